Source: an optimization exercise on an open RTL-to-GDS flow (aim: small area, a short achievable clock period and few clock cycles). Production flows keep margins and buffers that such runs may drop. In this exercise RTL edits were held to simulation tests only and were not proved equivalent to the original. The runs stand in the order in which they began. Some may have run side by side, so a run need not build on the results above it, and the first need not be the original design. Not every run is shown, and edits may drop behaviour that the tests do not exercise.

[design/flow/design.v]
module pe #(
    parameter int DATA_WIDTH = 8
)(
    input  logic clk,
    input  logic rst,
    input  logic signed [DATA_WIDTH-1:0] w,    
    input  logic signed [DATA_WIDTH-1:0] x,    
    output logic signed [2*DATA_WIDTH-1:0] y     
);
    logic signed [2*DATA_WIDTH-1:0] mult_result;
    always_ff @(posedge clk or posedge rst) begin
        if (rst) begin
            mult_result <= '0;
        end else begin
            mult_result <= w * x;
        end
    end
    assign y = mult_result;   
endmodule
module scale_calculator (
    input clk,
    input reset_n,
    input [31:0] max_abs,
    input start,
    output reg [31:0] reciprocal_scale,
    output reg ready
);
localparam DIVIDEND = 32'd2130706432;   
localparam MAX_CYCLES = 32;
reg [5:0] cycle_count;
reg [63:0] rem_quot;    
reg [31:0] divisor;
reg active;
always @(posedge clk or negedge reset_n) begin
    if (!reset_n) begin
        ready <= 0;
        reciprocal_scale <= 0;
        cycle_count <= 0;
        active <= 0;
        rem_quot <= 0;
        divisor <= 0;
    end else begin
        if (start && !active) begin
            if (max_abs == 0) begin
                reciprocal_scale <= 0;
                ready <= 1;
            end else begin
                divisor <= max_abs;
                rem_quot <= {32'b0, DIVIDEND};
                cycle_count <= 0;
                active <= 1;
                ready <= 0;
            end
        end else if (active) begin
            logic [63:0] next_rem_quot;
            next_rem_quot = rem_quot << 1;
            if (next_rem_quot[63:32] >= divisor) begin
                next_rem_quot[63:32] = next_rem_quot[63:32] - divisor;
                next_rem_quot[0] = 1'b1;   
            end
            rem_quot <= next_rem_quot;
            if (cycle_count == MAX_CYCLES-1) begin
                reciprocal_scale <= next_rem_quot[31:0];
                ready <= 1;
                active <= 0;
            end else begin
                cycle_count <= cycle_count + 1;
            end
        end else begin
            ready <= 0;
        end
    end
end
endmodule
module quantizer_pipeline (
    input clk,
    input reset_n,
    input signed [31:0] int32_value,
    input [31:0] reciprocal_scale,  
    input valid_in,
    output reg signed [7:0] int8_value,
    output reg valid_out
);
    reg signed [31:0] stage1_value;
    reg [31:0] stage1_scale;
    reg stage1_valid;
    always_ff @(posedge clk or negedge reset_n) begin
        if (!reset_n) begin
            stage1_valid <= 0;
        end else begin
            stage1_value <= int32_value;
            stage1_scale <= reciprocal_scale;
            stage1_valid <= valid_in;
        end
    end
    logic signed [63:0] stage2_product;
    logic stage2_valid;
    reg signed [63:0] mult_pipe [0:3];
    reg [3:0] valid_pipe;
    always_ff @(posedge clk or negedge reset_n) begin
        if(!reset_n) begin
             valid_pipe <= 0;
             mult_pipe[0] <= 0;
             mult_pipe[1] <= 0; 
             mult_pipe[2] <= 0; 
             mult_pipe[3] <= 0;
        end else begin
             valid_pipe <= {valid_pipe[2:0], stage1_valid};
             mult_pipe[0] <= $signed(stage1_value) * $signed({1'b0, stage1_scale});
             mult_pipe[1] <= mult_pipe[0];
             mult_pipe[2] <= mult_pipe[1];
             mult_pipe[3] <= mult_pipe[2];
        end
    end
    assign stage2_product = mult_pipe[3];
    assign stage2_valid = valid_pipe[3];
    reg signed [63:0] stage3_rounded;
    reg stage3_valid;
    always_ff @(posedge clk or negedge reset_n) begin
        if (!reset_n) begin
            stage3_valid <= 0;
        end else begin
            stage3_rounded <= (stage2_product + (1 << 23)) >>> 24;
            stage3_valid <= stage2_valid;
        end
    end
    always_ff @(posedge clk or negedge reset_n) begin
        if (!reset_n) begin
            int8_value <= 0;
            valid_out <= 0;
        end else begin
            valid_out <= stage3_valid;
            if (stage3_valid) begin
                if (stage3_rounded > 127)
                    int8_value <= 127;
                else if (stage3_rounded <= -128)
                    int8_value <= -128;
                else
                    int8_value <= $signed(stage3_rounded[7:0]);
            end
        end
    end
endmodule
module gemv_ram #(
    parameter int DEPTH = 64
) (
    output logic [31:0] dout,
    input  logic        clk,
    input  logic        wre,
    input  logic [9:0]  wad,
    input  logic [31:0] di,
    input  logic [9:0]  rad
);
    localparam int AW = $clog2(DEPTH);
    logic [31:0] mem [0:DEPTH-1];
    always_ff @(posedge clk) begin
        dout <= mem[rad[AW-1:0]];
    end
    always_ff @(posedge clk) begin
        if (wre)
            mem[wad[AW-1:0]] <= di;
    end
endmodule
module gemv_unit_core #(
    parameter DATA_WIDTH = 8,
    parameter MAX_ROWS = 784,
    parameter MAX_COLUMNS = 784,
    parameter TILE_SIZE = 32
) (
    input logic clk,
    input logic rst,
    input logic start,
    output logic w_ready,
    input logic w_valid,
    input logic [TILE_SIZE-1:0][DATA_WIDTH-1:0] w_tile_row_in,
    input logic x_tile_valid,
    input logic [TILE_SIZE-1:0][DATA_WIDTH-1:0] x_tile_in,
    output logic x_tile_ready,
    input logic [9:0] x_tile_idx,
    input logic bias_tile_valid,
    input logic [TILE_SIZE-1:0][DATA_WIDTH-1:0] bias_tile_in,
    output logic bias_tile_ready,
    input logic [9:0] bias_tile_idx,
    output logic y_tile_valid,
    output logic [TILE_SIZE-1:0][DATA_WIDTH-1:0] y_tile_out,
    input logic y_tile_ready,
    output logic [9:0] y_tile_idx,
    input logic [9:0] rows,
    input logic [9:0] cols,
    output logic tile_done,
    output logic done
);
    enum int unsigned {
        IDLE            = 0,
        LOAD_X          = 1,
        STORE_X         = 2,
        LOAD_BIAS       = 3,
        STORE_BIAS      = 4,      
        LOAD_X_TILE     = 6,      
        WAIT_TILE       = 7,
        WAIT_PE         = 8,
        READ_ACCUM      = 17,     
        ACCUMULATE      = 9,
        READ_ACCUM_2    = 18,     
        ACCUMULATE_2    = 10,
        WAIT_NEXT       = 11,
        READ_MAX        = 19,     
        FIND_MAX        = 12,
        COMPUTE_SCALE   = 13,
        READ_QUANTIZE   = 20,     
        QUANTIZE        = 14,
        READ_OUTPUT_Y   = 21,     
        SUM_PARTIAL     = 22,     
        PREP_ACCUM      = 23,     
        PREP_MAX        = 24,     
        READ_X_TILE     = 25,     
        OUTPUT_Y        = 15,
        DONE_STATE      = 16
    } state, next_state;
    localparam ROW_IDX_WIDTH  = $clog2(MAX_ROWS);
    localparam COL_IDX_WIDTH  = $clog2(MAX_COLUMNS);
    localparam TILE_IDX_WIDTH = $clog2(MAX_COLUMNS/TILE_SIZE + 1);
    logic [ROW_IDX_WIDTH-1:0] row_idx;
    logic [TILE_IDX_WIDTH-1:0] tile_idx;
    logic signed [DATA_WIDTH-1:0] w_latched [0:TILE_SIZE-1];
    logic signed [DATA_WIDTH-1:0] x_in [0:TILE_SIZE-1];
    logic signed [2*DATA_WIDTH-1:0] pe_out [0:TILE_SIZE-1];
    logic last_in_row;
    logic row_overflow;
    logic [COL_IDX_WIDTH-1:0] col_start;
    logic [COL_IDX_WIDTH-1:0] num_current_row;
    logic signed [4*DATA_WIDTH-1:0] sum_current_row;
    logic signed [4*DATA_WIDTH-1:0] sum_next_row;
    logic [COL_IDX_WIDTH-1:0] num_current_row_reg;
    logic last_in_row_reg;
    logic row_overflow_reg;
    logic signed [4*DATA_WIDTH-1:0] sum_current_row_reg;
    logic signed [4*DATA_WIDTH-1:0] sum_next_row_reg;
    logic signed [4*DATA_WIDTH-1:0] partial_sum_reg [0:TILE_SIZE/2-1];
    logic signed [4*DATA_WIDTH-1:0] accum_result_reg;
    logic signed [4*DATA_WIDTH-1:0] current_abs_reg;
    logic signed [4*DATA_WIDTH-1:0] reciprocal_scale;
    logic scale_ready;
    logic signed [4*DATA_WIDTH-1:0] max_abs_reg;
    logic signed [4*DATA_WIDTH-1:0] current_abs;
    logic [ROW_IDX_WIDTH-1:0] max_idx;
    logic signed [4*DATA_WIDTH-1:0] int32_value;
    logic signed [DATA_WIDTH-1:0] int8_value;
    logic [ROW_IDX_WIDTH-1:0] quant_in_idx, quant_out_idx;
    logic quant_valid_in, quant_valid_out;
    logic [ROW_IDX_WIDTH-1:0] output_y_idx;
    logic [31:0] res_dout, res_din;
    logic [ROW_IDX_WIDTH-1:0] res_rad, res_wad;
    logic res_wre;
    logic signed [DATA_WIDTH-1:0] x_current_tile [0:TILE_SIZE-1];
    logic [31:0] x_mem_dout, x_mem_din;
    logic [9:0] x_mem_wad, x_mem_rad;
    logic x_mem_wre;
    logic signed [DATA_WIDTH-1:0] x_latched [0:TILE_SIZE-1];
    logic [9:0] x_store_idx;       
    logic [0:0] x_store_elem;      
    logic [0:0] x_load_elem;       
    logic signed [DATA_WIDTH-1:0] bias_latched [0:TILE_SIZE-1];
    logic [ROW_IDX_WIDTH-1:0] bias_store_idx;    
    logic [2:0] bias_store_elem;                  
    logic [9:0] x_load_tile_count;
    logic [9:0] bias_load_tile_count;
    logic [9:0] total_x_tiles;
    logic [9:0] total_bias_tiles;
    logic [9:0] y_output_tile_count;
    logic [9:0] total_y_tiles;
    logic [2:0] y_elem_idx;
    localparam COL_START_WIDTH = TILE_IDX_WIDTH + $clog2(TILE_SIZE);
    logic [COL_START_WIDTH-1:0] col_start_full;
    assign col_start_full = tile_idx * TILE_SIZE;
    assign col_start = col_start_full[COL_IDX_WIDTH-1:0];
    assign num_current_row = (col_start < cols[COL_IDX_WIDTH-1:0]) ? 
                           ((int'(col_start) + TILE_SIZE <= cols[COL_IDX_WIDTH-1:0]) ? TILE_SIZE[9:0] : cols[COL_IDX_WIDTH-1:0] - col_start) : 
                           0; 
    always_comb begin
        for (int i = 0; i < TILE_SIZE; i++) begin
            x_in[i] = x_current_tile[i];
        end
    end
    always_comb begin
        sum_current_row = '0;
        sum_next_row = '0;   
        for (int j = 0; j < TILE_SIZE; j++) begin
            logic signed [4*DATA_WIDTH-1:0] extended_out;
            extended_out = {{(2*DATA_WIDTH){pe_out[j][2*DATA_WIDTH-1]}}, pe_out[j]};
            sum_current_row += extended_out;
        end
    end
    assign last_in_row = (int'(col_start) + TILE_SIZE >= cols[COL_IDX_WIDTH-1:0]);
    assign row_overflow = (col_start < cols[COL_IDX_WIDTH-1:0]) && (int'(col_start) + TILE_SIZE > cols[COL_IDX_WIDTH-1:0]);
    assign current_abs = ($signed(res_dout) >= 0) ? $signed(res_dout) : -$signed(res_dout);
    gemv_ram #(.DEPTH(32)) x_mem (
        .dout(x_mem_dout),
        .clk(clk),
        .wre(x_mem_wre),
        .wad(x_mem_wad),
        .di(x_mem_din),
        .rad(x_mem_rad)
    );
    gemv_ram #(.DEPTH(64)) res_mem (
        .dout(res_dout),
        .clk(clk),
        .wre(res_wre),
        .wad(res_wad),
        .di(res_din),
        .rad(res_rad)
    );
    always_comb begin
        x_mem_wre = 0;
        x_mem_wad = 0;
        x_mem_din = 0;
        x_mem_rad = 0;
        case(state)
            STORE_X: begin
                x_mem_wad = x_store_idx;
                x_mem_wre = 1;
                if (x_store_elem == 0)
                    x_mem_din = {x_latched[3], x_latched[2], x_latched[1], x_latched[0]};
                else
                    x_mem_din = {x_latched[7], x_latched[6], x_latched[5], x_latched[4]};
            end
            READ_X_TILE: begin
                x_mem_rad = {2'b0, tile_idx, 1'b0} + {9'b0, x_load_elem};
            end
            LOAD_X_TILE: begin
                x_mem_rad = {2'b0, tile_idx, 1'b0} + {9'b0, x_load_elem} + 10'd1;
            end
            PREP_ACCUM: begin
                if (last_in_row_reg)
                    x_mem_rad = 10'd0;   
                else
                    x_mem_rad = {2'b0, tile_idx + 1'b1, 1'b0};   
            end
            ACCUMULATE: begin
                if (last_in_row_reg)
                    x_mem_rad = 10'd1;   
                else
                    x_mem_rad = {2'b0, tile_idx + 1'b1, 1'b0} + 10'd1;   
            end
            default: ;
        endcase
    end
    always_comb begin
        res_wre = 0;
        res_wad = 0;
        res_din = 0;
        res_rad = 0;
        case(state)
            STORE_BIAS: begin
                res_wad = bias_store_idx;
                res_wre = 1;
                res_din = {{(3*DATA_WIDTH){bias_latched[bias_store_elem][DATA_WIDTH-1]}}, bias_latched[bias_store_elem]};
            end
            READ_ACCUM: begin
                res_rad = row_idx;           
            end
            ACCUMULATE: begin
                res_wad = row_idx;
                res_wre = 1;
                res_din = accum_result_reg;
            end
            READ_ACCUM_2: begin
                res_rad = row_idx + 1;       
            end
            ACCUMULATE_2: begin
                res_wad = row_idx + 1;
                res_wre = 1;
                res_din = $signed(res_dout) + sum_next_row_reg;
            end
            READ_MAX: begin
                res_rad = max_idx;           
            end
            READ_QUANTIZE: begin
                res_rad = quant_in_idx;      
            end
            QUANTIZE: begin
                res_rad = quant_in_idx + 1;
                if (quant_valid_out) begin
                    res_wre = 1;
                    res_wad = quant_out_idx;
                    res_din = {{(3*DATA_WIDTH){int8_value[DATA_WIDTH-1]}}, int8_value};
                end
            end
            READ_OUTPUT_Y: begin
                res_rad = output_y_idx;      
            end
            OUTPUT_Y: begin
                if (y_tile_ready || !y_tile_valid)
                    res_rad = output_y_idx + 1;  
                else
                    res_rad = output_y_idx;      
            end
            default: ;
        endcase
    end
    always_comb begin : next_state_logic
        next_state = IDLE;
        case (state)
            IDLE: next_state = start ? LOAD_X : IDLE;
            LOAD_X: next_state = x_tile_valid ? STORE_X : LOAD_X;
            STORE_X: begin
                if (x_store_elem == 1) begin   
                    if (x_load_tile_count + 1 >= total_x_tiles)
                        next_state = LOAD_BIAS;
                    else
                        next_state = LOAD_X;
                end else
                    next_state = STORE_X;
            end
            LOAD_BIAS: next_state = bias_tile_valid ? STORE_BIAS : LOAD_BIAS;
            STORE_BIAS: begin
                if (bias_store_elem == TILE_SIZE - 1) begin
                    if (bias_load_tile_count + 1 >= total_bias_tiles)
                        next_state = READ_X_TILE;    
                    else
                        next_state = LOAD_BIAS;
                end else
                    next_state = STORE_BIAS;
            end
            LOAD_X_TILE: begin
                next_state = (x_load_elem == 1) ? WAIT_TILE : LOAD_X_TILE;   
            end
            WAIT_TILE:    next_state = w_valid ? WAIT_PE : WAIT_TILE;
            WAIT_PE:      next_state = SUM_PARTIAL;     
            SUM_PARTIAL:  next_state = READ_ACCUM;      
            READ_ACCUM:   next_state = PREP_ACCUM;      
            PREP_ACCUM:   next_state = ACCUMULATE;
            ACCUMULATE:   next_state = row_overflow_reg ? READ_ACCUM_2 : WAIT_NEXT;
            READ_ACCUM_2: next_state = ACCUMULATE_2;
            ACCUMULATE_2: next_state = WAIT_NEXT;
            WAIT_NEXT: begin
                if (last_in_row_reg) begin
                    if (row_idx < rows[ROW_IDX_WIDTH-1:0] - 1)
                        next_state = WAIT_TILE;         
                    else
                        next_state = READ_MAX;          
                end else
                    next_state = WAIT_TILE;             
            end
            READ_X_TILE: next_state = LOAD_X_TILE;
            READ_MAX:   next_state = PREP_MAX;
            PREP_MAX:   next_state = FIND_MAX;
            FIND_MAX:   next_state = int'(max_idx) < int'(rows) - 1 ? READ_MAX : COMPUTE_SCALE;
            COMPUTE_SCALE: next_state = scale_ready ? READ_QUANTIZE : COMPUTE_SCALE;
            READ_QUANTIZE: next_state = QUANTIZE;
            QUANTIZE: next_state = quant_valid_out ? (quant_out_idx < rows[ROW_IDX_WIDTH-1:0] - 1 ? QUANTIZE : READ_OUTPUT_Y) : QUANTIZE;
            READ_OUTPUT_Y: next_state = OUTPUT_Y;
            OUTPUT_Y: next_state = (y_output_tile_count >= total_y_tiles && y_tile_ready) ? DONE_STATE : OUTPUT_Y;
            DONE_STATE: next_state = IDLE;
            default: next_state = IDLE;
        endcase
    end
    always_ff@(posedge clk or posedge rst) begin
        if(rst) state <= IDLE;
        else begin
            state <= next_state;
        end
    end
    always_ff @(posedge clk or posedge rst) begin
        if (rst) begin
            w_ready <= 0;
            tile_done <= 0;
            done <= 0;
            row_idx <= 0;
            tile_idx <= 0;
            max_idx <= 0;
            max_abs_reg <= 0;
            quant_in_idx <= 0;
            quant_out_idx <= 0;
            output_y_idx <= 0;
            x_tile_ready <= 0;
            bias_tile_ready <= 0;
            y_tile_valid <= 0;
            y_tile_idx <= 0;
            x_load_tile_count <= 0;
            bias_load_tile_count <= 0;
            y_output_tile_count <= 0;
            total_x_tiles <= 0;
            total_bias_tiles <= 0;
            total_y_tiles <= 0;
            y_elem_idx <= 0;
            quant_valid_in <= 0;
            int32_value <= 0;
            x_store_idx <= 0;
            x_store_elem <= 0;
            x_load_elem <= 0;
            bias_store_idx <= 0;
            bias_store_elem <= 0;
            for (int i = 0; i < TILE_SIZE; i++) begin
                x_current_tile[i] <= 0;
                w_latched[i] <= 0;
                y_tile_out[i] <= 0;
                x_latched[i] <= 0;
                bias_latched[i] <= 0;
            end
            num_current_row_reg <= 0;
            last_in_row_reg <= 0;
            row_overflow_reg <= 0;
            sum_current_row_reg <= 0;
            sum_next_row_reg <= 0;
            for (int p = 0; p < TILE_SIZE/2; p++)
                partial_sum_reg[p] <= '0;
            accum_result_reg <= '0;
            current_abs_reg  <= '0;
        end else begin
            case (state)
                IDLE: begin
                    w_ready <= 0;
                    tile_done <= 0;
                    done <= 0;
                    row_idx <= 0;
                    if (start) begin
                        total_x_tiles <= (cols + TILE_SIZE - 1) / TILE_SIZE;
                        total_bias_tiles <= (rows + TILE_SIZE - 1) / TILE_SIZE;
                        total_y_tiles <= (rows + TILE_SIZE - 1) / TILE_SIZE;
                        x_load_tile_count <= 0;
                        bias_load_tile_count <= 0;
                        y_output_tile_count <= 0;
                        x_store_idx <= 0;
                        x_store_elem <= 0;
                        bias_store_idx <= 0;
                        bias_store_elem <= 0;
                        x_tile_ready <= 1;
                        output_y_idx <= 0;
                        y_elem_idx <= 0;
                        quant_in_idx <= 0;
                        quant_out_idx <= 0;
                    end
                end
                LOAD_X: begin
                    x_tile_ready <= 1;
                    if (x_tile_valid) begin
                        for (int i = 0; i < TILE_SIZE; i++)
                            x_latched[i] <= x_tile_in[i];
                        x_store_elem <= 0;
                        x_tile_ready <= 0;  
                    end
                end
                STORE_X: begin
                    x_store_idx <= x_store_idx + 1;
                    x_store_elem <= x_store_elem + 1;
                    if (x_store_elem == 1) begin   
                        x_load_tile_count <= x_load_tile_count + 1;
                        if (x_load_tile_count + 1 >= total_x_tiles) begin
                            x_tile_ready <= 0;
                            bias_tile_ready <= 1;
                        end else begin
                            x_tile_ready <= 1;  
                        end
                    end
                end
                LOAD_BIAS: begin
                    bias_tile_ready <= 1;
                    if (bias_tile_valid) begin
                        for (int i = 0; i < TILE_SIZE; i++)
                            bias_latched[i] <= bias_tile_in[i];
                        bias_store_elem <= 0;
                        bias_tile_ready <= 0;  
                    end
                end
                STORE_BIAS: begin
                    bias_store_idx <= bias_store_idx + 1;
                    bias_store_elem <= bias_store_elem + 1;
                    if (bias_store_elem == TILE_SIZE - 1) begin
                        bias_load_tile_count <= bias_load_tile_count + 1;
                        if (bias_load_tile_count + 1 >= total_bias_tiles) begin
                            bias_tile_ready <= 0;
                            row_idx <= 0;
                            tile_idx <= '0;
                            max_idx <= '0;
                            max_abs_reg <= '0;
                        end else begin
                            bias_tile_ready <= 1;  
                        end
                    end
                end
                LOAD_X_TILE: begin
                    if (x_load_elem == 0) begin
                        x_current_tile[0] <= (10'd0 < num_current_row) ? x_mem_dout[0*8 +: 8] : '0;
                        x_current_tile[1] <= (10'd1 < num_current_row) ? x_mem_dout[1*8 +: 8] : '0;
                        x_current_tile[2] <= (10'd2 < num_current_row) ? x_mem_dout[2*8 +: 8] : '0;
                        x_current_tile[3] <= (10'd3 < num_current_row) ? x_mem_dout[3*8 +: 8] : '0;
                    end else begin
                        x_current_tile[4] <= (10'd4 < num_current_row) ? x_mem_dout[0*8 +: 8] : '0;
                        x_current_tile[5] <= (10'd5 < num_current_row) ? x_mem_dout[1*8 +: 8] : '0;
                        x_current_tile[6] <= (10'd6 < num_current_row) ? x_mem_dout[2*8 +: 8] : '0;
                        x_current_tile[7] <= (10'd7 < num_current_row) ? x_mem_dout[3*8 +: 8] : '0;
                    end
                    x_load_elem <= x_load_elem + 1;
                    if (x_load_elem == 1) begin   
                        x_load_elem <= 0;
                    end
                end
                WAIT_TILE: begin
                    w_ready <= 1;
                    tile_done <= 0;
                    num_current_row_reg <= num_current_row;
                    last_in_row_reg     <= last_in_row;
                    row_overflow_reg    <= row_overflow;
                    if (w_valid) begin
                        for (int i = 0; i < TILE_SIZE; i++) w_latched[i] <= w_tile_row_in[i];
                        w_ready <= 0;
                    end
                end
                WAIT_PE: begin
                    tile_done <= 0;
                end
                SUM_PARTIAL: begin
                    for (int p = 0; p < TILE_SIZE/2; p++) begin
                        partial_sum_reg[p] <=
                            {{(2*DATA_WIDTH){pe_out[2*p][2*DATA_WIDTH-1]}}, pe_out[2*p]}
                          + {{(2*DATA_WIDTH){pe_out[2*p+1][2*DATA_WIDTH-1]}}, pe_out[2*p+1]};
                    end
                end
                READ_ACCUM: begin
                    sum_current_row_reg <= partial_sum_reg[0] + partial_sum_reg[1]
                                        + partial_sum_reg[2] + partial_sum_reg[3];
                    sum_next_row_reg    <= '0;   
                end
                PREP_ACCUM: begin
                    accum_result_reg <= $signed(res_dout) + sum_current_row_reg;
                end
                ACCUMULATE: begin
                    tile_done <= !row_overflow_reg;
                    x_current_tile[0] <= x_mem_dout[0*8 +: 8];
                    x_current_tile[1] <= x_mem_dout[1*8 +: 8];
                    x_current_tile[2] <= x_mem_dout[2*8 +: 8];
                    x_current_tile[3] <= x_mem_dout[3*8 +: 8];
                end
                READ_ACCUM_2: begin
                    x_current_tile[4] <= x_mem_dout[0*8 +: 8];
                    x_current_tile[5] <= x_mem_dout[1*8 +: 8];
                    x_current_tile[6] <= x_mem_dout[2*8 +: 8];
                    x_current_tile[7] <= x_mem_dout[3*8 +: 8];
                end
                ACCUMULATE_2: begin
                    tile_done <= 1;
                end
                WAIT_NEXT: begin
                    tile_done <= 0;
                    if (last_in_row_reg) begin
                        tile_idx <= '0;
                        if (row_idx < rows[ROW_IDX_WIDTH-1:0] - 1) row_idx <= row_idx + 1;
                    end else begin
                        tile_idx <= tile_idx + 1;
                    end
                    if (!row_overflow_reg) begin
                        x_current_tile[4] <= x_mem_dout[0*8 +: 8];
                        x_current_tile[5] <= x_mem_dout[1*8 +: 8];
                        x_current_tile[6] <= x_mem_dout[2*8 +: 8];
                        x_current_tile[7] <= x_mem_dout[3*8 +: 8];
                    end
                end
                PREP_MAX: begin
                    current_abs_reg <= current_abs;
                end
                FIND_MAX: begin
                    if (current_abs_reg > max_abs_reg) max_abs_reg <= current_abs_reg;
                    if (int'(max_idx) < int'(rows) - 1) max_idx <= max_idx + 1;
                    else if (max_abs_reg == 0 && current_abs_reg == 0) max_abs_reg <= 1;
                end
                COMPUTE_SCALE: begin
                    if (scale_ready) begin
                        quant_in_idx <= 0;
                        quant_out_idx <= 0;
                    end
                end
                QUANTIZE: begin
                    quant_valid_in <= 0;
                    if (int'(quant_in_idx) < MAX_ROWS) begin
                        int32_value <= res_dout;
                        quant_in_idx <= quant_in_idx + 1;
                        quant_valid_in <= (quant_in_idx < rows[ROW_IDX_WIDTH-1:0]);
                    end
                    if (quant_valid_out) begin
                        if (int'(quant_out_idx) < MAX_ROWS) quant_out_idx <= quant_out_idx + 1;
                    end
                end
                OUTPUT_Y: begin
                    if (y_tile_ready || !y_tile_valid) begin
                        y_tile_out[y_elem_idx] <= res_dout[DATA_WIDTH-1:0];
                        output_y_idx <= output_y_idx + 1;
                        y_elem_idx <= y_elem_idx + 1;
                        if (y_elem_idx == TILE_SIZE - 1) begin
                            y_tile_valid <= 1;
                            y_tile_idx <= y_output_tile_count;
                            y_output_tile_count <= y_output_tile_count + 1;
                            y_elem_idx <= 0;
                        end
                    end
                    if (y_tile_ready && y_tile_valid) begin
                        y_tile_valid <= 0;
                    end
                end
                DONE_STATE: begin
                    done <= 1;
                    y_tile_valid <= 0;
                end
                default: ;
            endcase
        end
    end
    generate
        for (genvar i = 0; i < TILE_SIZE; i++) begin : pe_array
            pe #(.DATA_WIDTH(DATA_WIDTH)) pe_inst (.clk(clk), .rst(rst), .w(w_latched[i]), .x(x_in[i]), .y(pe_out[i]));
        end
    endgenerate
    scale_calculator scale_inst (.clk(clk), .reset_n(~rst), .max_abs(max_abs_reg), .start(state == COMPUTE_SCALE), .reciprocal_scale(reciprocal_scale), .ready(scale_ready));
    quantizer_pipeline quantize_inst (.clk(clk), .reset_n(~rst), .int32_value(int32_value), .reciprocal_scale(reciprocal_scale), .valid_in(quant_valid_in), .int8_value(int8_value), .valid_out(quant_valid_out));
endmodule
module gemv_top (
    input  logic        clk,
    input  logic        rst,
    input  logic        start,
    input  logic [9:0]  rows,
    input  logic [9:0]  cols,
    input  logic        x_tile_valid,
    input  logic [63:0] x_tile_in,
    output logic        x_tile_ready,
    input  logic        bias_tile_valid,
    input  logic [63:0] bias_tile_in,
    output logic        bias_tile_ready,
    input  logic        w_valid,
    input  logic [63:0] w_tile_row_in,
    output logic        w_ready,
    output logic        y_tile_valid,
    output logic [63:0] y_tile_out,
    output logic [9:0]  y_tile_idx,
    input  logic        y_tile_ready,
    output logic        tile_done,
    output logic        done
);
    gemv_unit_core #(
        .DATA_WIDTH(8),
        .MAX_ROWS(784),
        .MAX_COLUMNS(784),
        .TILE_SIZE(8)
    ) core (
        .clk(clk),
        .rst(rst),
        .start(start),
        .w_ready(w_ready),
        .w_valid(w_valid),
        .w_tile_row_in(w_tile_row_in),
        .x_tile_valid(x_tile_valid),
        .x_tile_in(x_tile_in),
        .x_tile_ready(x_tile_ready),
        .x_tile_idx(10'd0),
        .bias_tile_valid(bias_tile_valid),
        .bias_tile_in(bias_tile_in),
        .bias_tile_ready(bias_tile_ready),
        .bias_tile_idx(10'd0),
        .y_tile_valid(y_tile_valid),
        .y_tile_out(y_tile_out),
        .y_tile_ready(y_tile_ready),
        .y_tile_idx(y_tile_idx),
        .rows(rows),
        .cols(cols),
        .tile_done(tile_done),
        .done(done)
    );
endmodule
[design/flow/run.sh]
#!/bin/bash
# synth_recipe.tcl (not shown) runs the flow's synth.tcl, then flattens the netlist and writes it again
# the make line also repeats each setting of config.mk as NAME=value (left out here)
make -C /OpenROAD-flow-scripts/flow DESIGN_CONFIG=/design/flow/config.mk WORK_HOME=/design/flow/orfs CLKGATE_MAP_FILE= SYNTH_SCRIPT=/design/flow/synth_recipe.tcl finish
[design/flow/config.mk]
export PLATFORM = sky130hd
export DESIGN_NAME = gemv_top
export DESIGN_NICKNAME = gemv_top
export VERILOG_FILES = /design/flow/design.v
export SDC_FILE = /design/flow/constraint.sdc
export NUM_CORES = 4
export LEC_CHECK = 0
export CAP_MARGIN = 20
export CORE_MARGIN = 2
export CORE_UTILIZATION = 40
export SLEW_MARGIN = 20
[design/flow/constraint.sdc]
create_clock -name core_clock -period 10.0 [get_ports {clk}]
set_input_delay 2.0000 -clock core_clock [delete_from_list [all_inputs] [get_ports {clk}]]
set_output_delay 2.0000 -clock core_clock [all_outputs]
set_load 0.01 [all_outputs]
==> results_tabular.tex, run 1 <==
\begin{tabular}{lr}
\hline
Metric & Value \\
\hline
\multicolumn{2}{l}{\textbf{Global routing}} \\
\quad Maximum number of pins on one net before global-route repair & 175 \\
\quad Global route overflow & 0 \\
\quad All-Layer GR Usage & 23.1\% \\
\quad Global-route wire length before repair & 1020 mm \\
\quad Number of antenna violations at the first check in global routing & 79 \\
\quad Vias in the first global route & 151,000 \\
\multicolumn{2}{l}{\textbf{Clock tree}} \\
\quad Number of buffers on the longest clock path & 4 \\
\quad Clock Sink Count & 4,376 \\
\quad Number of levels in the clock H-tree & 5 \\
\quad \# Post-CTS Setup Buffers & 0 \\
\quad Post-CTS Hold Buffers & 0 \\
\quad CTS root buf & sky130\_fd\_sc\_hd\_\_clkbuf\_16 \\
\quad Clock latency of the later-clocked register in the worst-skew pair & 1.09 ns \\
\quad Inserted Clock Buffers & 460 \\
\quad Clock tree from TritonCTS & yes \\
\quad Clock transition time at the flip-flop clock pins of the worst setup and hold paths & 0.07 ns \\
\quad Post-cts repair resize count & 0 \\
\multicolumn{2}{l}{\textbf{Timing}} \\
\quad Achievable frequency & 113 MHz \\
\quad Setup-violating endpoint count in the final report & 0 \\
\quad Normalized max-slew margin & 17.8\% \\
\quad RSZ-0062 raised after global routing & false \\
\quad Share of the clock period used by the worst path after layout & 88.4\% \\
\quad Minimum period implied by the final worst setup slack & 8.84 ns \\
\quad Final hold viol count & 0 \\
\quad Final critical-path setup slack & 1.16 ns \\
\quad Number of max-slew violations in the final report & 0 \\
\quad Slew at the pin with the worst max-slew slack & 1.22 ns \\
\quad Total negative slack for setup checks & 0 ns \\
\quad Post-Route Skew & 0.120 ns \\
\multicolumn{2}{l}{\textbf{Hold path}} \\
\quad Hold Path Sink & core.quantize\_inst.mult\_pipe[3][45] \\
\quad Worst Hold Depth & 0 \\
\quad Hold/Removal Path Class & register to register \\
\quad Hold path startpoint & core.quantize\_inst.mult\_pipe[2][45] \\
\multicolumn{2}{l}{\textbf{Job}} \\
\quad Max-cap check violation count & 0 \\
\multicolumn{2}{l}{\textbf{Synth}} \\
\quad Syn Area/Cell & 11.9 µm² \\
\quad Library cells used by synthesis & 95 \\
\quad Leading post-synthesis cells by cell area & sky130\_fd\_sc\_hd\_\_edfxtp\_1 41\%, sky130\_fd\_sc\_hd\_\_dfrtp\_1 12\%, sky130\_fd\_sc\_hd\_\_fa\_1 12\% \\
\quad Top flip-flop cell by instance count after synthesis & sky130\_fd\_sc\_hd\_\_edfxtp\_1 \\
\quad Share of the yosys chip area belonging to registers & 53.7\% \\
\quad Share of flip-flops with an asynchronous set or reset after synthesis & 26.0\% \\
\quad Flip-flop and latch count after synthesis & 4,376 \\
\quad Area share of the largest cell type after synthesis & 41.0\% \\
\quad Post-synthesis instance area & 233,000 µm² \\
\quad Synth warnings & 20 \\
\quad Number of enable-type register cells in the synthesized netlist & 3,176 \\
\quad Dominant cell type by area after synthesis & sky130\_fd\_sc\_hd\_\_edfxtp\_1 \\
\quad Count of mapped cells out of synthesis & 19,500 \\
\multicolumn{2}{l}{\textbf{Placement}} \\
\quad RePlAce Congestion & 0.902 \\
\quad Pre-CTS setup slack & 0.937 ns \\
\quad DP HPWL & 457 mm \\
\quad Quantity of I/O buffers inserted on ports & 298 \\
\multicolumn{2}{l}{\textbf{Layout}} \\
\quad Fill cells & 52,900 \\
\quad Fraction of final layout cells with drive strength greater than 1 & 8.10\% \\
\quad Final layout net count & 22,100 \\
\quad Core utilization of the finished layout & 45.1\% \\
\quad Max FFs per register & 2,048 \\
\quad Commonest non-fill, non-tap cells in the layout & 3,181 x sky130\_fd\_sc\_hd\_\_nand2\_1, 3,176 x sky130\_fd\_sc\_hd\_\_edfxtp\_1, 1,629 x sky130\_fd\_sc\_hd\_\_inv\_1, 1,378 x sky130\_fd\_sc\_hd\_\_fa\_1, 1,227 x sky130\_fd\_sc\_hd\_\_and2\_1 \\
\quad Synth-to-Final Area Change & 12.4\% \\
\quad Commonest non-fill, non-tap cell in the layout & sky130\_fd\_sc\_hd\_\_nand2\_1 \\
\multicolumn{2}{l}{\textbf{Critical path}} \\
\quad Total buffers and inverters traversed by the critical path & 4 \\
\quad Length in cells of the worst reg-to-reg path & 24 \\
\quad FF-to-FF Start & core.quantize\_inst.stage1\_value[24] \\
\quad Most common cell type on the critical path & sky130\_fd\_sc\_hd\_\_fa\_1 \\
\quad Critical Path End Type & register \\
\quad Reg-to-reg setup timing slack & 1.16 ns \\
\quad Critical register-to-register path endpoint & core.quantize\_inst.mult\_pipe[0][62] \\
\quad Critical path peak fanout & 21 \\
\quad CP arrival & 9.72 ns \\
\quad Largest stage delay on the critical path & 0.83 ns \\
\quad Kind of start point of the critical path & register \\
\quad Critical path, cell by cell & buf\_4 -> nand2\_1 -> fa\_1 -> inv\_1 -> fa\_1 -> fa\_1 -> fa\_1 -> fa\_1 -> fa\_1 -> fa\_1 -> inv\_1 -> fa\_1 -> inv\_1 -> ha\_1 -> nand4\_1 -> nor2\_1 -> nand3\_1 -> nor2\_1 -> o21ai\_0 -> a31o\_2 -> o21bai\_1 -> a41oi\_1 -> o21bai\_1 -> xor2\_1 \\
\quad Critical path startpoint & core.quantize\_inst.stage1\_value[24] \\
\quad Critical setup path kind & register to register \\
\quad Critical-path cell with the highest stage delay & sky130\_fd\_sc\_hd\_\_edfxtp\_1 \\
\quad Required time at the worst-slack endpoint & 10.88 ns \\
\quad Cell family contributing the most delay on the critical path & adder cells \\
\multicolumn{2}{l}{\textbf{Floorplanning}} \\
\quad Area of the die & 588,000 µm² \\
\quad Die X-Extent & 767 µm \\
\quad Die height & 767 µm \\
\quad CORE AREA & 581,000 µm² \\
\quad I/O Pins & 299 \\
\quad Starting density of the core & 40.1\% \\
\quad Row count & 280 \\
\multicolumn{2}{l}{\textbf{Detailed routing}} \\
\quad Remaining routing DRC violations & 0 \\
\quad DR WL/cell & 24.9 µm \\
\quad Count of vias placed by the detailed router & 154,000 \\
\quad Count of nets left with antenna violations after detail routing & 0 \\
\quad Number of vias per cell & 5.52 \\
\quad Number of DRC markers in iteration 0 & 15,500 \\
\quad Wirelength, routed & 695 mm \\
\quad Number of search-and-repair iterations in the first detailed-routing pass & 9 \\
\multicolumn{2}{l}{\textbf{Run status}} \\
\quad Outcome & no timing/DRC/antenna violations \\
\hline
\end{tabular}
==> worst max-delay path by stage <==
stage | slack [ns] | depth (start not counted) | end
2_1_floorplan | -12.95 | 1 | core.quantize_inst.stage1_scale[0]
3_3_place_gp | 0.88 | 26 | core.quantize_inst.mult_pipe[0][62]
3_5_place_dp | 0.94 | 26 | core.quantize_inst.mult_pipe[0][62]
4_1_cts | 0.85 | 26 | core.quantize_inst.mult_pipe[0][62]
5_1_grt | 0.80 | 24 | core.quantize_inst.mult_pipe[0][62]
6_report | 1.16 | 24 | core.quantize_inst.mult_pipe[0][62]
==> kinds of logic after synthesis <==
group	count (synthesis)	share of synthesized area (%)
AND/OR/NAND/NOR	6632	13.4
flip-flops	4376	53.7
buffers and inverters	2675	4.44
AO/OA/AOI/OAI	2613	7.84
adder cells (fa/ha/maj)	2187	16.2
multiplexers	620	2.83
XOR/XNOR	425	1.60
==> synthesized netlist by cell type, drive strengths merged (292+ instances only) <==
master	n
fa	1378
nand2	3196
inv	1630
o21ai	562
dfrtp	1136
edfxtp	3176
mux2i	397
clkbuf	751
and2	1230
buf	292
a211oi	544
ha	809
nor2	495
nand3	920
==> per-stage QoR <==
stage / instances / cell area (µm²) / hold WS [ns]
global route: 27900 / 262000 / 0.309
finish: 27900 / 262000 / 0.286
detailed placement: 27000 / 246000 / 0.335
global placement: 27000 / 246000 / 0.333
CTS: 27800 / 262000 / 0.283
floorplan: 19500 / 233000 / 0.331
==> final cells by class <==
| class | instances | area (µm²) | share of cell area, % |
|---|---|---|---|
| Sequential cell | 4376 | 125000 | 47.8 |
| Multi-Input combinational cell | 12500 | 98900 | 37.8 |
| Clock buffer | 617 | 12600 | 4.80 |
| Tap cell | 7755 | 9700 | 3.71 |
| Timing Repair Buffer | 736 | 6780 | 2.59 |
| Inverter | 1632 | 6130 | 2.34 |
| Clock inverter | 245 | 2550 | 0.972 |
| Antenna cell | 49 | 123 | 0.0468 |
==> metal layers <==
metal  wire (µm)  track usage [%]  up-vias
met5         167                0        -
met4       24600             7.42       24
met3       57600             4.41     1140
met2      315000             36.0     5634
met1      298000             32.6    78800
li1            -                -    68200
Testbench counts, summed over its fixed seeds: cycles 86,326.
Power of run 1 is not shown: the default activity estimate is doubtful for this run.
==> inputs of run 2 (changes only) <==
==> design/flow/design.v (replaced) <==
module gemv_top (
    input  logic        clk,
    input  logic        rst,
    input  logic        start,
    input  logic [9:0]  rows,
    input  logic [9:0]  cols,
    input  logic        x_tile_valid,
    input  logic [63:0] x_tile_in,
    output logic        x_tile_ready,
    input  logic        bias_tile_valid,
    input  logic [63:0] bias_tile_in,
    output logic        bias_tile_ready,
    input  logic        w_valid,
    input  logic [63:0] w_tile_row_in,
    output logic        w_ready,
    output logic        y_tile_valid,
    output logic [63:0] y_tile_out,
    output logic [9:0]  y_tile_idx,
    input  logic        y_tile_ready,
    output logic        tile_done,
    output logic        done
);
    logic xrdy, wrdy, brdy, yvld;
    wire  xf = x_tile_valid & xrdy;
    wire  wf = w_valid & wrdy;
    wire  bf = bias_tile_valid & brdy;
    wire  yf = yvld & y_tile_ready;
    assign x_tile_ready    = xrdy;
    assign w_ready         = wrdy;
    assign bias_tile_ready = brdy;
    assign y_tile_valid    = yvld;
    logic       busy;
    logic [3:0] ntm1;        
    logic [3:0] lm1;         
    logic       u7, u4, u2, u1;    
    logic [5:0] rm1;         
    logic [3:0] nbt;         
    logic [2:0] xm;          
    wire [9:0] cm1_in = cols - 10'd1;
    wire [9:0] rm1_in = rows - 10'd1;
    wire [3:0] ntm1_in = cm1_in[6:3];
    wire [3:0] lm1_in = (ntm1_in == 4'd0) ? 4'd1 : ntm1_in;
    wire [3:0] d_in = lm1_in - 4'd1;               
    wire       u7_in = (d_in >= 4'd7);
    wire [3:0] r_in = u7_in ? d_in - 4'd7 : d_in;
    logic [63:0] xr [0:15];
    logic [3:0]  ph, phn;    
    logic [4:0]  kx;         
    logic        xall;       
    logic [7:0]  xmk;        
    wire [63:0] m7 = u7 ? xr[8]  : xr[1];
    wire [63:0] m4 = u4 ? xr[12] : m7;
    wire [63:0] m2 = u2 ? xr[14] : m4;
    wire [63:0] m1 = u1 ? xr[15] : m2;
    logic [63:0] xin_m;
    always_comb begin
        for (int e = 0; e < 8; e++)
            xin_m[8*e +: 8] = x_tile_in[8*e +: 8] & {8{xmk[e]}};
    end
    always_ff @(posedge clk) begin
        xr[0] <= xf ? xin_m : m1;
        xr[1] <= xr[0];
        for (int i = 2; i <= 8; i++)  xr[i] <= xr[i-1];
        xr[9] <= m7;
        for (int i = 10; i <= 12; i++) xr[i] <= xr[i-1];
        xr[13] <= m4;
        xr[14] <= xr[13];
        xr[15] <= m2;
    end
    function automatic [7:0] lastmask(input [2:0] m);
        for (int e = 0; e < 8; e++) lastmask[e] = (e <= m);
    endfunction
    logic [3:0]  tw;         
    logic [5:0]  rw;         
    logic        wact;       
    logic [3:0]  brd;        
    logic [63:0] breg;       
    wire        tw_last = (tw == ntm1);
    wire [3:0]  phn_n   = (phn == lm1) ? 4'd0 : phn + 4'd1;
    wire [4:0]  kx_n    = kx + {4'd0, xf};
    wire        xall_n  = xall | (xf & (kx[3:0] == ntm1));
    wire        xrdy_n  = xf ? (kx[3:0] != ntm1) : (~xall & (phn_n == kx[3:0]));
    wire [3:0]  tw_n    = wf ? (tw_last ? 4'd0 : tw + 4'd1) : tw;
    wire [5:0]  rw_n    = (wf & tw_last) ? rw + 6'd1 : rw;
    wire        wact_n  = wact & ~(wf & tw_last & (rw == rm1));
    wire [3:0]  brd_n   = brd + {3'd0, bf};
    wire [6:0]  nb_n    = (tw_n == 4'd0) ? {1'b0, rw_n} : {1'b0, rw_n} + 7'd1;
    wire        brdy_n  = (brd_n < nbt) & (nb_n[6:3] >= brd_n);
    wire        wrdy_n  = wact_n & (phn == tw_n) & (xall_n | ({1'b0, tw_n} < kx_n))
                        & ((tw_n != 4'd0) | ({1'b0, rw_n[5:3]} < brd_n));
    logic [63:0] wr;
    logic        v1, f1, l1;
    logic [7:0]  b1;
    logic signed [15:0] pr [0:7];
    logic        v2, f2, l2;
    logic [7:0]  b2;
    logic signed [22:0] acc;
    logic        rd3;
    assign tile_done = v1;
    always_ff @(posedge clk) begin
        wr <= w_tile_row_in;
        f1 <= (tw == 4'd0);
        l1 <= tw_last;
        b1 <= breg[8*rw[2:0] +: 8];
        for (int i = 0; i < 8; i++)
            pr[i] <= $signed(wr[8*i +: 8]) * $signed(xr[1][8*i +: 8]);
        f2 <= f1;
        l2 <= l1;
        b2 <= b1;
    end
    logic signed [18:0] psum;
    always_comb begin
        psum = '0;
        for (int i = 0; i < 8; i++) psum = psum + 19'(pr[i]);
    end
    always_ff @(posedge clk) begin
        if (v2) acc <= (f2 ? 23'($signed(b2)) : acc) + 23'(psum);
    end
    logic signed [22:0] st [0:63];
    logic sh;
    logic iss;
    assign sh = rd3 | iss;
    wire signed [22:0] s32 = rm1[5] ? st[32] : st[0];
    wire signed [22:0] s16 = rm1[4] ? st[48] : s32;
    wire signed [22:0] s8  = rm1[3] ? st[56] : s16;
    wire signed [22:0] s4  = rm1[2] ? st[60] : s8;
    wire signed [22:0] s2  = rm1[1] ? st[62] : s4;
    wire signed [22:0] head = rm1[0] ? st[63] : s2;
    always_ff @(posedge clk) begin
        if (sh) begin
            st[0] <= acc;
            st[1] <= st[0];
            for (int i = 2; i <= 32; i++) st[i] <= st[i-1];
            st[33] <= s32;
            for (int i = 34; i <= 48; i++) st[i] <= st[i-1];
            st[49] <= s16;
            for (int i = 50; i <= 56; i++) st[i] <= st[i-1];
            st[57] <= s8;
            for (int i = 58; i <= 60; i++) st[i] <= st[i-1];
            st[61] <= s4;
            st[62] <= st[61];
            st[63] <= s2;
        end
    end
    logic [22:0] maxkey;
    wire  [22:0] key = acc[22] ? {~acc[21:0], 1'b1} : {acc[21:0], 1'b0};
    wire         kup = rd3 & (key > maxkey);
    logic        mku;        
    logic        dinit;      
    logic [21:0] dM;
    logic [21:0] drem;
    logic [4:0]  dcnt;       
    logic [30:0] dq;
    wire [22:0] mk1 = maxkey + 23'd1;
    wire [21:0] Mv  = (mk1[22:1] == 22'd0) ? 22'd1 : mk1[22:1];
    logic [4:0] msb;
    always_comb begin
        msb = 5'd0;
        for (int i = 0; i < 22; i++) if (dM[i]) msb = 5'(i);
    end
    wire [4:0]  nit  = 5'd31 - msb;                          
    wire [31:0] kshr = 32'h7F000000 >> nit;                  
    wire        kb   = (dcnt >= 5'd25);                      
    wire [22:0] r2   = {drem, kb};
    wire [23:0] dif  = {1'b0, r2} - {2'b0, dM};
    wire        qb   = ~dif[23];
    logic        qph;        
    logic [2:0]  ecnt;       
    logic [6:0]  qi;         
    logic [3:0]  tx;         
    logic signed [22:0] qa;
    logic        qv1, ql1;
    logic [2:0]  qs1;
    logic [31:0] plo;
    logic [15:0] phi;
    logic        qv2, ql2;
    logic [2:0]  qs2;
    logic [63:0] asm_r;
    logic        acomp;
    logic [63:0] yout;
    logic [3:0]  yidx;
    wire divdone = ~mku & ~dinit & (dcnt == 5'd0);
    wire credit  = ({1'b0, qi[5:3]} <= tx + 4'd1);
    assign iss   = qph & divdone & (qi <= {1'b0, rm1}) & credit;
    wire [31:0] psumq = plo + {phi, 16'd0} + 32'h00800000;
    wire [7:0]  ybyte = psumq[31:24];
    wire        ymove = acomp & (~yvld | yf);
    assign y_tile_out = yout;
    assign y_tile_idx = {6'd0, yidx};
    always_ff @(posedge clk) begin
        if (iss) qa <= head;
        plo <= $signed(qa) * $signed({1'b0, dq[15:0]});
        phi <= 16'($signed(qa) * $signed({1'b0, dq[30:16]}));
        if (qv2) asm_r[8*qs2 +: 8] <= ybyte;
        if (ymove) yout <= asm_r;
        qs1 <= qi[2:0];
        ql1 <= (qi[5:0] == rm1);
        qs2 <= qs1;
        ql2 <= ql1;
    end
    always_ff @(posedge clk or posedge rst) begin
        if (rst) begin
            busy <= 1'b0;
            done <= 1'b0;
            xrdy <= 1'b0; wrdy <= 1'b0; brdy <= 1'b0; yvld <= 1'b0;
            ntm1 <= '0; lm1 <= 4'd1; u7 <= 1'b0; u4 <= 1'b0; u2 <= 1'b0; u1 <= 1'b0;
            rm1 <= '0; nbt <= '0; xm <= '0;
            ph <= '0; phn <= '0; kx <= '0; xall <= 1'b0; xmk <= '0;
            tw <= '0; rw <= '0; wact <= 1'b0; brd <= '0;
            v1 <= 1'b0; v2 <= 1'b0; rd3 <= 1'b0;
            maxkey <= '0; mku <= 1'b0; dinit <= 1'b0; dcnt <= '0;
            qph <= 1'b0; ecnt <= '0; qi <= '0; tx <= '0;
            qv1 <= 1'b0; qv2 <= 1'b0; acomp <= 1'b0; yidx <= '0;
        end else begin
            done <= 1'b0;
            ph  <= phn;
            phn <= phn_n;
            if (~busy) begin
                xrdy <= 1'b0; wrdy <= 1'b0; brdy <= 1'b0;
                if (start) begin
                    busy <= 1'b1;
                    ntm1 <= ntm1_in;
                    lm1  <= lm1_in;
                    u7 <= u7_in; u4 <= r_in[2]; u2 <= r_in[1]; u1 <= r_in[0];
                    rm1 <= rm1_in[5:0];
                    nbt <= {1'b0, rm1_in[5:3]} + 4'd1;
                    xm  <= cm1_in[2:0];
                    xmk <= (ntm1_in == 4'd0) ? lastmask(cm1_in[2:0]) : 8'hFF;
                    ph  <= lm1_in;
                    phn <= 4'd0;
                    kx <= '0; xall <= 1'b0; xrdy <= 1'b1;
                    tw <= '0; rw <= '0; wact <= 1'b1; brd <= '0; brdy <= 1'b1;
                    maxkey <= '0; mku <= 1'b1;
                    qph <= 1'b0; ecnt <= '0; qi <= '0; tx <= '0; yidx <= '0;
                    acomp <= 1'b0;
                end
            end else begin
                kx   <= kx_n;
                xall <= xall_n;
                xrdy <= xrdy_n;
                if (xf) xmk <= (kx[3:0] + 4'd1 == ntm1) ? lastmask(xm) : 8'hFF;
                tw   <= tw_n;
                rw   <= rw_n;
                wact <= wact_n;
                wrdy <= wrdy_n;
                brd  <= brd_n;
                brdy <= brdy_n;
                if (wf & tw_last & (rw == rm1)) ecnt <= 3'd1;
                else if (ecnt != 3'd0 && ecnt != 3'd4) ecnt <= ecnt + 3'd1;
                if (ecnt == 3'd3) qph <= 1'b1;
                if (iss) qi <= qi + 7'd1;
                if (yf) tx <= tx + 4'd1;
                if (ymove) begin
                    yvld <= 1'b1;
                    acomp <= 1'b0;
                end else if (yf) begin
                    yvld <= 1'b0;
                end
                if (qv2 & ((qs2 == 3'd7) | ql2)) acomp <= 1'b1;
                if (yf) yidx <= yidx + 4'd1;
                if (yf & (yidx == nbt - 4'd1)) begin
                    busy <= 1'b0;
                    done <= 1'b1;
                    xrdy <= 1'b0; wrdy <= 1'b0; brdy <= 1'b0;
                end
                if (kup) maxkey <= key;
                mku <= kup;
                dinit <= mku;
                if (dinit) begin
                    dcnt <= nit;
                end else if (dcnt != 5'd0) begin
                    dcnt <= dcnt - 5'd1;
                end
            end
            v1  <= wf;
            v2  <= v1;
            rd3 <= v2 & l2;
            qv1 <= iss;
            qv2 <= qv1;
        end
    end
    always_ff @(posedge clk) begin
        if (bf) breg <= bias_tile_in;
        if (mku) dM <= Mv;
        if (dinit) begin
            drem <= kshr[21:0];
            dq   <= '0;
        end else if (dcnt != 5'd0) begin
            drem <= qb ? dif[21:0] : r2[21:0];
            dq   <= {dq[29:0], qb};
        end
    end
endmodule
==> results_tabular.tex, run 2 <==
\begin{tabular}{lr}
\hline
Metric & Value \\
\hline
\multicolumn{2}{l}{\textbf{Detailed routing}} \\
\quad Remaining routing DRC violations & 0 (unchanged) \\
\quad Number of DRC markers in iteration 0 & 4,784 (was 15,500) \\
\quad Count of vias placed by the detailed router & 69,000 (was 154,000) \\
\quad Number of vias per cell & 4.68 (was 5.52) \\
\quad Wirelength, routed & 260 mm (was 695 mm) \\
\quad Count of nets left with antenna violations after detail routing & 0 (unchanged) \\
\quad Number of search-and-repair iterations in the first detailed-routing pass & 6 (was 9) \\
\quad DR WL/cell & 17.7 µm (was 24.9 µm) \\
\multicolumn{2}{l}{\textbf{Floorplanning}} \\
\quad Row count & 213 (was 280) \\
\quad Die X-Extent & 585 µm (was 767 µm) \\
\quad I/O Pins & 299 (unchanged) \\
\quad Area of the die & 342,000 µm² (was 588,000 µm²) \\
\quad Die height & 585 µm (was 767 µm) \\
\quad Starting density of the core & 40.2\% (was 40.1\%) \\
\quad CORE AREA & 336,000 µm² (was 581,000 µm²) \\
\multicolumn{2}{l}{\textbf{Global routing}} \\
\quad Vias in the first global route & 73,000 (was 151,000) \\
\quad Maximum number of pins on one net before global-route repair & 216 (was 175) \\
\quad Number of antenna violations at the first check in global routing & 17 (was 79) \\
\quad Global-route wire length before repair & 413 mm (was 1020 mm) \\
\quad All-Layer GR Usage & 15.3\% (was 23.1\%) \\
\quad Global route overflow & 0 (unchanged) \\
\multicolumn{2}{l}{\textbf{Clock tree}} \\
\quad Post-CTS Hold Buffers & 0 (unchanged) \\
\quad CTS root buf & sky130\_fd\_sc\_hd\_\_clkbuf\_16 (unchanged) \\
\quad \# Post-CTS Setup Buffers & 0 (unchanged) \\
\quad Clock transition time at the flip-flop clock pins of the worst setup and hold paths & 0.06 ns (was 0.07 ns) \\
\quad Clock Sink Count & 3,180 (was 4,376) \\
\quad Number of buffers on the longest clock path & 4 (unchanged) \\
\quad Number of levels in the clock H-tree & 5 (unchanged) \\
\quad Clock tree from TritonCTS & yes (unchanged) \\
\quad Inserted Clock Buffers & 320 (was 460) \\
\quad Post-cts repair resize count & 0 (unchanged) \\
\quad Clock latency of the later-clocked register in the worst-skew pair & 0.93 ns (was 1.09 ns) \\
\multicolumn{2}{l}{\textbf{Synth}} \\
\quad Synth Area in Compound Gates & 3.27\% (was 7.84\%) \\
\quad Post-synthesis share of cell area spent on and, or, nand and nor gates & 6.73\% (was 13.4\%) \\
\quad Post-synthesis instance area & 135,000 µm² (was 233,000 µm²) \\
\quad Number of enable-type register cells in the synthesized netlist & 1,754 (was 3,176) \\
\quad Flip-flop and latch count after synthesis & 3,180 (was 4,376) \\
\quad Top flip-flop cell by instance count after synthesis & sky130\_fd\_sc\_hd\_\_edfxtp\_1 (unchanged) \\
\quad Library cells used by synthesis & 87 (was 95) \\
\quad Largest family of logic cells by synthesized area & adder cells (unchanged) \\
\quad Arithmetic-cell share of the synthesized area counting full adders, half adders and majority gates & 18.8\% (was 16.2\%) \\
\quad Synth warnings & 4 (was 20) \\
\quad Share of the yosys chip area belonging to registers & 60.6\% (was 53.7\%) \\
\quad Post-synthesis xor/xnor area fraction & 2.19\% (was 1.60\%) \\
\quad Area share of the largest cell type after synthesis & 39.0\% (was 41.0\%) \\
\quad Most frequent cell after synthesis & sky130\_fd\_sc\_hd\_\_edfxtp\_1 (was sky130\_fd\_sc\_hd\_\_nand2\_1) \\
\quad Post-synth top cells & 1,754 x sky130\_fd\_sc\_hd\_\_edfxtp\_1, 1,311 x sky130\_fd\_sc\_hd\_\_inv\_1, 1,307 x sky130\_fd\_sc\_hd\_\_dfxtp\_1 (was 3,196 x sky130\_fd\_sc\_hd\_\_nand2\_1, 3,176 x sky130\_fd\_sc\_hd\_\_edfxtp\_1, 1,630 x sky130\_fd\_sc\_hd\_\_inv\_1) \\
\quad Syn Area/Cell & 14.2 µm² (was 11.9 µm²) \\
\quad Dominant cell type by area after synthesis & sky130\_fd\_sc\_hd\_\_edfxtp\_1 (unchanged) \\
\quad Multiplexer share of the synthesized area & 4.08\% (was 2.83\%) \\
\quad Share of flip-flops with an asynchronous set or reset after synthesis & 3.74\% (was 26.0\%) \\
\quad Count of mapped cells out of synthesis & 9,514 (was 19,500) \\
\quad Leading post-synthesis cells by cell area & sky130\_fd\_sc\_hd\_\_edfxtp\_1 39\%, sky130\_fd\_sc\_hd\_\_dfxtp\_1 19\%, sky130\_fd\_sc\_hd\_\_fa\_1 14\% (was sky130\_fd\_sc\_hd\_\_edfxtp\_1 41\%, sky130\_fd\_sc\_hd\_\_dfrtp\_1 12\%, sky130\_fd\_sc\_hd\_\_fa\_1 12\%) \\
\multicolumn{2}{l}{\textbf{Critical path}} \\
\quad Critical path peak fanout & 22 (was 21) \\
\quad Required time at the worst-slack endpoint & 10.75 ns (was 10.88 ns) \\
\quad Critical Path End Type & register (unchanged) \\
\quad CP arrival & 7.74 ns (was 9.72 ns) \\
\quad Critical setup path kind & register to register (unchanged) \\
\quad Kind of start point of the critical path & register (unchanged) \\
\multicolumn{2}{l}{\textbf{Layout}} \\
\quad Fill cells & 29,600 (was 52,900) \\
\quad Commonest non-fill, non-tap cells in the layout & 1,754 x sky130\_fd\_sc\_hd\_\_edfxtp\_1, 1,310 x sky130\_fd\_sc\_hd\_\_inv\_1, 1,306 x sky130\_fd\_sc\_hd\_\_dfxtp\_1, 948 x sky130\_fd\_sc\_hd\_\_fa\_1, 654 x sky130\_fd\_sc\_hd\_\_nand2\_1 (was 3,181 x sky130\_fd\_sc\_hd\_\_nand2\_1, 3,176 x sky130\_fd\_sc\_hd\_\_edfxtp\_1, 1,629 x sky130\_fd\_sc\_hd\_\_inv\_1, 1,378 x sky130\_fd\_sc\_hd\_\_fa\_1, 1,227 x sky130\_fd\_sc\_hd\_\_and2\_1) \\
\quad Synth-to-Final Area Change & 14.2\% (was 12.4\%) \\
\quad Max FFs per register & 1,472 (was 2,048) \\
\quad Core utilization of the finished layout & 45.9\% (was 45.1\%) \\
\quad Final layout net count & 11,600 (was 22,100) \\
\quad Commonest non-fill, non-tap cell in the layout & sky130\_fd\_sc\_hd\_\_edfxtp\_1 (was sky130\_fd\_sc\_hd\_\_nand2\_1) \\
\quad Fraction of final layout cells with drive strength greater than 1 & 9.54\% (was 8.10\%) \\
\multicolumn{2}{l}{\textbf{Job}} \\
\quad Max-cap check violation count & 0 (unchanged) \\
\multicolumn{2}{l}{\textbf{Timing}} \\
\quad Post-Route Skew & 0.0652 ns (was 0.120 ns) \\
\quad Number of max-slew violations in the final report & 0 (unchanged) \\
\quad Normalized max-slew margin & 25.5\% (was 17.8\%) \\
\quad Total negative slack for setup checks & 0 ns (unchanged) \\
\quad Final critical-path setup slack & 3.02 ns (was 1.16 ns) \\
\quad Setup-violating endpoint count in the final report & 0 (unchanged) \\
\quad Final hold viol count & 0 (unchanged) \\
\quad Share of the clock period used by the worst path after layout & 69.8\% (was 88.4\%) \\
\quad RSZ-0062 raised after global routing & false (unchanged) \\
\quad Slew at the pin with the worst max-slew slack & 1.12 ns (was 1.22 ns) \\
\quad Minimum period implied by the final worst setup slack & 6.98 ns (was 8.84 ns) \\
\quad Achievable frequency & 143 MHz (was 113 MHz) \\
\multicolumn{2}{l}{\textbf{Placement}} \\
\quad RePlAce Congestion & 0.831 (was 0.902) \\
\quad Pre-CTS setup slack & 2.98 ns (was 0.937 ns) \\
\quad DP HPWL & 181 mm (was 457 mm) \\
\quad Quantity of I/O buffers inserted on ports & 285 (was 298) \\
\multicolumn{2}{l}{\textbf{Run status}} \\
\quad Outcome & no timing/DRC/antenna violations (unchanged) \\
\multicolumn{2}{l}{\textbf{Hold path}} \\
\quad Hold/Removal Path Class & register to register (unchanged) \\
\hline
\end{tabular}
-- run 2: cell count changes after synthesis, sizes merged, moves of 311 or more --
cell and delta:
dfrtp -1018, nand3 -779, inv -311, dfxtp +1243
clkbuf -571, and2 -698, edfxtp -1422, fa -430
nand2 -2541, mux2i -327, a211oi -530, o21ai -324
-- run 2: logic make-up (layout without fill, tap and decap cells) --
logic type | count (synthesis) | in the layout
fa+ha+maj | 1460 | 1460
mux | 454 | 454
flops | 3180 | 3180
simple gates | 1828 | 1828
xor+xnor | 338 | 338
compound gates | 694 | 694
other cells | 1 | 12
buf+inv | 1559 | 2258
-- run 2: critical path, stage by stage, from the launching register on --
cell	delay, ns
sky130_fd_sc_hd__edfxtp_1	1.06
sky130_fd_sc_hd__and2_1	0.25
sky130_fd_sc_hd__fa_1	0.41
sky130_fd_sc_hd__inv_1	0.08
sky130_fd_sc_hd__fa_1	0.43
sky130_fd_sc_hd__fa_1	0.53
sky130_fd_sc_hd__inv_1	0.07
sky130_fd_sc_hd__fa_1	0.48
sky130_fd_sc_hd__fa_1	0.49
sky130_fd_sc_hd__inv_1	0.05
sky130_fd_sc_hd__fa_1	0.47
sky130_fd_sc_hd__inv_1	0.04
sky130_fd_sc_hd__ha_1	0.33
sky130_fd_sc_hd__a21oi_1	0.15
sky130_fd_sc_hd__a21oi_1	0.09
sky130_fd_sc_hd__o41ai_1	0.49
sky130_fd_sc_hd__nand2_1	0.11
sky130_fd_sc_hd__o221ai_1	0.40
sky130_fd_sc_hd__o21ai_1	0.20
sky130_fd_sc_hd__o41a_1	0.36
sky130_fd_sc_hd__a21oi_1	0.20
sky130_fd_sc_hd__xnor2_1	0.08
-- run 2: layout make-up --
class	count	area (µm²)	share of cell area, %
diodes	6	15.0	0.00973
clock buffers	414	8810	5.71
clock inverters	172	2040	1.32
inverters	1323	4970	3.22
multi-input cells	4780	47500	30.8
flip-flops and latches	3180	81800	53.0
well taps	4515	5650	3.66
repair buffers	349	3500	2.27
-- run 2: routing by layer --
metal | up-vias | wire length, µm | global-route usage (%)
met5 | - | 13 | 0
met3 | 434 | 9700 | 1.98
met2 | 1286 | 123000 | 25.0
met4 | 2 | 7860 | 4.86
met1 | 34900 | 120000 | 21.0
li1 | 32400 | - | -
-- run 2: per-stage QoR --
stage,instance area (µm²),cells,hold WS (ns)
global placement,143000,14100,0.310
detailed placement,143000,14100,0.312
CTS,154000,14700,0.296
global route,154000,14700,0.308
floorplan,135000,9519,0.310
finish,154000,14700,0.293
-- run 2: path summary, 6_finish.rpt --
| path | slack (ns) | depth (start not counted) | endpoint | from |
|---|---|---|---|---|
| max | 3.02 | 21 | plo[31] | qa[10] |
| min | 0.29 | 0 | xr[4][36] | xr[3][36] |
| max reg2reg | 3.02 | 21 | plo[31] | qa[10] |
| min reg2reg | 0.29 | 0 | xr[4][36] | xr[3][36] |
| max in group asynchronous | 7.03 | 3 | u2 | rst |
| min in group asynchronous | 1.80 | 2 | dcnt[1] | rst |
Testbench counts for the RTL of run 2, summed over its fixed seeds: cycles 10,808.
Power of run 2 is not shown: default switching activity piles up to over one toggle a cycle in this logic, so the estimate is an artifact.
==> inputs of run 3 (changes only) <==
==> design/flow/design.v (replaced) <==
module mac_pair (
    input  wire [7:0]  x0, x1,
    input  wire [11:0] e0, e1,    
    output wire [16:0] s, c
);
    wire t0;
    wire t1, t2, t3, t4, t5, t6, t7, t8, t9, t10, t11, t12, t13, t14, t15, t16, t17, t18, t19, t20, t21, t22, t23, t24, t25, t26, t27, t28, t29, t30, t31, t32, t33, t34, t35, t36, t37, t38, t39, t40, t41, t42, t43, t44, t45, t46, t47, t48, t49, t50, t51, t52, t53, t54, t55, t56, t57, t58, t59, t60, t61, t62, t63, t64, t65, t66, t67, t68, t69, t70, t71, t72, t73, t74, t75, t76, t77, t78, t79, t80, t81, t82, t83, t84, t85, t86, t87, t88, t89, t90, t91, t92, t93, t94, t95, t96, t97, t98, t99, t100, t101, t102, t103, t104, t105, t106, t107, t108, t109, t110, t111, t112, t113, t114, t115, t116, t117, t118, t119, t120, t121, t122, t123, t124, t125, t126, t127, t128, t129, t130, t131, t132, t133, t134, t135, t136, t137, t138, t139, t140, t141, t142, t143, t144, t145, t146, t147, t148, t149, t150, t151, t152, t153, t154, t155, t156, t157, t158, t159, t160, t161, t162, t163, t164, t165, t166, t167, t168, t169, t170, t171, t172, t173, t174, t175, t176, t177, t178, t179, t180, t181, t182, t183, t184, t185, t186, t187, t188, t189, t190, t191, t192;
    assign t1 = ((e0[0] & x0[0])) ^ e0[2];
    assign t2 = ((e0[0] & x0[1]) | (e0[1] & x0[0])) ^ e0[2];
    assign t3 = ((e0[0] & x0[2]) | (e0[1] & x0[1])) ^ e0[2];
    assign t4 = ((e0[0] & x0[3]) | (e0[1] & x0[2])) ^ e0[2];
    assign t5 = ((e0[0] & x0[4]) | (e0[1] & x0[3])) ^ e0[2];
    assign t6 = ((e0[0] & x0[5]) | (e0[1] & x0[4])) ^ e0[2];
    assign t7 = ((e0[0] & x0[6]) | (e0[1] & x0[5])) ^ e0[2];
    assign t8 = ((e0[0] & x0[7]) | (e0[1] & x0[6])) ^ e0[2];
    assign t9 = ~(((e0[0] & x0[7]) | (e0[1] & x0[7])) ^ e0[2]);
    assign t10 = ((e0[3] & x0[0])) ^ e0[5];
    assign t11 = ((e0[3] & x0[1]) | (e0[4] & x0[0])) ^ e0[5];
    assign t12 = ((e0[3] & x0[2]) | (e0[4] & x0[1])) ^ e0[5];
    assign t13 = ((e0[3] & x0[3]) | (e0[4] & x0[2])) ^ e0[5];
    assign t14 = ((e0[3] & x0[4]) | (e0[4] & x0[3])) ^ e0[5];
    assign t15 = ((e0[3] & x0[5]) | (e0[4] & x0[4])) ^ e0[5];
    assign t16 = ((e0[3] & x0[6]) | (e0[4] & x0[5])) ^ e0[5];
    assign t17 = ((e0[3] & x0[7]) | (e0[4] & x0[6])) ^ e0[5];
    assign t18 = ~(((e0[3] & x0[7]) | (e0[4] & x0[7])) ^ e0[5]);
    assign t19 = ((e0[6] & x0[0])) ^ e0[8];
    assign t20 = ((e0[6] & x0[1]) | (e0[7] & x0[0])) ^ e0[8];
    assign t21 = ((e0[6] & x0[2]) | (e0[7] & x0[1])) ^ e0[8];
    assign t22 = ((e0[6] & x0[3]) | (e0[7] & x0[2])) ^ e0[8];
    assign t23 = ((e0[6] & x0[4]) | (e0[7] & x0[3])) ^ e0[8];
    assign t24 = ((e0[6] & x0[5]) | (e0[7] & x0[4])) ^ e0[8];
    assign t25 = ((e0[6] & x0[6]) | (e0[7] & x0[5])) ^ e0[8];
    assign t26 = ((e0[6] & x0[7]) | (e0[7] & x0[6])) ^ e0[8];
    assign t27 = ~(((e0[6] & x0[7]) | (e0[7] & x0[7])) ^ e0[8]);
    assign t28 = ((e0[9] & x0[0])) ^ e0[11];
    assign t29 = ((e0[9] & x0[1]) | (e0[10] & x0[0])) ^ e0[11];
    assign t30 = ((e0[9] & x0[2]) | (e0[10] & x0[1])) ^ e0[11];
    assign t31 = ((e0[9] & x0[3]) | (e0[10] & x0[2])) ^ e0[11];
    assign t32 = ((e0[9] & x0[4]) | (e0[10] & x0[3])) ^ e0[11];
    assign t33 = ((e0[9] & x0[5]) | (e0[10] & x0[4])) ^ e0[11];
    assign t34 = ((e0[9] & x0[6]) | (e0[10] & x0[5])) ^ e0[11];
    assign t35 = ((e0[9] & x0[7]) | (e0[10] & x0[6])) ^ e0[11];
    assign t36 = ~(((e0[9] & x0[7]) | (e0[10] & x0[7])) ^ e0[11]);
    assign t37 = ((e1[0] & x1[0])) ^ e1[2];
    assign t38 = ((e1[0] & x1[1]) | (e1[1] & x1[0])) ^ e1[2];
    assign t39 = ((e1[0] & x1[2]) | (e1[1] & x1[1])) ^ e1[2];
    assign t40 = ((e1[0] & x1[3]) | (e1[1] & x1[2])) ^ e1[2];
    assign t41 = ((e1[0] & x1[4]) | (e1[1] & x1[3])) ^ e1[2];
    assign t42 = ((e1[0] & x1[5]) | (e1[1] & x1[4])) ^ e1[2];
    assign t43 = ((e1[0] & x1[6]) | (e1[1] & x1[5])) ^ e1[2];
    assign t44 = ((e1[0] & x1[7]) | (e1[1] & x1[6])) ^ e1[2];
    assign t45 = ~(((e1[0] & x1[7]) | (e1[1] & x1[7])) ^ e1[2]);
    assign t46 = ((e1[3] & x1[0])) ^ e1[5];
    assign t47 = ((e1[3] & x1[1]) | (e1[4] & x1[0])) ^ e1[5];
    assign t48 = ((e1[3] & x1[2]) | (e1[4] & x1[1])) ^ e1[5];
    assign t49 = ((e1[3] & x1[3]) | (e1[4] & x1[2])) ^ e1[5];
    assign t50 = ((e1[3] & x1[4]) | (e1[4] & x1[3])) ^ e1[5];
    assign t51 = ((e1[3] & x1[5]) | (e1[4] & x1[4])) ^ e1[5];
    assign t52 = ((e1[3] & x1[6]) | (e1[4] & x1[5])) ^ e1[5];
    assign t53 = ((e1[3] & x1[7]) | (e1[4] & x1[6])) ^ e1[5];
    assign t54 = ~(((e1[3] & x1[7]) | (e1[4] & x1[7])) ^ e1[5]);
    assign t55 = ((e1[6] & x1[0])) ^ e1[8];
    assign t56 = ((e1[6] & x1[1]) | (e1[7] & x1[0])) ^ e1[8];
    assign t57 = ((e1[6] & x1[2]) | (e1[7] & x1[1])) ^ e1[8];
    assign t58 = ((e1[6] & x1[3]) | (e1[7] & x1[2])) ^ e1[8];
    assign t59 = ((e1[6] & x1[4]) | (e1[7] & x1[3])) ^ e1[8];
    assign t60 = ((e1[6] & x1[5]) | (e1[7] & x1[4])) ^ e1[8];
    assign t61 = ((e1[6] & x1[6]) | (e1[7] & x1[5])) ^ e1[8];
    assign t62 = ((e1[6] & x1[7]) | (e1[7] & x1[6])) ^ e1[8];
    assign t63 = ~(((e1[6] & x1[7]) | (e1[7] & x1[7])) ^ e1[8]);
    assign t64 = ((e1[9] & x1[0])) ^ e1[11];
    assign t65 = ((e1[9] & x1[1]) | (e1[10] & x1[0])) ^ e1[11];
    assign t66 = ((e1[9] & x1[2]) | (e1[10] & x1[1])) ^ e1[11];
    assign t67 = ((e1[9] & x1[3]) | (e1[10] & x1[2])) ^ e1[11];
    assign t68 = ((e1[9] & x1[4]) | (e1[10] & x1[3])) ^ e1[11];
    assign t69 = ((e1[9] & x1[5]) | (e1[10] & x1[4])) ^ e1[11];
    assign t70 = ((e1[9] & x1[6]) | (e1[10] & x1[5])) ^ e1[11];
    assign t71 = ((e1[9] & x1[7]) | (e1[10] & x1[6])) ^ e1[11];
    assign t72 = ~(((e1[9] & x1[7]) | (e1[10] & x1[7])) ^ e1[11]);
    assign t73 = e0[2] ^ e1[2] ^ t1;
    assign t74 = (e0[2] & e1[2]) | (e0[2] & t1) | (e1[2] & t1);
    assign t75 = t2 ^ t38;
    assign t76 = t2 & t38;
    assign t77 = e0[5] ^ e1[5] ^ t3;
    assign t78 = (e0[5] & e1[5]) | (e0[5] & t3) | (e1[5] & t3);
    assign t79 = t10 ^ t39 ^ t46;
    assign t80 = (t10 & t39) | (t10 & t46) | (t39 & t46);
    assign t81 = t76 ^ t77;
    assign t82 = t76 & t77;
    assign t83 = t4 ^ t11 ^ t40;
    assign t84 = (t4 & t11) | (t4 & t40) | (t11 & t40);
    assign t85 = t47 ^ t78 ^ t80;
    assign t86 = (t47 & t78) | (t47 & t80) | (t78 & t80);
    assign t87 = t83 ^ t82;
    assign t88 = t83 & t82;
    assign t89 = e0[8] ^ e1[8] ^ t5;
    assign t90 = (e0[8] & e1[8]) | (e0[8] & t5) | (e1[8] & t5);
    assign t91 = t12 ^ t19 ^ t41;
    assign t92 = (t12 & t19) | (t12 & t41) | (t19 & t41);
    assign t93 = t48 ^ t55 ^ t84;
    assign t94 = (t48 & t55) | (t48 & t84) | (t55 & t84);
    assign t95 = t89 ^ t91 ^ t86;
    assign t96 = (t89 & t91) | (t89 & t86) | (t91 & t86);
    assign t97 = t93 ^ t88;
    assign t98 = t93 & t88;
    assign t99 = t6 ^ t13 ^ t20;
    assign t100 = (t6 & t13) | (t6 & t20) | (t13 & t20);
    assign t101 = t42 ^ t49 ^ t56;
    assign t102 = (t42 & t49) | (t42 & t56) | (t49 & t56);
    assign t103 = t90 ^ t92 ^ t99;
    assign t104 = (t90 & t92) | (t90 & t99) | (t92 & t99);
    assign t105 = t101 ^ t94 ^ t103;
    assign t106 = (t101 & t94) | (t101 & t103) | (t94 & t103);
    assign t107 = t96 ^ t98;
    assign t108 = t96 & t98;
    assign t109 = e0[11] ^ e1[11] ^ t7;
    assign t110 = (e0[11] & e1[11]) | (e0[11] & t7) | (e1[11] & t7);
    assign t111 = t14 ^ t21 ^ t28;
    assign t112 = (t14 & t21) | (t14 & t28) | (t21 & t28);
    assign t113 = t43 ^ t50 ^ t57;
    assign t114 = (t43 & t50) | (t43 & t57) | (t50 & t57);
    assign t115 = t64 ^ t100 ^ t102;
    assign t116 = (t64 & t100) | (t64 & t102) | (t100 & t102);
    assign t117 = t109 ^ t111 ^ t113;
    assign t118 = (t109 & t111) | (t109 & t113) | (t111 & t113);
    assign t119 = t115 ^ t104 ^ t117;
    assign t120 = (t115 & t104) | (t115 & t117) | (t104 & t117);
    assign t121 = t106 ^ t119;
    assign t122 = t106 & t119;
    assign t123 = t8 ^ t15 ^ t22;
    assign t124 = (t8 & t15) | (t8 & t22) | (t15 & t22);
    assign t125 = t29 ^ t44 ^ t51;
    assign t126 = (t29 & t44) | (t29 & t51) | (t44 & t51);
    assign t127 = t58 ^ t65 ^ t110;
    assign t128 = (t58 & t65) | (t58 & t110) | (t65 & t110);
    assign t129 = t112 ^ t114 ^ t123;
    assign t130 = (t112 & t114) | (t112 & t123) | (t114 & t123);
    assign t131 = t125 ^ t116 ^ t127;
    assign t132 = (t125 & t116) | (t125 & t127) | (t116 & t127);
    assign t133 = t118 ^ t129 ^ t120;
    assign t134 = (t118 & t129) | (t118 & t120) | (t129 & t120);
    assign t135 = t131 ^ t122;
    assign t136 = t131 & t122;
    assign t137 = t9 ^ t16 ^ t23;
    assign t138 = (t9 & t16) | (t9 & t23) | (t16 & t23);
    assign t139 = t30 ^ t45 ^ t52;
    assign t140 = (t30 & t45) | (t30 & t52) | (t45 & t52);
    assign t141 = t59 ^ t66 ^ t124;
    assign t142 = (t59 & t66) | (t59 & t124) | (t66 & t124);
    assign t143 = t126 ^ t137 ^ t139;
    assign t144 = (t126 & t137) | (t126 & t139) | (t137 & t139);
    assign t145 = t128 ^ t141 ^ t130;
    assign t146 = (t128 & t141) | (t128 & t130) | (t141 & t130);
    assign t147 = t143 ^ t132 ^ t145;
    assign t148 = (t143 & t132) | (t143 & t145) | (t132 & t145);
    assign t149 = t134 ^ t147;
    assign t150 = t134 & t147;
    assign t151 = t17 ^ t24 ^ t31;
    assign t152 = (t17 & t24) | (t17 & t31) | (t24 & t31);
    assign t153 = t53 ^ t60 ^ t67;
    assign t154 = (t53 & t60) | (t53 & t67) | (t60 & t67);
    assign t155 = t138 ^ t140 ^ t151;
    assign t156 = (t138 & t140) | (t138 & t151) | (t140 & t151);
    assign t157 = t153 ^ t142 ^ t144;
    assign t158 = (t153 & t142) | (t153 & t144) | (t142 & t144);
    assign t159 = t155 ^ t146 ^ t157;
    assign t160 = (t155 & t146) | (t155 & t157) | (t146 & t157);
    assign t161 = t148 ^ t159;
    assign t162 = t148 & t159;
    assign t163 = t18 ^ t25 ^ t32;
    assign t164 = (t18 & t25) | (t18 & t32) | (t25 & t32);
    assign t165 = t54 ^ t61 ^ t68;
    assign t166 = (t54 & t61) | (t54 & t68) | (t61 & t68);
    assign t167 = t152 ^ t154 ^ t163;
    assign t168 = (t152 & t154) | (t152 & t163) | (t154 & t163);
    assign t169 = t165 ^ t156 ^ t167;
    assign t170 = (t165 & t156) | (t165 & t167) | (t156 & t167);
    assign t171 = t158 ^ t169 ^ t160;
    assign t172 = (t158 & t169) | (t158 & t160) | (t169 & t160);
    assign t173 = t26 ^ t33 ^ t62;
    assign t174 = (t26 & t33) | (t26 & t62) | (t33 & t62);
    assign t175 = t69 ^ t164 ^ t166;
    assign t176 = (t69 & t164) | (t69 & t166) | (t164 & t166);
    assign t177 = t173 ^ t175 ^ t168;
    assign t178 = (t173 & t175) | (t173 & t168) | (t175 & t168);
    assign t179 = t170 ^ t177;
    assign t180 = t170 & t177;
    assign t181 = t27 ^ t34 ^ t63;
    assign t182 = (t27 & t34) | (t27 & t63) | (t34 & t63);
    assign t183 = t70 ^ t174 ^ t181;
    assign t184 = (t70 & t174) | (t70 & t181) | (t174 & t181);
    assign t185 = t176 ^ t183 ^ t178;
    assign t186 = (t176 & t183) | (t176 & t178) | (t183 & t178);
    assign t187 = t35 ^ t71 ^ t182;
    assign t188 = (t35 & t71) | (t35 & t182) | (t71 & t182);
    assign t189 = t187 ^ t184;
    assign t190 = t187 & t184;
    assign t191 = t36 ^ t72 ^ t188;
    assign t192 = (t36 & t72) | (t36 & t188) | (t72 & t188);
    assign s = {1'b0, t192, t190, t186, t180, t172, t162, t150, t136, t133, t108, t105, t95, t85, t79, t74, t37};
    assign c = {1'b0, 1'b0, t191, t189, t185, t179, t171, t161, t149, t135, t121, t107, t97, t87, t81, t75, t73};
endmodule
module mac_sum (
    input  wire [16:0] s0, c0, s1, c1, s2, c2, s3, c3,
    output wire [22:0] s, c
);
    wire t0;
    wire t1, t2, t3, t4, t5, t6, t7, t8, t9, t10, t11, t12, t13, t14, t15, t16, t17, t18, t19, t20, t21, t22, t23, t24, t25, t26, t27, t28, t29, t30, t31, t32, t33, t34, t35, t36, t37, t38, t39, t40, t41, t42, t43, t44, t45, t46, t47, t48, t49, t50, t51, t52, t53, t54, t55, t56, t57, t58, t59, t60, t61, t62, t63, t64, t65, t66, t67, t68, t69, t70, t71, t72, t73, t74, t75, t76, t77, t78, t79, t80, t81, t82, t83, t84, t85, t86, t87, t88, t89, t90, t91, t92, t93, t94, t95, t96, t97, t98, t99, t100, t101, t102, t103, t104, t105, t106, t107, t108, t109, t110, t111, t112, t113, t114, t115, t116, t117, t118, t119, t120, t121, t122, t123, t124, t125, t126, t127, t128, t129, t130, t131, t132, t133, t134, t135, t136, t137, t138, t139, t140, t141, t142, t143, t144, t145, t146, t147, t148, t149, t150, t151, t152, t153, t154, t155, t156, t157, t158, t159, t160, t161, t162, t163, t164, t165, t166, t167, t168, t169, t170, t171, t172, t173, t174, t175, t176, t177, t178, t179, t180, t181, t182, t183, t184, t185, t186, t187, t188, t189, t190, t191, t192, t193, t194, t195, t196, t197, t198, t199, t200, t201, t202, t203, t204, t205, t206, t207, t208, t209, t210, t211, t212, t213, t214, t215, t216;
    assign t1 = s0[0] ^ c0[0] ^ s1[0];
    assign t2 = (s0[0] & c0[0]) | (s0[0] & s1[0]) | (c0[0] & s1[0]);
    assign t3 = c1[0] ^ s2[0] ^ c2[0];
    assign t4 = (c1[0] & s2[0]) | (c1[0] & c2[0]) | (s2[0] & c2[0]);
    assign t5 = s3[0] ^ c3[0] ^ t1;
    assign t6 = (s3[0] & c3[0]) | (s3[0] & t1) | (c3[0] & t1);
    assign t7 = s0[1] ^ c0[1] ^ s1[1];
    assign t8 = (s0[1] & c0[1]) | (s0[1] & s1[1]) | (c0[1] & s1[1]);
    assign t9 = c1[1] ^ s2[1] ^ c2[1];
    assign t10 = (c1[1] & s2[1]) | (c1[1] & c2[1]) | (s2[1] & c2[1]);
    assign t11 = s3[1] ^ c3[1] ^ t2;
    assign t12 = (s3[1] & c3[1]) | (s3[1] & t2) | (c3[1] & t2);
    assign t13 = t4 ^ t7 ^ t9;
    assign t14 = (t4 & t7) | (t4 & t9) | (t7 & t9);
    assign t15 = t6 ^ t11;
    assign t16 = t6 & t11;
    assign t17 = s0[2] ^ c0[2] ^ s1[2];
    assign t18 = (s0[2] & c0[2]) | (s0[2] & s1[2]) | (c0[2] & s1[2]);
    assign t19 = c1[2] ^ s2[2] ^ c2[2];
    assign t20 = (c1[2] & s2[2]) | (c1[2] & c2[2]) | (s2[2] & c2[2]);
    assign t21 = s3[2] ^ c3[2] ^ t8;
    assign t22 = (s3[2] & c3[2]) | (s3[2] & t8) | (c3[2] & t8);
    assign t23 = t10 ^ t17 ^ t19;
    assign t24 = (t10 & t17) | (t10 & t19) | (t17 & t19);
    assign t25 = t12 ^ t14 ^ t21;
    assign t26 = (t12 & t14) | (t12 & t21) | (t14 & t21);
    assign t27 = t23 ^ t16;
    assign t28 = t23 & t16;
    assign t29 = s0[3] ^ c0[3] ^ s1[3];
    assign t30 = (s0[3] & c0[3]) | (s0[3] & s1[3]) | (c0[3] & s1[3]);
    assign t31 = c1[3] ^ s2[3] ^ c2[3];
    assign t32 = (c1[3] & s2[3]) | (c1[3] & c2[3]) | (s2[3] & c2[3]);
    assign t33 = s3[3] ^ c3[3] ^ t18;
    assign t34 = (s3[3] & c3[3]) | (s3[3] & t18) | (c3[3] & t18);
    assign t35 = t20 ^ t29 ^ t31;
    assign t36 = (t20 & t29) | (t20 & t31) | (t29 & t31);
    assign t37 = t22 ^ t24 ^ t33;
    assign t38 = (t22 & t24) | (t22 & t33) | (t24 & t33);
    assign t39 = t35 ^ t26 ^ t37;
    assign t40 = (t35 & t26) | (t35 & t37) | (t26 & t37);
    assign t41 = s0[4] ^ c0[4] ^ s1[4];
    assign t42 = (s0[4] & c0[4]) | (s0[4] & s1[4]) | (c0[4] & s1[4]);
    assign t43 = c1[4] ^ s2[4] ^ c2[4];
    assign t44 = (c1[4] & s2[4]) | (c1[4] & c2[4]) | (s2[4] & c2[4]);
    assign t45 = s3[4] ^ c3[4] ^ t30;
    assign t46 = (s3[4] & c3[4]) | (s3[4] & t30) | (c3[4] & t30);
    assign t47 = t32 ^ t41 ^ t43;
    assign t48 = (t32 & t41) | (t32 & t43) | (t41 & t43);
    assign t49 = t34 ^ t36 ^ t45;
    assign t50 = (t34 & t36) | (t34 & t45) | (t36 & t45);
    assign t51 = t47 ^ t38 ^ t49;
    assign t52 = (t47 & t38) | (t47 & t49) | (t38 & t49);
    assign t53 = s0[5] ^ c0[5] ^ s1[5];
    assign t54 = (s0[5] & c0[5]) | (s0[5] & s1[5]) | (c0[5] & s1[5]);
    assign t55 = c1[5] ^ s2[5] ^ c2[5];
    assign t56 = (c1[5] & s2[5]) | (c1[5] & c2[5]) | (s2[5] & c2[5]);
    assign t57 = s3[5] ^ c3[5] ^ t42;
    assign t58 = (s3[5] & c3[5]) | (s3[5] & t42) | (c3[5] & t42);
    assign t59 = t44 ^ t53 ^ t55;
    assign t60 = (t44 & t53) | (t44 & t55) | (t53 & t55);
    assign t61 = t46 ^ t48 ^ t57;
    assign t62 = (t46 & t48) | (t46 & t57) | (t48 & t57);
    assign t63 = t59 ^ t50 ^ t61;
    assign t64 = (t59 & t50) | (t59 & t61) | (t50 & t61);
    assign t65 = s0[6] ^ c0[6] ^ s1[6];
    assign t66 = (s0[6] & c0[6]) | (s0[6] & s1[6]) | (c0[6] & s1[6]);
    assign t67 = c1[6] ^ s2[6] ^ c2[6];
    assign t68 = (c1[6] & s2[6]) | (c1[6] & c2[6]) | (s2[6] & c2[6]);
    assign t69 = s3[6] ^ c3[6] ^ t54;
    assign t70 = (s3[6] & c3[6]) | (s3[6] & t54) | (c3[6] & t54);
    assign t71 = t56 ^ t65 ^ t67;
    assign t72 = (t56 & t65) | (t56 & t67) | (t65 & t67);
    assign t73 = t58 ^ t60 ^ t69;
    assign t74 = (t58 & t60) | (t58 & t69) | (t60 & t69);
    assign t75 = t71 ^ t62 ^ t73;
    assign t76 = (t71 & t62) | (t71 & t73) | (t62 & t73);
    assign t77 = s0[7] ^ c0[7] ^ s1[7];
    assign t78 = (s0[7] & c0[7]) | (s0[7] & s1[7]) | (c0[7] & s1[7]);
    assign t79 = c1[7] ^ s2[7] ^ c2[7];
    assign t80 = (c1[7] & s2[7]) | (c1[7] & c2[7]) | (s2[7] & c2[7]);
    assign t81 = s3[7] ^ c3[7] ^ t66;
    assign t82 = (s3[7] & c3[7]) | (s3[7] & t66) | (c3[7] & t66);
    assign t83 = t68 ^ t77 ^ t79;
    assign t84 = (t68 & t77) | (t68 & t79) | (t77 & t79);
    assign t85 = t70 ^ t72 ^ t81;
    assign t86 = (t70 & t72) | (t70 & t81) | (t72 & t81);
    assign t87 = t83 ^ t74 ^ t85;
    assign t88 = (t83 & t74) | (t83 & t85) | (t74 & t85);
    assign t89 = s0[8] ^ c0[8] ^ s1[8];
    assign t90 = (s0[8] & c0[8]) | (s0[8] & s1[8]) | (c0[8] & s1[8]);
    assign t91 = c1[8] ^ s2[8] ^ c2[8];
    assign t92 = (c1[8] & s2[8]) | (c1[8] & c2[8]) | (s2[8] & c2[8]);
    assign t93 = s3[8] ^ c3[8] ^ t78;
    assign t94 = (s3[8] & c3[8]) | (s3[8] & t78) | (c3[8] & t78);
    assign t95 = t80 ^ t89 ^ t91;
    assign t96 = (t80 & t89) | (t80 & t91) | (t89 & t91);
    assign t97 = t82 ^ t84 ^ t93;
    assign t98 = (t82 & t84) | (t82 & t93) | (t84 & t93);
    assign t99 = t95 ^ t86 ^ t97;
    assign t100 = (t95 & t86) | (t95 & t97) | (t86 & t97);
    assign t101 = s0[9] ^ c0[9] ^ s1[9];
    assign t102 = (s0[9] & c0[9]) | (s0[9] & s1[9]) | (c0[9] & s1[9]);
    assign t103 = c1[9] ^ s2[9] ^ c2[9];
    assign t104 = (c1[9] & s2[9]) | (c1[9] & c2[9]) | (s2[9] & c2[9]);
    assign t105 = s3[9] ^ c3[9] ^ t90;
    assign t106 = (s3[9] & c3[9]) | (s3[9] & t90) | (c3[9] & t90);
    assign t107 = t92 ^ t101 ^ t103;
    assign t108 = (t92 & t101) | (t92 & t103) | (t101 & t103);
    assign t109 = t94 ^ t96 ^ t105;
    assign t110 = (t94 & t96) | (t94 & t105) | (t96 & t105);
    assign t111 = t107 ^ t98 ^ t109;
    assign t112 = (t107 & t98) | (t107 & t109) | (t98 & t109);
    assign t113 = s0[10] ^ c0[10] ^ s1[10];
    assign t114 = (s0[10] & c0[10]) | (s0[10] & s1[10]) | (c0[10] & s1[10]);
    assign t115 = c1[10] ^ s2[10] ^ c2[10];
    assign t116 = (c1[10] & s2[10]) | (c1[10] & c2[10]) | (s2[10] & c2[10]);
    assign t117 = s3[10] ^ c3[10] ^ t102;
    assign t118 = (s3[10] & c3[10]) | (s3[10] & t102) | (c3[10] & t102);
    assign t119 = t104 ^ t113 ^ t115;
    assign t120 = (t104 & t113) | (t104 & t115) | (t113 & t115);
    assign t121 = t106 ^ t108 ^ t117;
    assign t122 = (t106 & t108) | (t106 & t117) | (t108 & t117);
    assign t123 = t119 ^ t110 ^ t121;
    assign t124 = (t119 & t110) | (t119 & t121) | (t110 & t121);
    assign t125 = s0[11] ^ c0[11] ^ s1[11];
    assign t126 = (s0[11] & c0[11]) | (s0[11] & s1[11]) | (c0[11] & s1[11]);
    assign t127 = c1[11] ^ s2[11] ^ c2[11];
    assign t128 = (c1[11] & s2[11]) | (c1[11] & c2[11]) | (s2[11] & c2[11]);
    assign t129 = s3[11] ^ c3[11] ^ 1'b1;
    assign t130 = (s3[11] & c3[11]) | (s3[11] & 1'b1) | (c3[11] & 1'b1);
    assign t131 = t114 ^ t116 ^ t125;
    assign t132 = (t114 & t116) | (t114 & t125) | (t116 & t125);
    assign t133 = t127 ^ t129 ^ t118;
    assign t134 = (t127 & t129) | (t127 & t118) | (t129 & t118);
    assign t135 = t120 ^ t131 ^ t122;
    assign t136 = (t120 & t131) | (t120 & t122) | (t131 & t122);
    assign t137 = t133 ^ t135;
    assign t138 = t133 & t135;
    assign t139 = s0[12] ^ c0[12] ^ s1[12];
    assign t140 = (s0[12] & c0[12]) | (s0[12] & s1[12]) | (c0[12] & s1[12]);
    assign t141 = c1[12] ^ s2[12] ^ c2[12];
    assign t142 = (c1[12] & s2[12]) | (c1[12] & c2[12]) | (s2[12] & c2[12]);
    assign t143 = s3[12] ^ c3[12] ^ 1'b1;
    assign t144 = (s3[12] & c3[12]) | (s3[12] & 1'b1) | (c3[12] & 1'b1);
    assign t145 = t126 ^ t128 ^ t130;
    assign t146 = (t126 & t128) | (t126 & t130) | (t128 & t130);
    assign t147 = t139 ^ t141 ^ t143;
    assign t148 = (t139 & t141) | (t139 & t143) | (t141 & t143);
    assign t149 = t132 ^ t145 ^ t147;
    assign t150 = (t132 & t145) | (t132 & t147) | (t145 & t147);
    assign t151 = t134 ^ t149 ^ t136;
    assign t152 = (t134 & t149) | (t134 & t136) | (t149 & t136);
    assign t153 = s0[13] ^ c0[13] ^ s1[13];
    assign t154 = (s0[13] & c0[13]) | (s0[13] & s1[13]) | (c0[13] & s1[13]);
    assign t155 = c1[13] ^ s2[13] ^ c2[13];
    assign t156 = (c1[13] & s2[13]) | (c1[13] & c2[13]) | (s2[13] & c2[13]);
    assign t157 = s3[13] ^ c3[13] ^ t140;
    assign t158 = (s3[13] & c3[13]) | (s3[13] & t140) | (c3[13] & t140);
    assign t159 = t142 ^ t144 ^ t153;
    assign t160 = (t142 & t144) | (t142 & t153) | (t144 & t153);
    assign t161 = t155 ^ t146 ^ t148;
    assign t162 = (t155 & t146) | (t155 & t148) | (t146 & t148);
    assign t163 = t157 ^ t159 ^ t150;
    assign t164 = (t157 & t159) | (t157 & t150) | (t159 & t150);
    assign t165 = t161 ^ t163;
    assign t166 = t161 & t163;
    assign t167 = s0[14] ^ c0[14] ^ s1[14];
    assign t168 = (s0[14] & c0[14]) | (s0[14] & s1[14]) | (c0[14] & s1[14]);
    assign t169 = c1[14] ^ s2[14] ^ c2[14];
    assign t170 = (c1[14] & s2[14]) | (c1[14] & c2[14]) | (s2[14] & c2[14]);
    assign t171 = s3[14] ^ c3[14] ^ 1'b1;
    assign t172 = (s3[14] & c3[14]) | (s3[14] & 1'b1) | (c3[14] & 1'b1);
    assign t173 = t154 ^ t156 ^ t167;
    assign t174 = (t154 & t156) | (t154 & t167) | (t156 & t167);
    assign t175 = t169 ^ t171 ^ t158;
    assign t176 = (t169 & t171) | (t169 & t158) | (t171 & t158);
    assign t177 = t160 ^ t173 ^ t162;
    assign t178 = (t160 & t173) | (t160 & t162) | (t173 & t162);
    assign t179 = t175 ^ t177 ^ t164;
    assign t180 = (t175 & t177) | (t175 & t164) | (t177 & t164);
    assign t181 = s0[15] ^ c0[15] ^ s1[15];
    assign t182 = (s0[15] & c0[15]) | (s0[15] & s1[15]) | (c0[15] & s1[15]);
    assign t183 = c1[15] ^ s2[15] ^ c2[15];
    assign t184 = (c1[15] & s2[15]) | (c1[15] & c2[15]) | (s2[15] & c2[15]);
    assign t185 = s3[15] ^ c3[15] ^ t168;
    assign t186 = (s3[15] & c3[15]) | (s3[15] & t168) | (c3[15] & t168);
    assign t187 = t170 ^ t172 ^ t181;
    assign t188 = (t170 & t172) | (t170 & t181) | (t172 & t181);
    assign t189 = t183 ^ t174 ^ t185;
    assign t190 = (t183 & t174) | (t183 & t185) | (t174 & t185);
    assign t191 = t187 ^ t176 ^ t189;
    assign t192 = (t187 & t176) | (t187 & t189) | (t176 & t189);
    assign t193 = t178 ^ t191;
    assign t194 = t178 & t191;
    assign t195 = s0[16] ^ c0[16] ^ s1[16];
    assign t196 = (s0[16] & c0[16]) | (s0[16] & s1[16]) | (c0[16] & s1[16]);
    assign t197 = c1[16] ^ s2[16] ^ c2[16];
    assign t198 = (c1[16] & s2[16]) | (c1[16] & c2[16]) | (s2[16] & c2[16]);
    assign t199 = s3[16] ^ c3[16] ^ 1'b1;
    assign t200 = (s3[16] & c3[16]) | (s3[16] & 1'b1) | (c3[16] & 1'b1);
    assign t201 = t182 ^ t184 ^ t195;
    assign t202 = (t182 & t184) | (t182 & t195) | (t184 & t195);
    assign t203 = t197 ^ t199 ^ t186;
    assign t204 = (t197 & t199) | (t197 & t186) | (t199 & t186);
    assign t205 = t188 ^ t201 ^ t190;
    assign t206 = (t188 & t201) | (t188 & t190) | (t201 & t190);
    assign t207 = t203 ^ t205 ^ t192;
    assign t208 = (t203 & t205) | (t203 & t192) | (t205 & t192);
    assign t209 = t196 ^ t198 ^ t200;
    assign t210 = (t196 & t198) | (t196 & t200) | (t198 & t200);
    assign t211 = t202 ^ t209 ^ t204;
    assign t212 = (t202 & t209) | (t202 & t204) | (t209 & t204);
    assign t213 = t206 ^ t211;
    assign t214 = t206 & t211;
    assign t215 = 1'b1 ^ t210 ^ t212;
    assign t216 = (1'b1 & t210) | (1'b1 & t212) | (t210 & t212);
    assign s = {1'b1, 1'b1, 1'b1, 1'b1, t214, t208, t194, t180, t166, t152, t138, t124, t112, t100, t88, t76, t64, t52, t40, t28, t25, t13, t3};
    assign c = {1'b0, 1'b0, 1'b0, t216, t215, t213, t207, t193, t179, t165, t151, t137, t123, t111, t99, t87, t75, t63, t51, t39, t27, t15, t5};
endmodule
module quant_tree (
    input  wire [39:0] e,         
    input  wire [31:0] q, q3,
    output wire [31:0] s, c
);
    wire t0;
    wire t1, t2, t3, t4, t5, t6, t7, t8, t9, t10, t11, t12, t13, t14, t15, t16, t17, t18, t19, t20, t21, t22, t23, t24, t25, t26, t27, t28, t29, t30, t31, t32, t33, t34, t35, t36, t37, t38, t39, t40, t41, t42, t43, t44, t45, t46, t47, t48, t49, t50, t51, t52, t53, t54, t55, t56, t57, t58, t59, t60, t61, t62, t63, t64, t65, t66, t67, t68, t69, t70, t71, t72, t73, t74, t75, t76, t77, t78, t79, t80, t81, t82, t83, t84, t85, t86, t87, t88, t89, t90, t91, t92, t93, t94, t95, t96, t97, t98, t99, t100, t101, t102, t103, t104, t105, t106, t107, t108, t109, t110, t111, t112, t113, t114, t115, t116, t117, t118, t119, t120, t121, t122, t123, t124, t125, t126, t127, t128, t129, t130, t131, t132, t133, t134, t135, t136, t137, t138, t139, t140, t141, t142, t143, t144, t145, t146, t147, t148, t149, t150, t151, t152, t153, t154, t155, t156, t157, t158, t159, t160, t161, t162, t163, t164, t165, t166, t167, t168, t169, t170, t171, t172, t173, t174, t175, t176, t177, t178, t179, t180, t181, t182, t183, t184, t185, t186, t187, t188, t189, t190, t191, t192, t193, t194, t195, t196, t197, t198, t199, t200, t201, t202, t203, t204, t205, t206, t207, t208, t209, t210, t211, t212, t213, t214, t215, t216, t217, t218, t219, t220, t221, t222, t223, t224, t225, t226, t227, t228, t229, t230, t231, t232, t233, t234, t235, t236, t237, t238, t239, t240, t241, t242, t243, t244, t245, t246, t247, t248, t249, t250, t251, t252, t253, t254, t255, t256, t257, t258, t259, t260, t261, t262, t263, t264, t265, t266, t267, t268, t269, t270, t271, t272, t273, t274, t275, t276, t277, t278, t279, t280, t281, t282, t283, t284, t285, t286, t287, t288, t289, t290, t291, t292, t293, t294, t295, t296, t297, t298, t299, t300, t301, t302, t303, t304, t305, t306, t307, t308, t309, t310, t311, t312, t313, t314, t315, t316, t317, t318, t319, t320, t321, t322, t323, t324, t325, t326, t327, t328, t329, t330, t331, t332, t333, t334, t335, t336, t337, t338, t339, t340, t341, t342, t343, t344, t345, t346, t347, t348, t349, t350, t351, t352, t353, t354, t355, t356, t357, t358, t359, t360, t361, t362, t363, t364, t365, t366, t367, t368, t369, t370, t371, t372, t373, t374, t375, t376, t377, t378, t379, t380, t381, t382, t383, t384, t385, t386, t387, t388, t389, t390, t391, t392, t393, t394, t395, t396, t397, t398, t399, t400, t401, t402, t403, t404, t405, t406, t407, t408, t409, t410, t411, t412, t413, t414, t415, t416, t417, t418, t419, t420, t421, t422, t423, t424, t425, t426, t427, t428, t429, t430, t431, t432, t433, t434, t435, t436, t437, t438, t439, t440, t441, t442, t443, t444, t445, t446, t447, t448, t449, t450, t451, t452, t453, t454, t455, t456, t457, t458, t459, t460;
    assign t1 = ((e[0] & q[0]) | (e[2] & q3[0])) ^ e[4];
    assign t2 = ((e[0] & q[1]) | (e[1] & q[0]) | (e[2] & q3[1])) ^ e[4];
    assign t3 = ((e[0] & q[2]) | (e[1] & q[1]) | (e[2] & q3[2]) | (e[3] & q[0])) ^ e[4];
    assign t4 = ((e[0] & q[3]) | (e[1] & q[2]) | (e[2] & q3[3]) | (e[3] & q[1])) ^ e[4];
    assign t5 = ((e[0] & q[4]) | (e[1] & q[3]) | (e[2] & q3[4]) | (e[3] & q[2])) ^ e[4];
    assign t6 = ((e[0] & q[5]) | (e[1] & q[4]) | (e[2] & q3[5]) | (e[3] & q[3])) ^ e[4];
    assign t7 = ((e[0] & q[6]) | (e[1] & q[5]) | (e[2] & q3[6]) | (e[3] & q[4])) ^ e[4];
    assign t8 = ((e[0] & q[7]) | (e[1] & q[6]) | (e[2] & q3[7]) | (e[3] & q[5])) ^ e[4];
    assign t9 = ((e[0] & q[8]) | (e[1] & q[7]) | (e[2] & q3[8]) | (e[3] & q[6])) ^ e[4];
    assign t10 = ((e[0] & q[9]) | (e[1] & q[8]) | (e[2] & q3[9]) | (e[3] & q[7])) ^ e[4];
    assign t11 = ((e[0] & q[10]) | (e[1] & q[9]) | (e[2] & q3[10]) | (e[3] & q[8])) ^ e[4];
    assign t12 = ((e[0] & q[11]) | (e[1] & q[10]) | (e[2] & q3[11]) | (e[3] & q[9])) ^ e[4];
    assign t13 = ((e[0] & q[12]) | (e[1] & q[11]) | (e[2] & q3[12]) | (e[3] & q[10])) ^ e[4];
    assign t14 = ((e[0] & q[13]) | (e[1] & q[12]) | (e[2] & q3[13]) | (e[3] & q[11])) ^ e[4];
    assign t15 = ((e[0] & q[14]) | (e[1] & q[13]) | (e[2] & q3[14]) | (e[3] & q[12])) ^ e[4];
    assign t16 = ((e[0] & q[15]) | (e[1] & q[14]) | (e[2] & q3[15]) | (e[3] & q[13])) ^ e[4];
    assign t17 = ((e[0] & q[16]) | (e[1] & q[15]) | (e[2] & q3[16]) | (e[3] & q[14])) ^ e[4];
    assign t18 = ((e[0] & q[17]) | (e[1] & q[16]) | (e[2] & q3[17]) | (e[3] & q[15])) ^ e[4];
    assign t19 = ((e[0] & q[18]) | (e[1] & q[17]) | (e[2] & q3[18]) | (e[3] & q[16])) ^ e[4];
    assign t20 = ((e[0] & q[19]) | (e[1] & q[18]) | (e[2] & q3[19]) | (e[3] & q[17])) ^ e[4];
    assign t21 = ((e[0] & q[20]) | (e[1] & q[19]) | (e[2] & q3[20]) | (e[3] & q[18])) ^ e[4];
    assign t22 = ((e[0] & q[21]) | (e[1] & q[20]) | (e[2] & q3[21]) | (e[3] & q[19])) ^ e[4];
    assign t23 = ((e[0] & q[22]) | (e[1] & q[21]) | (e[2] & q3[22]) | (e[3] & q[20])) ^ e[4];
    assign t24 = ((e[0] & q[23]) | (e[1] & q[22]) | (e[2] & q3[23]) | (e[3] & q[21])) ^ e[4];
    assign t25 = ((e[0] & q[24]) | (e[1] & q[23]) | (e[2] & q3[24]) | (e[3] & q[22])) ^ e[4];
    assign t26 = ((e[0] & q[25]) | (e[1] & q[24]) | (e[2] & q3[25]) | (e[3] & q[23])) ^ e[4];
    assign t27 = ((e[0] & q[26]) | (e[1] & q[25]) | (e[2] & q3[26]) | (e[3] & q[24])) ^ e[4];
    assign t28 = ((e[0] & q[27]) | (e[1] & q[26]) | (e[2] & q3[27]) | (e[3] & q[25])) ^ e[4];
    assign t29 = ((e[0] & q[28]) | (e[1] & q[27]) | (e[2] & q3[28]) | (e[3] & q[26])) ^ e[4];
    assign t30 = ((e[0] & q[29]) | (e[1] & q[28]) | (e[2] & q3[29]) | (e[3] & q[27])) ^ e[4];
    assign t31 = ((e[0] & q[30]) | (e[1] & q[29]) | (e[2] & q3[30]) | (e[3] & q[28])) ^ e[4];
    assign t32 = ((e[0] & q[31]) | (e[1] & q[30]) | (e[2] & q3[31]) | (e[3] & q[29])) ^ e[4];
    assign t33 = ((e[5] & q[0]) | (e[7] & q3[0])) ^ e[9];
    assign t34 = ((e[5] & q[1]) | (e[6] & q[0]) | (e[7] & q3[1])) ^ e[9];
    assign t35 = ((e[5] & q[2]) | (e[6] & q[1]) | (e[7] & q3[2]) | (e[8] & q[0])) ^ e[9];
    assign t36 = ((e[5] & q[3]) | (e[6] & q[2]) | (e[7] & q3[3]) | (e[8] & q[1])) ^ e[9];
    assign t37 = ((e[5] & q[4]) | (e[6] & q[3]) | (e[7] & q3[4]) | (e[8] & q[2])) ^ e[9];
    assign t38 = ((e[5] & q[5]) | (e[6] & q[4]) | (e[7] & q3[5]) | (e[8] & q[3])) ^ e[9];
    assign t39 = ((e[5] & q[6]) | (e[6] & q[5]) | (e[7] & q3[6]) | (e[8] & q[4])) ^ e[9];
    assign t40 = ((e[5] & q[7]) | (e[6] & q[6]) | (e[7] & q3[7]) | (e[8] & q[5])) ^ e[9];
    assign t41 = ((e[5] & q[8]) | (e[6] & q[7]) | (e[7] & q3[8]) | (e[8] & q[6])) ^ e[9];
    assign t42 = ((e[5] & q[9]) | (e[6] & q[8]) | (e[7] & q3[9]) | (e[8] & q[7])) ^ e[9];
    assign t43 = ((e[5] & q[10]) | (e[6] & q[9]) | (e[7] & q3[10]) | (e[8] & q[8])) ^ e[9];
    assign t44 = ((e[5] & q[11]) | (e[6] & q[10]) | (e[7] & q3[11]) | (e[8] & q[9])) ^ e[9];
    assign t45 = ((e[5] & q[12]) | (e[6] & q[11]) | (e[7] & q3[12]) | (e[8] & q[10])) ^ e[9];
    assign t46 = ((e[5] & q[13]) | (e[6] & q[12]) | (e[7] & q3[13]) | (e[8] & q[11])) ^ e[9];
    assign t47 = ((e[5] & q[14]) | (e[6] & q[13]) | (e[7] & q3[14]) | (e[8] & q[12])) ^ e[9];
    assign t48 = ((e[5] & q[15]) | (e[6] & q[14]) | (e[7] & q3[15]) | (e[8] & q[13])) ^ e[9];
    assign t49 = ((e[5] & q[16]) | (e[6] & q[15]) | (e[7] & q3[16]) | (e[8] & q[14])) ^ e[9];
    assign t50 = ((e[5] & q[17]) | (e[6] & q[16]) | (e[7] & q3[17]) | (e[8] & q[15])) ^ e[9];
    assign t51 = ((e[5] & q[18]) | (e[6] & q[17]) | (e[7] & q3[18]) | (e[8] & q[16])) ^ e[9];
    assign t52 = ((e[5] & q[19]) | (e[6] & q[18]) | (e[7] & q3[19]) | (e[8] & q[17])) ^ e[9];
    assign t53 = ((e[5] & q[20]) | (e[6] & q[19]) | (e[7] & q3[20]) | (e[8] & q[18])) ^ e[9];
    assign t54 = ((e[5] & q[21]) | (e[6] & q[20]) | (e[7] & q3[21]) | (e[8] & q[19])) ^ e[9];
    assign t55 = ((e[5] & q[22]) | (e[6] & q[21]) | (e[7] & q3[22]) | (e[8] & q[20])) ^ e[9];
    assign t56 = ((e[5] & q[23]) | (e[6] & q[22]) | (e[7] & q3[23]) | (e[8] & q[21])) ^ e[9];
    assign t57 = ((e[5] & q[24]) | (e[6] & q[23]) | (e[7] & q3[24]) | (e[8] & q[22])) ^ e[9];
    assign t58 = ((e[5] & q[25]) | (e[6] & q[24]) | (e[7] & q3[25]) | (e[8] & q[23])) ^ e[9];
    assign t59 = ((e[5] & q[26]) | (e[6] & q[25]) | (e[7] & q3[26]) | (e[8] & q[24])) ^ e[9];
    assign t60 = ((e[5] & q[27]) | (e[6] & q[26]) | (e[7] & q3[27]) | (e[8] & q[25])) ^ e[9];
    assign t61 = ((e[5] & q[28]) | (e[6] & q[27]) | (e[7] & q3[28]) | (e[8] & q[26])) ^ e[9];
    assign t62 = ((e[10] & q[0]) | (e[12] & q3[0])) ^ e[14];
    assign t63 = ((e[10] & q[1]) | (e[11] & q[0]) | (e[12] & q3[1])) ^ e[14];
    assign t64 = ((e[10] & q[2]) | (e[11] & q[1]) | (e[12] & q3[2]) | (e[13] & q[0])) ^ e[14];
    assign t65 = ((e[10] & q[3]) | (e[11] & q[2]) | (e[12] & q3[3]) | (e[13] & q[1])) ^ e[14];
    assign t66 = ((e[10] & q[4]) | (e[11] & q[3]) | (e[12] & q3[4]) | (e[13] & q[2])) ^ e[14];
    assign t67 = ((e[10] & q[5]) | (e[11] & q[4]) | (e[12] & q3[5]) | (e[13] & q[3])) ^ e[14];
    assign t68 = ((e[10] & q[6]) | (e[11] & q[5]) | (e[12] & q3[6]) | (e[13] & q[4])) ^ e[14];
    assign t69 = ((e[10] & q[7]) | (e[11] & q[6]) | (e[12] & q3[7]) | (e[13] & q[5])) ^ e[14];
    assign t70 = ((e[10] & q[8]) | (e[11] & q[7]) | (e[12] & q3[8]) | (e[13] & q[6])) ^ e[14];
    assign t71 = ((e[10] & q[9]) | (e[11] & q[8]) | (e[12] & q3[9]) | (e[13] & q[7])) ^ e[14];
    assign t72 = ((e[10] & q[10]) | (e[11] & q[9]) | (e[12] & q3[10]) | (e[13] & q[8])) ^ e[14];
    assign t73 = ((e[10] & q[11]) | (e[11] & q[10]) | (e[12] & q3[11]) | (e[13] & q[9])) ^ e[14];
    assign t74 = ((e[10] & q[12]) | (e[11] & q[11]) | (e[12] & q3[12]) | (e[13] & q[10])) ^ e[14];
    assign t75 = ((e[10] & q[13]) | (e[11] & q[12]) | (e[12] & q3[13]) | (e[13] & q[11])) ^ e[14];
    assign t76 = ((e[10] & q[14]) | (e[11] & q[13]) | (e[12] & q3[14]) | (e[13] & q[12])) ^ e[14];
    assign t77 = ((e[10] & q[15]) | (e[11] & q[14]) | (e[12] & q3[15]) | (e[13] & q[13])) ^ e[14];
    assign t78 = ((e[10] & q[16]) | (e[11] & q[15]) | (e[12] & q3[16]) | (e[13] & q[14])) ^ e[14];
    assign t79 = ((e[10] & q[17]) | (e[11] & q[16]) | (e[12] & q3[17]) | (e[13] & q[15])) ^ e[14];
    assign t80 = ((e[10] & q[18]) | (e[11] & q[17]) | (e[12] & q3[18]) | (e[13] & q[16])) ^ e[14];
    assign t81 = ((e[10] & q[19]) | (e[11] & q[18]) | (e[12] & q3[19]) | (e[13] & q[17])) ^ e[14];
    assign t82 = ((e[10] & q[20]) | (e[11] & q[19]) | (e[12] & q3[20]) | (e[13] & q[18])) ^ e[14];
    assign t83 = ((e[10] & q[21]) | (e[11] & q[20]) | (e[12] & q3[21]) | (e[13] & q[19])) ^ e[14];
    assign t84 = ((e[10] & q[22]) | (e[11] & q[21]) | (e[12] & q3[22]) | (e[13] & q[20])) ^ e[14];
    assign t85 = ((e[10] & q[23]) | (e[11] & q[22]) | (e[12] & q3[23]) | (e[13] & q[21])) ^ e[14];
    assign t86 = ((e[10] & q[24]) | (e[11] & q[23]) | (e[12] & q3[24]) | (e[13] & q[22])) ^ e[14];
    assign t87 = ((e[10] & q[25]) | (e[11] & q[24]) | (e[12] & q3[25]) | (e[13] & q[23])) ^ e[14];
    assign t88 = ((e[15] & q[0]) | (e[17] & q3[0])) ^ e[19];
    assign t89 = ((e[15] & q[1]) | (e[16] & q[0]) | (e[17] & q3[1])) ^ e[19];
    assign t90 = ((e[15] & q[2]) | (e[16] & q[1]) | (e[17] & q3[2]) | (e[18] & q[0])) ^ e[19];
    assign t91 = ((e[15] & q[3]) | (e[16] & q[2]) | (e[17] & q3[3]) | (e[18] & q[1])) ^ e[19];
    assign t92 = ((e[15] & q[4]) | (e[16] & q[3]) | (e[17] & q3[4]) | (e[18] & q[2])) ^ e[19];
    assign t93 = ((e[15] & q[5]) | (e[16] & q[4]) | (e[17] & q3[5]) | (e[18] & q[3])) ^ e[19];
    assign t94 = ((e[15] & q[6]) | (e[16] & q[5]) | (e[17] & q3[6]) | (e[18] & q[4])) ^ e[19];
    assign t95 = ((e[15] & q[7]) | (e[16] & q[6]) | (e[17] & q3[7]) | (e[18] & q[5])) ^ e[19];
    assign t96 = ((e[15] & q[8]) | (e[16] & q[7]) | (e[17] & q3[8]) | (e[18] & q[6])) ^ e[19];
    assign t97 = ((e[15] & q[9]) | (e[16] & q[8]) | (e[17] & q3[9]) | (e[18] & q[7])) ^ e[19];
    assign t98 = ((e[15] & q[10]) | (e[16] & q[9]) | (e[17] & q3[10]) | (e[18] & q[8])) ^ e[19];
    assign t99 = ((e[15] & q[11]) | (e[16] & q[10]) | (e[17] & q3[11]) | (e[18] & q[9])) ^ e[19];
    assign t100 = ((e[15] & q[12]) | (e[16] & q[11]) | (e[17] & q3[12]) | (e[18] & q[10])) ^ e[19];
    assign t101 = ((e[15] & q[13]) | (e[16] & q[12]) | (e[17] & q3[13]) | (e[18] & q[11])) ^ e[19];
    assign t102 = ((e[15] & q[14]) | (e[16] & q[13]) | (e[17] & q3[14]) | (e[18] & q[12])) ^ e[19];
    assign t103 = ((e[15] & q[15]) | (e[16] & q[14]) | (e[17] & q3[15]) | (e[18] & q[13])) ^ e[19];
    assign t104 = ((e[15] & q[16]) | (e[16] & q[15]) | (e[17] & q3[16]) | (e[18] & q[14])) ^ e[19];
    assign t105 = ((e[15] & q[17]) | (e[16] & q[16]) | (e[17] & q3[17]) | (e[18] & q[15])) ^ e[19];
    assign t106 = ((e[15] & q[18]) | (e[16] & q[17]) | (e[17] & q3[18]) | (e[18] & q[16])) ^ e[19];
    assign t107 = ((e[15] & q[19]) | (e[16] & q[18]) | (e[17] & q3[19]) | (e[18] & q[17])) ^ e[19];
    assign t108 = ((e[15] & q[20]) | (e[16] & q[19]) | (e[17] & q3[20]) | (e[18] & q[18])) ^ e[19];
    assign t109 = ((e[15] & q[21]) | (e[16] & q[20]) | (e[17] & q3[21]) | (e[18] & q[19])) ^ e[19];
    assign t110 = ((e[15] & q[22]) | (e[16] & q[21]) | (e[17] & q3[22]) | (e[18] & q[20])) ^ e[19];
    assign t111 = ((e[20] & q[0]) | (e[22] & q3[0])) ^ e[24];
    assign t112 = ((e[20] & q[1]) | (e[21] & q[0]) | (e[22] & q3[1])) ^ e[24];
    assign t113 = ((e[20] & q[2]) | (e[21] & q[1]) | (e[22] & q3[2]) | (e[23] & q[0])) ^ e[24];
    assign t114 = ((e[20] & q[3]) | (e[21] & q[2]) | (e[22] & q3[3]) | (e[23] & q[1])) ^ e[24];
    assign t115 = ((e[20] & q[4]) | (e[21] & q[3]) | (e[22] & q3[4]) | (e[23] & q[2])) ^ e[24];
    assign t116 = ((e[20] & q[5]) | (e[21] & q[4]) | (e[22] & q3[5]) | (e[23] & q[3])) ^ e[24];
    assign t117 = ((e[20] & q[6]) | (e[21] & q[5]) | (e[22] & q3[6]) | (e[23] & q[4])) ^ e[24];
    assign t118 = ((e[20] & q[7]) | (e[21] & q[6]) | (e[22] & q3[7]) | (e[23] & q[5])) ^ e[24];
    assign t119 = ((e[20] & q[8]) | (e[21] & q[7]) | (e[22] & q3[8]) | (e[23] & q[6])) ^ e[24];
    assign t120 = ((e[20] & q[9]) | (e[21] & q[8]) | (e[22] & q3[9]) | (e[23] & q[7])) ^ e[24];
    assign t121 = ((e[20] & q[10]) | (e[21] & q[9]) | (e[22] & q3[10]) | (e[23] & q[8])) ^ e[24];
    assign t122 = ((e[20] & q[11]) | (e[21] & q[10]) | (e[22] & q3[11]) | (e[23] & q[9])) ^ e[24];
    assign t123 = ((e[20] & q[12]) | (e[21] & q[11]) | (e[22] & q3[12]) | (e[23] & q[10])) ^ e[24];
    assign t124 = ((e[20] & q[13]) | (e[21] & q[12]) | (e[22] & q3[13]) | (e[23] & q[11])) ^ e[24];
    assign t125 = ((e[20] & q[14]) | (e[21] & q[13]) | (e[22] & q3[14]) | (e[23] & q[12])) ^ e[24];
    assign t126 = ((e[20] & q[15]) | (e[21] & q[14]) | (e[22] & q3[15]) | (e[23] & q[13])) ^ e[24];
    assign t127 = ((e[20] & q[16]) | (e[21] & q[15]) | (e[22] & q3[16]) | (e[23] & q[14])) ^ e[24];
    assign t128 = ((e[20] & q[17]) | (e[21] & q[16]) | (e[22] & q3[17]) | (e[23] & q[15])) ^ e[24];
    assign t129 = ((e[20] & q[18]) | (e[21] & q[17]) | (e[22] & q3[18]) | (e[23] & q[16])) ^ e[24];
    assign t130 = ((e[20] & q[19]) | (e[21] & q[18]) | (e[22] & q3[19]) | (e[23] & q[17])) ^ e[24];
    assign t131 = ((e[25] & q[0]) | (e[27] & q3[0])) ^ e[29];
    assign t132 = ((e[25] & q[1]) | (e[26] & q[0]) | (e[27] & q3[1])) ^ e[29];
    assign t133 = ((e[25] & q[2]) | (e[26] & q[1]) | (e[27] & q3[2]) | (e[28] & q[0])) ^ e[29];
    assign t134 = ((e[25] & q[3]) | (e[26] & q[2]) | (e[27] & q3[3]) | (e[28] & q[1])) ^ e[29];
    assign t135 = ((e[25] & q[4]) | (e[26] & q[3]) | (e[27] & q3[4]) | (e[28] & q[2])) ^ e[29];
    assign t136 = ((e[25] & q[5]) | (e[26] & q[4]) | (e[27] & q3[5]) | (e[28] & q[3])) ^ e[29];
    assign t137 = ((e[25] & q[6]) | (e[26] & q[5]) | (e[27] & q3[6]) | (e[28] & q[4])) ^ e[29];
    assign t138 = ((e[25] & q[7]) | (e[26] & q[6]) | (e[27] & q3[7]) | (e[28] & q[5])) ^ e[29];
    assign t139 = ((e[25] & q[8]) | (e[26] & q[7]) | (e[27] & q3[8]) | (e[28] & q[6])) ^ e[29];
    assign t140 = ((e[25] & q[9]) | (e[26] & q[8]) | (e[27] & q3[9]) | (e[28] & q[7])) ^ e[29];
    assign t141 = ((e[25] & q[10]) | (e[26] & q[9]) | (e[27] & q3[10]) | (e[28] & q[8])) ^ e[29];
    assign t142 = ((e[25] & q[11]) | (e[26] & q[10]) | (e[27] & q3[11]) | (e[28] & q[9])) ^ e[29];
    assign t143 = ((e[25] & q[12]) | (e[26] & q[11]) | (e[27] & q3[12]) | (e[28] & q[10])) ^ e[29];
    assign t144 = ((e[25] & q[13]) | (e[26] & q[12]) | (e[27] & q3[13]) | (e[28] & q[11])) ^ e[29];
    assign t145 = ((e[25] & q[14]) | (e[26] & q[13]) | (e[27] & q3[14]) | (e[28] & q[12])) ^ e[29];
    assign t146 = ((e[25] & q[15]) | (e[26] & q[14]) | (e[27] & q3[15]) | (e[28] & q[13])) ^ e[29];
    assign t147 = ((e[25] & q[16]) | (e[26] & q[15]) | (e[27] & q3[16]) | (e[28] & q[14])) ^ e[29];
    assign t148 = ((e[30] & q[0]) | (e[32] & q3[0])) ^ e[34];
    assign t149 = ((e[30] & q[1]) | (e[31] & q[0]) | (e[32] & q3[1])) ^ e[34];
    assign t150 = ((e[30] & q[2]) | (e[31] & q[1]) | (e[32] & q3[2]) | (e[33] & q[0])) ^ e[34];
    assign t151 = ((e[30] & q[3]) | (e[31] & q[2]) | (e[32] & q3[3]) | (e[33] & q[1])) ^ e[34];
    assign t152 = ((e[30] & q[4]) | (e[31] & q[3]) | (e[32] & q3[4]) | (e[33] & q[2])) ^ e[34];
    assign t153 = ((e[30] & q[5]) | (e[31] & q[4]) | (e[32] & q3[5]) | (e[33] & q[3])) ^ e[34];
    assign t154 = ((e[30] & q[6]) | (e[31] & q[5]) | (e[32] & q3[6]) | (e[33] & q[4])) ^ e[34];
    assign t155 = ((e[30] & q[7]) | (e[31] & q[6]) | (e[32] & q3[7]) | (e[33] & q[5])) ^ e[34];
    assign t156 = ((e[30] & q[8]) | (e[31] & q[7]) | (e[32] & q3[8]) | (e[33] & q[6])) ^ e[34];
    assign t157 = ((e[30] & q[9]) | (e[31] & q[8]) | (e[32] & q3[9]) | (e[33] & q[7])) ^ e[34];
    assign t158 = ((e[30] & q[10]) | (e[31] & q[9]) | (e[32] & q3[10]) | (e[33] & q[8])) ^ e[34];
    assign t159 = ((e[30] & q[11]) | (e[31] & q[10]) | (e[32] & q3[11]) | (e[33] & q[9])) ^ e[34];
    assign t160 = ((e[30] & q[12]) | (e[31] & q[11]) | (e[32] & q3[12]) | (e[33] & q[10])) ^ e[34];
    assign t161 = ((e[30] & q[13]) | (e[31] & q[12]) | (e[32] & q3[13]) | (e[33] & q[11])) ^ e[34];
    assign t162 = ((e[35] & q[0]) | (e[37] & q3[0])) ^ e[39];
    assign t163 = ((e[35] & q[1]) | (e[36] & q[0]) | (e[37] & q3[1])) ^ e[39];
    assign t164 = ((e[35] & q[2]) | (e[36] & q[1]) | (e[37] & q3[2]) | (e[38] & q[0])) ^ e[39];
    assign t165 = ((e[35] & q[3]) | (e[36] & q[2]) | (e[37] & q3[3]) | (e[38] & q[1])) ^ e[39];
    assign t166 = ((e[35] & q[4]) | (e[36] & q[3]) | (e[37] & q3[4]) | (e[38] & q[2])) ^ e[39];
    assign t167 = ((e[35] & q[5]) | (e[36] & q[4]) | (e[37] & q3[5]) | (e[38] & q[3])) ^ e[39];
    assign t168 = ((e[35] & q[6]) | (e[36] & q[5]) | (e[37] & q3[6]) | (e[38] & q[4])) ^ e[39];
    assign t169 = ((e[35] & q[7]) | (e[36] & q[6]) | (e[37] & q3[7]) | (e[38] & q[5])) ^ e[39];
    assign t170 = ((e[35] & q[8]) | (e[36] & q[7]) | (e[37] & q3[8]) | (e[38] & q[6])) ^ e[39];
    assign t171 = ((e[35] & q[9]) | (e[36] & q[8]) | (e[37] & q3[9]) | (e[38] & q[7])) ^ e[39];
    assign t172 = ((e[35] & q[10]) | (e[36] & q[9]) | (e[37] & q3[10]) | (e[38] & q[8])) ^ e[39];
    assign t173 = e[9] ^ t4;
    assign t174 = e[9] & t4;
    assign t175 = t5 ^ t34;
    assign t176 = t5 & t34;
    assign t177 = t6 ^ t35;
    assign t178 = t6 & t35;
    assign t179 = e[14] ^ t7 ^ t36;
    assign t180 = (e[14] & t7) | (e[14] & t36) | (t7 & t36);
    assign t181 = t62 ^ t178;
    assign t182 = t62 & t178;
    assign t183 = t8 ^ t37 ^ t63;
    assign t184 = (t8 & t37) | (t8 & t63) | (t37 & t63);
    assign t185 = t180 ^ t183;
    assign t186 = t180 & t183;
    assign t187 = t9 ^ t38 ^ t64;
    assign t188 = (t9 & t38) | (t9 & t64) | (t38 & t64);
    assign t189 = t184 ^ t187;
    assign t190 = t184 & t187;
    assign t191 = e[19] ^ t10 ^ t39;
    assign t192 = (e[19] & t10) | (e[19] & t39) | (t10 & t39);
    assign t193 = t65 ^ t88 ^ t188;
    assign t194 = (t65 & t88) | (t65 & t188) | (t88 & t188);
    assign t195 = t191 ^ t190;
    assign t196 = t191 & t190;
    assign t197 = t11 ^ t40 ^ t66;
    assign t198 = (t11 & t40) | (t11 & t66) | (t40 & t66);
    assign t199 = t89 ^ t192 ^ t197;
    assign t200 = (t89 & t192) | (t89 & t197) | (t192 & t197);
    assign t201 = t194 ^ t199;
    assign t202 = t194 & t199;
    assign t203 = t12 ^ t41 ^ t67;
    assign t204 = (t12 & t41) | (t12 & t67) | (t41 & t67);
    assign t205 = t90 ^ t198 ^ t203;
    assign t206 = (t90 & t198) | (t90 & t203) | (t198 & t203);
    assign t207 = t200 ^ t205;
    assign t208 = t200 & t205;
    assign t209 = e[24] ^ t13 ^ t42;
    assign t210 = (e[24] & t13) | (e[24] & t42) | (t13 & t42);
    assign t211 = t68 ^ t91 ^ t111;
    assign t212 = (t68 & t91) | (t68 & t111) | (t91 & t111);
    assign t213 = t204 ^ t209 ^ t211;
    assign t214 = (t204 & t209) | (t204 & t211) | (t209 & t211);
    assign t215 = t206 ^ t213;
    assign t216 = t206 & t213;
    assign t217 = t14 ^ t43 ^ t69;
    assign t218 = (t14 & t43) | (t14 & t69) | (t43 & t69);
    assign t219 = t92 ^ t112 ^ t210;
    assign t220 = (t92 & t112) | (t92 & t210) | (t112 & t210);
    assign t221 = t212 ^ t217 ^ t214;
    assign t222 = (t212 & t217) | (t212 & t214) | (t217 & t214);
    assign t223 = t219 ^ t216;
    assign t224 = t219 & t216;
    assign t225 = t15 ^ t44 ^ t70;
    assign t226 = (t15 & t44) | (t15 & t70) | (t44 & t70);
    assign t227 = t93 ^ t113 ^ t218;
    assign t228 = (t93 & t113) | (t93 & t218) | (t113 & t218);
    assign t229 = t225 ^ t220 ^ t227;
    assign t230 = (t225 & t220) | (t225 & t227) | (t220 & t227);
    assign t231 = t222 ^ t229;
    assign t232 = t222 & t229;
    assign t233 = e[29] ^ t16 ^ t45;
    assign t234 = (e[29] & t16) | (e[29] & t45) | (t16 & t45);
    assign t235 = t71 ^ t94 ^ t114;
    assign t236 = (t71 & t94) | (t71 & t114) | (t94 & t114);
    assign t237 = t131 ^ t226 ^ t233;
    assign t238 = (t131 & t226) | (t131 & t233) | (t226 & t233);
    assign t239 = t235 ^ t228 ^ t237;
    assign t240 = (t235 & t228) | (t235 & t237) | (t228 & t237);
    assign t241 = t230 ^ t239;
    assign t242 = t230 & t239;
    assign t243 = t17 ^ t46 ^ t72;
    assign t244 = (t17 & t46) | (t17 & t72) | (t46 & t72);
    assign t245 = t95 ^ t115 ^ t132;
    assign t246 = (t95 & t115) | (t95 & t132) | (t115 & t132);
    assign t247 = t234 ^ t236 ^ t243;
    assign t248 = (t234 & t236) | (t234 & t243) | (t236 & t243);
    assign t249 = t245 ^ t238 ^ t247;
    assign t250 = (t245 & t238) | (t245 & t247) | (t238 & t247);
    assign t251 = t240 ^ t249;
    assign t252 = t240 & t249;
    assign t253 = t18 ^ t47 ^ t73;
    assign t254 = (t18 & t47) | (t18 & t73) | (t47 & t73);
    assign t255 = t96 ^ t116 ^ t133;
    assign t256 = (t96 & t116) | (t96 & t133) | (t116 & t133);
    assign t257 = t244 ^ t246 ^ t253;
    assign t258 = (t244 & t246) | (t244 & t253) | (t246 & t253);
    assign t259 = t255 ^ t248 ^ t257;
    assign t260 = (t255 & t248) | (t255 & t257) | (t248 & t257);
    assign t261 = t250 ^ t259;
    assign t262 = t250 & t259;
    assign t263 = e[34] ^ t19 ^ t48;
    assign t264 = (e[34] & t19) | (e[34] & t48) | (t19 & t48);
    assign t265 = t74 ^ t97 ^ t117;
    assign t266 = (t74 & t97) | (t74 & t117) | (t97 & t117);
    assign t267 = t134 ^ t148 ^ t254;
    assign t268 = (t134 & t148) | (t134 & t254) | (t148 & t254);
    assign t269 = t256 ^ t263 ^ t265;
    assign t270 = (t256 & t263) | (t256 & t265) | (t263 & t265);
    assign t271 = t258 ^ t267 ^ t269;
    assign t272 = (t258 & t267) | (t258 & t269) | (t267 & t269);
    assign t273 = t260 ^ t271;
    assign t274 = t260 & t271;
    assign t275 = t20 ^ t49 ^ t75;
    assign t276 = (t20 & t49) | (t20 & t75) | (t49 & t75);
    assign t277 = t98 ^ t118 ^ t135;
    assign t278 = (t98 & t118) | (t98 & t135) | (t118 & t135);
    assign t279 = t149 ^ t264 ^ t266;
    assign t280 = (t149 & t264) | (t149 & t266) | (t264 & t266);
    assign t281 = t275 ^ t277 ^ t268;
    assign t282 = (t275 & t277) | (t275 & t268) | (t277 & t268);
    assign t283 = t270 ^ t279 ^ t281;
    assign t284 = (t270 & t279) | (t270 & t281) | (t279 & t281);
    assign t285 = t272 ^ t274;
    assign t286 = t272 & t274;
    assign t287 = t21 ^ t50 ^ t76;
    assign t288 = (t21 & t50) | (t21 & t76) | (t50 & t76);
    assign t289 = t99 ^ t119 ^ t136;
    assign t290 = (t99 & t119) | (t99 & t136) | (t119 & t136);
    assign t291 = t150 ^ t276 ^ t278;
    assign t292 = (t150 & t276) | (t150 & t278) | (t276 & t278);
    assign t293 = t287 ^ t289 ^ t280;
    assign t294 = (t287 & t289) | (t287 & t280) | (t289 & t280);
    assign t295 = t291 ^ t282 ^ t293;
    assign t296 = (t291 & t282) | (t291 & t293) | (t282 & t293);
    assign t297 = t284 ^ t295;
    assign t298 = t284 & t295;
    assign t299 = e[39] ^ t22 ^ t51;
    assign t300 = (e[39] & t22) | (e[39] & t51) | (t22 & t51);
    assign t301 = t77 ^ t100 ^ t120;
    assign t302 = (t77 & t100) | (t77 & t120) | (t100 & t120);
    assign t303 = t137 ^ t151 ^ t162;
    assign t304 = (t137 & t151) | (t137 & t162) | (t151 & t162);
    assign t305 = t288 ^ t290 ^ t299;
    assign t306 = (t288 & t290) | (t288 & t299) | (t290 & t299);
    assign t307 = t301 ^ t303 ^ t292;
    assign t308 = (t301 & t303) | (t301 & t292) | (t303 & t292);
    assign t309 = t305 ^ t294 ^ t307;
    assign t310 = (t305 & t294) | (t305 & t307) | (t294 & t307);
    assign t311 = t296 ^ t309;
    assign t312 = t296 & t309;
    assign t313 = t23 ^ t52 ^ t78;
    assign t314 = (t23 & t52) | (t23 & t78) | (t52 & t78);
    assign t315 = t101 ^ t121 ^ t138;
    assign t316 = (t101 & t121) | (t101 & t138) | (t121 & t138);
    assign t317 = t152 ^ t163 ^ t300;
    assign t318 = (t152 & t163) | (t152 & t300) | (t163 & t300);
    assign t319 = t302 ^ t304 ^ t313;
    assign t320 = (t302 & t304) | (t302 & t313) | (t304 & t313);
    assign t321 = t315 ^ t306 ^ t317;
    assign t322 = (t315 & t306) | (t315 & t317) | (t306 & t317);
    assign t323 = t319 ^ t308 ^ t321;
    assign t324 = (t319 & t308) | (t319 & t321) | (t308 & t321);
    assign t325 = t310 ^ t323;
    assign t326 = t310 & t323;
    assign t327 = 1'b1 ^ t24 ^ t53;
    assign t328 = (1'b1 & t24) | (1'b1 & t53) | (t24 & t53);
    assign t329 = t79 ^ t102 ^ t122;
    assign t330 = (t79 & t102) | (t79 & t122) | (t102 & t122);
    assign t331 = t139 ^ t153 ^ t164;
    assign t332 = (t139 & t153) | (t139 & t164) | (t153 & t164);
    assign t333 = t314 ^ t316 ^ t327;
    assign t334 = (t314 & t316) | (t314 & t327) | (t316 & t327);
    assign t335 = t329 ^ t331 ^ t318;
    assign t336 = (t329 & t331) | (t329 & t318) | (t331 & t318);
    assign t337 = t320 ^ t333 ^ t335;
    assign t338 = (t320 & t333) | (t320 & t335) | (t333 & t335);
    assign t339 = t322 ^ t324 ^ t337;
    assign t340 = (t322 & t324) | (t322 & t337) | (t324 & t337);
    assign t341 = t25 ^ t54 ^ t80;
    assign t342 = (t25 & t54) | (t25 & t80) | (t54 & t80);
    assign t343 = t103 ^ t123 ^ t140;
    assign t344 = (t103 & t123) | (t103 & t140) | (t123 & t140);
    assign t345 = t154 ^ t165 ^ t328;
    assign t346 = (t154 & t165) | (t154 & t328) | (t165 & t328);
    assign t347 = t330 ^ t332 ^ t341;
    assign t348 = (t330 & t332) | (t330 & t341) | (t332 & t341);
    assign t349 = t343 ^ t334 ^ t345;
    assign t350 = (t343 & t334) | (t343 & t345) | (t334 & t345);
    assign t351 = t347 ^ t336 ^ t349;
    assign t352 = (t347 & t336) | (t347 & t349) | (t336 & t349);
    assign t353 = t338 ^ t351;
    assign t354 = t338 & t351;
    assign t355 = t26 ^ t55 ^ t81;
    assign t356 = (t26 & t55) | (t26 & t81) | (t55 & t81);
    assign t357 = t104 ^ t124 ^ t141;
    assign t358 = (t104 & t124) | (t104 & t141) | (t124 & t141);
    assign t359 = t155 ^ t166 ^ t342;
    assign t360 = (t155 & t166) | (t155 & t342) | (t166 & t342);
    assign t361 = t344 ^ t355 ^ t357;
    assign t362 = (t344 & t355) | (t344 & t357) | (t355 & t357);
    assign t363 = t346 ^ t348 ^ t359;
    assign t364 = (t346 & t348) | (t346 & t359) | (t348 & t359);
    assign t365 = t361 ^ t350 ^ t363;
    assign t366 = (t361 & t350) | (t361 & t363) | (t350 & t363);
    assign t367 = t352 ^ t365;
    assign t368 = t352 & t365;
    assign t369 = t27 ^ t56 ^ t82;
    assign t370 = (t27 & t56) | (t27 & t82) | (t56 & t82);
    assign t371 = t105 ^ t125 ^ t142;
    assign t372 = (t105 & t125) | (t105 & t142) | (t125 & t142);
    assign t373 = t156 ^ t167 ^ t356;
    assign t374 = (t156 & t167) | (t156 & t356) | (t167 & t356);
    assign t375 = t358 ^ t369 ^ t371;
    assign t376 = (t358 & t369) | (t358 & t371) | (t369 & t371);
    assign t377 = t360 ^ t362 ^ t373;
    assign t378 = (t360 & t362) | (t360 & t373) | (t362 & t373);
    assign t379 = t375 ^ t364 ^ t377;
    assign t380 = (t375 & t364) | (t375 & t377) | (t364 & t377);
    assign t381 = t366 ^ t379;
    assign t382 = t366 & t379;
    assign t383 = t28 ^ t57 ^ t83;
    assign t384 = (t28 & t57) | (t28 & t83) | (t57 & t83);
    assign t385 = t106 ^ t126 ^ t143;
    assign t386 = (t106 & t126) | (t106 & t143) | (t126 & t143);
    assign t387 = t157 ^ t168 ^ t370;
    assign t388 = (t157 & t168) | (t157 & t370) | (t168 & t370);
    assign t389 = t372 ^ t383 ^ t385;
    assign t390 = (t372 & t383) | (t372 & t385) | (t383 & t385);
    assign t391 = t374 ^ t376 ^ t387;
    assign t392 = (t374 & t376) | (t374 & t387) | (t376 & t387);
    assign t393 = t389 ^ t378 ^ t391;
    assign t394 = (t389 & t378) | (t389 & t391) | (t378 & t391);
    assign t395 = t380 ^ t393;
    assign t396 = t380 & t393;
    assign t397 = t29 ^ t58 ^ t84;
    assign t398 = (t29 & t58) | (t29 & t84) | (t58 & t84);
    assign t399 = t107 ^ t127 ^ t144;
    assign t400 = (t107 & t127) | (t107 & t144) | (t127 & t144);
    assign t401 = t158 ^ t169 ^ t384;
    assign t402 = (t158 & t169) | (t158 & t384) | (t169 & t384);
    assign t403 = t386 ^ t397 ^ t399;
    assign t404 = (t386 & t397) | (t386 & t399) | (t397 & t399);
    assign t405 = t388 ^ t390 ^ t401;
    assign t406 = (t388 & t390) | (t388 & t401) | (t390 & t401);
    assign t407 = t403 ^ t392 ^ t405;
    assign t408 = (t403 & t392) | (t403 & t405) | (t392 & t405);
    assign t409 = t394 ^ t407;
    assign t410 = t394 & t407;
    assign t411 = t30 ^ t59 ^ t85;
    assign t412 = (t30 & t59) | (t30 & t85) | (t59 & t85);
    assign t413 = t108 ^ t128 ^ t145;
    assign t414 = (t108 & t128) | (t108 & t145) | (t128 & t145);
    assign t415 = t159 ^ t170 ^ t398;
    assign t416 = (t159 & t170) | (t159 & t398) | (t170 & t398);
    assign t417 = t400 ^ t411 ^ t413;
    assign t418 = (t400 & t411) | (t400 & t413) | (t411 & t413);
    assign t419 = t402 ^ t404 ^ t415;
    assign t420 = (t402 & t404) | (t402 & t415) | (t404 & t415);
    assign t421 = t417 ^ t406 ^ t419;
    assign t422 = (t417 & t406) | (t417 & t419) | (t406 & t419);
    assign t423 = t408 ^ t421;
    assign t424 = t408 & t421;
    assign t425 = t31 ^ t60 ^ t86;
    assign t426 = (t31 & t60) | (t31 & t86) | (t60 & t86);
    assign t427 = t109 ^ t129 ^ t146;
    assign t428 = (t109 & t129) | (t109 & t146) | (t129 & t146);
    assign t429 = t160 ^ t171 ^ t412;
    assign t430 = (t160 & t171) | (t160 & t412) | (t171 & t412);
    assign t431 = t414 ^ t425 ^ t427;
    assign t432 = (t414 & t425) | (t414 & t427) | (t425 & t427);
    assign t433 = t416 ^ t418 ^ t429;
    assign t434 = (t416 & t418) | (t416 & t429) | (t418 & t429);
    assign t435 = t431 ^ t420 ^ t433;
    assign t436 = (t431 & t420) | (t431 & t433) | (t420 & t433);
    assign t437 = t422 ^ t435;
    assign t438 = t422 & t435;
    assign t439 = t32 ^ t61 ^ t87;
    assign t440 = (t32 & t61) | (t32 & t87) | (t61 & t87);
    assign t441 = t110 ^ t130 ^ t147;
    assign t442 = (t110 & t130) | (t110 & t147) | (t130 & t147);
    assign t443 = t161 ^ t172 ^ t426;
    assign t444 = (t161 & t172) | (t161 & t426) | (t172 & t426);
    assign t445 = t428 ^ t439 ^ t441;
    assign t446 = (t428 & t439) | (t428 & t441) | (t439 & t441);
    assign t447 = t430 ^ t432 ^ t443;
    assign t448 = (t430 & t432) | (t430 & t443) | (t432 & t443);
    assign t449 = t445 ^ t434 ^ t447;
    assign t450 = (t445 & t434) | (t445 & t447) | (t434 & t447);
    assign t451 = t436 ^ t449;
    assign t452 = t436 & t449;
    assign t453 = t440 ^ t442 ^ t444;
    assign t454 = (t440 & t442) | (t440 & t444) | (t442 & t444);
    assign t455 = t446 ^ t453 ^ t448;
    assign t456 = (t446 & t453) | (t446 & t448) | (t453 & t448);
    assign t457 = t450 ^ t455;
    assign t458 = t450 & t455;
    assign t459 = t454 ^ t456;
    assign t460 = t454 & t456;
    assign s = {t438, t424, t410, t396, t382, t368, t354, t340, t326, t312, t298, t286, t283, t262, t252, t242, t232, t224, t221, t208, t202, t196, t193, t186, t182, t179, t176, t174, t33, t3, t2, t1};
    assign c = {t451, t437, t423, t409, t395, t381, t367, t353, t339, t325, t311, t297, t285, t273, t261, t251, t241, t231, t223, t215, t207, t201, t195, t189, t185, t181, t177, t175, t173, 1'b0, 1'b0, e[4]};
endmodule
module gemv_top (
    input  logic        clk,
    input  logic        rst,
    input  logic        start,
    input  logic [9:0]  rows,
    input  logic [9:0]  cols,
    input  logic        x_tile_valid,
    input  logic [63:0] x_tile_in,
    output logic        x_tile_ready,
    input  logic        bias_tile_valid,
    input  logic [63:0] bias_tile_in,
    output logic        bias_tile_ready,
    input  logic        w_valid,
    input  logic [63:0] w_tile_row_in,
    output logic        w_ready,
    output logic        y_tile_valid,
    output logic [63:0] y_tile_out,
    output logic [9:0]  y_tile_idx,
    input  logic        y_tile_ready,
    output logic        tile_done,
    output logic        done
);
    logic xrdy, wrdy, brdy, yvld;
    wire  xf = x_tile_valid & xrdy;
    wire  wf = w_valid & wrdy;
    wire  bf = bias_tile_valid & brdy;
    wire  yf = yvld & y_tile_ready;
    assign x_tile_ready    = xrdy;
    assign w_ready         = wrdy;
    assign bias_tile_ready = brdy;
    assign y_tile_valid    = yvld;
    logic       busy, cfg;
    logic [7:0] cq;          
    logic [6:0] rq;          
    logic [3:0] ntm1;        
    logic [3:0] lm1;         
    logic       u7, u4, u2, u1;    
    logic [5:0] rm1;         
    logic [3:0] nbt;         
    logic [7:0] lmask;       
    wire [7:0] cm1_c  = cq - 8'd1;
    wire [6:0] rm1_c  = rq - 7'd1;
    wire [3:0] ntm1_c = cm1_c[6:3];
    wire [3:0] lm1_c  = (ntm1_c == 4'd0) ? 4'd1 : ntm1_c;
    wire [3:0] d_c    = lm1_c - 4'd1;                
    wire       u7_c   = (d_c >= 4'd7);
    wire [3:0] r_c    = u7_c ? d_c - 4'd7 : d_c;
    logic [7:0] lmask_c;
    always_comb begin
        for (int e = 0; e < 8; e++) lmask_c[e] = (3'(e) <= cm1_c[2:0]);
    end
    logic [63:0] xr [0:15];
    logic [3:0]  ph, phn;    
    logic [4:0]  kx;         
    logic        xall;       
    logic [7:0]  xmk;        
    wire [63:0] m7 = u7 ? xr[8]  : xr[1];
    wire [63:0] m4 = u4 ? xr[12] : m7;
    wire [63:0] m2 = u2 ? xr[14] : m4;
    wire [63:0] m1 = u1 ? xr[15] : m2;
    logic [63:0] xin_m;
    always_comb begin
        for (int e = 0; e < 8; e++)
            xin_m[8*e +: 8] = x_tile_in[8*e +: 8] & {8{xmk[e]}};
    end
    always_ff @(posedge clk) begin
        xr[0] <= xrdy ? xin_m : m1;
        xr[1] <= xr[0];
        for (int i = 2; i <= 8; i++)  xr[i] <= xr[i-1];
        xr[9] <= m7;
        for (int i = 10; i <= 12; i++) xr[i] <= xr[i-1];
        xr[13] <= m4;
        xr[14] <= xr[13];
        xr[15] <= m2;
    end
    logic [3:0]  tw;         
    logic [5:0]  rw;         
    logic        wact;       
    logic [3:0]  brd;        
    logic [63:0] breg;       
    wire        tw_last = (tw == ntm1);
    wire        w_end   = tw_last & (rw == rm1);
    wire [3:0]  twi     = tw_last ? 4'd0 : tw + 4'd1;    
    wire [5:0]  rwi     = tw_last ? rw + 6'd1 : rw;
    wire [3:0]  phn_n   = (phn == lm1) ? 4'd0 : phn + 4'd1;
    wire        hv_pre  = xall | ({1'b0, phn} < kx);     
    wire        wa0     = wact & (phn == tw);
    wire        wa1     = wact & ~w_end & (phn == twi);
    wire        wb0     = (tw  != 4'd0) | ({1'b0, rw[5:3]}  < brd);
    wire        wb1     = (twi != 4'd0) | ({1'b0, rwi[5:3]} < brd);
    wire [6:0]  nb0     = (tw  == 4'd0) ? {1'b0, rw}  : {1'b0, rw}  + 7'd1;
    wire [6:0]  nb1     = (twi == 4'd0) ? {1'b0, rwi} : {1'b0, rwi} + 7'd1;
    wire        bg0     = (nb0[6:3] >= brd);
    wire        bg1     = (nb1[6:3] >= brd);
    wire        bmore   = (brd < nbt);
    wire        xrdy_n  = xf ? (kx[3:0] != ntm1) : (~xall & (phn_n == kx[3:0]));
    wire        wrdy_n  = (xf | hv_pre) & (wf ? wa1 : wa0) & (bf | (wf ? wb1 : wb0));
    wire        brdy_n  = ~bf & bmore & (wf ? bg1 : bg0);
    logic [95:0] we;
    logic        v1, f1, l1;
    logic [7:0]  b1;
    logic        v2, f2, l2;
    logic [7:0]  b2;
    logic        v3, f3, l3;
    logic [7:0]  b3;
    logic        rd4;
    logic signed [22:0] acc;
    assign tile_done = v1;
    function automatic [11:0] booth4(input [7:0] w);
        logic [8:0] wx;
        wx = {w, 1'b0};
        for (int j = 0; j < 4; j++) begin
            booth4[3*j]   = wx[2*j+1] ^ wx[2*j];                                    
            booth4[3*j+1] = (wx[2*j+2] & ~wx[2*j+1] & ~wx[2*j])
                          | (~wx[2*j+2] & wx[2*j+1] & wx[2*j]);                      
            booth4[3*j+2] = wx[2*j+2];                                               
        end
    endfunction
    always_ff @(posedge clk) begin
        for (int i = 0; i < 8; i++) we[12*i +: 12] <= booth4(w_tile_row_in[8*i +: 8]);
        f1 <= (tw == 4'd0);
        l1 <= tw_last;
        b1 <= breg[8*rw[2:0] +: 8];
        f2 <= f1; l2 <= l1; b2 <= b1;
        f3 <= f2; l3 <= l2; b3 <= b2;
    end
    localparam int PW = 17;
    logic [PW-1:0] ps [0:3];
    logic [PW-1:0] pc [0:3];
    logic [PW-1:0] ps_n [0:3];
    logic [PW-1:0] pc_n [0:3];
    logic [22:0]   ts, tc, ts_n, tc_n;
    for (genvar k = 0; k < 4; k++) begin : g_pair
        mac_pair u_pair (
            .x0(xr[1][16*k +: 8]), .x1(xr[1][16*k+8 +: 8]),
            .e0(we[24*k +: 12]),   .e1(we[24*k+12 +: 12]),
            .s(ps_n[k]), .c(pc_n[k])
        );
    end
    mac_sum u_sum (
        .s0(ps[0]), .c0(pc[0]), .s1(ps[1]), .c1(pc[1]),
        .s2(ps[2]), .c2(pc[2]), .s3(ps[3]), .c3(pc[3]),
        .s(ts_n), .c(tc_n)
    );
    always_ff @(posedge clk) begin
        for (int k = 0; k < 4; k++) begin
            ps[k] <= ps_n[k];
            pc[k] <= pc_n[k];
        end
        ts <= ts_n;
        tc <= tc_n;
        if (v3) acc <= (f3 ? 23'($signed(b3)) : acc) + ts + tc;
    end
    logic signed [22:0] st [0:63];
    logic iss, sh;           
    wire signed [22:0] s32  = rm1[5] ? st[32] : st[0];
    wire signed [22:0] s16  = rm1[4] ? st[48] : s32;
    wire signed [22:0] s8   = rm1[3] ? st[56] : s16;
    wire signed [22:0] s4   = rm1[2] ? st[60] : s8;
    wire signed [22:0] s2   = rm1[1] ? st[62] : s4;
    wire signed [22:0] head = rm1[0] ? st[63] : s2;
    always_ff @(posedge clk) begin
        if (sh) begin
            st[0] <= acc;
            for (int i = 1; i <= 32; i++) st[i] <= st[i-1];
            st[33] <= s32;
            for (int i = 34; i <= 48; i++) st[i] <= st[i-1];
            st[49] <= s16;
            for (int i = 50; i <= 56; i++) st[i] <= st[i-1];
            st[57] <= s8;
            for (int i = 58; i <= 60; i++) st[i] <= st[i-1];
            st[61] <= s4;
            st[62] <= st[61];
            st[63] <= s2;
        end
    end
    logic [22:0] maxkey;
    wire  [22:0] key = acc[22] ? {~acc[21:0], 1'b1} : {acc[21:0], 1'b0};
    wire         kup = rd4 & (key > maxkey);
    logic        mku;        
    logic        dinit;      
    logic [21:0] dM;
    logic [21:0] drem;
    logic [4:0]  dcnt;       
    logic [30:0] dq;
    logic [31:0] dq3;        
    wire [22:0] mk1 = maxkey + 23'd1;
    wire [21:0] Mv  = (mk1[22:1] == 22'd0) ? 22'd1 : mk1[22:1];
    logic [4:0] msb;
    always_comb begin
        msb = 5'd0;
        for (int i = 0; i < 22; i++) if (dM[i]) msb = 5'(i);
    end
    wire [4:0]  nit  = 5'd31 - msb;                          
    wire [31:0] kshr = 32'h7F000000 >> nit;                  
    wire        kb   = (dcnt >= 5'd25);                      
    wire [22:0] r2   = {drem, kb};
    wire [23:0] dif  = {1'b0, r2} - {2'b0, dM};
    wire        qb   = ~dif[23];
    always_ff @(posedge clk) begin
        if (brdy) breg <= bias_tile_in;    
        if (mku) dM <= Mv;
        if (dinit) begin
            drem <= kshr[21:0];
            dq   <= '0;
        end else if (dcnt != 5'd0) begin
            drem <= qb ? dif[21:0] : r2[21:0];
            dq   <= {dq[29:0], qb};
        end
        dq3 <= {1'b0, dq} + {dq, 1'b0};
    end
    logic        qph;        
    logic [2:0]  ecnt;       
    logic [6:0]  qi;         
    logic [3:0]  tx;         
    logic [39:0] qe;
    logic        qv1, ql1;
    logic [2:0]  qs1;
    logic [31:0] qs, qc, qs_n, qc_n;
    logic        qv2, ql2;
    logic [2:0]  qs2;
    logic [63:0] asm_r;
    logic        acomp;
    logic [63:0] yout;
    logic [3:0]  yidx;
    function automatic [39:0] booth8(input [22:0] a);
        logic [24:0] ax;
        logic [3:0]  g;
        logic signed [3:0] d;
        logic [2:0]  m;
        ax = {a[22], a, 1'b0};
        for (int j = 0; j < 8; j++) begin
            g = ax[3*j +: 4];
            d = -4 * $signed({3'b0, g[3]}) + 2 * $signed({3'b0, g[2]})
              + $signed({3'b0, g[1]}) + $signed({3'b0, g[0]});
            m = g[3] ? 3'(-d) : 3'(d);
            booth8[5*j]   = (m == 3'd1);
            booth8[5*j+1] = (m == 3'd2);
            booth8[5*j+2] = (m == 3'd3);
            booth8[5*j+3] = (m == 3'd4);
            booth8[5*j+4] = g[3];
        end
    endfunction
    wire [6:0] qi_n    = qi + {6'd0, iss};
    wire       iss_n   = (qph | (ecnt == 3'd4)) & ~kup & ~mku & ~dinit & (dcnt <= 5'd1)
                       & (qi_n <= {1'b0, rm1}) & ({1'b0, qi_n[5:3]} <= tx + 4'd1);
    quant_tree u_qt (.e(qe), .q({1'b0, dq}), .q3(dq3), .s(qs_n), .c(qc_n));
    wire [31:0] qsum  = qs + qc;
    wire [7:0]  ybyte = qsum[31:24];
    wire        ymove = acomp & ~yvld;
    assign y_tile_out = yout;
    assign y_tile_idx = {6'd0, yidx};
    always_ff @(posedge clk) begin
        if (iss) qe <= booth8(head);
        qs <= qs_n;
        qc <= qc_n;
        if (qv2) asm_r[8*qs2 +: 8] <= ybyte;
        if (ymove) yout <= asm_r;
        qs1 <= qi[2:0];
        ql1 <= (qi[5:0] == rm1);
        qs2 <= qs1;
        ql2 <= ql1;
    end
    always_ff @(posedge clk or posedge rst) begin
        if (rst) begin
            busy <= 1'b0; cfg <= 1'b0;
            done <= 1'b0;
            xrdy <= 1'b0; wrdy <= 1'b0; brdy <= 1'b0; yvld <= 1'b0;
            kx <= '0; xall <= 1'b0;
            tw <= '0; rw <= '0; wact <= 1'b0; brd <= '0;
            iss <= 1'b0; sh <= 1'b0;
            v1 <= 1'b0; v2 <= 1'b0; v3 <= 1'b0; rd4 <= 1'b0;
            mku <= 1'b0; dinit <= 1'b0; dcnt <= '0;
            qph <= 1'b0; ecnt <= '0; qi <= '0; tx <= '0;
            qv1 <= 1'b0; qv2 <= 1'b0; acomp <= 1'b0;
        end else begin
            done <= 1'b0;
            cfg  <= 1'b0;
            if (~busy) begin
                xrdy <= 1'b0; wrdy <= 1'b0; brdy <= 1'b0;
                if (start) begin
                    busy <= 1'b1;
                    cfg  <= 1'b1;
                end
            end else if (cfg) begin
                xrdy <= 1'b1;
                brdy <= 1'b1;
                kx <= '0; xall <= 1'b0;
                tw <= '0; rw <= '0; wact <= 1'b1; brd <= '0;
                mku <= 1'b1;
                qph <= 1'b0; ecnt <= '0; qi <= '0; tx <= '0;
                acomp <= 1'b0;
                iss <= 1'b0; sh <= 1'b0;
            end else begin
                kx   <= kx + {4'd0, xf};
                xall <= xall | (xf & (kx[3:0] == ntm1));
                xrdy <= xrdy_n;
                if (wf) begin
                    tw <= twi;
                    rw <= rwi;
                end
                wact <= wact & ~(wf & w_end);
                wrdy <= wrdy_n;
                brd  <= brd + {3'd0, bf};
                brdy <= brdy_n;
                if (wf & w_end) ecnt <= 3'd1;
                else if (ecnt != 3'd0 && ecnt != 3'd5) ecnt <= ecnt + 3'd1;
                if (ecnt == 3'd4) qph <= 1'b1;
                qi  <= qi_n;
                iss <= iss_n;
                sh  <= (v3 & l3) | iss_n;
                if (yf) tx <= tx + 4'd1;
                if (ymove) begin
                    yvld <= 1'b1;
                    acomp <= 1'b0;
                end else if (yf) begin
                    yvld <= 1'b0;
                end
                if (qv2 & ((qs2 == 3'd7) | ql2)) acomp <= 1'b1;
                if (yf & (yidx == nbt - 4'd1)) begin
                    busy <= 1'b0;
                    done <= 1'b1;
                    xrdy <= 1'b0; wrdy <= 1'b0; brdy <= 1'b0;
                end
                mku   <= kup;
                dinit <= mku;
                if (dinit) dcnt <= nit;
                else if (dcnt != 5'd0) dcnt <= dcnt - 5'd1;
            end
            v1  <= wf;
            v2  <= v1;
            v3  <= v2;
            rd4 <= v3 & l3;
            qv1 <= iss;
            qv2 <= qv1;
        end
    end
    always_ff @(posedge clk) begin
        if (~busy) begin
            cq <= cols[7:0];
            rq <= rows[6:0];
        end
        if (cfg) maxkey <= '0;
        else if (kup) maxkey <= key;
        if (cfg) begin
            ntm1 <= ntm1_c;
            lm1  <= lm1_c;
            u7 <= u7_c; u4 <= r_c[2]; u2 <= r_c[1]; u1 <= r_c[0];
            rm1 <= rm1_c[5:0];
            nbt <= {1'b0, rm1_c[5:3]} + 4'd1;
            lmask <= lmask_c;
            xmk <= (ntm1_c == 4'd0) ? lmask_c : 8'hFF;
            ph  <= lm1_c;
            phn <= 4'd0;
            yidx <= '0;
        end else begin
            ph  <= phn;
            phn <= phn_n;
            if (xf) xmk <= (kx[3:0] + 4'd1 == ntm1) ? lmask : 8'hFF;
            if (yf) yidx <= yidx + 4'd1;
        end
    end
endmodule
==> results_tabular.tex, run 3 <==
\begin{tabular}{lr}
\hline
Metric & Value \\
\hline
\multicolumn{2}{l}{\textbf{Run status}} \\
\quad Outcome & no timing/DRC/antenna violations (unchanged) \\
\multicolumn{2}{l}{\textbf{Timing}} \\
\quad Final critical-path setup slack & 5.50 ns (was 3.02 ns) \\
\quad Number of max-slew violations in the final report & 0 (unchanged) \\
\quad Slew at the pin with the worst max-slew slack & 1.16 ns (was 1.12 ns) \\
\quad Post-Route Skew & 0.0439 ns (was 0.0652 ns) \\
\quad Share of the clock period used by the worst path after layout & 45.0\% (was 69.8\%) \\
\quad Total negative slack for setup checks & 0 ns (unchanged) \\
\quad RSZ-0062 raised after global routing & false (unchanged) \\
\quad Normalized max-slew margin & 20.9\% (was 25.5\%) \\
\quad Setup-violating endpoint count in the final report & 0 (unchanged) \\
\quad Final hold viol count & 0 (unchanged) \\
\quad Achievable frequency & 222 MHz (was 143 MHz) \\
\quad Minimum period implied by the final worst setup slack & 4.50 ns (was 6.98 ns) \\
\multicolumn{2}{l}{\textbf{Synth}} \\
\quad Dominant cell type by area after synthesis & sky130\_fd\_sc\_hd\_\_edfxtp\_1 (unchanged) \\
\quad Leading post-synthesis cells by cell area & sky130\_fd\_sc\_hd\_\_edfxtp\_1 43\%, sky130\_fd\_sc\_hd\_\_dfxtp\_1 23\%, sky130\_fd\_sc\_hd\_\_fa\_1 6.5\% (was sky130\_fd\_sc\_hd\_\_edfxtp\_1 39\%, sky130\_fd\_sc\_hd\_\_dfxtp\_1 19\%, sky130\_fd\_sc\_hd\_\_fa\_1 14\%) \\
\quad Post-synth top cells & 1,822 x sky130\_fd\_sc\_hd\_\_edfxtp\_1, 1,475 x sky130\_fd\_sc\_hd\_\_dfxtp\_1, 577 x sky130\_fd\_sc\_hd\_\_inv\_1 (was 1,754 x sky130\_fd\_sc\_hd\_\_edfxtp\_1, 1,311 x sky130\_fd\_sc\_hd\_\_inv\_1, 1,307 x sky130\_fd\_sc\_hd\_\_dfxtp\_1) \\
\quad Share of the yosys chip area belonging to registers & 68.1\% (was 60.6\%) \\
\quad Synth warnings & 11 (was 4) \\
\quad Area share of the largest cell type after synthesis & 43.5\% (was 39.0\%) \\
\quad Share of flip-flops with an asynchronous set or reset after synthesis & 1.76\% (was 3.74\%) \\
\quad Syn Area/Cell & 15.2 µm² (was 14.2 µm²) \\
\quad Count of mapped cells out of synthesis & 8,300 (was 9,514) \\
\quad Most frequent cell after synthesis & sky130\_fd\_sc\_hd\_\_edfxtp\_1 (unchanged) \\
\quad Number of enable-type register cells in the synthesized netlist & 1,822 (was 1,754) \\
\quad Top flip-flop cell by instance count after synthesis & sky130\_fd\_sc\_hd\_\_edfxtp\_1 (unchanged) \\
\quad Post-synthesis instance area & 126,000 µm² (was 135,000 µm²) \\
\quad Flip-flop and latch count after synthesis & 3,356 (was 3,180) \\
\quad Library cells used by synthesis & 83 (was 87) \\
\multicolumn{2}{l}{\textbf{Critical path}} \\
\quad Critical path peak fanout & 24 (was 22) \\
\quad Critical Path End Type & register (unchanged) \\
\quad Critical setup path kind & register to register (unchanged) \\
\quad Largest stage delay on the critical path & 0.68 ns (was 1.06 ns) \\
\quad Cell family contributing the most delay on the critical path & multiplexers (was adder cells) \\
\quad Kind of start point of the critical path & register (unchanged) \\
\quad Critical-path cell with the highest stage delay & sky130\_fd\_sc\_hd\_\_inv\_2 (was sky130\_fd\_sc\_hd\_\_edfxtp\_1) \\
\quad Total buffers and inverters traversed by the critical path & 3 (was 4) \\
\quad Required time at the worst-slack endpoint & 10.74 ns (was 10.75 ns) \\
\quad Critical path, cell by cell & inv\_2 -> mux2\_2 -> mux2\_2 -> mux2\_2 -> mux2\_2 -> mux2i\_4 -> inv\_1 -> ha\_1 -> ha\_1 -> inv\_1 -> ha\_1 -> xnor2\_1 -> nor3b\_1 -> a21oi\_1 -> nor2\_1 (was and2\_1 -> fa\_1 -> inv\_1 -> fa\_1 -> fa\_1 -> inv\_1 -> fa\_1 -> fa\_1 -> inv\_1 -> fa\_1 -> inv\_1 -> ha\_1 -> a21oi\_1 -> a21oi\_1 -> o41ai\_1 -> nand2\_1 -> o221ai\_1 -> o21ai\_1 -> o41a\_1 -> a21oi\_1 -> xnor2\_1) \\
\quad Most common cell type on the critical path & sky130\_fd\_sc\_hd\_\_mux2\_2 (was sky130\_fd\_sc\_hd\_\_fa\_1) \\
\quad CP arrival & 5.24 ns (was 7.74 ns) \\
\multicolumn{2}{l}{\textbf{Placement}} \\
\quad RePlAce Congestion & 0.862 (was 0.831) \\
\quad Pre-CTS setup slack & 5.48 ns (was 2.98 ns) \\
\quad Post-placement cell count & 12,400 (was 14,100) \\
\quad DP HPWL & 174 mm (was 181 mm) \\
\quad Quantity of I/O buffers inserted on ports & 285 (unchanged) \\
\multicolumn{2}{l}{\textbf{Floorplanning}} \\
\quad Row count & 205 (was 213) \\
\quad Area of the die & 319,000 µm² (was 342,000 µm²) \\
\quad Die height & 565 µm (was 585 µm) \\
\quad I/O Pins & 299 (unchanged) \\
\quad Starting density of the core & 40.3\% (was 40.2\%) \\
\quad Die X-Extent & 565 µm (was 585 µm) \\
\quad CORE AREA & 312,000 µm² (was 336,000 µm²) \\
\multicolumn{2}{l}{\textbf{Layout}} \\
\quad Max FFs per register & 1,472 (unchanged) \\
\quad Commonest non-fill, non-tap cells in the layout & 1,822 x sky130\_fd\_sc\_hd\_\_edfxtp\_1, 1,474 x sky130\_fd\_sc\_hd\_\_dfxtp\_1, 576 x sky130\_fd\_sc\_hd\_\_inv\_1, 418 x sky130\_fd\_sc\_hd\_\_xnor2\_1, 407 x sky130\_fd\_sc\_hd\_\_fa\_1 (was 1,754 x sky130\_fd\_sc\_hd\_\_edfxtp\_1, 1,310 x sky130\_fd\_sc\_hd\_\_inv\_1, 1,306 x sky130\_fd\_sc\_hd\_\_dfxtp\_1, 948 x sky130\_fd\_sc\_hd\_\_fa\_1, 654 x sky130\_fd\_sc\_hd\_\_nand2\_1) \\
\quad Area taken by flip-flops and latches & 85,700 µm² (was 81,800 µm²) \\
\quad Final layout net count & 9,495 (was 11,600) \\
\quad Final instance count without filler cells & 13,000 (was 14,700) \\
\quad Commonest non-fill, non-tap cell in the layout & sky130\_fd\_sc\_hd\_\_edfxtp\_1 (unchanged) \\
\quad Fraction of final layout cells with drive strength greater than 1 & 11.5\% (was 9.54\%) \\
\quad Synth-to-Final Area Change & 14.6\% (was 14.2\%) \\
\quad Fill cells & 27,000 (was 29,600) \\
\quad Area of the multi-input gates & 36,200 µm² (was 47,500 µm²) \\
\multicolumn{2}{l}{\textbf{Clock tree}} \\
\quad Clock transition time at the flip-flop clock pins of the worst setup and hold paths & 0.06 ns (about the same) \\
\quad Clock tree from TritonCTS & yes (unchanged) \\
\quad Post-cts repair resize count & 0 (unchanged) \\
\quad Number of buffers on the longest clock path & 4 (unchanged) \\
\quad CTS root buf & sky130\_fd\_sc\_hd\_\_clkbuf\_16 (unchanged) \\
\quad Inserted Clock Buffers & 338 (was 320) \\
\quad Post-CTS Hold Buffers & 0 (unchanged) \\
\quad Clock Sink Count & 3,356 (was 3,180) \\
\quad Number of levels in the clock H-tree & 5 (unchanged) \\
\quad Clock latency of the later-clocked register in the worst-skew pair & 0.91 ns (was 0.93 ns) \\
\quad \# Post-CTS Setup Buffers & 0 (unchanged) \\
\multicolumn{2}{l}{\textbf{Hold path}} \\
\quad Hold/Removal Path Class & register to register (unchanged) \\
\multicolumn{2}{l}{\textbf{Global routing}} \\
\quad Met1 usage & 21.8\% (was 21.0\%) \\
\quad Peak-usage layer in the global routing report & met2 (unchanged) \\
\quad Number of antenna violations at the first check in global routing & 33 (was 17) \\
\quad All-Layer GR Usage & 16.0\% (was 15.3\%) \\
\quad Global-route wire length before repair & 399 mm (was 413 mm) \\
\quad Vias in the first global route & 66,100 (was 73,000) \\
\quad Maximum number of pins on one net before global-route repair & 210 (was 216) \\
\quad Met3 capacity usage during global routing & 2.76\% (was 1.98\%) \\
\quad Global route overflow & 0 (unchanged) \\
\quad Met2 Usage GRT & 26.2\% (was 25.0\%) \\
\multicolumn{2}{l}{\textbf{Detailed routing}} \\
\quad Number of search-and-repair iterations in the first detailed-routing pass & 8 (was 6) \\
\quad Count of vias placed by the detailed router & 64,800 (was 69,000) \\
\quad Count of nets left with antenna violations after detail routing & 0 (unchanged) \\
\quad Number of vias per cell & 4.98 (was 4.68) \\
\quad Remaining routing DRC violations & 0 (unchanged) \\
\quad Wirelength, routed & 259 mm (was 260 mm) \\
\quad DR WL/cell & 19.9 µm (was 17.7 µm) \\
\quad Number of DRC markers in iteration 0 & 4,775 (was 4,784) \\
\multicolumn{2}{l}{\textbf{Job}} \\
\quad Max-cap check violation count & 0 (unchanged) \\
\hline
\end{tabular}
[run 3: cell types whose count changed after synthesis, moves of 170 or more]
cell,before,now
sky130_fd_sc_hd__inv_1,1311,577
sky130_fd_sc_hd__fa_1,948,407
sky130_fd_sc_hd__and2_1,532,17
sky130_fd_sc_hd__nand2_1,655,231
sky130_fd_sc_hd__a22oi_1,0,235
sky130_fd_sc_hd__ha_1,512,290
sky130_fd_sc_hd__clkbuf_1,180,375
sky130_fd_sc_hd__xor2_1,90,271
sky130_fd_sc_hd__xnor2_1,248,418
[run 3: kinds of logic (layout without fill, tap and decap cells)]
| group | after synthesis | after routing | share of synthesized area, % |
|---|---|---|---|
| buf+inv | 1037 | 1586 | 3.14 |
| other cells | 1 | 14 | 0.00298 |
| xor+xnor | 689 | 689 | 4.80 |
| fa+ha+maj | 697 | 697 | 9.36 |
| mux | 475 | 475 | 4.40 |
| flops | 3356 | 3356 | 68.1 |
| simple gates | 810 | 810 | 3.09 |
| compound gates | 1235 | 1235 | 7.06 |
[run 3: path summary, 6_finish.rpt]
kind,end,depth (start not counted),slack (ns),start
min in group asynchronous,cfg,3,1.68,rst
hold / removal,xr[4][6],0,0.31,xr[3][6]
max in group asynchronous,sh,3,7.70,rst
hold reg to reg,xr[4][6],0,0.31,xr[3][6]
setup reg to reg,qe[20],15,5.50,rm1[4]
setup / recovery,qe[20],15,5.50,rm1[4]
[run 3: per-layer routing]
metal,part of all wire (%),routed length (µm)
met1,45,116000
met2,47,123000
met3,5.0,12800
met4,2.8,7350
met5,0.062,161
[run 3: final cells by class]
cell class,count,area share [%]
diodes,8,0.0139
clock buffers,429,6.37
clock inverters,186,1.43
inverters,597,1.55
multi-input cells,3912,25.1
flip-flops and latches,3356,59.5
well taps,4140,3.59
repair buffers,374,2.49
[run 3: worst reg2reg max path, cell delays in order (launching register included)]
cell and delay [ns]:
sky130_fd_sc_hd__edfxtp_1 0.50, sky130_fd_sc_hd__inv_2 0.69, sky130_fd_sc_hd__mux2_2 0.52, sky130_fd_sc_hd__mux2_2 0.30, sky130_fd_sc_hd__mux2_2 0.31, sky130_fd_sc_hd__mux2_2 0.32, sky130_fd_sc_hd__mux2i_4 0.22, sky130_fd_sc_hd__inv_1 0.11
sky130_fd_sc_hd__ha_1 0.20, sky130_fd_sc_hd__ha_1 0.29, sky130_fd_sc_hd__inv_1 0.08, sky130_fd_sc_hd__ha_1 0.20, sky130_fd_sc_hd__xnor2_1 0.23, sky130_fd_sc_hd__nor3b_1 0.21, sky130_fd_sc_hd__a21oi_1 0.06, sky130_fd_sc_hd__nor2_1 0.10
[run 3: metrics by stage]
| stage | utilization [%] | hold slack (ns) | instance area [µm²] |
|---|---|---|---|
| floorplan | - | 0.310 | 126000 |
| global placement | 42.5 | 0.310 | 133000 |
| detailed placement | 42.5 | 0.312 | 133000 |
| CTS | 46.1 | 0.311 | 144000 |
| global route | 46.1 | 0.318 | 144000 |
| finish | 46.2 | 0.313 | 144000 |
Testbench counts for the RTL of run 3, summed over its fixed seeds: cycles 10,859.
Power of run 3 is not shown: the default activity estimate is doubtful for this run.
## Run 4: large edit since run 3, in outline
design/flow/design.v: 1260 -> 1246 lines; modules unchanged: 1
  mac_sum: edited, 225 -> 256 lines
  quant_tree: edited, 470 -> 409 lines, shown in part
  gemv_top: edited, 363 -> 379 lines
==> module mac_sum as of run 4 <==
module mac_sum (
    input  wire [16:0] s0, c0, s1, c1, s2, c2, s3, c3,
    input  wire [7:0]  b,
    output wire [22:0] s, c
);
    wire t0;
    wire t1, t2, t3, t4, t5, t6, t7, t8, t9, t10, t11, t12, t13, t14, t15, t16, t17, t18, t19, t20, t21, t22, t23, t24, t25, t26, t27, t28, t29, t30, t31, t32, t33, t34, t35, t36, t37, t38, t39, t40, t41, t42, t43, t44, t45, t46, t47, t48, t49, t50, t51, t52, t53, t54, t55, t56, t57, t58, t59, t60, t61, t62, t63, t64, t65, t66, t67, t68, t69, t70, t71, t72, t73, t74, t75, t76, t77, t78, t79, t80, t81, t82, t83, t84, t85, t86, t87, t88, t89, t90, t91, t92, t93, t94, t95, t96, t97, t98, t99, t100, t101, t102, t103, t104, t105, t106, t107, t108, t109, t110, t111, t112, t113, t114, t115, t116, t117, t118, t119, t120, t121, t122, t123, t124, t125, t126, t127, t128, t129, t130, t131, t132, t133, t134, t135, t136, t137, t138, t139, t140, t141, t142, t143, t144, t145, t146, t147, t148, t149, t150, t151, t152, t153, t154, t155, t156, t157, t158, t159, t160, t161, t162, t163, t164, t165, t166, t167, t168, t169, t170, t171, t172, t173, t174, t175, t176, t177, t178, t179, t180, t181, t182, t183, t184, t185, t186, t187, t188, t189, t190, t191, t192, t193, t194, t195, t196, t197, t198, t199, t200, t201, t202, t203, t204, t205, t206, t207, t208, t209, t210, t211, t212, t213, t214, t215, t216, t217, t218, t219, t220, t221, t222, t223, t224, t225, t226, t227, t228, t229, t230, t231, t232, t233, t234, t235, t236, t237, t238, t239, t240, t241, t242, t243, t244, t245, t246;
    assign t1 = s0[0] ^ c0[0] ^ s1[0];
    assign t2 = (s0[0] & c0[0]) | (s0[0] & s1[0]) | (c0[0] & s1[0]);
    assign t3 = c1[0] ^ s2[0] ^ c2[0];
    assign t4 = (c1[0] & s2[0]) | (c1[0] & c2[0]) | (s2[0] & c2[0]);
    assign t5 = s3[0] ^ c3[0] ^ b[0];
    assign t6 = (s3[0] & c3[0]) | (s3[0] & b[0]) | (c3[0] & b[0]);
    assign t7 = t1 ^ t3;
    assign t8 = t1 & t3;
    assign t9 = s0[1] ^ c0[1] ^ s1[1];
    assign t10 = (s0[1] & c0[1]) | (s0[1] & s1[1]) | (c0[1] & s1[1]);
    assign t11 = c1[1] ^ s2[1] ^ c2[1];
    assign t12 = (c1[1] & s2[1]) | (c1[1] & c2[1]) | (s2[1] & c2[1]);
    assign t13 = s3[1] ^ c3[1] ^ b[1];
    assign t14 = (s3[1] & c3[1]) | (s3[1] & b[1]) | (c3[1] & b[1]);
    assign t15 = t2 ^ t4 ^ t6;
    assign t16 = (t2 & t4) | (t2 & t6) | (t4 & t6);
    assign t17 = t9 ^ t11 ^ t13;
    assign t18 = (t9 & t11) | (t9 & t13) | (t11 & t13);
    assign t19 = t8 ^ t15;
    assign t20 = t8 & t15;
    assign t21 = s0[2] ^ c0[2] ^ s1[2];
    assign t22 = (s0[2] & c0[2]) | (s0[2] & s1[2]) | (c0[2] & s1[2]);
    assign t23 = c1[2] ^ s2[2] ^ c2[2];
    assign t24 = (c1[2] & s2[2]) | (c1[2] & c2[2]) | (s2[2] & c2[2]);
    assign t25 = s3[2] ^ c3[2] ^ b[2];
    assign t26 = (s3[2] & c3[2]) | (s3[2] & b[2]) | (c3[2] & b[2]);
    assign t27 = t10 ^ t12 ^ t14;
    assign t28 = (t10 & t12) | (t10 & t14) | (t12 & t14);
    assign t29 = t21 ^ t23 ^ t25;
    assign t30 = (t21 & t23) | (t21 & t25) | (t23 & t25);
    assign t31 = t16 ^ t18 ^ t27;
    assign t32 = (t16 & t18) | (t16 & t27) | (t18 & t27);
    assign t33 = t29 ^ t20;
    assign t34 = t29 & t20;
    assign t35 = s0[3] ^ c0[3] ^ s1[3];
    assign t36 = (s0[3] & c0[3]) | (s0[3] & s1[3]) | (c0[3] & s1[3]);
    assign t37 = c1[3] ^ s2[3] ^ c2[3];
    assign t38 = (c1[3] & s2[3]) | (c1[3] & c2[3]) | (s2[3] & c2[3]);
    assign t39 = s3[3] ^ c3[3] ^ b[3];
    assign t40 = (s3[3] & c3[3]) | (s3[3] & b[3]) | (c3[3] & b[3]);
    assign t41 = t22 ^ t24 ^ t26;
    assign t42 = (t22 & t24) | (t22 & t26) | (t24 & t26);
    assign t43 = t35 ^ t37 ^ t39;
    assign t44 = (t35 & t37) | (t35 & t39) | (t37 & t39);
    assign t45 = t28 ^ t30 ^ t41;
    assign t46 = (t28 & t30) | (t28 & t41) | (t30 & t41);
    assign t47 = t43 ^ t32 ^ t45;
    assign t48 = (t43 & t32) | (t43 & t45) | (t32 & t45);
    assign t49 = s0[4] ^ c0[4] ^ s1[4];
    assign t50 = (s0[4] & c0[4]) | (s0[4] & s1[4]) | (c0[4] & s1[4]);
    assign t51 = c1[4] ^ s2[4] ^ c2[4];
    assign t52 = (c1[4] & s2[4]) | (c1[4] & c2[4]) | (s2[4] & c2[4]);
    assign t53 = s3[4] ^ c3[4] ^ b[4];
    assign t54 = (s3[4] & c3[4]) | (s3[4] & b[4]) | (c3[4] & b[4]);
    assign t55 = t36 ^ t38 ^ t40;
    assign t56 = (t36 & t38) | (t36 & t40) | (t38 & t40);
    assign t57 = t49 ^ t51 ^ t53;
    assign t58 = (t49 & t51) | (t49 & t53) | (t51 & t53);
    assign t59 = t42 ^ t44 ^ t55;
    assign t60 = (t42 & t44) | (t42 & t55) | (t44 & t55);
    assign t61 = t57 ^ t46 ^ t59;
    assign t62 = (t57 & t46) | (t57 & t59) | (t46 & t59);
    assign t63 = s0[5] ^ c0[5] ^ s1[5];
    assign t64 = (s0[5] & c0[5]) | (s0[5] & s1[5]) | (c0[5] & s1[5]);
    assign t65 = c1[5] ^ s2[5] ^ c2[5];
    assign t66 = (c1[5] & s2[5]) | (c1[5] & c2[5]) | (s2[5] & c2[5]);
    assign t67 = s3[5] ^ c3[5] ^ b[5];
    assign t68 = (s3[5] & c3[5]) | (s3[5] & b[5]) | (c3[5] & b[5]);
    assign t69 = t50 ^ t52 ^ t54;
    assign t70 = (t50 & t52) | (t50 & t54) | (t52 & t54);
    assign t71 = t63 ^ t65 ^ t67;
    assign t72 = (t63 & t65) | (t63 & t67) | (t65 & t67);
    assign t73 = t56 ^ t58 ^ t69;
    assign t74 = (t56 & t58) | (t56 & t69) | (t58 & t69);
    assign t75 = t71 ^ t60 ^ t73;
    assign t76 = (t71 & t60) | (t71 & t73) | (t60 & t73);
    assign t77 = s0[6] ^ c0[6] ^ s1[6];
    assign t78 = (s0[6] & c0[6]) | (s0[6] & s1[6]) | (c0[6] & s1[6]);
    assign t79 = c1[6] ^ s2[6] ^ c2[6];
    assign t80 = (c1[6] & s2[6]) | (c1[6] & c2[6]) | (s2[6] & c2[6]);
    assign t81 = s3[6] ^ c3[6] ^ b[6];
    assign t82 = (s3[6] & c3[6]) | (s3[6] & b[6]) | (c3[6] & b[6]);
    assign t83 = t64 ^ t66 ^ t68;
    assign t84 = (t64 & t66) | (t64 & t68) | (t66 & t68);
    assign t85 = t77 ^ t79 ^ t81;
    assign t86 = (t77 & t79) | (t77 & t81) | (t79 & t81);
    assign t87 = t70 ^ t72 ^ t83;
    assign t88 = (t70 & t72) | (t70 & t83) | (t72 & t83);
    assign t89 = t85 ^ t74 ^ t87;
    assign t90 = (t85 & t74) | (t85 & t87) | (t74 & t87);
    assign t91 = s0[7] ^ c0[7] ^ s1[7];
    assign t92 = (s0[7] & c0[7]) | (s0[7] & s1[7]) | (c0[7] & s1[7]);
    assign t93 = c1[7] ^ s2[7] ^ c2[7];
    assign t94 = (c1[7] & s2[7]) | (c1[7] & c2[7]) | (s2[7] & c2[7]);
    assign t95 = s3[7] ^ c3[7] ^ 1'b1;
    assign t96 = (s3[7] & c3[7]) | (s3[7] & 1'b1) | (c3[7] & 1'b1);
    assign t97 = ~b[7] ^ t78 ^ t80;
    assign t98 = (~b[7] & t78) | (~b[7] & t80) | (t78 & t80);
    assign t99 = t82 ^ t91 ^ t93;
    assign t100 = (t82 & t91) | (t82 & t93) | (t91 & t93);
    assign t101 = t95 ^ t84 ^ t86;
    assign t102 = (t95 & t84) | (t95 & t86) | (t84 & t86);
    assign t103 = t97 ^ t99 ^ t88;
    assign t104 = (t97 & t99) | (t97 & t88) | (t99 & t88);
    assign t105 = t101 ^ t103;
    assign t106 = t101 & t103;
    assign t107 = s0[8] ^ c0[8] ^ s1[8];
    assign t108 = (s0[8] & c0[8]) | (s0[8] & s1[8]) | (c0[8] & s1[8]);
    assign t109 = c1[8] ^ s2[8] ^ c2[8];
    assign t110 = (c1[8] & s2[8]) | (c1[8] & c2[8]) | (s2[8] & c2[8]);
    assign t111 = s3[8] ^ c3[8] ^ 1'b1;
    assign t112 = (s3[8] & c3[8]) | (s3[8] & 1'b1) | (c3[8] & 1'b1);
    assign t113 = t92 ^ t94 ^ t96;
    assign t114 = (t92 & t94) | (t92 & t96) | (t94 & t96);
    assign t115 = t107 ^ t109 ^ t111;
    assign t116 = (t107 & t109) | (t107 & t111) | (t109 & t111);
    assign t117 = t98 ^ t100 ^ t113;
    assign t118 = (t98 & t100) | (t98 & t113) | (t100 & t113);
    assign t119 = t115 ^ t102 ^ t117;
    assign t120 = (t115 & t102) | (t115 & t117) | (t102 & t117);
    assign t121 = t104 ^ t119;
    assign t122 = t104 & t119;
    assign t123 = s0[9] ^ c0[9] ^ s1[9];
    assign t124 = (s0[9] & c0[9]) | (s0[9] & s1[9]) | (c0[9] & s1[9]);
    assign t125 = c1[9] ^ s2[9] ^ c2[9];
    assign t126 = (c1[9] & s2[9]) | (c1[9] & c2[9]) | (s2[9] & c2[9]);
    assign t127 = s3[9] ^ c3[9] ^ 1'b1;
    assign t128 = (s3[9] & c3[9]) | (s3[9] & 1'b1) | (c3[9] & 1'b1);
    assign t129 = t108 ^ t110 ^ t112;
    assign t130 = (t108 & t110) | (t108 & t112) | (t110 & t112);
    assign t131 = t123 ^ t125 ^ t127;
    assign t132 = (t123 & t125) | (t123 & t127) | (t125 & t127);
    assign t133 = t114 ^ t116 ^ t129;
    assign t134 = (t114 & t116) | (t114 & t129) | (t116 & t129);
    assign t135 = t131 ^ t118 ^ t133;
    assign t136 = (t131 & t118) | (t131 & t133) | (t118 & t133);
    assign t137 = t120 ^ t135;
    assign t138 = t120 & t135;
    assign t139 = s0[10] ^ c0[10] ^ s1[10];
    assign t140 = (s0[10] & c0[10]) | (s0[10] & s1[10]) | (c0[10] & s1[10]);
    assign t141 = c1[10] ^ s2[10] ^ c2[10];
    assign t142 = (c1[10] & s2[10]) | (c1[10] & c2[10]) | (s2[10] & c2[10]);
    assign t143 = s3[10] ^ c3[10] ^ 1'b1;
    assign t144 = (s3[10] & c3[10]) | (s3[10] & 1'b1) | (c3[10] & 1'b1);
    assign t145 = t124 ^ t126 ^ t128;
    assign t146 = (t124 & t126) | (t124 & t128) | (t126 & t128);
    assign t147 = t139 ^ t141 ^ t143;
    assign t148 = (t139 & t141) | (t139 & t143) | (t141 & t143);
    assign t149 = t130 ^ t132 ^ t145;
    assign t150 = (t130 & t132) | (t130 & t145) | (t132 & t145);
    assign t151 = t147 ^ t134 ^ t149;
    assign t152 = (t147 & t134) | (t147 & t149) | (t134 & t149);
    assign t153 = t136 ^ t151;
    assign t154 = t136 & t151;
    assign t155 = s0[11] ^ c0[11] ^ s1[11];
    assign t156 = (s0[11] & c0[11]) | (s0[11] & s1[11]) | (c0[11] & s1[11]);
    assign t157 = c1[11] ^ s2[11] ^ c2[11];
    assign t158 = (c1[11] & s2[11]) | (c1[11] & c2[11]) | (s2[11] & c2[11]);
    assign t159 = s3[11] ^ c3[11] ^ t140;
    assign t160 = (s3[11] & c3[11]) | (s3[11] & t140) | (c3[11] & t140);
    assign t161 = t142 ^ t144 ^ t155;
    assign t162 = (t142 & t144) | (t142 & t155) | (t144 & t155);
    assign t163 = t157 ^ t146 ^ t148;
    assign t164 = (t157 & t146) | (t157 & t148) | (t146 & t148);
    assign t165 = t159 ^ t161 ^ t150;
    assign t166 = (t159 & t161) | (t159 & t150) | (t161 & t150);
    assign t167 = t163 ^ t165 ^ t152;
    assign t168 = (t163 & t165) | (t163 & t152) | (t165 & t152);
    assign t169 = s0[12] ^ c0[12] ^ s1[12];
    assign t170 = (s0[12] & c0[12]) | (s0[12] & s1[12]) | (c0[12] & s1[12]);
    assign t171 = c1[12] ^ s2[12] ^ c2[12];
    assign t172 = (c1[12] & s2[12]) | (c1[12] & c2[12]) | (s2[12] & c2[12]);
    assign t173 = s3[12] ^ c3[12] ^ 1'b1;
    assign t174 = (s3[12] & c3[12]) | (s3[12] & 1'b1) | (c3[12] & 1'b1);
    assign t175 = t156 ^ t158 ^ t169;
    assign t176 = (t156 & t158) | (t156 & t169) | (t158 & t169);
    assign t177 = t171 ^ t173 ^ t160;
    assign t178 = (t171 & t173) | (t171 & t160) | (t173 & t160);
    assign t179 = t162 ^ t175 ^ t164;
    assign t180 = (t162 & t175) | (t162 & t164) | (t175 & t164);
    assign t181 = t177 ^ t166 ^ t179;
    assign t182 = (t177 & t166) | (t177 & t179) | (t166 & t179);
    assign t183 = s0[13] ^ c0[13] ^ s1[13];
    assign t184 = (s0[13] & c0[13]) | (s0[13] & s1[13]) | (c0[13] & s1[13]);
    assign t185 = c1[13] ^ s2[13] ^ c2[13];
    assign t186 = (c1[13] & s2[13]) | (c1[13] & c2[13]) | (s2[13] & c2[13]);
    assign t187 = s3[13] ^ c3[13] ^ t170;
    assign t188 = (s3[13] & c3[13]) | (s3[13] & t170) | (c3[13] & t170);
    assign t189 = t172 ^ t174 ^ t183;
    assign t190 = (t172 & t174) | (t172 & t183) | (t174 & t183);
    assign t191 = t185 ^ t176 ^ t187;
    assign t192 = (t185 & t176) | (t185 & t187) | (t176 & t187);
    assign t193 = t189 ^ t178 ^ t191;
    assign t194 = (t189 & t178) | (t189 & t191) | (t178 & t191);
    assign t195 = t180 ^ t193;
    assign t196 = t180 & t193;
    assign t197 = s0[14] ^ c0[14] ^ s1[14];
    assign t198 = (s0[14] & c0[14]) | (s0[14] & s1[14]) | (c0[14] & s1[14]);
    assign t199 = c1[14] ^ s2[14] ^ c2[14];
    assign t200 = (c1[14] & s2[14]) | (c1[14] & c2[14]) | (s2[14] & c2[14]);
    assign t201 = s3[14] ^ c3[14] ^ 1'b1;
    assign t202 = (s3[14] & c3[14]) | (s3[14] & 1'b1) | (c3[14] & 1'b1);
    assign t203 = t184 ^ t186 ^ t197;
    assign t204 = (t184 & t186) | (t184 & t197) | (t186 & t197);
    assign t205 = t199 ^ t201 ^ t188;
    assign t206 = (t199 & t201) | (t199 & t188) | (t201 & t188);
    assign t207 = t190 ^ t203 ^ t192;
    assign t208 = (t190 & t203) | (t190 & t192) | (t203 & t192);
    assign t209 = t205 ^ t207 ^ t194;
    assign t210 = (t205 & t207) | (t205 & t194) | (t207 & t194);
    assign t211 = s0[15] ^ c0[15] ^ s1[15];
    assign t212 = (s0[15] & c0[15]) | (s0[15] & s1[15]) | (c0[15] & s1[15]);
    assign t213 = c1[15] ^ s2[15] ^ c2[15];
    assign t214 = (c1[15] & s2[15]) | (c1[15] & c2[15]) | (s2[15] & c2[15]);
    assign t215 = s3[15] ^ c3[15] ^ t198;
    assign t216 = (s3[15] & c3[15]) | (s3[15] & t198) | (c3[15] & t198);
    assign t217 = t200 ^ t202 ^ t211;
    assign t218 = (t200 & t202) | (t200 & t211) | (t202 & t211);
    assign t219 = t213 ^ t204 ^ t215;
    assign t220 = (t213 & t204) | (t213 & t215) | (t204 & t215);
    assign t221 = t217 ^ t206 ^ t219;
    assign t222 = (t217 & t206) | (t217 & t219) | (t206 & t219);
    assign t223 = t208 ^ t221;
    assign t224 = t208 & t221;
    assign t225 = s0[16] ^ c0[16] ^ s1[16];
    assign t226 = (s0[16] & c0[16]) | (s0[16] & s1[16]) | (c0[16] & s1[16]);
    assign t227 = c1[16] ^ s2[16] ^ c2[16];
    assign t228 = (c1[16] & s2[16]) | (c1[16] & c2[16]) | (s2[16] & c2[16]);
    assign t229 = s3[16] ^ c3[16] ^ 1'b1;
    assign t230 = (s3[16] & c3[16]) | (s3[16] & 1'b1) | (c3[16] & 1'b1);
    assign t231 = t212 ^ t214 ^ t225;
    assign t232 = (t212 & t214) | (t212 & t225) | (t214 & t225);
    assign t233 = t227 ^ t229 ^ t216;
    assign t234 = (t227 & t229) | (t227 & t216) | (t229 & t216);
    assign t235 = t218 ^ t231 ^ t220;
    assign t236 = (t218 & t231) | (t218 & t220) | (t231 & t220);
    assign t237 = t233 ^ t235 ^ t222;
    assign t238 = (t233 & t235) | (t233 & t222) | (t235 & t222);
    assign t239 = t226 ^ t228 ^ t230;
    assign t240 = (t226 & t228) | (t226 & t230) | (t228 & t230);
    assign t241 = t232 ^ t239 ^ t234;
    assign t242 = (t232 & t239) | (t232 & t234) | (t239 & t234);
    assign t243 = t236 ^ t241;
    assign t244 = t236 & t241;
    assign t245 = 1'b1 ^ t240 ^ t242;
    assign t246 = (1'b1 & t240) | (1'b1 & t242) | (t240 & t242);
    assign s = {1'b1, 1'b1, 1'b1, 1'b1, t244, t238, t224, t210, t196, t182, t168, t154, t138, t122, t106, t90, t76, t62, t48, t34, t31, t17, t5};
    assign c = {1'b0, 1'b0, 1'b0, t246, t245, t243, t237, t223, t209, t195, t181, t167, t153, t137, t121, t105, t89, t75, t61, t47, t33, t19, t7};
endmodule
==> module quant_tree as of run 4, first 6 of 409 lines <==
module quant_tree (
    input  wire [39:0] e,         
    input  wire [31:0] q, q3,
    output wire [31:0] s, c, d
);
    wire t0;
==> module gemv_top, changes in run 4 <==
@@ -63,8 +63,9 @@
         for (int e = 0; e < 8; e++)
             xin_m[8*e +: 8] = x_tile_in[8*e +: 8] & {8{xmk[e]}};
     end
+    logic xsel, bsel;
     always_ff @(posedge clk) begin
-        xr[0] <= xrdy ? xin_m : m1;
+        xr[0] <= xsel ? xin_m : m1;
         xr[1] <= xr[0];
         for (int i = 2; i <= 8; i++)  xr[i] <= xr[i-1];
         xr[9] <= m7;
@@ -102,9 +103,8 @@
     logic        v2, f2, l2;
     logic [7:0]  b2;
     logic        v3, f3, l3;
-    logic [7:0]  b3;
-    logic        rd4;
-    logic signed [22:0] acc;
+    logic        rd4, rd5;
+    logic [22:0] as_r, ac_r;     
     assign tile_done = v1;
     function automatic [11:0] booth4(input [7:0] w);
         logic [8:0] wx;
@@ -122,7 +122,7 @@
         l1 <= tw_last;
         b1 <= breg[8*rw[2:0] +: 8];
         f2 <= f1; l2 <= l1; b2 <= b1;
-        f3 <= f2; l3 <= l2; b3 <= b2;
+        f3 <= f2; l3 <= l2;
     end
     localparam int PW = 17;
     logic [PW-1:0] ps [0:3];
@@ -140,8 +140,17 @@
     mac_sum u_sum (
         .s0(ps[0]), .c0(pc[0]), .s1(ps[1]), .c1(pc[1]),
         .s2(ps[2]), .c2(pc[2]), .s3(ps[3]), .c3(pc[3]),
+        .b(f2 ? b2 : 8'd0),
         .s(ts_n), .c(tc_n)
     );
+    wire [22:0] ga  = f3 ? 23'd0 : as_r;
+    wire [22:0] gc  = f3 ? 23'd0 : ac_r;
+    wire [22:0] a3s = ga ^ gc ^ ts;
+    wire [22:0] a3c = (ga & gc) | (ga & ts) | (gc & ts);
+    wire [22:0] a3d = {a3c[21:0], 1'b0};
+    wire [22:0] a4s = a3s ^ a3d ^ tc;
+    wire [22:0] a4c = (a3s & a3d) | (a3s & tc) | (a3d & tc);
+    wire [22:0] acc = as_r + ac_r;    
     always_ff @(posedge clk) begin
         for (int k = 0; k < 4; k++) begin
             ps[k] <= ps_n[k];
@@ -149,7 +158,10 @@
         end
         ts <= ts_n;
         tc <= tc_n;
-        if (v3) acc <= (f3 ? 23'($signed(b3)) : acc) + ts + tc;
+        if (v3) begin            
+            as_r <= a4s;
+            ac_r <= {a4c[21:0], 1'b0};
+        end
     end
     logic signed [22:0] st [0:63];
     logic iss, sh;           
@@ -158,7 +170,8 @@
     wire signed [22:0] s8   = rm1[3] ? st[56] : s16;
     wire signed [22:0] s4   = rm1[2] ? st[60] : s8;
     wire signed [22:0] s2   = rm1[1] ? st[62] : s4;
-    wire signed [22:0] head = rm1[0] ? st[63] : s2;
+    wire signed [22:0] s1   = rm1[0] ? st[63] : s2;
+    logic signed [22:0] head;    
     always_ff @(posedge clk) begin
         if (sh) begin
             st[0] <= acc;
@@ -172,11 +185,12 @@
             st[61] <= s4;
             st[62] <= st[61];
             st[63] <= s2;
+            head   <= s1;
         end
     end
     logic [22:0] maxkey;
-    wire  [22:0] key = acc[22] ? {~acc[21:0], 1'b1} : {acc[21:0], 1'b0};
-    wire         kup = rd4 & (key > maxkey);
+    wire  [22:0] key = st[0][22] ? {~st[0][21:0], 1'b1} : {st[0][21:0], 1'b0};
+    wire         kup = rd5 & (key > maxkey);
     logic        mku;        
     logic        dinit;      
     logic [21:0] dM;
@@ -198,7 +212,9 @@
     wire [23:0] dif  = {1'b0, r2} - {2'b0, dM};
     wire        qb   = ~dif[23];
     always_ff @(posedge clk) begin
-        if (brdy) breg <= bias_tile_in;    
+        if (bsel) breg <= bias_tile_in;    
+        xsel <= busy & (cfg | xrdy_n);      
+        bsel <= busy & (cfg | brdy_n);      
         if (mku) dM <= Mv;
         if (dinit) begin
             drem <= kshr[21:0];
@@ -216,36 +232,34 @@
     logic [39:0] qe;
     logic        qv1, ql1;
     logic [2:0]  qs1;
-    logic [31:0] qs, qc, qs_n, qc_n;
+    logic [31:0] qs, qc, qd, qs_n, qc_n, qd_n;
     logic        qv2, ql2;
     logic [2:0]  qs2;
     logic [63:0] asm_r;
     logic        acomp;
     logic [63:0] yout;
     logic [3:0]  yidx;
+    logic        ylast;      
     function automatic [39:0] booth8(input [22:0] a);
         logic [24:0] ax;
-        logic [3:0]  g;
-        logic signed [3:0] d;
-        logic [2:0]  m;
+        logic b3, b2, b1, b0;
         ax = {a[22], a, 1'b0};
         for (int j = 0; j < 8; j++) begin
-            g = ax[3*j +: 4];
-            d = -4 * $signed({3'b0, g[3]}) + 2 * $signed({3'b0, g[2]})
-              + $signed({3'b0, g[1]}) + $signed({3'b0, g[0]});
-            m = g[3] ? 3'(-d) : 3'(d);
-            booth8[5*j]   = (m == 3'd1);
-            booth8[5*j+1] = (m == 3'd2);
-            booth8[5*j+2] = (m == 3'd3);
-            booth8[5*j+3] = (m == 3'd4);
-            booth8[5*j+4] = g[3];
+            {b3, b2, b1, b0} = ax[3*j +: 4];        
+            booth8[5*j]   = (b1 ^ b0) & ~(b3 ^ b2);                     
+            booth8[5*j+1] = b2 ? (~b1 & ~b0) : (b1 & b0);               
+            booth8[5*j+2] = (b3 ^ b2) & (b1 ^ b0);                      
+            booth8[5*j+3] = b3 ? (~b2 & ~b1 & ~b0) : (b2 & b1 & b0);    
+            booth8[5*j+4] = b3;                                         
         end
     endfunction
     wire [6:0] qi_n    = qi + {6'd0, iss};
-    wire       iss_n   = (qph | (ecnt == 3'd4)) & ~kup & ~mku & ~dinit & (dcnt <= 5'd1)
+    wire       iss_n   = (qph | (ecnt == 3'd6)) & ~mku & ~dinit & (dcnt <= 5'd1)
                        & (qi_n <= {1'b0, rm1}) & ({1'b0, qi_n[5:3]} <= tx + 4'd1);
-    quant_tree u_qt (.e(qe), .q({1'b0, dq}), .q3(dq3), .s(qs_n), .c(qc_n));
-    wire [31:0] qsum  = qs + qc;
+    quant_tree u_qt (.e(qe), .q({1'b0, dq}), .q3(dq3), .s(qs_n), .c(qc_n), .d(qd_n));
+    wire [31:0] q3s   = qs ^ qc ^ qd;
+    wire [31:0] q3c   = (qs & qc) | (qs & qd) | (qc & qd);
+    wire [31:0] qsum  = q3s + {q3c[30:0], 1'b0};
     wire [7:0]  ybyte = qsum[31:24];
     wire        ymove = acomp & ~yvld;
     assign y_tile_out = yout;
@@ -254,6 +268,7 @@
         if (iss) qe <= booth8(head);
         qs <= qs_n;
         qc <= qc_n;
+        qd <= qd_n;
         if (qv2) asm_r[8*qs2 +: 8] <= ybyte;
         if (ymove) yout <= asm_r;
         qs1 <= qi[2:0];
@@ -269,7 +284,7 @@
             kx <= '0; xall <= 1'b0;
             tw <= '0; rw <= '0; wact <= 1'b0; brd <= '0;
             iss <= 1'b0; sh <= 1'b0;
-            v1 <= 1'b0; v2 <= 1'b0; v3 <= 1'b0; rd4 <= 1'b0;
+            v1 <= 1'b0; v2 <= 1'b0; v3 <= 1'b0; rd4 <= 1'b0; rd5 <= 1'b0;
             mku <= 1'b0; dinit <= 1'b0; dcnt <= '0;
             qph <= 1'b0; ecnt <= '0; qi <= '0; tx <= '0;
             qv1 <= 1'b0; qv2 <= 1'b0; acomp <= 1'b0;
@@ -304,11 +319,11 @@
                 brd  <= brd + {3'd0, bf};
                 brdy <= brdy_n;
                 if (wf & w_end) ecnt <= 3'd1;
-                else if (ecnt != 3'd0 && ecnt != 3'd5) ecnt <= ecnt + 3'd1;
-                if (ecnt == 3'd4) qph <= 1'b1;
+                else if (ecnt != 3'd0 && ecnt != 3'd7) ecnt <= ecnt + 3'd1;
+                if (ecnt == 3'd6) qph <= 1'b1;
                 qi  <= qi_n;
                 iss <= iss_n;
-                sh  <= (v3 & l3) | iss_n;
+                sh  <= (v3 & l3) | (ecnt == 3'd4) | iss_n;    
                 if (yf) tx <= tx + 4'd1;
                 if (ymove) begin
                     yvld <= 1'b1;
@@ -317,10 +332,9 @@
                     yvld <= 1'b0;
                 end
                 if (qv2 & ((qs2 == 3'd7) | ql2)) acomp <= 1'b1;
-                if (yf & (yidx == nbt - 4'd1)) begin
+                if (yf & ylast) begin
                     busy <= 1'b0;
                     done <= 1'b1;
-                    xrdy <= 1'b0; wrdy <= 1'b0; brdy <= 1'b0;
                 end
                 mku   <= kup;
                 dinit <= mku;
@@ -331,6 +345,7 @@
             v2  <= v1;
             v3  <= v2;
             rd4 <= v3 & l3;
+            rd5 <= rd4;
             qv1 <= iss;
             qv2 <= qv1;
         end
@@ -358,6 +373,7 @@
             phn <= phn_n;
             if (xf) xmk <= (kx[3:0] + 4'd1 == ntm1) ? lmask : 8'hFF;
             if (yf) yidx <= yidx + 4'd1;
+            ylast <= ((yf ? yidx + 4'd1 : yidx) == nbt - 4'd1);
         end
     end
 endmodule
removed: design/flow/run.sh
==> design/flow/flow/run.sh (new file) <==
#!/bin/bash
set -euo pipefail
bash standard.sh SETUP_SLACK_MARGIN=6.4 MATCH_CELL_FOOTPRINT=0 \
    "BUFFER_PORTS_ARGS=-buffer_cell sky130_fd_sc_hd__buf_4" finish > flow_standard.log 2>&1
==> design/flow/standard.sh (new file) <==
#!/bin/bash
# synth_recipe.tcl (not shown) runs the flow's synth.tcl, then flattens the netlist and writes it again
# the make line also repeats each setting of config.mk as NAME=value (left out here)
make -C /OpenROAD-flow-scripts/flow DESIGN_CONFIG=/design/flow/config.mk WORK_HOME=/design/flow/orfs CLKGATE_MAP_FILE= SYNTH_SCRIPT=/design/flow/synth_recipe.tcl "${@:-finish}"
--- a/design/flow/config.mk
+++ b/design/flow/config.mk
@@ -8,4 +8,7 @@
 export CAP_MARGIN = 20
 export CORE_MARGIN = 2
 export CORE_UTILIZATION = 40
+export CTS_BUF_LIST = sky130_fd_sc_hd__clkbuf_8 sky130_fd_sc_hd__clkbuf_16
+export CTS_CLUSTER_DIAMETER = 60
+export CTS_CLUSTER_SIZE = 35
 export SLEW_MARGIN = 20
==> results_tabular.tex, run 4 <==
\begin{tabular}{lr}
\hline
Metric & Value \\
\hline
\multicolumn{2}{l}{\textbf{Run status}} \\
\quad Outcome & no timing/DRC/antenna violations (unchanged) \\
\multicolumn{2}{l}{\textbf{Clock tree}} \\
\quad Clock transition time at the flip-flop clock pins of the worst setup and hold paths & 0.11 ns (was 0.06 ns) \\
\quad Inserted Clock Buffers & 189 (was 338) \\
\quad CTS root buf & sky130\_fd\_sc\_hd\_\_clkbuf\_16 (unchanged) \\
\quad Number of buffers on the longest clock path & 4 (unchanged) \\
\quad Clock latency of the later-clocked register in the worst-skew pair & 0.91 ns (about the same) \\
\quad Clock tree from TritonCTS & yes (unchanged) \\
\quad Clock Sink Count & 3,423 (was 3,356) \\
\quad Post-CTS Hold Buffers & 0 (unchanged) \\
\quad Number of levels in the clock H-tree & 4 (was 5) \\
\multicolumn{2}{l}{\textbf{Synth}} \\
\quad Leading post-synthesis cells by cell area & sky130\_fd\_sc\_hd\_\_edfxtp\_1 44\%, sky130\_fd\_sc\_hd\_\_dfxtp\_1 23\%, sky130\_fd\_sc\_hd\_\_fa\_1 6.8\% (was sky130\_fd\_sc\_hd\_\_edfxtp\_1 43\%, sky130\_fd\_sc\_hd\_\_dfxtp\_1 23\%, sky130\_fd\_sc\_hd\_\_fa\_1 6.5\%) \\
\quad Share of the yosys chip area belonging to registers & 68.4\% (was 68.1\%) \\
\quad Library cells used by synthesis & 88 (was 83) \\
\quad Dominant cell type by area after synthesis & sky130\_fd\_sc\_hd\_\_edfxtp\_1 (unchanged) \\
\quad Share of flip-flops with an asynchronous set or reset after synthesis & 1.75\% (was 1.76\%) \\
\quad Area share of the largest cell type after synthesis & 43.8\% (was 43.5\%) \\
\quad Number of enable-type register cells in the synthesized netlist & 1,867 (was 1,822) \\
\quad Flip-flop and latch count after synthesis & 3,423 (was 3,356) \\
\quad Top flip-flop cell by instance count after synthesis & sky130\_fd\_sc\_hd\_\_edfxtp\_1 (unchanged) \\
\quad Post-synthesis instance area & 128,000 µm² (was 126,000 µm²) \\
\quad Most frequent cell after synthesis & sky130\_fd\_sc\_hd\_\_edfxtp\_1 (unchanged) \\
\quad Count of mapped cells out of synthesis & 8,408 (was 8,300) \\
\quad Post-synth top cells & 1,867 x sky130\_fd\_sc\_hd\_\_edfxtp\_1, 1,496 x sky130\_fd\_sc\_hd\_\_dfxtp\_1, 621 x sky130\_fd\_sc\_hd\_\_inv\_1 (was 1,822 x sky130\_fd\_sc\_hd\_\_edfxtp\_1, 1,475 x sky130\_fd\_sc\_hd\_\_dfxtp\_1, 577 x sky130\_fd\_sc\_hd\_\_inv\_1) \\
\quad Synth warnings & 11 (unchanged) \\
\quad Syn Area/Cell & 15.2 µm² (about the same) \\
\multicolumn{2}{l}{\textbf{Layout}} \\
\quad Core utilization of the finished layout & 44.9\% (was 46.2\%) \\
\quad Fraction of final layout cells with drive strength greater than 1 & 14.4\% (was 11.5\%) \\
\quad Commonest non-fill, non-tap cell in the layout & sky130\_fd\_sc\_hd\_\_edfxtp\_1 (unchanged) \\
\quad Final layout net count & 9,551 (was 9,495) \\
\quad Fill cells & 27,800 (was 27,000) \\
\quad Area taken by flip-flops and latches & 87,600 µm² (was 85,700 µm²) \\
\quad Area of the multi-input gates & 36,900 µm² (was 36,200 µm²) \\
\quad Synth-to-Final Area Change & 11.6\% (was 14.6\%) \\
\quad Commonest non-fill, non-tap cells in the layout & 1,867 x sky130\_fd\_sc\_hd\_\_edfxtp\_1, 1,468 x sky130\_fd\_sc\_hd\_\_dfxtp\_1, 621 x sky130\_fd\_sc\_hd\_\_inv\_1, 431 x sky130\_fd\_sc\_hd\_\_fa\_1, 416 x sky130\_fd\_sc\_hd\_\_xnor2\_1 (was 1,822 x sky130\_fd\_sc\_hd\_\_edfxtp\_1, 1,474 x sky130\_fd\_sc\_hd\_\_dfxtp\_1, 576 x sky130\_fd\_sc\_hd\_\_inv\_1, 418 x sky130\_fd\_sc\_hd\_\_xnor2\_1, 407 x sky130\_fd\_sc\_hd\_\_fa\_1) \\
\quad Max FFs per register & 1,472 (unchanged) \\
\multicolumn{2}{l}{\textbf{Global routing}} \\
\quad Maximum number of pins on one net before global-route repair & 191 (was 210) \\
\quad Global-route wire length before repair & 391 mm (was 399 mm) \\
\quad Vias in the first global route & 65,200 (was 66,100) \\
\quad All-Layer GR Usage & 15.4\% (was 16.0\%) \\
\quad Global route overflow & 0 (unchanged) \\
\quad Number of antenna violations at the first check in global routing & 21 (was 33) \\
\multicolumn{2}{l}{\textbf{Hold path}} \\
\quad Worst Hold Depth & 0 (unchanged) \\
\quad Hold Path Sink & xr[3][45] (was xr[4][6]) \\
\quad Hold path startpoint & xr[2][45] (was xr[3][6]) \\
\quad Hold/Removal Path Class & register to register (unchanged) \\
\multicolumn{2}{l}{\textbf{Timing}} \\
\quad Normalized max-slew margin & 27.8\% (was 20.9\%) \\
\quad Total negative slack for setup checks & 0 ns (unchanged) \\
\quad Number of max-slew violations in the final report & 0 (unchanged) \\
\quad Share of the clock period used by the worst path after layout & 36.8\% (was 45.0\%) \\
\quad Final hold viol count & 0 (unchanged) \\
\quad Post-Route Skew & 0.0744 ns (was 0.0439 ns) \\
\quad Setup-violating endpoint count in the final report & 0 (unchanged) \\
\quad Slew at the pin with the worst max-slew slack & 1.08 ns (was 1.16 ns) \\
\quad Achievable frequency & 272 MHz (was 222 MHz) \\
\quad Smallest hold slack & 0.303 ns (was 0.313 ns) \\
\quad Final critical-path setup slack & 6.32 ns (was 5.50 ns) \\
\quad RSZ-0062 raised after global routing & true (was false) \\
\quad Minimum period implied by the final worst setup slack & 3.68 ns (was 4.50 ns) \\
\multicolumn{2}{l}{\textbf{Critical path}} \\
\quad CP arrival & 4.24 ns (was 5.24 ns) \\
\quad Kind of start point of the critical path & register (unchanged) \\
\quad Reg-to-reg setup timing slack & 6.32 ns (was 5.50 ns) \\
\quad FF-to-FF Start & dcnt[0] (was rm1[4]) \\
\quad Critical path peak fanout & 5 (was 24) \\
\quad Required time at the worst-slack endpoint & 10.56 ns (was 10.74 ns) \\
\quad Critical register-to-register path endpoint & drem[7] (was qe[20]) \\
\quad Critical Path End Type & register (unchanged) \\
\quad Length in cells of the worst reg-to-reg path & 16 (was 15) \\
\quad Critical setup path kind & register to register (unchanged) \\
\multicolumn{2}{l}{\textbf{Job}} \\
\quad Max-cap check violation count & 0 (unchanged) \\
\multicolumn{2}{l}{\textbf{Placement}} \\
\quad Pre-CTS setup slack & 5.62 ns (was 5.48 ns) \\
\quad Quantity of I/O buffers inserted on ports & 285 (unchanged) \\
\quad RePlAce Congestion & 0.870 (was 0.862) \\
\quad DP HPWL & 172 mm (was 174 mm) \\
\multicolumn{2}{l}{\textbf{Detailed routing}} \\
\quad Count of vias placed by the detailed router & 64,500 (was 64,800) \\
\quad Wirelength, routed & 254 mm (was 259 mm) \\
\quad Number of vias per cell & 4.99 (was 4.98) \\
\quad DR WL/cell & 19.6 µm (was 19.9 µm) \\
\quad Number of search-and-repair iterations in the first detailed-routing pass & 10 (was 8) \\
\quad Remaining routing DRC violations & 0 (unchanged) \\
\quad Number of DRC markers in iteration 0 & 5,392 (was 4,775) \\
\quad Count of nets left with antenna violations after detail routing & 0 (unchanged) \\
\multicolumn{2}{l}{\textbf{Floorplanning}} \\
\quad Die height & 570 µm (was 565 µm) \\
\quad Row count & 207 (was 205) \\
\quad I/O Pins & 299 (unchanged) \\
\quad Area of the die & 324,000 µm² (was 319,000 µm²) \\
\quad Die X-Extent & 570 µm (was 565 µm) \\
\quad Starting density of the core & 40.2\% (was 40.3\%) \\
\quad CORE AREA & 318,000 µm² (was 312,000 µm²) \\
\hline
\end{tabular}
run 4: worst max-delay path by stage:
stage / start / end / slack, ns / cells after the start
floorplan: sh / head[0] / -7.79 / 0
global placement: dcnt[0] / drem[16] / 5.67 / 13
detailed placement: qs[11] / asm_r[27] / 5.62 / 10
CTS: qs[11] / asm_r[15] / 6.13 / 11
global route: dcnt[0] / drem[7] / 6.17 / 16
finish: dcnt[0] / drem[7] / 6.32 / 16
run 4: cells by family (layout without fill, tap and decap cells):
| logic type | count (synthesis) | after routing | synth area share (%) |
|---|---|---|---|
| DFF | 3423 | 3423 | 68.4 |
| AOI/OAI and AO/OA | 1220 | 1220 | 6.94 |
| buffers and inverters | 1065 | 1403 | 3.17 |
| and+or+nand+nor | 831 | 831 | 3.08 |
| adders and majority gates | 729 | 729 | 9.66 |
| xor gates and xnor gates | 697 | 697 | 4.78 |
| muxes | 442 | 442 | 3.96 |
| other | 1 | 13 | 0.00293 |
run 4: worst max-delay path, cell delays in order, from the launching register on:
cell and delay, ns:
sky130_fd_sc_hd__dfrtp_1 0.42, sky130_fd_sc_hd__nor2_2 0.15, sky130_fd_sc_hd__nand2_2 0.08, sky130_fd_sc_hd__o211ai_1 0.31
sky130_fd_sc_hd__ha_2 0.28, sky130_fd_sc_hd__nor2b_2 0.05, sky130_fd_sc_hd__o31a_1 0.29, sky130_fd_sc_hd__o41ai_4 0.37
sky130_fd_sc_hd__o21ai_4 0.13, sky130_fd_sc_hd__a31o_4 0.26, sky130_fd_sc_hd__a2111oi_4 0.31, sky130_fd_sc_hd__buf_4 0.19
sky130_fd_sc_hd__buf_6 0.13, sky130_fd_sc_hd__buf_6 0.12, sky130_fd_sc_hd__nor2_1 0.04, sky130_fd_sc_hd__a21oi_1 0.14
sky130_fd_sc_hd__o22ai_1 0.11
run 4: routing by layer:
layer / GRT usage, % / vias to the layer above / part of all wire, %
met2: 24.7 / 1442 / 46
met1: 21.6 / 32600 / 46
met3: 2.44 / 385 / 4.5
met5: 0 / - / 0.059
met4: 4.29 / 22 / 2.7
li1: - / 30000 / -
run 4: metrics by stage:
step | std cells | area [µm²]
floorplan | 8414 | 128000
global placement | 12500 | 134000
detailed placement | 12500 | 134000
CTS | 12900 | 142000
global route | 12900 | 143000
finish | 12900 | 143000
run 4: area by class of cell:
class | count | area share (%)
multi-input combinational | 3926 | 25.8
tap | 4180 | 3.66
sequential | 3423 | 61.4
timing repair buffer | 424 | 2.36
clock inverter | 148 | 1.72
clock buffer | 192 | 3.37
inverter | 639 | 1.68
antenna | 6 | 0.0105
run 4: timing repair:
action / 4_1_cts / 5_1_grt
pin swaps: 42 / 24
gates resized for setup: 68 / 71
endpoints found under the hold margin: 0 / 0
setup buffers: 36 / 14
setup endpoints to repair: 109 / 116
gates cloned: 2 / 0
Testbench counts for the RTL of run 4, summed over its fixed seeds: cycles 10,902.
Power of run 4 is not shown: the default activity estimate is doubtful for this run.
==> inputs of run 5 (changes only) <==
--- a/design/flow/config.mk
+++ b/design/flow/config.mk
@@ -8,7 +8,4 @@
 export CAP_MARGIN = 20
 export CORE_MARGIN = 2
 export CORE_UTILIZATION = 40
-export CTS_BUF_LIST = sky130_fd_sc_hd__clkbuf_8 sky130_fd_sc_hd__clkbuf_16
-export CTS_CLUSTER_DIAMETER = 60
-export CTS_CLUSTER_SIZE = 35
 export SLEW_MARGIN = 20
==> results_tabular.tex, run 5 <==
\begin{tabular}{lr}
\hline
Metric & Value \\
\hline
\multicolumn{2}{l}{\textbf{Clock tree}} \\
\quad Clock tree from TritonCTS & yes (unchanged) \\
\quad Clock latency of the later-clocked register in the worst-skew pair & 0.89 ns (was 0.91 ns) \\
\quad Post-CTS Hold Buffers & 0 (unchanged) \\
\quad Clock transition time at the flip-flop clock pins of the worst setup and hold paths & 0.06 ns (was 0.11 ns) \\
\quad Inserted Clock Buffers & 340 (was 189) \\
\quad CTS root buf & sky130\_fd\_sc\_hd\_\_clkbuf\_16 (unchanged) \\
\quad Number of buffers on the longest clock path & 4 (unchanged) \\
\quad Number of levels in the clock H-tree & 5 (was 4) \\
\quad Clock Sink Count & 3,423 (unchanged) \\
\multicolumn{2}{l}{\textbf{Critical path}} \\
\quad Critical path peak fanout & 8 (was 5) \\
\quad Required time at the worst-slack endpoint & 10.59 ns (was 10.56 ns) \\
\quad Largest stage delay on the critical path & 0.58 ns (was 0.42 ns) \\
\quad Cell family contributing the most delay on the critical path & compound AO/OA/AOI/OAI gates (unchanged) \\
\quad Total buffers and inverters traversed by the critical path & 2 (was 3) \\
\quad Kind of start point of the critical path & register (unchanged) \\
\quad Critical setup path kind & register to register (unchanged) \\
\quad Critical-path cell with the highest stage delay & sky130\_fd\_sc\_hd\_\_fa\_1 (was sky130\_fd\_sc\_hd\_\_dfrtp\_1) \\
\quad Critical Path End Type & register (unchanged) \\
\quad CP arrival & 4.29 ns (was 4.24 ns) \\
\quad Critical path, cell by cell & fa\_1 -> ha\_4 -> a21o\_1 -> a221o\_1 -> a211oi\_4 -> buf\_6 -> a311oi\_4 -> a2111oi\_4 -> o31ai\_4 -> a21oi\_4 -> xor2\_4 -> buf\_12 -> o21ai\_2 (was nor2\_2 -> nand2\_2 -> o211ai\_1 -> ha\_2 -> nor2b\_2 -> o31a\_1 -> o41ai\_4 -> o21ai\_4 -> a31o\_4 -> a2111oi\_4 -> buf\_4 -> buf\_6 -> buf\_6 -> nor2\_1 -> a21oi\_1 -> o22ai\_1) \\
\multicolumn{2}{l}{\textbf{Detailed routing}} \\
\quad Wirelength, routed & 259 mm (was 254 mm) \\
\quad Number of vias per cell & 4.97 (was 4.99) \\
\quad Remaining routing DRC violations & 0 (unchanged) \\
\quad Count of vias placed by the detailed router & 65,800 (was 64,500) \\
\quad Number of search-and-repair iterations in the first detailed-routing pass & 10 (unchanged) \\
\quad Count of nets left with antenna violations after detail routing & 0 (unchanged) \\
\quad DR WL/cell & 19.6 µm (about the same) \\
\quad Number of DRC markers in iteration 0 & 5,493 (was 5,392) \\
\multicolumn{2}{l}{\textbf{Timing}} \\
\quad Normalized max-slew margin & 27.4\% (was 27.8\%) \\
\quad Minimum period implied by the final worst setup slack & 3.71 ns (was 3.68 ns) \\
\quad Smallest hold slack & 0.299 ns (was 0.303 ns) \\
\quad Post-Route Skew & 0.0574 ns (was 0.0744 ns) \\
\quad RSZ-0062 raised after global routing & true (unchanged) \\
\quad Share of the clock period used by the worst path after layout & 37.1\% (was 36.8\%) \\
\quad Final hold viol count & 0 (unchanged) \\
\quad Slew at the pin with the worst max-slew slack & 1.09 ns (was 1.08 ns) \\
\quad Number of max-slew violations in the final report & 0 (unchanged) \\
\quad Total negative slack for setup checks & 0 ns (unchanged) \\
\quad Setup-violating endpoint count in the final report & 0 (unchanged) \\
\quad Achievable frequency & 270 MHz (was 272 MHz) \\
\multicolumn{2}{l}{\textbf{Synth}} \\
\quad Share of the yosys chip area belonging to registers & 68.4\% (unchanged) \\
\quad Count of mapped cells out of synthesis & 8,408 (unchanged) \\
\quad Number of enable-type register cells in the synthesized netlist & 1,867 (unchanged) \\
\quad Synth warnings & 11 (unchanged) \\
\quad Dominant cell type by area after synthesis & sky130\_fd\_sc\_hd\_\_edfxtp\_1 (unchanged) \\
\quad Post-synthesis instance area & 128,000 µm² (unchanged) \\
\quad Area share of the largest cell type after synthesis & 43.8\% (unchanged) \\
\quad Multiplexer share of the synthesized area & 3.96\% (unchanged) \\
\quad Post-synthesis share of cell area spent on and, or, nand and nor gates & 3.08\% (unchanged) \\
\quad Post-synth top cells & 1,867 x sky130\_fd\_sc\_hd\_\_edfxtp\_1, 1,496 x sky130\_fd\_sc\_hd\_\_dfxtp\_1, 621 x sky130\_fd\_sc\_hd\_\_inv\_1 (unchanged) \\
\quad Largest family of logic cells by synthesized area & adder cells (unchanged) \\
\quad Library cells used by synthesis & 88 (unchanged) \\
\quad Syn Area/Cell & 15.2 µm² (unchanged) \\
\quad Most frequent cell after synthesis & sky130\_fd\_sc\_hd\_\_edfxtp\_1 (unchanged) \\
\quad Synth Area in Compound Gates & 6.94\% (unchanged) \\
\quad Top flip-flop cell by instance count after synthesis & sky130\_fd\_sc\_hd\_\_edfxtp\_1 (unchanged) \\
\quad Flip-flop and latch count after synthesis & 3,423 (unchanged) \\
\quad Share of flip-flops with an asynchronous set or reset after synthesis & 1.75\% (unchanged) \\
\quad Leading post-synthesis cells by cell area & sky130\_fd\_sc\_hd\_\_edfxtp\_1 44\%, sky130\_fd\_sc\_hd\_\_dfxtp\_1 23\%, sky130\_fd\_sc\_hd\_\_fa\_1 6.8\% (unchanged) \\
\quad Post-synthesis xor/xnor area fraction & 4.78\% (unchanged) \\
\quad Arithmetic-cell share of the synthesized area counting full adders, half adders and majority gates & 9.66\% (unchanged) \\
\multicolumn{2}{l}{\textbf{Run status}} \\
\quad Outcome & no timing/DRC/antenna violations (unchanged) \\
\multicolumn{2}{l}{\textbf{Floorplanning}} \\
\quad Starting density of the core & 40.2\% (unchanged) \\
\quad Die height & 570 µm (unchanged) \\
\quad Area of the die & 324,000 µm² (unchanged) \\
\quad Die X-Extent & 570 µm (unchanged) \\
\quad CORE AREA & 318,000 µm² (unchanged) \\
\quad I/O Pins & 299 (unchanged) \\
\quad Row count & 207 (unchanged) \\
\multicolumn{2}{l}{\textbf{Global routing}} \\
\quad Maximum number of pins on one net before global-route repair & 191 (unchanged) \\
\quad All-Layer GR Usage & 15.7\% (was 15.4\%) \\
\quad Vias in the first global route & 67,200 (was 65,200) \\
\quad Global route overflow & 0 (unchanged) \\
\quad Global-route wire length before repair & 400 mm (was 391 mm) \\
\quad Number of antenna violations at the first check in global routing & 20 (was 21) \\
\multicolumn{2}{l}{\textbf{Layout}} \\
\quad Synth-to-Final Area Change & 14.9\% (was 11.6\%) \\
\quad Commonest non-fill, non-tap cell in the layout & sky130\_fd\_sc\_hd\_\_edfxtp\_1 (unchanged) \\
\quad Fraction of final layout cells with drive strength greater than 1 & 16.1\% (was 14.4\%) \\
\quad Max FFs per register & 1,472 (unchanged) \\
\quad Fill cells & 27,500 (was 27,800) \\
\quad Final layout net count & 9,719 (was 9,551) \\
\quad Commonest non-fill, non-tap cells in the layout & 1,867 x sky130\_fd\_sc\_hd\_\_edfxtp\_1, 1,469 x sky130\_fd\_sc\_hd\_\_dfxtp\_1, 618 x sky130\_fd\_sc\_hd\_\_inv\_1, 430 x sky130\_fd\_sc\_hd\_\_fa\_1, 417 x sky130\_fd\_sc\_hd\_\_xnor2\_1 (was 1,867 x sky130\_fd\_sc\_hd\_\_edfxtp\_1, 1,468 x sky130\_fd\_sc\_hd\_\_dfxtp\_1, 621 x sky130\_fd\_sc\_hd\_\_inv\_1, 431 x sky130\_fd\_sc\_hd\_\_fa\_1, 416 x sky130\_fd\_sc\_hd\_\_xnor2\_1) \\
\quad Area taken by flip-flops and latches & 87,600 µm² (about the same) \\
\quad Area of the multi-input gates & 36,900 µm² (about the same) \\
\multicolumn{2}{l}{\textbf{Hold path}} \\
\quad Hold/Removal Path Class & register to register (unchanged) \\
\multicolumn{2}{l}{\textbf{Placement}} \\
\quad DP HPWL & 172 mm (unchanged) \\
\quad Quantity of I/O buffers inserted on ports & 285 (unchanged) \\
\quad RePlAce Congestion & 0.870 (unchanged) \\
\multicolumn{2}{l}{\textbf{Job}} \\
\quad Max-cap check violation count & 0 (unchanged) \\
\hline
\end{tabular}
-- run 5: cell counts after synthesis --
No cell type changed its count.
-- run 5: cells by family (layout without fill, tap and decap cells) --
family | count (synthesis) | in the layout
AO/OA/AOI/OAI | 1220 | 1220
other | 1 | 12
XOR/XNOR | 697 | 697
buffers and inverters | 1065 | 1696
flip-flops | 3423 | 3423
multiplexers | 442 | 442
AND/OR/NAND/NOR | 831 | 831
adder cells (fa/ha/maj) | 729 | 729
-- run 5: timing repair --
action,CTS,global route
pin swaps,52,32
endpoints found under the setup margin,105,138
gates cloned,2,0
setup buffers,46,21
gates resized for setup,73,89
-- run 5: worst paths after layout --
check | startpoint | to | slack, ns | depth (start not counted)
worst max-delay path | qd[9] | asm_r[53] | 6.29 | 13
min in group asynchronous | rst | acomp | 1.43 | 3
max in group asynchronous | rst | sh | 7.88 | 3
worst min register to register | xr[7][14] | xr[8][14] | 0.30 | 0
worst min-delay path | xr[7][14] | xr[8][14] | 0.30 | 0
worst max register to register | qd[9] | asm_r[53] | 6.29 | 13
-- run 5: layout make-up --
cell class                 instances  area share [%]
tap                             4180            3.56
multi-input combinational       3926            25.1
clock buffer                     459            6.41
sequential                      3423            59.6
inverter                         639            1.63
timing repair buffer             441            2.40
clock inverter                   157            1.27
antenna                            5         0.00851
-- run 5: through the flow --
step	worst slack [ns]	util [%]	instance area, µm²	instances
2_1_floorplan	-7.79	-	128000	8414
3_3_place_gp	5.67	42.3	134000	12500
3_5_place_dp	5.62	42.3	134000	12500
4_1_cts	6.13	46.0	146000	13200
5_1_grt	6.17	46.2	147000	13200
6_report	6.29	46.2	147000	13200
-- run 5: per-layer routing --
metal	vias up	GRT usage, %	part of all wire (%)
li1	30500	-	-
met1	33100	21.8	46
met2	1686	25.0	46
met3	523	2.72	5.1
met4	22	5.11	3.1
met5	-	0	0.056
Power of run 5 is not shown: the default activity estimate is doubtful for this run.
==> inputs of run 6 (changes only) <==
--- a/design/flow/design.v
+++ b/design/flow/design.v
@@ -203,258 +203,345 @@
 module mac_sum (
     input  wire [16:0] s0, c0, s1, c1, s2, c2, s3, c3,
     input  wire [7:0]  b,
+    input  wire [22:0] as, ac,
     output wire [22:0] s, c
 );
     wire t0;
-    wire t1, t2, t3, t4, t5, t6, t7, t8, t9, t10, t11, t12, t13, t14, t15, t16, t17, t18, t19, t20, t21, t22, t23, t24, t25, t26, t27, t28, t29, t30, t31, t32, t33, t34, t35, t36, t37, t38, t39, t40, t41, t42, t43, t44, t45, t46, t47, t48, t49, t50, t51, t52, t53, t54, t55, t56, t57, t58, t59, t60, t61, t62, t63, t64, t65, t66, t67, t68, t69, t70, t71, t72, t73, t74, t75, t76, t77, t78, t79, t80, t81, t82, t83, t84, t85, t86, t87, t88, t89, t90, t91, t92, t93, t94, t95, t96, t97, t98, t99, t100, t101, t102, t103, t104, t105, t106, t107, t108, t109, t110, t111, t112, t113, t114, t115, t116, t117, t118, t119, t120, t121, t122, t123, t124, t125, t126, t127, t128, t129, t130, t131, t132, t133, t134, t135, t136, t137, t138, t139, t140, t141, t142, t143, t144, t145, t146, t147, t148, t149, t150, t151, t152, t153, t154, t155, t156, t157, t158, t159, t160, t161, t162, t163, t164, t165, t166, t167, t168, t169, t170, t171, t172, t173, t174, t175, t176, t177, t178, t179, t180, t181, t182, t183, t184, t185, t186, t187, t188, t189, t190, t191, t192, t193, t194, t195, t196, t197, t198, t199, t200, t201, t202, t203, t204, t205, t206, t207, t208, t209, t210, t211, t212, t213, t214, t215, t216, t217, t218, t219, t220, t221, t222, t223, t224, t225, t226, t227, t228, t229, t230, t231, t232, t233, t234, t235, t236, t237, t238, t239, t240, t241, t242, t243, t244, t245, t246;
+    wire t1, t2, t3, t4, t5, t6, t7, t8, t9, t10, t11, t12, t13, t14, t15, t16, t17, t18, t19, t20, t21, t22, t23, t24, t25, t26, t27, t28, t29, t30, t31, t32, t33, t34, t35, t36, t37, t38, t39, t40, t41, t42, t43, t44, t45, t46, t47, t48, t49, t50, t51, t52, t53, t54, t55, t56, t57, t58, t59, t60, t61, t62, t63, t64, t65, t66, t67, t68, t69, t70, t71, t72, t73, t74, t75, t76, t77, t78, t79, t80, t81, t82, t83, t84, t85, t86, t87, t88, t89, t90, t91, t92, t93, t94, t95, t96, t97, t98, t99, t100, t101, t102, t103, t104, t105, t106, t107, t108, t109, t110, t111, t112, t113, t114, t115, t116, t117, t118, t119, t120, t121, t122, t123, t124, t125, t126, t127, t128, t129, t130, t131, t132, t133, t134, t135, t136, t137, t138, t139, t140, t141, t142, t143, t144, t145, t146, t147, t148, t149, t150, t151, t152, t153, t154, t155, t156, t157, t158, t159, t160, t161, t162, t163, t164, t165, t166, t167, t168, t169, t170, t171, t172, t173, t174, t175, t176, t177, t178, t179, t180, t181, t182, t183, t184, t185, t186, t187, t188, t189, t190, t191, t192, t193, t194, t195, t196, t197, t198, t199, t200, t201, t202, t203, t204, t205, t206, t207, t208, t209, t210, t211, t212, t213, t214, t215, t216, t217, t218, t219, t220, t221, t222, t223, t224, t225, t226, t227, t228, t229, t230, t231, t232, t233, t234, t235, t236, t237, t238, t239, t240, t241, t242, t243, t244, t245, t246, t247, t248, t249, t250, t251, t252, t253, t254, t255, t256, t257, t258, t259, t260, t261, t262, t263, t264, t265, t266, t267, t268, t269, t270, t271, t272, t273, t274, t275, t276, t277, t278, t279, t280, t281, t282, t283, t284, t285, t286, t287, t288, t289, t290, t291, t292, t293, t294, t295, t296, t297, t298, t299, t300, t301, t302, t303, t304, t305, t306, t307, t308, t309, t310, t311, t312, t313, t314, t315, t316, t317, t318, t319, t320, t321, t322, t323, t324, t325, t326, t327, t328, t329, t330, t331, t332;
     assign t1 = s0[0] ^ c0[0] ^ s1[0];
     assign t2 = (s0[0] & c0[0]) | (s0[0] & s1[0]) | (c0[0] & s1[0]);
     assign t3 = c1[0] ^ s2[0] ^ c2[0];
     assign t4 = (c1[0] & s2[0]) | (c1[0] & c2[0]) | (s2[0] & c2[0]);
     assign t5 = s3[0] ^ c3[0] ^ b[0];
     assign t6 = (s3[0] & c3[0]) | (s3[0] & b[0]) | (c3[0] & b[0]);
-    assign t7 = t1 ^ t3;
-    assign t8 = t1 & t3;
-    assign t9 = s0[1] ^ c0[1] ^ s1[1];
-    assign t10 = (s0[1] & c0[1]) | (s0[1] & s1[1]) | (c0[1] & s1[1]);
-    assign t11 = c1[1] ^ s2[1] ^ c2[1];
-    assign t12 = (c1[1] & s2[1]) | (c1[1] & c2[1]) | (s2[1] & c2[1]);
-    assign t13 = s3[1] ^ c3[1] ^ b[1];
-    assign t14 = (s3[1] & c3[1]) | (s3[1] & b[1]) | (c3[1] & b[1]);
-    assign t15 = t2 ^ t4 ^ t6;
-    assign t16 = (t2 & t4) | (t2 & t6) | (t4 & t6);
-    assign t17 = t9 ^ t11 ^ t13;
-    assign t18 = (t9 & t11) | (t9 & t13) | (t11 & t13);
-    assign t19 = t8 ^ t15;
-    assign t20 = t8 & t15;
-    assign t21 = s0[2] ^ c0[2] ^ s1[2];
-    assign t22 = (s0[2] & c0[2]) | (s0[2] & s1[2]) | (c0[2] & s1[2]);
-    assign t23 = c1[2] ^ s2[2] ^ c2[2];
-    assign t24 = (c1[2] & s2[2]) | (c1[2] & c2[2]) | (s2[2] & c2[2]);
-    assign t25 = s3[2] ^ c3[2] ^ b[2];
-    assign t26 = (s3[2] & c3[2]) | (s3[2] & b[2]) | (c3[2] & b[2]);
-    assign t27 = t10 ^ t12 ^ t14;
-    assign t28 = (t10 & t12) | (t10 & t14) | (t12 & t14);
-    assign t29 = t21 ^ t23 ^ t25;
-    assign t30 = (t21 & t23) | (t21 & t25) | (t23 & t25);
-    assign t31 = t16 ^ t18 ^ t27;
-    assign t32 = (t16 & t18) | (t16 & t27) | (t18 & t27);
-    assign t33 = t29 ^ t20;
-    assign t34 = t29 & t20;
-    assign t35 = s0[3] ^ c0[3] ^ s1[3];
-    assign t36 = (s0[3] & c0[3]) | (s0[3] & s1[3]) | (c0[3] & s1[3]);
-    assign t37 = c1[3] ^ s2[3] ^ c2[3];
-    assign t38 = (c1[3] & s2[3]) | (c1[3] & c2[3]) | (s2[3] & c2[3]);
-    assign t39 = s3[3] ^ c3[3] ^ b[3];
-    assign t40 = (s3[3] & c3[3]) | (s3[3] & b[3]) | (c3[3] & b[3]);
-    assign t41 = t22 ^ t24 ^ t26;
-    assign t42 = (t22 & t24) | (t22 & t26) | (t24 & t26);
-    assign t43 = t35 ^ t37 ^ t39;
-    assign t44 = (t35 & t37) | (t35 & t39) | (t37 & t39);
-    assign t45 = t28 ^ t30 ^ t41;
-    assign t46 = (t28 & t30) | (t28 & t41) | (t30 & t41);
-    assign t47 = t43 ^ t32 ^ t45;
-    assign t48 = (t43 & t32) | (t43 & t45) | (t32 & t45);
-    assign t49 = s0[4] ^ c0[4] ^ s1[4];
-    assign t50 = (s0[4] & c0[4]) | (s0[4] & s1[4]) | (c0[4] & s1[4]);
-    assign t51 = c1[4] ^ s2[4] ^ c2[4];
-    assign t52 = (c1[4] & s2[4]) | (c1[4] & c2[4]) | (s2[4] & c2[4]);
-    assign t53 = s3[4] ^ c3[4] ^ b[4];
-    assign t54 = (s3[4] & c3[4]) | (s3[4] & b[4]) | (c3[4] & b[4]);
-    assign t55 = t36 ^ t38 ^ t40;
-    assign t56 = (t36 & t38) | (t36 & t40) | (t38 & t40);
-    assign t57 = t49 ^ t51 ^ t53;
-    assign t58 = (t49 & t51) | (t49 & t53) | (t51 & t53);
-    assign t59 = t42 ^ t44 ^ t55;
-    assign t60 = (t42 & t44) | (t42 & t55) | (t44 & t55);
-    assign t61 = t57 ^ t46 ^ t59;
-    assign t62 = (t57 & t46) | (t57 & t59) | (t46 & t59);
-    assign t63 = s0[5] ^ c0[5] ^ s1[5];
-    assign t64 = (s0[5] & c0[5]) | (s0[5] & s1[5]) | (c0[5] & s1[5]);
-    assign t65 = c1[5] ^ s2[5] ^ c2[5];
-    assign t66 = (c1[5] & s2[5]) | (c1[5] & c2[5]) | (s2[5] & c2[5]);
-    assign t67 = s3[5] ^ c3[5] ^ b[5];
-    assign t68 = (s3[5] & c3[5]) | (s3[5] & b[5]) | (c3[5] & b[5]);
-    assign t69 = t50 ^ t52 ^ t54;
-    assign t70 = (t50 & t52) | (t50 & t54) | (t52 & t54);
-    assign t71 = t63 ^ t65 ^ t67;
-    assign t72 = (t63 & t65) | (t63 & t67) | (t65 & t67);
-    assign t73 = t56 ^ t58 ^ t69;
-    assign t74 = (t56 & t58) | (t56 & t69) | (t58 & t69);
-    assign t75 = t71 ^ t60 ^ t73;
-    assign t76 = (t71 & t60) | (t71 & t73) | (t60 & t73);
-    assign t77 = s0[6] ^ c0[6] ^ s1[6];
-    assign t78 = (s0[6] & c0[6]) | (s0[6] & s1[6]) | (c0[6] & s1[6]);
-    assign t79 = c1[6] ^ s2[6] ^ c2[6];
-    assign t80 = (c1[6] & s2[6]) | (c1[6] & c2[6]) | (s2[6] & c2[6]);
-    assign t81 = s3[6] ^ c3[6] ^ b[6];
-    assign t82 = (s3[6] & c3[6]) | (s3[6] & b[6]) | (c3[6] & b[6]);
-    assign t83 = t64 ^ t66 ^ t68;
-    assign t84 = (t64 & t66) | (t64 & t68) | (t66 & t68);
-    assign t85 = t77 ^ t79 ^ t81;
-    assign t86 = (t77 & t79) | (t77 & t81) | (t79 & t81);
-    assign t87 = t70 ^ t72 ^ t83;
-    assign t88 = (t70 & t72) | (t70 & t83) | (t72 & t83);
-    assign t89 = t85 ^ t74 ^ t87;
-    assign t90 = (t85 & t74) | (t85 & t87) | (t74 & t87);
-    assign t91 = s0[7] ^ c0[7] ^ s1[7];
-    assign t92 = (s0[7] & c0[7]) | (s0[7] & s1[7]) | (c0[7] & s1[7]);
-    assign t93 = c1[7] ^ s2[7] ^ c2[7];
-    assign t94 = (c1[7] & s2[7]) | (c1[7] & c2[7]) | (s2[7] & c2[7]);
-    assign t95 = s3[7] ^ c3[7] ^ 1'b1;
-    assign t96 = (s3[7] & c3[7]) | (s3[7] & 1'b1) | (c3[7] & 1'b1);
-    assign t97 = ~b[7] ^ t78 ^ t80;
-    assign t98 = (~b[7] & t78) | (~b[7] & t80) | (t78 & t80);
-    assign t99 = t82 ^ t91 ^ t93;
-    assign t100 = (t82 & t91) | (t82 & t93) | (t91 & t93);
-    assign t101 = t95 ^ t84 ^ t86;
-    assign t102 = (t95 & t84) | (t95 & t86) | (t84 & t86);
-    assign t103 = t97 ^ t99 ^ t88;
-    assign t104 = (t97 & t99) | (t97 & t88) | (t99 & t88);
-    assign t105 = t101 ^ t103;
-    assign t106 = t101 & t103;
-    assign t107 = s0[8] ^ c0[8] ^ s1[8];
-    assign t108 = (s0[8] & c0[8]) | (s0[8] & s1[8]) | (c0[8] & s1[8]);
-    assign t109 = c1[8] ^ s2[8] ^ c2[8];
-    assign t110 = (c1[8] & s2[8]) | (c1[8] & c2[8]) | (s2[8] & c2[8]);
-    assign t111 = s3[8] ^ c3[8] ^ 1'b1;
-    assign t112 = (s3[8] & c3[8]) | (s3[8] & 1'b1) | (c3[8] & 1'b1);
-    assign t113 = t92 ^ t94 ^ t96;
-    assign t114 = (t92 & t94) | (t92 & t96) | (t94 & t96);
-    assign t115 = t107 ^ t109 ^ t111;
-    assign t116 = (t107 & t109) | (t107 & t111) | (t109 & t111);
-    assign t117 = t98 ^ t100 ^ t113;
-    assign t118 = (t98 & t100) | (t98 & t113) | (t100 & t113);
-    assign t119 = t115 ^ t102 ^ t117;
-    assign t120 = (t115 & t102) | (t115 & t117) | (t102 & t117);
-    assign t121 = t104 ^ t119;
-    assign t122 = t104 & t119;
-    assign t123 = s0[9] ^ c0[9] ^ s1[9];
-    assign t124 = (s0[9] & c0[9]) | (s0[9] & s1[9]) | (c0[9] & s1[9]);
-    assign t125 = c1[9] ^ s2[9] ^ c2[9];
-    assign t126 = (c1[9] & s2[9]) | (c1[9] & c2[9]) | (s2[9] & c2[9]);
-    assign t127 = s3[9] ^ c3[9] ^ 1'b1;
-    assign t128 = (s3[9] & c3[9]) | (s3[9] & 1'b1) | (c3[9] & 1'b1);
-    assign t129 = t108 ^ t110 ^ t112;
-    assign t130 = (t108 & t110) | (t108 & t112) | (t110 & t112);
-    assign t131 = t123 ^ t125 ^ t127;
-    assign t132 = (t123 & t125) | (t123 & t127) | (t125 & t127);
-    assign t133 = t114 ^ t116 ^ t129;
-    assign t134 = (t114 & t116) | (t114 & t129) | (t116 & t129);
-    assign t135 = t131 ^ t118 ^ t133;
-    assign t136 = (t131 & t118) | (t131 & t133) | (t118 & t133);
-    assign t137 = t120 ^ t135;
-    assign t138 = t120 & t135;
-    assign t139 = s0[10] ^ c0[10] ^ s1[10];
-    assign t140 = (s0[10] & c0[10]) | (s0[10] & s1[10]) | (c0[10] & s1[10]);
-    assign t141 = c1[10] ^ s2[10] ^ c2[10];
-    assign t142 = (c1[10] & s2[10]) | (c1[10] & c2[10]) | (s2[10] & c2[10]);
-    assign t143 = s3[10] ^ c3[10] ^ 1'b1;
-    assign t144 = (s3[10] & c3[10]) | (s3[10] & 1'b1) | (c3[10] & 1'b1);
-    assign t145 = t124 ^ t126 ^ t128;
-    assign t146 = (t124 & t126) | (t124 & t128) | (t126 & t128);
-    assign t147 = t139 ^ t141 ^ t143;
-    assign t148 = (t139 & t141) | (t139 & t143) | (t141 & t143);
-    assign t149 = t130 ^ t132 ^ t145;
-    assign t150 = (t130 & t132) | (t130 & t145) | (t132 & t145);
-    assign t151 = t147 ^ t134 ^ t149;
-    assign t152 = (t147 & t134) | (t147 & t149) | (t134 & t149);
-    assign t153 = t136 ^ t151;
-    assign t154 = t136 & t151;
-    assign t155 = s0[11] ^ c0[11] ^ s1[11];
-    assign t156 = (s0[11] & c0[11]) | (s0[11] & s1[11]) | (c0[11] & s1[11]);
-    assign t157 = c1[11] ^ s2[11] ^ c2[11];
-    assign t158 = (c1[11] & s2[11]) | (c1[11] & c2[11]) | (s2[11] & c2[11]);
-    assign t159 = s3[11] ^ c3[11] ^ t140;
-    assign t160 = (s3[11] & c3[11]) | (s3[11] & t140) | (c3[11] & t140);
-    assign t161 = t142 ^ t144 ^ t155;
-    assign t162 = (t142 & t144) | (t142 & t155) | (t144 & t155);
-    assign t163 = t157 ^ t146 ^ t148;
-    assign t164 = (t157 & t146) | (t157 & t148) | (t146 & t148);
-    assign t165 = t159 ^ t161 ^ t150;
-    assign t166 = (t159 & t161) | (t159 & t150) | (t161 & t150);
-    assign t167 = t163 ^ t165 ^ t152;
-    assign t168 = (t163 & t165) | (t163 & t152) | (t165 & t152);
-    assign t169 = s0[12] ^ c0[12] ^ s1[12];
-    assign t170 = (s0[12] & c0[12]) | (s0[12] & s1[12]) | (c0[12] & s1[12]);
-    assign t171 = c1[12] ^ s2[12] ^ c2[12];
-    assign t172 = (c1[12] & s2[12]) | (c1[12] & c2[12]) | (s2[12] & c2[12]);
-    assign t173 = s3[12] ^ c3[12] ^ 1'b1;
-    assign t174 = (s3[12] & c3[12]) | (s3[12] & 1'b1) | (c3[12] & 1'b1);
-    assign t175 = t156 ^ t158 ^ t169;
-    assign t176 = (t156 & t158) | (t156 & t169) | (t158 & t169);
-    assign t177 = t171 ^ t173 ^ t160;
-    assign t178 = (t171 & t173) | (t171 & t160) | (t173 & t160);
-    assign t179 = t162 ^ t175 ^ t164;
-    assign t180 = (t162 & t175) | (t162 & t164) | (t175 & t164);
-    assign t181 = t177 ^ t166 ^ t179;
-    assign t182 = (t177 & t166) | (t177 & t179) | (t166 & t179);
-    assign t183 = s0[13] ^ c0[13] ^ s1[13];
-    assign t184 = (s0[13] & c0[13]) | (s0[13] & s1[13]) | (c0[13] & s1[13]);
-    assign t185 = c1[13] ^ s2[13] ^ c2[13];
-    assign t186 = (c1[13] & s2[13]) | (c1[13] & c2[13]) | (s2[13] & c2[13]);
-    assign t187 = s3[13] ^ c3[13] ^ t170;
-    assign t188 = (s3[13] & c3[13]) | (s3[13] & t170) | (c3[13] & t170);
-    assign t189 = t172 ^ t174 ^ t183;
-    assign t190 = (t172 & t174) | (t172 & t183) | (t174 & t183);
-    assign t191 = t185 ^ t176 ^ t187;
-    assign t192 = (t185 & t176) | (t185 & t187) | (t176 & t187);
-    assign t193 = t189 ^ t178 ^ t191;
-    assign t194 = (t189 & t178) | (t189 & t191) | (t178 & t191);
-    assign t195 = t180 ^ t193;
-    assign t196 = t180 & t193;
-    assign t197 = s0[14] ^ c0[14] ^ s1[14];
-    assign t198 = (s0[14] & c0[14]) | (s0[14] & s1[14]) | (c0[14] & s1[14]);
-    assign t199 = c1[14] ^ s2[14] ^ c2[14];
-    assign t200 = (c1[14] & s2[14]) | (c1[14] & c2[14]) | (s2[14] & c2[14]);
-    assign t201 = s3[14] ^ c3[14] ^ 1'b1;
-    assign t202 = (s3[14] & c3[14]) | (s3[14] & 1'b1) | (c3[14] & 1'b1);
-    assign t203 = t184 ^ t186 ^ t197;
-    assign t204 = (t184 & t186) | (t184 & t197) | (t186 & t197);
-    assign t205 = t199 ^ t201 ^ t188;
-    assign t206 = (t199 & t201) | (t199 & t188) | (t201 & t188);
-    assign t207 = t190 ^ t203 ^ t192;
-    assign t208 = (t190 & t203) | (t190 & t192) | (t203 & t192);
-    assign t209 = t205 ^ t207 ^ t194;
-    assign t210 = (t205 & t207) | (t205 & t194) | (t207 & t194);
-    assign t211 = s0[15] ^ c0[15] ^ s1[15];
-    assign t212 = (s0[15] & c0[15]) | (s0[15] & s1[15]) | (c0[15] & s1[15]);
-    assign t213 = c1[15] ^ s2[15] ^ c2[15];
-    assign t214 = (c1[15] & s2[15]) | (c1[15] & c2[15]) | (s2[15] & c2[15]);
-    assign t215 = s3[15] ^ c3[15] ^ t198;
-    assign t216 = (s3[15] & c3[15]) | (s3[15] & t198) | (c3[15] & t198);
-    assign t217 = t200 ^ t202 ^ t211;
-    assign t218 = (t200 & t202) | (t200 & t211) | (t202 & t211);
-    assign t219 = t213 ^ t204 ^ t215;
-    assign t220 = (t213 & t204) | (t213 & t215) | (t204 & t215);
-    assign t221 = t217 ^ t206 ^ t219;
-    assign t222 = (t217 & t206) | (t217 & t219) | (t206 & t219);
-    assign t223 = t208 ^ t221;
-    assign t224 = t208 & t221;
-    assign t225 = s0[16] ^ c0[16] ^ s1[16];
-    assign t226 = (s0[16] & c0[16]) | (s0[16] & s1[16]) | (c0[16] & s1[16]);
-    assign t227 = c1[16] ^ s2[16] ^ c2[16];
-    assign t228 = (c1[16] & s2[16]) | (c1[16] & c2[16]) | (s2[16] & c2[16]);
-    assign t229 = s3[16] ^ c3[16] ^ 1'b1;
-    assign t230 = (s3[16] & c3[16]) | (s3[16] & 1'b1) | (c3[16] & 1'b1);
-    assign t231 = t212 ^ t214 ^ t225;
-    assign t232 = (t212 & t214) | (t212 & t225) | (t214 & t225);
-    assign t233 = t227 ^ t229 ^ t216;
-    assign t234 = (t227 & t229) | (t227 & t216) | (t229 & t216);
-    assign t235 = t218 ^ t231 ^ t220;
-    assign t236 = (t218 & t231) | (t218 & t220) | (t231 & t220);
-    assign t237 = t233 ^ t235 ^ t222;
-    assign t238 = (t233 & t235) | (t233 & t222) | (t235 & t222);
-    assign t239 = t226 ^ t228 ^ t230;
-    assign t240 = (t226 & t228) | (t226 & t230) | (t228 & t230);
-    assign t241 = t232 ^ t239 ^ t234;
-    assign t242 = (t232 & t239) | (t232 & t234) | (t239 & t234);
-    assign t243 = t236 ^ t241;
-    assign t244 = t236 & t241;
-    assign t245 = 1'b1 ^ t240 ^ t242;
-    assign t246 = (1'b1 & t240) | (1'b1 & t242) | (t240 & t242);
-    assign s = {1'b1, 1'b1, 1'b1, 1'b1, t244, t238, t224, t210, t196, t182, t168, t154, t138, t122, t106, t90, t76, t62, t48, t34, t31, t17, t5};
-    assign c = {1'b0, 1'b0, 1'b0, t246, t245, t243, t237, t223, t209, t195, t181, t167, t153, t137, t121, t105, t89, t75, t61, t47, t33, t19, t7};
+    assign t7 = as[0] ^ ac[0] ^ t1;
+    assign t8 = (as[0] & ac[0]) | (as[0] & t1) | (ac[0] & t1);
+    assign t9 = t3 ^ t5;
+    assign t10 = t3 & t5;
+    assign t11 = s0[1] ^ c0[1] ^ s1[1];
+    assign t12 = (s0[1] & c0[1]) | (s0[1] & s1[1]) | (c0[1] & s1[1]);
+    assign t13 = c1[1] ^ s2[1] ^ c2[1];
+    assign t14 = (c1[1] & s2[1]) | (c1[1] & c2[1]) | (s2[1] & c2[1]);
+    assign t15 = s3[1] ^ c3[1] ^ b[1];
+    assign t16 = (s3[1] & c3[1]) | (s3[1] & b[1]) | (c3[1] & b[1]);
+    assign t17 = as[1] ^ ac[1] ^ t2;
+    assign t18 = (as[1] & ac[1]) | (as[1] & t2) | (ac[1] & t2);
+    assign t19 = t4 ^ t6 ^ t11;
+    assign t20 = (t4 & t6) | (t4 & t11) | (t6 & t11);
+    assign t21 = t13 ^ t15 ^ t10;
+    assign t22 = (t13 & t15) | (t13 & t10) | (t15 & t10);
+    assign t23 = t8 ^ t17 ^ t19;
+    assign t24 = (t8 & t17) | (t8 & t19) | (t17 & t19);
+    assign t25 = s0[2] ^ c0[2] ^ s1[2];
+    assign t26 = (s0[2] & c0[2]) | (s0[2] & s1[2]) | (c0[2] & s1[2]);
+    assign t27 = c1[2] ^ s2[2] ^ c2[2];
+    assign t28 = (c1[2] & s2[2]) | (c1[2] & c2[2]) | (s2[2] & c2[2]);
+    assign t29 = s3[2] ^ c3[2] ^ b[2];
+    assign t30 = (s3[2] & c3[2]) | (s3[2] & b[2]) | (c3[2] & b[2]);
+    assign t31 = as[2] ^ ac[2] ^ t12;
+    assign t32 = (as[2] & ac[2]) | (as[2] & t12) | (ac[2] & t12);
+    assign t33 = t14 ^ t16 ^ t25;
+    assign t34 = (t14 & t16) | (t14 & t25) | (t16 & t25);
+    assign t35 = t27 ^ t29 ^ t18;
+    assign t36 = (t27 & t29) | (t27 & t18) | (t29 & t18);
+    assign t37 = t20 ^ t31 ^ t33;
+    assign t38 = (t20 & t31) | (t20 & t33) | (t31 & t33);
+    assign t39 = t22 ^ t35 ^ t24;
+    assign t40 = (t22 & t35) | (t22 & t24) | (t35 & t24);
+    assign t41 = s0[3] ^ c0[3] ^ s1[3];
+    assign t42 = (s0[3] & c0[3]) | (s0[3] & s1[3]) | (c0[3] & s1[3]);
+    assign t43 = c1[3] ^ s2[3] ^ c2[3];
+    assign t44 = (c1[3] & s2[3]) | (c1[3] & c2[3]) | (s2[3] & c2[3]);
+    assign t45 = s3[3] ^ c3[3] ^ b[3];
+    assign t46 = (s3[3] & c3[3]) | (s3[3] & b[3]) | (c3[3] & b[3]);
+    assign t47 = as[3] ^ ac[3] ^ t26;
+    assign t48 = (as[3] & ac[3]) | (as[3] & t26) | (ac[3] & t26);
+    assign t49 = t28 ^ t30 ^ t41;
+    assign t50 = (t28 & t30) | (t28 & t41) | (t30 & t41);
+    assign t51 = t43 ^ t45 ^ t32;
+    assign t52 = (t43 & t45) | (t43 & t32) | (t45 & t32);
+    assign t53 = t34 ^ t47 ^ t49;
+    assign t54 = (t34 & t47) | (t34 & t49) | (t47 & t49);
+    assign t55 = t36 ^ t51 ^ t38;
+    assign t56 = (t36 & t51) | (t36 & t38) | (t51 & t38);
+    assign t57 = t53 ^ t40;
+    assign t58 = t53 & t40;
+    assign t59 = s0[4] ^ c0[4] ^ s1[4];
+    assign t60 = (s0[4] & c0[4]) | (s0[4] & s1[4]) | (c0[4] & s1[4]);
+    assign t61 = c1[4] ^ s2[4] ^ c2[4];
+    assign t62 = (c1[4] & s2[4]) | (c1[4] & c2[4]) | (s2[4] & c2[4]);
+    assign t63 = s3[4] ^ c3[4] ^ b[4];
+    assign t64 = (s3[4] & c3[4]) | (s3[4] & b[4]) | (c3[4] & b[4]);
+    assign t65 = as[4] ^ ac[4] ^ t42;
+    assign t66 = (as[4] & ac[4]) | (as[4] & t42) | (ac[4] & t42);
+    assign t67 = t44 ^ t46 ^ t59;
+    assign t68 = (t44 & t46) | (t44 & t59) | (t46 & t59);
+    assign t69 = t61 ^ t63 ^ t48;
+    assign t70 = (t61 & t63) | (t61 & t48) | (t63 & t48);
+    assign t71 = t50 ^ t65 ^ t67;
+    assign t72 = (t50 & t65) | (t50 & t67) | (t65 & t67);
+    assign t73 = t52 ^ t69 ^ t54;
+    assign t74 = (t52 & t69) | (t52 & t54) | (t69 & t54);
+    assign t75 = t71 ^ t56 ^ t73;
+    assign t76 = (t71 & t56) | (t71 & t73) | (t56 & t73);
+    assign t77 = s0[5] ^ c0[5] ^ s1[5];
+    assign t78 = (s0[5] & c0[5]) | (s0[5] & s1[5]) | (c0[5] & s1[5]);
+    assign t79 = c1[5] ^ s2[5] ^ c2[5];
+    assign t80 = (c1[5] & s2[5]) | (c1[5] & c2[5]) | (s2[5] & c2[5]);
+    assign t81 = s3[5] ^ c3[5] ^ b[5];
+    assign t82 = (s3[5] & c3[5]) | (s3[5] & b[5]) | (c3[5] & b[5]);
+    assign t83 = as[5] ^ ac[5] ^ t60;
+    assign t84 = (as[5] & ac[5]) | (as[5] & t60) | (ac[5] & t60);
+    assign t85 = t62 ^ t64 ^ t77;
+    assign t86 = (t62 & t64) | (t62 & t77) | (t64 & t77);
+    assign t87 = t79 ^ t81 ^ t66;
+    assign t88 = (t79 & t81) | (t79 & t66) | (t81 & t66);
+    assign t89 = t68 ^ t83 ^ t85;
+    assign t90 = (t68 & t83) | (t68 & t85) | (t83 & t85);
+    assign t91 = t70 ^ t87 ^ t72;
+    assign t92 = (t70 & t87) | (t70 & t72) | (t87 & t72);
+    assign t93 = t89 ^ t74 ^ t91;
+    assign t94 = (t89 & t74) | (t89 & t91) | (t74 & t91);
+    assign t95 = s0[6] ^ c0[6] ^ s1[6];
+    assign t96 = (s0[6] & c0[6]) | (s0[6] & s1[6]) | (c0[6] & s1[6]);
+    assign t97 = c1[6] ^ s2[6] ^ c2[6];
+    assign t98 = (c1[6] & s2[6]) | (c1[6] & c2[6]) | (s2[6] & c2[6]);
+    assign t99 = s3[6] ^ c3[6] ^ b[6];
+    assign t100 = (s3[6] & c3[6]) | (s3[6] & b[6]) | (c3[6] & b[6]);
+    assign t101 = as[6] ^ ac[6] ^ t78;
+    assign t102 = (as[6] & ac[6]) | (as[6] & t78) | (ac[6] & t78);
+    assign t103 = t80 ^ t82 ^ t95;
+    assign t104 = (t80 & t82) | (t80 & t95) | (t82 & t95);
+    assign t105 = t97 ^ t99 ^ t84;
+    assign t106 = (t97 & t99) | (t97 & t84) | (t99 & t84);
+    assign t107 = t86 ^ t101 ^ t103;
+    assign t108 = (t86 & t101) | (t86 & t103) | (t101 & t103);
+    assign t109 = t88 ^ t105 ^ t90;
+    assign t110 = (t88 & t105) | (t88 & t90) | (t105 & t90);
+    assign t111 = t107 ^ t92 ^ t109;
+    assign t112 = (t107 & t92) | (t107 & t109) | (t92 & t109);
+    assign t113 = s0[7] ^ c0[7] ^ s1[7];
+    assign t114 = (s0[7] & c0[7]) | (s0[7] & s1[7]) | (c0[7] & s1[7]);
+    assign t115 = c1[7] ^ s2[7] ^ c2[7];
+    assign t116 = (c1[7] & s2[7]) | (c1[7] & c2[7]) | (s2[7] & c2[7]);
+    assign t117 = s3[7] ^ c3[7] ^ 1'b1;
+    assign t118 = (s3[7] & c3[7]) | (s3[7] & 1'b1) | (c3[7] & 1'b1);
+    assign t119 = ~b[7] ^ as[7] ^ ac[7];
+    assign t120 = (~b[7] & as[7]) | (~b[7] & ac[7]) | (as[7] & ac[7]);
+    assign t121 = t96 ^ t98 ^ t100;
+    assign t122 = (t96 & t98) | (t96 & t100) | (t98 & t100);
+    assign t123 = t113 ^ t115 ^ t117;
+    assign t124 = (t113 & t115) | (t113 & t117) | (t115 & t117);
+    assign t125 = t119 ^ t102 ^ t104;
+    assign t126 = (t119 & t102) | (t119 & t104) | (t102 & t104);
+    assign t127 = t121 ^ t123 ^ t106;
+    assign t128 = (t121 & t123) | (t121 & t106) | (t123 & t106);
+    assign t129 = t108 ^ t125 ^ t127;
+    assign t130 = (t108 & t125) | (t108 & t127) | (t125 & t127);
+    assign t131 = t110 ^ t129;
+    assign t132 = t110 & t129;
+    assign t133 = s0[8] ^ c0[8] ^ s1[8];
+    assign t134 = (s0[8] & c0[8]) | (s0[8] & s1[8]) | (c0[8] & s1[8]);
+    assign t135 = c1[8] ^ s2[8] ^ c2[8];
+    assign t136 = (c1[8] & s2[8]) | (c1[8] & c2[8]) | (s2[8] & c2[8]);
+    assign t137 = s3[8] ^ c3[8] ^ 1'b1;
+    assign t138 = (s3[8] & c3[8]) | (s3[8] & 1'b1) | (c3[8] & 1'b1);
+    assign t139 = as[8] ^ ac[8] ^ t114;
+    assign t140 = (as[8] & ac[8]) | (as[8] & t114) | (ac[8] & t114);
+    assign t141 = t116 ^ t118 ^ t133;
+    assign t142 = (t116 & t118) | (t116 & t133) | (t118 & t133);
+    assign t143 = t135 ^ t137 ^ t120;
+    assign t144 = (t135 & t137) | (t135 & t120) | (t137 & t120);
+    assign t145 = t122 ^ t124 ^ t139;
+    assign t146 = (t122 & t124) | (t122 & t139) | (t124 & t139);
+    assign t147 = t141 ^ t143 ^ t126;
+    assign t148 = (t141 & t143) | (t141 & t126) | (t143 & t126);
+    assign t149 = t145 ^ t128 ^ t147;
+    assign t150 = (t145 & t128) | (t145 & t147) | (t128 & t147);
+    assign t151 = t130 ^ t149;
+    assign t152 = t130 & t149;
+    assign t153 = s0[9] ^ c0[9] ^ s1[9];
+    assign t154 = (s0[9] & c0[9]) | (s0[9] & s1[9]) | (c0[9] & s1[9]);
+    assign t155 = c1[9] ^ s2[9] ^ c2[9];
+    assign t156 = (c1[9] & s2[9]) | (c1[9] & c2[9]) | (s2[9] & c2[9]);
+    assign t157 = s3[9] ^ c3[9] ^ 1'b1;
+    assign t158 = (s3[9] & c3[9]) | (s3[9] & 1'b1) | (c3[9] & 1'b1);
+    assign t159 = as[9] ^ ac[9] ^ t134;
+    assign t160 = (as[9] & ac[9]) | (as[9] & t134) | (ac[9] & t134);
+    assign t161 = t136 ^ t138 ^ t153;
+    assign t162 = (t136 & t138) | (t136 & t153) | (t138 & t153);
+    assign t163 = t155 ^ t157 ^ t140;
+    assign t164 = (t155 & t157) | (t155 & t140) | (t157 & t140);
+    assign t165 = t142 ^ t159 ^ t161;
+    assign t166 = (t142 & t159) | (t142 & t161) | (t159 & t161);
+    assign t167 = t144 ^ t146 ^ t163;
+    assign t168 = (t144 & t146) | (t144 & t163) | (t146 & t163);
+    assign t169 = t165 ^ t148 ^ t167;
+    assign t170 = (t165 & t148) | (t165 & t167) | (t148 & t167);
+    assign t171 = t150 ^ t169;
+    assign t172 = t150 & t169;
+    assign t173 = s0[10] ^ c0[10] ^ s1[10];
+    assign t174 = (s0[10] & c0[10]) | (s0[10] & s1[10]) | (c0[10] & s1[10]);
+    assign t175 = c1[10] ^ s2[10] ^ c2[10];
+    assign t176 = (c1[10] & s2[10]) | (c1[10] & c2[10]) | (s2[10] & c2[10]);
+    assign t177 = s3[10] ^ c3[10] ^ 1'b1;
+    assign t178 = (s3[10] & c3[10]) | (s3[10] & 1'b1) | (c3[10] & 1'b1);
+    assign t179 = as[10] ^ ac[10] ^ t154;
+    assign t180 = (as[10] & ac[10]) | (as[10] & t154) | (ac[10] & t154);
+    assign t181 = t156 ^ t158 ^ t173;
+    assign t182 = (t156 & t158) | (t156 & t173) | (t158 & t173);
+    assign t183 = t175 ^ t177 ^ t160;
+    assign t184 = (t175 & t177) | (t175 & t160) | (t177 & t160);
+    assign t185 = t162 ^ t179 ^ t181;
+    assign t186 = (t162 & t179) | (t162 & t181) | (t179 & t181);
+    assign t187 = t164 ^ t183 ^ t166;
+    assign t188 = (t164 & t183) | (t164 & t166) | (t183 & t166);
+    assign t189 = t185 ^ t168 ^ t187;
+    assign t190 = (t185 & t168) | (t185 & t187) | (t168 & t187);
+    assign t191 = t170 ^ t189;
+    assign t192 = t170 & t189;
+    assign t193 = s0[11] ^ c0[11] ^ s1[11];
+    assign t194 = (s0[11] & c0[11]) | (s0[11] & s1[11]) | (c0[11] & s1[11]);
+    assign t195 = c1[11] ^ s2[11] ^ c2[11];
+    assign t196 = (c1[11] & s2[11]) | (c1[11] & c2[11]) | (s2[11] & c2[11]);
+    assign t197 = s3[11] ^ c3[11] ^ as[11];
+    assign t198 = (s3[11] & c3[11]) | (s3[11] & as[11]) | (c3[11] & as[11]);
+    assign t199 = ac[11] ^ t174 ^ t176;
+    assign t200 = (ac[11] & t174) | (ac[11] & t176) | (t174 & t176);
+    assign t201 = t178 ^ t193 ^ t195;
+    assign t202 = (t178 & t193) | (t178 & t195) | (t193 & t195);
+    assign t203 = t197 ^ t180 ^ t182;
+    assign t204 = (t197 & t180) | (t197 & t182) | (t180 & t182);
+    assign t205 = t199 ^ t201 ^ t184;
+    assign t206 = (t199 & t201) | (t199 & t184) | (t201 & t184);
+    assign t207 = t186 ^ t203 ^ t205;
+    assign t208 = (t186 & t203) | (t186 & t205) | (t203 & t205);
+    assign t209 = t188 ^ t207 ^ t190;
+    assign t210 = (t188 & t207) | (t188 & t190) | (t207 & t190);
+    assign t211 = s0[12] ^ c0[12] ^ s1[12];
+    assign t212 = (s0[12] & c0[12]) | (s0[12] & s1[12]) | (c0[12] & s1[12]);
+    assign t213 = c1[12] ^ s2[12] ^ c2[12];
+    assign t214 = (c1[12] & s2[12]) | (c1[12] & c2[12]) | (s2[12] & c2[12]);
+    assign t215 = s3[12] ^ c3[12] ^ 1'b1;
+    assign t216 = (s3[12] & c3[12]) | (s3[12] & 1'b1) | (c3[12] & 1'b1);
+    assign t217 = as[12] ^ ac[12] ^ t194;
+    assign t218 = (as[12] & ac[12]) | (as[12] & t194) | (ac[12] & t194);
+    assign t219 = t196 ^ t211 ^ t213;
+    assign t220 = (t196 & t211) | (t196 & t213) | (t211 & t213);
+    assign t221 = t215 ^ t198 ^ t200;
+    assign t222 = (t215 & t198) | (t215 & t200) | (t198 & t200);
+    assign t223 = t202 ^ t217 ^ t219;
+    assign t224 = (t202 & t217) | (t202 & t219) | (t217 & t219);
+    assign t225 = t204 ^ t221 ^ t223;
+    assign t226 = (t204 & t221) | (t204 & t223) | (t221 & t223);
+    assign t227 = t206 ^ t225 ^ t208;
+    assign t228 = (t206 & t225) | (t206 & t208) | (t225 & t208);
+    assign t229 = s0[13] ^ c0[13] ^ s1[13];
+    assign t230 = (s0[13] & c0[13]) | (s0[13] & s1[13]) | (c0[13] & s1[13]);
+    assign t231 = c1[13] ^ s2[13] ^ c2[13];
+    assign t232 = (c1[13] & s2[13]) | (c1[13] & c2[13]) | (s2[13] & c2[13]);
+    assign t233 = s3[13] ^ c3[13] ^ as[13];
+    assign t234 = (s3[13] & c3[13]) | (s3[13] & as[13]) | (c3[13] & as[13]);
+    assign t235 = ac[13] ^ t212 ^ t214;
+    assign t236 = (ac[13] & t212) | (ac[13] & t214) | (t212 & t214);
+    assign t237 = t216 ^ t229 ^ t231;
+    assign t238 = (t216 & t229) | (t216 & t231) | (t229 & t231);
+    assign t239 = t233 ^ t218 ^ t220;
+    assign t240 = (t233 & t218) | (t233 & t220) | (t218 & t220);
+    assign t241 = t235 ^ t237 ^ t222;
+    assign t242 = (t235 & t237) | (t235 & t222) | (t237 & t222);
+    assign t243 = t224 ^ t239 ^ t241;
+    assign t244 = (t224 & t239) | (t224 & t241) | (t239 & t241);
+    assign t245 = t226 ^ t243;
+    assign t246 = t226 & t243;
+    assign t247 = s0[14] ^ c0[14] ^ s1[14];
+    assign t248 = (s0[14] & c0[14]) | (s0[14] & s1[14]) | (c0[14] & s1[14]);
+    assign t249 = c1[14] ^ s2[14] ^ c2[14];
+    assign t250 = (c1[14] & s2[14]) | (c1[14] & c2[14]) | (s2[14] & c2[14]);
+    assign t251 = s3[14] ^ c3[14] ^ 1'b1;
+    assign t252 = (s3[14] & c3[14]) | (s3[14] & 1'b1) | (c3[14] & 1'b1);
+    assign t253 = as[14] ^ ac[14] ^ t230;
+    assign t254 = (as[14] & ac[14]) | (as[14] & t230) | (ac[14] & t230);
+    assign t255 = t232 ^ t247 ^ t249;
+    assign t256 = (t232 & t247) | (t232 & t249) | (t247 & t249);
+    assign t257 = t251 ^ t234 ^ t236;
+    assign t258 = (t251 & t234) | (t251 & t236) | (t234 & t236);
+    assign t259 = t238 ^ t253 ^ t255;
+    assign t260 = (t238 & t253) | (t238 & t255) | (t253 & t255);
+    assign t261 = t240 ^ t257 ^ t259;
+    assign t262 = (t240 & t257) | (t240 & t259) | (t257 & t259);
+    assign t263 = t242 ^ t261 ^ t244;
+    assign t264 = (t242 & t261) | (t242 & t244) | (t261 & t244);
+    assign t265 = s0[15] ^ c0[15] ^ s1[15];
+    assign t266 = (s0[15] & c0[15]) | (s0[15] & s1[15]) | (c0[15] & s1[15]);
+    assign t267 = c1[15] ^ s2[15] ^ c2[15];
+    assign t268 = (c1[15] & s2[15]) | (c1[15] & c2[15]) | (s2[15] & c2[15]);
+    assign t269 = s3[15] ^ c3[15] ^ as[15];
+    assign t270 = (s3[15] & c3[15]) | (s3[15] & as[15]) | (c3[15] & as[15]);
+    assign t271 = ac[15] ^ t248 ^ t250;
+    assign t272 = (ac[15] & t248) | (ac[15] & t250) | (t248 & t250);
+    assign t273 = t252 ^ t265 ^ t267;
+    assign t274 = (t252 & t265) | (t252 & t267) | (t265 & t267);
+    assign t275 = t269 ^ t254 ^ t256;
+    assign t276 = (t269 & t254) | (t269 & t256) | (t254 & t256);
+    assign t277 = t271 ^ t273 ^ t258;
+    assign t278 = (t271 & t273) | (t271 & t258) | (t273 & t258);
+    assign t279 = t260 ^ t275 ^ t277;
+    assign t280 = (t260 & t275) | (t260 & t277) | (t275 & t277);
+    assign t281 = t262 ^ t279;
+    assign t282 = t262 & t279;
+    assign t283 = s0[16] ^ c0[16] ^ s1[16];
+    assign t284 = (s0[16] & c0[16]) | (s0[16] & s1[16]) | (c0[16] & s1[16]);
+    assign t285 = c1[16] ^ s2[16] ^ c2[16];
+    assign t286 = (c1[16] & s2[16]) | (c1[16] & c2[16]) | (s2[16] & c2[16]);
+    assign t287 = s3[16] ^ c3[16] ^ 1'b1;
+    assign t288 = (s3[16] & c3[16]) | (s3[16] & 1'b1) | (c3[16] & 1'b1);
+    assign t289 = as[16] ^ ac[16] ^ t266;
+    assign t290 = (as[16] & ac[16]) | (as[16] & t266) | (ac[16] & t266);
+    assign t291 = t268 ^ t283 ^ t285;
+    assign t292 = (t268 & t283) | (t268 & t285) | (t283 & t285);
+    assign t293 = t287 ^ t270 ^ t272;
+    assign t294 = (t287 & t270) | (t287 & t272) | (t270 & t272);
+    assign t295 = t274 ^ t289 ^ t291;
+    assign t296 = (t274 & t289) | (t274 & t291) | (t289 & t291);
+    assign t297 = t276 ^ t293 ^ t295;
+    assign t298 = (t276 & t293) | (t276 & t295) | (t293 & t295);
+    assign t299 = t278 ^ t297 ^ t280;
+    assign t300 = (t278 & t297) | (t278 & t280) | (t297 & t280);
+    assign t301 = as[17] ^ ac[17] ^ t284;
+    assign t302 = (as[17] & ac[17]) | (as[17] & t284) | (ac[17] & t284);
+    assign t303 = t286 ^ t288 ^ t290;
+    assign t304 = (t286 & t288) | (t286 & t290) | (t288 & t290);
+    assign t305 = t292 ^ t301 ^ t294;
+    assign t306 = (t292 & t301) | (t292 & t294) | (t301 & t294);
+    assign t307 = t303 ^ t296 ^ t305;
+    assign t308 = (t303 & t296) | (t303 & t305) | (t296 & t305);
+    assign t309 = t298 ^ t307;
+    assign t310 = t298 & t307;
+    assign t311 = 1'b1 ^ as[18] ^ ac[18];
+    assign t312 = (1'b1 & as[18]) | (1'b1 & ac[18]) | (as[18] & ac[18]);
+    assign t313 = t311 ^ t302 ^ t304;
+    assign t314 = (t311 & t302) | (t311 & t304) | (t302 & t304);
+    assign t315 = t306 ^ t313 ^ t308;
+    assign t316 = (t306 & t313) | (t306 & t308) | (t313 & t308);
+    assign t317 = 1'b1 ^ as[19] ^ ac[19];
+    assign t318 = (1'b1 & as[19]) | (1'b1 & ac[19]) | (as[19] & ac[19]);
+    assign t319 = t312 ^ t317 ^ t314;
+    assign t320 = (t312 & t317) | (t312 & t314) | (t317 & t314);
+    assign t321 = 1'b1 ^ as[20] ^ ac[20];
+    assign t322 = (1'b1 & as[20]) | (1'b1 & ac[20]) | (as[20] & ac[20]);
+    assign t323 = t318 ^ t321;
+    assign t324 = t318 & t321;
+    assign t325 = 1'b1 ^ as[21] ^ ac[21];
+    assign t326 = (1'b1 & as[21]) | (1'b1 & ac[21]) | (as[21] & ac[21]);
+    assign t327 = t322 ^ t325;
+    assign t328 = t322 & t325;
+    assign t329 = 1'b1 ^ as[22] ^ ac[22];
+    assign t330 = (1'b1 & as[22]) | (1'b1 & ac[22]) | (as[22] & ac[22]);
+    assign t331 = t326 ^ t329;
+    assign t332 = t326 & t329;
+    assign s = {t328, t324, t320, t316, t310, t300, t282, t264, t246, t228, t210, t192, t172, t152, t132, t112, t94, t76, t58, t55, t37, t21, t7};
+    assign c = {t331, t327, t323, t319, t315, t309, t299, t281, t263, t245, t227, t209, t191, t171, t151, t131, t111, t93, t75, t57, t39, t23, t9};
 endmodule
 module quant_tree (
     input  wire [39:0] e,         
@@ -969,8 +1056,7 @@
     logic [7:0]  b1;
     logic        v2, f2, l2;
     logic [7:0]  b2;
-    logic        v3, f3, l3;
-    logic        rd4, rd5;
+    logic        rd3, rd4;
     logic [22:0] as_r, ac_r;     
     assign tile_done = v1;
     function automatic [11:0] booth4(input [7:0] w);
@@ -989,14 +1075,13 @@
         l1 <= tw_last;
         b1 <= breg[8*rw[2:0] +: 8];
         f2 <= f1; l2 <= l1; b2 <= b1;
-        f3 <= f2; l3 <= l2;
     end
     localparam int PW = 17;
     logic [PW-1:0] ps [0:3];
     logic [PW-1:0] pc [0:3];
     logic [PW-1:0] ps_n [0:3];
     logic [PW-1:0] pc_n [0:3];
-    logic [22:0]   ts, tc, ts_n, tc_n;
+    logic [22:0]   as_n, ac_n;
     for (genvar k = 0; k < 4; k++) begin : g_pair
         mac_pair u_pair (
             .x0(xr[1][16*k +: 8]), .x1(xr[1][16*k+8 +: 8]),
@@ -1008,26 +1093,18 @@
         .s0(ps[0]), .c0(pc[0]), .s1(ps[1]), .c1(pc[1]),
         .s2(ps[2]), .c2(pc[2]), .s3(ps[3]), .c3(pc[3]),
         .b(f2 ? b2 : 8'd0),
-        .s(ts_n), .c(tc_n)
+        .as(f2 ? 23'd0 : as_r), .ac(f2 ? 23'd0 : ac_r),
+        .s(as_n), .c(ac_n)
     );
-    wire [22:0] ga  = f3 ? 23'd0 : as_r;
-    wire [22:0] gc  = f3 ? 23'd0 : ac_r;
-    wire [22:0] a3s = ga ^ gc ^ ts;
-    wire [22:0] a3c = (ga & gc) | (ga & ts) | (gc & ts);
-    wire [22:0] a3d = {a3c[21:0], 1'b0};
-    wire [22:0] a4s = a3s ^ a3d ^ tc;
-    wire [22:0] a4c = (a3s & a3d) | (a3s & tc) | (a3d & tc);
     wire [22:0] acc = as_r + ac_r;    
     always_ff @(posedge clk) begin
         for (int k = 0; k < 4; k++) begin
             ps[k] <= ps_n[k];
             pc[k] <= pc_n[k];
         end
-        ts <= ts_n;
-        tc <= tc_n;
-        if (v3) begin            
-            as_r <= a4s;
-            ac_r <= {a4c[21:0], 1'b0};
+        if (v2) begin
+            as_r <= as_n;
+            ac_r <= ac_n;
         end
     end
     logic signed [22:0] st [0:63];
@@ -1057,7 +1134,7 @@
     end
     logic [22:0] maxkey;
     wire  [22:0] key = st[0][22] ? {~st[0][21:0], 1'b1} : {st[0][21:0], 1'b0};
-    wire         kup = rd5 & (key > maxkey);
+    wire         kup = rd4 & (key > maxkey);
     logic        mku;        
     logic        dinit;      
     logic [21:0] dM;
@@ -1074,7 +1151,7 @@
     end
     wire [4:0]  nit  = 5'd31 - msb;                          
     wire [31:0] kshr = 32'h7F000000 >> nit;                  
-    wire        kb   = (dcnt >= 5'd25);                      
+    logic       kb;                                          
     wire [22:0] r2   = {drem, kb};
     wire [23:0] dif  = {1'b0, r2} - {2'b0, dM};
     wire        qb   = ~dif[23];
@@ -1091,6 +1168,7 @@
             dq   <= {dq[29:0], qb};
         end
         dq3 <= {1'b0, dq} + {dq, 1'b0};
+        kb  <= dinit ? (nit >= 5'd25) : (dcnt >= 5'd26);      
     end
     logic        qph;        
     logic [2:0]  ecnt;       
@@ -1121,7 +1199,7 @@
         end
     endfunction
     wire [6:0] qi_n    = qi + {6'd0, iss};
-    wire       iss_n   = (qph | (ecnt == 3'd6)) & ~mku & ~dinit & (dcnt <= 5'd1)
+    wire       iss_n   = (qph | (ecnt == 3'd4)) & ~kup & ~mku & ~dinit & (dcnt <= 5'd1)
                        & (qi_n <= {1'b0, rm1}) & ({1'b0, qi_n[5:3]} <= tx + 4'd1);
     quant_tree u_qt (.e(qe), .q({1'b0, dq}), .q3(dq3), .s(qs_n), .c(qc_n), .d(qd_n));
     wire [31:0] q3s   = qs ^ qc ^ qd;
@@ -1151,7 +1229,7 @@
             kx <= '0; xall <= 1'b0;
             tw <= '0; rw <= '0; wact <= 1'b0; brd <= '0;
             iss <= 1'b0; sh <= 1'b0;
-            v1 <= 1'b0; v2 <= 1'b0; v3 <= 1'b0; rd4 <= 1'b0; rd5 <= 1'b0;
+            v1 <= 1'b0; v2 <= 1'b0; rd3 <= 1'b0; rd4 <= 1'b0;
             mku <= 1'b0; dinit <= 1'b0; dcnt <= '0;
             qph <= 1'b0; ecnt <= '0; qi <= '0; tx <= '0;
             qv1 <= 1'b0; qv2 <= 1'b0; acomp <= 1'b0;
@@ -1186,11 +1264,11 @@
                 brd  <= brd + {3'd0, bf};
                 brdy <= brdy_n;
                 if (wf & w_end) ecnt <= 3'd1;
-                else if (ecnt != 3'd0 && ecnt != 3'd7) ecnt <= ecnt + 3'd1;
-                if (ecnt == 3'd6) qph <= 1'b1;
+                else if (ecnt != 3'd0 && ecnt != 3'd5) ecnt <= ecnt + 3'd1;
+                if (ecnt == 3'd4) qph <= 1'b1;
                 qi  <= qi_n;
                 iss <= iss_n;
-                sh  <= (v3 & l3) | (ecnt == 3'd4) | iss_n;    
+                sh  <= (v2 & l2) | (ecnt == 3'd3) | iss_n;    
                 if (yf) tx <= tx + 4'd1;
                 if (ymove) begin
                     yvld <= 1'b1;
@@ -1210,9 +1288,8 @@
             end
             v1  <= wf;
             v2  <= v1;
-            v3  <= v2;
-            rd4 <= v3 & l3;
-            rd5 <= rd4;
+            rd3 <= v2 & l2;
+            rd4 <= rd3;
             qv1 <= iss;
             qv2 <= qv1;
         end
--- a/design/flow/config.mk
+++ b/design/flow/config.mk
@@ -8,4 +8,7 @@
 export CAP_MARGIN = 20
 export CORE_MARGIN = 2
 export CORE_UTILIZATION = 40
+export CTS_BUF_LIST = sky130_fd_sc_hd__clkbuf_8 sky130_fd_sc_hd__clkbuf_16
+export CTS_CLUSTER_DIAMETER = 60
+export CTS_CLUSTER_SIZE = 35
 export SLEW_MARGIN = 20
==> results_tabular.tex, run 6 <==
\begin{tabular}{lr}
\hline
Metric & Value \\
\hline
\multicolumn{2}{l}{\textbf{Synth}} \\
\quad Count of mapped cells out of synthesis & 8,383 (was 8,408) \\
\quad Flip-flop and latch count after synthesis & 3,385 (was 3,423) \\
\quad Syn Area/Cell & 15.2 µm² (about the same) \\
\quad Dominant cell type by area after synthesis & sky130\_fd\_sc\_hd\_\_edfxtp\_1 (unchanged) \\
\quad Share of flip-flops with an asynchronous set or reset after synthesis & 1.74\% (was 1.75\%) \\
\quad Post-synthesis instance area & 128,000 µm² (about the same) \\
\quad Top flip-flop cell by instance count after synthesis & sky130\_fd\_sc\_hd\_\_edfxtp\_1 (unchanged) \\
\quad Synth warnings & 11 (unchanged) \\
\quad Share of the yosys chip area belonging to registers & 68.0\% (was 68.4\%) \\
\quad Library cells used by synthesis & 88 (unchanged) \\
\quad Number of enable-type register cells in the synthesized netlist & 1,868 (was 1,867) \\
\quad Post-synth top cells & 1,868 x sky130\_fd\_sc\_hd\_\_edfxtp\_1, 1,458 x sky130\_fd\_sc\_hd\_\_dfxtp\_1, 592 x sky130\_fd\_sc\_hd\_\_inv\_1 (was 1,867 x sky130\_fd\_sc\_hd\_\_edfxtp\_1, 1,496 x sky130\_fd\_sc\_hd\_\_dfxtp\_1, 621 x sky130\_fd\_sc\_hd\_\_inv\_1) \\
\quad Area share of the largest cell type after synthesis & 44.0\% (was 43.8\%) \\
\quad Leading post-synthesis cells by cell area & sky130\_fd\_sc\_hd\_\_edfxtp\_1 44\%, sky130\_fd\_sc\_hd\_\_dfxtp\_1 23\%, sky130\_fd\_sc\_hd\_\_fa\_1 6.7\% (was sky130\_fd\_sc\_hd\_\_edfxtp\_1 44\%, sky130\_fd\_sc\_hd\_\_dfxtp\_1 23\%, sky130\_fd\_sc\_hd\_\_fa\_1 6.8\%) \\
\quad Most frequent cell after synthesis & sky130\_fd\_sc\_hd\_\_edfxtp\_1 (unchanged) \\
\multicolumn{2}{l}{\textbf{Detailed routing}} \\
\quad Length of routed met2 wiring & 122 mm (was 119 mm) \\
\quad Wirelength, routed & 257 mm (was 259 mm) \\
\quad Detailed-routing wirelength on met1 & 116 mm (was 118 mm) \\
\quad Count of nets left with antenna violations after detail routing & 0 (unchanged) \\
\quad Remaining routing DRC violations & 0 (unchanged) \\
\quad Highest metal layer used by the detailed router & met5 (unchanged) \\
\quad Number of search-and-repair iterations in the first detailed-routing pass & 9 (was 10) \\
\quad Count of vias placed by the detailed router & 64,200 (was 65,800) \\
\quad Met3 WL post-DR & 12.3 mm (was 13.2 mm) \\
\quad DR WL/cell & 19.8 µm (was 19.6 µm) \\
\quad Number of vias per cell & 4.97 (about the same) \\
\quad Number of DRC markers in iteration 0 & 5,601 (was 5,493) \\
\multicolumn{2}{l}{\textbf{Timing}} \\
\quad Final critical-path setup slack & 6.50 ns (was 6.29 ns) \\
\quad Final hold viol count & 0 (unchanged) \\
\quad RSZ-0062 raised after global routing & true (unchanged) \\
\quad Share of the clock period used by the worst path after layout & 35.0\% (was 37.1\%) \\
\quad Total negative slack for setup checks & 0 ns (unchanged) \\
\quad Slew at the pin with the worst max-slew slack & 1.25 ns (was 1.09 ns) \\
\quad Post-Route Skew & 0.0669 ns (was 0.0574 ns) \\
\quad Minimum period implied by the final worst setup slack & 3.50 ns (was 3.71 ns) \\
\quad Setup-violating endpoint count in the final report & 0 (unchanged) \\
\quad Number of max-slew violations in the final report & 0 (unchanged) \\
\quad Normalized max-slew margin & 16.4\% (was 27.4\%) \\
\quad Achievable frequency & 286 MHz (was 270 MHz) \\
\multicolumn{2}{l}{\textbf{Placement}} \\
\quad RePlAce Congestion & 0.865 (was 0.870) \\
\quad DP HPWL & 176 mm (was 172 mm) \\
\quad Quantity of I/O buffers inserted on ports & 285 (unchanged) \\
\quad Pre-CTS setup slack & 5.61 ns (was 5.62 ns) \\
\quad Post-placement cell count & 12,500 (about the same) \\
\multicolumn{2}{l}{\textbf{Run status}} \\
\quad Outcome & no timing/DRC/antenna violations (unchanged) \\
\multicolumn{2}{l}{\textbf{Global routing}} \\
\quad Global-route wire length before repair & 394 mm (was 400 mm) \\
\quad Global route overflow & 0 (unchanged) \\
\quad Number of antenna violations at the first check in global routing & 19 (was 20) \\
\quad Vias in the first global route & 65,100 (was 67,200) \\
\quad All-Layer GR Usage & 15.6\% (was 15.7\%) \\
\quad Maximum number of pins on one net before global-route repair & 205 (was 191) \\
\multicolumn{2}{l}{\textbf{Clock tree}} \\
\quad Inserted Clock Buffers & 208 (was 340) \\
\quad Number of levels in the clock H-tree & 4 (was 5) \\
\quad Number of buffers on the longest clock path & 4 (unchanged) \\
\quad Clock tree from TritonCTS & yes (unchanged) \\
\quad Clock Sink Count & 3,385 (was 3,423) \\
\quad CTS root buf & sky130\_fd\_sc\_hd\_\_clkbuf\_16 (unchanged) \\
\quad Clock transition time at the flip-flop clock pins of the worst setup and hold paths & 0.12 ns (was 0.06 ns) \\
\quad Clock latency of the later-clocked register in the worst-skew pair & 0.93 ns (was 0.89 ns) \\
\multicolumn{2}{l}{\textbf{Layout}} \\
\quad Final layout net count & 9,513 (was 9,719) \\
\quad Synth-to-Final Area Change & 11.8\% (was 14.9\%) \\
\quad Final instance count without filler cells & 12,900 (was 13,200) \\
\quad Fraction of final layout cells with drive strength greater than 1 & 14.2\% (was 16.1\%) \\
\quad Commonest non-fill, non-tap cell in the layout & sky130\_fd\_sc\_hd\_\_edfxtp\_1 (unchanged) \\
\quad Commonest non-fill, non-tap cells in the layout & 1,868 x sky130\_fd\_sc\_hd\_\_edfxtp\_1, 1,429 x sky130\_fd\_sc\_hd\_\_dfxtp\_1, 596 x sky130\_fd\_sc\_hd\_\_inv\_1, 429 x sky130\_fd\_sc\_hd\_\_fa\_1, 421 x sky130\_fd\_sc\_hd\_\_xnor2\_1 (was 1,867 x sky130\_fd\_sc\_hd\_\_edfxtp\_1, 1,469 x sky130\_fd\_sc\_hd\_\_dfxtp\_1, 618 x sky130\_fd\_sc\_hd\_\_inv\_1, 430 x sky130\_fd\_sc\_hd\_\_fa\_1, 417 x sky130\_fd\_sc\_hd\_\_xnor2\_1) \\
\quad Fill cells & 27,700 (was 27,500) \\
\quad Area of the multi-input gates & 37,100 µm² (was 36,900 µm²) \\
\quad Max FFs per register & 1,472 (unchanged) \\
\quad Area taken by flip-flops and latches & 86,800 µm² (was 87,600 µm²) \\
\multicolumn{2}{l}{\textbf{Critical path}} \\
\quad Critical setup path kind & register to register (unchanged) \\
\quad CP arrival & 4.31 ns (was 4.29 ns) \\
\quad Largest stage delay on the critical path & 0.71 ns (was 0.58 ns) \\
\quad Critical path, cell by cell & a22oi\_1 -> xnor2\_1 -> fa\_1 -> inv\_1 -> fa\_1 -> inv\_1 -> fa\_1 -> fa\_1 -> inv\_1 -> ha\_1 (was fa\_1 -> ha\_4 -> a21o\_1 -> a221o\_1 -> a211oi\_4 -> buf\_6 -> a311oi\_4 -> a2111oi\_4 -> o31ai\_4 -> a21oi\_4 -> xor2\_4 -> buf\_12 -> o21ai\_2) \\
\quad Critical path peak fanout & 10 (was 8) \\
\quad Critical Path End Type & register (unchanged) \\
\quad Required time at the worst-slack endpoint & 10.80 ns (was 10.59 ns) \\
\quad Critical-path cell with the highest stage delay & sky130\_fd\_sc\_hd\_\_dfxtp\_1 (was sky130\_fd\_sc\_hd\_\_fa\_1) \\
\quad Kind of start point of the critical path & register (unchanged) \\
\quad Most common cell type on the critical path & sky130\_fd\_sc\_hd\_\_fa\_1 \\
\multicolumn{2}{l}{\textbf{Floorplanning}} \\
\quad I/O Pins & 299 (unchanged) \\
\quad CORE AREA & 318,000 µm² (about the same) \\
\quad Die height & 569 µm (was 570 µm) \\
\quad Row count & 207 (unchanged) \\
\quad Area of the die & 323,000 µm² (was 324,000 µm²) \\
\quad Starting density of the core & 40.2\% (about the same) \\
\quad Die X-Extent & 569 µm (was 570 µm) \\
\multicolumn{2}{l}{\textbf{Job}} \\
\quad Max-cap check violation count & 0 (unchanged) \\
\multicolumn{2}{l}{\textbf{Hold path}} \\
\quad Hold/Removal Path Class & register to register (unchanged) \\
\hline
\end{tabular}
run 6: area by class of cell:
type,instances,share of cell area [%]
multi-input combinational,3966,26.0
clock inverter,177,1.98
sequential,3385,60.9
timing repair buffer,392,2.14
antenna,7,0.0123
clock buffer,212,3.70
tap,4180,3.67
inverter,610,1.61
run 6: worst paths after layout:
path,startpoint,to,slack (ns),cells past startpoint
max,xr[1][11],pc[0][8],6.50,10
min,xr[0][9],xr[1][9],0.31,0
max reg2reg,xr[1][11],pc[0][8],6.50,10
min reg2reg,xr[0][9],xr[1][9],0.31,0
max in group asynchronous,rst,sh,7.95,3
min in group asynchronous,rst,cfg,1.36,3
run 6: per-stage QoR:
step	hold WS [ns]	instance area [µm²]	utilization (%)
finish	0.307	143000	44.9
detailed placement	0.312	134000	42.2
global route	0.317	143000	44.9
floorplan	0.310	128000	-
global placement	0.310	134000	42.2
CTS	0.306	142000	44.8
run 6: metal layers:
metal / up-vias / global-route usage, %
met4: 20 / 4.16
met3: 382 / 2.57
met5: - / 0
li1: 30000 / -
met2: 1431 / 25.8
met1: 32400 / 21.2
run 6: kinds of logic (layout without fill, tap and decap cells):
kind of cell,after synthesis,after routing,share of synthesized area [%]
AO/OA/AOI/OAI,1180,1180,6.65
XOR/XNOR,694,694,4.77
adder cells (fa/ha/maj),731,731,9.70
buffers and inverters,1038,1391,3.11
flip-flops,3385,3385,68.0
multiplexers,471,471,4.41
other,1,14,0.00294
AND/OR/NAND/NOR,883,883,3.34
run 6: critical path: cells and delay by family, from the launching register on:
| kind | cells | cell delay, ns |
|---|---|---|
| adder cells (fa/ha/maj) | 5 | 2.13 |
| flip-flops | 1 | 0.71 |
| AO/OA/AOI/OAI | 1 | 0.17 |
| buffers and inverters | 3 | 0.18 |
| XOR/XNOR | 1 | 0.18 |
run 6: repair_timing:
| item | 4_1_cts | 5_1_grt |
|---|---|---|
| hold buffers | 0 | 0 |
| endpoints found under the setup margin | 69 | 46 |
| buffers inserted | 8 | 6 |
| pin swaps | 8 | 6 |
| hold endpoints to repair | 0 | 0 |
| resized for setup | 27 | 47 |
Testbench counts for the RTL of run 6, summed over its fixed seeds: cycles 10,859.
Power of run 6 is not shown: the default activity estimate is doubtful for this run.
==> inputs of run 7 (changes only) <==
==> design/flow/flow/run.sh (replaced) <==
#!/bin/bash
set -euo pipefail
bash standard.sh SETUP_SLACK_MARGIN=6.4 MATCH_CELL_FOOTPRINT=0 \
    "BUFFER_PORTS_ARGS=-buffer_cell sky130_fd_sc_hd__buf_1" finish > flow_standard.log 2>&1
--- a/design/flow/config.mk
+++ b/design/flow/config.mk
@@ -7,8 +7,8 @@
 export LEC_CHECK = 0
 export CAP_MARGIN = 20
 export CORE_MARGIN = 2
-export CORE_UTILIZATION = 40
+export CORE_UTILIZATION = 55
 export CTS_BUF_LIST = sky130_fd_sc_hd__clkbuf_8 sky130_fd_sc_hd__clkbuf_16
-export CTS_CLUSTER_DIAMETER = 60
-export CTS_CLUSTER_SIZE = 35
+export CTS_CLUSTER_DIAMETER = 55
+export CTS_CLUSTER_SIZE = 30
 export SLEW_MARGIN = 20
==> results_tabular.tex, run 7 <==
\begin{tabular}{lr}
\hline
Metric & Value \\
\hline
\multicolumn{2}{l}{\textbf{Detailed routing}} \\
\quad Number of DRC markers in iteration 0 & 5,174 (was 5,601) \\
\quad Remaining routing DRC violations & 0 (unchanged) \\
\quad Number of vias per cell & 5.43 (was 4.97) \\
\quad Count of nets left with antenna violations after detail routing & 0 (unchanged) \\
\quad Number of search-and-repair iterations in the first detailed-routing pass & 9 (unchanged) \\
\quad Wirelength, routed & 255 mm (was 257 mm) \\
\quad Count of vias placed by the detailed router & 64,200 (about the same) \\
\quad DR WL/cell & 21.5 µm (was 19.8 µm) \\
\multicolumn{2}{l}{\textbf{Timing}} \\
\quad Normalized max-slew margin & 23.1\% (was 16.4\%) \\
\quad Final hold viol count & 0 (unchanged) \\
\quad Setup-violating endpoint count in the final report & 0 (unchanged) \\
\quad Share of the clock period used by the worst path after layout & 35.2\% (was 35.0\%) \\
\quad Achievable frequency & 284 MHz (was 286 MHz) \\
\quad Total negative slack for setup checks & 0 ns (unchanged) \\
\quad Number of max-slew violations in the final report & 0 (unchanged) \\
\quad Slew at the pin with the worst max-slew slack & 1.15 ns (was 1.25 ns) \\
\quad Post-Route Skew & 0.0815 ns (was 0.0669 ns) \\
\quad Minimum period implied by the final worst setup slack & 3.52 ns (was 3.50 ns) \\
\quad RSZ-0062 raised after global routing & true (unchanged) \\
\multicolumn{2}{l}{\textbf{Synth}} \\
\quad Top flip-flop cell by instance count after synthesis & sky130\_fd\_sc\_hd\_\_edfxtp\_1 (unchanged) \\
\quad Share of flip-flops with an asynchronous set or reset after synthesis & 1.74\% (unchanged) \\
\quad Syn Area/Cell & 15.2 µm² (unchanged) \\
\quad Share of the yosys chip area belonging to registers & 68.0\% (unchanged) \\
\quad Post-synthesis instance area & 128,000 µm² (unchanged) \\
\quad Dominant cell type by area after synthesis & sky130\_fd\_sc\_hd\_\_edfxtp\_1 (unchanged) \\
\quad Leading post-synthesis cells by cell area & sky130\_fd\_sc\_hd\_\_edfxtp\_1 44\%, sky130\_fd\_sc\_hd\_\_dfxtp\_1 23\%, sky130\_fd\_sc\_hd\_\_fa\_1 6.7\% (unchanged) \\
\quad Area share of the largest cell type after synthesis & 44.0\% (unchanged) \\
\quad Post-synth top cells & 1,868 x sky130\_fd\_sc\_hd\_\_edfxtp\_1, 1,458 x sky130\_fd\_sc\_hd\_\_dfxtp\_1, 592 x sky130\_fd\_sc\_hd\_\_inv\_1 (unchanged) \\
\quad Synth warnings & 11 (unchanged) \\
\quad Count of mapped cells out of synthesis & 8,383 (unchanged) \\
\quad Number of enable-type register cells in the synthesized netlist & 1,868 (unchanged) \\
\quad Library cells used by synthesis & 88 (unchanged) \\
\quad Most frequent cell after synthesis & sky130\_fd\_sc\_hd\_\_edfxtp\_1 (unchanged) \\
\quad Flip-flop and latch count after synthesis & 3,385 (unchanged) \\
\multicolumn{2}{l}{\textbf{Layout}} \\
\quad Max FFs per register & 1,472 (unchanged) \\
\quad Final layout net count & 9,541 (was 9,513) \\
\quad Synth-to-Final Area Change & 10.1\% (was 11.8\%) \\
\quad Fill cells & 17,600 (was 27,700) \\
\quad Fraction of final layout cells with drive strength greater than 1 & 11.4\% (was 14.2\%) \\
\quad Core utilization of the finished layout & 60.9\% (was 44.9\%) \\
\quad Commonest non-fill, non-tap cell in the layout & sky130\_fd\_sc\_hd\_\_edfxtp\_1 (unchanged) \\
\quad Commonest non-fill, non-tap cells in the layout & 1,868 x sky130\_fd\_sc\_hd\_\_edfxtp\_1, 1,429 x sky130\_fd\_sc\_hd\_\_dfxtp\_1, 600 x sky130\_fd\_sc\_hd\_\_inv\_1, 428 x sky130\_fd\_sc\_hd\_\_fa\_1, 420 x sky130\_fd\_sc\_hd\_\_xnor2\_1 (was 1,868 x sky130\_fd\_sc\_hd\_\_edfxtp\_1, 1,429 x sky130\_fd\_sc\_hd\_\_dfxtp\_1, 596 x sky130\_fd\_sc\_hd\_\_inv\_1, 429 x sky130\_fd\_sc\_hd\_\_fa\_1, 421 x sky130\_fd\_sc\_hd\_\_xnor2\_1) \\
\multicolumn{2}{l}{\textbf{Critical path}} \\
\quad Critical register-to-register path endpoint & pc[0][8] (unchanged) \\
\quad Critical setup path kind & register to output port (was register to register) \\
\quad Required time at the worst-slack endpoint & 8.00 ns (was 10.80 ns) \\
\quad CP arrival & 1.52 ns (was 4.31 ns) \\
\quad Critical path, cell by cell & buf\_4 (was a22oi\_1 -> xnor2\_1 -> fa\_1 -> inv\_1 -> fa\_1 -> inv\_1 -> fa\_1 -> fa\_1 -> inv\_1 -> ha\_1) \\
\quad Largest stage delay on the critical path & 0.47 ns (was 0.71 ns) \\
\quad Critical-path cell with the highest stage delay & sky130\_fd\_sc\_hd\_\_dfrtp\_2 (was sky130\_fd\_sc\_hd\_\_dfxtp\_1) \\
\quad Critical Path End Type & output port (was register) \\
\quad Kind of start point of the critical path & register (unchanged) \\
\quad Length in cells of the worst reg-to-reg path & 8 (was 10) \\
\quad Cell family contributing the most delay on the critical path & flip-flops (was adder cells) \\
\quad Total buffers and inverters traversed by the critical path & 1 (was 3) \\
\quad Reg-to-reg setup timing slack & 6.49 ns (was 6.50 ns) \\
\quad Critical path peak fanout & 6 (was 10) \\
\quad FF-to-FF Start & xr[1][5] (was xr[1][11]) \\
\multicolumn{2}{l}{\textbf{Run status}} \\
\quad Outcome & no timing/DRC/antenna violations (unchanged) \\
\multicolumn{2}{l}{\textbf{Placement}} \\
\quad Quantity of I/O buffers inserted on ports & 285 (unchanged) \\
\quad DP HPWL & 173 mm (was 176 mm) \\
\quad RePlAce Congestion & 0.880 (was 0.865) \\
\multicolumn{2}{l}{\textbf{Floorplanning}} \\
\quad Die height & 486 µm (was 569 µm) \\
\quad Area of the die & 236,000 µm² (was 323,000 µm²) \\
\quad Die X-Extent & 486 µm (was 569 µm) \\
\quad CORE AREA & 230,000 µm² (was 318,000 µm²) \\
\quad I/O Pins & 299 (unchanged) \\
\quad Row count & 176 (was 207) \\
\quad Starting density of the core & 55.4\% (was 40.2\%) \\
\multicolumn{2}{l}{\textbf{Global routing}} \\
\quad All-Layer GR Usage & 21.3\% (was 15.6\%) \\
\quad Global-route wire length before repair & 387 mm (was 394 mm) \\
\quad Maximum number of pins on one net before global-route repair & 205 (unchanged) \\
\quad Number of antenna violations at the first check in global routing & 25 (was 19) \\
\quad Global route overflow & 0 (unchanged) \\
\quad Vias in the first global route & 64,000 (was 65,100) \\
\multicolumn{2}{l}{\textbf{Hold path}} \\
\quad Worst Hold Depth & 0 (unchanged) \\
\quad Hold path startpoint & xr[6][15] (was xr[0][9]) \\
\quad Hold/Removal Path Class & register to register (unchanged) \\
\quad Hold Path Sink & xr[7][15] (was xr[1][9]) \\
\multicolumn{2}{l}{\textbf{Clock tree}} \\
\quad Clock latency of the later-clocked register in the worst-skew pair & 0.91 ns (was 0.93 ns) \\
\quad CTS root buf & sky130\_fd\_sc\_hd\_\_clkbuf\_16 (unchanged) \\
\quad Clock Sink Count & 3,385 (unchanged) \\
\quad Clock transition time at the flip-flop clock pins of the worst setup and hold paths & 0.10 ns (was 0.12 ns) \\
\quad Inserted Clock Buffers & 216 (was 208) \\
\quad Clock tree from TritonCTS & yes (unchanged) \\
\quad Post-CTS Hold Buffers & 0 (unchanged) \\
\quad Number of buffers on the longest clock path & 3 (was 4) \\
\quad Number of levels in the clock H-tree & 4 (unchanged) \\
\multicolumn{2}{l}{\textbf{Job}} \\
\quad Max-cap check violation count & 0 (unchanged) \\
\hline
\end{tabular}
## run 7: cell counts after synthesis
Identical to the previous run, type by type.
## run 7: layer usage
layer	vias up	share of wire (%)	routed length [µm]	GRT usage (%)
met2	1510	48	123000	35.2
li1	30100	-	-	-
met1	32200	45	114000	29.7
met3	399	4.7	11900	3.28
met5	-	0.068	174	0
met4	24	2.3	5790	5.20
## run 7: what timing repair did
action / 4_1_cts / 5_1_grt
endpoints found under the setup margin: 86 / 93
resized for setup: 33 / 51
setup buffers: 8 / 36
gates cloned: 0 / 5
pin swaps: 4 / 14
## run 7: kinds of logic after synthesis
| logic type | Yosys count | share of synthesized area (%) |
|---|---|---|
| AOI/OAI and AO/OA | 1180 | 6.65 |
| xor gates and xnor gates | 694 | 4.77 |
| adders and majority gates | 731 | 9.70 |
| buffers and inverters | 1038 | 3.11 |
| DFF | 3385 | 68.0 |
| muxes | 471 | 4.41 |
| other | 1 | 0.00294 |
| and+or+nand+nor | 883 | 3.34 |
## run 7: stage by stage
stage / cell area (µm²) / worst slack, ns / instances / hold slack, ns
after global routing: 140000 / 6.34 / 11800 / 0.266
after floorplan: 128000 / -7.79 / 8389 / 0.310
after detailed placement: 131000 / 5.58 / 11400 / 0.312
final: 140000 / 6.48 / 11800 / 0.273
after global placement: 131000 / 5.69 / 11400 / 0.310
after CTS: 140000 / 6.40 / 11800 / 0.263
## run 7: worst max path at each step
stage	cells past startpoint	from	slack, ns	end
after floorplan	0	sh	-7.79	head[0]
after global placement	11	qs[3]	5.69	asm_r[2]
after detailed placement	11	qs[3]	5.58	asm_r[22]
after CTS	1	yidx[1]	6.40	y_tile_idx[1]
after global routing	13	dq[0]	6.34	dq3[31]
final	1	yvld	6.48	y_tile_valid
## run 7: final cells by class
class | count | area [µm²] | share of cell area (%)
flip-flops and latches | 3385 | 86800 | 61.8
inverters | 610 | 2290 | 1.63
multi-input cells | 3967 | 37100 | 26.4
clock inverters | 189 | 2550 | 1.82
clock buffers | 224 | 5560 | 3.96
repair buffers | 411 | 2270 | 1.62
well taps | 3026 | 3790 | 2.70
diodes | 14 | 35.0 | 0.0250
Power of run 7 is not shown: the default activity estimate is doubtful for this run.
==> inputs of run 8 (changes only) <==
--- a/design/flow/design.v
+++ b/design/flow/design.v
@@ -546,10 +546,10 @@
 module quant_tree (
     input  wire [39:0] e,         
     input  wire [31:0] q, q3,
-    output wire [31:0] s, c, d
+    output wire [31:0] s, c, d, f
 );
     wire t0;
-    wire t1, t2, t3, t4, t5, t6, t7, t8, t9, t10, t11, t12, t13, t14, t15, t16, t17, t18, t19, t20, t21, t22, t23, t24, t25, t26, t27, t28, t29, t30, t31, t32, t33, t34, t35, t36, t37, t38, t39, t40, t41, t42, t43, t44, t45, t46, t47, t48, t49, t50, t51, t52, t53, t54, t55, t56, t57, t58, t59, t60, t61, t62, t63, t64, t65, t66, t67, t68, t69, t70, t71, t72, t73, t74, t75, t76, t77, t78, t79, t80, t81, t82, t83, t84, t85, t86, t87, t88, t89, t90, t91, t92, t93, t94, t95, t96, t97, t98, t99, t100, t101, t102, t103, t104, t105, t106, t107, t108, t109, t110, t111, t112, t113, t114, t115, t116, t117, t118, t119, t120, t121, t122, t123, t124, t125, t126, t127, t128, t129, t130, t131, t132, t133, t134, t135, t136, t137, t138, t139, t140, t141, t142, t143, t144, t145, t146, t147, t148, t149, t150, t151, t152, t153, t154, t155, t156, t157, t158, t159, t160, t161, t162, t163, t164, t165, t166, t167, t168, t169, t170, t171, t172, t173, t174, t175, t176, t177, t178, t179, t180, t181, t182, t183, t184, t185, t186, t187, t188, t189, t190, t191, t192, t193, t194, t195, t196, t197, t198, t199, t200, t201, t202, t203, t204, t205, t206, t207, t208, t209, t210, t211, t212, t213, t214, t215, t216, t217, t218, t219, t220, t221, t222, t223, t224, t225, t226, t227, t228, t229, t230, t231, t232, t233, t234, t235, t236, t237, t238, t239, t240, t241, t242, t243, t244, t245, t246, t247, t248, t249, t250, t251, t252, t253, t254, t255, t256, t257, t258, t259, t260, t261, t262, t263, t264, t265, t266, t267, t268, t269, t270, t271, t272, t273, t274, t275, t276, t277, t278, t279, t280, t281, t282, t283, t284, t285, t286, t287, t288, t289, t290, t291, t292, t293, t294, t295, t296, t297, t298, t299, t300, t301, t302, t303, t304, t305, t306, t307, t308, t309, t310, t311, t312, t313, t314, t315, t316, t317, t318, t319, t320, t321, t322, t323, t324, t325, t326, t327, t328, t329, t330, t331, t332, t333, t334, t335, t336, t337, t338, t339, t340, t341, t342, t343, t344, t345, t346, t347, t348, t349, t350, t351, t352, t353, t354, t355, t356, t357, t358, t359, t360, t361, t362, t363, t364, t365, t366, t367, t368, t369, t370, t371, t372, t373, t374, t375, t376, t377, t378, t379, t380, t381, t382, t383, t384, t385, t386, t387, t388, t389, t390, t391, t392, t393, t394, t395, t396, t397, t398;
+    wire t1, t2, t3, t4, t5, t6, t7, t8, t9, t10, t11, t12, t13, t14, t15, t16, t17, t18, t19, t20, t21, t22, t23, t24, t25, t26, t27, t28, t29, t30, t31, t32, t33, t34, t35, t36, t37, t38, t39, t40, t41, t42, t43, t44, t45, t46, t47, t48, t49, t50, t51, t52, t53, t54, t55, t56, t57, t58, t59, t60, t61, t62, t63, t64, t65, t66, t67, t68, t69, t70, t71, t72, t73, t74, t75, t76, t77, t78, t79, t80, t81, t82, t83, t84, t85, t86, t87, t88, t89, t90, t91, t92, t93, t94, t95, t96, t97, t98, t99, t100, t101, t102, t103, t104, t105, t106, t107, t108, t109, t110, t111, t112, t113, t114, t115, t116, t117, t118, t119, t120, t121, t122, t123, t124, t125, t126, t127, t128, t129, t130, t131, t132, t133, t134, t135, t136, t137, t138, t139, t140, t141, t142, t143, t144, t145, t146, t147, t148, t149, t150, t151, t152, t153, t154, t155, t156, t157, t158, t159, t160, t161, t162, t163, t164, t165, t166, t167, t168, t169, t170, t171, t172, t173, t174, t175, t176, t177, t178, t179, t180, t181, t182, t183, t184, t185, t186, t187, t188, t189, t190, t191, t192, t193, t194, t195, t196, t197, t198, t199, t200, t201, t202, t203, t204, t205, t206, t207, t208, t209, t210, t211, t212, t213, t214, t215, t216, t217, t218, t219, t220, t221, t222, t223, t224, t225, t226, t227, t228, t229, t230, t231, t232, t233, t234, t235, t236, t237, t238, t239, t240, t241, t242, t243, t244, t245, t246, t247, t248, t249, t250, t251, t252, t253, t254, t255, t256, t257, t258, t259, t260, t261, t262, t263, t264, t265, t266, t267, t268, t269, t270, t271, t272, t273, t274, t275, t276, t277, t278, t279, t280, t281, t282, t283, t284, t285, t286, t287, t288, t289, t290, t291, t292, t293, t294, t295, t296, t297, t298, t299, t300, t301, t302, t303, t304, t305, t306, t307, t308, t309, t310, t311, t312, t313, t314, t315, t316, t317, t318, t319, t320, t321, t322, t323, t324, t325, t326, t327, t328, t329, t330, t331, t332, t333, t334, t335, t336, t337, t338, t339, t340, t341, t342, t343, t344;
     assign t1 = ((e[0] & q[0]) | (e[2] & q3[0])) ^ e[4];
     assign t2 = ((e[0] & q[1]) | (e[1] & q[0]) | (e[2] & q3[1])) ^ e[4];
     assign t3 = ((e[0] & q[2]) | (e[1] & q[1]) | (e[2] & q3[2]) | (e[3] & q[0])) ^ e[4];
@@ -722,235 +722,182 @@
     assign t170 = ((e[35] & q[8]) | (e[36] & q[7]) | (e[37] & q3[8]) | (e[38] & q[6])) ^ e[39];
     assign t171 = ((e[35] & q[9]) | (e[36] & q[8]) | (e[37] & q3[9]) | (e[38] & q[7])) ^ e[39];
     assign t172 = ((e[35] & q[10]) | (e[36] & q[9]) | (e[37] & q3[10]) | (e[38] & q[8])) ^ e[39];
-    assign t173 = e[14] ^ t7;
-    assign t174 = e[14] & t7;
-    assign t175 = t8 ^ t37;
-    assign t176 = t8 & t37;
-    assign t177 = t9 ^ t38;
-    assign t178 = t9 & t38;
-    assign t179 = e[19] ^ t10 ^ t39;
-    assign t180 = (e[19] & t10) | (e[19] & t39) | (t10 & t39);
-    assign t181 = t65 ^ t88;
-    assign t182 = t65 & t88;
-    assign t183 = t11 ^ t40 ^ t66;
-    assign t184 = (t11 & t40) | (t11 & t66) | (t40 & t66);
-    assign t185 = t89 ^ t182;
-    assign t186 = t89 & t182;
-    assign t187 = t12 ^ t41 ^ t67;
-    assign t188 = (t12 & t41) | (t12 & t67) | (t41 & t67);
-    assign t189 = t90 ^ t184;
-    assign t190 = t90 & t184;
-    assign t191 = e[24] ^ t13 ^ t42;
-    assign t192 = (e[24] & t13) | (e[24] & t42) | (t13 & t42);
-    assign t193 = t68 ^ t91 ^ t111;
-    assign t194 = (t68 & t91) | (t68 & t111) | (t91 & t111);
-    assign t195 = t188 ^ t191;
-    assign t196 = t188 & t191;
-    assign t197 = t14 ^ t43 ^ t69;
-    assign t198 = (t14 & t43) | (t14 & t69) | (t43 & t69);
-    assign t199 = t92 ^ t112 ^ t192;
-    assign t200 = (t92 & t112) | (t92 & t192) | (t112 & t192);
-    assign t201 = t194 ^ t197;
-    assign t202 = t194 & t197;
-    assign t203 = t15 ^ t44 ^ t70;
-    assign t204 = (t15 & t44) | (t15 & t70) | (t44 & t70);
-    assign t205 = t93 ^ t113 ^ t198;
-    assign t206 = (t93 & t113) | (t93 & t198) | (t113 & t198);
-    assign t207 = t203 ^ t202;
-    assign t208 = t203 & t202;
-    assign t209 = e[29] ^ t16 ^ t45;
-    assign t210 = (e[29] & t16) | (e[29] & t45) | (t16 & t45);
-    assign t211 = t71 ^ t94 ^ t114;
-    assign t212 = (t71 & t94) | (t71 & t114) | (t94 & t114);
-    assign t213 = t131 ^ t204 ^ t209;
-    assign t214 = (t131 & t204) | (t131 & t209) | (t204 & t209);
-    assign t215 = t211 ^ t206;
-    assign t216 = t211 & t206;
-    assign t217 = t17 ^ t46 ^ t72;
-    assign t218 = (t17 & t46) | (t17 & t72) | (t46 & t72);
-    assign t219 = t95 ^ t115 ^ t132;
-    assign t220 = (t95 & t115) | (t95 & t132) | (t115 & t132);
-    assign t221 = t210 ^ t212 ^ t217;
-    assign t222 = (t210 & t212) | (t210 & t217) | (t212 & t217);
-    assign t223 = t219 ^ t214;
-    assign t224 = t219 & t214;
-    assign t225 = t18 ^ t47 ^ t73;
-    assign t226 = (t18 & t47) | (t18 & t73) | (t47 & t73);
-    assign t227 = t96 ^ t116 ^ t133;
-    assign t228 = (t96 & t116) | (t96 & t133) | (t116 & t133);
-    assign t229 = t218 ^ t220 ^ t225;
-    assign t230 = (t218 & t220) | (t218 & t225) | (t220 & t225);
-    assign t231 = t227 ^ t222;
-    assign t232 = t227 & t222;
-    assign t233 = e[34] ^ t19 ^ t48;
-    assign t234 = (e[34] & t19) | (e[34] & t48) | (t19 & t48);
-    assign t235 = t74 ^ t97 ^ t117;
-    assign t236 = (t74 & t97) | (t74 & t117) | (t97 & t117);
-    assign t237 = t134 ^ t148 ^ t226;
-    assign t238 = (t134 & t148) | (t134 & t226) | (t148 & t226);
-    assign t239 = t228 ^ t233 ^ t235;
-    assign t240 = (t228 & t233) | (t228 & t235) | (t233 & t235);
-    assign t241 = t230 ^ t237;
-    assign t242 = t230 & t237;
-    assign t243 = t20 ^ t49 ^ t75;
-    assign t244 = (t20 & t49) | (t20 & t75) | (t49 & t75);
-    assign t245 = t98 ^ t118 ^ t135;
-    assign t246 = (t98 & t118) | (t98 & t135) | (t118 & t135);
-    assign t247 = t149 ^ t234 ^ t236;
-    assign t248 = (t149 & t234) | (t149 & t236) | (t234 & t236);
-    assign t249 = t243 ^ t245 ^ t238;
-    assign t250 = (t243 & t245) | (t243 & t238) | (t245 & t238);
-    assign t251 = t240 ^ t247;
-    assign t252 = t240 & t247;
-    assign t253 = t21 ^ t50 ^ t76;
-    assign t254 = (t21 & t50) | (t21 & t76) | (t50 & t76);
-    assign t255 = t99 ^ t119 ^ t136;
-    assign t256 = (t99 & t119) | (t99 & t136) | (t119 & t136);
-    assign t257 = t150 ^ t244 ^ t246;
-    assign t258 = (t150 & t244) | (t150 & t246) | (t244 & t246);
-    assign t259 = t253 ^ t255 ^ t248;
-    assign t260 = (t253 & t255) | (t253 & t248) | (t255 & t248);
-    assign t261 = t257 ^ t252;
-    assign t262 = t257 & t252;
-    assign t263 = e[39] ^ t22 ^ t51;
-    assign t264 = (e[39] & t22) | (e[39] & t51) | (t22 & t51);
-    assign t265 = t77 ^ t100 ^ t120;
-    assign t266 = (t77 & t100) | (t77 & t120) | (t100 & t120);
-    assign t267 = t137 ^ t151 ^ t162;
-    assign t268 = (t137 & t151) | (t137 & t162) | (t151 & t162);
-    assign t269 = t254 ^ t256 ^ t263;
-    assign t270 = (t254 & t256) | (t254 & t263) | (t256 & t263);
-    assign t271 = t265 ^ t267 ^ t258;
-    assign t272 = (t265 & t267) | (t265 & t258) | (t267 & t258);
-    assign t273 = t269 ^ t260;
-    assign t274 = t269 & t260;
-    assign t275 = t23 ^ t52 ^ t78;
-    assign t276 = (t23 & t52) | (t23 & t78) | (t52 & t78);
-    assign t277 = t101 ^ t121 ^ t138;
-    assign t278 = (t101 & t121) | (t101 & t138) | (t121 & t138);
-    assign t279 = t152 ^ t163 ^ t264;
-    assign t280 = (t152 & t163) | (t152 & t264) | (t163 & t264);
-    assign t281 = t266 ^ t268 ^ t275;
-    assign t282 = (t266 & t268) | (t266 & t275) | (t268 & t275);
-    assign t283 = t277 ^ t270 ^ t279;
-    assign t284 = (t277 & t270) | (t277 & t279) | (t270 & t279);
-    assign t285 = t281 ^ t272;
-    assign t286 = t281 & t272;
-    assign t287 = 1'b1 ^ t24 ^ t53;
-    assign t288 = (1'b1 & t24) | (1'b1 & t53) | (t24 & t53);
-    assign t289 = t79 ^ t102 ^ t122;
-    assign t290 = (t79 & t102) | (t79 & t122) | (t102 & t122);
-    assign t291 = t139 ^ t153 ^ t164;
-    assign t292 = (t139 & t153) | (t139 & t164) | (t153 & t164);
-    assign t293 = t276 ^ t278 ^ t287;
-    assign t294 = (t276 & t278) | (t276 & t287) | (t278 & t287);
-    assign t295 = t289 ^ t291 ^ t280;
-    assign t296 = (t289 & t291) | (t289 & t280) | (t291 & t280);
-    assign t297 = t282 ^ t293 ^ t295;
-    assign t298 = (t282 & t293) | (t282 & t295) | (t293 & t295);
-    assign t299 = t25 ^ t54 ^ t80;
-    assign t300 = (t25 & t54) | (t25 & t80) | (t54 & t80);
-    assign t301 = t103 ^ t123 ^ t140;
-    assign t302 = (t103 & t123) | (t103 & t140) | (t123 & t140);
-    assign t303 = t154 ^ t165 ^ t288;
-    assign t304 = (t154 & t165) | (t154 & t288) | (t165 & t288);
-    assign t305 = t290 ^ t292 ^ t299;
-    assign t306 = (t290 & t292) | (t290 & t299) | (t292 & t299);
-    assign t307 = t301 ^ t294 ^ t303;
-    assign t308 = (t301 & t294) | (t301 & t303) | (t294 & t303);
-    assign t309 = t305 ^ t296;
-    assign t310 = t305 & t296;
-    assign t311 = t26 ^ t55 ^ t81;
-    assign t312 = (t26 & t55) | (t26 & t81) | (t55 & t81);
-    assign t313 = t104 ^ t124 ^ t141;
-    assign t314 = (t104 & t124) | (t104 & t141) | (t124 & t141);
-    assign t315 = t155 ^ t166 ^ t300;
-    assign t316 = (t155 & t166) | (t155 & t300) | (t166 & t300);
-    assign t317 = t302 ^ t311 ^ t313;
-    assign t318 = (t302 & t311) | (t302 & t313) | (t311 & t313);
-    assign t319 = t304 ^ t306 ^ t315;
-    assign t320 = (t304 & t306) | (t304 & t315) | (t306 & t315);
-    assign t321 = t317 ^ t308;
-    assign t322 = t317 & t308;
-    assign t323 = t27 ^ t56 ^ t82;
-    assign t324 = (t27 & t56) | (t27 & t82) | (t56 & t82);
-    assign t325 = t105 ^ t125 ^ t142;
-    assign t326 = (t105 & t125) | (t105 & t142) | (t125 & t142);
-    assign t327 = t156 ^ t167 ^ t312;
-    assign t328 = (t156 & t167) | (t156 & t312) | (t167 & t312);
-    assign t329 = t314 ^ t323 ^ t325;
-    assign t330 = (t314 & t323) | (t314 & t325) | (t323 & t325);
-    assign t331 = t316 ^ t318 ^ t327;
-    assign t332 = (t316 & t318) | (t316 & t327) | (t318 & t327);
-    assign t333 = t329 ^ t320;
-    assign t334 = t329 & t320;
-    assign t335 = t28 ^ t57 ^ t83;
-    assign t336 = (t28 & t57) | (t28 & t83) | (t57 & t83);
-    assign t337 = t106 ^ t126 ^ t143;
-    assign t338 = (t106 & t126) | (t106 & t143) | (t126 & t143);
-    assign t339 = t157 ^ t168 ^ t324;
-    assign t340 = (t157 & t168) | (t157 & t324) | (t168 & t324);
-    assign t341 = t326 ^ t335 ^ t337;
-    assign t342 = (t326 & t335) | (t326 & t337) | (t335 & t337);
-    assign t343 = t328 ^ t330 ^ t339;
-    assign t344 = (t328 & t330) | (t328 & t339) | (t330 & t339);
-    assign t345 = t341 ^ t332;
-    assign t346 = t341 & t332;
-    assign t347 = t29 ^ t58 ^ t84;
-    assign t348 = (t29 & t58) | (t29 & t84) | (t58 & t84);
-    assign t349 = t107 ^ t127 ^ t144;
-    assign t350 = (t107 & t127) | (t107 & t144) | (t127 & t144);
-    assign t351 = t158 ^ t169 ^ t336;
-    assign t352 = (t158 & t169) | (t158 & t336) | (t169 & t336);
-    assign t353 = t338 ^ t347 ^ t349;
-    assign t354 = (t338 & t347) | (t338 & t349) | (t347 & t349);
-    assign t355 = t340 ^ t342 ^ t351;
-    assign t356 = (t340 & t342) | (t340 & t351) | (t342 & t351);
-    assign t357 = t353 ^ t344;
-    assign t358 = t353 & t344;
-    assign t359 = t30 ^ t59 ^ t85;
-    assign t360 = (t30 & t59) | (t30 & t85) | (t59 & t85);
-    assign t361 = t108 ^ t128 ^ t145;
-    assign t362 = (t108 & t128) | (t108 & t145) | (t128 & t145);
-    assign t363 = t159 ^ t170 ^ t348;
-    assign t364 = (t159 & t170) | (t159 & t348) | (t170 & t348);
-    assign t365 = t350 ^ t359 ^ t361;
-    assign t366 = (t350 & t359) | (t350 & t361) | (t359 & t361);
-    assign t367 = t352 ^ t354 ^ t363;
-    assign t368 = (t352 & t354) | (t352 & t363) | (t354 & t363);
-    assign t369 = t365 ^ t356;
-    assign t370 = t365 & t356;
-    assign t371 = t31 ^ t60 ^ t86;
-    assign t372 = (t31 & t60) | (t31 & t86) | (t60 & t86);
-    assign t373 = t109 ^ t129 ^ t146;
-    assign t374 = (t109 & t129) | (t109 & t146) | (t129 & t146);
-    assign t375 = t160 ^ t171 ^ t360;
-    assign t376 = (t160 & t171) | (t160 & t360) | (t171 & t360);
-    assign t377 = t362 ^ t371 ^ t373;
-    assign t378 = (t362 & t371) | (t362 & t373) | (t371 & t373);
-    assign t379 = t364 ^ t366 ^ t375;
-    assign t380 = (t364 & t366) | (t364 & t375) | (t366 & t375);
-    assign t381 = t377 ^ t368;
-    assign t382 = t377 & t368;
-    assign t383 = t32 ^ t61 ^ t87;
-    assign t384 = (t32 & t61) | (t32 & t87) | (t61 & t87);
-    assign t385 = t110 ^ t130 ^ t147;
-    assign t386 = (t110 & t130) | (t110 & t147) | (t130 & t147);
-    assign t387 = t161 ^ t172 ^ t372;
-    assign t388 = (t161 & t172) | (t161 & t372) | (t172 & t372);
-    assign t389 = t374 ^ t383 ^ t385;
-    assign t390 = (t374 & t383) | (t374 & t385) | (t383 & t385);
-    assign t391 = t376 ^ t378 ^ t387;
-    assign t392 = (t376 & t378) | (t376 & t387) | (t378 & t387);
-    assign t393 = t389 ^ t380;
-    assign t394 = t389 & t380;
-    assign t395 = t384 ^ t386 ^ t388;
-    assign t396 = (t384 & t386) | (t384 & t388) | (t386 & t388);
-    assign t397 = t390 ^ t395;
-    assign t398 = t390 & t395;
-    assign s = {t391, t379, t367, t355, t343, t331, t319, t307, t284, t283, t271, t250, t242, t239, t229, t221, t213, t200, t196, t193, t187, t180, t178, t64, t63, t36, t6, t5, t4, t3, t2, t1};
-    assign c = {t382, t370, t358, t346, t334, t322, t310, t298, t286, t274, t262, t259, t249, t232, t224, t216, t208, t205, t199, t190, t186, t183, t179, t176, t174, t62, t35, t34, t33, 1'b0, 1'b0, e[4]};
-    assign d = {t393, t381, t369, t357, t345, t333, t321, t309, t297, t285, t273, t261, t251, t241, t231, t223, t215, t207, t201, t195, t189, t185, t181, t177, t175, t173, 1'b0, 1'b0, e[9], 1'b0, 1'b0, 1'b0};
+    assign t173 = e[19] ^ t10;
+    assign t174 = e[19] & t10;
+    assign t175 = t11 ^ t40;
+    assign t176 = t11 & t40;
+    assign t177 = t12 ^ t41;
+    assign t178 = t12 & t41;
+    assign t179 = e[24] ^ t13 ^ t42;
+    assign t180 = (e[24] & t13) | (e[24] & t42) | (t13 & t42);
+    assign t181 = t68 ^ t91;
+    assign t182 = t68 & t91;
+    assign t183 = t14 ^ t43 ^ t69;
+    assign t184 = (t14 & t43) | (t14 & t69) | (t43 & t69);
+    assign t185 = t92 ^ t112;
+    assign t186 = t92 & t112;
+    assign t187 = t15 ^ t44 ^ t70;
+    assign t188 = (t15 & t44) | (t15 & t70) | (t44 & t70);
+    assign t189 = t93 ^ t113;
+    assign t190 = t93 & t113;
+    assign t191 = e[29] ^ t16 ^ t45;
+    assign t192 = (e[29] & t16) | (e[29] & t45) | (t16 & t45);
+    assign t193 = t71 ^ t94 ^ t114;
+    assign t194 = (t71 & t94) | (t71 & t114) | (t94 & t114);
+    assign t195 = t131 ^ t190;
+    assign t196 = t131 & t190;
+    assign t197 = t17 ^ t46 ^ t72;
+    assign t198 = (t17 & t46) | (t17 & t72) | (t46 & t72);
+    assign t199 = t95 ^ t115 ^ t132;
+    assign t200 = (t95 & t115) | (t95 & t132) | (t115 & t132);
+    assign t201 = t192 ^ t194;
+    assign t202 = t192 & t194;
+    assign t203 = t18 ^ t47 ^ t73;
+    assign t204 = (t18 & t47) | (t18 & t73) | (t47 & t73);
+    assign t205 = t96 ^ t116 ^ t133;
+    assign t206 = (t96 & t116) | (t96 & t133) | (t116 & t133);
+    assign t207 = t198 ^ t200;
+    assign t208 = t198 & t200;
+    assign t209 = e[34] ^ t19 ^ t48;
+    assign t210 = (e[34] & t19) | (e[34] & t48) | (t19 & t48);
+    assign t211 = t74 ^ t97 ^ t117;
+    assign t212 = (t74 & t97) | (t74 & t117) | (t97 & t117);
+    assign t213 = t134 ^ t148 ^ t204;
+    assign t214 = (t134 & t148) | (t134 & t204) | (t148 & t204);
+    assign t215 = t206 ^ t209;
+    assign t216 = t206 & t209;
+    assign t217 = t20 ^ t49 ^ t75;
+    assign t218 = (t20 & t49) | (t20 & t75) | (t49 & t75);
+    assign t219 = t98 ^ t118 ^ t135;
+    assign t220 = (t98 & t118) | (t98 & t135) | (t118 & t135);
+    assign t221 = t149 ^ t210 ^ t212;
+    assign t222 = (t149 & t210) | (t149 & t212) | (t210 & t212);
+    assign t223 = t217 ^ t219;
+    assign t224 = t217 & t219;
+    assign t225 = t21 ^ t50 ^ t76;
+    assign t226 = (t21 & t50) | (t21 & t76) | (t50 & t76);
+    assign t227 = t99 ^ t119 ^ t136;
+    assign t228 = (t99 & t119) | (t99 & t136) | (t119 & t136);
+    assign t229 = t150 ^ t218 ^ t220;
+    assign t230 = (t150 & t218) | (t150 & t220) | (t218 & t220);
+    assign t231 = t225 ^ t227;
+    assign t232 = t225 & t227;
+    assign t233 = e[39] ^ t22 ^ t51;
+    assign t234 = (e[39] & t22) | (e[39] & t51) | (t22 & t51);
+    assign t235 = t77 ^ t100 ^ t120;
+    assign t236 = (t77 & t100) | (t77 & t120) | (t100 & t120);
+    assign t237 = t137 ^ t151 ^ t162;
+    assign t238 = (t137 & t151) | (t137 & t162) | (t151 & t162);
+    assign t239 = t226 ^ t228 ^ t233;
+    assign t240 = (t226 & t228) | (t226 & t233) | (t228 & t233);
+    assign t241 = t235 ^ t237;
+    assign t242 = t235 & t237;
+    assign t243 = t23 ^ t52 ^ t78;
+    assign t244 = (t23 & t52) | (t23 & t78) | (t52 & t78);
+    assign t245 = t101 ^ t121 ^ t138;
+    assign t246 = (t101 & t121) | (t101 & t138) | (t121 & t138);
+    assign t247 = t152 ^ t163 ^ t234;
+    assign t248 = (t152 & t163) | (t152 & t234) | (t163 & t234);
+    assign t249 = t236 ^ t238 ^ t243;
+    assign t250 = (t236 & t238) | (t236 & t243) | (t238 & t243);
+    assign t251 = t245 ^ t242;
+    assign t252 = t245 & t242;
+    assign t253 = 1'b1 ^ t24 ^ t53;
+    assign t254 = (1'b1 & t24) | (1'b1 & t53) | (t24 & t53);
+    assign t255 = t79 ^ t102 ^ t122;
+    assign t256 = (t79 & t102) | (t79 & t122) | (t102 & t122);
+    assign t257 = t139 ^ t153 ^ t164;
+    assign t258 = (t139 & t153) | (t139 & t164) | (t153 & t164);
+    assign t259 = t244 ^ t246 ^ t253;
+    assign t260 = (t244 & t246) | (t244 & t253) | (t246 & t253);
+    assign t261 = t255 ^ t257 ^ t248;
+    assign t262 = (t255 & t257) | (t255 & t248) | (t257 & t248);
+    assign t263 = t25 ^ t54 ^ t80;
+    assign t264 = (t25 & t54) | (t25 & t80) | (t54 & t80);
+    assign t265 = t103 ^ t123 ^ t140;
+    assign t266 = (t103 & t123) | (t103 & t140) | (t123 & t140);
+    assign t267 = t154 ^ t165 ^ t254;
+    assign t268 = (t154 & t165) | (t154 & t254) | (t165 & t254);
+    assign t269 = t256 ^ t258 ^ t263;
+    assign t270 = (t256 & t258) | (t256 & t263) | (t258 & t263);
+    assign t271 = t265 ^ t260;
+    assign t272 = t265 & t260;
+    assign t273 = t26 ^ t55 ^ t81;
+    assign t274 = (t26 & t55) | (t26 & t81) | (t55 & t81);
+    assign t275 = t104 ^ t124 ^ t141;
+    assign t276 = (t104 & t124) | (t104 & t141) | (t124 & t141);
+    assign t277 = t155 ^ t166 ^ t264;
+    assign t278 = (t155 & t166) | (t155 & t264) | (t166 & t264);
+    assign t279 = t266 ^ t273 ^ t275;
+    assign t280 = (t266 & t273) | (t266 & t275) | (t273 & t275);
+    assign t281 = t268 ^ t270;
+    assign t282 = t268 & t270;
+    assign t283 = t27 ^ t56 ^ t82;
+    assign t284 = (t27 & t56) | (t27 & t82) | (t56 & t82);
+    assign t285 = t105 ^ t125 ^ t142;
+    assign t286 = (t105 & t125) | (t105 & t142) | (t125 & t142);
+    assign t287 = t156 ^ t167 ^ t274;
+    assign t288 = (t156 & t167) | (t156 & t274) | (t167 & t274);
+    assign t289 = t276 ^ t283 ^ t285;
+    assign t290 = (t276 & t283) | (t276 & t285) | (t283 & t285);
+    assign t291 = t278 ^ t280;
+    assign t292 = t278 & t280;
+    assign t293 = t28 ^ t57 ^ t83;
+    assign t294 = (t28 & t57) | (t28 & t83) | (t57 & t83);
+    assign t295 = t106 ^ t126 ^ t143;
+    assign t296 = (t106 & t126) | (t106 & t143) | (t126 & t143);
+    assign t297 = t157 ^ t168 ^ t284;
+    assign t298 = (t157 & t168) | (t157 & t284) | (t168 & t284);
+    assign t299 = t286 ^ t293 ^ t295;
+    assign t300 = (t286 & t293) | (t286 & t295) | (t293 & t295);
+    assign t301 = t288 ^ t290;
+    assign t302 = t288 & t290;
+    assign t303 = t29 ^ t58 ^ t84;
+    assign t304 = (t29 & t58) | (t29 & t84) | (t58 & t84);
+    assign t305 = t107 ^ t127 ^ t144;
+    assign t306 = (t107 & t127) | (t107 & t144) | (t127 & t144);
+    assign t307 = t158 ^ t169 ^ t294;
+    assign t308 = (t158 & t169) | (t158 & t294) | (t169 & t294);
+    assign t309 = t296 ^ t303 ^ t305;
+    assign t310 = (t296 & t303) | (t296 & t305) | (t303 & t305);
+    assign t311 = t298 ^ t300;
+    assign t312 = t298 & t300;
+    assign t313 = t30 ^ t59 ^ t85;
+    assign t314 = (t30 & t59) | (t30 & t85) | (t59 & t85);
+    assign t315 = t108 ^ t128 ^ t145;
+    assign t316 = (t108 & t128) | (t108 & t145) | (t128 & t145);
+    assign t317 = t159 ^ t170 ^ t304;
+    assign t318 = (t159 & t170) | (t159 & t304) | (t170 & t304);
+    assign t319 = t306 ^ t313 ^ t315;
+    assign t320 = (t306 & t313) | (t306 & t315) | (t313 & t315);
+    assign t321 = t308 ^ t310;
+    assign t322 = t308 & t310;
+    assign t323 = t31 ^ t60 ^ t86;
+    assign t324 = (t31 & t60) | (t31 & t86) | (t60 & t86);
+    assign t325 = t109 ^ t129 ^ t146;
+    assign t326 = (t109 & t129) | (t109 & t146) | (t129 & t146);
+    assign t327 = t160 ^ t171 ^ t314;
+    assign t328 = (t160 & t171) | (t160 & t314) | (t171 & t314);
+    assign t329 = t316 ^ t323 ^ t325;
+    assign t330 = (t316 & t323) | (t316 & t325) | (t323 & t325);
+    assign t331 = t318 ^ t320;
+    assign t332 = t318 & t320;
+    assign t333 = t32 ^ t61 ^ t87;
+    assign t334 = (t32 & t61) | (t32 & t87) | (t61 & t87);
+    assign t335 = t110 ^ t130 ^ t147;
+    assign t336 = (t110 & t130) | (t110 & t147) | (t130 & t147);
+    assign t337 = t161 ^ t172 ^ t324;
+    assign t338 = (t161 & t172) | (t161 & t324) | (t172 & t324);
+    assign t339 = t326 ^ t333 ^ t335;
+    assign t340 = (t326 & t333) | (t326 & t335) | (t333 & t335);
+    assign t341 = t328 ^ t330;
+    assign t342 = t328 & t330;
+    assign t343 = t334 ^ t336;
+    assign t344 = t334 & t336;
+    assign s = {t337, t327, t317, t307, t297, t287, t277, t267, t250, t240, t232, t224, t216, t211, t203, t197, t188, t186, t182, t111, t67, t66, t39, t9, t8, t7, t6, t5, t4, t3, t2, t1};
+    assign c = {t339, t329, t319, t309, t299, t289, t279, t269, t259, t247, t230, t222, t214, t208, t205, t199, t191, t184, t180, t178, t90, t89, t65, t38, t37, t36, t35, t34, t33, 1'b0, 1'b0, e[4]};
+    assign d = {t332, t322, t312, t302, t292, t282, t272, t262, t252, t249, t239, t229, t221, t213, t202, t196, t193, t187, t183, t179, t176, t174, t88, t64, t63, t62, 1'b0, 1'b0, e[9], 1'b0, 1'b0, 1'b0};
+    assign f = {t341, t331, t321, t311, t301, t291, t281, t271, t261, t251, t241, t231, t223, t215, t207, t201, t195, t189, t185, t181, t177, t175, t173, 1'b0, 1'b0, e[14], 1'b0, 1'b0, 1'b0, 1'b0, 1'b0, 1'b0};
 endmodule
 module gemv_top (
     input  logic        clk,
@@ -975,10 +922,11 @@
     output logic        done
 );
     logic xrdy, wrdy, brdy, yvld;
-    wire  xf = x_tile_valid & xrdy;
-    wire  wf = w_valid & wrdy;
-    wire  bf = bias_tile_valid & brdy;
-    wire  yf = yvld & y_tile_ready;
+    logic xsel, wsel, bsel, ysel;
+    wire  xf = x_tile_valid & xsel;
+    wire  wf = w_valid & wsel;
+    wire  bf = bias_tile_valid & bsel;
+    wire  yf = ysel & y_tile_ready;
     assign x_tile_ready    = xrdy;
     assign w_ready         = wrdy;
     assign bias_tile_ready = brdy;
@@ -1017,7 +965,6 @@
         for (int e = 0; e < 8; e++)
             xin_m[8*e +: 8] = x_tile_in[8*e +: 8] & {8{xmk[e]}};
     end
-    logic xsel, bsel;
     always_ff @(posedge clk) begin
         xr[0] <= xsel ? xin_m : m1;
         xr[1] <= xr[0];
@@ -1159,6 +1106,8 @@
         if (bsel) breg <= bias_tile_in;    
         xsel <= busy & (cfg | xrdy_n);      
         bsel <= busy & (cfg | brdy_n);      
+        wsel <= busy & ~cfg & wrdy_n;       
+        ysel <= yvld_n;                     
         if (mku) dM <= Mv;
         if (dinit) begin
             drem <= kshr[21:0];
@@ -1177,7 +1126,7 @@
     logic [39:0] qe;
     logic        qv1, ql1;
     logic [2:0]  qs1;
-    logic [31:0] qs, qc, qd, qs_n, qc_n, qd_n;
+    logic [31:0] qs, qc, qd, qf, qs_n, qc_n, qd_n, qf_n;
     logic        qv2, ql2;
     logic [2:0]  qs2;
     logic [63:0] asm_r;
@@ -1201,12 +1150,16 @@
     wire [6:0] qi_n    = qi + {6'd0, iss};
     wire       iss_n   = (qph | (ecnt == 3'd4)) & ~kup & ~mku & ~dinit & (dcnt <= 5'd1)
                        & (qi_n <= {1'b0, rm1}) & ({1'b0, qi_n[5:3]} <= tx + 4'd1);
-    quant_tree u_qt (.e(qe), .q({1'b0, dq}), .q3(dq3), .s(qs_n), .c(qc_n), .d(qd_n));
+    quant_tree u_qt (.e(qe), .q({1'b0, dq}), .q3(dq3), .s(qs_n), .c(qc_n), .d(qd_n), .f(qf_n));
     wire [31:0] q3s   = qs ^ qc ^ qd;
     wire [31:0] q3c   = (qs & qc) | (qs & qd) | (qc & qd);
-    wire [31:0] qsum  = q3s + {q3c[30:0], 1'b0};
+    wire [31:0] q3d   = {q3c[30:0], 1'b0};
+    wire [31:0] q4s   = q3s ^ q3d ^ qf;
+    wire [31:0] q4c   = (q3s & q3d) | (q3s & qf) | (q3d & qf);
+    wire [31:0] qsum  = q4s + {q4c[30:0], 1'b0};
     wire [7:0]  ybyte = qsum[31:24];
-    wire        ymove = acomp & ~yvld;
+    wire        ymove = acomp & ~ysel;
+    wire        yvld_n = busy & ~cfg & (ymove | (ysel & ~yf));
     assign y_tile_out = yout;
     assign y_tile_idx = {6'd0, yidx};
     always_ff @(posedge clk) begin
@@ -1214,6 +1167,7 @@
         qs <= qs_n;
         qc <= qc_n;
         qd <= qd_n;
+        qf <= qf_n;
         if (qv2) asm_r[8*qs2 +: 8] <= ybyte;
         if (ymove) yout <= asm_r;
         qs1 <= qi[2:0];
@@ -1270,12 +1224,8 @@
                 iss <= iss_n;
                 sh  <= (v2 & l2) | (ecnt == 3'd3) | iss_n;    
                 if (yf) tx <= tx + 4'd1;
-                if (ymove) begin
-                    yvld <= 1'b1;
-                    acomp <= 1'b0;
-                end else if (yf) begin
-                    yvld <= 1'b0;
-                end
+                yvld <= yvld_n;
+                if (ymove) acomp <= 1'b0;
                 if (qv2 & ((qs2 == 3'd7) | ql2)) acomp <= 1'b1;
                 if (yf & ylast) begin
                     busy <= 1'b0;
==> results_tabular.tex, run 8 <==
\begin{tabular}{lr}
\hline
Metric & Value \\
\hline
\multicolumn{2}{l}{\textbf{Synth}} \\
\quad Dominant cell type by area after synthesis & sky130\_fd\_sc\_hd\_\_edfxtp\_1 (unchanged) \\
\quad Leading post-synthesis cells by cell area & sky130\_fd\_sc\_hd\_\_edfxtp\_1 44\%, sky130\_fd\_sc\_hd\_\_dfxtp\_1 23\%, sky130\_fd\_sc\_hd\_\_fa\_1 6.7\% (unchanged) \\
\quad Flip-flop and latch count after synthesis & 3,411 (was 3,385) \\
\quad Library cells used by synthesis & 87 (was 88) \\
\quad Post-synthesis instance area & 128,000 µm² (about the same) \\
\quad Arithmetic-cell share of the synthesized area counting full adders, half adders and majority gates & 9.69\% (was 9.70\%) \\
\quad Syn Area/Cell & 15.2 µm² (about the same) \\
\quad Synth warnings & 11 (unchanged) \\
\quad Area share of the largest cell type after synthesis & 43.8\% (was 44.0\%) \\
\quad Largest family of logic cells by synthesized area & adder cells (unchanged) \\
\quad Multiplexer share of the synthesized area & 4.15\% (was 4.41\%) \\
\quad Post-synthesis xor/xnor area fraction & 4.76\% (was 4.77\%) \\
\quad Share of flip-flops with an asynchronous set or reset after synthesis & 1.73\% (was 1.74\%) \\
\quad Top flip-flop cell by instance count after synthesis & sky130\_fd\_sc\_hd\_\_edfxtp\_1 (unchanged) \\
\quad Count of mapped cells out of synthesis & 8,406 (was 8,383) \\
\quad Synth Area in Compound Gates & 6.79\% (was 6.65\%) \\
\quad Post-synthesis share of cell area spent on and, or, nand and nor gates & 3.13\% (was 3.34\%) \\
\quad Number of enable-type register cells in the synthesized netlist & 1,868 (unchanged) \\
\quad Post-synth top cells & 1,868 x sky130\_fd\_sc\_hd\_\_edfxtp\_1, 1,484 x sky130\_fd\_sc\_hd\_\_dfxtp\_1, 648 x sky130\_fd\_sc\_hd\_\_inv\_1 (was 1,868 x sky130\_fd\_sc\_hd\_\_edfxtp\_1, 1,458 x sky130\_fd\_sc\_hd\_\_dfxtp\_1, 592 x sky130\_fd\_sc\_hd\_\_inv\_1) \\
\quad Most frequent cell after synthesis & sky130\_fd\_sc\_hd\_\_edfxtp\_1 (unchanged) \\
\quad Share of the yosys chip area belonging to registers & 68.2\% (was 68.0\%) \\
\multicolumn{2}{l}{\textbf{Global routing}} \\
\quad Global-route wire length before repair & 382 mm (was 387 mm) \\
\quad Number of antenna violations at the first check in global routing & 30 (was 25) \\
\quad Global route overflow & 0 (unchanged) \\
\quad All-Layer GR Usage & 20.9\% (was 21.3\%) \\
\quad Vias in the first global route & 64,400 (was 64,000) \\
\quad Maximum number of pins on one net before global-route repair & 200 (was 205) \\
\multicolumn{2}{l}{\textbf{Layout}} \\
\quad Synth-to-Final Area Change & 9.82\% (was 10.1\%) \\
\quad Final instance count without filler cells & 11,800 (about the same) \\
\quad Fraction of final layout cells with drive strength greater than 1 & 11.2\% (was 11.4\%) \\
\quad Final layout net count & 9,530 (was 9,541) \\
\quad Commonest non-fill, non-tap cells in the layout & 1,868 x sky130\_fd\_sc\_hd\_\_edfxtp\_1, 1,461 x sky130\_fd\_sc\_hd\_\_dfxtp\_1, 652 x sky130\_fd\_sc\_hd\_\_inv\_1, 442 x sky130\_fd\_sc\_hd\_\_xnor2\_1, 426 x sky130\_fd\_sc\_hd\_\_fa\_1 (was 1,868 x sky130\_fd\_sc\_hd\_\_edfxtp\_1, 1,429 x sky130\_fd\_sc\_hd\_\_dfxtp\_1, 600 x sky130\_fd\_sc\_hd\_\_inv\_1, 428 x sky130\_fd\_sc\_hd\_\_fa\_1, 420 x sky130\_fd\_sc\_hd\_\_xnor2\_1) \\
\quad Commonest non-fill, non-tap cell in the layout & sky130\_fd\_sc\_hd\_\_edfxtp\_1 (unchanged) \\
\quad Max FFs per register & 1,472 (unchanged) \\
\multicolumn{2}{l}{\textbf{Timing}} \\
\quad RSZ-0062 raised after global routing & true (unchanged) \\
\quad Total negative slack for setup checks & 0 ns (unchanged) \\
\quad Smallest hold slack & 0.305 ns (was 0.273 ns) \\
\quad Normalized max-slew margin & 24.2\% (was 23.1\%) \\
\quad Minimum period implied by the final worst setup slack & 3.85 ns (was 3.52 ns) \\
\quad Number of max-slew violations in the final report & 0 (unchanged) \\
\quad Final hold viol count & 0 (unchanged) \\
\quad Post-Route Skew & 0.0743 ns (was 0.0815 ns) \\
\quad Setup-violating endpoint count in the final report & 0 (unchanged) \\
\quad Share of the clock period used by the worst path after layout & 38.5\% (was 35.2\%) \\
\quad Slew at the pin with the worst max-slew slack & 1.14 ns (was 1.15 ns) \\
\quad Achievable frequency & 260 MHz (was 284 MHz) \\
\multicolumn{2}{l}{\textbf{Critical path}} \\
\quad Critical Path End Type & register (was output port) \\
\quad Largest stage delay on the critical path & 0.54 ns (was 0.47 ns) \\
\quad CP arrival & 4.46 ns (was 1.52 ns) \\
\quad Kind of start point of the critical path & register (unchanged) \\
\quad Critical setup path kind & register to register (was register to output port) \\
\quad Reg-to-reg setup timing slack & 6.15 ns (was 6.49 ns) \\
\quad Critical-path cell with the highest stage delay & sky130\_fd\_sc\_hd\_\_fa\_1 (was sky130\_fd\_sc\_hd\_\_dfrtp\_2) \\
\quad Critical path peak fanout & 8 (was 6) \\
\quad Critical path, cell by cell & inv\_2 -> fa\_1 -> fa\_1 -> inv\_2 -> ha\_4 -> nand4\_1 -> nor2\_4 -> a2111oi\_4 -> a211oi\_2 -> buf\_6 -> o221ai\_4 -> nand2\_4 -> a31oi\_4 -> xnor2\_4 -> a22o\_1 (was buf\_4) \\
\quad Required time at the worst-slack endpoint & 10.60 ns (was 8.00 ns) \\
\multicolumn{2}{l}{\textbf{Clock tree}} \\
\quad Clock tree from TritonCTS & yes (unchanged) \\
\quad Clock Sink Count & 3,411 (was 3,385) \\
\quad Number of levels in the clock H-tree & 4 (unchanged) \\
\quad Clock latency of the later-clocked register in the worst-skew pair & 0.87 ns (was 0.91 ns) \\
\quad Clock transition time at the flip-flop clock pins of the worst setup and hold paths & 0.10 ns (about the same) \\
\quad Inserted Clock Buffers & 214 (was 216) \\
\quad CTS root buf & sky130\_fd\_sc\_hd\_\_clkbuf\_16 (unchanged) \\
\quad Number of buffers on the longest clock path & 3 (unchanged) \\
\multicolumn{2}{l}{\textbf{Floorplanning}} \\
\quad CORE AREA & 232,000 µm² (was 230,000 µm²) \\
\quad Starting density of the core & 55.1\% (was 55.4\%) \\
\quad Row count & 177 (was 176) \\
\quad I/O Pins & 299 (unchanged) \\
\quad Area of the die & 237,000 µm² (was 236,000 µm²) \\
\quad Die height & 486 µm (about the same) \\
\quad Die X-Extent & 486 µm (about the same) \\
\multicolumn{2}{l}{\textbf{Placement}} \\
\quad DP HPWL & 168 mm (was 173 mm) \\
\quad Post-placement cell count & 11,400 (about the same) \\
\quad RePlAce Congestion & 0.849 (was 0.880) \\
\quad Quantity of I/O buffers inserted on ports & 285 (unchanged) \\
\multicolumn{2}{l}{\textbf{Detailed routing}} \\
\quad Count of vias placed by the detailed router & 64,200 (about the same) \\
\quad DR WL/cell & 21.1 µm (was 21.5 µm) \\
\quad Wirelength, routed & 250 mm (was 255 mm) \\
\quad Count of nets left with antenna violations after detail routing & 0 (unchanged) \\
\quad Remaining routing DRC violations & 0 (unchanged) \\
\quad Number of DRC markers in iteration 0 & 5,225 (was 5,174) \\
\quad Number of vias per cell & 5.43 (about the same) \\
\quad Number of search-and-repair iterations in the first detailed-routing pass & 9 (unchanged) \\
\multicolumn{2}{l}{\textbf{Job}} \\
\quad Max-cap check violation count & 0 (unchanged) \\
\multicolumn{2}{l}{\textbf{Hold path}} \\
\quad Hold/Removal Path Class & register to register (unchanged) \\
\multicolumn{2}{l}{\textbf{Run status}} \\
\quad Outcome & no timing/DRC/antenna violations (unchanged) \\
\hline
\end{tabular}
[run 8: cell types whose count changed in the layout (fill, tap and decap cells not counted), moves of 19 or more]
cell	delta
sky130_fd_sc_hd__a211oi_1	+21
sky130_fd_sc_hd__a21oi_1	+20
sky130_fd_sc_hd__buf_4	-28
sky130_fd_sc_hd__dfxtp_1	+32
sky130_fd_sc_hd__inv_1	+52
sky130_fd_sc_hd__mux2i_1	-34
sky130_fd_sc_hd__nand2_1	-69
sky130_fd_sc_hd__nor2_1	+32
sky130_fd_sc_hd__o21ai_0	-28
sky130_fd_sc_hd__xnor2_1	+22
sky130_fd_sc_hd__xor2_1	-19
[run 8: layout make-up]
cell class	count	area [µm²]
well taps	3043	3810
fillers	17600	91500
clock buffers	222	5480
flip-flops and latches	3411	87300
clock inverters	184	2420
diodes	24	60.1
multi-input cells	3908	37000
inverters	668	2510
repair buffers	375	1920
[run 8: path summary, 6_finish.rpt]
kind	start	to	cells after the start
min in group asynchronous	rst	qph	3
max in group asynchronous	rst	cfg	3
worst min-delay path	xr[10][8]	xr[11][8]	0
worst max register to register	qs[13]	asm_r[28]	15
worst max-delay path	qs[13]	asm_r[28]	15
worst min register to register	xr[10][8]	xr[11][8]	0
[run 8: cells by family after synthesis]
family | Yosys count
AOI/OAI and AO/OA | 1208
xor gates and xnor gates | 696
adders and majority gates | 733
buffers and inverters | 1097
DFF | 3411
muxes | 439
other | 1
and+or+nand+nor | 821
[run 8: worst max-delay path: cells and delay by family (launching register included)]
| family | cells | cell delay (ns) |
|---|---|---|
| adder cells (fa/ha/maj) | 3 | 1.28 |
| buffers and inverters | 3 | 0.24 |
| AO/OA/AOI/OAI | 5 | 1.28 |
| flip-flops | 1 | 0.32 |
| AND/OR/NAND/NOR | 3 | 0.34 |
| XOR/XNOR | 1 | 0.17 |
[run 8: routing by layer]
layer	track usage (%)	vias to the layer above	routed length, µm
li1	-	30000	-
met1	28.8	32300	109000
met2	34.6	1482	121000
met3	3.37	385	12300
met4	6.06	24	6550
met5	0	-	169
[run 8: what timing repair did]
item | 4_1_cts | 5_1_grt
cloned | 2 | 2
buffers inserted | 6 | 11
hold buffers | 0 | 0
pin swaps | 58 | 25
endpoints found under the setup margin | 97 | 111
gates resized for setup | 74 | 53
endpoints found under the hold margin | 0 | 0
[run 8: metrics by stage]
| stage | utilization, % | instance area [µm²] | worst slack [ns] |
|---|---|---|---|
| finish | 60.6 | 141000 | 6.15 |
| CTS | 60.4 | 140000 | 6.14 |
| floorplan | - | 128000 | -7.79 |
| global route | 60.6 | 141000 | 6.00 |
| detailed placement | 56.8 | 132000 | 5.42 |
| global placement | 56.8 | 132000 | 4.87 |
Testbench counts for the RTL of run 8, summed over its fixed seeds: cycles 10,859.
Power of run 8 is not shown: the default activity estimate is doubtful for this run.
==> inputs of run 9 (changes only) <==
--- a/design/flow/design.v
+++ b/design/flow/design.v
@@ -1129,6 +1129,9 @@
     logic [31:0] qs, qc, qd, qf, qs_n, qc_n, qd_n, qf_n;
     logic        qv2, ql2;
     logic [2:0]  qs2;
+    logic        qv3, ql3;
+    logic [2:0]  qs3;
+    logic [7:0]  yb3;
     logic [63:0] asm_r;
     logic        acomp;
     logic [63:0] yout;
@@ -1168,12 +1171,15 @@
         qc <= qc_n;
         qd <= qd_n;
         qf <= qf_n;
-        if (qv2) asm_r[8*qs2 +: 8] <= ybyte;
+        yb3 <= ybyte;
+        if (qv3) asm_r[8*qs3 +: 8] <= yb3;
         if (ymove) yout <= asm_r;
         qs1 <= qi[2:0];
         ql1 <= (qi[5:0] == rm1);
         qs2 <= qs1;
         ql2 <= ql1;
+        qs3 <= qs2;
+        ql3 <= ql2;
     end
     always_ff @(posedge clk or posedge rst) begin
         if (rst) begin
@@ -1186,7 +1192,7 @@
             v1 <= 1'b0; v2 <= 1'b0; rd3 <= 1'b0; rd4 <= 1'b0;
             mku <= 1'b0; dinit <= 1'b0; dcnt <= '0;
             qph <= 1'b0; ecnt <= '0; qi <= '0; tx <= '0;
-            qv1 <= 1'b0; qv2 <= 1'b0; acomp <= 1'b0;
+            qv1 <= 1'b0; qv2 <= 1'b0; qv3 <= 1'b0; acomp <= 1'b0;
         end else begin
             done <= 1'b0;
             cfg  <= 1'b0;
@@ -1226,7 +1232,7 @@
                 if (yf) tx <= tx + 4'd1;
                 yvld <= yvld_n;
                 if (ymove) acomp <= 1'b0;
-                if (qv2 & ((qs2 == 3'd7) | ql2)) acomp <= 1'b1;
+                if (qv3 & ((qs3 == 3'd7) | ql3)) acomp <= 1'b1;
                 if (yf & ylast) begin
                     busy <= 1'b0;
                     done <= 1'b1;
@@ -1242,6 +1248,7 @@
             rd4 <= rd3;
             qv1 <= iss;
             qv2 <= qv1;
+            qv3 <= qv2;
         end
     end
     always_ff @(posedge clk) begin
==> design/flow/flow/run.sh (replaced) <==
#!/bin/bash
set -euo pipefail
bash standard.sh SETUP_SLACK_MARGIN=6.65 MATCH_CELL_FOOTPRINT=0 \
    "BUFFER_PORTS_ARGS=-buffer_cell sky130_fd_sc_hd__buf_1" finish > flow_standard.log 2>&1
==> results_tabular.tex, run 9 <==
\begin{tabular}{lr}
\hline
Metric & Value \\
\hline
\multicolumn{2}{l}{\textbf{Run status}} \\
\quad Outcome & no timing/DRC/antenna violations (unchanged) \\
\multicolumn{2}{l}{\textbf{Synth}} \\
\quad Area share of the largest cell type after synthesis & 43.8\% (about the same) \\
\quad Leading post-synthesis cells by cell area & sky130\_fd\_sc\_hd\_\_edfxtp\_1 44\%, sky130\_fd\_sc\_hd\_\_dfxtp\_1 23\%, sky130\_fd\_sc\_hd\_\_fa\_1 6.7\% (unchanged) \\
\quad Post-synth top cells & 1,868 x sky130\_fd\_sc\_hd\_\_edfxtp\_1, 1,496 x sky130\_fd\_sc\_hd\_\_dfxtp\_1, 559 x sky130\_fd\_sc\_hd\_\_inv\_1 (was 1,868 x sky130\_fd\_sc\_hd\_\_edfxtp\_1, 1,484 x sky130\_fd\_sc\_hd\_\_dfxtp\_1, 648 x sky130\_fd\_sc\_hd\_\_inv\_1) \\
\quad Post-synthesis xor/xnor area fraction & 4.78\% (was 4.76\%) \\
\quad Post-synthesis instance area & 128,000 µm² (about the same) \\
\quad Dominant cell type by area after synthesis & sky130\_fd\_sc\_hd\_\_edfxtp\_1 (unchanged) \\
\quad Multiplexer share of the synthesized area & 4.20\% (was 4.15\%) \\
\quad Syn Area/Cell & 15.3 µm² (was 15.2 µm²) \\
\quad Number of enable-type register cells in the synthesized netlist & 1,868 (unchanged) \\
\quad Most frequent cell after synthesis & sky130\_fd\_sc\_hd\_\_edfxtp\_1 (unchanged) \\
\quad Post-synthesis share of cell area spent on and, or, nand and nor gates & 3.31\% (was 3.13\%) \\
\quad Arithmetic-cell share of the synthesized area counting full adders, half adders and majority gates & 9.68\% (was 9.69\%) \\
\quad Synth Area in Compound Gates & 6.73\% (was 6.79\%) \\
\quad Largest family of logic cells by synthesized area & adder cells (unchanged) \\
\quad Top flip-flop cell by instance count after synthesis & sky130\_fd\_sc\_hd\_\_edfxtp\_1 (unchanged) \\
\quad Share of flip-flops with an asynchronous set or reset after synthesis & 1.75\% (was 1.73\%) \\
\quad Library cells used by synthesis & 87 (unchanged) \\
\quad Count of mapped cells out of synthesis & 8,385 (was 8,406) \\
\quad Flip-flop and latch count after synthesis & 3,424 (was 3,411) \\
\quad Synth warnings & 11 (unchanged) \\
\quad Share of the yosys chip area belonging to registers & 68.3\% (was 68.2\%) \\
\multicolumn{2}{l}{\textbf{Clock tree}} \\
\quad Post-CTS Hold Buffers & 0 (unchanged) \\
\quad Inserted Clock Buffers & 220 (was 214) \\
\quad Clock tree from TritonCTS & yes (unchanged) \\
\quad Clock transition time at the flip-flop clock pins of the worst setup and hold paths & 0.10 ns (about the same) \\
\quad Number of buffers on the longest clock path & 3 (unchanged) \\
\quad Number of levels in the clock H-tree & 4 (unchanged) \\
\quad CTS root buf & sky130\_fd\_sc\_hd\_\_clkbuf\_16 (unchanged) \\
\quad Clock Sink Count & 3,424 (was 3,411) \\
\quad Clock latency of the later-clocked register in the worst-skew pair & 0.89 ns (was 0.87 ns) \\
\multicolumn{2}{l}{\textbf{Timing}} \\
\quad Setup-violating endpoint count in the final report & 0 (unchanged) \\
\quad RSZ-0062 raised after global routing & true (unchanged) \\
\quad Share of the clock period used by the worst path after layout & 34.6\% (was 38.5\%) \\
\quad Normalized max-slew margin & 20.1\% (was 24.2\%) \\
\quad Achievable frequency & 289 MHz (was 260 MHz) \\
\quad Minimum period implied by the final worst setup slack & 3.46 ns (was 3.85 ns) \\
\quad Slew at the pin with the worst max-slew slack & 1.20 ns (was 1.14 ns) \\
\quad Post-Route Skew & 0.0682 ns (was 0.0743 ns) \\
\quad Number of max-slew violations in the final report & 0 (unchanged) \\
\quad Total negative slack for setup checks & 0 ns (unchanged) \\
\quad Final hold viol count & 0 (unchanged) \\
\multicolumn{2}{l}{\textbf{Placement}} \\
\quad Quantity of I/O buffers inserted on ports & 285 (unchanged) \\
\quad DP HPWL & 170 mm (was 168 mm) \\
\quad RePlAce Congestion & 0.879 (was 0.849) \\
\multicolumn{2}{l}{\textbf{Global routing}} \\
\quad Vias in the first global route & 64,300 (was 64,400) \\
\quad All-Layer GR Usage & 21.2\% (was 20.9\%) \\
\quad Number of antenna violations at the first check in global routing & 24 (was 30) \\
\quad Global route overflow & 0 (unchanged) \\
\quad Maximum number of pins on one net before global-route repair & 227 (was 200) \\
\quad Global-route wire length before repair & 387 mm (was 382 mm) \\
\multicolumn{2}{l}{\textbf{Detailed routing}} \\
\quad Count of vias placed by the detailed router & 64,400 (was 64,200) \\
\quad Wirelength, routed & 253 mm (was 250 mm) \\
\quad Number of search-and-repair iterations in the first detailed-routing pass & 9 (unchanged) \\
\quad Number of vias per cell & 5.44 (was 5.43) \\
\quad Remaining routing DRC violations & 0 (unchanged) \\
\quad Number of DRC markers in iteration 0 & 5,141 (was 5,225) \\
\quad DR WL/cell & 21.4 µm (was 21.1 µm) \\
\quad Count of nets left with antenna violations after detail routing & 0 (unchanged) \\
\multicolumn{2}{l}{\textbf{Critical path}} \\
\quad Critical path peak fanout & 2 (was 8) \\
\quad Largest stage delay on the critical path & 0.48 ns (was 0.54 ns) \\
\quad Critical setup path kind & register to output port (was register to register) \\
\quad Critical-path cell with the highest stage delay & sky130\_fd\_sc\_hd\_\_dfrtp\_2 (was sky130\_fd\_sc\_hd\_\_fa\_1) \\
\quad Cell family contributing the most delay on the critical path & flip-flops (was adder cells) \\
\quad CP arrival & 1.46 ns (was 4.46 ns) \\
\quad Required time at the worst-slack endpoint & 8.00 ns (was 10.60 ns) \\
\quad Total buffers and inverters traversed by the critical path & 1 (was 3) \\
\quad Kind of start point of the critical path & register (unchanged) \\
\quad Critical Path End Type & output port (was register) \\
\quad Critical path, cell by cell & buf\_6 (was inv\_2 -> fa\_1 -> fa\_1 -> inv\_2 -> ha\_4 -> nand4\_1 -> nor2\_4 -> a2111oi\_4 -> a211oi\_2 -> buf\_6 -> o221ai\_4 -> nand2\_4 -> a31oi\_4 -> xnor2\_4 -> a22o\_1) \\
\multicolumn{2}{l}{\textbf{Layout}} \\
\quad Commonest non-fill, non-tap cells in the layout & 1,868 x sky130\_fd\_sc\_hd\_\_edfxtp\_1, 1,387 x sky130\_fd\_sc\_hd\_\_dfxtp\_1, 558 x sky130\_fd\_sc\_hd\_\_inv\_1, 450 x sky130\_fd\_sc\_hd\_\_xnor2\_1, 419 x sky130\_fd\_sc\_hd\_\_fa\_1 (was 1,868 x sky130\_fd\_sc\_hd\_\_edfxtp\_1, 1,461 x sky130\_fd\_sc\_hd\_\_dfxtp\_1, 652 x sky130\_fd\_sc\_hd\_\_inv\_1, 442 x sky130\_fd\_sc\_hd\_\_xnor2\_1, 426 x sky130\_fd\_sc\_hd\_\_fa\_1) \\
\quad Final layout net count & 9,523 (was 9,530) \\
\quad Commonest non-fill, non-tap cell in the layout & sky130\_fd\_sc\_hd\_\_edfxtp\_1 (unchanged) \\
\quad Fill cells & 17,500 (was 17,600) \\
\quad Fraction of final layout cells with drive strength greater than 1 & 13.1\% (was 11.2\%) \\
\quad Max FFs per register & 1,472 (unchanged) \\
\quad Synth-to-Final Area Change & 10.4\% (was 9.82\%) \\
\multicolumn{2}{l}{\textbf{Job}} \\
\quad Max-cap check violation count & 0 (unchanged) \\
\multicolumn{2}{l}{\textbf{Floorplanning}} \\
\quad Starting density of the core & 55.2\% (was 55.1\%) \\
\quad CORE AREA & 232,000 µm² (unchanged) \\
\quad Die height & 487 µm (was 486 µm) \\
\quad Row count & 177 (unchanged) \\
\quad Area of the die & 237,000 µm² (about the same) \\
\quad Die X-Extent & 487 µm (was 486 µm) \\
\quad I/O Pins & 299 (unchanged) \\
\multicolumn{2}{l}{\textbf{Hold path}} \\
\quad Hold/Removal Path Class & register to register (unchanged) \\
\hline
\end{tabular}
run 9: cell count changes after synthesis, moves of 7 or more:
cell / before / now
sky130_fd_sc_hd__nor2_1: 159 / 149
sky130_fd_sc_hd__nand3_1: 56 / 66
sky130_fd_sc_hd__o31ai_1: 14 / 21
sky130_fd_sc_hd__o21ai_0: 227 / 242
sky130_fd_sc_hd__and3_1: 13 / 20
sky130_fd_sc_hd__dfxtp_1: 1484 / 1496
sky130_fd_sc_hd__nor2b_1: 46 / 53
sky130_fd_sc_hd__inv_1: 648 / 559
sky130_fd_sc_hd__mux2i_1: 71 / 79
sky130_fd_sc_hd__a22o_1: 204 / 185
sky130_fd_sc_hd__nand2_1: 287 / 316
sky130_fd_sc_hd__a21o_1: 36 / 46
sky130_fd_sc_hd__xnor2_1: 445 / 452
run 9: through the flow:
stage,hold WS (ns),setup slack (ns),util [%],cell area (µm²),std cells
2_1_floorplan,0.310,-7.79,-,128000,8391
3_3_place_gp,0.310,5.95,56.9,132000,11400
3_5_place_dp,0.312,5.94,56.9,132000,11400
4_1_cts,0.287,6.45,60.7,141000,11800
5_1_grt,0.293,6.45,61.0,142000,11800
6_report,0.307,6.54,61.0,142000,11800
run 9: what timing repair did:
item,4_1_cts,5_1_grt
setup endpoints to repair,150,157
gates resized for setup,118,163
setup buffers,11,13
pin swaps,3,19
gates cloned,2,1
run 9: area by class of cell:
| cell class | count | area, µm² | area share, % |
|---|---|---|---|
| timing repair buffer | 383 | 2230 | 1.58 |
| sequential | 3424 | 87700 | 62.0 |
| multi-input combinational | 3960 | 37000 | 26.2 |
| antenna | 25 | 62.6 | 0.0442 |
| clock inverter | 191 | 2840 | 2.01 |
| inverter | 582 | 2180 | 1.54 |
| clock buffer | 227 | 5660 | 4.00 |
| tap | 3043 | 3810 | 2.69 |
run 9: per-layer routing:
layer / GRT usage [%] / routed length [µm]
met5: 0 / 124
met4: 6.12 / 7000
met3: 3.29 / 11800
met2: 35.1 / 122000
met1: 29.3 / 112000
run 9: worst reg2reg max path: stages, from the launching register on:
cell and delay (ns):
sky130_fd_sc_hd__dfxtp_2 0.34, sky130_fd_sc_hd__fa_1 0.59, sky130_fd_sc_hd__fa_1 0.42, sky130_fd_sc_hd__inv_1 0.09, sky130_fd_sc_hd__fa_2 0.18, sky130_fd_sc_hd__inv_1 0.05
sky130_fd_sc_hd__fa_1 0.49, sky130_fd_sc_hd__inv_2 0.04, sky130_fd_sc_hd__fa_2 0.56, sky130_fd_sc_hd__inv_1 0.04, sky130_fd_sc_hd__ha_1 0.26
run 9: logic make-up after synthesis:
kind of cell / count (synthesis)
XOR/XNOR: 699
AND/OR/NAND/NOR: 871
flip-flops: 3424
multiplexers: 447
AO/OA/AOI/OAI: 1202
adder cells (fa/ha/maj): 733
other: 1
buffers and inverters: 1008
run 9: final timing paths:
kind | start | end | slack [ns] | cells after the start
max | yvld | y_tile_valid | 6.54 | 1
min | xr[10][24] | xr[11][24] | 0.31 | 0
max reg2reg | pc[0][9] | ac_r[10] | 6.66 | 10
min reg2reg | xr[10][24] | xr[11][24] | 0.31 | 0
max in group asynchronous | rst | dinit | 7.83 | 3
min in group asynchronous | rst | done | 1.38 | 3
Testbench counts for the RTL of run 9, summed over its fixed seeds: cycles 10,883.
Power of run 9 is not shown: the default activity estimate is doubtful for this run.
==> inputs of run 10 (changes only) <==
==> design/flow/flow/run.sh (replaced) <==
#!/bin/bash
set -euo pipefail
bash standard.sh SETUP_SLACK_MARGIN=6.4 MATCH_CELL_FOOTPRINT=0 \
    "BUFFER_PORTS_ARGS=-buffer_cell sky130_fd_sc_hd__buf_1" finish > flow_standard.log 2>&1
==> results_tabular.tex, run 10 <==
\begin{tabular}{lr}
\hline
Metric & Value \\
\hline
\multicolumn{2}{l}{\textbf{Detailed routing}} \\
\quad DR WL/cell & 21.4 µm (about the same) \\
\quad Wirelength, routed & 253 mm (about the same) \\
\quad Count of nets left with antenna violations after detail routing & 0 (unchanged) \\
\quad Number of vias per cell & 5.43 (was 5.44) \\
\quad Number of DRC markers in iteration 0 & 5,069 (was 5,141) \\
\quad Count of vias placed by the detailed router & 64,100 (was 64,400) \\
\quad Number of search-and-repair iterations in the first detailed-routing pass & 9 (unchanged) \\
\quad Remaining routing DRC violations & 0 (unchanged) \\
\multicolumn{2}{l}{\textbf{Hold path}} \\
\quad Hold Path Sink & xr[11][24] (unchanged) \\
\quad Hold/Removal Path Class & register to register (unchanged) \\
\quad Worst Hold Depth & 0 (unchanged) \\
\quad Hold path startpoint & xr[10][24] (unchanged) \\
\multicolumn{2}{l}{\textbf{Synth}} \\
\quad Post-synthesis instance area & 128,000 µm² (unchanged) \\
\quad Share of flip-flops with an asynchronous set or reset after synthesis & 1.75\% (unchanged) \\
\quad Leading post-synthesis cells by cell area & sky130\_fd\_sc\_hd\_\_edfxtp\_1 44\%, sky130\_fd\_sc\_hd\_\_dfxtp\_1 23\%, sky130\_fd\_sc\_hd\_\_fa\_1 6.7\% (unchanged) \\
\quad Count of mapped cells out of synthesis & 8,385 (unchanged) \\
\quad Post-synth top cells & 1,868 x sky130\_fd\_sc\_hd\_\_edfxtp\_1, 1,496 x sky130\_fd\_sc\_hd\_\_dfxtp\_1, 559 x sky130\_fd\_sc\_hd\_\_inv\_1 (unchanged) \\
\quad Syn Area/Cell & 15.3 µm² (unchanged) \\
\quad Most frequent cell after synthesis & sky130\_fd\_sc\_hd\_\_edfxtp\_1 (unchanged) \\
\quad Dominant cell type by area after synthesis & sky130\_fd\_sc\_hd\_\_edfxtp\_1 (unchanged) \\
\quad Number of enable-type register cells in the synthesized netlist & 1,868 (unchanged) \\
\quad Flip-flop and latch count after synthesis & 3,424 (unchanged) \\
\quad Area share of the largest cell type after synthesis & 43.8\% (unchanged) \\
\quad Library cells used by synthesis & 87 (unchanged) \\
\quad Share of the yosys chip area belonging to registers & 68.3\% (unchanged) \\
\quad Top flip-flop cell by instance count after synthesis & sky130\_fd\_sc\_hd\_\_edfxtp\_1 (unchanged) \\
\quad Synth warnings & 11 (unchanged) \\
\multicolumn{2}{l}{\textbf{Floorplanning}} \\
\quad Row count & 177 (unchanged) \\
\quad Starting density of the core & 55.2\% (unchanged) \\
\quad CORE AREA & 232,000 µm² (unchanged) \\
\quad Die X-Extent & 487 µm (unchanged) \\
\quad I/O Pins & 299 (unchanged) \\
\quad Die height & 487 µm (unchanged) \\
\quad Area of the die & 237,000 µm² (unchanged) \\
\multicolumn{2}{l}{\textbf{Job}} \\
\quad Max-cap check violation count & 0 (unchanged) \\
\multicolumn{2}{l}{\textbf{Critical path}} \\
\quad CP arrival & 1.51 ns (was 1.46 ns) \\
\quad Cell family contributing the most delay on the critical path & flip-flops (unchanged) \\
\quad Critical-path cell with the highest stage delay & sky130\_fd\_sc\_hd\_\_dfxtp\_2 (was sky130\_fd\_sc\_hd\_\_dfrtp\_2) \\
\quad Reg-to-reg setup timing slack & 6.53 ns (was 6.66 ns) \\
\quad Critical setup path kind & register to output port (unchanged) \\
\quad Critical path, cell by cell & buf\_4 (was buf\_6) \\
\quad Largest stage delay on the critical path & 0.41 ns (was 0.48 ns) \\
\quad Total buffers and inverters traversed by the critical path & 1 (unchanged) \\
\quad Critical path peak fanout & 5 (was 2) \\
\quad Critical Path End Type & output port (unchanged) \\
\quad Critical register-to-register path endpoint & yb3[2] (was ac\_r[10]) \\
\quad FF-to-FF Start & qs[9] (was pc[0][9]) \\
\quad Kind of start point of the critical path & register (unchanged) \\
\quad Length in cells of the worst reg-to-reg path & 10 (unchanged) \\
\quad Required time at the worst-slack endpoint & 8.00 ns (about the same) \\
\multicolumn{2}{l}{\textbf{Run status}} \\
\quad Outcome & no timing/DRC/antenna violations (unchanged) \\
\multicolumn{2}{l}{\textbf{Placement}} \\
\quad Post-placement cell count & 11,400 (unchanged) \\
\quad DP HPWL & 170 mm (unchanged) \\
\quad Pre-CTS setup slack & 5.94 ns (unchanged) \\
\quad RePlAce Congestion & 0.879 (unchanged) \\
\quad Quantity of I/O buffers inserted on ports & 285 (unchanged) \\
\multicolumn{2}{l}{\textbf{Global routing}} \\
\quad Met2 Usage GRT & 35.0\% (was 35.1\%) \\
\quad Met3 capacity usage during global routing & 3.35\% (was 3.29\%) \\
\quad Met1 usage & 29.2\% (was 29.3\%) \\
\quad Number of antenna violations at the first check in global routing & 25 (was 24) \\
\quad Maximum number of pins on one net before global-route repair & 227 (unchanged) \\
\quad All-Layer GR Usage & 21.2\% (about the same) \\
\quad Global-route wire length before repair & 387 mm (about the same) \\
\quad Peak-usage layer in the global routing report & met2 (unchanged) \\
\quad Global route overflow & 0 (unchanged) \\
\quad Vias in the first global route & 64,200 (was 64,300) \\
\multicolumn{2}{l}{\textbf{Timing}} \\
\quad Number of max-slew violations in the final report & 0 (unchanged) \\
\quad Minimum period implied by the final worst setup slack & 3.51 ns (was 3.46 ns) \\
\quad Setup-violating endpoint count in the final report & 0 (unchanged) \\
\quad Final hold viol count & 0 (unchanged) \\
\quad RSZ-0062 raised after global routing & true (unchanged) \\
\quad Total negative slack for setup checks & 0 ns (unchanged) \\
\quad Share of the clock period used by the worst path after layout & 35.1\% (was 34.6\%) \\
\quad Achievable frequency & 285 MHz (was 289 MHz) \\
\quad Slew at the pin with the worst max-slew slack & 1.24 ns (was 1.20 ns) \\
\quad Post-Route Skew & 0.0723 ns (was 0.0682 ns) \\
\quad Final critical-path setup slack & 6.49 ns (was 6.54 ns) \\
\quad Normalized max-slew margin & 17.2\% (was 20.1\%) \\
\multicolumn{2}{l}{\textbf{Clock tree}} \\
\quad CTS root buf & sky130\_fd\_sc\_hd\_\_clkbuf\_16 (unchanged) \\
\quad Clock transition time at the flip-flop clock pins of the worst setup and hold paths & 0.10 ns (about the same) \\
\quad Inserted Clock Buffers & 220 (unchanged) \\
\quad Clock latency of the later-clocked register in the worst-skew pair & 0.90 ns (was 0.89 ns) \\
\quad Clock Sink Count & 3,424 (unchanged) \\
\quad Number of levels in the clock H-tree & 4 (unchanged) \\
\quad Number of buffers on the longest clock path & 3 (unchanged) \\
\quad Clock tree from TritonCTS & yes (unchanged) \\
\multicolumn{2}{l}{\textbf{Layout}} \\
\quad Final instance count without filler cells & 11,800 (about the same) \\
\quad Final layout net count & 9,498 (was 9,523) \\
\quad Commonest non-fill, non-tap cell in the layout & sky130\_fd\_sc\_hd\_\_edfxtp\_1 (unchanged) \\
\quad Area taken by flip-flops and latches & 87,600 µm² (was 87,700 µm²) \\
\quad Fill cells & 17,600 (was 17,500) \\
\quad Commonest non-fill, non-tap cells in the layout & 1,868 x sky130\_fd\_sc\_hd\_\_edfxtp\_1, 1,486 x sky130\_fd\_sc\_hd\_\_dfxtp\_1, 562 x sky130\_fd\_sc\_hd\_\_inv\_1, 452 x sky130\_fd\_sc\_hd\_\_xnor2\_1, 431 x sky130\_fd\_sc\_hd\_\_fa\_1 (was 1,868 x sky130\_fd\_sc\_hd\_\_edfxtp\_1, 1,387 x sky130\_fd\_sc\_hd\_\_dfxtp\_1, 558 x sky130\_fd\_sc\_hd\_\_inv\_1, 450 x sky130\_fd\_sc\_hd\_\_xnor2\_1, 419 x sky130\_fd\_sc\_hd\_\_fa\_1) \\
\quad Max FFs per register & 1,472 (unchanged) \\
\quad Area of the multi-input gates & 36,900 µm² (was 37,000 µm²) \\
\quad Synth-to-Final Area Change & 9.86\% (was 10.4\%) \\
\quad Fraction of final layout cells with drive strength greater than 1 & 10.6\% (was 13.1\%) \\
\hline
\end{tabular}
==> run 10: cell counts after synthesis <==
No cell type changed its count.
==> run 10: cell families after synthesis <==
kind of cell	count (synthesis)	synth area share, %
and+or+nand+nor	871	3.31
DFF	3424	68.3
buffers and inverters	1008	3.01
other	1	0.00293
adders and majority gates	733	9.68
xor gates and xnor gates	699	4.78
AOI/OAI and AO/OA	1202	6.73
muxes	447	4.20
==> run 10: how the worst max path moves through the flow <==
| stage | from | endpoint | slack (ns) | cells past startpoint |
|---|---|---|---|---|
| after floorplan | sh | head[0] | -7.79 | 0 |
| after global placement | qs[9] | yb3[2] | 5.95 | 10 |
| after detailed placement | qs[9] | yb3[2] | 5.94 | 10 |
| after CTS | qs[9] | yb3[2] | 6.32 | 10 |
| after global routing | qs[9] | yb3[2] | 6.30 | 10 |
| final | yidx[0] | y_tile_idx[0] | 6.49 | 1 |
==> run 10: layout make-up <==
cell class,count,area share (%)
sequential,3424,62.2
inverter,582,1.55
clock inverter,191,2.02
multi-input combinational,3960,26.2
clock buffer,227,4.02
tap,3043,2.70
antenna,22,0.0391
timing repair buffer,358,1.30
==> run 10: through the flow <==
step	cell area, µm²	hold slack (ns)	utilization [%]
detailed placement	132000	0.312	56.9
floorplan	128000	0.310	-
finish	141000	0.304	60.7
global route	141000	0.293	60.7
CTS	141000	0.287	60.6
global placement	132000	0.310	56.9
==> run 10: what timing repair did <==
item / in CTS / in global routing
buffers inserted: 2 / 0
resized for setup: 18 / 15
setup endpoints to repair: 25 / 44
gates cloned: 1 / 0
hold buffers: 0 / 0
pin swaps: 1 / 0
==> run 10: layer usage <==
| layer | part of all wire (%) | routed length [µm] |
|---|---|---|
| met1 | 44 | 112000 |
| met2 | 48 | 122000 |
| met3 | 4.7 | 11900 |
| met4 | 2.8 | 7040 |
| met5 | 0.045 | 114 |
Power of run 10 is not shown: the default activity estimate is doubtful for this run.
==> inputs of run 11 (changes only) <==
==> design/flow/flow/run.sh (replaced) <==
#!/bin/bash
set -euo pipefail
bash standard.sh SETUP_SLACK_MARGIN=6.65 MATCH_CELL_FOOTPRINT=0 \
    "BUFFER_PORTS_ARGS=-buffer_cell sky130_fd_sc_hd__buf_1" finish > flow_standard.log 2>&1
--- a/design/flow/config.mk
+++ b/design/flow/config.mk
@@ -9,6 +9,6 @@
 export CORE_MARGIN = 2
 export CORE_UTILIZATION = 55
 export CTS_BUF_LIST = sky130_fd_sc_hd__clkbuf_8 sky130_fd_sc_hd__clkbuf_16
-export CTS_CLUSTER_DIAMETER = 55
-export CTS_CLUSTER_SIZE = 30
+export CTS_CLUSTER_DIAMETER = 60
+export CTS_CLUSTER_SIZE = 35
 export SLEW_MARGIN = 20
==> results_tabular.tex, run 11 <==
\begin{tabular}{lr}
\hline
Metric & Value \\
\hline
\multicolumn{2}{l}{\textbf{Clock tree}} \\
\quad Clock transition time at the flip-flop clock pins of the worst setup and hold paths & 0.11 ns (was 0.10 ns) \\
\quad Post-CTS Hold Buffers & 0 (unchanged) \\
\quad Number of levels in the clock H-tree & 4 (unchanged) \\
\quad Clock tree from TritonCTS & yes (unchanged) \\
\quad Clock latency of the later-clocked register in the worst-skew pair & 0.87 ns (was 0.90 ns) \\
\quad Inserted Clock Buffers & 181 (was 220) \\
\quad Clock Sink Count & 3,424 (unchanged) \\
\quad CTS root buf & sky130\_fd\_sc\_hd\_\_clkbuf\_16 (unchanged) \\
\quad Number of buffers on the longest clock path & 3 (unchanged) \\
\multicolumn{2}{l}{\textbf{Run status}} \\
\quad Outcome & no timing/DRC/antenna violations (unchanged) \\
\multicolumn{2}{l}{\textbf{Timing}} \\
\quad Final hold viol count & 0 (unchanged) \\
\quad Total negative slack for setup checks & 0 ns (unchanged) \\
\quad Setup-violating endpoint count in the final report & 0 (unchanged) \\
\quad Normalized max-slew margin & 20.9\% (was 17.2\%) \\
\quad Achievable frequency & 287 MHz (was 285 MHz) \\
\quad Post-Route Skew & 0.0489 ns (was 0.0723 ns) \\
\quad Share of the clock period used by the worst path after layout & 34.8\% (was 35.1\%) \\
\quad Minimum period implied by the final worst setup slack & 3.48 ns (was 3.51 ns) \\
\quad RSZ-0062 raised after global routing & true (unchanged) \\
\quad Slew at the pin with the worst max-slew slack & 1.19 ns (was 1.24 ns) \\
\quad Number of max-slew violations in the final report & 0 (unchanged) \\
\multicolumn{2}{l}{\textbf{Global routing}} \\
\quad Number of antenna violations at the first check in global routing & 25 (unchanged) \\
\quad Maximum number of pins on one net before global-route repair & 227 (unchanged) \\
\quad Global-route wire length before repair & 385 mm (was 387 mm) \\
\quad Vias in the first global route & 63,800 (was 64,200) \\
\quad All-Layer GR Usage & 21.1\% (was 21.2\%) \\
\quad Global route overflow & 0 (unchanged) \\
\multicolumn{2}{l}{\textbf{Layout}} \\
\quad Max FFs per register & 1,472 (unchanged) \\
\quad Fill cells & 17,600 (about the same) \\
\quad Commonest non-fill, non-tap cell in the layout & sky130\_fd\_sc\_hd\_\_edfxtp\_1 (unchanged) \\
\quad Synth-to-Final Area Change & 9.41\% (was 9.86\%) \\
\quad Fraction of final layout cells with drive strength greater than 1 & 12.4\% (was 10.6\%) \\
\quad Final layout net count & 9,489 (was 9,498) \\
\quad Area taken by flip-flops and latches & 87,800 µm² (was 87,600 µm²) \\
\quad Commonest non-fill, non-tap cells in the layout & 1,868 x sky130\_fd\_sc\_hd\_\_edfxtp\_1, 1,382 x sky130\_fd\_sc\_hd\_\_dfxtp\_1, 558 x sky130\_fd\_sc\_hd\_\_inv\_1, 450 x sky130\_fd\_sc\_hd\_\_xnor2\_1, 422 x sky130\_fd\_sc\_hd\_\_fa\_1 (was 1,868 x sky130\_fd\_sc\_hd\_\_edfxtp\_1, 1,486 x sky130\_fd\_sc\_hd\_\_dfxtp\_1, 562 x sky130\_fd\_sc\_hd\_\_inv\_1, 452 x sky130\_fd\_sc\_hd\_\_xnor2\_1, 431 x sky130\_fd\_sc\_hd\_\_fa\_1) \\
\quad Area of the multi-input gates & 37,000 µm² (was 36,900 µm²) \\
\multicolumn{2}{l}{\textbf{Detailed routing}} \\
\quad Wirelength, routed & 253 mm (about the same) \\
\quad Number of DRC markers in iteration 0 & 5,287 (was 5,069) \\
\quad Remaining routing DRC violations & 0 (unchanged) \\
\quad Count of vias placed by the detailed router & 64,100 (about the same) \\
\quad Number of vias per cell & 5.46 (was 5.43) \\
\quad DR WL/cell & 21.5 µm (was 21.4 µm) \\
\quad Number of search-and-repair iterations in the first detailed-routing pass & 6 (was 9) \\
\quad Count of nets left with antenna violations after detail routing & 0 (unchanged) \\
\multicolumn{2}{l}{\textbf{Critical path}} \\
\quad Cell family contributing the most delay on the critical path & flip-flops (unchanged) \\
\quad Critical path peak fanout & 2 (was 5) \\
\quad Logic depth of the worst setup path including buffers & 1 (unchanged) \\
\quad Total buffers and inverters traversed by the critical path & 1 (unchanged) \\
\quad Kind of start point of the critical path & register (unchanged) \\
\quad Critical register-to-register path endpoint & ac\_r[11] (was yb3[2]) \\
\quad Length in cells of the worst reg-to-reg path & 10 (unchanged) \\
\quad Critical Path End Type & output port (unchanged) \\
\quad Critical-path cell with the highest stage delay & sky130\_fd\_sc\_hd\_\_dfrtp\_2 (was sky130\_fd\_sc\_hd\_\_dfxtp\_2) \\
\quad Critical path, cell by cell & buf\_6 (was buf\_4) \\
\quad Critical setup path kind & register to output port (unchanged) \\
\quad CP arrival & 1.48 ns (was 1.51 ns) \\
\quad Largest stage delay on the critical path & 0.49 ns (was 0.41 ns) \\
\quad FF-to-FF Start & f2 (was qs[9]) \\
\quad Reg-to-reg setup timing slack & 6.67 ns (was 6.53 ns) \\
\quad Required time at the worst-slack endpoint & 8.00 ns (about the same) \\
\multicolumn{2}{l}{\textbf{Synth}} \\
\quad Library cells used by synthesis & 87 (unchanged) \\
\quad Leading post-synthesis cells by cell area & sky130\_fd\_sc\_hd\_\_edfxtp\_1 44\%, sky130\_fd\_sc\_hd\_\_dfxtp\_1 23\%, sky130\_fd\_sc\_hd\_\_fa\_1 6.7\% (unchanged) \\
\quad Share of the yosys chip area belonging to registers & 68.3\% (unchanged) \\
\quad Most frequent cell after synthesis & sky130\_fd\_sc\_hd\_\_edfxtp\_1 (unchanged) \\
\quad Dominant cell type by area after synthesis & sky130\_fd\_sc\_hd\_\_edfxtp\_1 (unchanged) \\
\quad Area share of the largest cell type after synthesis & 43.8\% (unchanged) \\
\quad Post-synthesis instance area & 128,000 µm² (unchanged) \\
\quad Post-synth top cells & 1,868 x sky130\_fd\_sc\_hd\_\_edfxtp\_1, 1,496 x sky130\_fd\_sc\_hd\_\_dfxtp\_1, 559 x sky130\_fd\_sc\_hd\_\_inv\_1 (unchanged) \\
\quad Synth warnings & 11 (unchanged) \\
\quad Number of enable-type register cells in the synthesized netlist & 1,868 (unchanged) \\
\quad Share of flip-flops with an asynchronous set or reset after synthesis & 1.75\% (unchanged) \\
\quad Top flip-flop cell by instance count after synthesis & sky130\_fd\_sc\_hd\_\_edfxtp\_1 (unchanged) \\
\quad Count of mapped cells out of synthesis & 8,385 (unchanged) \\
\quad Flip-flop and latch count after synthesis & 3,424 (unchanged) \\
\quad Syn Area/Cell & 15.3 µm² (unchanged) \\
\multicolumn{2}{l}{\textbf{Hold path}} \\
\quad Hold path startpoint & xr[3][54] (was xr[10][24]) \\
\quad Worst Hold Depth & 0 (unchanged) \\
\quad Hold Path Sink & xr[4][54] (was xr[11][24]) \\
\quad Hold/Removal Path Class & register to register (unchanged) \\
\multicolumn{2}{l}{\textbf{Floorplanning}} \\
\quad Die height & 487 µm (unchanged) \\
\quad CORE AREA & 232,000 µm² (unchanged) \\
\quad Die X-Extent & 487 µm (unchanged) \\
\quad I/O Pins & 299 (unchanged) \\
\quad Area of the die & 237,000 µm² (unchanged) \\
\quad Row count & 177 (unchanged) \\
\quad Starting density of the core & 55.2\% (unchanged) \\
\multicolumn{2}{l}{\textbf{Placement}} \\
\quad Quantity of I/O buffers inserted on ports & 285 (unchanged) \\
\quad RePlAce Congestion & 0.879 (unchanged) \\
\quad DP HPWL & 170 mm (unchanged) \\
\multicolumn{2}{l}{\textbf{Job}} \\
\quad Max-cap check violation count & 0 (unchanged) \\
\hline
\end{tabular}
-- run 11: worst max-delay path by stage --
stage | start | to
final | yvld | y_tile_valid
after global routing | yvld | y_tile_valid
after CTS | yvld | y_tile_valid
after detailed placement | qs[9] | yb3[2]
after global placement | qs[9] | yb3[2]
after floorplan | sh | head[0]
-- run 11: repair_timing --
| item | in CTS | in global routing |
|---|---|---|
| endpoints found under the hold margin | 0 | 0 |
| cloned | 2 | 3 |
| gates resized for setup | 122 | 172 |
| buffers inserted | 11 | 17 |
| pin swaps | 2 | 23 |
| endpoints found under the setup margin | 155 | 161 |
-- run 11: layer usage --
| layer | vias to the layer above | track usage, % | routed length [µm] |
|---|---|---|---|
| met2 | 1569 | 35.1 | 122000 |
| met4 | 24 | 5.88 | 7060 |
| met5 | - | 0 | 152 |
| li1 | 30000 | - | - |
| met3 | 415 | 3.07 | 10900 |
| met1 | 32100 | 29.2 | 112000 |
-- run 11: logic make-up after synthesis --
logic type,Yosys count,synth area share (%)
flip-flops,3424,68.3
AO/OA/AOI/OAI,1202,6.73
other,1,0.00293
adder cells (fa/ha/maj),733,9.68
multiplexers,447,4.20
XOR/XNOR,699,4.78
AND/OR/NAND/NOR,871,3.31
buffers and inverters,1008,3.01
-- run 11: cell type report --
cell class,count,area share (%)
flip-flops and latches,3424,62.6
multi-input cells,3960,26.4
clock buffers,189,3.34
well taps,3043,2.71
clock inverters,150,1.73
repair buffers,388,1.65
inverters,582,1.56
diodes,14,0.0250
-- run 11: through the flow --
step,setup WS (ns),utilization [%],instances,hold WS [ns],area [µm²]
detailed placement,5.94,56.9,11400,0.312,132000
global route,6.45,60.4,11700,0.303,140000
global placement,5.95,56.9,11400,0.310,132000
finish,6.52,60.4,11800,0.305,140000
floorplan,-7.79,-,8391,0.310,128000
CTS,6.44,60.1,11700,0.303,139000
Power of run 11 is not shown: the default activity estimate is doubtful for this run.
==> inputs of run 12 (changes only) <==
--- a/design/flow/config.mk
+++ b/design/flow/config.mk
@@ -7,8 +7,8 @@
 export LEC_CHECK = 0
 export CAP_MARGIN = 20
 export CORE_MARGIN = 2
-export CORE_UTILIZATION = 55
+export CORE_UTILIZATION = 60
 export CTS_BUF_LIST = sky130_fd_sc_hd__clkbuf_8 sky130_fd_sc_hd__clkbuf_16
-export CTS_CLUSTER_DIAMETER = 60
-export CTS_CLUSTER_SIZE = 35
+export CTS_CLUSTER_DIAMETER = 55
+export CTS_CLUSTER_SIZE = 30
 export SLEW_MARGIN = 20
==> results_tabular.tex, run 12 <==
\begin{tabular}{lr}
\hline
Metric & Value \\
\hline
\multicolumn{2}{l}{\textbf{Run status}} \\
\quad Outcome & no timing/DRC/antenna violations (unchanged) \\
\multicolumn{2}{l}{\textbf{Clock tree}} \\
\quad Clock Sink Count & 3,424 (unchanged) \\
\quad Number of levels in the clock H-tree & 4 (unchanged) \\
\quad Clock tree from TritonCTS & yes (unchanged) \\
\quad Clock latency of the later-clocked register in the worst-skew pair & 0.89 ns (was 0.87 ns) \\
\quad Clock transition time at the flip-flop clock pins of the worst setup and hold paths & 0.10 ns (was 0.11 ns) \\
\quad Inserted Clock Buffers & 197 (was 181) \\
\quad CTS root buf & sky130\_fd\_sc\_hd\_\_clkbuf\_16 (unchanged) \\
\quad Number of buffers on the longest clock path & 3 (unchanged) \\
\multicolumn{2}{l}{\textbf{Floorplanning}} \\
\quad Die X-Extent & 466 µm (was 487 µm) \\
\quad Area of the die & 217,000 µm² (was 237,000 µm²) \\
\quad CORE AREA & 212,000 µm² (was 232,000 µm²) \\
\quad Starting density of the core & 60.4\% (was 55.2\%) \\
\quad I/O Pins & 299 (unchanged) \\
\quad Row count & 169 (was 177) \\
\quad Die height & 466 µm (was 487 µm) \\
\multicolumn{2}{l}{\textbf{Critical path}} \\
\quad Kind of start point of the critical path & register (unchanged) \\
\quad Logic depth of the worst setup path including buffers & 1 (unchanged) \\
\quad Critical path startpoint & yvld (unchanged) \\
\quad Cell family contributing the most delay on the critical path & flip-flops (unchanged) \\
\quad Critical setup path kind & register to output port (unchanged) \\
\quad Required time at the worst-slack endpoint & 8.00 ns (about the same) \\
\quad Critical path, cell by cell & buf\_6 (unchanged) \\
\quad Total buffers and inverters traversed by the critical path & 1 (unchanged) \\
\quad Critical-path cell with the highest stage delay & sky130\_fd\_sc\_hd\_\_dfrtp\_2 (unchanged) \\
\quad Length in cells of the worst reg-to-reg path & 10 (unchanged) \\
\quad Largest stage delay on the critical path & 0.49 ns (about the same) \\
\quad CP arrival & 1.50 ns (was 1.48 ns) \\
\quad Critical Path End Type & output port (unchanged) \\
\quad Critical path peak fanout & 2 (unchanged) \\
\quad FF-to-FF Start & qs[9] (was f2) \\
\multicolumn{2}{l}{\textbf{Timing}} \\
\quad Achievable frequency & 286 MHz (was 287 MHz) \\
\quad Post-Route Skew & 0.0421 ns (was 0.0489 ns) \\
\quad Normalized max-slew margin & 20.8\% (was 20.9\%) \\
\quad RSZ-0062 raised after global routing & true (unchanged) \\
\quad Setup-violating endpoint count in the final report & 0 (unchanged) \\
\quad Share of the clock period used by the worst path after layout & 35.0\% (was 34.8\%) \\
\quad Total negative slack for setup checks & 0 ns (unchanged) \\
\quad Final critical-path setup slack & 6.50 ns (was 6.52 ns) \\
\quad Final hold viol count & 0 (unchanged) \\
\quad Slew at the pin with the worst max-slew slack & 1.19 ns (about the same) \\
\quad Minimum period implied by the final worst setup slack & 3.50 ns (was 3.48 ns) \\
\quad Number of max-slew violations in the final report & 0 (unchanged) \\
\multicolumn{2}{l}{\textbf{Synth}} \\
\quad Top flip-flop cell by instance count after synthesis & sky130\_fd\_sc\_hd\_\_edfxtp\_1 (unchanged) \\
\quad Post-synth top cells & 1,868 x sky130\_fd\_sc\_hd\_\_edfxtp\_1, 1,496 x sky130\_fd\_sc\_hd\_\_dfxtp\_1, 559 x sky130\_fd\_sc\_hd\_\_inv\_1 (unchanged) \\
\quad Number of enable-type register cells in the synthesized netlist & 1,868 (unchanged) \\
\quad Dominant cell type by area after synthesis & sky130\_fd\_sc\_hd\_\_edfxtp\_1 (unchanged) \\
\quad Leading post-synthesis cells by cell area & sky130\_fd\_sc\_hd\_\_edfxtp\_1 44\%, sky130\_fd\_sc\_hd\_\_dfxtp\_1 23\%, sky130\_fd\_sc\_hd\_\_fa\_1 6.7\% (unchanged) \\
\quad Share of flip-flops with an asynchronous set or reset after synthesis & 1.75\% (unchanged) \\
\quad Post-synthesis instance area & 128,000 µm² (unchanged) \\
\quad Library cells used by synthesis & 87 (unchanged) \\
\quad Area share of the largest cell type after synthesis & 43.8\% (unchanged) \\
\quad Most frequent cell after synthesis & sky130\_fd\_sc\_hd\_\_edfxtp\_1 (unchanged) \\
\quad Flip-flop and latch count after synthesis & 3,424 (unchanged) \\
\quad Synth warnings & 11 (unchanged) \\
\quad Share of the yosys chip area belonging to registers & 68.3\% (unchanged) \\
\quad Syn Area/Cell & 15.3 µm² (unchanged) \\
\quad Count of mapped cells out of synthesis & 8,385 (unchanged) \\
\multicolumn{2}{l}{\textbf{Detailed routing}} \\
\quad Wirelength, routed & 247 mm (was 253 mm) \\
\quad Remaining routing DRC violations & 0 (unchanged) \\
\quad Number of DRC markers in iteration 0 & 5,265 (was 5,287) \\
\quad DR WL/cell & 21.4 µm (was 21.5 µm) \\
\quad Number of vias per cell & 5.55 (was 5.46) \\
\quad Number of search-and-repair iterations in the first detailed-routing pass & 7 (was 6) \\
\quad Count of nets left with antenna violations after detail routing & 0 (unchanged) \\
\quad Count of vias placed by the detailed router & 64,100 (about the same) \\
\multicolumn{2}{l}{\textbf{Hold path}} \\
\quad Hold/Removal Path Class & register to register (unchanged) \\
\quad Hold path startpoint & xr[0][15] (was xr[3][54]) \\
\quad Worst Hold Depth & 0 (unchanged) \\
\multicolumn{2}{l}{\textbf{Placement}} \\
\quad Post-placement cell count & 11,100 (was 11,400) \\
\quad RePlAce Congestion & 0.883 (was 0.879) \\
\quad Quantity of I/O buffers inserted on ports & 285 (unchanged) \\
\quad DP HPWL & 165 mm (was 170 mm) \\
\quad Pre-CTS setup slack & 5.97 ns (was 5.94 ns) \\
\multicolumn{2}{l}{\textbf{Layout}} \\
\quad Core utilization of the finished layout & 66.0\% (was 60.4\%) \\
\quad Fill cells & 15,200 (was 17,600) \\
\quad Commonest non-fill, non-tap cells in the layout & 1,868 x sky130\_fd\_sc\_hd\_\_edfxtp\_1, 1,391 x sky130\_fd\_sc\_hd\_\_dfxtp\_1, 562 x sky130\_fd\_sc\_hd\_\_inv\_1, 451 x sky130\_fd\_sc\_hd\_\_xnor2\_1, 421 x sky130\_fd\_sc\_hd\_\_fa\_1 (was 1,868 x sky130\_fd\_sc\_hd\_\_edfxtp\_1, 1,382 x sky130\_fd\_sc\_hd\_\_dfxtp\_1, 558 x sky130\_fd\_sc\_hd\_\_inv\_1, 450 x sky130\_fd\_sc\_hd\_\_xnor2\_1, 422 x sky130\_fd\_sc\_hd\_\_fa\_1) \\
\quad Synth-to-Final Area Change & 9.32\% (was 9.41\%) \\
\quad Fraction of final layout cells with drive strength greater than 1 & 12.5\% (was 12.4\%) \\
\quad Final layout net count & 9,507 (was 9,489) \\
\quad Commonest non-fill, non-tap cell in the layout & sky130\_fd\_sc\_hd\_\_edfxtp\_1 (unchanged) \\
\quad Final instance count without filler cells & 11,600 (was 11,800) \\
\quad Max FFs per register & 1,472 (unchanged) \\
\multicolumn{2}{l}{\textbf{Global routing}} \\
\quad Maximum number of pins on one net before global-route repair & 210 (was 227) \\
\quad Global route overflow & 0 (unchanged) \\
\quad Vias in the first global route & 64,300 (was 63,800) \\
\quad Global-route wire length before repair & 379 mm (was 385 mm) \\
\quad Number of antenna violations at the first check in global routing & 25 (unchanged) \\
\quad All-Layer GR Usage & 22.7\% (was 21.1\%) \\
\multicolumn{2}{l}{\textbf{Job}} \\
\quad Max-cap check violation count & 0 (unchanged) \\
\hline
\end{tabular}
-- run 12: path summary, 6_finish.rpt --
check	to	slack, ns
min in group asynchronous	qv3	1.38
hold / removal	xr[1][15]	0.31
setup / recovery	y_tile_valid	6.50
setup reg to reg	yb3[2]	6.72
max in group asynchronous	cfg	7.85
hold reg to reg	xr[1][15]	0.31
-- run 12: metrics by stage --
step | hold WS, ns | cell area (µm²)
floorplan | 0.310 | 128000
CTS | 0.305 | 139000
global route | 0.298 | 140000
detailed placement | 0.312 | 132000
finish | 0.308 | 140000
global placement | 0.310 | 132000
-- run 12: cell type report --
cell class | instances | area, µm² | area share [%]
timing repair buffer | 390 | 2300 | 1.64
antenna | 4 | 10.0 | 0.00714
inverter | 582 | 2180 | 1.56
multi-input combinational | 3960 | 37000 | 26.4
clock buffer | 203 | 5070 | 3.62
clock inverter | 166 | 2250 | 1.61
tap | 2821 | 3530 | 2.52
sequential | 3424 | 87700 | 62.6
-- run 12: routing by layer --
metal  wire, µm  up-vias  part of all wire (%)  global-route usage [%]
li1           -    30000                     -                       -
met1     108000    32000                    44                    31.0
met5        149        -                 0.060                       0
met4       7680       24                   3.1                    7.46
met2     119000     1616                    48                    37.7
met3      11700      470                   4.7                    3.26
-- run 12: cells by family after synthesis --
family	count (synthesis)	synth area share, %
adders and majority gates	733	9.68
AOI/OAI and AO/OA	1202	6.73
DFF	3424	68.3
buffers and inverters	1008	3.01
and+or+nand+nor	871	3.31
other	1	0.00293
xor gates and xnor gates	699	4.78
muxes	447	4.20
-- run 12: what timing repair did --
action	CTS	global route
hold buffers	0	0
setup endpoints to repair	273	285
pin swaps	1	18
gates cloned	2	4
buffers inserted	11	15
gates resized for setup	116	146
Power of run 12 is not shown: the default activity estimate is doubtful for this run.
==> inputs of run 13 (changes only) <==
--- a/design/flow/design.v
+++ b/design/flow/design.v
@@ -1197,7 +1197,7 @@
             done <= 1'b0;
             cfg  <= 1'b0;
             if (~busy) begin
-                xrdy <= 1'b0; wrdy <= 1'b0; brdy <= 1'b0;
+                xrdy <= 1'b0; brdy <= 1'b0;
                 if (start) begin
                     busy <= 1'b1;
                     cfg  <= 1'b1;
@@ -1220,7 +1220,6 @@
                     rw <= rwi;
                 end
                 wact <= wact & ~(wf & w_end);
-                wrdy <= wrdy_n;
                 brd  <= brd + {3'd0, bf};
                 brdy <= brdy_n;
                 if (wf & w_end) ecnt <= 3'd1;
@@ -1230,7 +1229,6 @@
                 iss <= iss_n;
                 sh  <= (v2 & l2) | (ecnt == 3'd3) | iss_n;    
                 if (yf) tx <= tx + 4'd1;
-                yvld <= yvld_n;
                 if (ymove) acomp <= 1'b0;
                 if (qv3 & ((qs3 == 3'd7) | ql3)) acomp <= 1'b1;
                 if (yf & ylast) begin
@@ -1244,6 +1242,8 @@
             end
             v1  <= wf;
             v2  <= v1;
+            wrdy <= busy & ~cfg & wrdy_n;    
+            yvld <= yvld_n;
             rd3 <= v2 & l2;
             rd4 <= rd3;
             qv1 <= iss;
--- a/design/flow/config.mk
+++ b/design/flow/config.mk
@@ -7,8 +7,8 @@
 export LEC_CHECK = 0
 export CAP_MARGIN = 20
 export CORE_MARGIN = 2
-export CORE_UTILIZATION = 60
+export CORE_UTILIZATION = 55
 export CTS_BUF_LIST = sky130_fd_sc_hd__clkbuf_8 sky130_fd_sc_hd__clkbuf_16
-export CTS_CLUSTER_DIAMETER = 55
-export CTS_CLUSTER_SIZE = 30
+export CTS_CLUSTER_DIAMETER = 60
+export CTS_CLUSTER_SIZE = 35
 export SLEW_MARGIN = 20
==> results_tabular.tex, run 13 <==
\begin{tabular}{lr}
\hline
Metric & Value \\
\hline
\multicolumn{2}{l}{\textbf{Run status}} \\
\quad Outcome & no timing/DRC/antenna violations (unchanged) \\
\multicolumn{2}{l}{\textbf{Critical path}} \\
\quad CP arrival & 1.51 ns (was 1.50 ns) \\
\quad Total buffers and inverters traversed by the critical path & 1 (unchanged) \\
\quad Worst setup path endpoint & bias\_tile\_ready (was y\_tile\_valid) \\
\quad Kind of start point of the critical path & register (unchanged) \\
\quad Critical Path End Type & output port (unchanged) \\
\quad Required time at the worst-slack endpoint & 8.00 ns (about the same) \\
\quad Critical path peak fanout & 1 (was 2) \\
\quad FF-to-FF Start & qs[16] (was qs[9]) \\
\quad Critical-path cell with the highest stage delay & sky130\_fd\_sc\_hd\_\_dfrtp\_2 (unchanged) \\
\quad Cell family contributing the most delay on the critical path & flip-flops (unchanged) \\
\quad Critical path startpoint & brdy (was yvld) \\
\quad Critical path, cell by cell & buf\_6 (unchanged) \\
\quad Logic depth of the worst setup path including buffers & 1 (unchanged) \\
\quad Largest stage delay on the critical path & 0.52 ns (was 0.49 ns) \\
\quad Critical setup path kind & register to output port (unchanged) \\
\quad Length in cells of the worst reg-to-reg path & 12 (was 10) \\
\quad Reg-to-reg setup timing slack & 6.59 ns (was 6.72 ns) \\
\quad Critical register-to-register path endpoint & yb3[7] (was yb3[2]) \\
\multicolumn{2}{l}{\textbf{Timing}} \\
\quad Total negative slack for setup checks & 0 ns (unchanged) \\
\quad Final hold viol count & 0 (unchanged) \\
\quad Share of the clock period used by the worst path after layout & 35.1\% (was 35.0\%) \\
\quad Post-Route Skew & 0.0512 ns (was 0.0421 ns) \\
\quad Number of max-slew violations in the final report & 0 (unchanged) \\
\quad Minimum period implied by the final worst setup slack & 3.51 ns (was 3.50 ns) \\
\quad Achievable frequency & 285 MHz (was 286 MHz) \\
\quad Normalized max-slew margin & 22.6\% (was 20.8\%) \\
\quad Setup-violating endpoint count in the final report & 0 (unchanged) \\
\quad RSZ-0062 raised after global routing & true (unchanged) \\
\quad Slew at the pin with the worst max-slew slack & 1.16 ns (was 1.19 ns) \\
\multicolumn{2}{l}{\textbf{Floorplanning}} \\
\quad Die X-Extent & 487 µm (was 466 µm) \\
\quad Starting density of the core & 55.2\% (was 60.4\%) \\
\quad Area of the die & 237,000 µm² (was 217,000 µm²) \\
\quad I/O Pins & 299 (unchanged) \\
\quad Row count & 177 (was 169) \\
\quad Die height & 487 µm (was 466 µm) \\
\quad CORE AREA & 232,000 µm² (was 212,000 µm²) \\
\multicolumn{2}{l}{\textbf{Global routing}} \\
\quad Number of antenna violations at the first check in global routing & 29 (was 25) \\
\quad All-Layer GR Usage & 21.0\% (was 22.7\%) \\
\quad Global-route wire length before repair & 382 mm (was 379 mm) \\
\quad Maximum number of pins on one net before global-route repair & 227 (was 210) \\
\quad Global route overflow & 0 (unchanged) \\
\quad Vias in the first global route & 63,700 (was 64,300) \\
\multicolumn{2}{l}{\textbf{Layout}} \\
\quad Commonest non-fill, non-tap cells in the layout & 1,868 x sky130\_fd\_sc\_hd\_\_edfxtp\_1, 1,385 x sky130\_fd\_sc\_hd\_\_dfxtp\_1, 558 x sky130\_fd\_sc\_hd\_\_inv\_1, 441 x sky130\_fd\_sc\_hd\_\_xnor2\_1, 419 x sky130\_fd\_sc\_hd\_\_fa\_1 (was 1,868 x sky130\_fd\_sc\_hd\_\_edfxtp\_1, 1,391 x sky130\_fd\_sc\_hd\_\_dfxtp\_1, 562 x sky130\_fd\_sc\_hd\_\_inv\_1, 451 x sky130\_fd\_sc\_hd\_\_xnor2\_1, 421 x sky130\_fd\_sc\_hd\_\_fa\_1) \\
\quad Area of the multi-input gates & 37,100 µm² (was 37,000 µm²) \\
\quad Max FFs per register & 1,472 (unchanged) \\
\quad Design Area, Final & 140,000 µm² (about the same) \\
\quad Commonest non-fill, non-tap cell in the layout & sky130\_fd\_sc\_hd\_\_edfxtp\_1 (unchanged) \\
\quad Fill cells & 17,700 (was 15,200) \\
\quad Final instance count without filler cells & 11,700 (was 11,600) \\
\quad Synth-to-Final Area Change & 9.30\% (was 9.32\%) \\
\quad Area taken by flip-flops and latches & 87,800 µm² (was 87,700 µm²) \\
\quad Final layout net count & 9,481 (was 9,507) \\
\quad Fraction of final layout cells with drive strength greater than 1 & 12.2\% (was 12.5\%) \\
\multicolumn{2}{l}{\textbf{Clock tree}} \\
\quad Number of levels in the clock H-tree & 4 (unchanged) \\
\quad Post-CTS Hold Buffers & 0 (unchanged) \\
\quad Number of buffers on the longest clock path & 3 (unchanged) \\
\quad Inserted Clock Buffers & 180 (was 197) \\
\quad Clock transition time at the flip-flop clock pins of the worst setup and hold paths & 0.11 ns (was 0.10 ns) \\
\quad Clock latency of the later-clocked register in the worst-skew pair & 0.85 ns (was 0.89 ns) \\
\quad Clock Sink Count & 3,424 (unchanged) \\
\quad CTS root buf & sky130\_fd\_sc\_hd\_\_clkbuf\_16 (unchanged) \\
\quad Clock tree from TritonCTS & yes (unchanged) \\
\multicolumn{2}{l}{\textbf{Placement}} \\
\quad Post-place instance area & 132,000 µm² (about the same) \\
\quad Post-placement cell count & 11,400 (was 11,100) \\
\quad DP HPWL & 170 mm (was 165 mm) \\
\quad Quantity of I/O buffers inserted on ports & 285 (unchanged) \\
\quad RePlAce Congestion & 0.854 (was 0.883) \\
\multicolumn{2}{l}{\textbf{Synth}} \\
\quad Synth warnings & 11 (unchanged) \\
\quad Area share of the largest cell type after synthesis & 43.8\% (about the same) \\
\quad Post-synthesis instance area & 128,000 µm² (about the same) \\
\quad Most frequent cell after synthesis & sky130\_fd\_sc\_hd\_\_edfxtp\_1 (unchanged) \\
\quad Flip-flop and latch count after synthesis & 3,424 (unchanged) \\
\quad Leading post-synthesis cells by cell area & sky130\_fd\_sc\_hd\_\_edfxtp\_1 44\%, sky130\_fd\_sc\_hd\_\_dfxtp\_1 23\%, sky130\_fd\_sc\_hd\_\_fa\_1 6.7\% (unchanged) \\
\quad Top flip-flop cell by instance count after synthesis & sky130\_fd\_sc\_hd\_\_edfxtp\_1 (unchanged) \\
\quad Share of flip-flops with an asynchronous set or reset after synthesis & 1.75\% (unchanged) \\
\quad Dominant cell type by area after synthesis & sky130\_fd\_sc\_hd\_\_edfxtp\_1 (unchanged) \\
\quad Library cells used by synthesis & 81 (was 87) \\
\quad Syn Area/Cell & 15.3 µm² (about the same) \\
\quad Count of mapped cells out of synthesis & 8,383 (was 8,385) \\
\quad Share of the yosys chip area belonging to registers & 68.3\% (about the same) \\
\quad Number of enable-type register cells in the synthesized netlist & 1,868 (unchanged) \\
\quad Post-synth top cells & 1,868 x sky130\_fd\_sc\_hd\_\_edfxtp\_1, 1,496 x sky130\_fd\_sc\_hd\_\_dfxtp\_1, 556 x sky130\_fd\_sc\_hd\_\_inv\_1 (was 1,868 x sky130\_fd\_sc\_hd\_\_edfxtp\_1, 1,496 x sky130\_fd\_sc\_hd\_\_dfxtp\_1, 559 x sky130\_fd\_sc\_hd\_\_inv\_1) \\
\multicolumn{2}{l}{\textbf{Hold path}} \\
\quad Hold/Removal Path Class & register to register (unchanged) \\
\quad Hold path startpoint & xr[0][16] (was xr[0][15]) \\
\multicolumn{2}{l}{\textbf{Detailed routing}} \\
\quad Number of search-and-repair iterations in the first detailed-routing pass & 8 (was 7) \\
\quad Wirelength, routed & 251 mm (was 247 mm) \\
\quad DR WL/cell & 21.4 µm (about the same) \\
\quad Number of vias per cell & 5.41 (was 5.55) \\
\quad Remaining routing DRC violations & 0 (unchanged) \\
\quad Count of nets left with antenna violations after detail routing & 0 (unchanged) \\
\quad Count of vias placed by the detailed router & 63,500 (was 64,100) \\
\quad Number of DRC markers in iteration 0 & 4,991 (was 5,265) \\
\multicolumn{2}{l}{\textbf{Job}} \\
\quad Max-cap check violation count & 0 (unchanged) \\
\hline
\end{tabular}
-- run 13: cell count changes in the layout (fill, tap and decap cells not counted), sizes merged, moves of 7 or more --
| cell | before | now |
|---|---|---|
| a211oi | 32 | 15 |
| a21boi | 5 | 12 |
| buf | 333 | 319 |
| clkbuf | 260 | 247 |
| diode | 4 | 11 |
| inv | 665 | 647 |
| mux2i | 79 | 90 |
| nand2b | 74 | 81 |
| nand3 | 67 | 58 |
| nand4 | 26 | 19 |
| nor2 | 150 | 171 |
| o21a | 18 | 26 |
| o21ai | 245 | 256 |
| xnor2 | 452 | 441 |
-- run 13: how the worst min path moves through the flow --
stage / to / depth (start not counted)
floorplan: b2[0] / 0
detailed placement: xr[3][44] / 0
finish: xr[1][16] / 0
global placement: xr[1][58] / 0
global route: xr[5][23] / 0
CTS: xr[1][16] / 0
-- run 13: logic make-up after synthesis --
logic type               count (synthesis)  share of synthesized area (%)
AND/OR/NAND/NOR                        872                           3.24
multiplexers                           455                           4.27
adder cells (fa/ha/maj)                733                           9.69
flip-flops                            3424                           68.3
AO/OA/AOI/OAI                         1209                           6.74
other                                    1                        0.00293
XOR/XNOR                               692                           4.73
buffers and inverters                  997                           2.97
-- run 13: layout make-up --
cell class	instances	area share, %
Sequential cell	3424	62.7
Multi-Input combinational cell	3969	26.5
Clock buffer	187	3.34
Tap cell	3043	2.72
Clock inverter	147	1.66
Inverter	575	1.54
Timing Repair Buffer	379	1.54
Antenna cell	11	0.0197
-- run 13: stage by stage --
stage / util, % / worst slack (ns) / hold slack (ns)
global placement: 56.9 / 6.01 / 0.310
finish: 60.3 / 6.49 / 0.317
CTS: 60.0 / 6.39 / 0.319
floorplan: - / -7.79 / 0.310
detailed placement: 56.9 / 5.98 / 0.312
global route: 60.3 / 6.40 / 0.314
-- run 13: routing by layer --
| layer | part of all wire, % | global-route usage, % | wire, µm |
|---|---|---|---|
| met1 | 44 | 28.6 | 111000 |
| met2 | 49 | 35.5 | 123000 |
| met3 | 4.5 | 3.25 | 11200 |
| met4 | 2.5 | 5.23 | 6150 |
| met5 | 0.056 | 0 | 141 |
-- run 13: repair_timing --
action                                  4_1_cts  5_1_grt
setup buffers                                10       11
gates resized for setup                     152      164
gates cloned                                  2        1
pin swaps                                     5       28
endpoints found under the setup margin      274      342
-- run 13: worst reg2reg max path, delay by kind of cell (launching register included) --
kind	cells	cell delay (ns)
simple gates	1	0.11
compound gates	7	1.47
xor+xnor	1	0.13
fa+ha+maj	3	1.31
flops	1	0.33
Testbench counts for the RTL of run 13, summed over its fixed seeds: cycles 10,883.
Power of run 13 is not shown: the default activity estimate is doubtful for this run.
==> inputs of run 14 (changes only) <==
--- a/design/flow/config.mk
+++ b/design/flow/config.mk
@@ -7,8 +7,8 @@
 export LEC_CHECK = 0
 export CAP_MARGIN = 20
 export CORE_MARGIN = 2
-export CORE_UTILIZATION = 55
+export CORE_UTILIZATION = 60
 export CTS_BUF_LIST = sky130_fd_sc_hd__clkbuf_8 sky130_fd_sc_hd__clkbuf_16
-export CTS_CLUSTER_DIAMETER = 60
-export CTS_CLUSTER_SIZE = 35
+export CTS_CLUSTER_DIAMETER = 55
+export CTS_CLUSTER_SIZE = 30
 export SLEW_MARGIN = 20
==> results_tabular.tex, run 14 <==
\begin{tabular}{lr}
\hline
Metric & Value \\
\hline
\multicolumn{2}{l}{\textbf{Run status}} \\
\quad Outcome & no timing/DRC/antenna violations (unchanged) \\
\multicolumn{2}{l}{\textbf{Critical path}} \\
\quad Critical Path End Type & output port (unchanged) \\
\quad Critical path, cell by cell & buf\_6 (unchanged) \\
\quad Critical-path cell with the highest stage delay & sky130\_fd\_sc\_hd\_\_dfrtp\_2 (unchanged) \\
\quad Largest stage delay on the critical path & 0.49 ns (was 0.52 ns) \\
\quad Critical setup path kind & register to output port (unchanged) \\
\quad Required time at the worst-slack endpoint & 8.00 ns (about the same) \\
\quad Cell family contributing the most delay on the critical path & flip-flops (unchanged) \\
\quad Total buffers and inverters traversed by the critical path & 1 (unchanged) \\
\quad Critical path peak fanout & 1 (unchanged) \\
\quad Kind of start point of the critical path & register (unchanged) \\
\quad CP arrival & 1.50 ns (was 1.51 ns) \\
\multicolumn{2}{l}{\textbf{Clock tree}} \\
\quad Clock latency of the later-clocked register in the worst-skew pair & 0.88 ns (was 0.85 ns) \\
\quad Number of buffers on the longest clock path & 3 (unchanged) \\
\quad Clock transition time at the flip-flop clock pins of the worst setup and hold paths & 0.10 ns (was 0.11 ns) \\
\quad Inserted Clock Buffers & 201 (was 180) \\
\quad Clock tree from TritonCTS & yes (unchanged) \\
\quad Clock Sink Count & 3,424 (unchanged) \\
\quad Number of levels in the clock H-tree & 4 (unchanged) \\
\quad CTS root buf & sky130\_fd\_sc\_hd\_\_clkbuf\_16 (unchanged) \\
\multicolumn{2}{l}{\textbf{Detailed routing}} \\
\quad Number of search-and-repair iterations in the first detailed-routing pass & 10 (was 8) \\
\quad Number of DRC markers in iteration 0 & 5,393 (was 4,991) \\
\quad Count of nets left with antenna violations after detail routing & 0 (unchanged) \\
\quad Count of vias placed by the detailed router & 64,000 (was 63,500) \\
\quad Number of vias per cell & 5.54 (was 5.41) \\
\quad Wirelength, routed & 249 mm (was 251 mm) \\
\quad Remaining routing DRC violations & 0 (unchanged) \\
\quad DR WL/cell & 21.5 µm (was 21.4 µm) \\
\multicolumn{2}{l}{\textbf{Hold path}} \\
\quad Hold/Removal Path Class & register to register (unchanged) \\
\multicolumn{2}{l}{\textbf{Synth}} \\
\quad Synth warnings & 11 (unchanged) \\
\quad Top flip-flop cell by instance count after synthesis & sky130\_fd\_sc\_hd\_\_edfxtp\_1 (unchanged) \\
\quad Flip-flop and latch count after synthesis & 3,424 (unchanged) \\
\quad Number of enable-type register cells in the synthesized netlist & 1,868 (unchanged) \\
\quad Dominant cell type by area after synthesis & sky130\_fd\_sc\_hd\_\_edfxtp\_1 (unchanged) \\
\quad Area share of the largest cell type after synthesis & 43.8\% (unchanged) \\
\quad Post-synthesis instance area & 128,000 µm² (unchanged) \\
\quad Share of the yosys chip area belonging to registers & 68.3\% (unchanged) \\
\quad Library cells used by synthesis & 81 (unchanged) \\
\quad Count of mapped cells out of synthesis & 8,383 (unchanged) \\
\quad Syn Area/Cell & 15.3 µm² (unchanged) \\
\quad Share of flip-flops with an asynchronous set or reset after synthesis & 1.75\% (unchanged) \\
\quad Leading post-synthesis cells by cell area & sky130\_fd\_sc\_hd\_\_edfxtp\_1 44\%, sky130\_fd\_sc\_hd\_\_dfxtp\_1 23\%, sky130\_fd\_sc\_hd\_\_fa\_1 6.7\% (unchanged) \\
\quad Post-synth top cells & 1,868 x sky130\_fd\_sc\_hd\_\_edfxtp\_1, 1,496 x sky130\_fd\_sc\_hd\_\_dfxtp\_1, 556 x sky130\_fd\_sc\_hd\_\_inv\_1 (unchanged) \\
\quad Most frequent cell after synthesis & sky130\_fd\_sc\_hd\_\_edfxtp\_1 (unchanged) \\
\multicolumn{2}{l}{\textbf{Global routing}} \\
\quad Vias in the first global route & 64,500 (was 63,700) \\
\quad All-Layer GR Usage & 22.9\% (was 21.0\%) \\
\quad Maximum number of pins on one net before global-route repair & 224 (was 227) \\
\quad Number of antenna violations at the first check in global routing & 24 (was 29) \\
\quad Global-route wire length before repair & 383 mm (was 382 mm) \\
\quad Global route overflow & 0 (unchanged) \\
\multicolumn{2}{l}{\textbf{Layout}} \\
\quad Final layout net count & 9,509 (was 9,481) \\
\quad Commonest non-fill, non-tap cells in the layout & 1,868 x sky130\_fd\_sc\_hd\_\_edfxtp\_1, 1,379 x sky130\_fd\_sc\_hd\_\_dfxtp\_1, 557 x sky130\_fd\_sc\_hd\_\_inv\_1, 439 x sky130\_fd\_sc\_hd\_\_xnor2\_1, 419 x sky130\_fd\_sc\_hd\_\_fa\_1 (was 1,868 x sky130\_fd\_sc\_hd\_\_edfxtp\_1, 1,385 x sky130\_fd\_sc\_hd\_\_dfxtp\_1, 558 x sky130\_fd\_sc\_hd\_\_inv\_1, 441 x sky130\_fd\_sc\_hd\_\_xnor2\_1, 419 x sky130\_fd\_sc\_hd\_\_fa\_1) \\
\quad Max FFs per register & 1,472 (unchanged) \\
\quad Synth-to-Final Area Change & 9.58\% (was 9.30\%) \\
\quad Commonest non-fill, non-tap cell in the layout & sky130\_fd\_sc\_hd\_\_edfxtp\_1 (unchanged) \\
\quad Core utilization of the finished layout & 66.2\% (was 60.3\%) \\
\quad Fraction of final layout cells with drive strength greater than 1 & 12.6\% (was 12.2\%) \\
\multicolumn{2}{l}{\textbf{Placement}} \\
\quad Quantity of I/O buffers inserted on ports & 285 (unchanged) \\
\quad RePlAce Congestion & 0.887 (was 0.854) \\
\quad DP HPWL & 168 mm (was 170 mm) \\
\multicolumn{2}{l}{\textbf{Timing}} \\
\quad Number of max-slew violations in the final report & 0 (unchanged) \\
\quad Minimum period implied by the final worst setup slack & 3.50 ns (was 3.51 ns) \\
\quad Normalized max-slew margin & 18.1\% (was 22.6\%) \\
\quad Total negative slack for setup checks & 0 ns (unchanged) \\
\quad Achievable frequency & 286 MHz (was 285 MHz) \\
\quad Setup-violating endpoint count in the final report & 0 (unchanged) \\
\quad Share of the clock period used by the worst path after layout & 35.0\% (was 35.1\%) \\
\quad Slew at the pin with the worst max-slew slack & 1.23 ns (was 1.16 ns) \\
\quad RSZ-0062 raised after global routing & true (unchanged) \\
\quad Final hold viol count & 0 (unchanged) \\
\quad Post-Route Skew & 0.0504 ns (was 0.0512 ns) \\
\multicolumn{2}{l}{\textbf{Floorplanning}} \\
\quad Area of the die & 217,000 µm² (was 237,000 µm²) \\
\quad Die height & 466 µm (was 487 µm) \\
\quad I/O Pins & 299 (unchanged) \\
\quad Row count & 169 (was 177) \\
\quad Die X-Extent & 466 µm (was 487 µm) \\
\quad CORE AREA & 212,000 µm² (was 232,000 µm²) \\
\quad Starting density of the core & 60.4\% (was 55.2\%) \\
\multicolumn{2}{l}{\textbf{Job}} \\
\quad Max-cap check violation count & 0 (unchanged) \\
\hline
\end{tabular}
[run 14: cell counts after synthesis]
Identical to the previous run, type by type.
[run 14: path summary, 6_finish.rpt]
kind,end,startpoint,slack [ns],depth (start not counted)
max in group asynchronous,rw[0],rst,7.89,3
worst max-delay path,y_tile_valid,yvld,6.50,1
worst min-delay path,xr[1][39],xr[0][39],0.30,0
min in group asynchronous,qv1,rst,1.39,3
worst max register to register,yb3[7],qd[23],6.64,12
worst min register to register,xr[1][39],xr[0][39],0.30,0
[run 14: metrics by stage]
step,worst slack (ns),cells,cell area (µm²),hold slack [ns]
2_1_floorplan,-7.79,8389,128000,0.310
3_3_place_gp,5.93,11100,132000,0.310
3_5_place_dp,5.95,11100,132000,0.312
4_1_cts,6.38,11500,140000,0.299
5_1_grt,6.41,11600,140000,0.300
6_report,6.50,11600,140000,0.297
[run 14: area by class of cell]
type	instances	area [µm²]
clock buffers	207	5150
multi-input cells	3968	37100
clock inverters	168	2410
diodes	14	35.0
flip-flops and latches	3424	87800
well taps	2821	3530
fillers	15000	71700
inverters	575	2160
repair buffers	387	2250
[run 14: logic make-up after synthesis]
family | after synthesis | synth area share [%]
buffers and inverters | 997 | 2.97
XOR/XNOR | 692 | 4.73
other | 1 | 0.00293
flip-flops | 3424 | 68.3
multiplexers | 455 | 4.27
AND/OR/NAND/NOR | 872 | 3.24
adder cells (fa/ha/maj) | 733 | 9.69
AO/OA/AOI/OAI | 1209 | 6.74
[run 14: metal layers]
metal | global-route usage [%] | wire length (µm) | vias up
met2 | 37.8 | 120000 | 1640
met4 | 7.76 | 8920 | 18
li1 | - | - | 30000
met1 | 31.4 | 108000 | 31900
met5 | 0 | 110 | -
met3 | 3.41 | 12100 | 497
[run 14: repair_timing]
| action | 4_1_cts | 5_1_grt |
|---|---|---|
| setup endpoints to repair | 128 | 331 |
| setup buffers | 8 | 13 |
| hold buffers | 0 | 0 |
| gates resized for setup | 127 | 183 |
| cloned | 2 | 1 |
| pin swaps | 1 | 20 |
Power of run 14 is not shown: the default activity estimate is doubtful for this run.
==> inputs of run 15 (changes only) <==
==> design/flow/config.mk (replaced) <==
export PLATFORM = sky130hd
export DESIGN_NAME = gemv_top
export DESIGN_NICKNAME = gemv_top
export VERILOG_FILES = /design/flow/design.v
export SDC_FILE = /design/flow/constraint.sdc
export NUM_CORES = 4
export LEC_CHECK = 0
export CAP_MARGIN = 10
export CORE_MARGIN = 2
export CORE_UTILIZATION = 55
export CTS_BUF_LIST = sky130_fd_sc_hd__clkbuf_8 sky130_fd_sc_hd__clkbuf_16
export CTS_CLUSTER_DIAMETER = 60
export CTS_CLUSTER_SIZE = 35
export SLEW_MARGIN = 10
==> results_tabular.tex, run 15 <==
\begin{tabular}{lr}
\hline
Metric & Value \\
\hline
\multicolumn{2}{l}{\textbf{Detailed routing}} \\
\quad Number of DRC markers in iteration 0 & 5,157 (was 5,393) \\
\quad Number of vias per cell & 5.41 (was 5.54) \\
\quad Remaining routing DRC violations & 0 (unchanged) \\
\quad DR WL/cell & 21.3 µm (was 21.5 µm) \\
\quad Number of search-and-repair iterations in the first detailed-routing pass & 7 (was 10) \\
\quad Wirelength, routed & 250 mm (was 249 mm) \\
\quad Count of nets left with antenna violations after detail routing & 0 (unchanged) \\
\quad Count of vias placed by the detailed router & 63,500 (was 64,000) \\
\multicolumn{2}{l}{\textbf{Synth}} \\
\quad Share of the yosys chip area belonging to registers & 68.3\% (unchanged) \\
\quad Syn Area/Cell & 15.3 µm² (unchanged) \\
\quad Share of flip-flops with an asynchronous set or reset after synthesis & 1.75\% (unchanged) \\
\quad Count of mapped cells out of synthesis & 8,383 (unchanged) \\
\quad Post-synthesis instance area & 128,000 µm² (unchanged) \\
\quad Area share of the largest cell type after synthesis & 43.8\% (unchanged) \\
\quad Library cells used by synthesis & 81 (unchanged) \\
\quad Number of enable-type register cells in the synthesized netlist & 1,868 (unchanged) \\
\quad Leading post-synthesis cells by cell area & sky130\_fd\_sc\_hd\_\_edfxtp\_1 44\%, sky130\_fd\_sc\_hd\_\_dfxtp\_1 23\%, sky130\_fd\_sc\_hd\_\_fa\_1 6.7\% (unchanged) \\
\quad Most frequent cell after synthesis & sky130\_fd\_sc\_hd\_\_edfxtp\_1 (unchanged) \\
\quad Dominant cell type by area after synthesis & sky130\_fd\_sc\_hd\_\_edfxtp\_1 (unchanged) \\
\quad Flip-flop and latch count after synthesis & 3,424 (unchanged) \\
\quad Post-synth top cells & 1,868 x sky130\_fd\_sc\_hd\_\_edfxtp\_1, 1,496 x sky130\_fd\_sc\_hd\_\_dfxtp\_1, 556 x sky130\_fd\_sc\_hd\_\_inv\_1 (unchanged) \\
\quad Top flip-flop cell by instance count after synthesis & sky130\_fd\_sc\_hd\_\_edfxtp\_1 (unchanged) \\
\quad Synth warnings & 11 (unchanged) \\
\multicolumn{2}{l}{\textbf{Global routing}} \\
\quad All-Layer GR Usage & 21.0\% (was 22.9\%) \\
\quad Global-route wire length before repair & 382 mm (was 383 mm) \\
\quad Number of antenna violations at the first check in global routing & 29 (was 24) \\
\quad Maximum number of pins on one net before global-route repair & 227 (was 224) \\
\quad Global route overflow & 0 (unchanged) \\
\quad Vias in the first global route & 63,700 (was 64,500) \\
\multicolumn{2}{l}{\textbf{Timing}} \\
\quad Normalized max-slew margin & 18.4\% (was 18.1\%) \\
\quad Minimum period implied by the final worst setup slack & 3.51 ns (was 3.50 ns) \\
\quad Setup-violating endpoint count in the final report & 0 (unchanged) \\
\quad Post-Route Skew & 0.0509 ns (was 0.0504 ns) \\
\quad Total negative slack for setup checks & 0 ns (unchanged) \\
\quad Final critical-path setup slack & 6.49 ns (was 6.50 ns) \\
\quad RSZ-0062 raised after global routing & true (unchanged) \\
\quad Number of max-slew violations in the final report & 0 (unchanged) \\
\quad Slew at the pin with the worst max-slew slack & 1.22 ns (was 1.23 ns) \\
\quad Share of the clock period used by the worst path after layout & 35.1\% (was 35.0\%) \\
\quad Achievable frequency & 285 MHz (was 286 MHz) \\
\quad Final hold viol count & 0 (unchanged) \\
\multicolumn{2}{l}{\textbf{Critical path}} \\
\quad Kind of start point of the critical path & register (unchanged) \\
\quad Largest stage delay on the critical path & 0.52 ns (was 0.49 ns) \\
\quad Reg-to-reg setup timing slack & 6.59 ns (was 6.64 ns) \\
\quad Critical-path cell with the highest stage delay & sky130\_fd\_sc\_hd\_\_dfrtp\_2 (unchanged) \\
\quad CP arrival & 1.51 ns (was 1.50 ns) \\
\quad Critical path peak fanout & 1 (unchanged) \\
\quad FF-to-FF Start & qs[16] (was qd[23]) \\
\quad Critical setup path kind & register to output port (unchanged) \\
\quad Critical Path End Type & output port (unchanged) \\
\quad Critical path startpoint & brdy (was yvld) \\
\quad Critical path, cell by cell & buf\_6 (unchanged) \\
\quad Cell family contributing the most delay on the critical path & flip-flops (unchanged) \\
\quad Required time at the worst-slack endpoint & 8.00 ns (about the same) \\
\quad Total buffers and inverters traversed by the critical path & 1 (unchanged) \\
\multicolumn{2}{l}{\textbf{Run status}} \\
\quad Outcome & no timing/DRC/antenna violations (unchanged) \\
\multicolumn{2}{l}{\textbf{Layout}} \\
\quad Max FFs per register & 1,472 (unchanged) \\
\quad Synth-to-Final Area Change & 9.23\% (was 9.58\%) \\
\quad Final layout net count & 9,477 (was 9,509) \\
\quad Fraction of final layout cells with drive strength greater than 1 & 12.2\% (was 12.6\%) \\
\quad Final instance count without filler cells & 11,700 (was 11,600) \\
\quad Design Area, Final & 140,000 µm² (about the same) \\
\quad Commonest non-fill, non-tap cell in the layout & sky130\_fd\_sc\_hd\_\_edfxtp\_1 (unchanged) \\
\quad Fill cells & 17,700 (was 15,000) \\
\quad Commonest non-fill, non-tap cells in the layout & 1,868 x sky130\_fd\_sc\_hd\_\_edfxtp\_1, 1,385 x sky130\_fd\_sc\_hd\_\_dfxtp\_1, 558 x sky130\_fd\_sc\_hd\_\_inv\_1, 441 x sky130\_fd\_sc\_hd\_\_xnor2\_1, 419 x sky130\_fd\_sc\_hd\_\_fa\_1 (was 1,868 x sky130\_fd\_sc\_hd\_\_edfxtp\_1, 1,379 x sky130\_fd\_sc\_hd\_\_dfxtp\_1, 557 x sky130\_fd\_sc\_hd\_\_inv\_1, 439 x sky130\_fd\_sc\_hd\_\_xnor2\_1, 419 x sky130\_fd\_sc\_hd\_\_fa\_1) \\
\multicolumn{2}{l}{\textbf{Floorplanning}} \\
\quad Starting density of the core & 55.2\% (was 60.4\%) \\
\quad Row count & 177 (was 169) \\
\quad Area of the die & 237,000 µm² (was 217,000 µm²) \\
\quad CORE AREA & 232,000 µm² (was 212,000 µm²) \\
\quad Die X-Extent & 487 µm (was 466 µm) \\
\quad Die height & 487 µm (was 466 µm) \\
\quad I/O Pins & 299 (unchanged) \\
\multicolumn{2}{l}{\textbf{Hold path}} \\
\quad Hold path startpoint & xr[6][42] (was xr[0][39]) \\
\quad Hold/Removal Path Class & register to register (unchanged) \\
\multicolumn{2}{l}{\textbf{Placement}} \\
\quad DP HPWL & 170 mm (was 168 mm) \\
\quad Post-place instance area & 132,000 µm² (about the same) \\
\quad Post-placement cell count & 11,400 (was 11,100) \\
\quad Pre-CTS setup slack & 5.98 ns (was 5.95 ns) \\
\quad RePlAce Congestion & 0.854 (was 0.887) \\
\quad Quantity of I/O buffers inserted on ports & 285 (unchanged) \\
\multicolumn{2}{l}{\textbf{Clock tree}} \\
\quad CTS root buf & sky130\_fd\_sc\_hd\_\_clkbuf\_16 (unchanged) \\
\quad Number of levels in the clock H-tree & 4 (unchanged) \\
\quad Inserted Clock Buffers & 180 (was 201) \\
\quad Clock transition time at the flip-flop clock pins of the worst setup and hold paths & 0.12 ns (was 0.10 ns) \\
\quad Number of buffers on the longest clock path & 3 (unchanged) \\
\quad Clock Sink Count & 3,424 (unchanged) \\
\quad Clock latency of the later-clocked register in the worst-skew pair & 0.85 ns (was 0.88 ns) \\
\quad Clock tree from TritonCTS & yes (unchanged) \\
\multicolumn{2}{l}{\textbf{Job}} \\
\quad Max-cap check violation count & 0 (unchanged) \\
\hline
\end{tabular}
[run 15: cell counts after synthesis]
Identical to the previous run, type by type.
[run 15: what timing repair did]
item	CTS	global route
cloned	2	1
hold endpoints to repair	0	0
pin swaps	5	28
endpoints found under the setup margin	274	499
buffers inserted	10	10
hold buffers	0	0
gates resized for setup	152	167
[run 15: layout make-up]
| class | instances | area, µm² | area share (%) |
|---|---|---|---|
| Antenna cell | 9 | 22.5 | 0.0161 |
| Clock buffer | 187 | 4680 | 3.34 |
| Clock inverter | 147 | 2320 | 1.66 |
| Inverter | 575 | 2160 | 1.54 |
| Multi-Input combinational cell | 3969 | 37100 | 26.5 |
| Sequential cell | 3424 | 87800 | 62.7 |
| Tap cell | 3043 | 3810 | 2.72 |
| Timing Repair Buffer | 375 | 2070 | 1.48 |
[run 15: kinds of logic (layout without fill, tap and decap cells)]
kind of cell / count (synthesis) / count (layout) / synth area share [%]
xor+xnor: 692 / 692 / 4.73
simple gates: 872 / 872 / 3.24
mux: 455 / 455 / 4.27
buf+inv: 997 / 1284 / 2.97
flops: 3424 / 3424 / 68.3
fa+ha+maj: 733 / 733 / 9.69
other cells: 1 / 16 / 0.00293
compound gates: 1209 / 1210 / 6.74
[run 15: layer usage]
metal / track usage [%] / wire length, µm / vias up
met4: 5.23 / 6060 / 22
met1: 28.6 / 110000 / 31800
met5: 0 / 141 / -
met2: 35.5 / 123000 / 1370
li1: - / - / 29900
met3: 3.25 / 11200 / 366
[run 15: through the flow]
stage | hold slack, ns | utilization (%)
4_1_cts | 0.319 | 60.0
3_3_place_gp | 0.310 | 56.9
2_1_floorplan | 0.310 | -
5_1_grt | 0.314 | 60.3
6_report | 0.322 | 60.3
3_5_place_dp | 0.312 | 56.9
[run 15: path summary, 6_finish.rpt]
kind	endpoint	cells past startpoint
setup / recovery	bias_tile_ready	1
hold reg to reg	xr[7][42]	0
min in group asynchronous	ecnt[2]	3
max in group asynchronous	cfg	3
hold / removal	xr[7][42]	0
setup reg to reg	yb3[7]	12
[run 15: worst reg2reg max path, stage by stage (launching register included)]
cell and delay (ns):
sky130_fd_sc_hd__dfxtp_1 0.33, sky130_fd_sc_hd__fa_1 0.55, sky130_fd_sc_hd__fa_1 0.42, sky130_fd_sc_hd__ha_1 0.34, sky130_fd_sc_hd__a41o_1 0.26, sky130_fd_sc_hd__a211o_1 0.29, sky130_fd_sc_hd__a41oi_2 0.20, sky130_fd_sc_hd__o21ai_4 0.12
sky130_fd_sc_hd__o211ai_1 0.27, sky130_fd_sc_hd__a21boi_2 0.11, sky130_fd_sc_hd__o21a_1 0.21, sky130_fd_sc_hd__nor2_1 0.11, sky130_fd_sc_hd__xnor2_1 0.13
Power of run 15 is not shown: the default activity estimate is doubtful for this run.
==> inputs of run 16 (changes only) <==
==> design/flow/flow/run.sh (replaced) <==
#!/bin/bash
set -euo pipefail
bash standard.sh SETUP_SLACK_MARGIN=6.55 MATCH_CELL_FOOTPRINT=0 \
    "BUFFER_PORTS_ARGS=-buffer_cell sky130_fd_sc_hd__buf_1" finish > flow_standard.log 2>&1
--- a/design/flow/config.mk
+++ b/design/flow/config.mk
@@ -5,10 +5,10 @@
 export SDC_FILE = /design/flow/constraint.sdc
 export NUM_CORES = 4
 export LEC_CHECK = 0
-export CAP_MARGIN = 10
+export CAP_MARGIN = 20
 export CORE_MARGIN = 2
 export CORE_UTILIZATION = 55
 export CTS_BUF_LIST = sky130_fd_sc_hd__clkbuf_8 sky130_fd_sc_hd__clkbuf_16
 export CTS_CLUSTER_DIAMETER = 60
 export CTS_CLUSTER_SIZE = 35
-export SLEW_MARGIN = 10
+export SLEW_MARGIN = 20
==> results_tabular.tex, run 16 <==
\begin{tabular}{lr}
\hline
Metric & Value \\
\hline
\multicolumn{2}{l}{\textbf{Critical path}} \\
\quad Kind of start point of the critical path & register (unchanged) \\
\quad Critical Path End Type & output port (unchanged) \\
\quad Critical path, cell by cell & buf\_6 (unchanged) \\
\quad Critical-path cell with the highest stage delay & sky130\_fd\_sc\_hd\_\_dfrtp\_2 (unchanged) \\
\quad Total buffers and inverters traversed by the critical path & 1 (unchanged) \\
\quad Length in cells of the worst reg-to-reg path & 12 (unchanged) \\
\quad Largest stage delay on the critical path & 0.52 ns (about the same) \\
\quad Critical path peak fanout & 1 (unchanged) \\
\quad Critical setup path kind & register to output port (unchanged) \\
\quad Required time at the worst-slack endpoint & 8.00 ns (about the same) \\
\quad Cell family contributing the most delay on the critical path & flip-flops (unchanged) \\
\quad Logic depth of the worst setup path including buffers & 1 (unchanged) \\
\quad CP arrival & 1.52 ns (was 1.51 ns) \\
\multicolumn{2}{l}{\textbf{Timing}} \\
\quad Minimum period implied by the final worst setup slack & 3.52 ns (was 3.51 ns) \\
\quad Setup-violating endpoint count in the final report & 0 (unchanged) \\
\quad Final hold viol count & 0 (unchanged) \\
\quad Normalized max-slew margin & 26.0\% (was 18.4\%) \\
\quad Achievable frequency & 284 MHz (was 285 MHz) \\
\quad Slew at the pin with the worst max-slew slack & 1.11 ns (was 1.22 ns) \\
\quad Share of the clock period used by the worst path after layout & 35.2\% (was 35.1\%) \\
\quad Number of max-slew violations in the final report & 0 (unchanged) \\
\quad Post-Route Skew & 0.0512 ns (was 0.0509 ns) \\
\quad Total negative slack for setup checks & 0 ns (unchanged) \\
\quad RSZ-0062 raised after global routing & true (unchanged) \\
\multicolumn{2}{l}{\textbf{Synth}} \\
\quad Post-synthesis xor/xnor area fraction & 4.73\% (unchanged) \\
\quad Post-synthesis instance area & 128,000 µm² (unchanged) \\
\quad Count of mapped cells out of synthesis & 8,383 (unchanged) \\
\quad Leading post-synthesis cells by cell area & sky130\_fd\_sc\_hd\_\_edfxtp\_1 44\%, sky130\_fd\_sc\_hd\_\_dfxtp\_1 23\%, sky130\_fd\_sc\_hd\_\_fa\_1 6.7\% (unchanged) \\
\quad Dominant cell type by area after synthesis & sky130\_fd\_sc\_hd\_\_edfxtp\_1 (unchanged) \\
\quad Area share of the largest cell type after synthesis & 43.8\% (unchanged) \\
\quad Flip-flop and latch count after synthesis & 3,424 (unchanged) \\
\quad Library cells used by synthesis & 81 (unchanged) \\
\quad Post-synth top cells & 1,868 x sky130\_fd\_sc\_hd\_\_edfxtp\_1, 1,496 x sky130\_fd\_sc\_hd\_\_dfxtp\_1, 556 x sky130\_fd\_sc\_hd\_\_inv\_1 (unchanged) \\
\quad Post-synthesis share of cell area spent on and, or, nand and nor gates & 3.24\% (unchanged) \\
\quad Synth Area in Compound Gates & 6.74\% (unchanged) \\
\quad Multiplexer share of the synthesized area & 4.27\% (unchanged) \\
\quad Largest family of logic cells by synthesized area & adder cells (unchanged) \\
\quad Arithmetic-cell share of the synthesized area counting full adders, half adders and majority gates & 9.69\% (unchanged) \\
\quad Share of flip-flops with an asynchronous set or reset after synthesis & 1.75\% (unchanged) \\
\quad Top flip-flop cell by instance count after synthesis & sky130\_fd\_sc\_hd\_\_edfxtp\_1 (unchanged) \\
\quad Synth warnings & 11 (unchanged) \\
\quad Share of the yosys chip area belonging to registers & 68.3\% (unchanged) \\
\quad Syn Area/Cell & 15.3 µm² (unchanged) \\
\quad Number of enable-type register cells in the synthesized netlist & 1,868 (unchanged) \\
\quad Most frequent cell after synthesis & sky130\_fd\_sc\_hd\_\_edfxtp\_1 (unchanged) \\
\multicolumn{2}{l}{\textbf{Clock tree}} \\
\quad Number of buffers on the longest clock path & 3 (unchanged) \\
\quad CTS root buf & sky130\_fd\_sc\_hd\_\_clkbuf\_16 (unchanged) \\
\quad Clock tree from TritonCTS & yes (unchanged) \\
\quad Clock latency of the later-clocked register in the worst-skew pair & 0.85 ns (about the same) \\
\quad Clock transition time at the flip-flop clock pins of the worst setup and hold paths & 0.12 ns (about the same) \\
\quad Inserted Clock Buffers & 180 (unchanged) \\
\quad Clock Sink Count & 3,424 (unchanged) \\
\quad Post-CTS Hold Buffers & 0 (unchanged) \\
\quad Number of levels in the clock H-tree & 4 (unchanged) \\
\multicolumn{2}{l}{\textbf{Placement}} \\
\quad Quantity of I/O buffers inserted on ports & 285 (unchanged) \\
\quad Post-place instance area & 132,000 µm² (unchanged) \\
\quad RePlAce Congestion & 0.854 (unchanged) \\
\quad DP HPWL & 170 mm (unchanged) \\
\multicolumn{2}{l}{\textbf{Floorplanning}} \\
\quad Area of the die & 237,000 µm² (unchanged) \\
\quad Die height & 487 µm (unchanged) \\
\quad Die X-Extent & 487 µm (unchanged) \\
\quad CORE AREA & 232,000 µm² (unchanged) \\
\quad Starting density of the core & 55.2\% (unchanged) \\
\quad Row count & 177 (unchanged) \\
\quad I/O Pins & 299 (unchanged) \\
\multicolumn{2}{l}{\textbf{Run status}} \\
\quad Outcome & no timing/DRC/antenna violations (unchanged) \\
\multicolumn{2}{l}{\textbf{Detailed routing}} \\
\quad Wirelength, routed & 250 mm (about the same) \\
\quad Remaining routing DRC violations & 0 (unchanged) \\
\quad DR WL/cell & 21.4 µm (was 21.3 µm) \\
\quad Count of vias placed by the detailed router & 63,600 (was 63,500) \\
\quad Number of vias per cell & 5.42 (was 5.41) \\
\quad Number of search-and-repair iterations in the first detailed-routing pass & 8 (was 7) \\
\quad Count of nets left with antenna violations after detail routing & 0 (unchanged) \\
\quad Number of DRC markers in iteration 0 & 4,917 (was 5,157) \\
\multicolumn{2}{l}{\textbf{Hold path}} \\
\quad Hold/Removal Path Class & register to register (unchanged) \\
\quad Worst Hold Depth & 0 (unchanged) \\
\multicolumn{2}{l}{\textbf{Layout}} \\
\quad Commonest non-fill, non-tap cells in the layout & 1,868 x sky130\_fd\_sc\_hd\_\_edfxtp\_1, 1,428 x sky130\_fd\_sc\_hd\_\_dfxtp\_1, 561 x sky130\_fd\_sc\_hd\_\_inv\_1, 441 x sky130\_fd\_sc\_hd\_\_xnor2\_1, 429 x sky130\_fd\_sc\_hd\_\_fa\_1 (was 1,868 x sky130\_fd\_sc\_hd\_\_edfxtp\_1, 1,385 x sky130\_fd\_sc\_hd\_\_dfxtp\_1, 558 x sky130\_fd\_sc\_hd\_\_inv\_1, 441 x sky130\_fd\_sc\_hd\_\_xnor2\_1, 419 x sky130\_fd\_sc\_hd\_\_fa\_1) \\
\quad Max FFs per register & 1,472 (unchanged) \\
\quad Final layout net count & 9,471 (was 9,477) \\
\quad Synth-to-Final Area Change & 8.95\% (was 9.23\%) \\
\quad Design Area, Final & 140,000 µm² (about the same) \\
\quad Fraction of final layout cells with drive strength greater than 1 & 10.6\% (was 12.2\%) \\
\quad Commonest non-fill, non-tap cell in the layout & sky130\_fd\_sc\_hd\_\_edfxtp\_1 (unchanged) \\
\multicolumn{2}{l}{\textbf{Global routing}} \\
\quad Vias in the first global route & 63,700 (about the same) \\
\quad Global-route wire length before repair & 381 mm (was 382 mm) \\
\quad Number of antenna violations at the first check in global routing & 29 (unchanged) \\
\quad Global route overflow & 0 (unchanged) \\
\quad All-Layer GR Usage & 21.0\% (about the same) \\
\quad Maximum number of pins on one net before global-route repair & 227 (unchanged) \\
\multicolumn{2}{l}{\textbf{Job}} \\
\quad Max-cap check violation count & 0 (unchanged) \\
\hline
\end{tabular}
-- run 16: cell counts after synthesis --
No cell type changed its count.
-- run 16: area by class of cell --
cell class / instances / area [µm²]
diodes: 12 / 30.0
clock buffers: 187 / 4680
clock inverters: 147 / 2320
fillers: 17800 / 92500
inverters: 575 / 2160
multi-input cells: 3969 / 36900
flip-flops and latches: 3424 / 87700
well taps: 3043 / 3810
repair buffers: 369 / 1960
-- run 16: stage by stage --
stage	hold WS [ns]	std cells	worst slack, ns	util, %
2_1_floorplan	0.310	8389	-7.79	-
3_3_place_gp	0.310	11400	6.01	56.9
3_5_place_dp	0.312	11400	5.98	56.9
4_1_cts	0.320	11700	6.33	59.9
5_1_grt	0.314	11700	6.39	60.1
6_report	0.315	11700	6.48	60.1
-- run 16: worst paths after layout --
kind	startpoint	to	slack (ns)
worst max-delay path	brdy	bias_tile_ready	6.48
worst min register to register	xr[4][23]	xr[5][23]	0.32
worst min-delay path	xr[4][23]	xr[5][23]	0.32
max in group asynchronous	rst	cfg	7.86
worst max register to register	qs[16]	yb3[7]	6.57
min in group asynchronous	rst	ecnt[2]	1.43
-- run 16: logic make-up (layout without fill, tap and decap cells) --
logic type,after synthesis,after routing
AOI/OAI and AO/OA,1209,1210
xor gates and xnor gates,692,692
adders and majority gates,733,733
buffers and inverters,997,1278
DFF,3424,3424
muxes,455,455
other,1,19
and+or+nand+nor,872,872
-- run 16: what timing repair did --
| item | in CTS | in global routing |
|---|---|---|
| setup endpoints to repair | 56 | 76 |
| setup buffers | 3 | 9 |
| resized for setup | 67 | 88 |
| gates cloned | 1 | 1 |
| pin swaps | 2 | 6 |
-- run 16: metal layers --
metal | vias to the layer above | global-route usage, % | share of wire [%]
li1 | 29900 | - | -
met1 | 31900 | 28.5 | 44
met2 | 1367 | 35.4 | 49
met3 | 364 | 3.26 | 4.6
met4 | 22 | 5.27 | 2.4
met5 | - | 0 | 0.056
Power of run 16 is not shown: the default activity estimate is doubtful for this run.
==> inputs of run 17 (changes only) <==
==> design/flow/flow/run.sh (replaced) <==
#!/bin/bash
set -euo pipefail
bash standard.sh SETUP_SLACK_MARGIN=6.6 MATCH_CELL_FOOTPRINT=0 \
    "BUFFER_PORTS_ARGS=-buffer_cell sky130_fd_sc_hd__buf_1" finish > flow_standard.log 2>&1
--- a/design/flow/config.mk
+++ b/design/flow/config.mk
@@ -5,10 +5,10 @@
 export SDC_FILE = /design/flow/constraint.sdc
 export NUM_CORES = 4
 export LEC_CHECK = 0
-export CAP_MARGIN = 20
+export CAP_MARGIN = 10
 export CORE_MARGIN = 2
 export CORE_UTILIZATION = 55
 export CTS_BUF_LIST = sky130_fd_sc_hd__clkbuf_8 sky130_fd_sc_hd__clkbuf_16
 export CTS_CLUSTER_DIAMETER = 60
 export CTS_CLUSTER_SIZE = 35
-export SLEW_MARGIN = 20
+export SLEW_MARGIN = 10
==> results_tabular.tex, run 17 <==
\begin{tabular}{lr}
\hline
Metric & Value \\
\hline
\multicolumn{2}{l}{\textbf{Run status}} \\
\quad Outcome & no timing/DRC/antenna violations (unchanged) \\
\multicolumn{2}{l}{\textbf{Clock tree}} \\
\quad Clock latency of the later-clocked register in the worst-skew pair & 0.85 ns (about the same) \\
\quad Inserted Clock Buffers & 180 (unchanged) \\
\quad Clock tree from TritonCTS & yes (unchanged) \\
\quad Number of levels in the clock H-tree & 4 (unchanged) \\
\quad Clock transition time at the flip-flop clock pins of the worst setup and hold paths & 0.12 ns (about the same) \\
\quad Post-CTS Hold Buffers & 0 (unchanged) \\
\quad Clock Sink Count & 3,424 (unchanged) \\
\quad Number of buffers on the longest clock path & 3 (unchanged) \\
\quad CTS root buf & sky130\_fd\_sc\_hd\_\_clkbuf\_16 (unchanged) \\
\multicolumn{2}{l}{\textbf{Global routing}} \\
\quad Met3 capacity usage during global routing & 3.26\% (unchanged) \\
\quad Met1 usage & 28.5\% (about the same) \\
\quad Met2 Usage GRT & 35.4\% (about the same) \\
\quad All-Layer GR Usage & 21.0\% (about the same) \\
\quad Global-route wire length before repair & 382 mm (was 381 mm) \\
\quad Maximum number of pins on one net before global-route repair & 227 (unchanged) \\
\quad Global route overflow & 0 (unchanged) \\
\quad Peak-usage layer in the global routing report & met2 (unchanged) \\
\quad Vias in the first global route & 63,700 (about the same) \\
\quad Number of antenna violations at the first check in global routing & 29 (unchanged) \\
\multicolumn{2}{l}{\textbf{Critical path}} \\
\quad Required time at the worst-slack endpoint & 8.00 ns (about the same) \\
\quad Critical setup path kind & register to output port (unchanged) \\
\quad FF-to-FF Start & qs[16] (unchanged) \\
\quad Total buffers and inverters traversed by the critical path & 1 (unchanged) \\
\quad Kind of start point of the critical path & register (unchanged) \\
\quad Length in cells of the worst reg-to-reg path & 12 (unchanged) \\
\quad Critical path, cell by cell & buf\_6 (unchanged) \\
\quad Critical register-to-register path endpoint & yb3[7] (unchanged) \\
\quad CP arrival & 1.52 ns (about the same) \\
\quad Largest stage delay on the critical path & 0.52 ns (about the same) \\
\quad Critical path peak fanout & 1 (unchanged) \\
\quad Critical-path cell with the highest stage delay & sky130\_fd\_sc\_hd\_\_dfrtp\_2 (unchanged) \\
\quad Reg-to-reg setup timing slack & 6.58 ns (was 6.57 ns) \\
\quad Critical Path End Type & output port (unchanged) \\
\quad Cell family contributing the most delay on the critical path & flip-flops (unchanged) \\
\multicolumn{2}{l}{\textbf{Placement}} \\
\quad Quantity of I/O buffers inserted on ports & 285 (unchanged) \\
\quad DP HPWL & 170 mm (unchanged) \\
\quad RePlAce Congestion & 0.854 (unchanged) \\
\quad Post-place instance area & 132,000 µm² (unchanged) \\
\multicolumn{2}{l}{\textbf{Layout}} \\
\quad Area taken by flip-flops and latches & 87,700 µm² (about the same) \\
\quad Synth-to-Final Area Change & 9.05\% (was 8.95\%) \\
\quad Max FFs per register & 1,472 (unchanged) \\
\quad Design Area, Final & 140,000 µm² (about the same) \\
\quad Commonest non-fill, non-tap cell in the layout & sky130\_fd\_sc\_hd\_\_edfxtp\_1 (unchanged) \\
\quad Fill cells & 17,800 (about the same) \\
\quad Final layout net count & 9,472 (was 9,471) \\
\quad Commonest non-fill, non-tap cells in the layout & 1,868 x sky130\_fd\_sc\_hd\_\_edfxtp\_1, 1,410 x sky130\_fd\_sc\_hd\_\_dfxtp\_1, 560 x sky130\_fd\_sc\_hd\_\_inv\_1, 441 x sky130\_fd\_sc\_hd\_\_xnor2\_1, 426 x sky130\_fd\_sc\_hd\_\_fa\_1 (was 1,868 x sky130\_fd\_sc\_hd\_\_edfxtp\_1, 1,428 x sky130\_fd\_sc\_hd\_\_dfxtp\_1, 561 x sky130\_fd\_sc\_hd\_\_inv\_1, 441 x sky130\_fd\_sc\_hd\_\_xnor2\_1, 429 x sky130\_fd\_sc\_hd\_\_fa\_1) \\
\quad Fraction of final layout cells with drive strength greater than 1 & 11.5\% (was 10.6\%) \\
\quad Area of the multi-input gates & 37,000 µm² (was 36,900 µm²) \\
\multicolumn{2}{l}{\textbf{Synth}} \\
\quad Post-synthesis instance area & 128,000 µm² (unchanged) \\
\quad Post-synth top cells & 1,868 x sky130\_fd\_sc\_hd\_\_edfxtp\_1, 1,496 x sky130\_fd\_sc\_hd\_\_dfxtp\_1, 556 x sky130\_fd\_sc\_hd\_\_inv\_1 (unchanged) \\
\quad Share of the yosys chip area belonging to registers & 68.3\% (unchanged) \\
\quad Synth warnings & 11 (unchanged) \\
\quad Dominant cell type by area after synthesis & sky130\_fd\_sc\_hd\_\_edfxtp\_1 (unchanged) \\
\quad Syn Area/Cell & 15.3 µm² (unchanged) \\
\quad Share of flip-flops with an asynchronous set or reset after synthesis & 1.75\% (unchanged) \\
\quad Flip-flop and latch count after synthesis & 3,424 (unchanged) \\
\quad Library cells used by synthesis & 81 (unchanged) \\
\quad Number of enable-type register cells in the synthesized netlist & 1,868 (unchanged) \\
\quad Area share of the largest cell type after synthesis & 43.8\% (unchanged) \\
\quad Most frequent cell after synthesis & sky130\_fd\_sc\_hd\_\_edfxtp\_1 (unchanged) \\
\quad Leading post-synthesis cells by cell area & sky130\_fd\_sc\_hd\_\_edfxtp\_1 44\%, sky130\_fd\_sc\_hd\_\_dfxtp\_1 23\%, sky130\_fd\_sc\_hd\_\_fa\_1 6.7\% (unchanged) \\
\quad Count of mapped cells out of synthesis & 8,383 (unchanged) \\
\quad Top flip-flop cell by instance count after synthesis & sky130\_fd\_sc\_hd\_\_edfxtp\_1 (unchanged) \\
\multicolumn{2}{l}{\textbf{Timing}} \\
\quad Post-Route Skew & 0.0530 ns (was 0.0512 ns) \\
\quad Achievable frequency & 284 MHz (about the same) \\
\quad Number of max-slew violations in the final report & 0 (unchanged) \\
\quad Normalized max-slew margin & 18.1\% (was 26.0\%) \\
\quad Slew at the pin with the worst max-slew slack & 1.23 ns (was 1.11 ns) \\
\quad Total negative slack for setup checks & 0 ns (unchanged) \\
\quad Final hold viol count & 0 (unchanged) \\
\quad Setup-violating endpoint count in the final report & 0 (unchanged) \\
\quad Minimum period implied by the final worst setup slack & 3.52 ns (about the same) \\
\quad RSZ-0062 raised after global routing & true (unchanged) \\
\quad Share of the clock period used by the worst path after layout & 35.2\% (about the same) \\
\multicolumn{2}{l}{\textbf{Hold path}} \\
\quad Hold/Removal Path Class & register to register (unchanged) \\
\quad Hold Path Sink & xr[5][23] (unchanged) \\
\quad Worst Hold Depth & 0 (unchanged) \\
\quad Hold path startpoint & xr[4][23] (unchanged) \\
\multicolumn{2}{l}{\textbf{Floorplanning}} \\
\quad CORE AREA & 232,000 µm² (unchanged) \\
\quad Starting density of the core & 55.2\% (unchanged) \\
\quad Die X-Extent & 487 µm (unchanged) \\
\quad Row count & 177 (unchanged) \\
\quad I/O Pins & 299 (unchanged) \\
\quad Area of the die & 237,000 µm² (unchanged) \\
\quad Die height & 487 µm (unchanged) \\
\multicolumn{2}{l}{\textbf{Detailed routing}} \\
\quad DR WL/cell & 21.3 µm (was 21.4 µm) \\
\quad Number of DRC markers in iteration 0 & 5,105 (was 4,917) \\
\quad Remaining routing DRC violations & 0 (unchanged) \\
\quad Wirelength, routed & 250 mm (about the same) \\
\quad Count of vias placed by the detailed router & 63,500 (was 63,600) \\
\quad Number of vias per cell & 5.41 (was 5.42) \\
\quad Count of nets left with antenna violations after detail routing & 0 (unchanged) \\
\quad Number of search-and-repair iterations in the first detailed-routing pass & 8 (unchanged) \\
\multicolumn{2}{l}{\textbf{Job}} \\
\quad Max-cap check violation count & 0 (unchanged) \\
\hline
\end{tabular}
[run 17: worst max path at each step]
stage,depth (start not counted),startpoint,endpoint
6_report,1,brdy,bias_tile_ready
5_1_grt,12,qs[16],yb3[7]
4_1_cts,1,brdy,bias_tile_ready
3_5_place_dp,14,qs[6],yb3[7]
3_3_place_gp,14,qs[6],yb3[7]
2_1_floorplan,0,sh,head[0]
[run 17: final cells by class]
class	instances	share of cell area [%]
multi-input cells	3969	26.5
repair buffers	370	1.43
clock buffers	187	3.35
inverters	575	1.55
diodes	11	0.0197
well taps	3043	2.73
clock inverters	147	1.66
flip-flops and latches	3424	62.8
[run 17: what timing repair did]
action / 4_1_cts / 5_1_grt
endpoints found under the setup margin: 116 / 532
gates resized for setup: 116 / 128
buffers inserted: 8 / 7
pin swaps: 4 / 11
cloned: 1 / 2
hold endpoints to repair: 0 / 0
[run 17: routing by layer]
layer,routed length [µm],vias up
met3,11200,381
met4,6140,22
met5,139,-
met2,122000,1378
met1,111000,31800
li1,-,29900
[run 17: through the flow]
| stage | std cells | utilization [%] | setup WS (ns) | hold slack [ns] |
|---|---|---|---|---|
| after detailed placement | 11400 | 56.9 | 5.98 | 0.312 |
| after global placement | 11400 | 56.9 | 6.01 | 0.310 |
| final | 11700 | 60.2 | 6.48 | 0.316 |
| after global routing | 11700 | 60.2 | 6.40 | 0.314 |
| after CTS | 11700 | 60.0 | 6.39 | 0.320 |
| after floorplan | 8389 | - | -7.79 | 0.310 |
[run 17: cells by family after synthesis]
group | after synthesis | share of synthesized area, %
buffers and inverters | 997 | 2.97
adder cells (fa/ha/maj) | 733 | 9.69
flip-flops | 3424 | 68.3
AND/OR/NAND/NOR | 872 | 3.24
multiplexers | 455 | 4.27
other | 1 | 0.00293
XOR/XNOR | 692 | 4.73
AO/OA/AOI/OAI | 1209 | 6.74
Power of run 17 is not shown: the default activity estimate is doubtful for this run.
==> inputs of run 18 (changes only) <==
==> design/flow/flow/run.sh (replaced) <==
#!/bin/bash
set -euo pipefail
bash standard.sh SETUP_SLACK_MARGIN=6.65 MATCH_CELL_FOOTPRINT=0 \
    "BUFFER_PORTS_ARGS=-buffer_cell sky130_fd_sc_hd__buf_1" finish > flow_standard.log 2>&1
--- a/design/flow/config.mk
+++ b/design/flow/config.mk
@@ -5,10 +5,10 @@
 export SDC_FILE = /design/flow/constraint.sdc
 export NUM_CORES = 4
 export LEC_CHECK = 0
-export CAP_MARGIN = 10
+export CAP_MARGIN = 5
 export CORE_MARGIN = 2
 export CORE_UTILIZATION = 55
 export CTS_BUF_LIST = sky130_fd_sc_hd__clkbuf_8 sky130_fd_sc_hd__clkbuf_16
 export CTS_CLUSTER_DIAMETER = 60
 export CTS_CLUSTER_SIZE = 35
-export SLEW_MARGIN = 10
+export SLEW_MARGIN = 5
==> results_tabular.tex, run 18 <==
\begin{tabular}{lr}
\hline
Metric & Value \\
\hline
\multicolumn{2}{l}{\textbf{Detailed routing}} \\
\quad DR WL/cell & 21.3 µm (about the same) \\
\quad Remaining routing DRC violations & 0 (unchanged) \\
\quad Number of vias per cell & 5.41 (about the same) \\
\quad Number of DRC markers in iteration 0 & 5,157 (was 5,105) \\
\quad Number of search-and-repair iterations in the first detailed-routing pass & 7 (was 8) \\
\quad Wirelength, routed & 250 mm (about the same) \\
\quad Count of vias placed by the detailed router & 63,500 (unchanged) \\
\quad Count of nets left with antenna violations after detail routing & 0 (unchanged) \\
\multicolumn{2}{l}{\textbf{Synth}} \\
\quad Top flip-flop cell by instance count after synthesis & sky130\_fd\_sc\_hd\_\_edfxtp\_1 (unchanged) \\
\quad Dominant cell type by area after synthesis & sky130\_fd\_sc\_hd\_\_edfxtp\_1 (unchanged) \\
\quad Flip-flop and latch count after synthesis & 3,424 (unchanged) \\
\quad Post-synth top cells & 1,868 x sky130\_fd\_sc\_hd\_\_edfxtp\_1, 1,496 x sky130\_fd\_sc\_hd\_\_dfxtp\_1, 556 x sky130\_fd\_sc\_hd\_\_inv\_1 (unchanged) \\
\quad Count of mapped cells out of synthesis & 8,383 (unchanged) \\
\quad Syn Area/Cell & 15.3 µm² (unchanged) \\
\quad Library cells used by synthesis & 81 (unchanged) \\
\quad Leading post-synthesis cells by cell area & sky130\_fd\_sc\_hd\_\_edfxtp\_1 44\%, sky130\_fd\_sc\_hd\_\_dfxtp\_1 23\%, sky130\_fd\_sc\_hd\_\_fa\_1 6.7\% (unchanged) \\
\quad Number of enable-type register cells in the synthesized netlist & 1,868 (unchanged) \\
\quad Most frequent cell after synthesis & sky130\_fd\_sc\_hd\_\_edfxtp\_1 (unchanged) \\
\quad Share of flip-flops with an asynchronous set or reset after synthesis & 1.75\% (unchanged) \\
\quad Share of the yosys chip area belonging to registers & 68.3\% (unchanged) \\
\quad Area share of the largest cell type after synthesis & 43.8\% (unchanged) \\
\quad Post-synthesis instance area & 128,000 µm² (unchanged) \\
\quad Synth warnings & 11 (unchanged) \\
\multicolumn{2}{l}{\textbf{Critical path}} \\
\quad Length in cells of the worst reg-to-reg path & 12 (unchanged) \\
\quad Reg-to-reg setup timing slack & 6.59 ns (was 6.58 ns) \\
\quad Kind of start point of the critical path & register (unchanged) \\
\quad Required time at the worst-slack endpoint & 8.00 ns (about the same) \\
\quad Critical-path cell with the highest stage delay & sky130\_fd\_sc\_hd\_\_dfrtp\_2 (unchanged) \\
\quad Critical path startpoint & brdy (unchanged) \\
\quad Critical path peak fanout & 1 (unchanged) \\
\quad Logic depth of the worst setup path including buffers & 1 (unchanged) \\
\quad Critical setup path kind & register to output port (unchanged) \\
\quad Total buffers and inverters traversed by the critical path & 1 (unchanged) \\
\quad FF-to-FF Start & qs[16] (unchanged) \\
\quad Critical path, cell by cell & buf\_6 (unchanged) \\
\quad Worst setup path endpoint & bias\_tile\_ready (unchanged) \\
\quad Largest stage delay on the critical path & 0.52 ns (about the same) \\
\quad CP arrival & 1.51 ns (was 1.52 ns) \\
\quad Cell family contributing the most delay on the critical path & flip-flops (unchanged) \\
\quad Critical register-to-register path endpoint & yb3[7] (unchanged) \\
\quad Critical Path End Type & output port (unchanged) \\
\multicolumn{2}{l}{\textbf{Layout}} \\
\quad Commonest non-fill, non-tap cells in the layout & 1,868 x sky130\_fd\_sc\_hd\_\_edfxtp\_1, 1,385 x sky130\_fd\_sc\_hd\_\_dfxtp\_1, 558 x sky130\_fd\_sc\_hd\_\_inv\_1, 441 x sky130\_fd\_sc\_hd\_\_xnor2\_1, 419 x sky130\_fd\_sc\_hd\_\_fa\_1 (was 1,868 x sky130\_fd\_sc\_hd\_\_edfxtp\_1, 1,410 x sky130\_fd\_sc\_hd\_\_dfxtp\_1, 560 x sky130\_fd\_sc\_hd\_\_inv\_1, 441 x sky130\_fd\_sc\_hd\_\_xnor2\_1, 426 x sky130\_fd\_sc\_hd\_\_fa\_1) \\
\quad Core utilization of the finished layout & 60.3\% (was 60.2\%) \\
\quad Fill cells & 17,700 (was 17,800) \\
\quad Max FFs per register & 1,472 (unchanged) \\
\quad Synth-to-Final Area Change & 9.23\% (was 9.05\%) \\
\quad Final instance count without filler cells & 11,700 (about the same) \\
\quad Area taken by flip-flops and latches & 87,800 µm² (was 87,700 µm²) \\
\quad Final layout net count & 9,477 (was 9,472) \\
\quad Area of the multi-input gates & 37,100 µm² (was 37,000 µm²) \\
\quad Commonest non-fill, non-tap cell in the layout & sky130\_fd\_sc\_hd\_\_edfxtp\_1 (unchanged) \\
\quad Fraction of final layout cells with drive strength greater than 1 & 12.2\% (was 11.5\%) \\
\multicolumn{2}{l}{\textbf{Timing}} \\
\quad Setup-violating endpoint count in the final report & 0 (unchanged) \\
\quad Number of max-slew violations in the final report & 0 (unchanged) \\
\quad Post-Route Skew & 0.0509 ns (was 0.0530 ns) \\
\quad Achievable frequency & 285 MHz (was 284 MHz) \\
\quad Normalized max-slew margin & 18.4\% (was 18.1\%) \\
\quad Total negative slack for setup checks & 0 ns (unchanged) \\
\quad RSZ-0062 raised after global routing & true (unchanged) \\
\quad Minimum period implied by the final worst setup slack & 3.51 ns (was 3.52 ns) \\
\quad Slew at the pin with the worst max-slew slack & 1.22 ns (was 1.23 ns) \\
\quad Final hold viol count & 0 (unchanged) \\
\quad Share of the clock period used by the worst path after layout & 35.1\% (was 35.2\%) \\
\multicolumn{2}{l}{\textbf{Global routing}} \\
\quad Global route overflow & 0 (unchanged) \\
\quad Global-route wire length before repair & 382 mm (about the same) \\
\quad Vias in the first global route & 63,700 (about the same) \\
\quad All-Layer GR Usage & 21.0\% (about the same) \\
\quad Maximum number of pins on one net before global-route repair & 227 (unchanged) \\
\quad Number of antenna violations at the first check in global routing & 29 (unchanged) \\
\multicolumn{2}{l}{\textbf{Floorplanning}} \\
\quad CORE AREA & 232,000 µm² (unchanged) \\
\quad Row count & 177 (unchanged) \\
\quad I/O Pins & 299 (unchanged) \\
\quad Area of the die & 237,000 µm² (unchanged) \\
\quad Die height & 487 µm (unchanged) \\
\quad Die X-Extent & 487 µm (unchanged) \\
\quad Starting density of the core & 55.2\% (unchanged) \\
\multicolumn{2}{l}{\textbf{Hold path}} \\
\quad Hold/Removal Path Class & register to register (unchanged) \\
\quad Hold path startpoint & xr[6][42] (was xr[4][23]) \\
\multicolumn{2}{l}{\textbf{Run status}} \\
\quad Outcome & no timing/DRC/antenna violations (unchanged) \\
\multicolumn{2}{l}{\textbf{Clock tree}} \\
\quad Clock latency of the later-clocked register in the worst-skew pair & 0.85 ns (about the same) \\
\quad Inserted Clock Buffers & 180 (unchanged) \\
\quad Clock tree from TritonCTS & yes (unchanged) \\
\quad Number of levels in the clock H-tree & 4 (unchanged) \\
\quad Number of buffers on the longest clock path & 3 (unchanged) \\
\quad Clock Sink Count & 3,424 (unchanged) \\
\quad CTS root buf & sky130\_fd\_sc\_hd\_\_clkbuf\_16 (unchanged) \\
\quad Clock transition time at the flip-flop clock pins of the worst setup and hold paths & 0.12 ns (about the same) \\
\quad Post-CTS Hold Buffers & 0 (unchanged) \\
\multicolumn{2}{l}{\textbf{Placement}} \\
\quad Post-placement cell count & 11,400 (unchanged) \\
\quad RePlAce Congestion & 0.854 (unchanged) \\
\quad DP HPWL & 170 mm (unchanged) \\
\quad Quantity of I/O buffers inserted on ports & 285 (unchanged) \\
\multicolumn{2}{l}{\textbf{Job}} \\
\quad Max-cap check violation count & 0 (unchanged) \\
\hline
\end{tabular}
-- run 18: cell types whose count changed in the layout (fill, tap and decap cells not counted), sizes merged --
cell and delta:
diode -2, buf -4, clkbuf +9
-- run 18: final cells by class --
cell class | instances | area share (%)
Tap cell | 3043 | 2.72
Clock inverter | 147 | 1.66
Clock buffer | 187 | 3.34
Antenna cell | 9 | 0.0161
Sequential cell | 3424 | 62.7
Multi-Input combinational cell | 3969 | 26.5
Timing Repair Buffer | 375 | 1.48
Inverter | 575 | 1.54
-- run 18: logic make-up after synthesis --
group           Yosys count  synth area share [%]
fa+ha+maj               733                  9.69
simple gates            872                  3.24
buf+inv                 997                  2.97
other cells               1               0.00293
xor+xnor                692                  4.73
mux                     455                  4.27
flops                  3424                  68.3
compound gates         1209                  6.74
-- run 18: how the worst min path moves through the flow --
stage	endpoint	cells after the start
floorplan	b2[0]	0
global placement	xr[1][58]	0
detailed placement	xr[3][44]	0
CTS	xr[1][16]	0
global route	xr[5][23]	0
finish	xr[7][42]	0
-- run 18: what timing repair did --
action / CTS / global route
cloned: 2 / 1
gates resized for setup: 152 / 167
buffers inserted: 10 / 10
pin swaps: 5 / 28
setup endpoints to repair: 274 / 499
-- run 18: routing by layer --
layer  GRT usage (%)  vias to the layer above  share of wire, %
met1            28.6                    31800                44
li1                -                    29900                 -
met4            5.23                       22               2.4
met2            35.5                     1370                49
met3            3.25                      366               4.5
met5               0                        -             0.056
-- run 18: metrics by stage --
step                      hold WS [ns]  cell area, µm²  setup slack (ns)
final                            0.322          140000              6.49
after global routing             0.314          140000              6.40
after detailed placement         0.312          132000              5.98
after CTS                        0.319          139000              6.39
after global placement           0.310          132000              6.01
after floorplan                  0.310          128000             -7.79
Power of run 18 is not shown: the default activity estimate is doubtful for this run.

afterwards: timing with drivers on the ports:
In the flow no input, the clock included, has a driving cell. The finished layouts below were timed again as built, in two steps. Step 1, drivers: a clkbuf_16 drives clk and a buf_2 each remaining input, both assumed. Step 2 also shifts input and output timing later by t, the mid clock arrival at the registers, as if the neighbouring blocks saw the same clock. Slacks: ideal / step 1 / step 2; pairs: ideal / step 1.
run	shift t [ns]	setup slack, ns	worst setup path after step 2	worst slew at a driven data input, ns	pins driven straight from the clock port
run 1	1.144	1.163 / 1.163 / 1.163	register to register	0.32	1
run 2	0.994	3.015 / 3.015 / 3.015	register to register	0.20	1
run 3	0.989	5.504 / 5.465 / 5.504	register to register	0.16	1
run 4	0.966	6.320 / 6.320 / 6.320	register to register	0.20	1
run 5	0.949	6.294 / 6.294 / 6.294	register to register	0.20	1
run 6	0.999	6.498 / 6.395 / 6.276	input to register	0.16	1
run 7	0.955	6.485 / 6.393 / 6.203	input to register	0.20	1
run 8	0.929	6.148 / 6.148 / 6.147	input to register	0.18	1
run 9	0.948	6.535 / 6.447 / 6.111	input to register	0.16	1
run 10	0.948	6.494 / 6.406 / 6.103	input to register	0.16	1
run 11	0.936	6.517 / 6.427 / 6.120	input to register	0.16	1
run 12	0.957	6.499 / 6.408 / 5.872	input to register	0.11	1
run 13	0.925	6.486 / 6.392 / 6.313	input to register	0.18	1
run 14	0.942	6.498 / 6.408 / 6.310	input to register	0.16	1
run 15	0.924	6.488 / 6.394 / 6.338	input to register	0.17	1
run 16	0.926	6.484 / 6.390 / 6.364	input to register	0.16	1
run 17	0.924	6.485 / 6.391 / 6.353	input to register	0.16	1
run 18	0.924	6.488 / 6.394 / 6.338	input to register	0.17	1
After both steps setup and hold are still met in every run listed. For run 12, which loses most, drivers alone change the setup slack by -0.091 ns; drivers and shift together by -0.627 ns.
